This design comes from an exercise in tuning for small area on the open sky130 flow, not from production work. RTL that was checked went through simulation tests only; none was proved equivalent to the original. Runs are listed by start time; runs that overlapped did not see each other's results, and the first one shown may already differ from the original design. Not every run is shown, and edits may drop behaviour that the tests do not exercise. Only the layout flow was run in run 1; the RTL was not checked for function there. Power is estimated from default activity; no workload was simulated.

`flow/design.v`:
```
module clk_counter_fc
  (
    input clk,
    input rstn,
    input start,
    input done,
    output reg [31:0] clk_counter
  );
  always @(posedge clk or negedge rstn) begin
    if (!rstn) begin
      clk_counter <= 32'd0;
    end
    else begin
      if (start && !done) begin
        clk_counter <= clk_counter+1;
      end
      else begin
        clk_counter <= clk_counter;
      end
    end
  end
endmodule
module fc_apb
  (
    input wire PCLK,
    input wire PRESETB,         
    input wire [31:0] PADDR,    
    input wire PSEL,            
    input wire PENABLE,         
    input wire PWRITE,          
    input wire [31:0] PWDATA,   
    output wire [31:0] PRDATA,   
    input wire [31:0] clk_counter,
    input wire [31:0] max_index,
    input wire [0:0] fc_done,
    output reg [0:0] fc_start,
    output reg [2:0] COMMAND,       
    input wire F_writedone,         
    input wire B_writedone,         
    input wire cal_done,            
    output reg [31:0] num_input_words,   
    output reg [31:0] num_output_words   
  );
  wire state_enable;
  wire state_enable_pre;
  reg [31:0] prdata_reg;
  assign state_enable = PSEL & PENABLE;
  assign state_enable_pre = PSEL & ~PENABLE;
  always @(posedge PCLK, negedge PRESETB) begin
    if (PRESETB == 1'b0) begin
      prdata_reg <= 32'h00000000;  
    end
    else begin
      if (~PWRITE & state_enable_pre) begin
        case ({PADDR[31:2], 2'h0})
          32'h00000000 : prdata_reg <= {28'd0, fc_start, COMMAND};
          32'h00000004 : prdata_reg <= {29'd0, cal_done, B_writedone, F_writedone};
          32'h00000008 : prdata_reg <= clk_counter;
          32'h0000000c : prdata_reg <= {31'd0, fc_done};
          32'h00000010 : prdata_reg <= max_index;
          32'h00000014 : prdata_reg <= num_input_words;
          32'h00000018 : prdata_reg <= num_output_words;
          default: prdata_reg <= 32'h0;
        endcase
      end
      else begin
        prdata_reg <= 32'h0;
      end
    end
  end
  assign PRDATA = (~PWRITE & state_enable) ? prdata_reg : 32'h00000000;
  always @(posedge PCLK, negedge PRESETB) begin
    if (PRESETB == 1'b0) begin
      fc_start <= 1'b0;
      COMMAND  <= 3'b000;
      num_input_words  <= 32'd64;
      num_output_words <= 32'd16;
    end
    else begin
      if (PWRITE & state_enable) begin
        case ({PADDR[31:2], 2'h0})
          32'h00000000 : begin
            COMMAND <= PWDATA[2:0];
            if(PWDATA[2:0] != 3'b000) begin
              fc_start <= 1'b1;
            end 
            else begin
              fc_start <= 1'b0;
            end
          end
          32'h00000004 : begin
          end
          32'h00000014 : begin
             num_input_words <= PWDATA;
          end
          32'h00000018 : begin
             num_output_words <= PWDATA;
          end
          default: ;
        endcase
      end
    end
  end
endmodule
module fc_module 
  #(
    parameter integer C_S00_AXIS_TDATA_WIDTH = 32
  )
  (
    input wire clk,
    input wire rstn,
    output wire S_AXIS_TREADY,
    input wire [C_S00_AXIS_TDATA_WIDTH-1 : 0] S_AXIS_TDATA,
    input wire [(C_S00_AXIS_TDATA_WIDTH/8)-1 : 0] S_AXIS_TKEEP, 
    input wire S_AXIS_TUSER, 
    input wire S_AXIS_TLAST, 
    input wire S_AXIS_TVALID, 
    input wire M_AXIS_TREADY, 
    output wire M_AXIS_TUSER, 
    output wire [C_S00_AXIS_TDATA_WIDTH-1 : 0] M_AXIS_TDATA, 
    output wire [(C_S00_AXIS_TDATA_WIDTH/8)-1 : 0] M_AXIS_TKEEP, 
    output wire M_AXIS_TLAST, 
    output wire M_AXIS_TVALID,
    input fc_start, 
    output reg fc_done,
    input wire [2:0] COMMAND,
    input wire [31:0] num_input_words,   
    input wire [31:0] num_output_words,  
    output reg F_writedone,
    output reg B_writedone,
    output reg [31:0] max_index,
    output reg cal_done
  ); 
  wire [C_S00_AXIS_TDATA_WIDTH-1 : 0] m_axis_tdata;
  reg m_axis_tlast;
  reg m_axis_tvalid;
  wire s_axis_tready;
  assign M_AXIS_TDATA = m_axis_tdata;
  assign M_AXIS_TLAST = m_axis_tlast;
  assign M_AXIS_TVALID = m_axis_tvalid;
  assign M_AXIS_TUSER = 1'b0;
  assign M_AXIS_TKEEP = {(C_S00_AXIS_TDATA_WIDTH/8) {1'b1}};
  localparam FEATURE_WORD_LEN  = 64;   
  localparam BIAS_WORD_LEN     = 16;
  localparam RESULT_WORD_LEN   = 16;
  localparam SCALE_SHIFT = 6;
  reg [31:0]        buf_feature [0:FEATURE_WORD_LEN-1]; 
  reg signed [31:0] buf_bias   [0:RESULT_WORD_LEN-1]; 
  reg [31:0]        buf_result [0:RESULT_WORD_LEN-1]; 
  reg [31:0] input_len;   
  reg [31:0] output_len; 
  reg [31:0] idx;        
  reg [31:0]  k_idx;       
  reg [31:0]  neuron_idx;  
  reg [31:0]  result_idx;  
  reg signed [31:0] current_max_val;  
  reg [31:0]        max_idx_reg;      
  always @(*) max_index = max_idx_reg;
  reg s_ready_reg;
  assign S_AXIS_TREADY = s_ready_reg;
  reg signed [63:0] acc;         
  wire signed [63:0] next_acc;       
  wire signed [31:0] scaled_val;     
  wire signed [31:0] biased_val;     
  wire signed [31:0] final_val;      
  wire signed [7:0] w0, w1, w2, w3; 
  wire signed [7:0] f0, f1, f2, f3; 
  wire [31:0] current_feat_word;    
  assign w0 = $signed(S_AXIS_TDATA[7:0]);   
  assign w1 = $signed(S_AXIS_TDATA[15:8]);
  assign w2 = $signed(S_AXIS_TDATA[23:16]);
  assign w3 = $signed(S_AXIS_TDATA[31:24]); 
  assign current_feat_word = buf_feature[k_idx];
  assign f0 = $signed(current_feat_word[7:0]); 
  assign f1 = $signed(current_feat_word[15:8]);
  assign f2 = $signed(current_feat_word[23:16]);
  assign f3 = $signed(current_feat_word[31:24]); 
  wire signed [63:0] term0 = $signed(w0) * $signed(f0);
  wire signed [63:0] term1 = $signed(w1) * $signed(f1);
  wire signed [63:0] term2 = $signed(w2) * $signed(f2);
  wire signed [63:0] term3 = $signed(w3) * $signed(f3);
  wire signed [63:0] mac_result_64 = term0 + term1 + term2 + term3;
  assign next_acc = acc + mac_result_64;
  assign scaled_val = (next_acc >>> SCALE_SHIFT);  
  wire [1:0] bias_byte_pos;
  wire [7:0] current_bias_q1_6;
  wire signed [31:0] signed_bias_32;
  assign bias_byte_pos = neuron_idx[1:0];   
  assign current_bias_q1_6 = buf_bias[result_idx] >> (8 * bias_byte_pos);
  assign signed_bias_32 = $signed({ {24{current_bias_q1_6[7]}}, current_bias_q1_6 }); 
  assign biased_val = scaled_val + signed_bias_32;
  assign final_val = (biased_val < 0)   ? 32'd0   :  
                     (biased_val > 127) ? 32'd127 :  
                     biased_val;                     
  localparam S_IDLE       = 3'd0; 
  localparam S_LOAD_FEAT  = 3'd1; 
  localparam S_LOAD_BIAS  = 3'd2; 
  localparam S_CALC_W     = 3'd3; 
  localparam S_SEND_RES   = 3'd4; 
  localparam S_WAIT_CMD   = 3'd5; 
  reg [2:0] state;
  reg [2:0] prev_command; 
  assign m_axis_tdata = (state == S_SEND_RES) ? buf_result[result_idx] : 32'h00000000;
  always @(posedge clk or negedge rstn) begin
    if (!rstn) begin
      state             <= S_IDLE;
      s_ready_reg       <= 0;
      m_axis_tvalid     <= 0; 
      m_axis_tlast      <= 0; 
      F_writedone       <= 0;
      B_writedone       <= 0;
      cal_done          <= 0;
      fc_done           <= 0;
      idx               <= 0;
      k_idx             <= 0;
      neuron_idx        <= 0;
      result_idx        <= 0;
      acc               <= 0;
      input_len         <= 0;
      output_len        <= 0;
      prev_command      <= 3'b000;
      current_max_val <= 32'h80000000;  
      max_idx_reg <= 0;
    end 
    else begin
      if (m_axis_tvalid && M_AXIS_TREADY) begin
        m_axis_tvalid <= 0;
        m_axis_tlast  <= 0;
      end
      case (state)
        S_IDLE: begin
          s_ready_reg       <= 0;
          m_axis_tvalid     <= 0; 
          m_axis_tlast      <= 0; 
          F_writedone       <= 0;
          B_writedone       <= 0;
          cal_done          <= 0;
          fc_done           <= 0;
          if (fc_start) begin
            prev_command <= COMMAND;
            current_max_val <= 32'h80000000;  
            max_idx_reg <= 0;
            case (COMMAND)
              3'b001: begin  
                state             <= S_LOAD_FEAT;
                s_ready_reg       <= 1; 
                idx               <= 0;
              end
              3'b010: begin  
                state             <= S_LOAD_BIAS;
                s_ready_reg       <= 1; 
                idx               <= 0;
              end
              3'b100: begin  
                state             <= S_CALC_W;
                s_ready_reg       <= 1; 
                k_idx             <= 0; 
                neuron_idx        <= 0; 
                result_idx        <= 0; 
                acc               <= 0;
              end
              3'b101: begin  
                state             <= S_SEND_RES;
                result_idx        <= 0;  
              end
              default: state <= S_IDLE;
            endcase
          end
        end
        S_LOAD_FEAT: begin
          if (S_AXIS_TVALID && s_ready_reg) begin
            buf_feature[idx] <= S_AXIS_TDATA; 
            idx <= idx + 1;
            if (S_AXIS_TLAST || idx == num_input_words - 1) begin
              input_len     <= idx + 1;
              s_ready_reg   <= 0; 
              F_writedone   <= 1; 
              state         <= S_WAIT_CMD;
            end
          end
        end
        S_LOAD_BIAS: begin
          if (S_AXIS_TVALID && s_ready_reg) begin
            buf_bias[idx] <= $signed(S_AXIS_TDATA); 
            idx <= idx + 1;
            if (S_AXIS_TLAST || idx == num_output_words - 1) begin
              output_len    <= idx + 1;
              s_ready_reg   <= 0; 
              B_writedone   <= 1; 
              state         <= S_WAIT_CMD;
            end
          end
        end
        S_CALC_W: begin
          if (S_AXIS_TVALID && s_ready_reg) begin
            acc   <= next_acc;
            k_idx <= k_idx + 1; 
            if (k_idx == num_input_words - 1) begin
              if (neuron_idx == 0) begin
                current_max_val <= final_val;
                max_idx_reg <= 0;
              end 
              else if (final_val > current_max_val) begin
                current_max_val <= final_val;
                max_idx_reg <= neuron_idx;  
              end
              case (neuron_idx % 4)
                0: buf_result[result_idx]        <= {24'd0, final_val[7:0]};  
                1: buf_result[result_idx][15:8]  <= final_val[7:0]; 
                2: buf_result[result_idx][23:16] <= final_val[7:0]; 
                3: begin
                  buf_result[result_idx][31:24] <= final_val[7:0]; 
                  result_idx                    <= result_idx + 1; 
                end
              endcase
              acc        <= 0;
              k_idx      <= 0; 
              neuron_idx <= neuron_idx + 1; 
            end
            if (S_AXIS_TLAST) begin
              s_ready_reg   <= 0; 
              cal_done      <= 1; 
              state         <= S_WAIT_CMD;
            end
          end
        end
        S_SEND_RES: begin
          if (!m_axis_tvalid || (M_AXIS_TREADY && m_axis_tvalid)) begin
            m_axis_tvalid <= 1;
            if (M_AXIS_TREADY && m_axis_tvalid) begin
              if (result_idx == num_output_words - 1) begin
                m_axis_tvalid <= 0;
                m_axis_tlast  <= 0;
                fc_done     <= 1; 
                state       <= S_WAIT_CMD;
              end 
              else if (result_idx == num_output_words - 2) begin
                result_idx <= result_idx + 1;
                m_axis_tlast  <= 1;
              end
              else begin
                result_idx <= result_idx + 1;
              end
            end 
          end
        end
        S_WAIT_CMD: begin
          if (fc_start == 1'b0) begin
            state <= S_IDLE;
            input_len         <= 0;
            output_len        <= 0;
            prev_command      <= 3'b000;
          end
          else if (COMMAND != prev_command) begin 
             prev_command <= COMMAND; 
             case (COMMAND)
               3'b001: begin 
                  state <= S_LOAD_FEAT;
                  s_ready_reg <= 1; 
                  idx <= 0; 
                  F_writedone <= 0; 
                end
               3'b010: begin 
                  state <= S_LOAD_BIAS;
                  s_ready_reg <= 1; 
                  idx <= 0; 
                  B_writedone <= 0; 
                end
               3'b100: begin 
                  state <= S_CALC_W;
                  s_ready_reg <= 1; 
                  k_idx <= 0; 
                  neuron_idx <= 0; 
                  result_idx <= 0; 
                  acc <= 0; 
                  cal_done <= 0;
                end
               3'b101: begin 
                  state <= S_SEND_RES;
                  result_idx <= 0; 
                  fc_done <= 0; 
                end
               default: state <= S_IDLE;
             endcase
          end
        end
        default: state <= S_IDLE;
      endcase
    end
  end
endmodule
`timescale 1ns / 1ps
module fc_top 
  #(
    parameter integer C_S00_AXIS_TDATA_WIDTH = 32
  )
  (
    input wire CLK,
    input wire RESETN,
    output wire S_AXIS_TREADY,
    input wire [C_S00_AXIS_TDATA_WIDTH-1 : 0] S_AXIS_TDATA,
    input wire [(C_S00_AXIS_TDATA_WIDTH/8)-1 : 0] S_AXIS_TKEEP, 
    input wire S_AXIS_TUSER, 
    input wire S_AXIS_TLAST, 
    input wire S_AXIS_TVALID, 
    input wire M_AXIS_TREADY, 
    output wire M_AXIS_TUSER, 
    output wire [C_S00_AXIS_TDATA_WIDTH-1 : 0] M_AXIS_TDATA, 
    output wire [(C_S00_AXIS_TDATA_WIDTH/8)-1 : 0] M_AXIS_TKEEP, 
    output wire M_AXIS_TLAST, 
    output wire M_AXIS_TVALID, 
    input wire [31:0] PADDR, 
    input wire PENABLE, 
    input wire PSEL, 
    input wire PWRITE, 
    input wire [31:0] PWDATA, 
    output wire [31:0] PRDATA, 
    output wire PREADY, 
    output wire PSLVERR
  );
  wire fc_start;
  wire fc_done;
  wire [31:0] clk_counter;
  wire [31:0] max_index;
  assign PREADY = 1'b1;
  assign PSLVERR = 1'b0;
  wire [2:0] fc_cmd;            
  wire F_writedone;             
  wire B_writedone;             
  wire cal_done;                
  wire [31:0] num_input_words;  
  wire [31:0] num_output_words; 
  clk_counter_fc u_clk_counter(
    .clk   (CLK),
    .rstn  (RESETN),
    .start (fc_start),
    .done  (fc_done),
    .clk_counter (clk_counter)
  );
  fc_apb u_fc_apb(
    .PCLK    (CLK),
    .PRESETB (RESETN),
    .PADDR   ({16'd0,PADDR[15:0]}),
    .PSEL    (PSEL),
    .PENABLE (PENABLE),
    .PWRITE  (PWRITE),
    .PWDATA  (PWDATA),
    .PRDATA  (PRDATA),
    .fc_start    (fc_start),
    .fc_done     (fc_done),
    .clk_counter (clk_counter),
    .COMMAND          (fc_cmd),            
    .F_writedone      (F_writedone),       
    .B_writedone      (B_writedone),       
    .cal_done         (cal_done),          
    .max_index        (max_index),        
    .num_input_words  (num_input_words),   
    .num_output_words (num_output_words)   
  );
  fc_module u_fc_module(
    .clk  (CLK),
    .rstn (RESETN),
    .S_AXIS_TREADY (S_AXIS_TREADY),
    .S_AXIS_TDATA  (S_AXIS_TDATA),
    .S_AXIS_TKEEP  (S_AXIS_TKEEP),
    .S_AXIS_TUSER  (S_AXIS_TUSER),
    .S_AXIS_TLAST  (S_AXIS_TLAST),
    .S_AXIS_TVALID (S_AXIS_TVALID),
    .M_AXIS_TREADY (M_AXIS_TREADY),
    .M_AXIS_TUSER  (M_AXIS_TUSER),
    .M_AXIS_TDATA  (M_AXIS_TDATA),
    .M_AXIS_TKEEP  (M_AXIS_TKEEP),
    .M_AXIS_TLAST  (M_AXIS_TLAST),
    .M_AXIS_TVALID (M_AXIS_TVALID),
    .fc_start      (fc_start),
    .fc_done       (fc_done),
    .COMMAND          (fc_cmd),            
    .F_writedone      (F_writedone),       
    .B_writedone      (B_writedone),       
    .cal_done         (cal_done),          
    .max_index        (max_index),         
    .num_input_words  (num_input_words),   
    .num_output_words (num_output_words)   
  );
endmodule
```
`flow/config.mk`:
```
export PLATFORM = sky130hd
export DESIGN_NAME = fc_top
export DESIGN_NICKNAME = fc_top
export VERILOG_FILES = /design/flow/design.v
export SDC_FILE = /design/flow/constraint.sdc
export NUM_CORES = 4
export LEC_CHECK = 0
export CAP_MARGIN = 20
export CORE_MARGIN = 2
export CORE_UTILIZATION = 40
export PLACE_DENSITY = 0.6
export SLEW_MARGIN = 20
```
`flow/constraint.sdc`:
```
create_clock -name core_clock -period 22.0 [get_ports {CLK}]
set_input_delay 4.4000 -clock core_clock [delete_from_list [all_inputs] [get_ports {CLK}]]
set_output_delay 4.4000 -clock core_clock [all_outputs]
set_load 0.01 [all_outputs]
```
`flow/run.sh`:
```
#!/bin/bash
# synth_recipe.tcl (not shown) runs the flow's synth.tcl, then flattens the netlist and writes it again
# the make line also repeats each setting of config.mk as NAME=value (left out here)
make -C /OpenROAD-flow-scripts/flow DESIGN_CONFIG=/design/flow/config.mk WORK_HOME=/design/flow/orfs CLKGATE_MAP_FILE= SYNTH_SCRIPT=/design/flow/synth_recipe.tcl finish
```
==> flow_summary.yaml, run 1 <==
outcome:
  outcome: "finished clean"
clock_tree:
  cts_buffers: 349
  numClockSinks: 3447
  clk_latency_ns: 0.98
  cts_tree: "built"
  ctsLongestPathBuffers: 4
  holdBufCountCts: 0
  post_cts_buffers: 0
  root_buffer: "clkbuf_16"
  clk_pin_slew_ns: 0.06
  cts_resized: 0
  cts_max_level: 5
timing:
  post-route-period-util_pct: 92.32
  slew_headroom_pct: 13.34
  finClkSkew_ns: 0.09997
  maxSlewViolCount: 0
  hold_viol: 0
  worstMarginPinSlew_ns: 1.300
  setup_viol: 0
  min_period_ns: 20.31
  fin_setup_tns_ns: 0
  fmax_mhz: 49.24
  rsz0062_at_grt: "no"
  whs_ns: 0.4955
floorplan:
  start_util_pct: 40.20
  dieArea_um2: 375600
  coreArea_um2: 368900
  die_h_um: 612.9
  fp.dieW_um: 612.9
  ios: 183
  row_count: 223
setup_path:
  path_class: "reg2reg"
  cp_common_cell: "fa_1"
  slowest_delay_ns: 0.98
  cp-end-kind: "flip-flop"
  worst_ep_required_time_ns: 22.83
  start_kind: "flip-flop"
  crit_arrival_ns: 21.14
  slowest_stage: "nand2b_2"
  cp_max_fo: 39
finish:
  area_growth_pct: 14.25
  fin_nets: 11120
  largest_reg_flops: 2048
  num-fill-cells: 31980
  drive_above_1_share_pct: 11.30
synth:
  async_flop_share_pct: 10.88
  post-synth-top-area-fraction_pct: 62.21
  synth_cell_type_count: 91
  yosysTopAreaCell: "edfxtp_1"
  ys_warn_count: 6
  synthCells: 10090
  synth_edf_count: 3072
  synthTopCellsByArea: "edfxtp_1 (62%), dfrtp_1 (6.3%), fa_1 (3.9%)"
  syn_area_um2: 148300
  avgSynthCellArea_um2: 14.70
  yosysSeqAreaShare_pct: 68.54
  ys_ff_latch: 3447
  synth_ff_type: "edfxtp_1"
drt:
  wirelength_um: 558900
  drc: 0
  wire_per_inst_um: 35.53
  vias_per_cell: 6.431
  ant_nets: 0
  vias: 101200
  dr.pass1.iters: 9
  drtIter0Drc: 16830
placed_design:
  post-dp-hpwl_um: 322500
  portBuffers: 152
  gp_congestion: 0.9065
global_route:
  gr-total-overflow: 0
  grt_pass1_vias: 95210
  antenna_found_initial: 28
  grt_usage_pct: 28.95
  grt_pass1_wl_um: 759300
  grt_max_degree: 86
hold_path:
  hp-class: "reg2reg"
run:
  maxCapViolations: 0
[routing by layer]
layer	vias up	share of wire, %	global-route usage (%)
met4	22	6.2	14.67
met3	1762	13	7.794
met1	51390	36	37.58
met2	7945	44	44.72
met5	-	0.029	0
li1	40040	-	-
[final cells by class]
cell class / instances / area [um2] / area share [%]
repair buffers: 486 / 4095 / 2.417
diodes: 23 / 57.56 / 0.03397
well taps: 4950 / 6193 / 3.656
clock inverters: 188 / 1932 / 1.140
clock buffers: 438 / 9243 / 5.455
flip-flops and latches: 3447 / 101600 / 59.99
inverters: 564 / 2117 / 1.250
multi-input cells: 5634 / 44150 / 26.06
[worst max-delay path: cells and delay by family (launching register included)]
family          cells  cell delay [ns]
fa+ha+maj          11             4.63
buf+inv            11             2.40
simple gates       18             6.22
compound gates     20             4.34
flops               1             0.80
mux                 2             0.99
xor+xnor            3             0.59
[synth_stat cells (all sizes together) (91+ instances only)]
library cell / number
a21oi: 256
a221oi: 357
a22o: 371
a22oi: 750
and2: 91
buf: 108
clkbuf: 429
dfrtp: 372
edfxtp: 3072
fa: 290
ha: 238
inv: 563
mux2i: 92
nand2: 390
nand3: 213
nand4: 291
nor2: 609
nor3: 95
o21ai: 164
xnor2: 278
xor2: 125
[logic make-up after synthesis]
logic type | share of synthesized area [%]
DFF | 68.54
AOI/OAI and AO/OA | 11.90
and+or+nand+nor | 7.089
buffers and inverters | 2.825
adders and majority gates | 5.923
xor gates and xnor gates | 2.472
muxes | 1.244
other | 0.005064
[path summary, 6_finish.rpt]
path,start,end,slack (ns),depth (start not counted)
worst max-delay path,u_fc_module.k_idx[5]$_DFFE_PN0P_,u_fc_module.max_idx_reg[18]$_DFFE_PN0P_,1.69,65
worst min-delay path,u_clk_counter.clk_counter[18]$_DFFE_PN0P_,u_clk_counter.clk_counter[18]$_DFFE_PN0P_,0.50,1
worst max register to register,u_fc_module.k_idx[5]$_DFFE_PN0P_,u_fc_module.max_idx_reg[18]$_DFFE_PN0P_,1.69,65
worst min register to register,u_clk_counter.clk_counter[18]$_DFFE_PN0P_,u_clk_counter.clk_counter[18]$_DFFE_PN0P_,0.50,1
max in group asynchronous,RESETN,u_fc_module.acc[3]$_DFFE_PN0P_,16.51,3
min in group asynchronous,RESETN,u_fc_apb.num_output_words[8]$_DFFE_PN0P_,3.45,1
[cell usage in the layout (no fill, tap or decap), types with 30 or more instances in the layout]
cell type           n
mux2_2             72
a22o_1            371
or3_1              41
clkbuf_16         353
nor2b_1            30
mux2i_1            92
nand3_1           211
a21oi_1           247
a221oi_1          357
o221a_2            30
inv_1             563
a222oi_1           39
or4_1              52
fa_1              290
and3_1             42
o31ai_1            32
and2_1             87
clkinv_1           75
nand2_1           387
clkinv_2           49
ha_1              238
a21o_1             47
o21ai_0           157
a31oi_1            54
dfrtp_1           371
or2_2              31
xor2_1            125
nor2_1            453
conb_1             95
nand2b_1           65
nor2_4            140
clkdlybuf4s50_1   119
buf_4             322
a22oi_1           750
xnor2_1           278
edfxtp_1         3072
nand4_1           291
clkbuf_1           76
nor3_1             87
nor4_1             80
[metrics by stage]
stage	cell area, um2	std cells	worst slack, ns	util (%)
after floorplan	148600	10180	4.453	-
after CTS	169300	15700	1.728	45.89
final	169400	15730	1.691	45.93
after global routing	169400	15710	0.6946	45.92
after global placement	158000	15080	1.628	42.84
after detailed placement	158100	15080	1.580	42.86
Power of run 1 is left out: the tool's default activity adds up to more than one toggle a clock period on the data nets, which glitch-free logic cannot reach.
==> inputs of run 2 (changes only) <==
==> flow/design.v (replaced) <==
module clk_counter_fc
  (
    input clk,
    input rstn,
    input start,
    input done,
    output reg [31:0] clk_counter
  );
  always @(posedge clk or negedge rstn) begin
    if (!rstn) begin
      clk_counter <= 32'd0;
    end
    else begin
      if (start && !done) begin
        clk_counter <= clk_counter+1;
      end
      else begin
        clk_counter <= clk_counter;
      end
    end
  end
endmodule
module fc_apb
  (
    input wire PCLK,
    input wire PRESETB,
    input wire [31:0] PADDR,
    input wire PSEL,
    input wire PENABLE,
    input wire PWRITE,
    input wire [31:0] PWDATA,
    output wire [31:0] PRDATA,
    input wire [31:0] clk_counter,
    input wire [31:0] max_index,
    input wire [0:0] fc_done,
    output reg [0:0] fc_start,
    output reg [2:0] COMMAND,
    input wire F_writedone,
    input wire B_writedone,
    input wire cal_done,
    output wire [31:0] num_input_words,
    output wire [31:0] num_output_words
  );
  reg [6:0] nin;
  reg [4:0] nout;
  reg [31:0] prdata_reg;
  assign num_input_words  = {25'd0, nin};
  assign num_output_words = {27'd0, nout};
  wire setup  = PSEL & ~PENABLE;
  wire enable = PSEL & PENABLE;
  wire [13:0] a = PADDR[15:2];
  always @(posedge PCLK, negedge PRESETB) begin
    if (PRESETB == 1'b0) begin
      prdata_reg <= 32'h0;
    end
    else begin
      if (~PWRITE & setup) begin
        case (a)
          14'd0: prdata_reg <= {28'd0, fc_start, COMMAND};
          14'd1: prdata_reg <= {29'd0, cal_done, B_writedone, F_writedone};
          14'd2: prdata_reg <= clk_counter;
          14'd3: prdata_reg <= {31'd0, fc_done};
          14'd4: prdata_reg <= max_index;
          14'd5: prdata_reg <= num_input_words;
          14'd6: prdata_reg <= num_output_words;
          default: prdata_reg <= 32'h0;
        endcase
      end
      else begin
        prdata_reg <= 32'h0;
      end
    end
  end
  assign PRDATA = (~PWRITE & enable) ? prdata_reg : 32'h0;
  always @(posedge PCLK, negedge PRESETB) begin
    if (PRESETB == 1'b0) begin
      fc_start <= 1'b0;
      COMMAND  <= 3'b000;
      nin      <= 7'd64;
      nout     <= 5'd16;
    end
    else if (PWRITE & enable) begin
      case (a)
        14'd0: begin
          COMMAND  <= PWDATA[2:0];
          fc_start <= (PWDATA[2:0] != 3'b000);
        end
        14'd5: nin  <= PWDATA[6:0];
        14'd6: nout <= PWDATA[4:0];
        default: ;
      endcase
    end
  end
endmodule
module fc_module
  #(
    parameter integer C_S00_AXIS_TDATA_WIDTH = 32
  )
  (
    input wire clk,
    input wire rstn,
    output wire S_AXIS_TREADY,
    input wire [C_S00_AXIS_TDATA_WIDTH-1 : 0] S_AXIS_TDATA,
    input wire [(C_S00_AXIS_TDATA_WIDTH/8)-1 : 0] S_AXIS_TKEEP,
    input wire S_AXIS_TUSER,
    input wire S_AXIS_TLAST,
    input wire S_AXIS_TVALID,
    input wire M_AXIS_TREADY,
    output wire M_AXIS_TUSER,
    output wire [C_S00_AXIS_TDATA_WIDTH-1 : 0] M_AXIS_TDATA,
    output wire [(C_S00_AXIS_TDATA_WIDTH/8)-1 : 0] M_AXIS_TKEEP,
    output wire M_AXIS_TLAST,
    output wire M_AXIS_TVALID,
    input fc_start,
    output reg fc_done,
    input wire [2:0] COMMAND,
    input wire [31:0] num_input_words,
    input wire [31:0] num_output_words,
    output reg F_writedone,
    output reg B_writedone,
    output wire [31:0] max_index,
    output reg cal_done
  );
  localparam S_IDLE      = 3'd0;
  localparam S_LOAD_FEAT = 3'd1;
  localparam S_LOAD_BIAS = 3'd2;
  localparam S_CALC_W    = 3'd3;
  localparam S_SEND_RES  = 3'd4;
  localparam S_WAIT_CMD  = 3'd5;
  reg [2:0] state;
  reg [2:0] prev_command;
  reg s_ready_reg;
  reg m_axis_tvalid;
  reg m_axis_tlast;
  reg [6:0] cnt;         
  reg [6:0] neuron_idx;  
  reg signed [23:0] acc;
  reg [6:0] cur_max;
  reg [6:0] max_idx;
  reg [31:0] buf_feature [0:63];
  reg [31:0] buf_bias    [0:15];
  reg [6:0]  buf_res     [0:63];    
  wire [6:0] nin  = num_input_words[6:0];
  wire [4:0] nout = num_output_words[4:0];
  assign S_AXIS_TREADY = s_ready_reg;
  assign M_AXIS_TVALID = m_axis_tvalid;
  assign M_AXIS_TLAST  = m_axis_tlast;
  assign M_AXIS_TUSER  = 1'b0;
  assign M_AXIS_TKEEP  = 4'hF;
  assign max_index     = {25'd0, max_idx};
  wire s_fire = S_AXIS_TVALID & s_ready_reg;
  wire last_in_word = (cnt == nin - 7'd1);
  wire sending = (state == S_SEND_RES);
  wire send_fire = sending & m_axis_tvalid & M_AXIS_TREADY;
  wire [63:0] f_sel = 64'd1 << cnt[5:0];
  reg [31:0] fw;
  integer q;
  always @(*) begin
    fw = 32'd0;
    for (q = 0; q < 64; q = q + 1)
      fw = fw | (buf_feature[q] & {32{f_sel[q]}});
  end
  wire signed [15:0] p0 = $signed(S_AXIS_TDATA[7:0])   * $signed(fw[7:0]);
  wire signed [15:0] p1 = $signed(S_AXIS_TDATA[15:8])  * $signed(fw[15:8]);
  wire signed [15:0] p2 = $signed(S_AXIS_TDATA[23:16]) * $signed(fw[23:16]);
  wire signed [15:0] p3 = $signed(S_AXIS_TDATA[31:24]) * $signed(fw[31:24]);
  wire signed [23:0] next_acc = acc + p0 + p1 + p2 + p3;
  wire [63:0] b_sel = 64'd1 << neuron_idx[5:0];
  reg [7:0] bias_byte;
  always @(*) begin
    bias_byte = 8'd0;
    for (q = 0; q < 64; q = q + 1)
      bias_byte = bias_byte | (buf_bias[q/4][8*(q%4) +: 8] & {8{b_sel[q]}});
  end
  wire signed [18:0] biased = (next_acc >>> 6) + $signed(bias_byte);
  wire [6:0] final_val = biased[18] ? 7'd0 : (|biased[17:7]) ? 7'd127 : biased[6:0];
  wire feat_we = (state == S_LOAD_FEAT) & s_fire;
  wire bias_we = (state == S_LOAD_BIAS) & s_fire;
  wire res_we  = (state == S_CALC_W) & s_fire & last_in_word;
  integer j, b;
  always @(posedge clk) begin
    if (feat_we) buf_feature[cnt[5:0]] <= S_AXIS_TDATA;
    if (bias_we) buf_bias[cnt[3:0]] <= S_AXIS_TDATA;
    for (j = 0; j < 16; j = j + 1)
      for (b = 0; b < 4; b = b + 1)
        if (res_we && neuron_idx[5:2] == j &&
            (neuron_idx[1:0] == b || neuron_idx[1:0] == 2'd0))
          buf_res[4*j+b] <= (neuron_idx[1:0] == b) ? final_val : 7'd0;
  end
  wire [15:0] r_sel = {15'd0, sending} << cnt[3:0];
  reg [27:0] rw;
  always @(*) begin
    rw = 28'd0;
    for (q = 0; q < 16; q = q + 1)
      rw = rw | ({buf_res[4*q+3], buf_res[4*q+2], buf_res[4*q+1], buf_res[4*q]} & {28{r_sel[q]}});
  end
  assign M_AXIS_TDATA = {1'b0, rw[27:21], 1'b0, rw[20:14], 1'b0, rw[13:7], 1'b0, rw[6:0]};
  wire phase_start = fc_start && ((state == S_IDLE) ||
                     (state == S_WAIT_CMD && COMMAND != prev_command));
  always @(posedge clk) begin
    if (phase_start && COMMAND == 3'b100) begin
      acc <= 24'd0;
      neuron_idx <= 7'd0;
    end
    else if (state == S_CALC_W && s_fire) begin
      if (last_in_word) begin
        acc <= 24'd0;
        neuron_idx <= neuron_idx + 7'd1;
        if (neuron_idx == 7'd0 || final_val > cur_max)
          cur_max <= final_val;
      end
      else begin
        acc <= next_acc;
      end
    end
  end
  wire [6:0] cnt_inc = {cnt[6] | (&cnt[5:0]), cnt[5:0] + 6'd1};
  always @(posedge clk) begin
    if (phase_start)
      cnt <= 7'd0;
    else if (s_fire && (state == S_LOAD_FEAT || state == S_LOAD_BIAS))
      cnt <= cnt_inc;
    else if (s_fire && state == S_CALC_W)
      cnt <= last_in_word ? 7'd0 : cnt_inc;
    else if (send_fire)
      cnt <= cnt_inc;
  end
  always @(posedge clk or negedge rstn) begin
    if (!rstn) begin
      state         <= S_IDLE;
      s_ready_reg   <= 1'b0;
      m_axis_tvalid <= 1'b0;
      m_axis_tlast  <= 1'b0;
      F_writedone   <= 1'b0;
      B_writedone   <= 1'b0;
      cal_done      <= 1'b0;
      fc_done       <= 1'b0;
      prev_command  <= 3'b000;
      max_idx       <= 7'd0;
    end
    else begin
      if (m_axis_tvalid && M_AXIS_TREADY) begin
        m_axis_tvalid <= 1'b0;
        m_axis_tlast  <= 1'b0;
      end
      case (state)
        S_IDLE: begin
          s_ready_reg   <= 1'b0;
          m_axis_tvalid <= 1'b0;
          m_axis_tlast  <= 1'b0;
          F_writedone   <= 1'b0;
          B_writedone   <= 1'b0;
          cal_done      <= 1'b0;
          fc_done       <= 1'b0;
          if (fc_start) begin
            prev_command <= COMMAND;
            max_idx      <= 7'd0;
            case (COMMAND)
              3'b001: begin state <= S_LOAD_FEAT; s_ready_reg <= 1'b1; end
              3'b010: begin state <= S_LOAD_BIAS; s_ready_reg <= 1'b1; end
              3'b100: begin state <= S_CALC_W;    s_ready_reg <= 1'b1; end
              3'b101: begin state <= S_SEND_RES; end
              default: state <= S_IDLE;
            endcase
          end
        end
        S_LOAD_FEAT: begin
          if (s_fire && (S_AXIS_TLAST || last_in_word)) begin
            s_ready_reg <= 1'b0;
            F_writedone <= 1'b1;
            state       <= S_WAIT_CMD;
          end
        end
        S_LOAD_BIAS: begin
          if (s_fire && (S_AXIS_TLAST || cnt == {2'b0, nout} - 7'd1)) begin
            s_ready_reg <= 1'b0;
            B_writedone <= 1'b1;
            state       <= S_WAIT_CMD;
          end
        end
        S_CALC_W: begin
          if (s_fire) begin
            if (last_in_word) begin
              if (neuron_idx == 7'd0)
                max_idx <= 7'd0;
              else if (final_val > cur_max)
                max_idx <= neuron_idx;
            end
            if (S_AXIS_TLAST) begin
              s_ready_reg <= 1'b0;
              cal_done    <= 1'b1;
              state       <= S_WAIT_CMD;
            end
          end
        end
        S_SEND_RES: begin
          if (!m_axis_tvalid || M_AXIS_TREADY) begin
            m_axis_tvalid <= 1'b1;
            if (M_AXIS_TREADY && m_axis_tvalid) begin
              if (cnt == {2'b0, nout} - 7'd1) begin
                m_axis_tvalid <= 1'b0;
                m_axis_tlast  <= 1'b0;
                fc_done       <= 1'b1;
                state         <= S_WAIT_CMD;
              end
              else if (cnt == {2'b0, nout} - 7'd2) begin
                m_axis_tlast <= 1'b1;
              end
            end
          end
        end
        S_WAIT_CMD: begin
          if (fc_start == 1'b0) begin
            state        <= S_IDLE;
            prev_command <= 3'b000;
          end
          else if (COMMAND != prev_command) begin
            prev_command <= COMMAND;
            case (COMMAND)
              3'b001: begin state <= S_LOAD_FEAT; s_ready_reg <= 1'b1; F_writedone <= 1'b0; end
              3'b010: begin state <= S_LOAD_BIAS; s_ready_reg <= 1'b1; B_writedone <= 1'b0; end
              3'b100: begin state <= S_CALC_W;    s_ready_reg <= 1'b1; cal_done <= 1'b0; end
              3'b101: begin state <= S_SEND_RES;  fc_done <= 1'b0; end
              default: state <= S_IDLE;
            endcase
          end
        end
        default: state <= S_IDLE;
      endcase
    end
  end
endmodule
`timescale 1ns / 1ps
module fc_top 
  #(
    parameter integer C_S00_AXIS_TDATA_WIDTH = 32
  )
  (
    input wire CLK,
    input wire RESETN,
    output wire S_AXIS_TREADY,
    input wire [C_S00_AXIS_TDATA_WIDTH-1 : 0] S_AXIS_TDATA,
    input wire [(C_S00_AXIS_TDATA_WIDTH/8)-1 : 0] S_AXIS_TKEEP, 
    input wire S_AXIS_TUSER, 
    input wire S_AXIS_TLAST, 
    input wire S_AXIS_TVALID, 
    input wire M_AXIS_TREADY, 
    output wire M_AXIS_TUSER, 
    output wire [C_S00_AXIS_TDATA_WIDTH-1 : 0] M_AXIS_TDATA, 
    output wire [(C_S00_AXIS_TDATA_WIDTH/8)-1 : 0] M_AXIS_TKEEP, 
    output wire M_AXIS_TLAST, 
    output wire M_AXIS_TVALID, 
    input wire [31:0] PADDR, 
    input wire PENABLE, 
    input wire PSEL, 
    input wire PWRITE, 
    input wire [31:0] PWDATA, 
    output wire [31:0] PRDATA, 
    output wire PREADY, 
    output wire PSLVERR
  );
  wire fc_start;
  wire fc_done;
  wire [31:0] clk_counter;
  wire [31:0] max_index;
  assign PREADY = 1'b1;
  assign PSLVERR = 1'b0;
  wire [2:0] fc_cmd;            
  wire F_writedone;             
  wire B_writedone;             
  wire cal_done;                
  wire [31:0] num_input_words;  
  wire [31:0] num_output_words; 
  clk_counter_fc u_clk_counter(
    .clk   (CLK),
    .rstn  (RESETN),
    .start (fc_start),
    .done  (fc_done),
    .clk_counter (clk_counter)
  );
  fc_apb u_fc_apb(
    .PCLK    (CLK),
    .PRESETB (RESETN),
    .PADDR   ({16'd0,PADDR[15:0]}),
    .PSEL    (PSEL),
    .PENABLE (PENABLE),
    .PWRITE  (PWRITE),
    .PWDATA  (PWDATA),
    .PRDATA  (PRDATA),
    .fc_start    (fc_start),
    .fc_done     (fc_done),
    .clk_counter (clk_counter),
    .COMMAND          (fc_cmd),            
    .F_writedone      (F_writedone),       
    .B_writedone      (B_writedone),       
    .cal_done         (cal_done),          
    .max_index        (max_index),        
    .num_input_words  (num_input_words),   
    .num_output_words (num_output_words)   
  );
  fc_module u_fc_module(
    .clk  (CLK),
    .rstn (RESETN),
    .S_AXIS_TREADY (S_AXIS_TREADY),
    .S_AXIS_TDATA  (S_AXIS_TDATA),
    .S_AXIS_TKEEP  (S_AXIS_TKEEP),
    .S_AXIS_TUSER  (S_AXIS_TUSER),
    .S_AXIS_TLAST  (S_AXIS_TLAST),
    .S_AXIS_TVALID (S_AXIS_TVALID),
    .M_AXIS_TREADY (M_AXIS_TREADY),
    .M_AXIS_TUSER  (M_AXIS_TUSER),
    .M_AXIS_TDATA  (M_AXIS_TDATA),
    .M_AXIS_TKEEP  (M_AXIS_TKEEP),
    .M_AXIS_TLAST  (M_AXIS_TLAST),
    .M_AXIS_TVALID (M_AXIS_TVALID),
    .fc_start      (fc_start),
    .fc_done       (fc_done),
    .COMMAND          (fc_cmd),            
    .F_writedone      (F_writedone),       
    .B_writedone      (B_writedone),       
    .cal_done         (cal_done),          
    .max_index        (max_index),         
    .num_input_words  (num_input_words),   
    .num_output_words (num_output_words)   
  );
endmodule
--- a/flow/config.mk
+++ b/flow/config.mk
@@ -10,2 +10,3 @@
 export CORE_UTILIZATION = 40
+export CTS_BUF_LIST = sky130_fd_sc_hd__clkbuf_4
 export PLACE_DENSITY = 0.6
==> run 2 against run 1 <==
  * Area after synthesis down 12%
  * Cell count fell by 11%
  * Flip-flop and latch count fell by 294
  * Routed wire length decreased by 14%
  * Clock skew grew 0.17 ns
  * Count of clock-buffer cells in the layout increased by 663
  * Fmax grew 22%
  * Critical path depth down 21
  * Critical path type unchanged
  * Largest cell class unchanged
==> flow_summary.yaml, run 2 <==
clock_tree:
  clk_latency_ns: 1.69
  ctsLongestPathBuffers: 4
  cts_tree: "built"
  post_cts_buffers: 0
  root_buffer: "clkbuf_4"
  numClockSinks: 3153
  cts_max_level: 6
  cts_buffers: 782
  cts_resized: 0
  clk_pin_slew_ns: 0.07
  holdBufCountCts: 0
placed_design:
  portBuffers: 123
  gp_congestion: 0.8803
  dpl_cell_area_um2: 139300
  post-dp-hpwl_um: 279200
synth:
  ys_warn_count: 4
  yosysMostFrequentCell: "edfxtp_1"
  synth_edf_count: 3015
  avgSynthCellArea_um2: 16.02
  synthTopCellsByCount: "edfxtp_1 (3015), a22oi_1 (948), inv_1 (477)"
  ys_ff_latch: 3153
  syn_area_um2: 130700
  synthCells: 8156
  yosysSeqAreaShare_pct: 71.78
  synth_ff_type: "edfxtp_1"
  yosysTopAreaCell: "edfxtp_1"
  synth_cell_type_count: 87
  post-synth-top-area-fraction_pct: 69.28
  async_flop_share_pct: 3.172
  synthTopCellsByArea: "edfxtp_1 (69%), fa_1 (6.1%), a22oi_1 (5.4%)"
global_route:
  grt_usage_pct: 28.40
  grt_max_degree: 89
  gr-total-overflow: 0
  grt_pass1_vias: 84350
  grt_pass1_wl_um: 656900
  antenna_found_initial: 29
timing:
  setup_viol: 0
  post-route-period-util_pct: 75.74
  fin_setup_tns_ns: 0
  slew_headroom_pct: 14.91
  whs_ns: 0.4612
  min_period_ns: 16.66
  finClkSkew_ns: 0.2712
  hold_viol: 0
  fmax_mhz: 60.01
  rsz0062_at_grt: "no"
  maxSlewViolCount: 0
  worstMarginPinSlew_ns: 1.276
setup_path:
  rr_endpoint: "u_fc_module.max_idx[1]$_DFFE_PN0P_"
  cp-endpoint: "u_fc_module.max_idx[1]$_DFFE_PN0P_"
  r2r_slack_ns: 5.34
  cp_common_cell: "fa_1"
  slowest_stage: "nor2_1"
  crit_arrival_ns: 18.02
  rr_worst_depth: 44
  start_kind: "flip-flop"
  cp_max_fo: 25
  path_class: "reg2reg"
  cp-startpoint: "u_fc_module.cnt[0]$_SDFFE_PP0P_"
  cp-end-kind: "flip-flop"
  slowest_delay_ns: 0.78
  r2r_start: "u_fc_module.cnt[0]$_SDFFE_PP0P_"
  worst_ep_required_time_ns: 23.36
floorplan:
  dieArea_um2: 331300
  row_count: 209
  start_util_pct: 40.27
  ios: 183
  coreArea_um2: 324500
  fp.dieW_um: 575.6
  die_h_um: 575.6
run:
  maxCapViolations: 0
drt:
  drc: 0
  dr.pass1.iters: 9
  ant_nets: 0
  drtIter0Drc: 15090
  wire_per_inst_um: 34.65
  wirelength_um: 482700
  vias_per_cell: 6.221
  vias: 86660
finish:
  final_cell_mix: "edfxtp_1 (3015), clkbuf_4 (1101), a22oi_1 (948)"
  drive_above_1_share_pct: 18.67
  fin_nets: 9699
  largest_reg_flops: 2048
  finish.utilization_pct: 45.97
  area_growth_pct: 14.16
  num-fill-cells: 28200
  layout_commonest_cell: "edfxtp_1"
  postLayoutCellArea_um2: 149200
hold_path:
  hp-class: "reg2reg"
  worstHoldStart: "u_fc_module.acc[1]$_SDFFE_PP0P_"
outcome:
  outcome: "finished clean"
==> run 2: cell count changes after synthesis, sizes merged, moves of 94 or more <==
cell | previous run | this run
nor2 | 609 | 359
xor2 | 125 | 31
a21oi | 256 | 107
dfrtp | 372 | 98
fa | 290 | 395
clkbuf | 429 | 192
a22o | 371 | 198
nand3 | 213 | 117
xnor2 | 278 | 69
a221oi | 357 | 195
a22oi | 750 | 948
nand4 | 291 | 186
==> run 2: worst min-delay path by stage <==
| stage | end | slack [ns] | cells after the start |
|---|---|---|---|
| 2_1_floorplan | u_fc_module.acc[1]$_SDFFE_PP0P_ | 0.43 | 2 |
| 3_3_place_gp | u_fc_module.acc[3]$_SDFFE_PP0P_ | 0.44 | 2 |
| 3_5_place_dp | u_fc_module.acc[1]$_SDFFE_PP0P_ | 0.45 | 2 |
| 4_1_cts | u_fc_module.acc[1]$_SDFFE_PP0P_ | 0.46 | 2 |
| 5_1_grt | u_fc_module.acc[2]$_SDFFE_PP0P_ | 0.48 | 2 |
| 6_report | u_fc_module.acc[1]$_SDFFE_PP0P_ | 0.46 | 2 |
==> run 2: area by class of cell <==
cell class | count | area (um2) | share of cell area (%)
clock inverter | 211 | 1290 | 0.8646
tap | 4325 | 5411 | 3.627
sequential | 3153 | 93810 | 62.88
antenna | 32 | 80.08 | 0.05367
multi-input combinational | 4177 | 34780 | 23.31
inverter | 478 | 1794 | 1.203
timing repair buffer | 452 | 3762 | 2.522
clock buffer | 1101 | 8265 | 5.540
==> run 2: logic make-up after synthesis <==
logic type      after synthesis  share of synthesized area (%)
other cells                   2                       0.005746
buf+inv                     835                          2.563
compound gates             1749                          10.22
flops                      3153                          71.78
simple gates               1696                          6.652
fa+ha+maj                   546                          7.496
xor+xnor                    101                         0.6874
mux                          74                         0.6051
==> run 2: critical path: cells and delay by family (launching register included) <==
family / cells / cell delay (ns)
adder cells (fa/ha/maj): 13 / 5.84
AND/OR/NAND/NOR: 15 / 5.56
AO/OA/AOI/OAI: 11 / 2.31
buffers and inverters: 3 / 1.39
multiplexers: 1 / 0.59
flip-flops: 1 / 0.44
XOR/XNOR: 1 / 0.21
==> run 2: stage by stage <==
| stage | cells | setup WS (ns) |
|---|---|---|
| floorplan | 8165 | 7.661 |
| global placement | 12580 | 5.050 |
| detailed placement | 12580 | 5.253 |
| CTS | 13890 | 5.580 |
| global route | 13900 | 4.768 |
| finish | 13930 | 5.337 |
==> run 2: layer usage <==
layer / routed length (um) / GRT usage [%] / vias to the layer above / part of all wire, %
met1: 169400 / 36.22 / 43680 / 35
met4: 31050 / 15.58 / 12 / 6.4
li1: - / - / 34270 / -
met3: 64870 / 7.522 / 1493 / 13
met2: 217200 / 44.23 / 7208 / 45
met5: 116 / 0 / - / 0.024
Power of run 2 is not shown: the default activity estimate is doubtful for this run.
==> inputs of run 3 (changes only) <==
--- a/flow/design.v
+++ b/flow/design.v
@@ -136,3 +136,3 @@
   reg [6:0] neuron_idx;  
-  reg signed [23:0] acc;
+  reg [23:0] acc_n;      
   reg [6:0] cur_max;
@@ -162,7 +162,14 @@
   end
-  wire signed [15:0] p0 = $signed(S_AXIS_TDATA[7:0])   * $signed(fw[7:0]);
-  wire signed [15:0] p1 = $signed(S_AXIS_TDATA[15:8])  * $signed(fw[15:8]);
-  wire signed [15:0] p2 = $signed(S_AXIS_TDATA[23:16]) * $signed(fw[23:16]);
-  wire signed [15:0] p3 = $signed(S_AXIS_TDATA[31:24]) * $signed(fw[31:24]);
-  wire signed [23:0] next_acc = acc + p0 + p1 + p2 + p3;
+  wire use_acc = (cnt != 7'd0);    
+  wire [23:0] sum_n;               
+  fc_dot u_dot (
+    .w       (S_AXIS_TDATA),
+    .f       (fw),
+    .acc_n   (acc_n),
+    .use_acc (use_acc),
+    .last    (last_in_word),
+    .bias    (bias_byte),
+    .sum_n   (sum_n)
+  );
+  wire [23:0] biased = ~sum_n;
   wire [63:0] b_sel = 64'd1 << neuron_idx[5:0];
@@ -174,4 +181,3 @@
   end
-  wire signed [18:0] biased = (next_acc >>> 6) + $signed(bias_byte);
-  wire [6:0] final_val = biased[18] ? 7'd0 : (|biased[17:7]) ? 7'd127 : biased[6:0];
+  wire [6:0] final_val = biased[23] ? 7'd0 : (|biased[22:13]) ? 7'd127 : biased[12:6];
   wire feat_we = (state == S_LOAD_FEAT) & s_fire;
@@ -200,16 +206,12 @@
   always @(posedge clk) begin
-    if (phase_start && COMMAND == 3'b100) begin
-      acc <= 24'd0;
+    if (state == S_CALC_W && s_fire)
+      acc_n <= sum_n;
+  end
+  always @(posedge clk) begin
+    if (phase_start && COMMAND == 3'b100)
       neuron_idx <= 7'd0;
-    end
-    else if (state == S_CALC_W && s_fire) begin
-      if (last_in_word) begin
-        acc <= 24'd0;
-        neuron_idx <= neuron_idx + 7'd1;
-        if (neuron_idx == 7'd0 || final_val > cur_max)
-          cur_max <= final_val;
-      end
-      else begin
-        acc <= next_acc;
-      end
+    else if (state == S_CALC_W && s_fire && last_in_word) begin
+      neuron_idx <= neuron_idx + 7'd1;
+      if (neuron_idx == 7'd0 || final_val > cur_max)
+        cur_max <= final_val;
     end
@@ -332,2 +334,1801 @@
 endmodule
+module fc_dot (
+  input wire [31:0] w,
+  input wire [31:0] f,
+  input wire [23:0] acc_n,
+  input wire use_acc,
+  input wire last,
+  input wire [7:0] bias,
+  output wire [23:0] sum_n
+);
+  wire t0;
+  wire t1;
+  wire t2;
+  wire t3;
+  wire t4;
+  wire t5;
+  wire t6;
+  wire t7;
+  wire t8;
+  wire t9;
+  wire t10;
+  wire t11;
+  wire t12;
+  wire t13;
+  wire t14;
+  wire t15;
+  wire t16;
+  wire t17;
+  wire t18;
+  wire t19;
+  wire t20;
+  wire t21;
+  wire t22;
+  wire t23;
+  wire t24;
+  wire t25;
+  wire t26;
+  wire t27;
+  wire t28;
+  wire t29;
+  wire t30;
+  wire t31;
+  wire t32;
+  wire t33;
+  wire t34;
+  wire t35;
+  wire t36;
+  wire t37;
+  wire t38;
+  wire t39;
+  wire t40;
+  wire t41;
+  wire t42;
+  wire t43;
+  wire t44;
+  wire t45;
+  wire t46;
+  wire t47;
+  wire t48;
+  wire t49;
+  wire t50;
+  wire t51;
+  wire t52;
+  wire t53;
+  wire t54;
+  wire t55;
+  wire t56;
+  wire t57;
+  wire t58;
+  wire t59;
+  wire t60;
+  wire t61;
+  wire t62;
+  wire t63;
+  wire t64;
+  wire t65;
+  wire t66;
+  wire t67;
+  wire t68;
+  wire t69;
+  wire t70;
+  wire t71;
+  wire t72;
+  wire t73;
+  wire t74;
+  wire t75;
+  wire t76;
+  wire t77;
+  wire t78;
+  wire t79;
+  wire t80;
+  wire t81;
+  wire t82;
+  wire t83;
+  wire t84;
+  wire t85;
+  wire t86;
+  wire t87;
+  wire t88;
+  wire t89;
+  wire t90;
+  wire t91;
+  wire t92;
+  wire t93;
+  wire t94;
+  wire t95;
+  wire t96;
+  wire t97;
+  wire t98;
+  wire t99;
+  wire t100;
+  wire t101;
+  wire t102;
+  wire t103;
+  wire t104;
+  wire t105;
+  wire t106;
+  wire t107;
+  wire t108;
+  wire t109;
+  wire t110;
+  wire t111;
+  wire t112;
+  wire t113;
+  wire t114;
+  wire t115;
+  wire t116;
+  wire t117;
+  wire t118;
+  wire t119;
+  wire t120;
+  wire t121;
+  wire t122;
+  wire t123;
+  wire t124;
+  wire t125;
+  wire t126;
+  wire t127;
+  wire t128;
+  wire t129;
+  wire t130;
+  wire t131;
+  wire t132;
+  wire t133;
+  wire t134;
+  wire t135;
+  wire t136;
+  wire t137;
+  wire t138;
+  wire t139;
+  wire t140;
+  wire t141;
+  wire t142;
+  wire t143;
+  wire t144;
+  wire t145;
+  wire t146;
+  wire t147;
+  wire t148;
+  wire t149;
+  wire t150;
+  wire t151;
+  wire t152;
+  wire t153;
+  wire t154;
+  wire t155;
+  wire t156;
+  wire t157;
+  wire t158;
+  wire t159;
+  wire t160;
+  wire t161;
+  wire t162;
+  wire t163;
+  wire t164;
+  wire t165;
+  wire t166;
+  wire t167;
+  wire t168;
+  wire t169;
+  wire t170;
+  wire t171;
+  wire t172;
+  wire t173;
+  wire t174;
+  wire t175;
+  wire t176;
+  wire t177;
+  wire t178;
+  wire t179;
+  wire t180;
+  wire t181;
+  wire t182;
+  wire t183;
+  wire t184;
+  wire t185;
+  wire t186;
+  wire t187;
+  wire t188;
+  wire t189;
+  wire t190;
+  wire t191;
+  wire t192;
+  wire t193;
+  wire t194;
+  wire t195;
+  wire t196;
+  wire t197;
+  wire t198;
+  wire t199;
+  wire t200;
+  wire t201;
+  wire t202;
+  wire t203;
+  wire t204;
+  wire t205;
+  wire t206;
+  wire t207;
+  wire t208;
+  wire t209;
+  wire t210;
+  wire t211;
+  wire t212;
+  wire t213;
+  wire t214;
+  wire t215;
+  wire t216;
+  wire t217;
+  wire t218;
+  wire t219;
+  wire t220;
+  wire t221;
+  wire t222;
+  wire t223;
+  wire t224;
+  wire t225;
+  wire t226;
+  wire t227;
+  wire t228;
+  wire t229;
+  wire t230;
+  wire t231;
+  wire t232;
+  wire t233;
+  wire t234;
+  wire t235;
+  wire t236;
+  wire t237;
+  wire t238;
+  wire t239;
+  wire t240;
+  wire t241;
+  wire t242;
+  wire t243;
+  wire t244;
+  wire t245;
+  wire t246;
+  wire t247;
+  wire t248;
+  wire t249;
+  wire t250;
+  wire t251;
+  wire t252;
+  wire t253;
+  wire t254;
+  wire t255;
+  wire t256;
+  wire t257;
+  wire t258;
+  wire t259;
+  wire t260;
+  wire t261;
+  wire t262;
+  wire t263;
+  wire t264;
+  wire t265;
+  wire t266;
+  wire t267;
+  wire t268;
+  wire t269;
+  wire t270;
+  wire t271;
+  wire t272;
+  wire t273;
+  wire t274;
+  wire t275;
+  wire t276;
+  wire t277;
+  wire t278;
+  wire t279;
+  wire t280;
+  wire t281;
+  wire t282;
+  wire t283;
+  wire t284;
+  wire t285;
+  wire t286;
+  wire t287;
+  wire t288;
+  wire t289;
+  wire t290;
+  wire t291;
+  wire t292;
+  wire t293;
+  wire t294;
+  wire t295;
+  wire t296;
+  wire t297;
+  wire t298;
+  wire t299;
+  wire t300;
+  wire t301;
+  wire t302;
+  wire t303;
+  wire t304;
+  wire t305;
+  wire t306;
+  wire t307;
+  wire t308;
+  wire t309;
+  wire t310;
+  wire t311;
+  wire t312;
+  wire t313;
+  wire t314;
+  wire t315;
+  wire t316;
+  wire t317;
+  wire t318;
+  wire t319;
+  wire t320;
+  wire t321;
+  wire t322;
+  wire t323;
+  wire t324;
+  wire t325;
+  wire t326;
+  wire t327;
+  wire t328;
+  wire t329;
+  wire t330;
+  wire t331;
+  wire t332;
+  wire t333;
+  wire t334;
+  wire t335;
+  wire t336;
+  wire t337;
+  wire t338;
+  wire t339;
+  wire t340;
+  wire t341;
+  wire t342;
+  wire t343;
+  wire t344;
+  wire t345;
+  wire t346;
+  wire t347;
+  wire t348;
+  wire t349;
+  wire t350;
+  wire t351;
+  wire t352;
+  wire t353;
+  wire t354;
+  wire t355;
+  wire t356;
+  wire t357;
+  wire t358;
+  wire t359;
+  wire t360;
+  wire t361;
+  wire t362;
+  wire t363;
+  wire t364;
+  wire t365;
+  wire t366;
+  wire t367;
+  wire t368;
+  wire t369;
+  wire t370;
+  wire t371;
+  wire t372;
+  wire t373;
+  wire t374;
+  wire t375;
+  wire t376;
+  wire t377;
+  wire t378;
+  wire t379;
+  wire t380;
+  wire t381;
+  wire t382;
+  wire t383;
+  wire t384;
+  wire t385;
+  wire t386;
+  wire t387;
+  wire t388;
+  wire t389;
+  wire t390;
+  wire t391;
+  wire t392;
+  wire t393;
+  wire t394;
+  wire t395;
+  wire t396;
+  wire t397;
+  wire t398;
+  wire t399;
+  wire t400;
+  wire t401;
+  wire t402;
+  wire t403;
+  wire t404;
+  wire t405;
+  wire t406;
+  wire t407;
+  wire t408;
+  wire t409;
+  wire t410;
+  wire t411;
+  wire t412;
+  wire t413;
+  wire t414;
+  wire t415;
+  wire t416;
+  wire t417;
+  wire t418;
+  wire t419;
+  wire t420;
+  wire t421;
+  wire t422;
+  wire t423;
+  wire t424;
+  wire t425;
+  wire t426;
+  wire t427;
+  wire t428;
+  wire t429;
+  wire t430;
+  wire t431;
+  wire t432;
+  wire t433;
+  wire t434;
+  wire t435;
+  wire t436;
+  wire t437;
+  wire t438;
+  wire t439;
+  wire t440;
+  wire t441;
+  wire t442;
+  wire t443;
+  wire t444;
+  wire t445;
+  wire t446;
+  wire t447;
+  wire t448;
+  wire t449;
+  wire t450;
+  wire t451;
+  wire t452;
+  wire t453;
+  wire t454;
+  wire t455;
+  wire t456;
+  wire t457;
+  wire t458;
+  wire t459;
+  wire t460;
+  wire t461;
+  wire t462;
+  wire t463;
+  wire t464;
+  wire t465;
+  wire t466;
+  wire t467;
+  wire t468;
+  wire t469;
+  wire t470;
+  wire t471;
+  wire t472;
+  wire t473;
+  wire t474;
+  wire t475;
+  wire t476;
+  wire t477;
+  wire t478;
+  wire t479;
+  wire t480;
+  wire t481;
+  wire t482;
+  wire t483;
+  wire t484;
+  wire t485;
+  wire t486;
+  wire t487;
+  wire t488;
+  wire t489;
+  wire t490;
+  wire t491;
+  wire t492;
+  wire t493;
+  wire t494;
+  wire t495;
+  wire t496;
+  wire t497;
+  wire t498;
+  wire t499;
+  wire t500;
+  wire t501;
+  wire t502;
+  wire t503;
+  wire t504;
+  wire t505;
+  wire t506;
+  wire t507;
+  wire t508;
+  wire t509;
+  wire t510;
+  wire t511;
+  wire t512;
+  wire t513;
+  wire t514;
+  wire t515;
+  wire t516;
+  wire t517;
+  wire t518;
+  wire t519;
+  wire t520;
+  wire t521;
+  wire t522;
+  wire t523;
+  wire t524;
+  wire t525;
+  wire t526;
+  wire t527;
+  wire t528;
+  wire t529;
+  wire t530;
+  wire t531;
+  wire t532;
+  wire t533;
+  wire t534;
+  wire t535;
+  wire t536;
+  wire t537;
+  wire t538;
+  wire t539;
+  wire t540;
+  wire t541;
+  wire t542;
+  wire t543;
+  wire t544;
+  wire t545;
+  wire t546;
+  wire t547;
+  wire t548;
+  wire t549;
+  wire t550;
+  wire t551;
+  wire t552;
+  wire t553;
+  wire t554;
+  wire t555;
+  wire t556;
+  wire t557;
+  wire t558;
+  wire t559;
+  wire t560;
+  wire t561;
+  wire t562;
+  wire t563;
+  wire t564;
+  wire t565;
+  wire t566;
+  wire t567;
+  wire t568;
+  wire t569;
+  wire t570;
+  wire t571;
+  wire t572;
+  wire t573;
+  wire t574;
+  wire t575;
+  wire t576;
+  wire t577;
+  wire t578;
+  wire t579;
+  wire t580;
+  wire t581;
+  wire t582;
+  wire t583;
+  wire t584;
+  wire t585;
+  wire t586;
+  wire t587;
+  wire t588;
+  wire t589;
+  wire t590;
+  wire t591;
+  wire t592;
+  wire t593;
+  wire t594;
+  wire t595;
+  wire t596;
+  wire t597;
+  wire t598;
+  wire t599;
+  wire t600;
+  wire t601;
+  wire t602;
+  wire t603;
+  wire t604;
+  wire t605;
+  wire t606;
+  wire t607;
+  wire t608;
+  wire t609;
+  wire t610;
+  wire t611;
+  wire t612;
+  wire t613;
+  wire t614;
+  wire t615;
+  wire t616;
+  wire t617;
+  wire t618;
+  wire t619;
+  wire t620;
+  wire t621;
+  wire t622;
+  wire t623;
+  wire t624;
+  wire t625;
+  wire t626;
+  wire t627;
+  wire t628;
+  wire t629;
+  wire t630;
+  wire t631;
+  wire t632;
+  wire t633;
+  wire t634;
+  wire t635;
+  wire t636;
+  wire t637;
+  wire t638;
+  wire t639;
+  wire t640;
+  wire t641;
+  wire t642;
+  wire t643;
+  wire t644;
+  wire t645;
+  wire t646;
+  wire t647;
+  wire t648;
+  wire t649;
+  wire t650;
+  wire t651;
+  wire t652;
+  wire t653;
+  wire t654;
+  wire t655;
+  wire t656;
+  wire t657;
+  wire t658;
+  wire t659;
+  wire t660;
+  wire t661;
+  wire t662;
+  wire t663;
+  wire t664;
+  wire t665;
+  wire t666;
+  wire t667;
+  wire t668;
+  wire t669;
+  wire t670;
+  wire t671;
+  wire t672;
+  wire t673;
+  wire t674;
+  wire t675;
+  wire t676;
+  wire t677;
+  wire t678;
+  wire t679;
+  wire t680;
+  wire t681;
+  wire t682;
+  wire t683;
+  wire t684;
+  wire t685;
+  wire t686;
+  wire t687;
+  wire t688;
+  wire t689;
+  wire t690;
+  wire t691;
+  wire t692;
+  wire t693;
+  wire t694;
+  wire t695;
+  wire t696;
+  wire t697;
+  wire t698;
+  wire t699;
+  wire t700;
+  wire t701;
+  wire t702;
+  wire t703;
+  wire t704;
+  wire t705;
+  wire t706;
+  wire t707;
+  wire t708;
+  wire t709;
+  wire t710;
+  wire t711;
+  wire t712;
+  wire t713;
+  wire t714;
+  wire t715;
+  wire t716;
+  wire t717;
+  wire t718;
+  wire t719;
+  wire t720;
+  wire t721;
+  wire t722;
+  wire t723;
+  wire t724;
+  wire t725;
+  wire t726;
+  wire t727;
+  wire t728;
+  wire t729;
+  wire t730;
+  wire t731;
+  wire t732;
+  wire t733;
+  wire t734;
+  wire t735;
+  wire t736;
+  wire t737;
+  wire t738;
+  wire t739;
+  wire t740;
+  wire t741;
+  wire t742;
+  wire t743;
+  wire t744;
+  wire t745;
+  wire t746;
+  wire t747;
+  wire t748;
+  wire t749;
+  wire t750;
+  wire t751;
+  wire t752;
+  wire t753;
+  wire t754;
+  wire t755;
+  wire t756;
+  wire t757;
+  wire t758;
+  wire t759;
+  wire t760;
+  wire t761;
+  wire t762;
+  wire t763;
+  wire t764;
+  wire t765;
+  wire t766;
+  wire t767;
+  wire t768;
+  wire t769;
+  wire t770;
+  wire t771;
+  wire t772;
+  wire t773;
+  wire t774;
+  wire t775;
+  wire t776;
+  wire t777;
+  wire t778;
+  wire t779;
+  wire t780;
+  wire t781;
+  wire t782;
+  wire t783;
+  wire t784;
+  wire t785;
+  wire t786;
+  wire t787;
+  wire t788;
+  wire t789;
+  wire t790;
+  wire t791;
+  wire t792;
+  wire t793;
+  wire t794;
+  wire t795;
+  wire t796;
+  wire t797;
+  wire t798;
+  wire t799;
+  wire t800;
+  wire t801;
+  wire t802;
+  wire t803;
+  wire t804;
+  wire t805;
+  wire t806;
+  wire t807;
+  wire t808;
+  wire t809;
+  wire t810;
+  wire t811;
+  wire t812;
+  wire t813;
+  wire t814;
+  wire t815;
+  wire t816;
+  wire t817;
+  wire t818;
+  wire t819;
+  wire t820;
+  wire t821;
+  wire t822;
+  wire t823;
+  wire t824;
+  wire t825;
+  wire t826;
+  wire t827;
+  wire t828;
+  wire t829;
+  wire t830;
+  wire t831;
+  wire t832;
+  wire t833;
+  wire t834;
+  wire t835;
+  wire t836;
+  wire t837;
+  wire t838;
+  wire t839;
+  wire t840;
+  wire t841;
+  wire t842;
+  wire t843;
+  wire t844;
+  wire t845;
+  wire t846;
+  wire t847;
+  wire t848;
+  wire t849;
+  wire t850;
+  wire t851;
+  wire t852;
+  wire t853;
+  wire t854;
+  wire t855;
+  wire t856;
+  wire t857;
+  wire t858;
+  wire t859;
+  wire t860;
+  wire t861;
+  wire t862;
+  wire t863;
+  wire t864;
+  wire t865;
+  wire t866;
+  wire t867;
+  wire t868;
+  wire t869;
+  wire t870;
+  wire t871;
+  wire t872;
+  wire t873;
+  wire t874;
+  wire t875;
+  wire t876;
+  wire t877;
+  wire t878;
+  wire t879;
+  wire t880;
+  wire t881;
+  wire t882;
+  wire t883;
+  wire t884;
+  wire t885;
+  wire t886;
+  wire t887;
+  wire t888;
+  wire t889;
+  wire t890;
+  wire t891;
+  wire t892;
+  wire t893;
+  assign t0 = ~(w[0] & f[0]);
+  assign t1 = ~(w[0] & f[1]);
+  assign t2 = ~(w[0] & f[2]);
+  assign t3 = ~(w[0] & f[3]);
+  assign t4 = ~(w[0] & f[4]);
+  assign t5 = ~(w[0] & f[5]);
+  assign t6 = ~(w[0] & f[6]);
+  assign t7 = (w[0] & f[7]);
+  assign t8 = ~(w[1] & f[0]);
+  assign t9 = ~(w[1] & f[1]);
+  assign t10 = ~(w[1] & f[2]);
+  assign t11 = ~(w[1] & f[3]);
+  assign t12 = ~(w[1] & f[4]);
+  assign t13 = ~(w[1] & f[5]);
+  assign t14 = ~(w[1] & f[6]);
+  assign t15 = (w[1] & f[7]);
+  assign t16 = ~(w[2] & f[0]);
+  assign t17 = ~(w[2] & f[1]);
+  assign t18 = ~(w[2] & f[2]);
+  assign t19 = ~(w[2] & f[3]);
+  assign t20 = ~(w[2] & f[4]);
+  assign t21 = ~(w[2] & f[5]);
+  assign t22 = ~(w[2] & f[6]);
+  assign t23 = (w[2] & f[7]);
+  assign t24 = ~(w[3] & f[0]);
+  assign t25 = ~(w[3] & f[1]);
+  assign t26 = ~(w[3] & f[2]);
+  assign t27 = ~(w[3] & f[3]);
+  assign t28 = ~(w[3] & f[4]);
+  assign t29 = ~(w[3] & f[5]);
+  assign t30 = ~(w[3] & f[6]);
+  assign t31 = (w[3] & f[7]);
+  assign t32 = ~(w[4] & f[0]);
+  assign t33 = ~(w[4] & f[1]);
+  assign t34 = ~(w[4] & f[2]);
+  assign t35 = ~(w[4] & f[3]);
+  assign t36 = ~(w[4] & f[4]);
+  assign t37 = ~(w[4] & f[5]);
+  assign t38 = ~(w[4] & f[6]);
+  assign t39 = (w[4] & f[7]);
+  assign t40 = ~(w[5] & f[0]);
+  assign t41 = ~(w[5] & f[1]);
+  assign t42 = ~(w[5] & f[2]);
+  assign t43 = ~(w[5] & f[3]);
+  assign t44 = ~(w[5] & f[4]);
+  assign t45 = ~(w[5] & f[5]);
+  assign t46 = ~(w[5] & f[6]);
+  assign t47 = (w[5] & f[7]);
+  assign t48 = ~(w[6] & f[0]);
+  assign t49 = ~(w[6] & f[1]);
+  assign t50 = ~(w[6] & f[2]);
+  assign t51 = ~(w[6] & f[3]);
+  assign t52 = ~(w[6] & f[4]);
+  assign t53 = ~(w[6] & f[5]);
+  assign t54 = ~(w[6] & f[6]);
+  assign t55 = (w[6] & f[7]);
+  assign t56 = (w[7] & f[0]);
+  assign t57 = (w[7] & f[1]);
+  assign t58 = (w[7] & f[2]);
+  assign t59 = (w[7] & f[3]);
+  assign t60 = (w[7] & f[4]);
+  assign t61 = (w[7] & f[5]);
+  assign t62 = (w[7] & f[6]);
+  assign t63 = ~(w[7] & f[7]);
+  assign t64 = ~(w[8] & f[8]);
+  assign t65 = ~(w[8] & f[9]);
+  assign t66 = ~(w[8] & f[10]);
+  assign t67 = ~(w[8] & f[11]);
+  assign t68 = ~(w[8] & f[12]);
+  assign t69 = ~(w[8] & f[13]);
+  assign t70 = ~(w[8] & f[14]);
+  assign t71 = (w[8] & f[15]);
+  assign t72 = ~(w[9] & f[8]);
+  assign t73 = ~(w[9] & f[9]);
+  assign t74 = ~(w[9] & f[10]);
+  assign t75 = ~(w[9] & f[11]);
+  assign t76 = ~(w[9] & f[12]);
+  assign t77 = ~(w[9] & f[13]);
+  assign t78 = ~(w[9] & f[14]);
+  assign t79 = (w[9] & f[15]);
+  assign t80 = ~(w[10] & f[8]);
+  assign t81 = ~(w[10] & f[9]);
+  assign t82 = ~(w[10] & f[10]);
+  assign t83 = ~(w[10] & f[11]);
+  assign t84 = ~(w[10] & f[12]);
+  assign t85 = ~(w[10] & f[13]);
+  assign t86 = ~(w[10] & f[14]);
+  assign t87 = (w[10] & f[15]);
+  assign t88 = ~(w[11] & f[8]);
+  assign t89 = ~(w[11] & f[9]);
+  assign t90 = ~(w[11] & f[10]);
+  assign t91 = ~(w[11] & f[11]);
+  assign t92 = ~(w[11] & f[12]);
+  assign t93 = ~(w[11] & f[13]);
+  assign t94 = ~(w[11] & f[14]);
+  assign t95 = (w[11] & f[15]);
+  assign t96 = ~(w[12] & f[8]);
+  assign t97 = ~(w[12] & f[9]);
+  assign t98 = ~(w[12] & f[10]);
+  assign t99 = ~(w[12] & f[11]);
+  assign t100 = ~(w[12] & f[12]);
+  assign t101 = ~(w[12] & f[13]);
+  assign t102 = ~(w[12] & f[14]);
+  assign t103 = (w[12] & f[15]);
+  assign t104 = ~(w[13] & f[8]);
+  assign t105 = ~(w[13] & f[9]);
+  assign t106 = ~(w[13] & f[10]);
+  assign t107 = ~(w[13] & f[11]);
+  assign t108 = ~(w[13] & f[12]);
+  assign t109 = ~(w[13] & f[13]);
+  assign t110 = ~(w[13] & f[14]);
+  assign t111 = (w[13] & f[15]);
+  assign t112 = ~(w[14] & f[8]);
+  assign t113 = ~(w[14] & f[9]);
+  assign t114 = ~(w[14] & f[10]);
+  assign t115 = ~(w[14] & f[11]);
+  assign t116 = ~(w[14] & f[12]);
+  assign t117 = ~(w[14] & f[13]);
+  assign t118 = ~(w[14] & f[14]);
+  assign t119 = (w[14] & f[15]);
+  assign t120 = (w[15] & f[8]);
+  assign t121 = (w[15] & f[9]);
+  assign t122 = (w[15] & f[10]);
+  assign t123 = (w[15] & f[11]);
+  assign t124 = (w[15] & f[12]);
+  assign t125 = (w[15] & f[13]);
+  assign t126 = (w[15] & f[14]);
+  assign t127 = ~(w[15] & f[15]);
+  assign t128 = ~(w[16] & f[16]);
+  assign t129 = ~(w[16] & f[17]);
+  assign t130 = ~(w[16] & f[18]);
+  assign t131 = ~(w[16] & f[19]);
+  assign t132 = ~(w[16] & f[20]);
+  assign t133 = ~(w[16] & f[21]);
+  assign t134 = ~(w[16] & f[22]);
+  assign t135 = (w[16] & f[23]);
+  assign t136 = ~(w[17] & f[16]);
+  assign t137 = ~(w[17] & f[17]);
+  assign t138 = ~(w[17] & f[18]);
+  assign t139 = ~(w[17] & f[19]);
+  assign t140 = ~(w[17] & f[20]);
+  assign t141 = ~(w[17] & f[21]);
+  assign t142 = ~(w[17] & f[22]);
+  assign t143 = (w[17] & f[23]);
+  assign t144 = ~(w[18] & f[16]);
+  assign t145 = ~(w[18] & f[17]);
+  assign t146 = ~(w[18] & f[18]);
+  assign t147 = ~(w[18] & f[19]);
+  assign t148 = ~(w[18] & f[20]);
+  assign t149 = ~(w[18] & f[21]);
+  assign t150 = ~(w[18] & f[22]);
+  assign t151 = (w[18] & f[23]);
+  assign t152 = ~(w[19] & f[16]);
+  assign t153 = ~(w[19] & f[17]);
+  assign t154 = ~(w[19] & f[18]);
+  assign t155 = ~(w[19] & f[19]);
+  assign t156 = ~(w[19] & f[20]);
+  assign t157 = ~(w[19] & f[21]);
+  assign t158 = ~(w[19] & f[22]);
+  assign t159 = (w[19] & f[23]);
+  assign t160 = ~(w[20] & f[16]);
+  assign t161 = ~(w[20] & f[17]);
+  assign t162 = ~(w[20] & f[18]);
+  assign t163 = ~(w[20] & f[19]);
+  assign t164 = ~(w[20] & f[20]);
+  assign t165 = ~(w[20] & f[21]);
+  assign t166 = ~(w[20] & f[22]);
+  assign t167 = (w[20] & f[23]);
+  assign t168 = ~(w[21] & f[16]);
+  assign t169 = ~(w[21] & f[17]);
+  assign t170 = ~(w[21] & f[18]);
+  assign t171 = ~(w[21] & f[19]);
+  assign t172 = ~(w[21] & f[20]);
+  assign t173 = ~(w[21] & f[21]);
+  assign t174 = ~(w[21] & f[22]);
+  assign t175 = (w[21] & f[23]);
+  assign t176 = ~(w[22] & f[16]);
+  assign t177 = ~(w[22] & f[17]);
+  assign t178 = ~(w[22] & f[18]);
+  assign t179 = ~(w[22] & f[19]);
+  assign t180 = ~(w[22] & f[20]);
+  assign t181 = ~(w[22] & f[21]);
+  assign t182 = ~(w[22] & f[22]);
+  assign t183 = (w[22] & f[23]);
+  assign t184 = (w[23] & f[16]);
+  assign t185 = (w[23] & f[17]);
+  assign t186 = (w[23] & f[18]);
+  assign t187 = (w[23] & f[19]);
+  assign t188 = (w[23] & f[20]);
+  assign t189 = (w[23] & f[21]);
+  assign t190 = (w[23] & f[22]);
+  assign t191 = ~(w[23] & f[23]);
+  assign t192 = ~(w[24] & f[24]);
+  assign t193 = ~(w[24] & f[25]);
+  assign t194 = ~(w[24] & f[26]);
+  assign t195 = ~(w[24] & f[27]);
+  assign t196 = ~(w[24] & f[28]);
+  assign t197 = ~(w[24] & f[29]);
+  assign t198 = ~(w[24] & f[30]);
+  assign t199 = (w[24] & f[31]);
+  assign t200 = ~(w[25] & f[24]);
+  assign t201 = ~(w[25] & f[25]);
+  assign t202 = ~(w[25] & f[26]);
+  assign t203 = ~(w[25] & f[27]);
+  assign t204 = ~(w[25] & f[28]);
+  assign t205 = ~(w[25] & f[29]);
+  assign t206 = ~(w[25] & f[30]);
+  assign t207 = (w[25] & f[31]);
+  assign t208 = ~(w[26] & f[24]);
+  assign t209 = ~(w[26] & f[25]);
+  assign t210 = ~(w[26] & f[26]);
+  assign t211 = ~(w[26] & f[27]);
+  assign t212 = ~(w[26] & f[28]);
+  assign t213 = ~(w[26] & f[29]);
+  assign t214 = ~(w[26] & f[30]);
+  assign t215 = (w[26] & f[31]);
+  assign t216 = ~(w[27] & f[24]);
+  assign t217 = ~(w[27] & f[25]);
+  assign t218 = ~(w[27] & f[26]);
+  assign t219 = ~(w[27] & f[27]);
+  assign t220 = ~(w[27] & f[28]);
+  assign t221 = ~(w[27] & f[29]);
+  assign t222 = ~(w[27] & f[30]);
+  assign t223 = (w[27] & f[31]);
+  assign t224 = ~(w[28] & f[24]);
+  assign t225 = ~(w[28] & f[25]);
+  assign t226 = ~(w[28] & f[26]);
+  assign t227 = ~(w[28] & f[27]);
+  assign t228 = ~(w[28] & f[28]);
+  assign t229 = ~(w[28] & f[29]);
+  assign t230 = ~(w[28] & f[30]);
+  assign t231 = (w[28] & f[31]);
+  assign t232 = ~(w[29] & f[24]);
+  assign t233 = ~(w[29] & f[25]);
+  assign t234 = ~(w[29] & f[26]);
+  assign t235 = ~(w[29] & f[27]);
+  assign t236 = ~(w[29] & f[28]);
+  assign t237 = ~(w[29] & f[29]);
+  assign t238 = ~(w[29] & f[30]);
+  assign t239 = (w[29] & f[31]);
+  assign t240 = ~(w[30] & f[24]);
+  assign t241 = ~(w[30] & f[25]);
+  assign t242 = ~(w[30] & f[26]);
+  assign t243 = ~(w[30] & f[27]);
+  assign t244 = ~(w[30] & f[28]);
+  assign t245 = ~(w[30] & f[29]);
+  assign t246 = ~(w[30] & f[30]);
+  assign t247 = (w[30] & f[31]);
+  assign t248 = (w[31] & f[24]);
+  assign t249 = (w[31] & f[25]);
+  assign t250 = (w[31] & f[26]);
+  assign t251 = (w[31] & f[27]);
+  assign t252 = (w[31] & f[28]);
+  assign t253 = (w[31] & f[29]);
+  assign t254 = (w[31] & f[30]);
+  assign t255 = ~(w[31] & f[31]);
+  assign t256 = (~use_acc | acc_n[0]);
+  assign t257 = (~use_acc | acc_n[1]);
+  assign t258 = (~use_acc | acc_n[2]);
+  assign t259 = (~use_acc | acc_n[3]);
+  assign t260 = (~use_acc | acc_n[4]);
+  assign t261 = (~use_acc | acc_n[5]);
+  assign t262 = (~use_acc | acc_n[6]);
+  assign t263 = (~use_acc | acc_n[7]);
+  assign t264 = (~use_acc | acc_n[8]);
+  assign t265 = (~use_acc | acc_n[9]);
+  assign t266 = (~use_acc | acc_n[10]);
+  assign t267 = (~use_acc | acc_n[11]);
+  assign t268 = (~use_acc | acc_n[12]);
+  assign t269 = (~use_acc | acc_n[13]);
+  assign t270 = (~use_acc | acc_n[14]);
+  assign t271 = (~use_acc | acc_n[15]);
+  assign t272 = (~use_acc | acc_n[16]);
+  assign t273 = (~use_acc | acc_n[17]);
+  assign t274 = (~use_acc | acc_n[18]);
+  assign t275 = (~use_acc | acc_n[19]);
+  assign t276 = (~use_acc | acc_n[20]);
+  assign t277 = (~use_acc | acc_n[21]);
+  assign t278 = (~use_acc | acc_n[22]);
+  assign t279 = (~use_acc | acc_n[23]);
+  assign t280 = ~(last & bias[0]);
+  assign t281 = ~(last & bias[1]);
+  assign t282 = ~(last & bias[2]);
+  assign t283 = ~(last & bias[3]);
+  assign t284 = ~(last & bias[4]);
+  assign t285 = ~(last & bias[5]);
+  assign t286 = ~(last & bias[6]);
+  assign t287 = (last & bias[7]);
+  assign t288 = t6 ^ t13 ^ t20;
+  assign t289 = (t6 & t13) | (t6 & t20) | (t13 & t20);
+  assign t290 = t7 ^ t14 ^ t21;
+  assign t291 = (t7 & t14) | (t7 & t21) | (t14 & t21);
+  assign t292 = t28 ^ t35 ^ t42;
+  assign t293 = (t28 & t35) | (t28 & t42) | (t35 & t42);
+  assign t294 = t49 ^ t56 ^ t71;
+  assign t295 = (t49 & t56) | (t49 & t71) | (t56 & t71);
+  assign t296 = t78 ^ t85;
+  assign t297 = t78 & t85;
+  assign t298 = t15 ^ t22 ^ t29;
+  assign t299 = (t15 & t22) | (t15 & t29) | (t22 & t29);
+  assign t300 = t36 ^ t43 ^ t50;
+  assign t301 = (t36 & t43) | (t36 & t50) | (t43 & t50);
+  assign t302 = t57 ^ t79 ^ t86;
+  assign t303 = (t57 & t79) | (t57 & t86) | (t79 & t86);
+  assign t304 = t23 ^ t30;
+  assign t305 = t23 & t30;
+  assign t306 = t4 ^ t11 ^ t18;
+  assign t307 = (t4 & t11) | (t4 & t18) | (t11 & t18);
+  assign t308 = t25 ^ t32;
+  assign t309 = t25 & t32;
+  assign t310 = t5 ^ t12 ^ t19;
+  assign t311 = (t5 & t12) | (t5 & t19) | (t12 & t19);
+  assign t312 = t26 ^ t33 ^ t40;
+  assign t313 = (t26 & t33) | (t26 & t40) | (t33 & t40);
+  assign t314 = t69 ^ t76 ^ t83;
+  assign t315 = (t69 & t76) | (t69 & t83) | (t76 & t83);
+  assign t316 = t90 ^ t97 ^ t104;
+  assign t317 = (t90 & t97) | (t90 & t104) | (t97 & t104);
+  assign t318 = t133 ^ t140;
+  assign t319 = t133 & t140;
+  assign t320 = t27 ^ t34 ^ t41;
+  assign t321 = (t27 & t34) | (t27 & t41) | (t34 & t41);
+  assign t322 = t48 ^ t70 ^ t77;
+  assign t323 = (t48 & t70) | (t48 & t77) | (t70 & t77);
+  assign t324 = t84 ^ t91 ^ t98;
+  assign t325 = (t84 & t91) | (t84 & t98) | (t91 & t98);
+  assign t326 = t105 ^ t112 ^ t134;
+  assign t327 = (t105 & t112) | (t105 & t134) | (t112 & t134);
+  assign t328 = t141 ^ t148 ^ t155;
+  assign t329 = (t141 & t148) | (t141 & t155) | (t148 & t155);
+  assign t330 = t162 ^ t169 ^ t176;
+  assign t331 = (t162 & t169) | (t162 & t176) | (t169 & t176);
+  assign t332 = t198 ^ t205 ^ t212;
+  assign t333 = (t198 & t205) | (t198 & t212) | (t205 & t212);
+  assign t334 = t92 ^ t99 ^ t106;
+  assign t335 = (t92 & t99) | (t92 & t106) | (t99 & t106);
+  assign t336 = t113 ^ t120 ^ t135;
+  assign t337 = (t113 & t120) | (t113 & t135) | (t120 & t135);
+  assign t338 = t142 ^ t149 ^ t156;
+  assign t339 = (t142 & t149) | (t142 & t156) | (t149 & t156);
+  assign t340 = t163 ^ t170 ^ t177;
+  assign t341 = (t163 & t170) | (t163 & t177) | (t170 & t177);
+  assign t342 = t184 ^ t199 ^ t206;
+  assign t343 = (t184 & t199) | (t184 & t206) | (t199 & t206);
+  assign t344 = t213 ^ t220 ^ t227;
+  assign t345 = (t213 & t220) | (t213 & t227) | (t220 & t227);
+  assign t346 = t234 ^ t241 ^ t248;
+  assign t347 = (t234 & t241) | (t234 & t248) | (t241 & t248);
+  assign t348 = t263 ^ t281 ^ t290;
+  assign t349 = (t263 & t281) | (t263 & t290) | (t281 & t290);
+  assign t350 = t93 ^ t100 ^ t107;
+  assign t351 = (t93 & t100) | (t93 & t107) | (t100 & t107);
+  assign t352 = t114 ^ t121 ^ t143;
+  assign t353 = (t114 & t121) | (t114 & t143) | (t121 & t143);
+  assign t354 = t150 ^ t157 ^ t164;
+  assign t355 = (t150 & t157) | (t150 & t164) | (t157 & t164);
+  assign t356 = t171 ^ t178 ^ t185;
+  assign t357 = (t171 & t178) | (t171 & t185) | (t178 & t185);
+  assign t358 = t207 ^ t214 ^ t221;
+  assign t359 = (t207 & t214) | (t207 & t221) | (t214 & t221);
+  assign t360 = t228 ^ t235 ^ t242;
+  assign t361 = (t228 & t235) | (t228 & t242) | (t235 & t242);
+  assign t362 = t249 ^ t264 ^ t282;
+  assign t363 = (t249 & t264) | (t249 & t282) | (t264 & t282);
+  assign t364 = t298 ^ t300 ^ t302;
+  assign t365 = (t298 & t300) | (t298 & t302) | (t300 & t302);
+  assign t366 = t291 ^ t293;
+  assign t367 = t291 & t293;
+  assign t368 = t37 ^ t44 ^ t51;
+  assign t369 = (t37 & t44) | (t37 & t51) | (t44 & t51);
+  assign t370 = t58 ^ t87 ^ t94;
+  assign t371 = (t58 & t87) | (t58 & t94) | (t87 & t94);
+  assign t372 = t101 ^ t108 ^ t115;
+  assign t373 = (t101 & t108) | (t101 & t115) | (t108 & t115);
+  assign t374 = t122 ^ t151 ^ t158;
+  assign t375 = (t122 & t151) | (t122 & t158) | (t151 & t158);
+  assign t376 = t165 ^ t172 ^ t179;
+  assign t377 = (t165 & t172) | (t165 & t179) | (t172 & t179);
+  assign t378 = t186 ^ t215 ^ t222;
+  assign t379 = (t186 & t215) | (t186 & t222) | (t215 & t222);
+  assign t380 = t229 ^ t236 ^ t243;
+  assign t381 = (t229 & t236) | (t229 & t243) | (t236 & t243);
+  assign t382 = t250 ^ t265 ^ t283;
+  assign t383 = (t250 & t265) | (t250 & t283) | (t265 & t283);
+  assign t384 = t304 ^ t299 ^ t301;
+  assign t385 = (t304 & t299) | (t304 & t301) | (t299 & t301);
+  assign t386 = t31 ^ t38 ^ t45;
+  assign t387 = (t31 & t38) | (t31 & t45) | (t38 & t45);
+  assign t388 = t52 ^ t59 ^ t95;
+  assign t389 = (t52 & t59) | (t52 & t95) | (t59 & t95);
+  assign t390 = t102 ^ t109 ^ t116;
+  assign t391 = (t102 & t109) | (t102 & t116) | (t109 & t116);
+  assign t392 = t123 ^ t159 ^ t166;
+  assign t393 = (t123 & t159) | (t123 & t166) | (t159 & t166);
+  assign t394 = t173 ^ t180 ^ t187;
+  assign t395 = (t173 & t180) | (t173 & t187) | (t180 & t187);
+  assign t396 = t223 ^ t230 ^ t237;
+  assign t397 = (t223 & t230) | (t223 & t237) | (t230 & t237);
+  assign t398 = t244 ^ t251 ^ t266;
+  assign t399 = (t244 & t251) | (t244 & t266) | (t251 & t266);
+  assign t400 = t39 ^ t46 ^ t53;
+  assign t401 = (t39 & t46) | (t39 & t53) | (t46 & t53);
+  assign t402 = t60 ^ t103 ^ t110;
+  assign t403 = (t60 & t103) | (t60 & t110) | (t103 & t110);
+  assign t404 = t117 ^ t124 ^ t167;
+  assign t405 = (t117 & t124) | (t117 & t167) | (t124 & t167);
+  assign t406 = t2 ^ t9;
+  assign t407 = t2 & t9;
+  assign t408 = t3 ^ t10 ^ t17;
+  assign t409 = (t3 & t10) | (t3 & t17) | (t10 & t17);
+  assign t410 = t24 ^ t67 ^ t74;
+  assign t411 = (t24 & t67) | (t24 & t74) | (t67 & t74);
+  assign t412 = t81 ^ t88 ^ t131;
+  assign t413 = (t81 & t88) | (t81 & t131) | (t88 & t131);
+  assign t414 = t68 ^ t75 ^ t82;
+  assign t415 = (t68 & t75) | (t68 & t82) | (t75 & t82);
+  assign t416 = t89 ^ t96 ^ t132;
+  assign t417 = (t89 & t96) | (t89 & t132) | (t96 & t132);
+  assign t418 = t139 ^ t146 ^ t153;
+  assign t419 = (t139 & t146) | (t139 & t153) | (t146 & t153);
+  assign t420 = t160 ^ t196 ^ t203;
+  assign t421 = (t160 & t196) | (t160 & t203) | (t196 & t203);
+  assign t422 = t210 ^ t217;
+  assign t423 = t210 & t217;
+  assign t424 = t147 ^ t154 ^ t161;
+  assign t425 = (t147 & t154) | (t147 & t161) | (t154 & t161);
+  assign t426 = t168 ^ t197 ^ t204;
+  assign t427 = (t168 & t197) | (t168 & t204) | (t197 & t204);
+  assign t428 = t211 ^ t218 ^ t225;
+  assign t429 = (t211 & t218) | (t211 & t225) | (t218 & t225);
+  assign t430 = t232 ^ t261 ^ 1'b1;
+  assign t431 = (t232 & t261) | (t232 & 1'b1) | (t261 & 1'b1);
+  assign t432 = t310 ^ t312 ^ t314;
+  assign t433 = (t310 & t312) | (t310 & t314) | (t312 & t314);
+  assign t434 = t316 ^ t318;
+  assign t435 = t316 & t318;
+  assign t436 = t219 ^ t226 ^ t233;
+  assign t437 = (t219 & t226) | (t219 & t233) | (t226 & t233);
+  assign t438 = t240 ^ t262 ^ t280;
+  assign t439 = (t240 & t262) | (t240 & t280) | (t262 & t280);
+  assign t440 = t288 ^ t320 ^ t322;
+  assign t441 = (t288 & t320) | (t288 & t322) | (t320 & t322);
+  assign t442 = t324 ^ t326 ^ t328;
+  assign t443 = (t324 & t326) | (t324 & t328) | (t326 & t328);
+  assign t444 = t330 ^ t332 ^ t311;
+  assign t445 = (t330 & t332) | (t330 & t311) | (t332 & t311);
+  assign t446 = t313 ^ t315 ^ t317;
+  assign t447 = (t313 & t315) | (t313 & t317) | (t315 & t317);
+  assign t448 = t292 ^ t294 ^ t296;
+  assign t449 = (t292 & t294) | (t292 & t296) | (t294 & t296);
+  assign t450 = t289 ^ t334 ^ t336;
+  assign t451 = (t289 & t334) | (t289 & t336) | (t334 & t336);
+  assign t452 = t338 ^ t340 ^ t342;
+  assign t453 = (t338 & t340) | (t338 & t342) | (t340 & t342);
+  assign t454 = t344 ^ t346 ^ t348;
+  assign t455 = (t344 & t346) | (t344 & t348) | (t346 & t348);
+  assign t456 = t321 ^ t323 ^ t325;
+  assign t457 = (t321 & t323) | (t321 & t325) | (t323 & t325);
+  assign t458 = t327 ^ t329 ^ t331;
+  assign t459 = (t327 & t329) | (t327 & t331) | (t329 & t331);
+  assign t460 = t295 ^ t297 ^ t350;
+  assign t461 = (t295 & t297) | (t295 & t350) | (t297 & t350);
+  assign t462 = t352 ^ t354 ^ t356;
+  assign t463 = (t352 & t354) | (t352 & t356) | (t354 & t356);
+  assign t464 = t358 ^ t360 ^ t362;
+  assign t465 = (t358 & t360) | (t358 & t362) | (t360 & t362);
+  assign t466 = t364 ^ t366 ^ t335;
+  assign t467 = (t364 & t366) | (t364 & t335) | (t366 & t335);
+  assign t468 = t337 ^ t339 ^ t341;
+  assign t469 = (t337 & t339) | (t337 & t341) | (t339 & t341);
+  assign t470 = t343 ^ t345 ^ t347;
+  assign t471 = (t343 & t345) | (t343 & t347) | (t345 & t347);
+  assign t472 = t303 ^ t368 ^ t370;
+  assign t473 = (t303 & t368) | (t303 & t370) | (t368 & t370);
+  assign t474 = t372 ^ t374 ^ t376;
+  assign t475 = (t372 & t374) | (t372 & t376) | (t374 & t376);
+  assign t476 = t378 ^ t380 ^ t382;
+  assign t477 = (t378 & t380) | (t378 & t382) | (t380 & t382);
+  assign t478 = t384 ^ t351 ^ t353;
+  assign t479 = (t384 & t351) | (t384 & t353) | (t351 & t353);
+  assign t480 = t355 ^ t357 ^ t359;
+  assign t481 = (t355 & t357) | (t355 & t359) | (t357 & t359);
+  assign t482 = t361 ^ t363 ^ t365;
+  assign t483 = (t361 & t363) | (t361 & t365) | (t363 & t365);
+  assign t484 = t284 ^ 1'b1 ^ t305;
+  assign t485 = (t284 & 1'b1) | (t284 & t305) | (1'b1 & t305);
+  assign t486 = t386 ^ t388 ^ t390;
+  assign t487 = (t386 & t388) | (t386 & t390) | (t388 & t390);
+  assign t488 = t392 ^ t394 ^ t396;
+  assign t489 = (t392 & t394) | (t392 & t396) | (t394 & t396);
+  assign t490 = t398 ^ t369 ^ t371;
+  assign t491 = (t398 & t369) | (t398 & t371) | (t369 & t371);
+  assign t492 = t373 ^ t375 ^ t377;
+  assign t493 = (t373 & t375) | (t373 & t377) | (t375 & t377);
+  assign t494 = t379 ^ t381 ^ t383;
+  assign t495 = (t379 & t381) | (t379 & t383) | (t381 & t383);
+  assign t496 = t174 ^ t181 ^ t188;
+  assign t497 = (t174 & t181) | (t174 & t188) | (t181 & t188);
+  assign t498 = t231 ^ t238 ^ t245;
+  assign t499 = (t231 & t238) | (t231 & t245) | (t238 & t245);
+  assign t500 = t252 ^ t267 ^ t285;
+  assign t501 = (t252 & t267) | (t252 & t285) | (t267 & t285);
+  assign t502 = t400 ^ t402 ^ t404;
+  assign t503 = (t400 & t402) | (t400 & t404) | (t402 & t404);
+  assign t504 = t387 ^ t389 ^ t391;
+  assign t505 = (t387 & t389) | (t387 & t391) | (t389 & t391);
+  assign t506 = t393 ^ t395 ^ t397;
+  assign t507 = (t393 & t395) | (t393 & t397) | (t395 & t397);
+  assign t508 = t47 ^ t54 ^ t61;
+  assign t509 = (t47 & t54) | (t47 & t61) | (t54 & t61);
+  assign t510 = t111 ^ t118 ^ t125;
+  assign t511 = (t111 & t118) | (t111 & t125) | (t118 & t125);
+  assign t512 = t175 ^ t182 ^ t189;
+  assign t513 = (t175 & t182) | (t175 & t189) | (t182 & t189);
+  assign t514 = t239 ^ t246 ^ t253;
+  assign t515 = (t239 & t246) | (t239 & t253) | (t246 & t253);
+  assign t516 = t268 ^ t286 ^ t401;
+  assign t517 = (t268 & t286) | (t268 & t401) | (t286 & t401);
+  assign t518 = t55 ^ t62 ^ t119;
+  assign t519 = (t55 & t62) | (t55 & t119) | (t62 & t119);
+  assign t520 = t126 ^ t183;
+  assign t521 = t126 & t183;
+  assign t522 = t16 ^ t66 ^ t73;
+  assign t523 = (t16 & t66) | (t16 & t73) | (t66 & t73);
+  assign t524 = t80 ^ t130 ^ t137;
+  assign t525 = (t80 & t130) | (t80 & t137) | (t130 & t137);
+  assign t526 = t138 ^ t145 ^ t152;
+  assign t527 = (t138 & t145) | (t138 & t152) | (t145 & t152);
+  assign t528 = t195 ^ t202 ^ t209;
+  assign t529 = (t195 & t202) | (t195 & t209) | (t202 & t209);
+  assign t530 = t216 ^ t259 ^ 1'b1;
+  assign t531 = (t216 & t259) | (t216 & 1'b1) | (t259 & 1'b1);
+  assign t532 = t224 ^ t260 ^ 1'b1;
+  assign t533 = (t224 & t260) | (t224 & 1'b1) | (t260 & 1'b1);
+  assign t534 = t306 ^ t308 ^ t414;
+  assign t535 = (t306 & t308) | (t306 & t414) | (t308 & t414);
+  assign t536 = t416 ^ t418 ^ t420;
+  assign t537 = (t416 & t418) | (t416 & t420) | (t418 & t420);
+  assign t538 = t422 ^ t409;
+  assign t539 = t422 & t409;
+  assign t540 = t307 ^ t309 ^ t424;
+  assign t541 = (t307 & t309) | (t307 & t424) | (t309 & t424);
+  assign t542 = t426 ^ t428 ^ t430;
+  assign t543 = (t426 & t428) | (t426 & t430) | (t428 & t430);
+  assign t544 = t432 ^ t434 ^ t415;
+  assign t545 = (t432 & t434) | (t432 & t415) | (t434 & t415);
+  assign t546 = t417 ^ t419 ^ t421;
+  assign t547 = (t417 & t419) | (t417 & t421) | (t419 & t421);
+  assign t548 = t319 ^ t436 ^ t438;
+  assign t549 = (t319 & t436) | (t319 & t438) | (t436 & t438);
+  assign t550 = t440 ^ t442 ^ t444;
+  assign t551 = (t440 & t442) | (t440 & t444) | (t442 & t444);
+  assign t552 = t446 ^ t425 ^ t427;
+  assign t553 = (t446 & t425) | (t446 & t427) | (t425 & t427);
+  assign t554 = t429 ^ t431 ^ t433;
+  assign t555 = (t429 & t431) | (t429 & t433) | (t431 & t433);
+  assign t556 = t333 ^ t448 ^ t450;
+  assign t557 = (t333 & t448) | (t333 & t450) | (t448 & t450);
+  assign t558 = t452 ^ t454 ^ t456;
+  assign t559 = (t452 & t454) | (t452 & t456) | (t454 & t456);
+  assign t560 = t458 ^ t437 ^ t439;
+  assign t561 = (t458 & t437) | (t458 & t439) | (t437 & t439);
+  assign t562 = t441 ^ t443 ^ t445;
+  assign t563 = (t441 & t443) | (t441 & t445) | (t443 & t445);
+  assign t564 = t349 ^ t460 ^ t462;
+  assign t565 = (t349 & t460) | (t349 & t462) | (t460 & t462);
+  assign t566 = t464 ^ t466 ^ t468;
+  assign t567 = (t464 & t466) | (t464 & t468) | (t466 & t468);
+  assign t568 = t470 ^ t449 ^ t451;
+  assign t569 = (t470 & t449) | (t470 & t451) | (t449 & t451);
+  assign t570 = t453 ^ t455 ^ t457;
+  assign t571 = (t453 & t455) | (t453 & t457) | (t455 & t457);
+  assign t572 = t367 ^ t472 ^ t474;
+  assign t573 = (t367 & t472) | (t367 & t474) | (t472 & t474);
+  assign t574 = t476 ^ t478 ^ t480;
+  assign t575 = (t476 & t478) | (t476 & t480) | (t478 & t480);
+  assign t576 = t482 ^ t461 ^ t463;
+  assign t577 = (t482 & t461) | (t482 & t463) | (t461 & t463);
+  assign t578 = t465 ^ t467 ^ t469;
+  assign t579 = (t465 & t467) | (t465 & t469) | (t467 & t469);
+  assign t580 = t385 ^ t484 ^ t486;
+  assign t581 = (t385 & t484) | (t385 & t486) | (t484 & t486);
+  assign t582 = t488 ^ t490 ^ t492;
+  assign t583 = (t488 & t490) | (t488 & t492) | (t490 & t492);
+  assign t584 = t494 ^ t473 ^ t475;
+  assign t585 = (t494 & t473) | (t494 & t475) | (t473 & t475);
+  assign t586 = t477 ^ t479 ^ t481;
+  assign t587 = (t477 & t479) | (t477 & t481) | (t479 & t481);
+  assign t588 = t399 ^ t496 ^ t498;
+  assign t589 = (t399 & t496) | (t399 & t498) | (t496 & t498);
+  assign t590 = t500 ^ t502 ^ t504;
+  assign t591 = (t500 & t502) | (t500 & t504) | (t502 & t504);
+  assign t592 = t506 ^ t485 ^ t487;
+  assign t593 = (t506 & t485) | (t506 & t487) | (t485 & t487);
+  assign t594 = t489 ^ t491 ^ t493;
+  assign t595 = (t489 & t491) | (t489 & t493) | (t491 & t493);
+  assign t596 = t403 ^ t405 ^ t508;
+  assign t597 = (t403 & t405) | (t403 & t508) | (t405 & t508);
+  assign t598 = t510 ^ t512 ^ t514;
+  assign t599 = (t510 & t512) | (t510 & t514) | (t512 & t514);
+  assign t600 = t516 ^ t497 ^ t499;
+  assign t601 = (t516 & t497) | (t516 & t499) | (t497 & t499);
+  assign t602 = t501 ^ t503 ^ t505;
+  assign t603 = (t501 & t503) | (t501 & t505) | (t503 & t505);
+  assign t604 = t190 ^ t247 ^ t254;
+  assign t605 = (t190 & t247) | (t190 & t254) | (t247 & t254);
+  assign t606 = t269 ^ t287 ^ 1'b1;
+  assign t607 = (t269 & t287) | (t269 & 1'b1) | (t287 & 1'b1);
+  assign t608 = t518 ^ t520 ^ t509;
+  assign t609 = (t518 & t520) | (t518 & t509) | (t520 & t509);
+  assign t610 = t511 ^ t513 ^ t515;
+  assign t611 = (t511 & t513) | (t511 & t515) | (t513 & t515);
+  assign t612 = t63 ^ t127 ^ t191;
+  assign t613 = (t63 & t127) | (t63 & t191) | (t127 & t191);
+  assign t614 = t255 ^ t270;
+  assign t615 = t255 & t270;
+  assign t616 = t1 ^ t8 ^ t65;
+  assign t617 = (t1 & t8) | (t1 & t65) | (t8 & t65);
+  assign t618 = t72 ^ t129;
+  assign t619 = t72 & t129;
+  assign t620 = t144 ^ t194 ^ t201;
+  assign t621 = (t144 & t194) | (t144 & t201) | (t194 & t201);
+  assign t622 = t208 ^ t258 ^ 1'b1;
+  assign t623 = (t208 & t258) | (t208 & 1'b1) | (t258 & 1'b1);
+  assign t624 = t406 ^ t522;
+  assign t625 = t406 & t522;
+  assign t626 = t408 ^ t410 ^ t412;
+  assign t627 = (t408 & t410) | (t408 & t412) | (t410 & t412);
+  assign t628 = t407 ^ t526 ^ t528;
+  assign t629 = (t407 & t526) | (t407 & t528) | (t526 & t528);
+  assign t630 = t530 ^ t523 ^ t525;
+  assign t631 = (t530 & t523) | (t530 & t525) | (t523 & t525);
+  assign t632 = t411 ^ t413 ^ t532;
+  assign t633 = (t411 & t413) | (t411 & t532) | (t413 & t532);
+  assign t634 = t534 ^ t536 ^ t538;
+  assign t635 = (t534 & t536) | (t534 & t538) | (t536 & t538);
+  assign t636 = t527 ^ t529 ^ t531;
+  assign t637 = (t527 & t529) | (t527 & t531) | (t529 & t531);
+  assign t638 = t423 ^ t540 ^ t542;
+  assign t639 = (t423 & t540) | (t423 & t542) | (t540 & t542);
+  assign t640 = t544 ^ t546 ^ t533;
+  assign t641 = (t544 & t546) | (t544 & t533) | (t546 & t533);
+  assign t642 = t535 ^ t537 ^ t539;
+  assign t643 = (t535 & t537) | (t535 & t539) | (t537 & t539);
+  assign t644 = t435 ^ t548 ^ t550;
+  assign t645 = (t435 & t548) | (t435 & t550) | (t548 & t550);
+  assign t646 = t552 ^ t554 ^ t541;
+  assign t647 = (t552 & t554) | (t552 & t541) | (t554 & t541);
+  assign t648 = t543 ^ t545 ^ t547;
+  assign t649 = (t543 & t545) | (t543 & t547) | (t545 & t547);
+  assign t650 = t447 ^ t556 ^ t558;
+  assign t651 = (t447 & t556) | (t447 & t558) | (t556 & t558);
+  assign t652 = t560 ^ t562 ^ t549;
+  assign t653 = (t560 & t562) | (t560 & t549) | (t562 & t549);
+  assign t654 = t551 ^ t553 ^ t555;
+  assign t655 = (t551 & t553) | (t551 & t555) | (t553 & t555);
+  assign t656 = t459 ^ t564 ^ t566;
+  assign t657 = (t459 & t564) | (t459 & t566) | (t564 & t566);
+  assign t658 = t568 ^ t570 ^ t557;
+  assign t659 = (t568 & t570) | (t568 & t557) | (t570 & t557);
+  assign t660 = t559 ^ t561 ^ t563;
+  assign t661 = (t559 & t561) | (t559 & t563) | (t561 & t563);
+  assign t662 = t471 ^ t572 ^ t574;
+  assign t663 = (t471 & t572) | (t471 & t574) | (t572 & t574);
+  assign t664 = t576 ^ t578 ^ t565;
+  assign t665 = (t576 & t578) | (t576 & t565) | (t578 & t565);
+  assign t666 = t567 ^ t569 ^ t571;
+  assign t667 = (t567 & t569) | (t567 & t571) | (t569 & t571);
+  assign t668 = t483 ^ t580 ^ t582;
+  assign t669 = (t483 & t580) | (t483 & t582) | (t580 & t582);
+  assign t670 = t584 ^ t586 ^ t573;
+  assign t671 = (t584 & t586) | (t584 & t573) | (t586 & t573);
+  assign t672 = t575 ^ t577 ^ t579;
+  assign t673 = (t575 & t577) | (t575 & t579) | (t577 & t579);
+  assign t674 = t495 ^ t588 ^ t590;
+  assign t675 = (t495 & t588) | (t495 & t590) | (t588 & t590);
+  assign t676 = t592 ^ t594 ^ t581;
+  assign t677 = (t592 & t594) | (t592 & t581) | (t594 & t581);
+  assign t678 = t583 ^ t585 ^ t587;
+  assign t679 = (t583 & t585) | (t583 & t587) | (t585 & t587);
+  assign t680 = t507 ^ t596 ^ t598;
+  assign t681 = (t507 & t596) | (t507 & t598) | (t596 & t598);
+  assign t682 = t600 ^ t602 ^ t589;
+  assign t683 = (t600 & t602) | (t600 & t589) | (t602 & t589);
+  assign t684 = t591 ^ t593 ^ t595;
+  assign t685 = (t591 & t593) | (t591 & t595) | (t593 & t595);
+  assign t686 = t517 ^ t604 ^ t606;
+  assign t687 = (t517 & t604) | (t517 & t606) | (t604 & t606);
+  assign t688 = t608 ^ t610 ^ t597;
+  assign t689 = (t608 & t610) | (t608 & t597) | (t610 & t597);
+  assign t690 = t599 ^ t601 ^ t603;
+  assign t691 = (t599 & t601) | (t599 & t603) | (t601 & t603);
+  assign t692 = 1'b1 ^ t519 ^ t521;
+  assign t693 = (1'b1 & t519) | (1'b1 & t521) | (t519 & t521);
+  assign t694 = t612 ^ t614 ^ t605;
+  assign t695 = (t612 & t614) | (t612 & t605) | (t614 & t605);
+  assign t696 = t607 ^ t609 ^ t611;
+  assign t697 = (t607 & t609) | (t607 & t611) | (t609 & t611);
+  assign t698 = t271 ^ 1'b1;
+  assign t699 = t271 & 1'b1;
+  assign t700 = t0 ^ t64;
+  assign t701 = t0 & t64;
+  assign t702 = t136 ^ t193 ^ t200;
+  assign t703 = (t136 & t193) | (t136 & t200) | (t193 & t200);
+  assign t704 = t257 ^ t616;
+  assign t705 = t257 & t616;
+  assign t706 = t524 ^ t620 ^ t622;
+  assign t707 = (t524 & t620) | (t524 & t622) | (t620 & t622);
+  assign t708 = t624 ^ t617 ^ t619;
+  assign t709 = (t624 & t617) | (t624 & t619) | (t617 & t619);
+  assign t710 = t626 ^ t628 ^ t630;
+  assign t711 = (t626 & t628) | (t626 & t630) | (t628 & t630);
+  assign t712 = t621 ^ t623 ^ t625;
+  assign t713 = (t621 & t623) | (t621 & t625) | (t623 & t625);
+  assign t714 = t632 ^ t634 ^ t636;
+  assign t715 = (t632 & t634) | (t632 & t636) | (t634 & t636);
+  assign t716 = t627 ^ t629 ^ t631;
+  assign t717 = (t627 & t629) | (t627 & t631) | (t629 & t631);
+  assign t718 = t638 ^ t640 ^ t642;
+  assign t719 = (t638 & t640) | (t638 & t642) | (t640 & t642);
+  assign t720 = t633 ^ t635 ^ t637;
+  assign t721 = (t633 & t635) | (t633 & t637) | (t635 & t637);
+  assign t722 = t644 ^ t646 ^ t648;
+  assign t723 = (t644 & t646) | (t644 & t648) | (t646 & t648);
+  assign t724 = t639 ^ t641 ^ t643;
+  assign t725 = (t639 & t641) | (t639 & t643) | (t641 & t643);
+  assign t726 = t650 ^ t652 ^ t654;
+  assign t727 = (t650 & t652) | (t650 & t654) | (t652 & t654);
+  assign t728 = t645 ^ t647 ^ t649;
+  assign t729 = (t645 & t647) | (t645 & t649) | (t647 & t649);
+  assign t730 = t656 ^ t658 ^ t660;
+  assign t731 = (t656 & t658) | (t656 & t660) | (t658 & t660);
+  assign t732 = t651 ^ t653 ^ t655;
+  assign t733 = (t651 & t653) | (t651 & t655) | (t653 & t655);
+  assign t734 = t662 ^ t664 ^ t666;
+  assign t735 = (t662 & t664) | (t662 & t666) | (t664 & t666);
+  assign t736 = t657 ^ t659 ^ t661;
+  assign t737 = (t657 & t659) | (t657 & t661) | (t659 & t661);
+  assign t738 = t668 ^ t670 ^ t672;
+  assign t739 = (t668 & t670) | (t668 & t672) | (t670 & t672);
+  assign t740 = t663 ^ t665 ^ t667;
+  assign t741 = (t663 & t665) | (t663 & t667) | (t665 & t667);
+  assign t742 = t674 ^ t676 ^ t678;
+  assign t743 = (t674 & t676) | (t674 & t678) | (t676 & t678);
+  assign t744 = t669 ^ t671 ^ t673;
+  assign t745 = (t669 & t671) | (t669 & t673) | (t671 & t673);
+  assign t746 = t680 ^ t682 ^ t684;
+  assign t747 = (t680 & t682) | (t680 & t684) | (t682 & t684);
+  assign t748 = t675 ^ t677 ^ t679;
+  assign t749 = (t675 & t677) | (t675 & t679) | (t677 & t679);
+  assign t750 = t686 ^ t688 ^ t690;
+  assign t751 = (t686 & t688) | (t686 & t690) | (t688 & t690);
+  assign t752 = t681 ^ t683 ^ t685;
+  assign t753 = (t681 & t683) | (t681 & t685) | (t683 & t685);
+  assign t754 = t692 ^ t694 ^ t696;
+  assign t755 = (t692 & t694) | (t692 & t696) | (t694 & t696);
+  assign t756 = t687 ^ t689 ^ t691;
+  assign t757 = (t687 & t689) | (t687 & t691) | (t689 & t691);
+  assign t758 = t613 ^ t615 ^ t698;
+  assign t759 = (t613 & t615) | (t613 & t698) | (t615 & t698);
+  assign t760 = t693 ^ t695 ^ t697;
+  assign t761 = (t693 & t695) | (t693 & t697) | (t695 & t697);
+  assign t762 = t272 ^ 1'b1;
+  assign t763 = t272 & 1'b1;
+  assign t764 = t128 ^ t192;
+  assign t765 = t128 & t192;
+  assign t766 = t618 ^ t702 ^ t704;
+  assign t767 = (t618 & t702) | (t618 & t704) | (t702 & t704);
+  assign t768 = t706 ^ t708 ^ t703;
+  assign t769 = (t706 & t708) | (t706 & t703) | (t708 & t703);
+  assign t770 = t710 ^ t712 ^ t707;
+  assign t771 = (t710 & t712) | (t710 & t707) | (t712 & t707);
+  assign t772 = t714 ^ t716 ^ t711;
+  assign t773 = (t714 & t716) | (t714 & t711) | (t716 & t711);
+  assign t774 = t718 ^ t720 ^ t715;
+  assign t775 = (t718 & t720) | (t718 & t715) | (t720 & t715);
+  assign t776 = t722 ^ t724 ^ t719;
+  assign t777 = (t722 & t724) | (t722 & t719) | (t724 & t719);
+  assign t778 = t726 ^ t728 ^ t723;
+  assign t779 = (t726 & t728) | (t726 & t723) | (t728 & t723);
+  assign t780 = t730 ^ t732 ^ t727;
+  assign t781 = (t730 & t732) | (t730 & t727) | (t732 & t727);
+  assign t782 = t734 ^ t736 ^ t731;
+  assign t783 = (t734 & t736) | (t734 & t731) | (t736 & t731);
+  assign t784 = t738 ^ t740 ^ t735;
+  assign t785 = (t738 & t740) | (t738 & t735) | (t740 & t735);
+  assign t786 = t742 ^ t744 ^ t739;
+  assign t787 = (t742 & t744) | (t742 & t739) | (t744 & t739);
+  assign t788 = t746 ^ t748 ^ t743;
+  assign t789 = (t746 & t748) | (t746 & t743) | (t748 & t743);
+  assign t790 = t750 ^ t752 ^ t747;
+  assign t791 = (t750 & t752) | (t750 & t747) | (t752 & t747);
+  assign t792 = t754 ^ t756 ^ t751;
+  assign t793 = (t754 & t756) | (t754 & t751) | (t756 & t751);
+  assign t794 = t758 ^ t760 ^ t755;
+  assign t795 = (t758 & t760) | (t758 & t755) | (t760 & t755);
+  assign t796 = t699 ^ t762 ^ t759;
+  assign t797 = (t699 & t762) | (t699 & t759) | (t762 & t759);
+  assign t798 = t256 ^ t700;
+  assign t799 = t256 & t700;
+  assign t800 = t701 ^ t766 ^ t765;
+  assign t801 = (t701 & t766) | (t701 & t765) | (t766 & t765);
+  assign t802 = t705 ^ t768 ^ t767;
+  assign t803 = (t705 & t768) | (t705 & t767) | (t768 & t767);
+  assign t804 = t709 ^ t770 ^ t769;
+  assign t805 = (t709 & t770) | (t709 & t769) | (t770 & t769);
+  assign t806 = t713 ^ t772 ^ t771;
+  assign t807 = (t713 & t772) | (t713 & t771) | (t772 & t771);
+  assign t808 = t717 ^ t774 ^ t773;
+  assign t809 = (t717 & t774) | (t717 & t773) | (t774 & t773);
+  assign t810 = t721 ^ t776 ^ t775;
+  assign t811 = (t721 & t776) | (t721 & t775) | (t776 & t775);
+  assign t812 = t725 ^ t778 ^ t777;
+  assign t813 = (t725 & t778) | (t725 & t777) | (t778 & t777);
+  assign t814 = t729 ^ t780 ^ t779;
+  assign t815 = (t729 & t780) | (t729 & t779) | (t780 & t779);
+  assign t816 = t733 ^ t782 ^ t781;
+  assign t817 = (t733 & t782) | (t733 & t781) | (t782 & t781);
+  assign t818 = t737 ^ t784 ^ t783;
+  assign t819 = (t737 & t784) | (t737 & t783) | (t784 & t783);
+  assign t820 = t741 ^ t786 ^ t785;
+  assign t821 = (t741 & t786) | (t741 & t785) | (t786 & t785);
+  assign t822 = t745 ^ t788 ^ t787;
+  assign t823 = (t745 & t788) | (t745 & t787) | (t788 & t787);
+  assign t824 = t749 ^ t790 ^ t789;
+  assign t825 = (t749 & t790) | (t749 & t789) | (t790 & t789);
+  assign t826 = t753 ^ t792 ^ t791;
+  assign t827 = (t753 & t792) | (t753 & t791) | (t792 & t791);
+  assign t828 = t757 ^ t794 ^ t793;
+  assign t829 = (t757 & t794) | (t757 & t793) | (t794 & t793);
+  assign t830 = t761 ^ t796 ^ t795;
+  assign t831 = (t761 & t796) | (t761 & t795) | (t796 & t795);
+  assign t832 = t273 ^ t763 ^ t797;
+  assign t833 = (t273 & t763) | (t273 & t797) | (t763 & t797);
+  assign t834 = t274 ^ 1'b1;
+  assign t835 = t274 & 1'b1;
+  assign t836 = t275 ^ 1'b1;
+  assign t837 = t275 & 1'b1;
+  assign t838 = t276 ^ 1'b1;
+  assign t839 = t276 & 1'b1;
+  assign t840 = t277 ^ 1'b1;
+  assign t841 = t277 & 1'b1;
+  assign t842 = t278 ^ 1'b1;
+  assign t843 = t278 & 1'b1;
+  assign t844 = t279 ^ 1'b1;
+  assign t845 = t279 & 1'b1;
+  assign t846 = t764 ^ t798;
+  assign t847 = t764 & t798;
+  assign t848 = t800 ^ t799 ^ t847;
+  assign t849 = (t800 & t799) | (t800 & t847) | (t799 & t847);
+  assign t850 = t802 ^ t801 ^ t849;
+  assign t851 = (t802 & t801) | (t802 & t849) | (t801 & t849);
+  assign t852 = t804 ^ t803 ^ t851;
+  assign t853 = (t804 & t803) | (t804 & t851) | (t803 & t851);
+  assign t854 = t806 ^ t805 ^ t853;
+  assign t855 = (t806 & t805) | (t806 & t853) | (t805 & t853);
+  assign t856 = t808 ^ t807 ^ t855;
+  assign t857 = (t808 & t807) | (t808 & t855) | (t807 & t855);
+  assign t858 = t810 ^ t809 ^ t857;
+  assign t859 = (t810 & t809) | (t810 & t857) | (t809 & t857);
+  assign t860 = t812 ^ t811 ^ t859;
+  assign t861 = (t812 & t811) | (t812 & t859) | (t811 & t859);
+  assign t862 = t814 ^ t813 ^ t861;
+  assign t863 = (t814 & t813) | (t814 & t861) | (t813 & t861);
+  assign t864 = t816 ^ t815 ^ t863;
+  assign t865 = (t816 & t815) | (t816 & t863) | (t815 & t863);
+  assign t866 = t818 ^ t817 ^ t865;
+  assign t867 = (t818 & t817) | (t818 & t865) | (t817 & t865);
+  assign t868 = t820 ^ t819 ^ t867;
+  assign t869 = (t820 & t819) | (t820 & t867) | (t819 & t867);
+  assign t870 = t822 ^ t821 ^ t869;
+  assign t871 = (t822 & t821) | (t822 & t869) | (t821 & t869);
+  assign t872 = t824 ^ t823 ^ t871;
+  assign t873 = (t824 & t823) | (t824 & t871) | (t823 & t871);
+  assign t874 = t826 ^ t825 ^ t873;
+  assign t875 = (t826 & t825) | (t826 & t873) | (t825 & t873);
+  assign t876 = t828 ^ t827 ^ t875;
+  assign t877 = (t828 & t827) | (t828 & t875) | (t827 & t875);
+  assign t878 = t830 ^ t829 ^ t877;
+  assign t879 = (t830 & t829) | (t830 & t877) | (t829 & t877);
+  assign t880 = t832 ^ t831 ^ t879;
+  assign t881 = (t832 & t831) | (t832 & t879) | (t831 & t879);
+  assign t882 = t834 ^ t833 ^ t881;
+  assign t883 = (t834 & t833) | (t834 & t881) | (t833 & t881);
+  assign t884 = t836 ^ t835 ^ t883;
+  assign t885 = (t836 & t835) | (t836 & t883) | (t835 & t883);
+  assign t886 = t838 ^ t837 ^ t885;
+  assign t887 = (t838 & t837) | (t838 & t885) | (t837 & t885);
+  assign t888 = t840 ^ t839 ^ t887;
+  assign t889 = (t840 & t839) | (t840 & t887) | (t839 & t887);
+  assign t890 = t842 ^ t841 ^ t889;
+  assign t891 = (t842 & t841) | (t842 & t889) | (t841 & t889);
+  assign t892 = t844 ^ t843 ^ t891;
+  assign t893 = (t844 & t843) | (t844 & t891) | (t843 & t891);
+  assign sum_n = {t892, t890, t888, t886, t884, t882, t880, t878, t876, t874, t872, t870, t868, t866, t864, t862, t860, t858, t856, t854, t852, t850, t848, t846};
+endmodule
 `timescale 1ns / 1ps
==> flow/flow/run.sh (new file) <==
#!/bin/bash
# Layout flow: the standard flow (standard.sh, standard synthesis, floorplan,
# placement, routing), with a leaner clock tree: no dummy loads, clkbuf_8 only,
# and sink clusters of up to 14 flip-flops within 60 um. Port buffers use buf_1.
# make's output goes to make_finish.log; ORFS writes each step's log under orfs/logs.
set -euo pipefail
CTS="-sink_clustering_enable -repair_clock_nets -dont_use_dummy_load"
CTS="$CTS -buf_list sky130_fd_sc_hd__clkbuf_8 -sink_clustering_size 14 -sink_clustering_max_diameter 60"
bash standard.sh "CTS_ARGS=$CTS" "BUFFER_PORTS_ARGS=-buffer_cell sky130_fd_sc_hd__buf_1" finish > make_finish.log 2>&1
==> flow/standard.sh (new file) <==
#!/bin/bash
# synth_recipe.tcl (not shown) runs the flow's synth.tcl, then flattens the netlist and writes it again
# the make line also repeats each setting of config.mk as NAME=value (left out here)
make -C /OpenROAD-flow-scripts/flow DESIGN_CONFIG=/design/flow/config.mk WORK_HOME=/design/flow/orfs CLKGATE_MAP_FILE= SYNTH_SCRIPT=/design/flow/synth_recipe.tcl "${@:-finish}"
--- a/flow/config.mk
+++ b/flow/config.mk
@@ -9,5 +9,4 @@
 export CORE_MARGIN = 2
-export CORE_UTILIZATION = 40
-export CTS_BUF_LIST = sky130_fd_sc_hd__clkbuf_4
-export PLACE_DENSITY = 0.6
+export CORE_UTILIZATION = 55
+export PLACE_DENSITY = 0.7
 export SLEW_MARGIN = 20
removed: flow/run.sh
==> run 3 against run 2 <==
  * Still clean on timing, DRC and antenna
  * Via count shrank 2.9%
  * Worst hold slack gained 0.030 ns
  * Sequential share of layout area grew 5.4 points
  * Register-to-register slack lost 2.2 ns
  * Cell count shrank 19%
  * Count of clock-buffer cells in the layout shrank 820
  * Routed wire length shrank 4.1%
  * Setup slack lost 2.2 ns
  * Fmax shrank 11%
  * Non-clock buffer count grew 13
  * First-iteration DRC count grew 22%
  * Critical endpoint is now u_fc_module.max_idx[5]$_DFFE_PN0P_
  * Largest cell class unchanged
==> flow_summary.yaml, run 3 <==
synth:
  synthTopCellsByCount: "edfxtp_1 (3039), a22oi_1 (913), nand2_1 (452)"
  yosysTopAreaCell: "edfxtp_1"
  synth_ff_type: "edfxtp_1"
  synth_cell_type_count: 90
  synthCells: 7943
  post-synth-top-area-fraction_pct: 71.51
  ys_warn_count: 4
  syn_area_um2: 127600
  synthTopCellsByArea: "edfxtp_1 (72%), a22oi_1 (5.4%), fa_1 (4.2%)"
  ys_ff_latch: 3153
  avgSynthCellArea_um2: 16.07
  yosysMostFrequentCell: "edfxtp_1"
  async_flop_share_pct: 3.172
  synth_edf_count: 3039
  yosysSeqAreaShare_pct: 73.69
finish:
  postLayoutCellArea_um2: 137800
  layout_commonest_cell: "edfxtp_1"
  final_cell_mix: "edfxtp_1 (3039), a22oi_1 (913), nand2_1 (452)"
  finish.utilization_pct: 59.83
  fin_nets: 8710
  num-fill-cells: 16900
  drive_above_1_share_pct: 11.42
  largest_reg_flops: 2048
  area_growth_pct: 7.983
drt:
  wirelength_um: 462900
  drtIter0Drc: 18390
  dr.pass1.iters: 12
  ant_nets: 0
  vias_per_cell: 7.423
  drc: 0
  wire_per_inst_um: 40.85
  vias: 84110
setup_path:
  cp_common_cell: "fa_1"
  start_kind: "flip-flop"
  path_class: "reg2reg"
  crit_arrival_ns: 19.81
  slowest_delay_ns: 1.09
  rr_worst_depth: 54
  cp_max_fo: 18
  slowest_stage: "nand3_1"
  worst_ep_required_time_ns: 22.99
  r2r_start: "u_fc_module.cnt[0]$_SDFFE_PP0P_"
  r2r_slack_ns: 3.18
  critPathTopFamily: "adder cells"
  cp-end-kind: "flip-flop"
  rr_endpoint: "u_fc_module.max_idx[5]$_DFFE_PN0P_"
  cp_num_buf_inv: 11
  cp-startpoint: "u_fc_module.cnt[0]$_SDFFE_PP0P_"
timing:
  hold_viol: 0
  slew_headroom_pct: 16.27
  whs_ns: 0.4916
  rsz0062_at_grt: "no"
  min_period_ns: 18.82
  worstMarginPinSlew_ns: 1.256
  fin_setup_tns_ns: 0
  fmax_mhz: 53.14
  maxSlewViolCount: 0
  finClkSkew_ns: 0.1174
  setup_viol: 0
  post-route-period-util_pct: 85.54
clock_tree:
  holdBufCountCts: 0
  cts_resized: 0
  post_cts_buffers: 0
  root_buffer: "clkbuf_8"
  cts_tree: "built"
  ctsLongestPathBuffers: 4
  cts_max_level: 5
  numClockSinks: 3153
  clk_latency_ns: 1.17
  clk_pin_slew_ns: 0.09
  cts_buffers: 281
floorplan:
  fp.dieW_um: 485.7
  row_count: 176
  dieArea_um2: 235900
  ios: 183
  start_util_pct: 55.40
  die_h_um: 485.7
  coreArea_um2: 230300
global_route:
  gr-total-overflow: 0
  grt_pass1_vias: 79000
  grt_max_degree: 89
  grt_usage_pct: 38.58
  grt_pass1_wl_um: 625400
  antenna_found_initial: 24
placed_design:
  gp_congestion: 0.9697
  portBuffers: 123
  post-dp-hpwl_um: 272600
  dpl_cell_area_um2: 133800
hold_path:
  hp-class: "reg2reg"
  min_to: "u_clk_counter.clk_counter[31]$_DFFE_PN0P_"
  min_path_cells: 1
  worstHoldStart: "u_clk_counter.clk_counter[31]$_DFFE_PN0P_"
outcome:
  outcome: "finished clean"
run:
  maxCapViolations: 0
[run 3: worst max-delay path by stage]
| stage | end | cells past startpoint |
|---|---|---|
| 2_1_floorplan | u_fc_module.cur_max[0]$_DFFE_PP_ | 42 |
| 3_3_place_gp | u_fc_module.cur_max[1]$_DFFE_PP_ | 45 |
| 3_5_place_dp | u_fc_module.max_idx[5]$_DFFE_PN0P_ | 46 |
| 4_1_cts | u_fc_module.cur_max[0]$_DFFE_PP_ | 53 |
| 5_1_grt | u_fc_module.max_idx[5]$_DFFE_PN0P_ | 55 |
| 6_report | u_fc_module.max_idx[5]$_DFFE_PN0P_ | 54 |
[run 3: cell type report]
type | instances | area [um2] | area share, %
diodes | 24 | 60.06 | 0.04358
clock buffers | 281 | 3867 | 2.807
inverters | 362 | 1359 | 0.9861
multi-input cells | 4020 | 31480 | 22.84
flip-flops and latches | 3153 | 94070 | 68.26
well taps | 3026 | 3786 | 2.748
repair buffers | 465 | 3189 | 2.314
[run 3: routing by layer]
layer  track usage, %  wire (um)  up-vias
met3            16.33      84720     1851
li1                 -          -    31510
met2            54.77     193100     9001
met4            20.97      32300       30
met5           0.1837        494        -
met1            50.41     152300    41720
[run 3: cells by family (layout without fill, tap and decap cells)]
group | count (synthesis) | after routing | synth area share [%]
DFF | 3153 | 3153 | 73.69
and+or+nand+nor | 1737 | 1737 | 6.822
AOI/OAI and AO/OA | 1633 | 1633 | 9.616
buffers and inverters | 779 | 1108 | 2.479
adders and majority gates | 318 | 318 | 4.700
muxes | 257 | 257 | 2.229
xor gates and xnor gates | 64 | 64 | 0.4559
other | 2 | 35 | 0.005885
[run 3: stage by stage]
stage	instances	worst slack [ns]
detailed placement	11030	3.188
floorplan	7952	5.235
global placement	11020	3.338
CTS	11310	3.455
global route	11310	2.745
finish	11330	3.180
Power of run 3 is not shown: the default activity estimate is doubtful for this run.
==> inputs of run 4 (changes only) <==
--- a/flow/config.mk
+++ b/flow/config.mk
@@ -9,4 +9,4 @@
 export CORE_MARGIN = 2
-export CORE_UTILIZATION = 55
-export PLACE_DENSITY = 0.7
+export CORE_UTILIZATION = 40
+export PLACE_DENSITY = 0.6
 export SLEW_MARGIN = 20
==> run 4 against run 3 <==
  * Setup slack lost 0.031 ns
  * Worst hold slack got worse by 0.0049 ns
  * Global-route usage fell by 8.9 points
  * Fmax shrank 0.16%
  * Area after synthesis did not move
  * Highest routed layer unchanged
  * Still clean
==> flow_summary.yaml, run 4 <==
setup_path:
  slowest_stage: "a2111oi_1"
  path_class: "reg2reg"
  slowest_delay_ns: 1.16
  rr_worst_depth: 55
  cp-startpoint: "u_fc_module.cnt[0]$_SDFFE_PP0P_"
  crit_arrival_ns: 19.71
  r2r_start: "u_fc_module.cnt[0]$_SDFFE_PP0P_"
  cp-endpoint: "u_fc_module.max_idx[2]$_DFFE_PN0P_"
  r2r_slack_ns: 3.15
  rr_endpoint: "u_fc_module.max_idx[2]$_DFFE_PN0P_"
  cp_max_fo: 14
  start_kind: "flip-flop"
  cp-end-kind: "flip-flop"
  worst_ep_required_time_ns: 22.86
  cp_common_cell: "fa_1"
global_route:
  gr-total-overflow: 0
  antenna_found_initial: 36
  grt_usage_pct: 29.70
  grt_pass1_wl_um: 660000
  grt_pass1_vias: 77590
  grt_max_degree: 89
timing:
  setup_viol: 0
  maxSlewViolCount: 0
  post-route-period-util_pct: 85.68
  worstMarginPinSlew_ns: 1.360
  min_period_ns: 18.85
  fin_setup_tns_ns: 0
  rsz0062_at_grt: "no"
  hold_viol: 0
  finClkSkew_ns: 0.2169
  slew_headroom_pct: 9.074
  fmax_mhz: 53.05
synth:
  avgSynthCellArea_um2: 16.07
  post-synth-top-area-fraction_pct: 71.51
  synthCells: 7943
  synth_cell_type_count: 90
  yosysTopAreaCell: "edfxtp_1"
  yosysMostFrequentCell: "edfxtp_1"
  ys_ff_latch: 3153
  ys_warn_count: 4
  synth_ff_type: "edfxtp_1"
  synthTopCellsByArea: "edfxtp_1 (72%), a22oi_1 (5.4%), fa_1 (4.2%)"
  async_flop_share_pct: 3.172
  synthTopCellsByCount: "edfxtp_1 (3039), a22oi_1 (913), nand2_1 (452)"
  synth_edf_count: 3039
  yosysSeqAreaShare_pct: 73.69
  syn_area_um2: 127600
clock_tree:
  cts_max_level: 5
  post_cts_buffers: 0
  root_buffer: "clkbuf_8"
  clk_latency_ns: 1.16
  clk_pin_slew_ns: 0.08
  numClockSinks: 3153
  cts_resized: 0
  cts_tree: "built"
  holdBufCountCts: 0
  ctsLongestPathBuffers: 4
  cts_buffers: 282
finish:
  largest_reg_flops: 2048
  fin_nets: 8722
  area_growth_pct: 9.293
  final_cell_mix: "edfxtp_1 (3039), a22oi_1 (913), nand2_1 (452)"
  layout_commonest_cell: "edfxtp_1"
  drive_above_1_share_pct: 11.62
drt:
  wirelength_um: 492600
  wire_per_inst_um: 39.44
  ant_nets: 0
  drc: 0
  vias: 82700
  dr.pass1.iters: 9
  vias_per_cell: 6.622
  drtIter0Drc: 16240
floorplan:
  die_h_um: 568.8
  dieArea_um2: 323600
  ios: 183
  start_util_pct: 40.16
  fp.dieW_um: 568.8
  coreArea_um2: 317800
  row_count: 207
placed_design:
  post-dp-hpwl_um: 290000
  gp_congestion: 0.9327
  portBuffers: 123
run:
  maxCapViolations: 0
outcome:
  outcome: "finished clean"
hold_path:
  hp-class: "reg2reg"
[run 4: cell counts after synthesis]
Identical to the previous run, type by type.
[run 4: how the worst min path moves through the flow]
| stage | start | end | depth (start not counted) |
|---|---|---|---|
| 6_report | u_clk_counter.clk_counter[31]$_DFFE_PN0P_ | u_clk_counter.clk_counter[31]$_DFFE_PN0P_ | 1 |
| 3_3_place_gp | u_clk_counter.clk_counter[31]$_DFFE_PN0P_ | u_clk_counter.clk_counter[31]$_DFFE_PN0P_ | 1 |
| 3_5_place_dp | u_clk_counter.clk_counter[18]$_DFFE_PN0P_ | u_clk_counter.clk_counter[18]$_DFFE_PN0P_ | 1 |
| 2_1_floorplan | u_clk_counter.clk_counter[31]$_DFFE_PN0P_ | u_clk_counter.clk_counter[31]$_DFFE_PN0P_ | 1 |
| 5_1_grt | u_clk_counter.clk_counter[31]$_DFFE_PN0P_ | u_clk_counter.clk_counter[31]$_DFFE_PN0P_ | 1 |
| 4_1_cts | u_clk_counter.clk_counter[18]$_DFFE_PN0P_ | u_clk_counter.clk_counter[18]$_DFFE_PN0P_ | 1 |
[run 4: per-layer routing]
metal / global-route usage [%] / routed length, um
met1: 39.49 / 176000
met2: 43.11 / 208400
met3: 10.19 / 77170
met4: 15.25 / 30800
met5: 0 / 201
[run 4: cell type report]
type,count,area (um2)
Sequential cell,3153,94070
Antenna cell,15,37.54
Multi-Input combinational cell,4020,31570
Fill cell,27650,178300
Timing Repair Buffer,476,3336
Clock buffer,282,3881
Tap cell,4180,5230
Inverter,362,1359
[run 4: critical path: cells and delay by family, from the launching register on]
| family | cells | cell delay [ns] |
|---|---|---|
| compound gates | 6 | 2.81 |
| fa+ha+maj | 27 | 10.69 |
| buf+inv | 11 | 1.69 |
| flops | 1 | 0.56 |
| mux | 1 | 0.24 |
| simple gates | 10 | 2.68 |
[run 4: cells by family (layout without fill, tap and decap cells)]
kind of cell	count (synthesis)	count (layout)	share of synthesized area, %
DFF	3153	3153	73.69
and+or+nand+nor	1737	1737	6.822
AOI/OAI and AO/OA	1633	1633	9.616
buffers and inverters	779	1120	2.479
adders and majority gates	318	318	4.700
muxes	257	257	2.229
xor gates and xnor gates	64	64	0.4559
other	2	26	0.005885
[run 4: metrics by stage]
stage / cells / cell area [um2] / hold slack [ns] / setup WS (ns) / utilization, %
after floorplan: 7952 / 127600 / 0.4376 / 5.235 / -
after global placement: 12190 / 135300 / 0.4563 / 3.194 / 42.58
after detailed placement: 12190 / 135400 / 0.4772 / 3.258 / 42.59
after CTS: 12470 / 139200 / 0.4907 / 3.515 / 43.81
after global routing: 12480 / 139400 / 0.5087 / 2.603 / 43.88
final: 12490 / 139500 / 0.4867 / 3.150 / 43.89
Power of run 4 is not shown: the default activity estimate is doubtful for this run.
==> inputs of run 5 (changes only) <==
--- a/flow/design.v
+++ b/flow/design.v
@@ -8,4 +8,14 @@
   );
+  reg inc_d;
+  wire [32:0] carry;
+  assign carry[0] = inc_d;
+  genvar i;
+  generate
+    for (i = 0; i < 32; i = i + 1) begin : g_inc
+      assign carry[i+1] = carry[i] & clk_counter[i];
+    end
+  endgenerate
   always @(posedge clk or negedge rstn) begin
     if (!rstn) begin
+      inc_d       <= 1'b0;
       clk_counter <= 32'd0;
@@ -13,8 +23,4 @@
     else begin
-      if (start && !done) begin
-        clk_counter <= clk_counter+1;
-      end
-      else begin
-        clk_counter <= clk_counter;
-      end
+      inc_d       <= start && !done;
+      clk_counter <= clk_counter ^ carry[31:0];
     end
@@ -35,3 +41,3 @@
     input wire [0:0] fc_done,
-    output reg [0:0] fc_start,
+    output wire [0:0] fc_start,
     output reg [2:0] COMMAND,
@@ -45,5 +51,7 @@
   reg [4:0] nout;
-  reg [31:0] prdata_reg;
+  reg [2:0] rsel;       
+  reg [6:0] cap;        
   assign num_input_words  = {25'd0, nin};
   assign num_output_words = {27'd0, nout};
+  assign fc_start = (COMMAND != 3'b000);
   wire setup  = PSEL & ~PENABLE;
@@ -51,28 +59,32 @@
   wire [13:0] a = PADDR[15:2];
+  wire rd_setup = ~PWRITE & setup;
   always @(posedge PCLK, negedge PRESETB) begin
-    if (PRESETB == 1'b0) begin
-      prdata_reg <= 32'h0;
-    end
-    else begin
-      if (~PWRITE & setup) begin
-        case (a)
-          14'd0: prdata_reg <= {28'd0, fc_start, COMMAND};
-          14'd1: prdata_reg <= {29'd0, cal_done, B_writedone, F_writedone};
-          14'd2: prdata_reg <= clk_counter;
-          14'd3: prdata_reg <= {31'd0, fc_done};
-          14'd4: prdata_reg <= max_index;
-          14'd5: prdata_reg <= num_input_words;
-          14'd6: prdata_reg <= num_output_words;
-          default: prdata_reg <= 32'h0;
-        endcase
-      end
-      else begin
-        prdata_reg <= 32'h0;
-      end
-    end
+    if (PRESETB == 1'b0)
+      rsel <= 3'd7;
+    else if (rd_setup && a < 14'd7)
+      rsel <= a[2:0];
+    else
+      rsel <= 3'd7;
+  end
+  always @(posedge PCLK) begin
+    case (a[2:0])
+      3'd1: cap <= {4'd0, cal_done, B_writedone, F_writedone};
+      3'd3: cap <= {6'd0, fc_done};
+      default: cap <= max_index[6:0];
+    endcase
+  end
+  reg [31:0] rdata;
+  always @(*) begin
+    case (rsel)
+      3'd0: rdata = {28'd0, fc_start, COMMAND};
+      3'd1, 3'd3, 3'd4: rdata = {25'd0, cap};
+      3'd2: rdata = clk_counter;
+      3'd5: rdata = num_input_words;
+      3'd6: rdata = num_output_words;
+      default: rdata = 32'd0;
+    endcase
   end
-  assign PRDATA = (~PWRITE & enable) ? prdata_reg : 32'h0;
+  assign PRDATA = (~PWRITE & enable) ? rdata : 32'h0;
   always @(posedge PCLK, negedge PRESETB) begin
     if (PRESETB == 1'b0) begin
-      fc_start <= 1'b0;
       COMMAND  <= 3'b000;
@@ -83,6 +95,3 @@
       case (a)
-        14'd0: begin
-          COMMAND  <= PWDATA[2:0];
-          fc_start <= (PWDATA[2:0] != 3'b000);
-        end
+        14'd0: COMMAND <= PWDATA[2:0];
         14'd5: nin  <= PWDATA[6:0];
==> flow/flow/run.sh (replaced) <==
#!/bin/bash
# Layout flow: the standard flow (standard.sh) with three changes.
#  - Synthesis: the standard synthesis script, except that ABC maps the logic
#    with flow/area.abc (area-oriented mapping with don't-care optimisation)
#    instead of ORFS's abc_speed script. Registers are mapped before ABC runs,
#    so they are the standard synthesis's.
#  - Clock tree: no dummy loads, clkbuf_8 only, sink clusters of up to 14
#    flip-flops within 60 um.
#  - Port buffers: buf_1.
# make's output goes to make_finish.log; ORFS writes each step's log under orfs/logs.
set -euo pipefail
W=$(pwd)
F=$W/flow
# ORFS's synth.tcl with only the ABC script changed
sed 's|^  log_cmd abc {\*}\$abc_args$|  log_cmd abc {*}[lreplace $abc_args 1 1 $::env(FLOW_ABC_SCRIPT)]|' \
  "$FLOW_HOME/scripts/synth.tcl" > "$W/orfs_synth_area.tcl"
grep -q 'FLOW_ABC_SCRIPT' "$W/orfs_synth_area.tcl"
sed "s|source \$::env(SCRIPTS_DIR)/synth.tcl|source $W/orfs_synth_area.tcl|" \
  "$W/synth_recipe.tcl" > "$W/flow_synth.tcl"
grep -q 'orfs_synth_area.tcl' "$W/flow_synth.tcl"
export FLOW_ABC_SCRIPT=$F/area.abc
CTS="-sink_clustering_enable -repair_clock_nets -dont_use_dummy_load"
CTS="$CTS -buf_list sky130_fd_sc_hd__clkbuf_8 -sink_clustering_size 14 -sink_clustering_max_diameter 60"
bash standard.sh "SYNTH_SCRIPT=$W/flow_synth.tcl" "CTS_ARGS=$CTS" \
  "BUFFER_PORTS_ARGS=-buffer_cell sky130_fd_sc_hd__buf_1" ${FLOW_TARGETS:-finish} > make_finish.log 2>&1
==> flow/flow/area.abc (new file) <==
strash
dc2
&get -n
&st
&dch -f
&nf -a
&put
mfs2
&get -n
&st
&dch -f
&nf -a
&put
==> run 5 against run 4 <==
  * Cell area shrank 4.2%
  * Clock skew shrank 0.012 ns
  * Critical path depth shrank 3
  * Worst hold slack lost 0.023 ns
  * Global-route usage shrank 1.1 points
  * Via count shrank 8.7%
  * Area after synthesis shrank 5.7%
  * Non-clock buffer count shrank 9
  * First-iteration DRC count grew 7.9%
  * Setup slack lost 0.41 ns
  * Die area shrank 5.7%
  * Still clean on timing, DRC and antenna
  * Fmax shrank 2.1%
==> flow_summary.yaml, run 5 <==
setup_path:
  r2r_start: "u_fc_module.cnt[0]$_SDFFE_PP0P_"
  slowest_delay_ns: 0.97
  rr_worst_depth: 52
  start_kind: "flip-flop"
  worst_ep_required_time_ns: 22.65
  cp-end-kind: "flip-flop"
  rr_endpoint: "u_fc_module.cur_max[0]$_DFFE_PP_"
  crit_arrival_ns: 19.91
  path_class: "reg2reg"
  r2r_slack_ns: 2.74
  slowest_stage: "nor4_4"
  cp-endpoint: "u_fc_module.cur_max[0]$_DFFE_PP_"
  cp_max_fo: 21
  cp-startpoint: "u_fc_module.cnt[0]$_SDFFE_PP0P_"
  cp_common_cell: "fa_1"
drt:
  wire_per_inst_um: 39.68
  drc: 0
  drtIter0Drc: 17530
  vias: 75510
  vias_per_cell: 6.660
  wirelength_um: 449800
  dr.pass1.iters: 13
  ant_nets: 0
synth:
  post-synth-top-area-fraction_pct: 75.84
  synth_ff_type: "edfxtp_1"
  synthTopCellsByCount: "edfxtp_1 (3039), a222oi_1 (615), a22oi_1 (401)"
  yosysTopAreaCell: "edfxtp_1"
  syn_area_um2: 120300
  ys_ff_latch: 3131
  yosysMostFrequentCell: "edfxtp_1"
  synth_cell_type_count: 58
  yosysSeqAreaShare_pct: 77.67
  avgSynthCellArea_um2: 18.19
  synthTopCellsByArea: "edfxtp_1 (76%), a222oi_1 (5.1%), fa_1 (4.5%)"
  synth_edf_count: 3039
  async_flop_share_pct: 2.268
  ys_warn_count: 4
  synthCells: 6614
pwr:
  p_seq_share_pct: 58.0
  power_density_nw_per_um2: 86.74
  p_int_uw: 8491
  p_sw_uw: 3097
  combPwrFrac_pct: 16.1
  clockPowerShare_pct: 25.9
  p_sw_share_pct: 26.73
  p_leak_uw: 0.04121
  ir_drop_mv: 0.1567
  finalPower_uw: 11590
floorplan:
  coreArea_um2: 299500
  start_util_pct: 40.17
  die_h_um: 552.5
  dieArea_um2: 305200
  fp.dieW_um: 552.5
  row_count: 201
  ios: 183
clock_tree:
  numClockSinks: 3131
  ctsLongestPathBuffers: 4
  cts_buffers: 278
  cts_max_level: 5
  holdBufCountCts: 0
  clk_pin_slew_ns: 0.09
  root_buffer: "clkbuf_8"
  cts_resized: 0
  cts_tree: "built"
  post_cts_buffers: 0
  clk_latency_ns: 1.12
placed_design:
  dp_slack_ns: 2.642
  portBuffers: 123
  dpl_cell_area_um2: 129700
  post-dp-hpwl_um: 262400
  gp_congestion: 0.9158
timing:
  hold_viol: 0
  fmax_mhz: 51.92
  finClkSkew_ns: 0.2047
  slew_headroom_pct: 20.45
  min_period_ns: 19.26
  post-route-period-util_pct: 87.54
  fin_setup_tns_ns: 0
  rsz0062_at_grt: "no"
  maxSlewViolCount: 0
  worstMarginPinSlew_ns: 1.189
  setup_viol: 0
  fin_ws_ns: 2.741
  whs_ns: 0.4634
hold_path:
  hp-class: "reg2reg"
  worstHoldStart: "u_clk_counter.clk_counter[31]$_DFF_PN0_"
finish:
  largest_reg_flops: 2048
  drive_above_1_share_pct: 11.54
  final_cell_mix: "edfxtp_1 (3039), a222oi_1 (615), a22oi_1 (401)"
  fin_nets: 7816
  layout_commonest_cell: "edfxtp_1"
  area_growth_pct: 11.03
  postLayoutCellArea_um2: 133600
global_route:
  gr-total-overflow: 0
  grt_pass1_wl_um: 603400
  grt_usage_pct: 28.62
  grt_max_degree: 89
  antenna_found_initial: 33
  grt_pass1_vias: 72340
outcome:
  outcome: "finished clean"
run:
  maxCapViolations: 0
[run 5: changes by cell type after synthesis, sizes merged, moves of 142 or more]
| cell | change |
|---|---|
| inv | -358 |
| clkinv | +343 |
| a22oi | -512 |
| clkbuf | -264 |
| a222oi | +590 |
| mux2i | -192 |
| nand2 | -198 |
| buf | -142 |
[run 5: area by class of cell]
cell class	count	area, um2
fill	25680	165900
sequential	3131	93460
multi-input combinational	3134	26700
tap	3958	4952
clock buffer	278	3826
timing repair buffer	467	3298
inverter	347	1303
antenna	22	55.05
[run 5: routing by layer]
| layer | global-route usage, % | routed length (um) | vias up |
|---|---|---|---|
| li1 | - | - | 28770 |
| met1 | 37.48 | 158400 | 38640 |
| met2 | 43.16 | 196300 | 6769 |
| met3 | 9.197 | 69480 | 1322 |
| met4 | 13.68 | 25570 | 14 |
| met5 | 0 | 103 | - |
[run 5: power groups by stage]
stage	logic (uW)	clock network, uW	registers [uW]
4_1_cts	1910	3000	6730
5_1_grt	2060	3200	6730
3_5_place_dp	1900	0	6860
6_report	1860	3000	6730
2_1_floorplan	1040	0	6860
3_3_place_gp	1880	0	6860
[run 5: how the worst min path moves through the flow]
stage,to,slack [ns],cells past startpoint
2_1_floorplan,u_clk_counter.inc_d$_DFF_PN0_,0.43,1
3_3_place_gp,u_clk_counter.clk_counter[31]$_DFF_PN0_,0.45,1
3_5_place_dp,u_clk_counter.clk_counter[31]$_DFF_PN0_,0.45,1
4_1_cts,u_clk_counter.inc_d$_DFF_PN0_,0.46,1
5_1_grt,u_clk_counter.inc_d$_DFF_PN0_,0.46,1
6_report,u_clk_counter.clk_counter[31]$_DFF_PN0_,0.46,1
[run 5: per-stage QoR]
step | cells | utilization [%]
after floorplan | 6623 | -
after global placement | 11040 | 43.29
after detailed placement | 11040 | 43.29
after CTS | 11310 | 44.57
after global routing | 11320 | 44.59
final | 11340 | 44.60
[run 5: kinds of logic after synthesis]
family	after synthesis	share of synthesized area, %
compound gates	1265	9.157
flops	3131	77.67
fa+ha+maj	348	5.297
mux	22	0.2049
xor+xnor	28	0.2152
other cells	2	0.006241
simple gates	1460	6.294
buf+inv	358	1.151
[run 5: worst max-delay path: cells and delay by family (launching register included)]
kind | cells | cell delay, ns
fa+ha+maj | 26 | 10.76
buf+inv | 9 | 1.32
simple gates | 9 | 3.48
compound gates | 8 | 2.49
flops | 1 | 0.80
==> inputs of run 6 (changes only) <==
--- a/flow/config.mk
+++ b/flow/config.mk
@@ -7,6 +7,6 @@
 export LEC_CHECK = 0
-export CAP_MARGIN = 20
+export CAP_MARGIN = 5
 export CORE_MARGIN = 2
-export CORE_UTILIZATION = 40
-export PLACE_DENSITY = 0.6
-export SLEW_MARGIN = 20
+export CORE_UTILIZATION = 55
+export PLACE_DENSITY = 0.7
+export SLEW_MARGIN = 5
==> run 6 against run 5 <==
  * Now fails the layout checks on max-capacitance violations
  * Cell count down 9.8%
  * Worst hold slack worse by 0.0012 ns
  * Flip-flop and latch count unchanged
  * Via count up 1.5%
  * Total power down 2.8%
  * Core utilization up 16 points
  * Global-route usage up 9.0 points
  * Register-to-register slack worse by 0.32 ns
  * Fmax down 1.7%
  * Non-clock buffer count down 7
  * Largest cell class unchanged
  * Largest power group unchanged
  * Highest routed layer unchanged
==> flow_summary.yaml, run 6 <==
outcome:
  outcome: "complete, but fails checks"
  violations: "max-capacitance violations"
pwr:
  finalPower_uw: 11260
  ir_drop_mv: 0.2346
  power_density_nw_per_um2: 85.28
  p_leak_uw: 0.04116
global_route:
  grt_max_degree: 89
  grt_pass1_vias: 72530
  grt_usage_pct: 37.64
  antenna_found_initial: 31
  gr-total-overflow: 0
  grt_pass1_wl_um: 574200
clock_tree:
  post_cts_buffers: 0
  cts_resized: 0
  numClockSinks: 3131
  root_buffer: "clkbuf_8"
  cts_tree: "built"
  ctsLongestPathBuffers: 4
  clk_pin_slew_ns: 0.09
  clk_latency_ns: 1.13
  cts_max_level: 5
  holdBufCountCts: 0
  cts_buffers: 279
timing:
  rsz0062_at_grt: "no"
  worstMarginPinSlew_ns: 1.537
  slew_headroom_pct: -3.242
  finClkSkew_ns: 0.1122
  hold_viol: 0
  min_period_ns: 19.58
  fmax_mhz: 51.06
  fin_setup_tns_ns: 0
  setup_viol: 0
  maxSlewViolCount: 2
  post-route-period-util_pct: 89.02
setup_path:
  slowest_delay_ns: 1.12
  critPathTopFamily: "adder cells"
  crit_arrival_ns: 20.30
  start_kind: "flip-flop"
  cp_max_fo: 18
  worst_ep_required_time_ns: 22.71
  path_class: "reg2reg"
  cp-startpoint: "u_fc_module.cnt[0]$_SDFFE_PP0P_"
  cp_num_buf_inv: 10
  rr_worst_depth: 52
  r2r_start: "u_fc_module.cnt[0]$_SDFFE_PP0P_"
  slowest_stage: "nor3_1"
  crit_cells: 52
  cp-end-kind: "flip-flop"
  cp_common_cell: "fa_1"
floorplan:
  start_util_pct: 55.35
  fp.dieW_um: 471.7
  dieArea_um2: 222500
  ios: 183
  die_h_um: 471.7
  coreArea_um2: 217400
  row_count: 171
drt:
  wirelength_um: 424600
  dr_wl_met3_um: 79420
  vias_per_cell: 7.496
  wl_met2_um: 180500
  drtIter0Drc: 19800
  ant_nets: 0
  drc: 0
  dr.pass1.iters: 13
  wire_per_inst_um: 41.53
  top_layer_used: "met5"
  vias: 76650
  wl_met1_um: 136300
finish:
  drive_above_1_share_pct: 11.41
  area_growth_pct: 9.757
  final_cell_mix: "edfxtp_1 (3039), a222oi_1 (615), a22oi_1 (401)"
  fin_nets: 7810
  largest_reg_flops: 2048
  layout_commonest_cell: "edfxtp_1"
  finish.utilization_pct: 60.75
synth:
  async_flop_share_pct: 2.268
  yosysTopAreaCell: "edfxtp_1"
  yosysMostFrequentCell: "edfxtp_1"
  synth_cell_type_count: 58
  post-synth-top-area-fraction_pct: 75.84
  synthCells: 6614
  ys_ff_latch: 3131
  synthTopCellsByCount: "edfxtp_1 (3039), a222oi_1 (615), a22oi_1 (401)"
  synthTopCellsByArea: "edfxtp_1 (76%), a222oi_1 (5.1%), fa_1 (4.5%)"
  ys_warn_count: 4
  synth_ff_type: "edfxtp_1"
  avgSynthCellArea_um2: 18.19
  synth_edf_count: 3039
  syn_area_um2: 120300
  yosysSeqAreaShare_pct: 77.67
placed_design:
  post-dp-hpwl_um: 248800
  portBuffers: 123
  gp_congestion: 0.9770
run:
  maxCapViolations: 1
hold_path:
  worstHoldStart: "u_clk_counter.clk_counter[31]$_DFF_PN0_"
  min_path_cells: 1
  hp-class: "reg2reg"
[run 6: cells by family (layout without fill, tap and decap cells)]
group | count (synthesis) | count (layout) | share of synthesized area, %
fa+ha+maj | 348 | 348 | 5.297
flops | 3131 | 3131 | 77.67
simple gates | 1460 | 1460 | 6.294
xor+xnor | 28 | 28 | 0.2152
compound gates | 1265 | 1265 | 9.157
buf+inv | 358 | 1086 | 1.151
mux | 22 | 22 | 0.2049
other cells | 2 | 31 | 0.006241
[run 6: routing by layer]
metal	vias to the layer above	GRT usage (%)
met2	8139	54.97
li1	28770	-
met1	38120	48.84
met5	-	0.9085
met4	36	18.84
met3	1580	15.43
[run 6: path summary, 6_finish.rpt]
check / endpoint / slack (ns)
setup reg to reg: u_fc_module.cur_max[3]$_DFFE_PP_ / 2.42
setup / recovery: u_fc_module.cur_max[3]$_DFFE_PP_ / 2.42
hold reg to reg: u_clk_counter.clk_counter[31]$_DFF_PN0_ / 0.46
min in group asynchronous: u_clk_counter.clk_counter[19]$_DFF_PN0_ / 3.50
max in group asynchronous: u_fc_module.max_idx[3]$_DFFE_PN0P_ / 17.83
hold / removal: u_clk_counter.clk_counter[31]$_DFF_PN0_ / 0.46
[run 6: where the power goes]
| part | internal (uW) | leakage, uW | switching (uW) |
|---|---|---|---|
| Clock | 1140 | 0.00201 | 1800 |
| Sequential | 6730 | 0.0282 | 0.928 |
| Combinational | 588 | 0.0109 | 1000 |
[run 6: area by class of cell]
class / instances / area [um2]
flip-flops and latches: 3131 / 93460
well taps: 2854 / 3571
fillers: 15430 / 85310
repair buffers: 460 / 3138
clock buffers: 279 / 3840
multi-input cells: 3134 / 26700
inverters: 347 / 1303
diodes: 20 / 50.05
[run 6: metrics by stage]
step           instance area [um2]  hold slack, ns  instances  setup slack (ns)
6_report                    132100          0.4622      10230             2.416
5_1_grt                     132000          0.4835      10210             1.784
4_1_cts                     132000          0.4667      10200             2.909
3_5_place_dp                128200          0.4558       9925             2.581
3_3_place_gp                128200          0.4477       9925             2.603
2_1_floorplan               120400          0.4267       6623             4.717
==> inputs of run 7 (changes only) <==
--- a/flow/flow/run.sh
+++ b/flow/flow/run.sh
@@ -6,4 +6,4 @@
 #    so they are the standard synthesis's.
-#  - Clock tree: no dummy loads, clkbuf_8 only, sink clusters of up to 14
-#    flip-flops within 60 um.
+#  - Clock tree: no dummy loads, clkbuf_4 only, sink clusters of up to 8
+#    flip-flops within 40 um.
 #  - Port buffers: buf_1.
@@ -22,3 +22,3 @@
 CTS="-sink_clustering_enable -repair_clock_nets -dont_use_dummy_load"
-CTS="$CTS -buf_list sky130_fd_sc_hd__clkbuf_8 -sink_clustering_size 14 -sink_clustering_max_diameter 60"
+CTS="$CTS -buf_list sky130_fd_sc_hd__clkbuf_4 -sink_clustering_size 8 -sink_clustering_max_diameter 40"
 bash standard.sh "SYNTH_SCRIPT=$W/flow_synth.tcl" "CTS_ARGS=$CTS" \
--- a/flow/config.mk
+++ b/flow/config.mk
@@ -7,3 +7,3 @@
 export LEC_CHECK = 0
-export CAP_MARGIN = 5
+export CAP_MARGIN = 20
 export CORE_MARGIN = 2
@@ -11,2 +11,2 @@
 export PLACE_DENSITY = 0.7
-export SLEW_MARGIN = 5
+export SLEW_MARGIN = 20
==> run 7 against run 6 <==
  * Global-route usage is 0.30 points higher
  * The run now finishes clean
  * Critical path type unchanged
  * Largest cell class unchanged
  * Cell count is 1.9% higher
  * Flip-flop and latch count unchanged
  * Clock power is 5% lower
  * Sequential power about the same
  * Core utilization decreased by 0.15 points
  * Total power is 1.3% lower
==> flow_summary.yaml, run 7 <==
outcome:
  outcome: "finished clean"
drt:
  drc: 0
  vias: 77980
  wirelength_um: 427200
  ant_nets: 0
  drtIter0Drc: 19970
  vias_per_cell: 7.486
  dr.pass1.iters: 22
  wire_per_inst_um: 41.02
clock_tree:
  ctsLongestPathBuffers: 4
  cts_tree: "built"
  numClockSinks: 3131
  clk_latency_ns: 1.65
  cts_resized: 0
  cts_max_level: 5
  cts_buffers: 461
  root_buffer: "clkbuf_4"
  post_cts_buffers: 0
  clk_pin_slew_ns: 0.08
  holdBufCountCts: 0
floorplan:
  dieArea_um2: 222500
  fp.dieW_um: 471.7
  row_count: 171
  ios: 183
  start_util_pct: 55.35
  coreArea_um2: 217400
  die_h_um: 471.7
pwr:
  p_sw_uw: 2848
  ir_drop_mv: 0.2224
  combPwrFrac_pct: 14.3
  p_leak_uw: 0.04128
  p_int_uw: 8271
  p_seq_share_pct: 60.5
  p_sw_share_pct: 25.61
  clockPowerShare_pct: 25.2
  power_density_nw_per_um2: 84.40
setup_path:
  cp_max_fo: 19
  crit_cells: 52
  slowest_delay_ns: 0.77
  cp_num_buf_inv: 10
  rr_worst_depth: 52
  slowest_stage: "and4_1"
  start_kind: "flip-flop"
  r2r_slack_ns: 2.68
  cp-end-kind: "flip-flop"
  crit_arrival_ns: 20.41
  worst_ep_required_time_ns: 23.09
  critPathTopFamily: "adder cells"
  path_class: "reg2reg"
  cp_common_cell: "fa_1"
global_route:
  grt_usage_pct: 37.94
  antenna_found_initial: 36
  met2_usage_pct: 54.96
  grt_pass1_vias: 74100
  met1_usage_pct: 49.17
  busiest_layer: "met2"
  grt_max_degree: 89
  use_met3_pct: 15.77
  gr-total-overflow: 0
  grt_pass1_wl_um: 579100
timing:
  min_period_ns: 19.32
  maxSlewViolCount: 0
  hold_viol: 0
  finClkSkew_ns: 0.2420
  post-route-period-util_pct: 87.82
  setup_viol: 0
  fin_setup_tns_ns: 0
  worstMarginPinSlew_ns: 1.342
  slew_headroom_pct: 9.851
  fmax_mhz: 51.76
  rsz0062_at_grt: "no"
synth:
  synthTopCellsByCount: "edfxtp_1 (3039), a222oi_1 (615), a22oi_1 (401)"
  synth_edf_count: 3039
  ys_ff_latch: 3131
  yosysMostFrequentCell: "edfxtp_1"
  synthCells: 6614
  avgSynthCellArea_um2: 18.19
  ys_warn_count: 4
  synth_cell_type_count: 58
  yosysTopAreaCell: "edfxtp_1"
  syn_area_um2: 120300
  synthTopCellsByArea: "edfxtp_1 (76%), a222oi_1 (5.1%), fa_1 (4.5%)"
  yosysSeqAreaShare_pct: 77.67
  post-synth-top-area-fraction_pct: 75.84
  synth_ff_type: "edfxtp_1"
  async_flop_share_pct: 2.268
finish:
  area_growth_pct: 9.491
  final_cells: 10420
  postLayoutCellArea_um2: 131700
  largest_reg_flops: 2048
  fin_nets: 7992
  final_cell_mix: "edfxtp_1 (3039), a222oi_1 (615), clkbuf_4 (492)"
  drive_above_1_share_pct: 13.62
  layout_commonest_cell: "edfxtp_1"
hold_path:
  hp-class: "reg2reg"
  min_path_cells: 1
run:
  maxCapViolations: 0
placed_design:
  dpl_cell_area_um2: 128200
  post-dp-hpwl_um: 248900
  dpl.cell_count: 9925
  portBuffers: 123
  gp_congestion: 0.9770
==> run 7: cell counts after synthesis <==
No cell type changed its count.
==> run 7: routing by layer <==
metal	routed length, um	vias up	part of all wire, %
met5	299	-	0.070
met4	28110	26	6.6
met1	136300	38340	32
met3	80650	1659	19
met2	181900	8618	43
li1	-	29340	-
==> run 7: kinds of logic (layout without fill, tap and decap cells) <==
group,after synthesis,count (layout),share of synthesized area [%]
buffers and inverters,358,1268,1.151
adder cells (fa/ha/maj),348,348,5.297
AO/OA/AOI/OAI,1265,1265,9.157
AND/OR/NAND/NOR,1460,1460,6.294
flip-flops,3131,3131,77.67
multiplexers,22,22,0.2049
other,2,40,0.006241
XOR/XNOR,28,28,0.2152
==> run 7: layout make-up <==
class / instances / area, um2
antenna: 29 / 72.57
clock buffer: 461 / 3461
fill: 15660 / 85630
inverter: 347 / 1303
multi-input combinational: 3134 / 26730
sequential: 3131 / 93460
tap: 2854 / 3571
timing repair buffer: 460 / 3142
==> run 7: worst paths after layout <==
| check | from | endpoint |
|---|---|---|
| worst min-delay path | u_fc_module.fc_done$_DFFE_PN0P_ | u_clk_counter.inc_d$_DFF_PN0_ |
| min in group asynchronous | RESETN | u_clk_counter.clk_counter[26]$_DFF_PN0_ |
| worst max-delay path | u_fc_module.cnt[0]$_SDFFE_PP0P_ | u_fc_module.cur_max[3]$_DFFE_PP_ |
| max in group asynchronous | RESETN | u_fc_module.state[2]$_DFFE_PN0P_ |
| worst min register to register | u_fc_module.fc_done$_DFFE_PN0P_ | u_clk_counter.inc_d$_DFF_PN0_ |
| worst max register to register | u_fc_module.cnt[0]$_SDFFE_PP0P_ | u_fc_module.cur_max[3]$_DFFE_PP_ |
==> run 7: through the flow <==
| stage | util [%] | power (uW) | setup slack (ns) | hold slack, ns |
|---|---|---|---|---|
| after floorplan | - | 7905 | 4.717 | 0.4267 |
| after global placement | 58.96 | 8420 | 2.603 | 0.4477 |
| after detailed placement | 58.97 | 8436 | 2.580 | 0.4558 |
| after CTS | 60.56 | 11090 | 2.888 | 0.4208 |
| after global routing | 60.58 | 11530 | 2.128 | 0.4269 |
| final | 60.61 | 11120 | 2.679 | 0.4337 |
==> run 7: power groups by stage <==
stage	clock [uW]	sequential, uW	combinational, uW
final	2800	6730	1590
after global routing	3010	6730	1790
after CTS	2780	6730	1580
after detailed placement	0	6860	1570
after global placement	0	6860	1560
after floorplan	0	6860	1040
==> inputs of run 8 (changes only) <==
--- a/flow/design.v
+++ b/flow/design.v
@@ -148,3 +148,5 @@
   reg [6:0] max_idx;
-  reg [31:0] buf_feature [0:63];
+  reg [31:0] feat0 [0:15];         
+  reg [31:0] ring [1:3][0:15];     
+  reg [3:0] ring_rot [1:3];
   reg [31:0] buf_bias    [0:15];
@@ -163,10 +165,14 @@
   wire send_fire = sending & m_axis_tvalid & M_AXIS_TREADY;
-  wire [63:0] f_sel = 64'd1 << cnt[5:0];
-  reg [31:0] fw;
+  wire [15:0] f_sel = 16'd1 << cnt[3:0];
+  reg [31:0] fw0;
   integer q;
   always @(*) begin
-    fw = 32'd0;
-    for (q = 0; q < 64; q = q + 1)
-      fw = fw | (buf_feature[q] & {32{f_sel[q]}});
+    fw0 = 32'd0;
+    for (q = 0; q < 16; q = q + 1)
+      fw0 = fw0 | (feat0[q] & {32{f_sel[q]}});
   end
+  wire [1:0] grp = cnt[5:4];
+  wire [31:0] fw = (grp == 2'd0) ? fw0 :
+                   (grp == 2'd1) ? ring[1][0] :
+                   (grp == 2'd2) ? ring[2][0] : ring[3][0];
   wire use_acc = (cnt != 7'd0);    
@@ -196,3 +202,3 @@
   always @(posedge clk) begin
-    if (feat_we) buf_feature[cnt[5:0]] <= S_AXIS_TDATA;
+    if (feat_we && grp == 2'd0) feat0[cnt[3:0]] <= S_AXIS_TDATA;
     if (bias_we) buf_bias[cnt[3:0]] <= S_AXIS_TDATA;
@@ -212,2 +218,22 @@
   assign M_AXIS_TDATA = {1'b0, rw[27:21], 1'b0, rw[20:14], 1'b0, rw[13:7], 1'b0, rw[6:0]};
+  wire feat_busy = (state == S_LOAD_FEAT) || (state == S_CALC_W);
+  wire calc_fire = (state == S_CALC_W) & s_fire;
+  reg [3:1] ring_step, ring_load;
+  integer g, p;
+  always @(*) begin
+    for (g = 1; g <= 3; g = g + 1) begin
+      ring_load[g] = feat_we && grp == g;
+      ring_step[g] = ring_load[g] || (calc_fire && grp == g) ||
+                     (ring_rot[g] != 4'd0 && !(feat_busy && grp == g));
+    end
+  end
+  always @(posedge clk) begin
+    for (g = 1; g <= 3; g = g + 1)
+      if (ring_step[g]) begin
+        ring_rot[g] <= ring_rot[g] + 4'd1;
+        for (p = 0; p < 15; p = p + 1)
+          ring[g][p] <= ring[g][p+1];
+        ring[g][15] <= ring_load[g] ? S_AXIS_TDATA : ring[g][0];
+      end
+  end
   wire phase_start = fc_start && ((state == S_IDLE) ||
==> run 8 against run 7 <==
  * Worst hold slack lost 0.15 ns
  * Sequential share of layout area up 4.6 points
  * First-iteration DRC count decreased by 55%
  * Sequential power is 2% lower
  * Fmax is 7.5% higher
  * Cell count down 8.9%
  * Clock power is 3% lower
  * Still clean on timing, DRC and antenna
  * Clock skew is 0.036 ns lower
  * Global-route usage down 13 points
==> flow_summary.yaml, run 8 <==
outcome:
  outcome: "finished clean"
finish:
  finish.utilization_pct: 59.94
  area_growth_pct: 8.129
  final_cell_mix: "edfxtp_1 (3051), clkbuf_4 (463), nand2_1 (365)"
  fin_nets: 7152
  layout_commonest_cell: "edfxtp_1"
  largest_reg_flops: 1536
  drive_above_1_share_pct: 11.46
timing:
  maxSlewViolCount: 0
  post-route-period-util_pct: 81.67
  worstMarginPinSlew_ns: 1.302
  rsz0062_at_grt: "no"
  finClkSkew_ns: 0.2057
  min_period_ns: 17.97
  fin_setup_tns_ns: 0
  fmax_mhz: 55.65
  hold_viol: 0
  setup_viol: 0
  slew_headroom_pct: 13.21
clock_tree:
  root_buffer: "clkbuf_4"
  holdBufCountCts: 0
  ctsLongestPathBuffers: 4
  numClockSinks: 3143
  post_cts_buffers: 0
  cts_tree: "built"
  cts_resized: 0
  cts_max_level: 5
  clk_pin_slew_ns: 0.08
  cts_buffers: 463
  clk_latency_ns: 1.53
synth:
  post-synth-top-area-fraction_pct: 79.74
  synth_cell_type_count: 51
  ys_ff_latch: 3143
  syn_area_um2: 114900
  avgSynthCellArea_um2: 19.44
  ys_warn_count: 6
  yosysTopAreaCell: "edfxtp_1"
  synthTopCellsByArea: "edfxtp_1 (80%), fa_1 (4.7%), a222oi_1 (2.0%)"
  yosysSeqAreaShare_pct: 81.66
  synthCells: 5909
  yosysMostFrequentCell: "edfxtp_1"
  synth_edf_count: 3051
  synth_ff_type: "edfxtp_1"
  synthTopCellsByCount: "edfxtp_1 (3051), nand2_1 (367), clkinv_1 (359)"
  async_flop_share_pct: 2.259
pwr:
  power_density_nw_per_um2: 86.69
  p_leak_uw: 0.03702
  ir_drop_mv: 0.3506
setup_path:
  slowest_delay_ns: 0.85
  cp_common_cell: "fa_1"
  crit_arrival_ns: 18.99
  cp_max_fo: 22
  path_class: "reg2reg"
  start_kind: "flip-flop"
  worst_ep_required_time_ns: 23.02
  cp-end-kind: "flip-flop"
  slowest_stage: "xor2_1"
global_route:
  gr-total-overflow: 0
  grt_max_degree: 202
  grt_pass1_wl_um: 388700
  grt_pass1_vias: 58730
  antenna_found_initial: 16
  grt_usage_pct: 25.42
drt:
  vias_per_cell: 6.242
  vias: 59220
  ant_nets: 0
  drtIter0Drc: 9065
  drc: 0
  wire_per_inst_um: 28.55
  dr.pass1.iters: 9
  wirelength_um: 270800
placed_design:
  gp_congestion: 0.9081
  portBuffers: 123
  post-dp-hpwl_um: 159500
floorplan:
  dieArea_um2: 212600
  die_h_um: 461.1
  coreArea_um2: 207300
  ios: 183
  start_util_pct: 55.43
  fp.dieW_um: 461.1
  row_count: 167
run:
  maxCapViolations: 0
hold_path:
  hp-class: "reg2reg"
[run 8: final cells by class]
cell class                      instances  area (um2)
Sequential cell                      3143       93820
Fill cell                           14960       83040
Multi-Input combinational cell       2405       20050
Tap cell                             2788        3488
Clock buffer                          463        3476
Timing Repair Buffer                  317        2017
Inverter                              359        1348
Antenna cell                           12       30.03
[run 8: power breakdown]
| part | internal, uW | leakage [uW] | total, uW | switching (uW) |
|---|---|---|---|---|
| clock network | 961 | 0.00213 | 2730 | 1770 |
| logic | 542 | 0.00863 | 1450 | 906 |
| registers | 6590 | 0.0263 | 6590 | 0.223 |
| total | 8090 | 0.0370 | 10800 | 2670 |
[run 8: critical path, delay by kind of cell, from the launching register on]
kind	cells	cell delay (ns)
AO/OA/AOI/OAI	7	2.20
adder cells (fa/ha/maj)	26	10.61
flip-flops	1	0.73
AND/OR/NAND/NOR	5	1.35
XOR/XNOR	1	0.85
buffers and inverters	12	1.74
[run 8: path summary, 6_finish.rpt]
kind                       slack [ns]  cells past startpoint                                       to                                from
max                              4.03                     51         u_fc_module.cur_max[0]$_DFFE_PP_     u_fc_module.cnt[1]$_SDFFE_PP0P_
min                              0.29                      0       u_fc_module.ring[14][28]$_DFFE_PP_  u_fc_module.ring[15][28]$_DFFE_PP_
max reg2reg                      4.03                     51         u_fc_module.cur_max[0]$_DFFE_PP_     u_fc_module.cnt[1]$_SDFFE_PP0P_
min reg2reg                      0.29                      0       u_fc_module.ring[14][28]$_DFFE_PP_  u_fc_module.ring[15][28]$_DFFE_PP_
max in group asynchronous       18.24                      2         u_fc_module.cal_done$_DFFE_PN0P_                              RESETN
min in group asynchronous        3.16                      2  u_clk_counter.clk_counter[14]$_DFF_PN0_                              RESETN
[run 8: metal layers]
metal | wire (um) | part of all wire [%] | global-route usage, %
met1 | 104300 | 39 | 35.47
met2 | 120400 | 44 | 38.07
met3 | 31490 | 12 | 6.033
met4 | 14500 | 5.4 | 12.38
met5 | 31 | 0.011 | 0
[run 8: logic make-up (layout without fill, tap and decap cells)]
group	count (synthesis)	in the layout	synth area share (%)
AND/OR/NAND/NOR	1114	1114	4.580
adder cells (fa/ha/maj)	354	354	5.613
buffers and inverters	370	1139	1.245
other	2	23	0.006536
flip-flops	3143	3143	81.66
XOR/XNOR	35	35	0.2668
AO/OA/AOI/OAI	772	772	5.467
multiplexers	119	119	1.163
[run 8: through the flow]
stage / cells / hold slack [ns] / worst slack (ns) / cell area [um2] / power, uW
2_1_floorplan: 5918 / 0.4003 / 1.837 / 114900 / 7598
3_3_place_gp: 9011 / 0.4004 / 2.885 / 120700 / 8144
3_5_place_dp: 9012 / 0.4045 / 2.732 / 120700 / 8117
4_1_cts: 9475 / 0.2680 / 4.057 / 124200 / 10820
5_1_grt: 9477 / 0.2988 / 3.482 / 124200 / 11250
6_report: 9487 / 0.2877 / 4.032 / 124200 / 10770
==> inputs of run 9 (changes only) <==
--- a/flow/design.v
+++ b/flow/design.v
@@ -148,5 +148,9 @@
   reg [6:0] max_idx;
-  reg [31:0] feat0 [0:15];         
-  reg [31:0] ring [1:3][0:15];     
-  reg [3:0] ring_rot [1:3];
+  reg [31:0] feat0 [0:7];          
+  reg [31:0] ring1 [0:7];           
+  reg [31:0] ring2 [0:15];          
+  reg [31:0] ring3 [0:31];          
+  reg [2:0] rot1;
+  reg [3:0] rot2;
+  reg [4:0] rot3;
   reg [31:0] buf_bias    [0:15];
@@ -165,3 +169,3 @@
   wire send_fire = sending & m_axis_tvalid & M_AXIS_TREADY;
-  wire [15:0] f_sel = 16'd1 << cnt[3:0];
+  wire [7:0] f_sel = 8'd1 << cnt[2:0];
   reg [31:0] fw0;
@@ -170,9 +174,10 @@
     fw0 = 32'd0;
-    for (q = 0; q < 16; q = q + 1)
+    for (q = 0; q < 8; q = q + 1)
       fw0 = fw0 | (feat0[q] & {32{f_sel[q]}});
   end
-  wire [1:0] grp = cnt[5:4];
-  wire [31:0] fw = (grp == 2'd0) ? fw0 :
-                   (grp == 2'd1) ? ring[1][0] :
-                   (grp == 2'd2) ? ring[2][0] : ring[3][0];
+  wire in_g0 = (cnt[5:3] == 3'd0);
+  wire in_r1 = (cnt[5:3] == 3'd1);
+  wire in_r2 = (cnt[5:4] == 2'd1);
+  wire in_r3 = cnt[5];
+  wire [31:0] fw = in_r3 ? ring3[0] : in_r2 ? ring2[0] : in_r1 ? ring1[0] : fw0;
   wire use_acc = (cnt != 7'd0);    
@@ -202,3 +207,3 @@
   always @(posedge clk) begin
-    if (feat_we && grp == 2'd0) feat0[cnt[3:0]] <= S_AXIS_TDATA;
+    if (feat_we && in_g0) feat0[cnt[2:0]] <= S_AXIS_TDATA;
     if (bias_we) buf_bias[cnt[3:0]] <= S_AXIS_TDATA;
@@ -220,19 +225,25 @@
   wire calc_fire = (state == S_CALC_W) & s_fire;
-  reg [3:1] ring_step, ring_load;
-  integer g, p;
-  always @(*) begin
-    for (g = 1; g <= 3; g = g + 1) begin
-      ring_load[g] = feat_we && grp == g;
-      ring_step[g] = ring_load[g] || (calc_fire && grp == g) ||
-                     (ring_rot[g] != 4'd0 && !(feat_busy && grp == g));
-    end
-  end
+  wire load1 = feat_we & in_r1;
+  wire load2 = feat_we & in_r2;
+  wire load3 = feat_we & in_r3;
+  wire step1 = load1 | (calc_fire & in_r1) | (rot1 != 3'd0 & ~(feat_busy & in_r1));
+  wire step2 = load2 | (calc_fire & in_r2) | (rot2 != 4'd0 & ~(feat_busy & in_r2));
+  wire step3 = load3 | (calc_fire & in_r3) | (rot3 != 5'd0 & ~(feat_busy & in_r3));
+  integer p;
   always @(posedge clk) begin
-    for (g = 1; g <= 3; g = g + 1)
-      if (ring_step[g]) begin
-        ring_rot[g] <= ring_rot[g] + 4'd1;
-        for (p = 0; p < 15; p = p + 1)
-          ring[g][p] <= ring[g][p+1];
-        ring[g][15] <= ring_load[g] ? S_AXIS_TDATA : ring[g][0];
-      end
+    if (step1) begin
+      rot1 <= rot1 + 3'd1;
+      for (p = 0; p < 7; p = p + 1) ring1[p] <= ring1[p+1];
+      ring1[7] <= load1 ? S_AXIS_TDATA : ring1[0];
+    end
+    if (step2) begin
+      rot2 <= rot2 + 4'd1;
+      for (p = 0; p < 15; p = p + 1) ring2[p] <= ring2[p+1];
+      ring2[15] <= load2 ? S_AXIS_TDATA : ring2[0];
+    end
+    if (step3) begin
+      rot3 <= rot3 + 5'd1;
+      for (p = 0; p < 31; p = p + 1) ring3[p] <= ring3[p+1];
+      ring3[31] <= load3 ? S_AXIS_TDATA : ring3[0];
+    end
   end
==> run 9 against run 8 <==
  * Area after synthesis fell by 1.3%
  * Synthesized cell count fell by 3.9%
  * Clock power fell by 1%
  * Clock skew fell by 0.063 ns
  * Total power rose by 6.3%
  * Sequential power rose by 0.6%
  * Critical path type unchanged
  * Core utilization fell by 0.21 points
  * Flip-flop and latch count did not move
  * Routed wire length fell by 9.3%
  * Global-route usage fell by 2.1 points
  * Via count fell by 5.6%
==> flow_summary.yaml, run 9 <==
setup_path:
  slowest_delay_ns: 0.85
  crit_arrival_ns: 18.81
  cp_max_fo: 32
  rr_endpoint: "u_fc_module.cur_max[2]$_DFFE_PP_"
  cp-end-kind: "flip-flop"
  r2r_start: "u_fc_module.cnt[0]$_SDFFE_PP0P_"
  cp_common_cell: "fa_1"
  slowest_stage: "dfxtp_1"
  start_kind: "flip-flop"
  rr_worst_depth: 50
  worst_ep_required_time_ns: 23.03
  path_class: "reg2reg"
  r2r_slack_ns: 4.22
clock_tree:
  root_buffer: "clkbuf_4"
  cts_max_level: 5
  clk_latency_ns: 1.49
  ctsLongestPathBuffers: 4
  holdBufCountCts: 0
  numClockSinks: 3143
  post_cts_buffers: 0
  cts_buffers: 454
  cts_tree: "built"
  clk_pin_slew_ns: 0.11
  cts_resized: 0
pwr:
  ir_drop_mv: 0.4225
  power_density_nw_per_um2: 93.62
  p_leak_uw: 0.03479
synth:
  post-synth-top-area-fraction_pct: 80.81
  async_flop_share_pct: 2.259
  synth_edf_count: 3051
  yosysSeqAreaShare_pct: 82.75
  avgSynthCellArea_um2: 19.98
  synth_cell_type_count: 53
  ys_ff_latch: 3143
  yosysMostFrequentCell: "edfxtp_1"
  syn_area_um2: 113400
  ys_warn_count: 7
  synthCells: 5676
  yosysTopAreaCell: "edfxtp_1"
  synthTopCellsByCount: "edfxtp_1 (3051), clkinv_1 (353), nand2_1 (320)"
  synth_ff_type: "edfxtp_1"
  synthTopCellsByArea: "edfxtp_1 (81%), fa_1 (4.7%), a222oi_1 (2.1%)"
global_route:
  grt_pass1_vias: 55220
  grt_pass1_wl_um: 356600
  grt_usage_pct: 23.29
  gr-total-overflow: 0
  grt_max_degree: 203
  antenna_found_initial: 21
finish:
  final_cell_mix: "edfxtp_1 (3051), clkbuf_4 (454), clkinv_1 (353)"
  fin_nets: 6885
  layout_commonest_cell: "edfxtp_1"
  area_growth_pct: 7.876
  largest_reg_flops: 1024
  postLayoutCellArea_um2: 122300
  finish.utilization_pct: 59.72
  drive_above_1_share_pct: 10.92
floorplan:
  die_h_um: 458.0
  row_count: 166
  fp.dieW_um: 458.0
  coreArea_um2: 204800
  start_util_pct: 55.36
  ios: 183
  dieArea_um2: 209800
timing:
  post-route-period-util_pct: 80.81
  rsz0062_at_grt: "no"
  setup_viol: 0
  finClkSkew_ns: 0.1432
  slew_headroom_pct: 17.37
  worstMarginPinSlew_ns: 1.235
  min_period_ns: 17.78
  hold_viol: 0
  fin_setup_tns_ns: 0
  fmax_mhz: 56.25
  maxSlewViolCount: 0
  fin_ws_ns: 4.221
drt:
  dr.pass1.iters: 10
  ant_nets: 0
  vias_per_cell: 6.129
  wirelength_um: 245600
  drtIter0Drc: 8682
  wire_per_inst_um: 26.92
  vias: 55920
  drc: 0
placed_design:
  dpl_cell_area_um2: 118800
  post-dp-hpwl_um: 145900
  gp_congestion: 0.8926
  portBuffers: 123
  dp_slack_ns: 2.978
hold_path:
  worstHoldStart: "u_fc_module.ring2[15][17]$_DFFE_PP_"
  min_path_cells: 0
  hp-class: "reg2reg"
  min_to: "u_fc_module.ring2[14][17]$_DFFE_PP_"
outcome:
  outcome: "finished clean"
run:
  maxCapViolations: 0
-- run 9: stage by stage --
step	cells	total power, uW	hold slack (ns)
2_1_floorplan	5685	8068	0.4003
3_3_place_gp	8650	8855	0.4000
3_5_place_dp	8652	8844	0.4045
4_1_cts	9106	11530	0.3272
5_1_grt	9114	12010	0.3223
6_report	9123	11450	0.3381
-- run 9: worst max-delay path by stage --
stage,cells after the start,endpoint,start,slack [ns]
finish,50,u_fc_module.cur_max[2]$_DFFE_PP_,u_fc_module.cnt[0]$_SDFFE_PP0P_,4.22
floorplan,3,u_fc_module.ring3[0][0]$_DFFE_PP_,S_AXIS_TVALID,-0.63
detailed placement,46,u_fc_module.max_idx[1]$_DFFE_PN0P_,S_AXIS_TDATA[2],2.98
CTS,52,u_fc_module.max_idx[1]$_DFFE_PN0P_,u_fc_module.cnt[0]$_SDFFE_PP0P_,4.37
global route,52,u_fc_module.max_idx[3]$_DFFE_PN0P_,u_fc_module.cnt[0]$_SDFFE_PP0P_,3.68
global placement,42,u_fc_module.cur_max[0]$_DFFE_PP_,S_AXIS_TDATA[15],2.84
-- run 9: layout make-up --
cell class	instances	area [um2]
timing repair buffer	292	1886
fill	14660	82480
clock buffer	454	3408
inverter	353	1325
antenna	15	37.54
tap	2688	3363
sequential	3143	93820
multi-input combinational	2178	18470
-- run 9: logic make-up after synthesis --
| logic type | after synthesis | synth area share, % |
|---|---|---|
| XOR/XNOR | 39 | 0.3013 |
| flip-flops | 3143 | 82.75 |
| AO/OA/AOI/OAI | 641 | 4.631 |
| adder cells (fa/ha/maj) | 354 | 5.688 |
| AND/OR/NAND/NOR | 1020 | 4.260 |
| buffers and inverters | 364 | 1.242 |
| multiplexers | 113 | 1.122 |
| other | 2 | 0.006624 |
-- run 9: per-layer routing --
layer / track usage (%) / vias up / share of wire [%] / wire length (um)
li1: - / 23770 / - / -
met1: 33.78 / 28220 / 40 / 98450
met2: 33.96 / 3341 / 44 / 108400
met3: 5.845 / 582 / 12 / 28300
met4: 9.997 / 4 / 4.2 / 10400
met5: 0 / - / 0.0094 / 23
-- run 9: critical path, delay by kind of cell, from the launching register on --
family | cells | cell delay, ns
fa+ha+maj | 26 | 10.30
compound gates | 9 | 3.06
simple gates | 7 | 1.79
buf+inv | 8 | 1.26
flops | 1 | 0.85
-- run 9: power breakdown --
part	switching, uW	internal (uW)	total, uW	leakage, uW
combinational	1320	807	2130	0.00808
clock	1750	944	2690	0.00209
sequential	0.958	6630	6630	0.0246
total	3070	8380	11500	0.0348
==> inputs of run 10 (changes only) <==
==> flow/design.v (replaced) <==
module clk_counter_fc
  (
    input clk,
    input rstn,
    input start,
    input done,
    output reg [31:0] clk_counter
  );
  reg inc_d;
  wire [32:0] carry;
  assign carry[0] = inc_d;
  genvar i;
  generate
    for (i = 0; i < 32; i = i + 1) begin : g_inc
      assign carry[i+1] = carry[i] & clk_counter[i];
    end
  endgenerate
  always @(posedge clk or negedge rstn) begin
    if (!rstn) begin
      inc_d       <= 1'b0;
      clk_counter <= 32'd0;
    end
    else begin
      inc_d       <= start && !done;
      clk_counter <= clk_counter ^ carry[31:0];
    end
  end
endmodule
module fc_apb
  (
    input wire PCLK,
    input wire PRESETB,
    input wire [31:0] PADDR,
    input wire PSEL,
    input wire PENABLE,
    input wire PWRITE,
    input wire [31:0] PWDATA,
    output wire [31:0] PRDATA,
    input wire [31:0] clk_counter,
    input wire [31:0] max_index,
    input wire [0:0] fc_done,
    output wire [0:0] fc_start,
    output reg [2:0] COMMAND,
    input wire F_writedone,
    input wire B_writedone,
    input wire cal_done,
    output wire [31:0] num_input_words,
    output wire [31:0] num_output_words
  );
  reg [6:0] nin;
  reg [4:0] nout;
  reg [2:0] rsel;       
  reg [6:0] cap;        
  assign num_input_words  = {25'd0, nin};
  assign num_output_words = {27'd0, nout};
  assign fc_start = (COMMAND != 3'b000);
  wire setup  = PSEL & ~PENABLE;
  wire enable = PSEL & PENABLE;
  wire [13:0] a = PADDR[15:2];
  wire rd_setup = ~PWRITE & setup;
  always @(posedge PCLK, negedge PRESETB) begin
    if (PRESETB == 1'b0)
      rsel <= 3'd7;
    else if (rd_setup && a < 14'd7)
      rsel <= a[2:0];
    else
      rsel <= 3'd7;
  end
  always @(posedge PCLK) begin
    case (a[2:0])
      3'd1: cap[2:0] <= {cal_done, B_writedone, F_writedone};
      3'd3: cap[2:0] <= {2'd0, fc_done};
      default: cap[2:0] <= max_index[2:0];
    endcase
    cap[6:3] <= max_index[6:3];
  end
  reg [31:0] rdata;
  always @(*) begin
    case (rsel)
      3'd0: rdata = {28'd0, fc_start, COMMAND};
      3'd1, 3'd3: rdata = {29'd0, cap[2:0]};
      3'd4: rdata = {25'd0, cap};
      3'd2: rdata = clk_counter;
      3'd5: rdata = num_input_words;
      3'd6: rdata = num_output_words;
      default: rdata = 32'd0;
    endcase
  end
  assign PRDATA = (~PWRITE & enable) ? rdata : 32'h0;
  always @(posedge PCLK, negedge PRESETB) begin
    if (PRESETB == 1'b0) begin
      COMMAND  <= 3'b000;
      nin      <= 7'd64;
      nout     <= 5'd16;
    end
    else if (PWRITE & enable) begin
      case (a)
        14'd0: COMMAND <= PWDATA[2:0];
        14'd5: nin  <= PWDATA[6:0];
        14'd6: nout <= PWDATA[4:0];
        default: ;
      endcase
    end
  end
endmodule
module fc_module
  #(
    parameter integer C_S00_AXIS_TDATA_WIDTH = 32
  )
  (
    input wire clk,
    input wire rstn,
    output wire S_AXIS_TREADY,
    input wire [C_S00_AXIS_TDATA_WIDTH-1 : 0] S_AXIS_TDATA,
    input wire [(C_S00_AXIS_TDATA_WIDTH/8)-1 : 0] S_AXIS_TKEEP,
    input wire S_AXIS_TUSER,
    input wire S_AXIS_TLAST,
    input wire S_AXIS_TVALID,
    input wire M_AXIS_TREADY,
    output wire M_AXIS_TUSER,
    output wire [C_S00_AXIS_TDATA_WIDTH-1 : 0] M_AXIS_TDATA,
    output wire [(C_S00_AXIS_TDATA_WIDTH/8)-1 : 0] M_AXIS_TKEEP,
    output wire M_AXIS_TLAST,
    output wire M_AXIS_TVALID,
    input fc_start,
    output reg fc_done,
    input wire [2:0] COMMAND,
    input wire [31:0] num_input_words,
    input wire [31:0] num_output_words,
    output reg F_writedone,
    output reg B_writedone,
    output wire [31:0] max_index,
    output reg cal_done
  );
  localparam S_IDLE      = 3'd0;
  localparam S_LOAD_FEAT = 3'd1;
  localparam S_LOAD_BIAS = 3'd2;
  localparam S_CALC_W    = 3'd3;
  localparam S_SEND_RES  = 3'd4;
  localparam S_WAIT_CMD  = 3'd5;
  reg [2:0] state;
  reg [2:0] prev_command;
  reg s_ready_reg;
  reg m_axis_tvalid;
  reg m_axis_tlast;
  reg [6:0] cnt;         
  reg [6:0] neuron_idx;  
  reg [23:0] acc;
  reg [6:0] cur_max;
  reg [6:0] max_idx;
  reg [31:0] feat0 [0:7];          
  reg [31:0] ring1 [0:7];           
  reg [31:0] ring2 [0:15];          
  reg [31:0] ring3 [0:31];          
  reg [2:0] rot1;
  reg [3:0] rot2;
  reg [4:0] rot3;
  reg [31:0] buf_bias    [0:15];
  reg [6:0]  buf_res     [0:63];    
  wire [6:0] nin  = num_input_words[6:0];
  wire [4:0] nout = num_output_words[4:0];
  assign S_AXIS_TREADY = s_ready_reg;
  assign M_AXIS_TVALID = m_axis_tvalid;
  assign M_AXIS_TLAST  = m_axis_tlast;
  assign M_AXIS_TUSER  = 1'b0;
  assign M_AXIS_TKEEP  = 4'hF;
  assign max_index     = {25'd0, max_idx};
  wire s_fire = S_AXIS_TVALID & s_ready_reg;
  wire last_in_word = (cnt == nin - 7'd1);
  wire sending = (state == S_SEND_RES);
  wire send_fire = sending & m_axis_tvalid & M_AXIS_TREADY;
  wire [7:0] f_sel = 8'd1 << cnt[2:0];
  reg [31:0] fw0;
  integer q;
  always @(*) begin
    fw0 = 32'd0;
    for (q = 0; q < 8; q = q + 1)
      fw0 = fw0 | (feat0[q] & {32{f_sel[q]}});
  end
  wire in_g0 = (cnt[5:3] == 3'd0);
  wire in_r1 = (cnt[5:3] == 3'd1);
  wire in_r2 = (cnt[5:4] == 2'd1);
  wire in_r3 = cnt[5];
  wire [31:0] fw = in_r3 ? ring3[0] : in_r2 ? ring2[0] : in_r1 ? ring1[0] : fw0;
  wire use_acc = (cnt != 7'd0);    
  wire [23:0] sum;                 
  fc_dot u_dot (
    .w       (S_AXIS_TDATA),
    .f       (fw),
    .acc     (acc),
    .use_acc (use_acc),
    .last    (last_in_word),
    .bias    (bias_byte),
    .sum     (sum)
  );
  wire [23:0] biased = sum;
  wire [63:0] b_sel = 64'd1 << neuron_idx[5:0];
  reg [7:0] bias_byte;
  always @(*) begin
    bias_byte = 8'd0;
    for (q = 0; q < 64; q = q + 1)
      bias_byte = bias_byte | (buf_bias[q/4][8*(q%4) +: 8] & {8{b_sel[q]}});
  end
  wire [6:0] final_val = biased[23] ? 7'd0 : (|biased[22:13]) ? 7'd127 : biased[12:6];
  wire feat_we = (state == S_LOAD_FEAT) & s_fire;
  wire bias_we = (state == S_LOAD_BIAS) & s_fire;
  wire res_we  = (state == S_CALC_W) & s_fire & last_in_word;
  integer j, b;
  always @(posedge clk) begin
    if (feat_we && in_g0) feat0[cnt[2:0]] <= S_AXIS_TDATA;
    if (bias_we) buf_bias[cnt[3:0]] <= S_AXIS_TDATA;
    for (j = 0; j < 16; j = j + 1)
      for (b = 0; b < 4; b = b + 1)
        if (res_we && neuron_idx[5:2] == j &&
            (neuron_idx[1:0] == b || neuron_idx[1:0] == 2'd0))
          buf_res[4*j+b] <= (neuron_idx[1:0] == b) ? final_val : 7'd0;
  end
  wire [15:0] r_sel = {15'd0, sending} << cnt[3:0];
  reg [27:0] rw;
  always @(*) begin
    rw = 28'd0;
    for (q = 0; q < 16; q = q + 1)
      rw = rw | ({buf_res[4*q+3], buf_res[4*q+2], buf_res[4*q+1], buf_res[4*q]} & {28{r_sel[q]}});
  end
  assign M_AXIS_TDATA = {1'b0, rw[27:21], 1'b0, rw[20:14], 1'b0, rw[13:7], 1'b0, rw[6:0]};
  wire feat_busy = (state == S_LOAD_FEAT) || (state == S_CALC_W);
  wire calc_fire = (state == S_CALC_W) & s_fire;
  wire load1 = feat_we & in_r1;
  wire load2 = feat_we & in_r2;
  wire load3 = feat_we & in_r3;
  wire step1 = load1 | (calc_fire & in_r1) | (rot1 != 3'd0 & ~(feat_busy & in_r1));
  wire step2 = load2 | (calc_fire & in_r2) | (rot2 != 4'd0 & ~(feat_busy & in_r2));
  wire step3 = load3 | (calc_fire & in_r3) | (rot3 != 5'd0 & ~(feat_busy & in_r3));
  integer p;
  always @(posedge clk) begin
    if (step1) begin
      rot1 <= rot1 + 3'd1;
      for (p = 0; p < 7; p = p + 1) ring1[p] <= ring1[p+1];
      ring1[7] <= load1 ? S_AXIS_TDATA : ring1[0];
    end
    if (step2) begin
      rot2 <= rot2 + 4'd1;
      for (p = 0; p < 15; p = p + 1) ring2[p] <= ring2[p+1];
      ring2[15] <= load2 ? S_AXIS_TDATA : ring2[0];
    end
    if (step3) begin
      rot3 <= rot3 + 5'd1;
      for (p = 0; p < 31; p = p + 1) ring3[p] <= ring3[p+1];
      ring3[31] <= load3 ? S_AXIS_TDATA : ring3[0];
    end
  end
  wire phase_start = fc_start && ((state == S_IDLE) ||
                     (state == S_WAIT_CMD && COMMAND != prev_command));
  always @(posedge clk) begin
    if (state == S_CALC_W && s_fire)
      acc <= sum;
  end
  always @(posedge clk) begin
    if (phase_start && COMMAND == 3'b100)
      neuron_idx <= 7'd0;
    else if (state == S_CALC_W && s_fire && last_in_word) begin
      neuron_idx <= neuron_idx + 7'd1;
      if (neuron_idx == 7'd0 || final_val > cur_max)
        cur_max <= final_val;
    end
  end
  wire [6:0] cnt_inc = {cnt[6] | (&cnt[5:0]), cnt[5:0] + 6'd1};
  always @(posedge clk) begin
    if (phase_start)
      cnt <= 7'd0;
    else if (s_fire && (state == S_LOAD_FEAT || state == S_LOAD_BIAS))
      cnt <= cnt_inc;
    else if (s_fire && state == S_CALC_W)
      cnt <= last_in_word ? 7'd0 : cnt_inc;
    else if (send_fire)
      cnt <= cnt_inc;
  end
  always @(posedge clk or negedge rstn) begin
    if (!rstn) begin
      state         <= S_IDLE;
      s_ready_reg   <= 1'b0;
      m_axis_tvalid <= 1'b0;
      m_axis_tlast  <= 1'b0;
      F_writedone   <= 1'b0;
      B_writedone   <= 1'b0;
      cal_done      <= 1'b0;
      fc_done       <= 1'b0;
      prev_command  <= 3'b000;
      max_idx       <= 7'd0;
    end
    else begin
      if (m_axis_tvalid && M_AXIS_TREADY) begin
        m_axis_tvalid <= 1'b0;
        m_axis_tlast  <= 1'b0;
      end
      case (state)
        S_IDLE: begin
          s_ready_reg   <= 1'b0;
          m_axis_tvalid <= 1'b0;
          m_axis_tlast  <= 1'b0;
          F_writedone   <= 1'b0;
          B_writedone   <= 1'b0;
          cal_done      <= 1'b0;
          fc_done       <= 1'b0;
          if (fc_start) begin
            prev_command <= COMMAND;
            max_idx      <= 7'd0;
            case (COMMAND)
              3'b001: begin state <= S_LOAD_FEAT; s_ready_reg <= 1'b1; end
              3'b010: begin state <= S_LOAD_BIAS; s_ready_reg <= 1'b1; end
              3'b100: begin state <= S_CALC_W;    s_ready_reg <= 1'b1; end
              3'b101: begin state <= S_SEND_RES; end
              default: state <= S_IDLE;
            endcase
          end
        end
        S_LOAD_FEAT: begin
          if (s_fire && (S_AXIS_TLAST || last_in_word)) begin
            s_ready_reg <= 1'b0;
            F_writedone <= 1'b1;
            state       <= S_WAIT_CMD;
          end
        end
        S_LOAD_BIAS: begin
          if (s_fire && (S_AXIS_TLAST || cnt == {2'b0, nout} - 7'd1)) begin
            s_ready_reg <= 1'b0;
            B_writedone <= 1'b1;
            state       <= S_WAIT_CMD;
          end
        end
        S_CALC_W: begin
          if (s_fire) begin
            if (last_in_word) begin
              if (neuron_idx == 7'd0)
                max_idx <= 7'd0;
              else if (final_val > cur_max)
                max_idx <= neuron_idx;
            end
            if (S_AXIS_TLAST) begin
              s_ready_reg <= 1'b0;
              cal_done    <= 1'b1;
              state       <= S_WAIT_CMD;
            end
          end
        end
        S_SEND_RES: begin
          if (!m_axis_tvalid || M_AXIS_TREADY) begin
            m_axis_tvalid <= 1'b1;
            if (M_AXIS_TREADY && m_axis_tvalid) begin
              if (cnt == {2'b0, nout} - 7'd1) begin
                m_axis_tvalid <= 1'b0;
                m_axis_tlast  <= 1'b0;
                fc_done       <= 1'b1;
                state         <= S_WAIT_CMD;
              end
              else if (cnt == {2'b0, nout} - 7'd2) begin
                m_axis_tlast <= 1'b1;
              end
            end
          end
        end
        S_WAIT_CMD: begin
          if (fc_start == 1'b0) begin
            state        <= S_IDLE;
            prev_command <= 3'b000;
          end
          else if (COMMAND != prev_command) begin
            prev_command <= COMMAND;
            case (COMMAND)
              3'b001: begin state <= S_LOAD_FEAT; s_ready_reg <= 1'b1; F_writedone <= 1'b0; end
              3'b010: begin state <= S_LOAD_BIAS; s_ready_reg <= 1'b1; B_writedone <= 1'b0; end
              3'b100: begin state <= S_CALC_W;    s_ready_reg <= 1'b1; cal_done <= 1'b0; end
              3'b101: begin state <= S_SEND_RES;  fc_done <= 1'b0; end
              default: state <= S_IDLE;
            endcase
          end
        end
        default: state <= S_IDLE;
      endcase
    end
  end
endmodule
module fc_dot (
  input wire [31:0] w,
  input wire [31:0] f,
  input wire [23:0] acc,
  input wire use_acc,
  input wire last,
  input wire [7:0] bias,
  output wire [23:0] sum
);
  wire t0;
  wire t1;
  wire t2;
  wire t3;
  wire t4;
  wire t5;
  wire t6;
  wire t7;
  wire t8;
  wire t9;
  wire t10;
  wire t11;
  wire t12;
  wire t13;
  wire t14;
  wire t15;
  wire t16;
  wire t17;
  wire t18;
  wire t19;
  wire t20;
  wire t21;
  wire t22;
  wire t23;
  wire t24;
  wire t25;
  wire t26;
  wire t27;
  wire t28;
  wire t29;
  wire t30;
  wire t31;
  wire t32;
  wire t33;
  wire t34;
  wire t35;
  wire t36;
  wire t37;
  wire t38;
  wire t39;
  wire t40;
  wire t41;
  wire t42;
  wire t43;
  wire t44;
  wire t45;
  wire t46;
  wire t47;
  wire t48;
  wire t49;
  wire t50;
  wire t51;
  wire t52;
  wire t53;
  wire t54;
  wire t55;
  wire t56;
  wire t57;
  wire t58;
  wire t59;
  wire t60;
  wire t61;
  wire t62;
  wire t63;
  wire t64;
  wire t65;
  wire t66;
  wire t67;
  wire t68;
  wire t69;
  wire t70;
  wire t71;
  wire t72;
  wire t73;
  wire t74;
  wire t75;
  wire t76;
  wire t77;
  wire t78;
  wire t79;
  wire t80;
  wire t81;
  wire t82;
  wire t83;
  wire t84;
  wire t85;
  wire t86;
  wire t87;
  wire t88;
  wire t89;
  wire t90;
  wire t91;
  wire t92;
  wire t93;
  wire t94;
  wire t95;
  wire t96;
  wire t97;
  wire t98;
  wire t99;
  wire t100;
  wire t101;
  wire t102;
  wire t103;
  wire t104;
  wire t105;
  wire t106;
  wire t107;
  wire t108;
  wire t109;
  wire t110;
  wire t111;
  wire t112;
  wire t113;
  wire t114;
  wire t115;
  wire t116;
  wire t117;
  wire t118;
  wire t119;
  wire t120;
  wire t121;
  wire t122;
  wire t123;
  wire t124;
  wire t125;
  wire t126;
  wire t127;
  wire t128;
  wire t129;
  wire t130;
  wire t131;
  wire t132;
  wire t133;
  wire t134;
  wire t135;
  wire t136;
  wire t137;
  wire t138;
  wire t139;
  wire t140;
  wire t141;
  wire t142;
  wire t143;
  wire t144;
  wire t145;
  wire t146;
  wire t147;
  wire t148;
  wire t149;
  wire t150;
  wire t151;
  wire t152;
  wire t153;
  wire t154;
  wire t155;
  wire t156;
  wire t157;
  wire t158;
  wire t159;
  wire t160;
  wire t161;
  wire t162;
  wire t163;
  wire t164;
  wire t165;
  wire t166;
  wire t167;
  wire t168;
  wire t169;
  wire t170;
  wire t171;
  wire t172;
  wire t173;
  wire t174;
  wire t175;
  wire t176;
  wire t177;
  wire t178;
  wire t179;
  wire t180;
  wire t181;
  wire t182;
  wire t183;
  wire t184;
  wire t185;
  wire t186;
  wire t187;
  wire t188;
  wire t189;
  wire t190;
  wire t191;
  wire t192;
  wire t193;
  wire t194;
  wire t195;
  wire t196;
  wire t197;
  wire t198;
  wire t199;
  wire t200;
  wire t201;
  wire t202;
  wire t203;
  wire t204;
  wire t205;
  wire t206;
  wire t207;
  wire t208;
  wire t209;
  wire t210;
  wire t211;
  wire t212;
  wire t213;
  wire t214;
  wire t215;
  wire t216;
  wire t217;
  wire t218;
  wire t219;
  wire t220;
  wire t221;
  wire t222;
  wire t223;
  wire t224;
  wire t225;
  wire t226;
  wire t227;
  wire t228;
  wire t229;
  wire t230;
  wire t231;
  wire t232;
  wire t233;
  wire t234;
  wire t235;
  wire t236;
  wire t237;
  wire t238;
  wire t239;
  wire t240;
  wire t241;
  wire t242;
  wire t243;
  wire t244;
  wire t245;
  wire t246;
  wire t247;
  wire t248;
  wire t249;
  wire t250;
  wire t251;
  wire t252;
  wire t253;
  wire t254;
  wire t255;
  wire t256;
  wire t257;
  wire t258;
  wire t259;
  wire t260;
  wire t261;
  wire t262;
  wire t263;
  wire t264;
  wire t265;
  wire t266;
  wire t267;
  wire t268;
  wire t269;
  wire t270;
  wire t271;
  wire t272;
  wire t273;
  wire t274;
  wire t275;
  wire t276;
  wire t277;
  wire t278;
  wire t279;
  wire t280;
  wire t281;
  wire t282;
  wire t283;
  wire t284;
  wire t285;
  wire t286;
  wire t287;
  wire t288;
  wire t289;
  wire t290;
  wire t291;
  wire t292;
  wire t293;
  wire t294;
  wire t295;
  wire t296;
  wire t297;
  wire t298;
  wire t299;
  wire t300;
  wire t301;
  wire t302;
  wire t303;
  wire t304;
  wire t305;
  wire t306;
  wire t307;
  wire t308;
  wire t309;
  wire t310;
  wire t311;
  wire t312;
  wire t313;
  wire t314;
  wire t315;
  wire t316;
  wire t317;
  wire t318;
  wire t319;
  wire t320;
  wire t321;
  wire t322;
  wire t323;
  wire t324;
  wire t325;
  wire t326;
  wire t327;
  wire t328;
  wire t329;
  wire t330;
  wire t331;
  wire t332;
  wire t333;
  wire t334;
  wire t335;
  wire t336;
  wire t337;
  wire t338;
  wire t339;
  wire t340;
  wire t341;
  wire t342;
  wire t343;
  wire t344;
  wire t345;
  wire t346;
  wire t347;
  wire t348;
  wire t349;
  wire t350;
  wire t351;
  wire t352;
  wire t353;
  wire t354;
  wire t355;
  wire t356;
  wire t357;
  wire t358;
  wire t359;
  wire t360;
  wire t361;
  wire t362;
  wire t363;
  wire t364;
  wire t365;
  wire t366;
  wire t367;
  wire t368;
  wire t369;
  wire t370;
  wire t371;
  wire t372;
  wire t373;
  wire t374;
  wire t375;
  wire t376;
  wire t377;
  wire t378;
  wire t379;
  wire t380;
  wire t381;
  wire t382;
  wire t383;
  wire t384;
  wire t385;
  wire t386;
  wire t387;
  wire t388;
  wire t389;
  wire t390;
  wire t391;
  wire t392;
  wire t393;
  wire t394;
  wire t395;
  wire t396;
  wire t397;
  wire t398;
  wire t399;
  wire t400;
  wire t401;
  wire t402;
  wire t403;
  wire t404;
  wire t405;
  wire t406;
  wire t407;
  wire t408;
  wire t409;
  wire t410;
  wire t411;
  wire t412;
  wire t413;
  wire t414;
  wire t415;
  wire t416;
  wire t417;
  wire t418;
  wire t419;
  wire t420;
  wire t421;
  wire t422;
  wire t423;
  wire t424;
  wire t425;
  wire t426;
  wire t427;
  wire t428;
  wire t429;
  wire t430;
  wire t431;
  wire t432;
  wire t433;
  wire t434;
  wire t435;
  wire t436;
  wire t437;
  wire t438;
  wire t439;
  wire t440;
  wire t441;
  wire t442;
  wire t443;
  wire t444;
  wire t445;
  wire t446;
  wire t447;
  wire t448;
  wire t449;
  wire t450;
  wire t451;
  wire t452;
  wire t453;
  wire t454;
  wire t455;
  wire t456;
  wire t457;
  wire t458;
  wire t459;
  wire t460;
  wire t461;
  wire t462;
  wire t463;
  wire t464;
  wire t465;
  wire t466;
  wire t467;
  wire t468;
  wire t469;
  wire t470;
  wire t471;
  wire t472;
  wire t473;
  wire t474;
  wire t475;
  wire t476;
  wire t477;
  wire t478;
  wire t479;
  wire t480;
  wire t481;
  wire t482;
  wire t483;
  wire t484;
  wire t485;
  wire t486;
  wire t487;
  wire t488;
  wire t489;
  wire t490;
  wire t491;
  wire t492;
  wire t493;
  wire t494;
  wire t495;
  wire t496;
  wire t497;
  wire t498;
  wire t499;
  wire t500;
  wire t501;
  wire t502;
  wire t503;
  wire t504;
  wire t505;
  wire t506;
  wire t507;
  wire t508;
  wire t509;
  wire t510;
  wire t511;
  wire t512;
  wire t513;
  wire t514;
  wire t515;
  wire t516;
  wire t517;
  wire t518;
  wire t519;
  wire t520;
  wire t521;
  wire t522;
  wire t523;
  wire t524;
  wire t525;
  wire t526;
  wire t527;
  wire t528;
  wire t529;
  wire t530;
  wire t531;
  wire t532;
  wire t533;
  wire t534;
  wire t535;
  wire t536;
  wire t537;
  wire t538;
  wire t539;
  wire t540;
  wire t541;
  wire t542;
  wire t543;
  wire t544;
  wire t545;
  wire t546;
  wire t547;
  wire t548;
  wire t549;
  wire t550;
  wire t551;
  wire t552;
  wire t553;
  wire t554;
  wire t555;
  wire t556;
  wire t557;
  wire t558;
  wire t559;
  wire t560;
  wire t561;
  wire t562;
  wire t563;
  wire t564;
  wire t565;
  wire t566;
  wire t567;
  wire t568;
  wire t569;
  wire t570;
  wire t571;
  wire t572;
  wire t573;
  wire t574;
  wire t575;
  wire t576;
  wire t577;
  wire t578;
  wire t579;
  wire t580;
  wire t581;
  wire t582;
  wire t583;
  wire t584;
  wire t585;
  wire t586;
  wire t587;
  wire t588;
  wire t589;
  wire t590;
  wire t591;
  wire t592;
  wire t593;
  wire t594;
  wire t595;
  wire t596;
  wire t597;
  wire t598;
  wire t599;
  wire t600;
  wire t601;
  wire t602;
  wire t603;
  wire t604;
  wire t605;
  wire t606;
  wire t607;
  wire t608;
  wire t609;
  wire t610;
  wire t611;
  wire t612;
  wire t613;
  wire t614;
  wire t615;
  wire t616;
  wire t617;
  wire t618;
  wire t619;
  wire t620;
  wire t621;
  wire t622;
  wire t623;
  wire t624;
  wire t625;
  wire t626;
  wire t627;
  wire t628;
  wire t629;
  wire t630;
  wire t631;
  wire t632;
  wire t633;
  wire t634;
  wire t635;
  wire t636;
  wire t637;
  wire t638;
  wire t639;
  wire t640;
  wire t641;
  wire t642;
  wire t643;
  wire t644;
  wire t645;
  wire t646;
  wire t647;
  wire t648;
  wire t649;
  wire t650;
  wire t651;
  wire t652;
  wire t653;
  wire t654;
  wire t655;
  wire t656;
  wire t657;
  wire t658;
  wire t659;
  wire t660;
  wire t661;
  wire t662;
  wire t663;
  wire t664;
  wire t665;
  wire t666;
  wire t667;
  wire t668;
  wire t669;
  wire t670;
  wire t671;
  wire t672;
  wire t673;
  wire t674;
  wire t675;
  wire t676;
  wire t677;
  wire t678;
  wire t679;
  wire t680;
  wire t681;
  wire t682;
  wire t683;
  wire t684;
  wire t685;
  wire t686;
  wire t687;
  wire t688;
  wire t689;
  wire t690;
  wire t691;
  wire t692;
  wire t693;
  wire t694;
  wire t695;
  wire t696;
  wire t697;
  wire t698;
  wire t699;
  wire t700;
  wire t701;
  wire t702;
  wire t703;
  wire t704;
  wire t705;
  wire t706;
  wire t707;
  wire t708;
  wire t709;
  wire t710;
  wire t711;
  wire t712;
  wire t713;
  wire t714;
  wire t715;
  wire t716;
  wire t717;
  wire t718;
  wire t719;
  wire t720;
  wire t721;
  wire t722;
  wire t723;
  wire t724;
  wire t725;
  wire t726;
  wire t727;
  wire t728;
  wire t729;
  wire t730;
  wire t731;
  wire t732;
  wire t733;
  wire t734;
  wire t735;
  wire t736;
  wire t737;
  wire t738;
  wire t739;
  wire t740;
  wire t741;
  wire t742;
  wire t743;
  wire t744;
  wire t745;
  wire t746;
  wire t747;
  wire t748;
  wire t749;
  wire t750;
  wire t751;
  wire t752;
  wire t753;
  wire t754;
  wire t755;
  wire t756;
  wire t757;
  wire t758;
  wire t759;
  wire t760;
  wire t761;
  wire t762;
  wire t763;
  wire t764;
  wire t765;
  wire t766;
  wire t767;
  wire t768;
  wire t769;
  wire t770;
  wire t771;
  wire t772;
  wire t773;
  wire t774;
  wire t775;
  wire t776;
  wire t777;
  wire t778;
  wire t779;
  wire t780;
  wire t781;
  wire t782;
  wire t783;
  wire t784;
  wire t785;
  wire t786;
  wire t787;
  wire t788;
  wire t789;
  wire t790;
  wire t791;
  wire t792;
  wire t793;
  wire t794;
  wire t795;
  wire t796;
  wire t797;
  wire t798;
  wire t799;
  wire t800;
  wire t801;
  wire t802;
  wire t803;
  wire t804;
  wire t805;
  wire t806;
  wire t807;
  wire t808;
  wire t809;
  wire t810;
  wire t811;
  wire t812;
  wire t813;
  wire t814;
  wire t815;
  wire t816;
  wire t817;
  wire t818;
  wire t819;
  wire t820;
  wire t821;
  wire t822;
  wire t823;
  wire t824;
  wire t825;
  wire t826;
  wire t827;
  wire t828;
  wire t829;
  wire t830;
  wire t831;
  wire t832;
  wire t833;
  wire t834;
  wire t835;
  wire t836;
  wire t837;
  wire t838;
  wire t839;
  wire t840;
  wire t841;
  wire t842;
  wire t843;
  wire t844;
  wire t845;
  wire t846;
  wire t847;
  wire t848;
  wire t849;
  wire t850;
  wire t851;
  wire t852;
  wire t853;
  wire t854;
  wire t855;
  wire t856;
  wire t857;
  wire t858;
  wire t859;
  wire t860;
  wire t861;
  wire t862;
  wire t863;
  wire t864;
  wire t865;
  wire t866;
  wire t867;
  wire t868;
  wire t869;
  wire t870;
  wire t871;
  wire t872;
  wire t873;
  wire t874;
  wire t875;
  wire t876;
  wire t877;
  wire t878;
  wire t879;
  wire t880;
  wire t881;
  assign t0 = (w[0] & f[0]);
  assign t1 = (w[0] & f[1]);
  assign t2 = (w[0] & f[2]);
  assign t3 = (w[0] & f[3]);
  assign t4 = (w[0] & f[4]);
  assign t5 = (w[0] & f[5]);
  assign t6 = (w[0] & f[6]);
  assign t7 = ~(w[0] & f[7]);
  assign t8 = (w[1] & f[0]);
  assign t9 = (w[1] & f[1]);
  assign t10 = (w[1] & f[2]);
  assign t11 = (w[1] & f[3]);
  assign t12 = (w[1] & f[4]);
  assign t13 = (w[1] & f[5]);
  assign t14 = (w[1] & f[6]);
  assign t15 = ~(w[1] & f[7]);
  assign t16 = (w[2] & f[0]);
  assign t17 = (w[2] & f[1]);
  assign t18 = (w[2] & f[2]);
  assign t19 = (w[2] & f[3]);
  assign t20 = (w[2] & f[4]);
  assign t21 = (w[2] & f[5]);
  assign t22 = (w[2] & f[6]);
  assign t23 = ~(w[2] & f[7]);
  assign t24 = (w[3] & f[0]);
  assign t25 = (w[3] & f[1]);
  assign t26 = (w[3] & f[2]);
  assign t27 = (w[3] & f[3]);
  assign t28 = (w[3] & f[4]);
  assign t29 = (w[3] & f[5]);
  assign t30 = (w[3] & f[6]);
  assign t31 = ~(w[3] & f[7]);
  assign t32 = (w[4] & f[0]);
  assign t33 = (w[4] & f[1]);
  assign t34 = (w[4] & f[2]);
  assign t35 = (w[4] & f[3]);
  assign t36 = (w[4] & f[4]);
  assign t37 = (w[4] & f[5]);
  assign t38 = (w[4] & f[6]);
  assign t39 = ~(w[4] & f[7]);
  assign t40 = (w[5] & f[0]);
  assign t41 = (w[5] & f[1]);
  assign t42 = (w[5] & f[2]);
  assign t43 = (w[5] & f[3]);
  assign t44 = (w[5] & f[4]);
  assign t45 = (w[5] & f[5]);
  assign t46 = (w[5] & f[6]);
  assign t47 = ~(w[5] & f[7]);
  assign t48 = (w[6] & f[0]);
  assign t49 = (w[6] & f[1]);
  assign t50 = (w[6] & f[2]);
  assign t51 = (w[6] & f[3]);
  assign t52 = (w[6] & f[4]);
  assign t53 = (w[6] & f[5]);
  assign t54 = (w[6] & f[6]);
  assign t55 = ~(w[6] & f[7]);
  assign t56 = ~(w[7] & f[0]);
  assign t57 = ~(w[7] & f[1]);
  assign t58 = ~(w[7] & f[2]);
  assign t59 = ~(w[7] & f[3]);
  assign t60 = ~(w[7] & f[4]);
  assign t61 = ~(w[7] & f[5]);
  assign t62 = ~(w[7] & f[6]);
  assign t63 = (w[7] & f[7]);
  assign t64 = (w[8] & f[8]);
  assign t65 = (w[8] & f[9]);
  assign t66 = (w[8] & f[10]);
  assign t67 = (w[8] & f[11]);
  assign t68 = (w[8] & f[12]);
  assign t69 = (w[8] & f[13]);
  assign t70 = (w[8] & f[14]);
  assign t71 = ~(w[8] & f[15]);
  assign t72 = (w[9] & f[8]);
  assign t73 = (w[9] & f[9]);
  assign t74 = (w[9] & f[10]);
  assign t75 = (w[9] & f[11]);
  assign t76 = (w[9] & f[12]);
  assign t77 = (w[9] & f[13]);
  assign t78 = (w[9] & f[14]);
  assign t79 = ~(w[9] & f[15]);
  assign t80 = (w[10] & f[8]);
  assign t81 = (w[10] & f[9]);
  assign t82 = (w[10] & f[10]);
  assign t83 = (w[10] & f[11]);
  assign t84 = (w[10] & f[12]);
  assign t85 = (w[10] & f[13]);
  assign t86 = (w[10] & f[14]);
  assign t87 = ~(w[10] & f[15]);
  assign t88 = (w[11] & f[8]);
  assign t89 = (w[11] & f[9]);
  assign t90 = (w[11] & f[10]);
  assign t91 = (w[11] & f[11]);
  assign t92 = (w[11] & f[12]);
  assign t93 = (w[11] & f[13]);
  assign t94 = (w[11] & f[14]);
  assign t95 = ~(w[11] & f[15]);
  assign t96 = (w[12] & f[8]);
  assign t97 = (w[12] & f[9]);
  assign t98 = (w[12] & f[10]);
  assign t99 = (w[12] & f[11]);
  assign t100 = (w[12] & f[12]);
  assign t101 = (w[12] & f[13]);
  assign t102 = (w[12] & f[14]);
  assign t103 = ~(w[12] & f[15]);
  assign t104 = (w[13] & f[8]);
  assign t105 = (w[13] & f[9]);
  assign t106 = (w[13] & f[10]);
  assign t107 = (w[13] & f[11]);
  assign t108 = (w[13] & f[12]);
  assign t109 = (w[13] & f[13]);
  assign t110 = (w[13] & f[14]);
  assign t111 = ~(w[13] & f[15]);
  assign t112 = (w[14] & f[8]);
  assign t113 = (w[14] & f[9]);
  assign t114 = (w[14] & f[10]);
  assign t115 = (w[14] & f[11]);
  assign t116 = (w[14] & f[12]);
  assign t117 = (w[14] & f[13]);
  assign t118 = (w[14] & f[14]);
  assign t119 = ~(w[14] & f[15]);
  assign t120 = ~(w[15] & f[8]);
  assign t121 = ~(w[15] & f[9]);
  assign t122 = ~(w[15] & f[10]);
  assign t123 = ~(w[15] & f[11]);
  assign t124 = ~(w[15] & f[12]);
  assign t125 = ~(w[15] & f[13]);
  assign t126 = ~(w[15] & f[14]);
  assign t127 = (w[15] & f[15]);
  assign t128 = (w[16] & f[16]);
  assign t129 = (w[16] & f[17]);
  assign t130 = (w[16] & f[18]);
  assign t131 = (w[16] & f[19]);
  assign t132 = (w[16] & f[20]);
  assign t133 = (w[16] & f[21]);
  assign t134 = (w[16] & f[22]);
  assign t135 = ~(w[16] & f[23]);
  assign t136 = (w[17] & f[16]);
  assign t137 = (w[17] & f[17]);
  assign t138 = (w[17] & f[18]);
  assign t139 = (w[17] & f[19]);
  assign t140 = (w[17] & f[20]);
  assign t141 = (w[17] & f[21]);
  assign t142 = (w[17] & f[22]);
  assign t143 = ~(w[17] & f[23]);
  assign t144 = (w[18] & f[16]);
  assign t145 = (w[18] & f[17]);
  assign t146 = (w[18] & f[18]);
  assign t147 = (w[18] & f[19]);
  assign t148 = (w[18] & f[20]);
  assign t149 = (w[18] & f[21]);
  assign t150 = (w[18] & f[22]);
  assign t151 = ~(w[18] & f[23]);
  assign t152 = (w[19] & f[16]);
  assign t153 = (w[19] & f[17]);
  assign t154 = (w[19] & f[18]);
  assign t155 = (w[19] & f[19]);
  assign t156 = (w[19] & f[20]);
  assign t157 = (w[19] & f[21]);
  assign t158 = (w[19] & f[22]);
  assign t159 = ~(w[19] & f[23]);
  assign t160 = (w[20] & f[16]);
  assign t161 = (w[20] & f[17]);
  assign t162 = (w[20] & f[18]);
  assign t163 = (w[20] & f[19]);
  assign t164 = (w[20] & f[20]);
  assign t165 = (w[20] & f[21]);
  assign t166 = (w[20] & f[22]);
  assign t167 = ~(w[20] & f[23]);
  assign t168 = (w[21] & f[16]);
  assign t169 = (w[21] & f[17]);
  assign t170 = (w[21] & f[18]);
  assign t171 = (w[21] & f[19]);
  assign t172 = (w[21] & f[20]);
  assign t173 = (w[21] & f[21]);
  assign t174 = (w[21] & f[22]);
  assign t175 = ~(w[21] & f[23]);
  assign t176 = (w[22] & f[16]);
  assign t177 = (w[22] & f[17]);
  assign t178 = (w[22] & f[18]);
  assign t179 = (w[22] & f[19]);
  assign t180 = (w[22] & f[20]);
  assign t181 = (w[22] & f[21]);
  assign t182 = (w[22] & f[22]);
  assign t183 = ~(w[22] & f[23]);
  assign t184 = ~(w[23] & f[16]);
  assign t185 = ~(w[23] & f[17]);
  assign t186 = ~(w[23] & f[18]);
  assign t187 = ~(w[23] & f[19]);
  assign t188 = ~(w[23] & f[20]);
  assign t189 = ~(w[23] & f[21]);
  assign t190 = ~(w[23] & f[22]);
  assign t191 = (w[23] & f[23]);
  assign t192 = (w[24] & f[24]);
  assign t193 = (w[24] & f[25]);
  assign t194 = (w[24] & f[26]);
  assign t195 = (w[24] & f[27]);
  assign t196 = (w[24] & f[28]);
  assign t197 = (w[24] & f[29]);
  assign t198 = (w[24] & f[30]);
  assign t199 = ~(w[24] & f[31]);
  assign t200 = (w[25] & f[24]);
  assign t201 = (w[25] & f[25]);
  assign t202 = (w[25] & f[26]);
  assign t203 = (w[25] & f[27]);
  assign t204 = (w[25] & f[28]);
  assign t205 = (w[25] & f[29]);
  assign t206 = (w[25] & f[30]);
  assign t207 = ~(w[25] & f[31]);
  assign t208 = (w[26] & f[24]);
  assign t209 = (w[26] & f[25]);
  assign t210 = (w[26] & f[26]);
  assign t211 = (w[26] & f[27]);
  assign t212 = (w[26] & f[28]);
  assign t213 = (w[26] & f[29]);
  assign t214 = (w[26] & f[30]);
  assign t215 = ~(w[26] & f[31]);
  assign t216 = (w[27] & f[24]);
  assign t217 = (w[27] & f[25]);
  assign t218 = (w[27] & f[26]);
  assign t219 = (w[27] & f[27]);
  assign t220 = (w[27] & f[28]);
  assign t221 = (w[27] & f[29]);
  assign t222 = (w[27] & f[30]);
  assign t223 = ~(w[27] & f[31]);
  assign t224 = (w[28] & f[24]);
  assign t225 = (w[28] & f[25]);
  assign t226 = (w[28] & f[26]);
  assign t227 = (w[28] & f[27]);
  assign t228 = (w[28] & f[28]);
  assign t229 = (w[28] & f[29]);
  assign t230 = (w[28] & f[30]);
  assign t231 = ~(w[28] & f[31]);
  assign t232 = (w[29] & f[24]);
  assign t233 = (w[29] & f[25]);
  assign t234 = (w[29] & f[26]);
  assign t235 = (w[29] & f[27]);
  assign t236 = (w[29] & f[28]);
  assign t237 = (w[29] & f[29]);
  assign t238 = (w[29] & f[30]);
  assign t239 = ~(w[29] & f[31]);
  assign t240 = (w[30] & f[24]);
  assign t241 = (w[30] & f[25]);
  assign t242 = (w[30] & f[26]);
  assign t243 = (w[30] & f[27]);
  assign t244 = (w[30] & f[28]);
  assign t245 = (w[30] & f[29]);
  assign t246 = (w[30] & f[30]);
  assign t247 = ~(w[30] & f[31]);
  assign t248 = ~(w[31] & f[24]);
  assign t249 = ~(w[31] & f[25]);
  assign t250 = ~(w[31] & f[26]);
  assign t251 = ~(w[31] & f[27]);
  assign t252 = ~(w[31] & f[28]);
  assign t253 = ~(w[31] & f[29]);
  assign t254 = ~(w[31] & f[30]);
  assign t255 = (w[31] & f[31]);
  assign t256 = (use_acc & acc[0]);
  assign t257 = (use_acc & acc[1]);
  assign t258 = (use_acc & acc[2]);
  assign t259 = (use_acc & acc[3]);
  assign t260 = (use_acc & acc[4]);
  assign t261 = (use_acc & acc[5]);
  assign t262 = (use_acc & acc[6]);
  assign t263 = (use_acc & acc[7]);
  assign t264 = (use_acc & acc[8]);
  assign t265 = (use_acc & acc[9]);
  assign t266 = (use_acc & acc[10]);
  assign t267 = (use_acc & acc[11]);
  assign t268 = (use_acc & acc[12]);
  assign t269 = (use_acc & acc[13]);
  assign t270 = (use_acc & acc[14]);
  assign t271 = (use_acc & acc[15]);
  assign t272 = (use_acc & acc[16]);
  assign t273 = (use_acc & acc[17]);
  assign t274 = (use_acc & acc[18]);
  assign t275 = (use_acc & acc[19]);
  assign t276 = (use_acc & acc[20]);
  assign t277 = (use_acc & acc[21]);
  assign t278 = (use_acc & acc[22]);
  assign t279 = (use_acc & acc[23]);
  assign t280 = (last & bias[0]);
  assign t281 = (last & bias[1]);
  assign t282 = (last & bias[2]);
  assign t283 = (last & bias[3]);
  assign t284 = (last & bias[4]);
  assign t285 = (last & bias[5]);
  assign t286 = (last & bias[6]);
  assign t287 = ~(last & bias[7]);
  assign t288 = t6 ^ t13 ^ t20;
  assign t289 = (t6 & t13) | (t6 & t20) | (t13 & t20);
  assign t290 = t7 ^ t14 ^ t21;
  assign t291 = (t7 & t14) | (t7 & t21) | (t14 & t21);
  assign t292 = t28 ^ t35 ^ t42;
  assign t293 = (t28 & t35) | (t28 & t42) | (t35 & t42);
  assign t294 = t49 ^ t56 ^ t71;
  assign t295 = (t49 & t56) | (t49 & t71) | (t56 & t71);
  assign t296 = t78 ^ t85;
  assign t297 = t78 & t85;
  assign t298 = t15 ^ t22 ^ t29;
  assign t299 = (t15 & t22) | (t15 & t29) | (t22 & t29);
  assign t300 = t36 ^ t43 ^ t50;
  assign t301 = (t36 & t43) | (t36 & t50) | (t43 & t50);
  assign t302 = t57 ^ t79 ^ t86;
  assign t303 = (t57 & t79) | (t57 & t86) | (t79 & t86);
  assign t304 = t23 ^ t30;
  assign t305 = t23 & t30;
  assign t306 = t4 ^ t11 ^ t18;
  assign t307 = (t4 & t11) | (t4 & t18) | (t11 & t18);
  assign t308 = t5 ^ t12 ^ t19;
  assign t309 = (t5 & t12) | (t5 & t19) | (t12 & t19);
  assign t310 = t26 ^ t33 ^ t40;
  assign t311 = (t26 & t33) | (t26 & t40) | (t33 & t40);
  assign t312 = t69 ^ t76 ^ t83;
  assign t313 = (t69 & t76) | (t69 & t83) | (t76 & t83);
  assign t314 = t90 ^ t97;
  assign t315 = t90 & t97;
  assign t316 = t27 ^ t34 ^ t41;
  assign t317 = (t27 & t34) | (t27 & t41) | (t34 & t41);
  assign t318 = t48 ^ t70 ^ t77;
  assign t319 = (t48 & t70) | (t48 & t77) | (t70 & t77);
  assign t320 = t84 ^ t91 ^ t98;
  assign t321 = (t84 & t91) | (t84 & t98) | (t91 & t98);
  assign t322 = t105 ^ t112 ^ t134;
  assign t323 = (t105 & t112) | (t105 & t134) | (t112 & t134);
  assign t324 = t141 ^ t148 ^ t155;
  assign t325 = (t141 & t148) | (t141 & t155) | (t148 & t155);
  assign t326 = t162 ^ t169 ^ t176;
  assign t327 = (t162 & t169) | (t162 & t176) | (t169 & t176);
  assign t328 = t198 ^ t205;
  assign t329 = t198 & t205;
  assign t330 = t92 ^ t99 ^ t106;
  assign t331 = (t92 & t99) | (t92 & t106) | (t99 & t106);
  assign t332 = t113 ^ t120 ^ t135;
  assign t333 = (t113 & t120) | (t113 & t135) | (t120 & t135);
  assign t334 = t142 ^ t149 ^ t156;
  assign t335 = (t142 & t149) | (t142 & t156) | (t149 & t156);
  assign t336 = t163 ^ t170 ^ t177;
  assign t337 = (t163 & t170) | (t163 & t177) | (t170 & t177);
  assign t338 = t184 ^ t199 ^ t206;
  assign t339 = (t184 & t199) | (t184 & t206) | (t199 & t206);
  assign t340 = t213 ^ t220 ^ t227;
  assign t341 = (t213 & t220) | (t213 & t227) | (t220 & t227);
  assign t342 = t234 ^ t241 ^ t248;
  assign t343 = (t234 & t241) | (t234 & t248) | (t241 & t248);
  assign t344 = t263 ^ t281 ^ t290;
  assign t345 = (t263 & t281) | (t263 & t290) | (t281 & t290);
  assign t346 = t93 ^ t100 ^ t107;
  assign t347 = (t93 & t100) | (t93 & t107) | (t100 & t107);
  assign t348 = t114 ^ t121 ^ t143;
  assign t349 = (t114 & t121) | (t114 & t143) | (t121 & t143);
  assign t350 = t150 ^ t157 ^ t164;
  assign t351 = (t150 & t157) | (t150 & t164) | (t157 & t164);
  assign t352 = t171 ^ t178 ^ t185;
  assign t353 = (t171 & t178) | (t171 & t185) | (t178 & t185);
  assign t354 = t207 ^ t214 ^ t221;
  assign t355 = (t207 & t214) | (t207 & t221) | (t214 & t221);
  assign t356 = t228 ^ t235 ^ t242;
  assign t357 = (t228 & t235) | (t228 & t242) | (t235 & t242);
  assign t358 = t249 ^ t264 ^ t282;
  assign t359 = (t249 & t264) | (t249 & t282) | (t264 & t282);
  assign t360 = t298 ^ t300 ^ t302;
  assign t361 = (t298 & t300) | (t298 & t302) | (t300 & t302);
  assign t362 = t291 ^ t293;
  assign t363 = t291 & t293;
  assign t364 = t37 ^ t44 ^ t51;
  assign t365 = (t37 & t44) | (t37 & t51) | (t44 & t51);
  assign t366 = t58 ^ t87 ^ t94;
  assign t367 = (t58 & t87) | (t58 & t94) | (t87 & t94);
  assign t368 = t101 ^ t108 ^ t115;
  assign t369 = (t101 & t108) | (t101 & t115) | (t108 & t115);
  assign t370 = t122 ^ t151 ^ t158;
  assign t371 = (t122 & t151) | (t122 & t158) | (t151 & t158);
  assign t372 = t165 ^ t172 ^ t179;
  assign t373 = (t165 & t172) | (t165 & t179) | (t172 & t179);
  assign t374 = t186 ^ t215 ^ t222;
  assign t375 = (t186 & t215) | (t186 & t222) | (t215 & t222);
  assign t376 = t229 ^ t236 ^ t243;
  assign t377 = (t229 & t236) | (t229 & t243) | (t236 & t243);
  assign t378 = t250 ^ t265 ^ t283;
  assign t379 = (t250 & t265) | (t250 & t283) | (t265 & t283);
  assign t380 = t304 ^ t299 ^ t301;
  assign t381 = (t304 & t299) | (t304 & t301) | (t299 & t301);
  assign t382 = t31 ^ t38 ^ t45;
  assign t383 = (t31 & t38) | (t31 & t45) | (t38 & t45);
  assign t384 = t52 ^ t59 ^ t95;
  assign t385 = (t52 & t59) | (t52 & t95) | (t59 & t95);
  assign t386 = t102 ^ t109 ^ t116;
  assign t387 = (t102 & t109) | (t102 & t116) | (t109 & t116);
  assign t388 = t123 ^ t159 ^ t166;
  assign t389 = (t123 & t159) | (t123 & t166) | (t159 & t166);
  assign t390 = t173 ^ t180 ^ t187;
  assign t391 = (t173 & t180) | (t173 & t187) | (t180 & t187);
  assign t392 = t223 ^ t230 ^ t237;
  assign t393 = (t223 & t230) | (t223 & t237) | (t230 & t237);
  assign t394 = t244 ^ t251 ^ t266;
  assign t395 = (t244 & t251) | (t244 & t266) | (t251 & t266);
  assign t396 = t39 ^ t46 ^ t53;
  assign t397 = (t39 & t46) | (t39 & t53) | (t46 & t53);
  assign t398 = t60 ^ t103 ^ t110;
  assign t399 = (t60 & t103) | (t60 & t110) | (t103 & t110);
  assign t400 = t117 ^ t124 ^ t167;
  assign t401 = (t117 & t124) | (t117 & t167) | (t124 & t167);
  assign t402 = t3 ^ t10 ^ t17;
  assign t403 = (t3 & t10) | (t3 & t17) | (t10 & t17);
  assign t404 = t24 ^ t67 ^ t74;
  assign t405 = (t24 & t67) | (t24 & t74) | (t67 & t74);
  assign t406 = t25 ^ t32 ^ t68;
  assign t407 = (t25 & t32) | (t25 & t68) | (t32 & t68);
  assign t408 = t75 ^ t82 ^ t89;
  assign t409 = (t75 & t82) | (t75 & t89) | (t82 & t89);
  assign t410 = t96 ^ t132 ^ t139;
  assign t411 = (t96 & t132) | (t96 & t139) | (t132 & t139);
  assign t412 = t146 ^ t153 ^ t160;
  assign t413 = (t146 & t153) | (t146 & t160) | (t153 & t160);
  assign t414 = t104 ^ t133 ^ t140;
  assign t415 = (t104 & t133) | (t104 & t140) | (t133 & t140);
  assign t416 = t147 ^ t154 ^ t161;
  assign t417 = (t147 & t154) | (t147 & t161) | (t154 & t161);
  assign t418 = t168 ^ t197 ^ t204;
  assign t419 = (t168 & t197) | (t168 & t204) | (t197 & t204);
  assign t420 = t211 ^ t218 ^ t225;
  assign t421 = (t211 & t218) | (t211 & t225) | (t218 & t225);
  assign t422 = t232 ^ t261 ^ t308;
  assign t423 = (t232 & t261) | (t232 & t308) | (t261 & t308);
  assign t424 = t212 ^ t219 ^ t226;
  assign t425 = (t212 & t219) | (t212 & t226) | (t219 & t226);
  assign t426 = t233 ^ t240 ^ t262;
  assign t427 = (t233 & t240) | (t233 & t262) | (t240 & t262);
  assign t428 = t280 ^ t288 ^ t316;
  assign t429 = (t280 & t288) | (t280 & t316) | (t288 & t316);
  assign t430 = t318 ^ t320 ^ t322;
  assign t431 = (t318 & t320) | (t318 & t322) | (t320 & t322);
  assign t432 = t324 ^ t326 ^ t328;
  assign t433 = (t324 & t326) | (t324 & t328) | (t326 & t328);
  assign t434 = t309 ^ t311;
  assign t435 = t309 & t311;
  assign t436 = t292 ^ t294 ^ t296;
  assign t437 = (t292 & t294) | (t292 & t296) | (t294 & t296);
  assign t438 = t289 ^ t330 ^ t332;
  assign t439 = (t289 & t330) | (t289 & t332) | (t330 & t332);
  assign t440 = t334 ^ t336 ^ t338;
  assign t441 = (t334 & t336) | (t334 & t338) | (t336 & t338);
  assign t442 = t340 ^ t342 ^ t344;
  assign t443 = (t340 & t342) | (t340 & t344) | (t342 & t344);
  assign t444 = t317 ^ t319 ^ t321;
  assign t445 = (t317 & t319) | (t317 & t321) | (t319 & t321);
  assign t446 = t323 ^ t325 ^ t327;
  assign t447 = (t323 & t325) | (t323 & t327) | (t325 & t327);
  assign t448 = t295 ^ t297 ^ t346;
  assign t449 = (t295 & t297) | (t295 & t346) | (t297 & t346);
  assign t450 = t348 ^ t350 ^ t352;
  assign t451 = (t348 & t350) | (t348 & t352) | (t350 & t352);
  assign t452 = t354 ^ t356 ^ t358;
  assign t453 = (t354 & t356) | (t354 & t358) | (t356 & t358);
  assign t454 = t360 ^ t362 ^ t331;
  assign t455 = (t360 & t362) | (t360 & t331) | (t362 & t331);
  assign t456 = t333 ^ t335 ^ t337;
  assign t457 = (t333 & t335) | (t333 & t337) | (t335 & t337);
  assign t458 = t339 ^ t341 ^ t343;
  assign t459 = (t339 & t341) | (t339 & t343) | (t341 & t343);
  assign t460 = t303 ^ t364 ^ t366;
  assign t461 = (t303 & t364) | (t303 & t366) | (t364 & t366);
  assign t462 = t368 ^ t370 ^ t372;
  assign t463 = (t368 & t370) | (t368 & t372) | (t370 & t372);
  assign t464 = t374 ^ t376 ^ t378;
  assign t465 = (t374 & t376) | (t374 & t378) | (t376 & t378);
  assign t466 = t380 ^ t347 ^ t349;
  assign t467 = (t380 & t347) | (t380 & t349) | (t347 & t349);
  assign t468 = t351 ^ t353 ^ t355;
  assign t469 = (t351 & t353) | (t351 & t355) | (t353 & t355);
  assign t470 = t357 ^ t359 ^ t361;
  assign t471 = (t357 & t359) | (t357 & t361) | (t359 & t361);
  assign t472 = t284 ^ 1'b1 ^ t305;
  assign t473 = (t284 & 1'b1) | (t284 & t305) | (1'b1 & t305);
  assign t474 = t382 ^ t384 ^ t386;
  assign t475 = (t382 & t384) | (t382 & t386) | (t384 & t386);
  assign t476 = t388 ^ t390 ^ t392;
  assign t477 = (t388 & t390) | (t388 & t392) | (t390 & t392);
  assign t478 = t394 ^ t365 ^ t367;
  assign t479 = (t394 & t365) | (t394 & t367) | (t365 & t367);
  assign t480 = t369 ^ t371 ^ t373;
  assign t481 = (t369 & t371) | (t369 & t373) | (t371 & t373);
  assign t482 = t375 ^ t377 ^ t379;
  assign t483 = (t375 & t377) | (t375 & t379) | (t377 & t379);
  assign t484 = t174 ^ t181 ^ t188;
  assign t485 = (t174 & t181) | (t174 & t188) | (t181 & t188);
  assign t486 = t231 ^ t238 ^ t245;
  assign t487 = (t231 & t238) | (t231 & t245) | (t238 & t245);
  assign t488 = t252 ^ t267 ^ t285;
  assign t489 = (t252 & t267) | (t252 & t285) | (t267 & t285);
  assign t490 = t396 ^ t398 ^ t400;
  assign t491 = (t396 & t398) | (t396 & t400) | (t398 & t400);
  assign t492 = t383 ^ t385 ^ t387;
  assign t493 = (t383 & t385) | (t383 & t387) | (t385 & t387);
  assign t494 = t389 ^ t391 ^ t393;
  assign t495 = (t389 & t391) | (t389 & t393) | (t391 & t393);
  assign t496 = t47 ^ t54 ^ t61;
  assign t497 = (t47 & t54) | (t47 & t61) | (t54 & t61);
  assign t498 = t111 ^ t118 ^ t125;
  assign t499 = (t111 & t118) | (t111 & t125) | (t118 & t125);
  assign t500 = t175 ^ t182 ^ t189;
  assign t501 = (t175 & t182) | (t175 & t189) | (t182 & t189);
  assign t502 = t239 ^ t246 ^ t253;
  assign t503 = (t239 & t246) | (t239 & t253) | (t246 & t253);
  assign t504 = t268 ^ t286 ^ t397;
  assign t505 = (t268 & t286) | (t268 & t397) | (t286 & t397);
  assign t506 = t55 ^ t62 ^ t119;
  assign t507 = (t55 & t62) | (t55 & t119) | (t62 & t119);
  assign t508 = t126 ^ t183;
  assign t509 = t126 & t183;
  assign t510 = t2 ^ t9 ^ t16;
  assign t511 = (t2 & t9) | (t2 & t16) | (t9 & t16);
  assign t512 = t66 ^ t73 ^ t80;
  assign t513 = (t66 & t73) | (t66 & t80) | (t73 & t80);
  assign t514 = t81 ^ t88 ^ t131;
  assign t515 = (t81 & t88) | (t81 & t131) | (t88 & t131);
  assign t516 = t138 ^ t145 ^ t152;
  assign t517 = (t138 & t145) | (t138 & t152) | (t145 & t152);
  assign t518 = t195 ^ t202 ^ t209;
  assign t519 = (t195 & t202) | (t195 & t209) | (t202 & t209);
  assign t520 = t196 ^ t203 ^ t210;
  assign t521 = (t196 & t203) | (t196 & t210) | (t203 & t210);
  assign t522 = t217 ^ t224 ^ t260;
  assign t523 = (t217 & t224) | (t217 & t260) | (t224 & t260);
  assign t524 = t306 ^ t406 ^ t408;
  assign t525 = (t306 & t406) | (t306 & t408) | (t406 & t408);
  assign t526 = t410 ^ t412;
  assign t527 = t410 & t412;
  assign t528 = t310 ^ t312 ^ t314;
  assign t529 = (t310 & t312) | (t310 & t314) | (t312 & t314);
  assign t530 = t307 ^ t414 ^ t416;
  assign t531 = (t307 & t414) | (t307 & t416) | (t414 & t416);
  assign t532 = t418 ^ t420 ^ t422;
  assign t533 = (t418 & t420) | (t418 & t422) | (t420 & t422);
  assign t534 = t407 ^ t409 ^ t411;
  assign t535 = (t407 & t409) | (t407 & t411) | (t409 & t411);
  assign t536 = t313 ^ t315 ^ t424;
  assign t537 = (t313 & t315) | (t313 & t424) | (t315 & t424);
  assign t538 = t426 ^ t428 ^ t430;
  assign t539 = (t426 & t428) | (t426 & t430) | (t428 & t430);
  assign t540 = t432 ^ t434 ^ t415;
  assign t541 = (t432 & t434) | (t432 & t415) | (t434 & t415);
  assign t542 = t417 ^ t419 ^ t421;
  assign t543 = (t417 & t419) | (t417 & t421) | (t419 & t421);
  assign t544 = t329 ^ t436 ^ t438;
  assign t545 = (t329 & t436) | (t329 & t438) | (t436 & t438);
  assign t546 = t440 ^ t442 ^ t444;
  assign t547 = (t440 & t442) | (t440 & t444) | (t442 & t444);
  assign t548 = t446 ^ t425 ^ t427;
  assign t549 = (t446 & t425) | (t446 & t427) | (t425 & t427);
  assign t550 = t429 ^ t431 ^ t433;
  assign t551 = (t429 & t431) | (t429 & t433) | (t431 & t433);
  assign t552 = t345 ^ t448 ^ t450;
  assign t553 = (t345 & t448) | (t345 & t450) | (t448 & t450);
  assign t554 = t452 ^ t454 ^ t456;
  assign t555 = (t452 & t454) | (t452 & t456) | (t454 & t456);
  assign t556 = t458 ^ t437 ^ t439;
  assign t557 = (t458 & t437) | (t458 & t439) | (t437 & t439);
  assign t558 = t441 ^ t443 ^ t445;
  assign t559 = (t441 & t443) | (t441 & t445) | (t443 & t445);
  assign t560 = t363 ^ t460 ^ t462;
  assign t561 = (t363 & t460) | (t363 & t462) | (t460 & t462);
  assign t562 = t464 ^ t466 ^ t468;
  assign t563 = (t464 & t466) | (t464 & t468) | (t466 & t468);
  assign t564 = t470 ^ t449 ^ t451;
  assign t565 = (t470 & t449) | (t470 & t451) | (t449 & t451);
  assign t566 = t453 ^ t455 ^ t457;
  assign t567 = (t453 & t455) | (t453 & t457) | (t455 & t457);
  assign t568 = t381 ^ t472 ^ t474;
  assign t569 = (t381 & t472) | (t381 & t474) | (t472 & t474);
  assign t570 = t476 ^ t478 ^ t480;
  assign t571 = (t476 & t478) | (t476 & t480) | (t478 & t480);
  assign t572 = t482 ^ t461 ^ t463;
  assign t573 = (t482 & t461) | (t482 & t463) | (t461 & t463);
  assign t574 = t465 ^ t467 ^ t469;
  assign t575 = (t465 & t467) | (t465 & t469) | (t467 & t469);
  assign t576 = t395 ^ t484 ^ t486;
  assign t577 = (t395 & t484) | (t395 & t486) | (t484 & t486);
  assign t578 = t488 ^ t490 ^ t492;
  assign t579 = (t488 & t490) | (t488 & t492) | (t490 & t492);
  assign t580 = t494 ^ t473 ^ t475;
  assign t581 = (t494 & t473) | (t494 & t475) | (t473 & t475);
  assign t582 = t477 ^ t479 ^ t481;
  assign t583 = (t477 & t479) | (t477 & t481) | (t479 & t481);
  assign t584 = t399 ^ t401 ^ t496;
  assign t585 = (t399 & t401) | (t399 & t496) | (t401 & t496);
  assign t586 = t498 ^ t500 ^ t502;
  assign t587 = (t498 & t500) | (t498 & t502) | (t500 & t502);
  assign t588 = t504 ^ t485 ^ t487;
  assign t589 = (t504 & t485) | (t504 & t487) | (t485 & t487);
  assign t590 = t489 ^ t491 ^ t493;
  assign t591 = (t489 & t491) | (t489 & t493) | (t491 & t493);
  assign t592 = t190 ^ t247 ^ t254;
  assign t593 = (t190 & t247) | (t190 & t254) | (t247 & t254);
  assign t594 = t269 ^ t287 ^ 1'b1;
  assign t595 = (t269 & t287) | (t269 & 1'b1) | (t287 & 1'b1);
  assign t596 = t506 ^ t508 ^ t497;
  assign t597 = (t506 & t508) | (t506 & t497) | (t508 & t497);
  assign t598 = t499 ^ t501 ^ t503;
  assign t599 = (t499 & t501) | (t499 & t503) | (t501 & t503);
  assign t600 = t63 ^ t127 ^ t191;
  assign t601 = (t63 & t127) | (t63 & t191) | (t127 & t191);
  assign t602 = t255 ^ t270;
  assign t603 = t255 & t270;
  assign t604 = t1 ^ t8 ^ t65;
  assign t605 = (t1 & t8) | (t1 & t65) | (t8 & t65);
  assign t606 = t72 ^ t129;
  assign t607 = t72 & t129;
  assign t608 = t130 ^ t137 ^ t144;
  assign t609 = (t130 & t137) | (t130 & t144) | (t137 & t144);
  assign t610 = t194 ^ t201 ^ t208;
  assign t611 = (t194 & t201) | (t194 & t208) | (t201 & t208);
  assign t612 = t258 ^ t510;
  assign t613 = t258 & t510;
  assign t614 = t216 ^ t259 ^ t402;
  assign t615 = (t216 & t259) | (t216 & t402) | (t259 & t402);
  assign t616 = t404 ^ t514 ^ t516;
  assign t617 = (t404 & t514) | (t404 & t516) | (t514 & t516);
  assign t618 = t518 ^ t511 ^ t513;
  assign t619 = (t518 & t511) | (t518 & t513) | (t511 & t513);
  assign t620 = t403 ^ t405 ^ t520;
  assign t621 = (t403 & t405) | (t403 & t520) | (t405 & t520);
  assign t622 = t522 ^ t524 ^ t526;
  assign t623 = (t522 & t524) | (t522 & t526) | (t524 & t526);
  assign t624 = t515 ^ t517 ^ t519;
  assign t625 = (t515 & t517) | (t515 & t519) | (t517 & t519);
  assign t626 = t413 ^ t528 ^ t530;
  assign t627 = (t413 & t528) | (t413 & t530) | (t528 & t530);
  assign t628 = t532 ^ t534 ^ t521;
  assign t629 = (t532 & t534) | (t532 & t521) | (t534 & t521);
  assign t630 = t523 ^ t525 ^ t527;
  assign t631 = (t523 & t525) | (t523 & t527) | (t525 & t527);
  assign t632 = t423 ^ t536 ^ t538;
  assign t633 = (t423 & t536) | (t423 & t538) | (t536 & t538);
  assign t634 = t540 ^ t542 ^ t529;
  assign t635 = (t540 & t542) | (t540 & t529) | (t542 & t529);
  assign t636 = t531 ^ t533 ^ t535;
  assign t637 = (t531 & t533) | (t531 & t535) | (t533 & t535);
  assign t638 = t435 ^ t544 ^ t546;
  assign t639 = (t435 & t544) | (t435 & t546) | (t544 & t546);
  assign t640 = t548 ^ t550 ^ t537;
  assign t641 = (t548 & t550) | (t548 & t537) | (t550 & t537);
  assign t642 = t539 ^ t541 ^ t543;
  assign t643 = (t539 & t541) | (t539 & t543) | (t541 & t543);
  assign t644 = t447 ^ t552 ^ t554;
  assign t645 = (t447 & t552) | (t447 & t554) | (t552 & t554);
  assign t646 = t556 ^ t558 ^ t545;
  assign t647 = (t556 & t558) | (t556 & t545) | (t558 & t545);
  assign t648 = t547 ^ t549 ^ t551;
  assign t649 = (t547 & t549) | (t547 & t551) | (t549 & t551);
  assign t650 = t459 ^ t560 ^ t562;
  assign t651 = (t459 & t560) | (t459 & t562) | (t560 & t562);
  assign t652 = t564 ^ t566 ^ t553;
  assign t653 = (t564 & t566) | (t564 & t553) | (t566 & t553);
  assign t654 = t555 ^ t557 ^ t559;
  assign t655 = (t555 & t557) | (t555 & t559) | (t557 & t559);
  assign t656 = t471 ^ t568 ^ t570;
  assign t657 = (t471 & t568) | (t471 & t570) | (t568 & t570);
  assign t658 = t572 ^ t574 ^ t561;
  assign t659 = (t572 & t574) | (t572 & t561) | (t574 & t561);
  assign t660 = t563 ^ t565 ^ t567;
  assign t661 = (t563 & t565) | (t563 & t567) | (t565 & t567);
  assign t662 = t483 ^ t576 ^ t578;
  assign t663 = (t483 & t576) | (t483 & t578) | (t576 & t578);
  assign t664 = t580 ^ t582 ^ t569;
  assign t665 = (t580 & t582) | (t580 & t569) | (t582 & t569);
  assign t666 = t571 ^ t573 ^ t575;
  assign t667 = (t571 & t573) | (t571 & t575) | (t573 & t575);
  assign t668 = t495 ^ t584 ^ t586;
  assign t669 = (t495 & t584) | (t495 & t586) | (t584 & t586);
  assign t670 = t588 ^ t590 ^ t577;
  assign t671 = (t588 & t590) | (t588 & t577) | (t590 & t577);
  assign t672 = t579 ^ t581 ^ t583;
  assign t673 = (t579 & t581) | (t579 & t583) | (t581 & t583);
  assign t674 = t505 ^ t592 ^ t594;
  assign t675 = (t505 & t592) | (t505 & t594) | (t592 & t594);
  assign t676 = t596 ^ t598 ^ t585;
  assign t677 = (t596 & t598) | (t596 & t585) | (t598 & t585);
  assign t678 = t587 ^ t589 ^ t591;
  assign t679 = (t587 & t589) | (t587 & t591) | (t589 & t591);
  assign t680 = 1'b1 ^ t507 ^ t509;
  assign t681 = (1'b1 & t507) | (1'b1 & t509) | (t507 & t509);
  assign t682 = t600 ^ t602 ^ t593;
  assign t683 = (t600 & t602) | (t600 & t593) | (t602 & t593);
  assign t684 = t595 ^ t597 ^ t599;
  assign t685 = (t595 & t597) | (t595 & t599) | (t597 & t599);
  assign t686 = t271 ^ 1'b1;
  assign t687 = t271 & 1'b1;
  assign t688 = t0 ^ t64;
  assign t689 = t0 & t64;
  assign t690 = t136 ^ t193 ^ t200;
  assign t691 = (t136 & t193) | (t136 & t200) | (t193 & t200);
  assign t692 = t257 ^ t604;
  assign t693 = t257 & t604;
  assign t694 = t512 ^ t608 ^ t610;
  assign t695 = (t512 & t608) | (t512 & t610) | (t608 & t610);
  assign t696 = t612 ^ t605 ^ t607;
  assign t697 = (t612 & t605) | (t612 & t607) | (t605 & t607);
  assign t698 = t614 ^ t616 ^ t618;
  assign t699 = (t614 & t616) | (t614 & t618) | (t616 & t618);
  assign t700 = t609 ^ t611 ^ t613;
  assign t701 = (t609 & t611) | (t609 & t613) | (t611 & t613);
  assign t702 = t620 ^ t622 ^ t624;
  assign t703 = (t620 & t622) | (t620 & t624) | (t622 & t624);
  assign t704 = t615 ^ t617 ^ t619;
  assign t705 = (t615 & t617) | (t615 & t619) | (t617 & t619);
  assign t706 = t626 ^ t628 ^ t630;
  assign t707 = (t626 & t628) | (t626 & t630) | (t628 & t630);
  assign t708 = t621 ^ t623 ^ t625;
  assign t709 = (t621 & t623) | (t621 & t625) | (t623 & t625);
  assign t710 = t632 ^ t634 ^ t636;
  assign t711 = (t632 & t634) | (t632 & t636) | (t634 & t636);
  assign t712 = t627 ^ t629 ^ t631;
  assign t713 = (t627 & t629) | (t627 & t631) | (t629 & t631);
  assign t714 = t638 ^ t640 ^ t642;
  assign t715 = (t638 & t640) | (t638 & t642) | (t640 & t642);
  assign t716 = t633 ^ t635 ^ t637;
  assign t717 = (t633 & t635) | (t633 & t637) | (t635 & t637);
  assign t718 = t644 ^ t646 ^ t648;
  assign t719 = (t644 & t646) | (t644 & t648) | (t646 & t648);
  assign t720 = t639 ^ t641 ^ t643;
  assign t721 = (t639 & t641) | (t639 & t643) | (t641 & t643);
  assign t722 = t650 ^ t652 ^ t654;
  assign t723 = (t650 & t652) | (t650 & t654) | (t652 & t654);
  assign t724 = t645 ^ t647 ^ t649;
  assign t725 = (t645 & t647) | (t645 & t649) | (t647 & t649);
  assign t726 = t656 ^ t658 ^ t660;
  assign t727 = (t656 & t658) | (t656 & t660) | (t658 & t660);
  assign t728 = t651 ^ t653 ^ t655;
  assign t729 = (t651 & t653) | (t651 & t655) | (t653 & t655);
  assign t730 = t662 ^ t664 ^ t666;
  assign t731 = (t662 & t664) | (t662 & t666) | (t664 & t666);
  assign t732 = t657 ^ t659 ^ t661;
  assign t733 = (t657 & t659) | (t657 & t661) | (t659 & t661);
  assign t734 = t668 ^ t670 ^ t672;
  assign t735 = (t668 & t670) | (t668 & t672) | (t670 & t672);
  assign t736 = t663 ^ t665 ^ t667;
  assign t737 = (t663 & t665) | (t663 & t667) | (t665 & t667);
  assign t738 = t674 ^ t676 ^ t678;
  assign t739 = (t674 & t676) | (t674 & t678) | (t676 & t678);
  assign t740 = t669 ^ t671 ^ t673;
  assign t741 = (t669 & t671) | (t669 & t673) | (t671 & t673);
  assign t742 = t680 ^ t682 ^ t684;
  assign t743 = (t680 & t682) | (t680 & t684) | (t682 & t684);
  assign t744 = t675 ^ t677 ^ t679;
  assign t745 = (t675 & t677) | (t675 & t679) | (t677 & t679);
  assign t746 = t601 ^ t603 ^ t686;
  assign t747 = (t601 & t603) | (t601 & t686) | (t603 & t686);
  assign t748 = t681 ^ t683 ^ t685;
  assign t749 = (t681 & t683) | (t681 & t685) | (t683 & t685);
  assign t750 = t272 ^ 1'b1;
  assign t751 = t272 & 1'b1;
  assign t752 = t128 ^ t192;
  assign t753 = t128 & t192;
  assign t754 = t606 ^ t690 ^ t692;
  assign t755 = (t606 & t690) | (t606 & t692) | (t690 & t692);
  assign t756 = t694 ^ t696 ^ t691;
  assign t757 = (t694 & t696) | (t694 & t691) | (t696 & t691);
  assign t758 = t698 ^ t700 ^ t695;
  assign t759 = (t698 & t700) | (t698 & t695) | (t700 & t695);
  assign t760 = t702 ^ t704 ^ t699;
  assign t761 = (t702 & t704) | (t702 & t699) | (t704 & t699);
  assign t762 = t706 ^ t708 ^ t703;
  assign t763 = (t706 & t708) | (t706 & t703) | (t708 & t703);
  assign t764 = t710 ^ t712 ^ t707;
  assign t765 = (t710 & t712) | (t710 & t707) | (t712 & t707);
  assign t766 = t714 ^ t716 ^ t711;
  assign t767 = (t714 & t716) | (t714 & t711) | (t716 & t711);
  assign t768 = t718 ^ t720 ^ t715;
  assign t769 = (t718 & t720) | (t718 & t715) | (t720 & t715);
  assign t770 = t722 ^ t724 ^ t719;
  assign t771 = (t722 & t724) | (t722 & t719) | (t724 & t719);
  assign t772 = t726 ^ t728 ^ t723;
  assign t773 = (t726 & t728) | (t726 & t723) | (t728 & t723);
  assign t774 = t730 ^ t732 ^ t727;
  assign t775 = (t730 & t732) | (t730 & t727) | (t732 & t727);
  assign t776 = t734 ^ t736 ^ t731;
  assign t777 = (t734 & t736) | (t734 & t731) | (t736 & t731);
  assign t778 = t738 ^ t740 ^ t735;
  assign t779 = (t738 & t740) | (t738 & t735) | (t740 & t735);
  assign t780 = t742 ^ t744 ^ t739;
  assign t781 = (t742 & t744) | (t742 & t739) | (t744 & t739);
  assign t782 = t746 ^ t748 ^ t743;
  assign t783 = (t746 & t748) | (t746 & t743) | (t748 & t743);
  assign t784 = t687 ^ t750 ^ t747;
  assign t785 = (t687 & t750) | (t687 & t747) | (t750 & t747);
  assign t786 = t256 ^ t688;
  assign t787 = t256 & t688;
  assign t788 = t689 ^ t754 ^ t753;
  assign t789 = (t689 & t754) | (t689 & t753) | (t754 & t753);
  assign t790 = t693 ^ t756 ^ t755;
  assign t791 = (t693 & t756) | (t693 & t755) | (t756 & t755);
  assign t792 = t697 ^ t758 ^ t757;
  assign t793 = (t697 & t758) | (t697 & t757) | (t758 & t757);
  assign t794 = t701 ^ t760 ^ t759;
  assign t795 = (t701 & t760) | (t701 & t759) | (t760 & t759);
  assign t796 = t705 ^ t762 ^ t761;
  assign t797 = (t705 & t762) | (t705 & t761) | (t762 & t761);
  assign t798 = t709 ^ t764 ^ t763;
  assign t799 = (t709 & t764) | (t709 & t763) | (t764 & t763);
  assign t800 = t713 ^ t766 ^ t765;
  assign t801 = (t713 & t766) | (t713 & t765) | (t766 & t765);
  assign t802 = t717 ^ t768 ^ t767;
  assign t803 = (t717 & t768) | (t717 & t767) | (t768 & t767);
  assign t804 = t721 ^ t770 ^ t769;
  assign t805 = (t721 & t770) | (t721 & t769) | (t770 & t769);
  assign t806 = t725 ^ t772 ^ t771;
  assign t807 = (t725 & t772) | (t725 & t771) | (t772 & t771);
  assign t808 = t729 ^ t774 ^ t773;
  assign t809 = (t729 & t774) | (t729 & t773) | (t774 & t773);
  assign t810 = t733 ^ t776 ^ t775;
  assign t811 = (t733 & t776) | (t733 & t775) | (t776 & t775);
  assign t812 = t737 ^ t778 ^ t777;
  assign t813 = (t737 & t778) | (t737 & t777) | (t778 & t777);
  assign t814 = t741 ^ t780 ^ t779;
  assign t815 = (t741 & t780) | (t741 & t779) | (t780 & t779);
  assign t816 = t745 ^ t782 ^ t781;
  assign t817 = (t745 & t782) | (t745 & t781) | (t782 & t781);
  assign t818 = t749 ^ t784 ^ t783;
  assign t819 = (t749 & t784) | (t749 & t783) | (t784 & t783);
  assign t820 = t273 ^ t751 ^ t785;
  assign t821 = (t273 & t751) | (t273 & t785) | (t751 & t785);
  assign t822 = t274 ^ 1'b1;
  assign t823 = t274 & 1'b1;
  assign t824 = t275 ^ 1'b1;
  assign t825 = t275 & 1'b1;
  assign t826 = t276 ^ 1'b1;
  assign t827 = t276 & 1'b1;
  assign t828 = t277 ^ 1'b1;
  assign t829 = t277 & 1'b1;
  assign t830 = t278 ^ 1'b1;
  assign t831 = t278 & 1'b1;
  assign t832 = t279 ^ 1'b1;
  assign t833 = t279 & 1'b1;
  assign t834 = t752 ^ t786;
  assign t835 = t752 & t786;
  assign t836 = t788 ^ t787 ^ t835;
  assign t837 = (t788 & t787) | (t788 & t835) | (t787 & t835);
  assign t838 = t790 ^ t789 ^ t837;
  assign t839 = (t790 & t789) | (t790 & t837) | (t789 & t837);
  assign t840 = t792 ^ t791 ^ t839;
  assign t841 = (t792 & t791) | (t792 & t839) | (t791 & t839);
  assign t842 = t794 ^ t793 ^ t841;
  assign t843 = (t794 & t793) | (t794 & t841) | (t793 & t841);
  assign t844 = t796 ^ t795 ^ t843;
  assign t845 = (t796 & t795) | (t796 & t843) | (t795 & t843);
  assign t846 = t798 ^ t797 ^ t845;
  assign t847 = (t798 & t797) | (t798 & t845) | (t797 & t845);
  assign t848 = t800 ^ t799 ^ t847;
  assign t849 = (t800 & t799) | (t800 & t847) | (t799 & t847);
  assign t850 = t802 ^ t801 ^ t849;
  assign t851 = (t802 & t801) | (t802 & t849) | (t801 & t849);
  assign t852 = t804 ^ t803 ^ t851;
  assign t853 = (t804 & t803) | (t804 & t851) | (t803 & t851);
  assign t854 = t806 ^ t805 ^ t853;
  assign t855 = (t806 & t805) | (t806 & t853) | (t805 & t853);
  assign t856 = t808 ^ t807 ^ t855;
  assign t857 = (t808 & t807) | (t808 & t855) | (t807 & t855);
  assign t858 = t810 ^ t809 ^ t857;
  assign t859 = (t810 & t809) | (t810 & t857) | (t809 & t857);
  assign t860 = t812 ^ t811 ^ t859;
  assign t861 = (t812 & t811) | (t812 & t859) | (t811 & t859);
  assign t862 = t814 ^ t813 ^ t861;
  assign t863 = (t814 & t813) | (t814 & t861) | (t813 & t861);
  assign t864 = t816 ^ t815 ^ t863;
  assign t865 = (t816 & t815) | (t816 & t863) | (t815 & t863);
  assign t866 = t818 ^ t817 ^ t865;
  assign t867 = (t818 & t817) | (t818 & t865) | (t817 & t865);
  assign t868 = t820 ^ t819 ^ t867;
  assign t869 = (t820 & t819) | (t820 & t867) | (t819 & t867);
  assign t870 = t822 ^ t821 ^ t869;
  assign t871 = (t822 & t821) | (t822 & t869) | (t821 & t869);
  assign t872 = t824 ^ t823 ^ t871;
  assign t873 = (t824 & t823) | (t824 & t871) | (t823 & t871);
  assign t874 = t826 ^ t825 ^ t873;
  assign t875 = (t826 & t825) | (t826 & t873) | (t825 & t873);
  assign t876 = t828 ^ t827 ^ t875;
  assign t877 = (t828 & t827) | (t828 & t875) | (t827 & t875);
  assign t878 = t830 ^ t829 ^ t877;
  assign t879 = (t830 & t829) | (t830 & t877) | (t829 & t877);
  assign t880 = t832 ^ t831 ^ t879;
  assign t881 = (t832 & t831) | (t832 & t879) | (t831 & t879);
  assign sum = {t880, t878, t876, t874, t872, t870, t868, t866, t864, t862, t860, t858, t856, t854, t852, t850, t848, t846, t844, t842, t840, t838, t836, t834};
endmodule
`timescale 1ns / 1ps
module fc_top 
  #(
    parameter integer C_S00_AXIS_TDATA_WIDTH = 32
  )
  (
    input wire CLK,
    input wire RESETN,
    output wire S_AXIS_TREADY,
    input wire [C_S00_AXIS_TDATA_WIDTH-1 : 0] S_AXIS_TDATA,
    input wire [(C_S00_AXIS_TDATA_WIDTH/8)-1 : 0] S_AXIS_TKEEP, 
    input wire S_AXIS_TUSER, 
    input wire S_AXIS_TLAST, 
    input wire S_AXIS_TVALID, 
    input wire M_AXIS_TREADY, 
    output wire M_AXIS_TUSER, 
    output wire [C_S00_AXIS_TDATA_WIDTH-1 : 0] M_AXIS_TDATA, 
    output wire [(C_S00_AXIS_TDATA_WIDTH/8)-1 : 0] M_AXIS_TKEEP, 
    output wire M_AXIS_TLAST, 
    output wire M_AXIS_TVALID, 
    input wire [31:0] PADDR, 
    input wire PENABLE, 
    input wire PSEL, 
    input wire PWRITE, 
    input wire [31:0] PWDATA, 
    output wire [31:0] PRDATA, 
    output wire PREADY, 
    output wire PSLVERR
  );
  wire fc_start;
  wire fc_done;
  wire [31:0] clk_counter;
  wire [31:0] max_index;
  assign PREADY = 1'b1;
  assign PSLVERR = 1'b0;
  wire [2:0] fc_cmd;            
  wire F_writedone;             
  wire B_writedone;             
  wire cal_done;                
  wire [31:0] num_input_words;  
  wire [31:0] num_output_words; 
  clk_counter_fc u_clk_counter(
    .clk   (CLK),
    .rstn  (RESETN),
    .start (fc_start),
    .done  (fc_done),
    .clk_counter (clk_counter)
  );
  fc_apb u_fc_apb(
    .PCLK    (CLK),
    .PRESETB (RESETN),
    .PADDR   ({16'd0,PADDR[15:0]}),
    .PSEL    (PSEL),
    .PENABLE (PENABLE),
    .PWRITE  (PWRITE),
    .PWDATA  (PWDATA),
    .PRDATA  (PRDATA),
    .fc_start    (fc_start),
    .fc_done     (fc_done),
    .clk_counter (clk_counter),
    .COMMAND          (fc_cmd),            
    .F_writedone      (F_writedone),       
    .B_writedone      (B_writedone),       
    .cal_done         (cal_done),          
    .max_index        (max_index),        
    .num_input_words  (num_input_words),   
    .num_output_words (num_output_words)   
  );
  fc_module u_fc_module(
    .clk  (CLK),
    .rstn (RESETN),
    .S_AXIS_TREADY (S_AXIS_TREADY),
    .S_AXIS_TDATA  (S_AXIS_TDATA),
    .S_AXIS_TKEEP  (S_AXIS_TKEEP),
    .S_AXIS_TUSER  (S_AXIS_TUSER),
    .S_AXIS_TLAST  (S_AXIS_TLAST),
    .S_AXIS_TVALID (S_AXIS_TVALID),
    .M_AXIS_TREADY (M_AXIS_TREADY),
    .M_AXIS_TUSER  (M_AXIS_TUSER),
    .M_AXIS_TDATA  (M_AXIS_TDATA),
    .M_AXIS_TKEEP  (M_AXIS_TKEEP),
    .M_AXIS_TLAST  (M_AXIS_TLAST),
    .M_AXIS_TVALID (M_AXIS_TVALID),
    .fc_start      (fc_start),
    .fc_done       (fc_done),
    .COMMAND          (fc_cmd),            
    .F_writedone      (F_writedone),       
    .B_writedone      (B_writedone),       
    .cal_done         (cal_done),          
    .max_index        (max_index),         
    .num_input_words  (num_input_words),   
    .num_output_words (num_output_words)   
  );
endmodule
--- a/flow/flow/run.sh
+++ b/flow/flow/run.sh
@@ -4,4 +4,7 @@
 #    with flow/area.abc (area-oriented mapping with don't-care optimisation)
-#    instead of ORFS's abc_speed script. Registers are mapped before ABC runs,
-#    so they are the standard synthesis's.
+#    instead of ORFS's abc_speed script, and Yosys's generic synth skips its
+#    quick ABC pass before full adders are extracted (that pass rewrites the
+#    adders' XORs so that the extracted adders need inverters between them).
+#    Registers are mapped before the final ABC run, so they are the standard
+#    synthesis's.
 #  - Clock tree: no dummy loads, clkbuf_4 only, sink clusters of up to 8
@@ -14,5 +17,7 @@
 # ORFS's synth.tcl with only the ABC script changed
-sed 's|^  log_cmd abc {\*}\$abc_args$|  log_cmd abc {*}[lreplace $abc_args 1 1 $::env(FLOW_ABC_SCRIPT)]|' \
+sed -e 's|^  log_cmd abc {\*}\$abc_args$|  log_cmd abc {*}[lreplace $abc_args 1 1 $::env(FLOW_ABC_SCRIPT)]|' \
+  -e 's|^  synth -top \$::env(DESIGN_NAME) -run fine: {\*}\$synth_full_args$|  synth -top $::env(DESIGN_NAME) -run fine: -noabc {*}$synth_full_args|' \
   "$FLOW_HOME/scripts/synth.tcl" > "$W/orfs_synth_area.tcl"
 grep -q 'FLOW_ABC_SCRIPT' "$W/orfs_synth_area.tcl"
+grep -q 'run fine: -noabc' "$W/orfs_synth_area.tcl"
 sed "s|source \$::env(SCRIPTS_DIR)/synth.tcl|source $W/orfs_synth_area.tcl|" \
==> run 10 against run 9 <==
  * Cell count decreased by 1.5%
  * Critical endpoint is now u_fc_module.max_idx[4]$_DFFE_PN0P_
  * Setup slack improved by 0.60 ns
  * Via count hardly changed
  * Clock power about the same
  * Combinational power is 34% lower
  * Still clean on timing, DRC and antenna
  * Sequential power fell by 0.8%
  * Global-route usage up 0.81 points
  * Die area fell by 0.25%
  * First-iteration DRC count shrank 2.8%
  * Register-to-register slack better by 1.4 ns
==> flow_summary.yaml, run 10 <==
hold_path:
  min_to: "u_fc_module.ring3[14][15]$_DFFE_PP_"
  hp-class: "reg2reg"
  worstHoldStart: "u_fc_module.ring3[15][15]$_DFFE_PP_"
  min_path_cells: 0
global_route:
  grt_usage_pct: 24.10
  grt_pass1_wl_um: 367100
  antenna_found_initial: 22
  grt_pass1_vias: 55620
  grt_max_degree: 224
  gr-total-overflow: 0
pwr:
  p_sw_share_pct: 24.50
  p_sw_uw: 2616
  clockPowerShare_pct: 25.3
  combPwrFrac_pct: 13.1
  ir_drop_mv: 0.2038
  p_int_uw: 8059
  p_seq_share_pct: 61.6
  p_leak_uw: 0.03659
  power_density_nw_per_um2: 87.05
  finalPower_uw: 10680
synth:
  synth_cell_type_count: 56
  synthCells: 5464
  yosysMostFrequentCell: "edfxtp_1"
  synthTopCellsByCount: "edfxtp_1 (3051), fa_1 (269), nand2_1 (222)"
  avgSynthCellArea_um2: 20.70
  ys_ff_latch: 3143
  async_flop_share_pct: 2.259
  post-synth-top-area-fraction_pct: 81.01
  synth_edf_count: 3051
  synth_ff_type: "edfxtp_1"
  syn_area_um2: 113100
  yosysTopAreaCell: "edfxtp_1"
  synthTopCellsByArea: "edfxtp_1 (81%), fa_1 (4.8%), a222oi_1 (1.7%)"
  ys_warn_count: 7
  yosysSeqAreaShare_pct: 82.96
clock_tree:
  cts_buffers: 463
  cts_max_level: 5
  holdBufCountCts: 0
  cts_resized: 0
  clk_latency_ns: 1.45
  root_buffer: "clkbuf_4"
  clk_pin_slew_ns: 0.08
  cts_tree: "built"
  post_cts_buffers: 0
  ctsLongestPathBuffers: 4
  numClockSinks: 3143
floorplan:
  dieArea_um2: 209300
  start_util_pct: 55.28
  coreArea_um2: 204600
  ios: 183
  die_h_um: 457.5
  fp.dieW_um: 457.5
  row_count: 166
setup_path:
  cp_max_fo: 35
  rr_worst_depth: 49
  slowest_stage: "clkbuf_2"
  cp-end-kind: "flip-flop"
  rr_endpoint: "u_fc_module.max_idx[4]$_DFFE_PN0P_"
  r2r_start: "u_fc_module.cnt[0]$_SDFFE_PP0P_"
  cp_common_cell: "fa_1"
  slowest_delay_ns: 0.82
  crit_arrival_ns: 18.47
  worst_ep_required_time_ns: 23.28
  path_class: "in2reg"
  start_kind: "input pin"
  r2r_slack_ns: 5.60
drt:
  wirelength_um: 254000
  ant_nets: 0
  vias_per_cell: 6.230
  wire_per_inst_um: 28.28
  drc: 0
  vias: 55970
  drtIter0Drc: 8436
  dr.pass1.iters: 10
timing:
  min_period_ns: 17.18
  fmax_mhz: 58.19
  slew_headroom_pct: 17.41
  setup_viol: 0
  fin_setup_tns_ns: 0
  finClkSkew_ns: 0.1010
  rsz0062_at_grt: "no"
  post-route-period-util_pct: 78.11
  worstMarginPinSlew_ns: 1.239
  hold_viol: 0
  fin_ws_ns: 4.816
  maxSlewViolCount: 0
finish:
  largest_reg_flops: 1024
  finish.utilization_pct: 59.94
  postLayoutCellArea_um2: 122600
  final_cell_mix: "edfxtp_1 (3051), clkbuf_4 (463), fa_1 (269)"
  drive_above_1_share_pct: 12.50
  num-fill-cells: 14280
  fin_nets: 6735
  layout_commonest_cell: "edfxtp_1"
  area_growth_pct: 8.439
placed_design:
  dpl_cell_area_um2: 119000
  portBuffers: 123
  dp_slack_ns: 3.541
  gp_congestion: 0.8863
  post-dp-hpwl_um: 149100
outcome:
  outcome: "finished clean"
run:
  maxCapViolations: 0
run 10: cells by family after synthesis:
logic type	share of synthesized area [%]
fa+ha+maj	5.614
xor+xnor	0.2666
compound gates	4.914
buf+inv	0.4547
flops	82.96
mux	1.205
simple gates	4.579
other cells	0.006641
run 10: layout make-up:
type                    count  area (um2)  share of cell area [%]
inverters                 115       431.7                  0.3520
well taps                2688        3363                   2.742
multi-input cells        2204       19110                   15.59
flip-flops and latches   3143       93820                   76.50
clock buffers             463        3476                   2.834
repair buffers            353        2387                   1.947
diodes                     17       42.54                 0.03469
run 10: power groups by stage:
stage / Combinational, uW / Clock [uW] / Sequential [uW]
2_1_floorplan: 699 / 0 / 6710
3_3_place_gp: 1400 / 0 / 6710
4_1_cts: 1410 / 2790 / 6580
6_report: 1400 / 2700 / 6580
3_5_place_dp: 1400 / 0 / 6710
5_1_grt: 1470 / 3020 / 6580
run 10: worst max-delay path: cells and delay by family:
kind / cells / cell delay [ns]
adder cells (fa/ha/maj): 26 / 10.17
multiplexers: 1 / 0.38
AO/OA/AOI/OAI: 6 / 1.65
AND/OR/NAND/NOR: 5 / 0.84
buffers and inverters: 3 / 1.02
run 10: through the flow:
stage          hold WS, ns  std cells
6_report            0.3415       8983
5_1_grt             0.3527       8975
4_1_cts             0.3449       8961
3_5_place_dp        0.3803       8498
3_3_place_gp        0.3752       8496
2_1_floorplan       0.3402       5473
run 10: routing by layer:
| metal | vias to the layer above | GRT usage [%] | routed length [um] | part of all wire, % |
|---|---|---|---|---|
| li1 | 23540 | - | - | - |
| met1 | 28390 | 33.67 | 99130 | 39 |
| met2 | 3313 | 36.46 | 115700 | 46 |
| met3 | 721 | 5.316 | 26050 | 10 |
| met4 | 10 | 11.69 | 13100 | 5.2 |
| met5 | - | 0 | 50 | 0.020 |
run 10: how the worst max path moves through the flow:
stage,slack (ns),from,cells after the start,to
after floorplan,-9.23,S_AXIS_TVALID,2,u_fc_module.ring2[0][0]$_DFFE_PP_
after global placement,3.60,S_AXIS_TDATA[1],41,u_fc_module.max_idx[4]$_DFFE_PN0P_
after detailed placement,3.54,S_AXIS_TDATA[1],41,u_fc_module.max_idx[4]$_DFFE_PN0P_
after CTS,5.05,S_AXIS_TDATA[1],41,u_fc_module.max_idx[4]$_DFFE_PN0P_
after global routing,4.38,S_AXIS_TDATA[1],41,u_fc_module.max_idx[4]$_DFFE_PN0P_
final,4.82,S_AXIS_TDATA[1],41,u_fc_module.max_idx[4]$_DFFE_PN0P_
==> inputs of run 11 (changes only) <==
--- a/flow/config.mk
+++ b/flow/config.mk
@@ -9,4 +9,4 @@
 export CORE_MARGIN = 2
-export CORE_UTILIZATION = 55
-export PLACE_DENSITY = 0.7
+export CORE_UTILIZATION = 62
+export PLACE_DENSITY = 0.78
 export SLEW_MARGIN = 20
==> run 11 against run 10 <==
  * Still clean
  * Cell area is 0.45% lower
  * Count of clock-buffer cells in the layout is 4 lower
  * Routed wire length is 0.93% higher
  * Fmax is 0.26% lower
==> flow_summary.yaml, run 11 <==
clock_tree:
  clk_latency_ns: 1.46
  cts_buffers: 459
  holdBufCountCts: 0
  root_buffer: "clkbuf_4"
  cts_tree: "built"
  ctsLongestPathBuffers: 4
  numClockSinks: 3143
  clk_pin_slew_ns: 0.11
  cts_max_level: 5
  cts_resized: 0
  post_cts_buffers: 0
drt:
  vias_per_cell: 6.522
  vias: 56400
  dr.pass1.iters: 9
  ant_nets: 0
  drtIter0Drc: 9069
  drc: 0
  wirelength_um: 256400
  wire_per_inst_um: 29.64
synth:
  async_flop_share_pct: 2.259
  synthCells: 5464
  syn_area_um2: 113100
  synth_cell_type_count: 56
  yosysSeqAreaShare_pct: 82.96
  yosysMostFrequentCell: "edfxtp_1"
  synth_ff_type: "edfxtp_1"
  yosysTopAreaCell: "edfxtp_1"
  ys_warn_count: 7
  synthTopCellsByArea: "edfxtp_1 (81%), fa_1 (4.8%), a222oi_1 (1.7%)"
  synth_edf_count: 3051
  synthTopCellsByCount: "edfxtp_1 (3051), fa_1 (269), nand2_1 (222)"
  ys_ff_latch: 3143
  avgSynthCellArea_um2: 20.70
  post-synth-top-area-fraction_pct: 81.01
floorplan:
  start_util_pct: 62.50
  row_count: 156
  ios: 183
  dieArea_um2: 185800
  fp.dieW_um: 431.1
  coreArea_um2: 180900
  die_h_um: 431.1
global_route:
  grt_usage_pct: 27.35
  grt_pass1_vias: 56560
  gr-total-overflow: 0
  grt_max_degree: 213
  grt_pass1_wl_um: 366700
  antenna_found_initial: 20
setup_path:
  cp_common_cell: "fa_1"
  r2r_start: "u_fc_module.cnt[0]$_SDFFE_PP0P_"
  path_class: "in2reg"
  worst_ep_required_time_ns: 23.23
  cp-startpoint: "S_AXIS_TDATA[3]"
  slowest_delay_ns: 0.73
  start_kind: "input pin"
  cp-end-kind: "flip-flop"
  crit_arrival_ns: 18.46
  cp_max_fo: 35
  slowest_stage: "a21oi_1"
placed_design:
  gp_congestion: 0.8729
  dpl_cell_area_um2: 118500
  portBuffers: 123
  post-dp-hpwl_um: 149400
hold_path:
  worstHoldStart: "u_fc_module.ring3[14][14]$_DFFE_PP_"
  hp-class: "reg2reg"
pwr:
  finalPower_uw: 10620
  p_leak_uw: 0.03647
  ir_drop_mv: 0.1480
  power_density_nw_per_um2: 87.00
timing:
  fmax_mhz: 58.04
  finClkSkew_ns: 0.1517
  hold_viol: 0
  maxSlewViolCount: 0
  setup_viol: 0
  rsz0062_at_grt: "no"
  worstMarginPinSlew_ns: 1.228
  min_period_ns: 17.23
  post-route-period-util_pct: 78.31
  slew_headroom_pct: 17.80
finish:
  layout_commonest_cell: "edfxtp_1"
  num-fill-cells: 11040
  area_growth_pct: 7.953
  largest_reg_flops: 1024
  multiInputGateArea_um2: 19130
  final_cell_mix: "edfxtp_1 (3051), clkbuf_4 (459), fa_1 (269)"
  fin_nets: 6721
  drive_above_1_share_pct: 12.31
  seqCellArea_um2: 93820
  postLayoutCellArea_um2: 122100
outcome:
  outcome: "finished clean"
run:
  maxCapViolations: 0
run 11: cell counts after synthesis:
No cell type changed its count.
run 11: cell families (layout without fill, tap and decap cells):
kind of cell | Yosys count | count (layout) | synth area share, %
flops | 3143 | 3143 | 82.96
simple gates | 995 | 995 | 4.579
compound gates | 699 | 699 | 4.914
fa+ha+maj | 346 | 346 | 5.614
buf+inv | 126 | 917 | 0.4547
mux | 122 | 122 | 1.205
xor+xnor | 31 | 31 | 0.2666
other cells | 2 | 25 | 0.006641
run 11: power breakdown:
group	total [uW]	leakage [uW]	switching [uW]	internal (uW)
Clock	2710	0.00211	1760	954
Sequential	6580	0.0260	0.175	6580
Combinational	1330	0.00840	820	515
run 11: metrics by stage:
stage	util (%)	hold WS [ns]	setup TNS, ns	cells	setup slack [ns]
2_1_floorplan	-	0.3402	-5742.63	5473	-9.234
3_3_place_gp	65.45	0.3740	0	8171	3.722
3_5_place_dp	65.48	0.3660	0	8171	3.631
4_1_cts	67.38	0.3634	0	8630	5.092
5_1_grt	67.46	0.3770	0	8641	4.405
6_report	67.47	0.3764	0	8648	4.771
run 11: path summary, 6_finish.rpt:
path | endpoint | slack [ns] | cells past startpoint
worst max register to register | u_fc_module.max_idx[4]$_DFFE_PN0P_ | 5.07 | 47
worst max-delay path | u_fc_module.max_idx[4]$_DFFE_PN0P_ | 4.77 | 41
min in group asynchronous | u_clk_counter.clk_counter[12]$_DFF_PN0_ | 3.25 | 2
max in group asynchronous | u_fc_module.s_ready_reg$_DFFE_PN0P_ | 18.15 | 2
worst min register to register | u_fc_module.ring3[13][14]$_DFFE_PP_ | 0.38 | 0
worst min-delay path | u_fc_module.ring3[13][14]$_DFFE_PP_ | 0.38 | 0
run 11: cell type report:
class,instances,share of cell area (%)
inverters,115,0.3536
multi-input cells,2204,15.67
flip-flops and latches,3143,76.85
diodes,14,0.02870
clock buffers,459,2.822
well taps,2370,2.429
repair buffers,343,1.851
run 11: routing by layer:
layer / vias up / part of all wire [%] / global-route usage (%)
li1: 23490 / - / -
met1: 28190 / 37 / 37.57
met2: 3935 / 46 / 41.61
met3: 771 / 12 / 6.652
met4: 12 / 5.3 / 13.81
met5: - / 0.034 / 0
run 11: critical path, delay by kind of cell:
kind / cells / cell delay [ns]
fa+ha+maj: 26 / 10.17
buf+inv: 3 / 0.83
compound gates: 6 / 1.70
mux: 1 / 0.39
simple gates: 5 / 0.93
==> inputs of run 12 (changes only) <==
--- a/flow/config.mk
+++ b/flow/config.mk
@@ -9,4 +9,5 @@
 export CORE_MARGIN = 2
-export CORE_UTILIZATION = 62
-export PLACE_DENSITY = 0.78
+export CORE_UTILIZATION = 55
+export GPL_TIMING_DRIVEN = 0
+export PLACE_DENSITY = 0.7
 export SLEW_MARGIN = 20
==> run 12 against run 11 <==
  * Still clean on timing, DRC and antenna
  * Cell count increased by 3.8%
  * First-iteration DRC count decreased by 6.0%
  * Count of clock-buffer cells in the layout increased by 2
  * Setup slack got worse by 0.73 ns
  * Worst hold slack got worse by 0.044 ns
  * Core utilization decreased by 5.9 points
  * Highest routed layer unchanged
  * Clock power about the same
  * Clock skew increased by 0.027 ns
  * Routed wire length decreased by 0.67%
  * Die area increased by 13%
  * Critical path type is now reg2reg
  * Synthesized cell count unchanged
  * Critical endpoint unchanged
==> flow_summary.yaml, run 12 <==
hold_path:
  hp-class: "reg2reg"
synth:
  yosysTopAreaCell: "edfxtp_1"
  synth_edf_count: 3051
  synthTopCellsByArea: "edfxtp_1 (81%), fa_1 (4.8%), a222oi_1 (1.7%)"
  syn_area_um2: 113100
  synthTopCellsByCount: "edfxtp_1 (3051), fa_1 (269), nand2_1 (222)"
  synth_ff_type: "edfxtp_1"
  ys_ff_latch: 3143
  yosysSeqAreaShare_pct: 82.96
  synth_cell_type_count: 56
  synthCells: 5464
  async_flop_share_pct: 2.259
  post-synth-top-area-fraction_pct: 81.01
  yosysMostFrequentCell: "edfxtp_1"
  ys_warn_count: 7
  avgSynthCellArea_um2: 20.70
finish:
  area_growth_pct: 11.38
  layout_commonest_cell: "edfxtp_1"
  drive_above_1_share_pct: 14.22
  num-fill-cells: 13740
  fin_nets: 6729
  largest_reg_flops: 1024
  final_cell_mix: "edfxtp_1 (3051), clkbuf_4 (461), fa_1 (269)"
timing:
  min_period_ns: 17.96
  slew_headroom_pct: 13.83
  fmax_mhz: 55.69
  whs_ns: 0.3321
  rsz0062_at_grt: "no"
  worstMarginPinSlew_ns: 1.288
  setup_viol: 0
  hold_viol: 0
  maxSlewViolCount: 0
  finClkSkew_ns: 0.1783
  post-route-period-util_pct: 81.61
floorplan:
  start_util_pct: 55.28
  fp.dieW_um: 457.5
  row_count: 166
  dieArea_um2: 209300
  ios: 183
  die_h_um: 457.5
  coreArea_um2: 204600
clock_tree:
  clk_latency_ns: 1.48
  post_cts_buffers: 0
  holdBufCountCts: 0
  ctsLongestPathBuffers: 4
  root_buffer: "clkbuf_4"
  cts_max_level: 5
  clk_pin_slew_ns: 0.09
  cts_resized: 0
  cts_buffers: 461
  cts_tree: "built"
  numClockSinks: 3143
placed_design:
  portBuffers: 123
  gp_congestion: 0.8820
  post-dp-hpwl_um: 162500
global_route:
  gr-total-overflow: 0
  grt_pass1_wl_um: 369200
  grt_max_degree: 50
  antenna_found_initial: 22
  grt_usage_pct: 24.19
  grt_pass1_vias: 56110
run:
  maxCapViolations: 0
drt:
  wl_met1_um: 99810
  drtIter0Drc: 8527
  vias_per_cell: 6.250
  dr.pass1.iters: 11
  dr_wl_met3_um: 24740
  wirelength_um: 254600
  ant_nets: 0
  top_layer_used: "met5"
  wl_met2_um: 117600
  wire_per_inst_um: 28.36
  vias: 56110
  drc: 0
setup_path:
  slowest_delay_ns: 1.13
  r2r_start: "u_fc_module.cnt[3]$_SDFFE_PP0P_"
  worst_ep_required_time_ns: 23.35
  cp-end-kind: "flip-flop"
  cp-startpoint: "u_fc_module.cnt[3]$_SDFFE_PP0P_"
  start_kind: "flip-flop"
  path_class: "reg2reg"
  cp_common_cell: "fa_1"
  r2r_slack_ns: 4.04
  rr_worst_depth: 46
  crit_arrival_ns: 19.30
  cp_max_fo: 26
  rr_endpoint: "u_fc_module.max_idx[4]$_DFFE_PN0P_"
  cp-endpoint: "u_fc_module.max_idx[4]$_DFFE_PN0P_"
  slowest_stage: "nand2_1"
outcome:
  outcome: "finished clean"
pwr:
  p_leak_uw: 0.03772
  ir_drop_mv: 0.1536
  finalPower_uw: 10460
  power_density_nw_per_um2: 83.04
==> run 12: metrics by stage <==
stage	instance area, um2	worst slack, ns	std cells	util [%]	TNS, ns
finish	126000	4.045	8978	61.57	0
global route	125900	3.548	8969	61.56	0
CTS	125900	4.203	8959	61.54	0
detailed placement	122400	3.390	8498	59.85	0
global placement	117000	-21.19	8284	57.18	-
floorplan	113200	-9.234	5473	-	-5742.63
==> run 12: worst min-delay path by stage <==
stage / start / to / slack [ns] / cells after the start
after floorplan: u_fc_module.max_idx[4]$_DFFE_PN0P_ / u_fc_apb.cap[4]$_DFF_P_ / 0.34 / 0
after global placement: u_fc_module.max_idx[4]$_DFFE_PN0P_ / u_fc_apb.cap[4]$_DFF_P_ / 0.36 / 0
after detailed placement: u_fc_module.max_idx[4]$_DFFE_PN0P_ / u_fc_apb.cap[4]$_DFF_P_ / 0.37 / 0
after CTS: u_fc_module.ring3[4][25]$_DFFE_PP_ / u_fc_module.ring3[3][25]$_DFFE_PP_ / 0.29 / 0
after global routing: u_fc_module.ring3[4][25]$_DFFE_PP_ / u_fc_module.ring3[3][25]$_DFFE_PP_ / 0.28 / 0
final: u_fc_module.ring3[4][25]$_DFFE_PP_ / u_fc_module.ring3[3][25]$_DFFE_PP_ / 0.33 / 0
==> run 12: kinds of logic after synthesis <==
kind of cell | after synthesis | share of synthesized area [%]
compound gates | 699 | 4.914
flops | 3143 | 82.96
mux | 122 | 1.205
simple gates | 995 | 4.579
buf+inv | 126 | 0.4547
fa+ha+maj | 346 | 5.614
xor+xnor | 31 | 0.2666
other cells | 2 | 0.006641
==> run 12: cell type report <==
class | instances | area (um2) | area share (%)
Sequential cell | 3143 | 93830 | 74.49
Multi-Input combinational cell | 2204 | 19590 | 15.55
Timing Repair Buffer | 338 | 5162 | 4.098
Clock buffer | 461 | 3461 | 2.747
Tap cell | 2688 | 3363 | 2.670
Inverter | 115 | 432.9 | 0.3437
Buffer | 11 | 82.58 | 0.06556
Antenna cell | 18 | 45.04 | 0.03576
==> run 12: report_power, final <==
group | switching, uW | internal (uW)
registers | 0.157 | 6570
clock network | 1750 | 957
logic | 672 | 504
total | 2430 | 8030
==> run 12: per-layer routing <==
metal / vias up / GRT usage, %
met1: 28520 / 33.53
met3: 717 / 5.282
li1: 23570 / -
met5: - / 0
met2: 3288 / 37.22
met4: 14 / 11.13
==> run 12: critical path: cells and delay by family, from the launching register on <==
| kind | cells | cell delay, ns |
|---|---|---|
| AND/OR/NAND/NOR | 6 | 1.86 |
| multiplexers | 1 | 0.38 |
| buffers and inverters | 3 | 1.19 |
| adder cells (fa/ha/maj) | 27 | 10.34 |
| AO/OA/AOI/OAI | 9 | 3.19 |
| flip-flops | 1 | 0.83 |
==> inputs of run 13 (changes only) <==
==> flow/design.v (replaced) <==
module clk_counter_fc
  (
    input clk,
    input rstn,
    input start,
    input done,
    output reg [31:0] clk_counter
  );
  reg inc_d;
  wire [32:0] carry;
  assign carry[0] = inc_d;
  genvar i;
  generate
    for (i = 0; i < 32; i = i + 1) begin : g_inc
      assign carry[i+1] = carry[i] & clk_counter[i];
    end
  endgenerate
  always @(posedge clk or negedge rstn) begin
    if (!rstn) begin
      inc_d       <= 1'b0;
      clk_counter <= 32'd0;
    end
    else begin
      inc_d       <= start && !done;
      clk_counter <= clk_counter ^ carry[31:0];
    end
  end
endmodule
module fc_apb
  (
    input wire PCLK,
    input wire PRESETB,
    input wire [31:0] PADDR,
    input wire PSEL,
    input wire PENABLE,
    input wire PWRITE,
    input wire [31:0] PWDATA,
    output wire [31:0] PRDATA,
    input wire [31:0] clk_counter,
    input wire [31:0] max_index,
    input wire [0:0] fc_done,
    output wire [0:0] fc_start,
    output reg [2:0] COMMAND,
    input wire F_writedone,
    input wire B_writedone,
    input wire cal_done,
    output wire [31:0] num_input_words,
    output wire [31:0] num_output_words
  );
  reg [6:0] nin;
  reg [4:0] nout;
  reg [2:0] rsel;       
  reg [6:0] cap;        
  assign num_input_words  = {25'd0, nin};
  assign num_output_words = {27'd0, nout};
  assign fc_start = (COMMAND != 3'b000);
  wire setup  = PSEL & ~PENABLE;
  wire enable = PSEL & PENABLE;
  wire [13:0] a = PADDR[15:2];
  wire rd_setup = ~PWRITE & setup;
  always @(posedge PCLK, negedge PRESETB) begin
    if (PRESETB == 1'b0)
      rsel <= 3'd7;
    else if (rd_setup && a < 14'd7)
      rsel <= a[2:0];
    else
      rsel <= 3'd7;
  end
  always @(posedge PCLK) begin
    case (a[2:0])
      3'd1: cap <= {4'd0, cal_done, B_writedone, F_writedone};
      3'd3: cap <= {6'd0, fc_done};
      default: cap <= max_index[6:0];
    endcase
  end
  reg [31:0] rdata;
  always @(*) begin
    case (rsel)
      3'd0: rdata = {28'd0, fc_start, COMMAND};
      3'd1, 3'd3, 3'd4: rdata = {25'd0, cap};
      3'd2: rdata = clk_counter;
      3'd5: rdata = num_input_words;
      3'd6: rdata = num_output_words;
      default: rdata = 32'd0;
    endcase
  end
  assign PRDATA = (~PWRITE & enable) ? rdata : 32'h0;
  always @(posedge PCLK, negedge PRESETB) begin
    if (PRESETB == 1'b0) begin
      COMMAND  <= 3'b000;
      nin      <= 7'd64;
      nout     <= 5'd16;
    end
    else if (PWRITE & enable) begin
      case (a)
        14'd0: COMMAND <= PWDATA[2:0];
        14'd5: nin  <= PWDATA[6:0];
        14'd6: nout <= PWDATA[4:0];
        default: ;
      endcase
    end
  end
endmodule
module fc_module
  #(
    parameter integer C_S00_AXIS_TDATA_WIDTH = 32
  )
  (
    input wire clk,
    input wire rstn,
    output wire S_AXIS_TREADY,
    input wire [C_S00_AXIS_TDATA_WIDTH-1 : 0] S_AXIS_TDATA,
    input wire [(C_S00_AXIS_TDATA_WIDTH/8)-1 : 0] S_AXIS_TKEEP,
    input wire S_AXIS_TUSER,
    input wire S_AXIS_TLAST,
    input wire S_AXIS_TVALID,
    input wire M_AXIS_TREADY,
    output wire M_AXIS_TUSER,
    output wire [C_S00_AXIS_TDATA_WIDTH-1 : 0] M_AXIS_TDATA,
    output wire [(C_S00_AXIS_TDATA_WIDTH/8)-1 : 0] M_AXIS_TKEEP,
    output wire M_AXIS_TLAST,
    output wire M_AXIS_TVALID,
    input fc_start,
    output reg fc_done,
    input wire [2:0] COMMAND,
    input wire [31:0] num_input_words,
    input wire [31:0] num_output_words,
    output reg F_writedone,
    output reg B_writedone,
    output wire [31:0] max_index,
    output reg cal_done
  );
  localparam S_IDLE      = 3'd0;
  localparam S_LOAD_FEAT = 3'd1;
  localparam S_LOAD_BIAS = 3'd2;
  localparam S_CALC_W    = 3'd3;
  localparam S_SEND_RES  = 3'd4;
  localparam S_WAIT_CMD  = 3'd5;
  reg [2:0] state;
  reg [2:0] prev_command;
  reg s_ready_reg;
  reg m_axis_tvalid;
  reg m_axis_tlast;
  reg [6:0] cnt;         
  reg [6:0] neuron_idx;  
  reg [23:0] acc_n;      
  reg [6:0] cur_max;
  reg [6:0] max_idx;
  reg [31:0] feat0 [0:7];          
  reg [31:0] ring1 [0:7];           
  reg [31:0] ring2 [0:15];          
  reg [31:0] ring3 [0:31];          
  reg [2:0] rot1;
  reg [3:0] rot2;
  reg [4:0] rot3;
  reg [31:0] buf_bias    [0:15];
  reg [6:0]  buf_res     [0:63];    
  wire [6:0] nin  = num_input_words[6:0];
  wire [4:0] nout = num_output_words[4:0];
  assign S_AXIS_TREADY = s_ready_reg;
  assign M_AXIS_TVALID = m_axis_tvalid;
  assign M_AXIS_TLAST  = m_axis_tlast;
  assign M_AXIS_TUSER  = 1'b0;
  assign M_AXIS_TKEEP  = 4'hF;
  assign max_index     = {25'd0, max_idx};
  wire s_fire = S_AXIS_TVALID & s_ready_reg;
  wire last_in_word = (cnt == nin - 7'd1);
  wire sending = (state == S_SEND_RES);
  wire send_fire = sending & m_axis_tvalid & M_AXIS_TREADY;
  wire [7:0] f_sel = 8'd1 << cnt[2:0];
  reg [31:0] fw0;
  integer q;
  always @(*) begin
    fw0 = 32'd0;
    for (q = 0; q < 8; q = q + 1)
      fw0 = fw0 | (feat0[q] & {32{f_sel[q]}});
  end
  wire in_g0 = (cnt[5:3] == 3'd0);
  wire in_r1 = (cnt[5:3] == 3'd1);
  wire in_r2 = (cnt[5:4] == 2'd1);
  wire in_r3 = cnt[5];
  wire [31:0] fw = in_r3 ? ring3[0] : in_r2 ? ring2[0] : in_r1 ? ring1[0] : fw0;
  wire use_acc = (cnt != 7'd0);    
  wire [23:0] sum_n;               
  fc_dot u_dot (
    .w       (S_AXIS_TDATA),
    .f       (fw),
    .acc_n   (acc_n),
    .use_acc (use_acc),
    .last    (last_in_word),
    .bias    (bias_byte),
    .sum_n   (sum_n)
  );
  wire [23:0] biased = ~sum_n;
  wire [63:0] b_sel = 64'd1 << neuron_idx[5:0];
  reg [7:0] bias_byte;
  always @(*) begin
    bias_byte = 8'd0;
    for (q = 0; q < 64; q = q + 1)
      bias_byte = bias_byte | (buf_bias[q/4][8*(q%4) +: 8] & {8{b_sel[q]}});
  end
  wire [6:0] final_val = biased[23] ? 7'd0 : (|biased[22:13]) ? 7'd127 : biased[12:6];
  wire feat_we = (state == S_LOAD_FEAT) & s_fire;
  wire bias_we = (state == S_LOAD_BIAS) & s_fire;
  wire res_we  = (state == S_CALC_W) & s_fire & last_in_word;
  integer j, b;
  always @(posedge clk) begin
    if (feat_we && in_g0) feat0[cnt[2:0]] <= S_AXIS_TDATA;
    if (bias_we) buf_bias[cnt[3:0]] <= S_AXIS_TDATA;
    for (j = 0; j < 16; j = j + 1)
      for (b = 0; b < 4; b = b + 1)
        if (res_we && neuron_idx[5:2] == j &&
            (neuron_idx[1:0] == b || neuron_idx[1:0] == 2'd0))
          buf_res[4*j+b] <= (neuron_idx[1:0] == b) ? final_val : 7'd0;
  end
  wire [15:0] r_sel = {15'd0, sending} << cnt[3:0];
  reg [27:0] rw;
  always @(*) begin
    rw = 28'd0;
    for (q = 0; q < 16; q = q + 1)
      rw = rw | ({buf_res[4*q+3], buf_res[4*q+2], buf_res[4*q+1], buf_res[4*q]} & {28{r_sel[q]}});
  end
  assign M_AXIS_TDATA = {1'b0, rw[27:21], 1'b0, rw[20:14], 1'b0, rw[13:7], 1'b0, rw[6:0]};
  wire feat_busy = (state == S_LOAD_FEAT) || (state == S_CALC_W);
  wire calc_fire = (state == S_CALC_W) & s_fire;
  wire load1 = feat_we & in_r1;
  wire load2 = feat_we & in_r2;
  wire load3 = feat_we & in_r3;
  wire step1 = load1 | (calc_fire & in_r1) | (rot1 != 3'd0 & ~(feat_busy & in_r1));
  wire step2 = load2 | (calc_fire & in_r2) | (rot2 != 4'd0 & ~(feat_busy & in_r2));
  wire step3 = load3 | (calc_fire & in_r3) | (rot3 != 5'd0 & ~(feat_busy & in_r3));
  integer p;
  always @(posedge clk) begin
    if (step1) begin
      rot1 <= rot1 + 3'd1;
      for (p = 0; p < 7; p = p + 1) ring1[p] <= ring1[p+1];
      ring1[7] <= load1 ? S_AXIS_TDATA : ring1[0];
    end
    if (step2) begin
      rot2 <= rot2 + 4'd1;
      for (p = 0; p < 15; p = p + 1) ring2[p] <= ring2[p+1];
      ring2[15] <= load2 ? S_AXIS_TDATA : ring2[0];
    end
    if (step3) begin
      rot3 <= rot3 + 5'd1;
      for (p = 0; p < 31; p = p + 1) ring3[p] <= ring3[p+1];
      ring3[31] <= load3 ? S_AXIS_TDATA : ring3[0];
    end
  end
  wire phase_start = fc_start && ((state == S_IDLE) ||
                     (state == S_WAIT_CMD && COMMAND != prev_command));
  always @(posedge clk) begin
    if (state == S_CALC_W && s_fire)
      acc_n <= sum_n;
  end
  always @(posedge clk) begin
    if (phase_start && COMMAND == 3'b100)
      neuron_idx <= 7'd0;
    else if (state == S_CALC_W && s_fire && last_in_word) begin
      neuron_idx <= neuron_idx + 7'd1;
      if (neuron_idx == 7'd0 || final_val > cur_max)
        cur_max <= final_val;
    end
  end
  wire [6:0] cnt_inc = {cnt[6] | (&cnt[5:0]), cnt[5:0] + 6'd1};
  always @(posedge clk) begin
    if (phase_start)
      cnt <= 7'd0;
    else if (s_fire && (state == S_LOAD_FEAT || state == S_LOAD_BIAS))
      cnt <= cnt_inc;
    else if (s_fire && state == S_CALC_W)
      cnt <= last_in_word ? 7'd0 : cnt_inc;
    else if (send_fire)
      cnt <= cnt_inc;
  end
  always @(posedge clk or negedge rstn) begin
    if (!rstn) begin
      state         <= S_IDLE;
      s_ready_reg   <= 1'b0;
      m_axis_tvalid <= 1'b0;
      m_axis_tlast  <= 1'b0;
      F_writedone   <= 1'b0;
      B_writedone   <= 1'b0;
      cal_done      <= 1'b0;
      fc_done       <= 1'b0;
      prev_command  <= 3'b000;
      max_idx       <= 7'd0;
    end
    else begin
      if (m_axis_tvalid && M_AXIS_TREADY) begin
        m_axis_tvalid <= 1'b0;
        m_axis_tlast  <= 1'b0;
      end
      case (state)
        S_IDLE: begin
          s_ready_reg   <= 1'b0;
          m_axis_tvalid <= 1'b0;
          m_axis_tlast  <= 1'b0;
          F_writedone   <= 1'b0;
          B_writedone   <= 1'b0;
          cal_done      <= 1'b0;
          fc_done       <= 1'b0;
          if (fc_start) begin
            prev_command <= COMMAND;
            max_idx      <= 7'd0;
            case (COMMAND)
              3'b001: begin state <= S_LOAD_FEAT; s_ready_reg <= 1'b1; end
              3'b010: begin state <= S_LOAD_BIAS; s_ready_reg <= 1'b1; end
              3'b100: begin state <= S_CALC_W;    s_ready_reg <= 1'b1; end
              3'b101: begin state <= S_SEND_RES; end
              default: state <= S_IDLE;
            endcase
          end
        end
        S_LOAD_FEAT: begin
          if (s_fire && (S_AXIS_TLAST || last_in_word)) begin
            s_ready_reg <= 1'b0;
            F_writedone <= 1'b1;
            state       <= S_WAIT_CMD;
          end
        end
        S_LOAD_BIAS: begin
          if (s_fire && (S_AXIS_TLAST || cnt == {2'b0, nout} - 7'd1)) begin
            s_ready_reg <= 1'b0;
            B_writedone <= 1'b1;
            state       <= S_WAIT_CMD;
          end
        end
        S_CALC_W: begin
          if (s_fire) begin
            if (last_in_word) begin
              if (neuron_idx == 7'd0)
                max_idx <= 7'd0;
              else if (final_val > cur_max)
                max_idx <= neuron_idx;
            end
            if (S_AXIS_TLAST) begin
              s_ready_reg <= 1'b0;
              cal_done    <= 1'b1;
              state       <= S_WAIT_CMD;
            end
          end
        end
        S_SEND_RES: begin
          if (!m_axis_tvalid || M_AXIS_TREADY) begin
            m_axis_tvalid <= 1'b1;
            if (M_AXIS_TREADY && m_axis_tvalid) begin
              if (cnt == {2'b0, nout} - 7'd1) begin
                m_axis_tvalid <= 1'b0;
                m_axis_tlast  <= 1'b0;
                fc_done       <= 1'b1;
                state         <= S_WAIT_CMD;
              end
              else if (cnt == {2'b0, nout} - 7'd2) begin
                m_axis_tlast <= 1'b1;
              end
            end
          end
        end
        S_WAIT_CMD: begin
          if (fc_start == 1'b0) begin
            state        <= S_IDLE;
            prev_command <= 3'b000;
          end
          else if (COMMAND != prev_command) begin
            prev_command <= COMMAND;
            case (COMMAND)
              3'b001: begin state <= S_LOAD_FEAT; s_ready_reg <= 1'b1; F_writedone <= 1'b0; end
              3'b010: begin state <= S_LOAD_BIAS; s_ready_reg <= 1'b1; B_writedone <= 1'b0; end
              3'b100: begin state <= S_CALC_W;    s_ready_reg <= 1'b1; cal_done <= 1'b0; end
              3'b101: begin state <= S_SEND_RES;  fc_done <= 1'b0; end
              default: state <= S_IDLE;
            endcase
          end
        end
        default: state <= S_IDLE;
      endcase
    end
  end
endmodule
module fc_dot (
  input wire [31:0] w,
  input wire [31:0] f,
  input wire [23:0] acc_n,
  input wire use_acc,
  input wire last,
  input wire [7:0] bias,
  output wire [23:0] sum_n
);
  wire t0;
  wire t1;
  wire t2;
  wire t3;
  wire t4;
  wire t5;
  wire t6;
  wire t7;
  wire t8;
  wire t9;
  wire t10;
  wire t11;
  wire t12;
  wire t13;
  wire t14;
  wire t15;
  wire t16;
  wire t17;
  wire t18;
  wire t19;
  wire t20;
  wire t21;
  wire t22;
  wire t23;
  wire t24;
  wire t25;
  wire t26;
  wire t27;
  wire t28;
  wire t29;
  wire t30;
  wire t31;
  wire t32;
  wire t33;
  wire t34;
  wire t35;
  wire t36;
  wire t37;
  wire t38;
  wire t39;
  wire t40;
  wire t41;
  wire t42;
  wire t43;
  wire t44;
  wire t45;
  wire t46;
  wire t47;
  wire t48;
  wire t49;
  wire t50;
  wire t51;
  wire t52;
  wire t53;
  wire t54;
  wire t55;
  wire t56;
  wire t57;
  wire t58;
  wire t59;
  wire t60;
  wire t61;
  wire t62;
  wire t63;
  wire t64;
  wire t65;
  wire t66;
  wire t67;
  wire t68;
  wire t69;
  wire t70;
  wire t71;
  wire t72;
  wire t73;
  wire t74;
  wire t75;
  wire t76;
  wire t77;
  wire t78;
  wire t79;
  wire t80;
  wire t81;
  wire t82;
  wire t83;
  wire t84;
  wire t85;
  wire t86;
  wire t87;
  wire t88;
  wire t89;
  wire t90;
  wire t91;
  wire t92;
  wire t93;
  wire t94;
  wire t95;
  wire t96;
  wire t97;
  wire t98;
  wire t99;
  wire t100;
  wire t101;
  wire t102;
  wire t103;
  wire t104;
  wire t105;
  wire t106;
  wire t107;
  wire t108;
  wire t109;
  wire t110;
  wire t111;
  wire t112;
  wire t113;
  wire t114;
  wire t115;
  wire t116;
  wire t117;
  wire t118;
  wire t119;
  wire t120;
  wire t121;
  wire t122;
  wire t123;
  wire t124;
  wire t125;
  wire t126;
  wire t127;
  wire t128;
  wire t129;
  wire t130;
  wire t131;
  wire t132;
  wire t133;
  wire t134;
  wire t135;
  wire t136;
  wire t137;
  wire t138;
  wire t139;
  wire t140;
  wire t141;
  wire t142;
  wire t143;
  wire t144;
  wire t145;
  wire t146;
  wire t147;
  wire t148;
  wire t149;
  wire t150;
  wire t151;
  wire t152;
  wire t153;
  wire t154;
  wire t155;
  wire t156;
  wire t157;
  wire t158;
  wire t159;
  wire t160;
  wire t161;
  wire t162;
  wire t163;
  wire t164;
  wire t165;
  wire t166;
  wire t167;
  wire t168;
  wire t169;
  wire t170;
  wire t171;
  wire t172;
  wire t173;
  wire t174;
  wire t175;
  wire t176;
  wire t177;
  wire t178;
  wire t179;
  wire t180;
  wire t181;
  wire t182;
  wire t183;
  wire t184;
  wire t185;
  wire t186;
  wire t187;
  wire t188;
  wire t189;
  wire t190;
  wire t191;
  wire t192;
  wire t193;
  wire t194;
  wire t195;
  wire t196;
  wire t197;
  wire t198;
  wire t199;
  wire t200;
  wire t201;
  wire t202;
  wire t203;
  wire t204;
  wire t205;
  wire t206;
  wire t207;
  wire t208;
  wire t209;
  wire t210;
  wire t211;
  wire t212;
  wire t213;
  wire t214;
  wire t215;
  wire t216;
  wire t217;
  wire t218;
  wire t219;
  wire t220;
  wire t221;
  wire t222;
  wire t223;
  wire t224;
  wire t225;
  wire t226;
  wire t227;
  wire t228;
  wire t229;
  wire t230;
  wire t231;
  wire t232;
  wire t233;
  wire t234;
  wire t235;
  wire t236;
  wire t237;
  wire t238;
  wire t239;
  wire t240;
  wire t241;
  wire t242;
  wire t243;
  wire t244;
  wire t245;
  wire t246;
  wire t247;
  wire t248;
  wire t249;
  wire t250;
  wire t251;
  wire t252;
  wire t253;
  wire t254;
  wire t255;
  wire t256;
  wire t257;
  wire t258;
  wire t259;
  wire t260;
  wire t261;
  wire t262;
  wire t263;
  wire t264;
  wire t265;
  wire t266;
  wire t267;
  wire t268;
  wire t269;
  wire t270;
  wire t271;
  wire t272;
  wire t273;
  wire t274;
  wire t275;
  wire t276;
  wire t277;
  wire t278;
  wire t279;
  wire t280;
  wire t281;
  wire t282;
  wire t283;
  wire t284;
  wire t285;
  wire t286;
  wire t287;
  wire t288;
  wire t289;
  wire t290;
  wire t291;
  wire t292;
  wire t293;
  wire t294;
  wire t295;
  wire t296;
  wire t297;
  wire t298;
  wire t299;
  wire t300;
  wire t301;
  wire t302;
  wire t303;
  wire t304;
  wire t305;
  wire t306;
  wire t307;
  wire t308;
  wire t309;
  wire t310;
  wire t311;
  wire t312;
  wire t313;
  wire t314;
  wire t315;
  wire t316;
  wire t317;
  wire t318;
  wire t319;
  wire t320;
  wire t321;
  wire t322;
  wire t323;
  wire t324;
  wire t325;
  wire t326;
  wire t327;
  wire t328;
  wire t329;
  wire t330;
  wire t331;
  wire t332;
  wire t333;
  wire t334;
  wire t335;
  wire t336;
  wire t337;
  wire t338;
  wire t339;
  wire t340;
  wire t341;
  wire t342;
  wire t343;
  wire t344;
  wire t345;
  wire t346;
  wire t347;
  wire t348;
  wire t349;
  wire t350;
  wire t351;
  wire t352;
  wire t353;
  wire t354;
  wire t355;
  wire t356;
  wire t357;
  wire t358;
  wire t359;
  wire t360;
  wire t361;
  wire t362;
  wire t363;
  wire t364;
  wire t365;
  wire t366;
  wire t367;
  wire t368;
  wire t369;
  wire t370;
  wire t371;
  wire t372;
  wire t373;
  wire t374;
  wire t375;
  wire t376;
  wire t377;
  wire t378;
  wire t379;
  wire t380;
  wire t381;
  wire t382;
  wire t383;
  wire t384;
  wire t385;
  wire t386;
  wire t387;
  wire t388;
  wire t389;
  wire t390;
  wire t391;
  wire t392;
  wire t393;
  wire t394;
  wire t395;
  wire t396;
  wire t397;
  wire t398;
  wire t399;
  wire t400;
  wire t401;
  wire t402;
  wire t403;
  wire t404;
  wire t405;
  wire t406;
  wire t407;
  wire t408;
  wire t409;
  wire t410;
  wire t411;
  wire t412;
  wire t413;
  wire t414;
  wire t415;
  wire t416;
  wire t417;
  wire t418;
  wire t419;
  wire t420;
  wire t421;
  wire t422;
  wire t423;
  wire t424;
  wire t425;
  wire t426;
  wire t427;
  wire t428;
  wire t429;
  wire t430;
  wire t431;
  wire t432;
  wire t433;
  wire t434;
  wire t435;
  wire t436;
  wire t437;
  wire t438;
  wire t439;
  wire t440;
  wire t441;
  wire t442;
  wire t443;
  wire t444;
  wire t445;
  wire t446;
  wire t447;
  wire t448;
  wire t449;
  wire t450;
  wire t451;
  wire t452;
  wire t453;
  wire t454;
  wire t455;
  wire t456;
  wire t457;
  wire t458;
  wire t459;
  wire t460;
  wire t461;
  wire t462;
  wire t463;
  wire t464;
  wire t465;
  wire t466;
  wire t467;
  wire t468;
  wire t469;
  wire t470;
  wire t471;
  wire t472;
  wire t473;
  wire t474;
  wire t475;
  wire t476;
  wire t477;
  wire t478;
  wire t479;
  wire t480;
  wire t481;
  wire t482;
  wire t483;
  wire t484;
  wire t485;
  wire t486;
  wire t487;
  wire t488;
  wire t489;
  wire t490;
  wire t491;
  wire t492;
  wire t493;
  wire t494;
  wire t495;
  wire t496;
  wire t497;
  wire t498;
  wire t499;
  wire t500;
  wire t501;
  wire t502;
  wire t503;
  wire t504;
  wire t505;
  wire t506;
  wire t507;
  wire t508;
  wire t509;
  wire t510;
  wire t511;
  wire t512;
  wire t513;
  wire t514;
  wire t515;
  wire t516;
  wire t517;
  wire t518;
  wire t519;
  wire t520;
  wire t521;
  wire t522;
  wire t523;
  wire t524;
  wire t525;
  wire t526;
  wire t527;
  wire t528;
  wire t529;
  wire t530;
  wire t531;
  wire t532;
  wire t533;
  wire t534;
  wire t535;
  wire t536;
  wire t537;
  wire t538;
  wire t539;
  wire t540;
  wire t541;
  wire t542;
  wire t543;
  wire t544;
  wire t545;
  wire t546;
  wire t547;
  wire t548;
  wire t549;
  wire t550;
  wire t551;
  wire t552;
  wire t553;
  wire t554;
  wire t555;
  wire t556;
  wire t557;
  wire t558;
  wire t559;
  wire t560;
  wire t561;
  wire t562;
  wire t563;
  wire t564;
  wire t565;
  wire t566;
  wire t567;
  wire t568;
  wire t569;
  wire t570;
  wire t571;
  wire t572;
  wire t573;
  wire t574;
  wire t575;
  wire t576;
  wire t577;
  wire t578;
  wire t579;
  wire t580;
  wire t581;
  wire t582;
  wire t583;
  wire t584;
  wire t585;
  wire t586;
  wire t587;
  wire t588;
  wire t589;
  wire t590;
  wire t591;
  wire t592;
  wire t593;
  wire t594;
  wire t595;
  wire t596;
  wire t597;
  wire t598;
  wire t599;
  wire t600;
  wire t601;
  wire t602;
  wire t603;
  wire t604;
  wire t605;
  wire t606;
  wire t607;
  wire t608;
  wire t609;
  wire t610;
  wire t611;
  wire t612;
  wire t613;
  wire t614;
  wire t615;
  wire t616;
  wire t617;
  wire t618;
  wire t619;
  wire t620;
  wire t621;
  wire t622;
  wire t623;
  wire t624;
  wire t625;
  wire t626;
  wire t627;
  wire t628;
  wire t629;
  wire t630;
  wire t631;
  wire t632;
  wire t633;
  wire t634;
  wire t635;
  wire t636;
  wire t637;
  wire t638;
  wire t639;
  wire t640;
  wire t641;
  wire t642;
  wire t643;
  wire t644;
  wire t645;
  wire t646;
  wire t647;
  wire t648;
  wire t649;
  wire t650;
  wire t651;
  wire t652;
  wire t653;
  wire t654;
  wire t655;
  wire t656;
  wire t657;
  wire t658;
  wire t659;
  wire t660;
  wire t661;
  wire t662;
  wire t663;
  wire t664;
  wire t665;
  wire t666;
  wire t667;
  wire t668;
  wire t669;
  wire t670;
  wire t671;
  wire t672;
  wire t673;
  wire t674;
  wire t675;
  wire t676;
  wire t677;
  wire t678;
  wire t679;
  wire t680;
  wire t681;
  wire t682;
  wire t683;
  wire t684;
  wire t685;
  wire t686;
  wire t687;
  wire t688;
  wire t689;
  wire t690;
  wire t691;
  wire t692;
  wire t693;
  wire t694;
  wire t695;
  wire t696;
  wire t697;
  wire t698;
  wire t699;
  wire t700;
  wire t701;
  wire t702;
  wire t703;
  wire t704;
  wire t705;
  wire t706;
  wire t707;
  wire t708;
  wire t709;
  wire t710;
  wire t711;
  wire t712;
  wire t713;
  wire t714;
  wire t715;
  wire t716;
  wire t717;
  wire t718;
  wire t719;
  wire t720;
  wire t721;
  wire t722;
  wire t723;
  wire t724;
  wire t725;
  wire t726;
  wire t727;
  wire t728;
  wire t729;
  wire t730;
  wire t731;
  wire t732;
  wire t733;
  wire t734;
  wire t735;
  wire t736;
  wire t737;
  wire t738;
  wire t739;
  wire t740;
  wire t741;
  wire t742;
  wire t743;
  wire t744;
  wire t745;
  wire t746;
  wire t747;
  wire t748;
  wire t749;
  wire t750;
  wire t751;
  wire t752;
  wire t753;
  wire t754;
  wire t755;
  wire t756;
  wire t757;
  wire t758;
  wire t759;
  wire t760;
  wire t761;
  wire t762;
  wire t763;
  wire t764;
  wire t765;
  wire t766;
  wire t767;
  wire t768;
  wire t769;
  wire t770;
  wire t771;
  wire t772;
  wire t773;
  wire t774;
  wire t775;
  wire t776;
  wire t777;
  wire t778;
  wire t779;
  wire t780;
  wire t781;
  wire t782;
  wire t783;
  wire t784;
  wire t785;
  wire t786;
  wire t787;
  wire t788;
  wire t789;
  wire t790;
  wire t791;
  wire t792;
  wire t793;
  wire t794;
  wire t795;
  wire t796;
  wire t797;
  wire t798;
  wire t799;
  wire t800;
  wire t801;
  wire t802;
  wire t803;
  wire t804;
  wire t805;
  wire t806;
  wire t807;
  wire t808;
  wire t809;
  wire t810;
  wire t811;
  wire t812;
  wire t813;
  wire t814;
  wire t815;
  wire t816;
  wire t817;
  wire t818;
  wire t819;
  wire t820;
  wire t821;
  wire t822;
  wire t823;
  wire t824;
  wire t825;
  wire t826;
  wire t827;
  wire t828;
  wire t829;
  wire t830;
  wire t831;
  wire t832;
  wire t833;
  wire t834;
  wire t835;
  wire t836;
  wire t837;
  wire t838;
  wire t839;
  wire t840;
  wire t841;
  wire t842;
  wire t843;
  wire t844;
  wire t845;
  wire t846;
  wire t847;
  wire t848;
  wire t849;
  wire t850;
  wire t851;
  wire t852;
  wire t853;
  wire t854;
  wire t855;
  wire t856;
  wire t857;
  wire t858;
  wire t859;
  wire t860;
  wire t861;
  wire t862;
  wire t863;
  wire t864;
  wire t865;
  wire t866;
  wire t867;
  wire t868;
  wire t869;
  wire t870;
  wire t871;
  wire t872;
  wire t873;
  wire t874;
  wire t875;
  wire t876;
  wire t877;
  wire t878;
  wire t879;
  wire t880;
  wire t881;
  wire t882;
  wire t883;
  wire t884;
  wire t885;
  wire t886;
  wire t887;
  wire t888;
  wire t889;
  wire t890;
  wire t891;
  wire t892;
  wire t893;
  assign t0 = ~(w[0] & f[0]);
  assign t1 = ~(w[0] & f[1]);
  assign t2 = ~(w[0] & f[2]);
  assign t3 = ~(w[0] & f[3]);
  assign t4 = ~(w[0] & f[4]);
  assign t5 = ~(w[0] & f[5]);
  assign t6 = ~(w[0] & f[6]);
  assign t7 = (w[0] & f[7]);
  assign t8 = ~(w[1] & f[0]);
  assign t9 = ~(w[1] & f[1]);
  assign t10 = ~(w[1] & f[2]);
  assign t11 = ~(w[1] & f[3]);
  assign t12 = ~(w[1] & f[4]);
  assign t13 = ~(w[1] & f[5]);
  assign t14 = ~(w[1] & f[6]);
  assign t15 = (w[1] & f[7]);
  assign t16 = ~(w[2] & f[0]);
  assign t17 = ~(w[2] & f[1]);
  assign t18 = ~(w[2] & f[2]);
  assign t19 = ~(w[2] & f[3]);
  assign t20 = ~(w[2] & f[4]);
  assign t21 = ~(w[2] & f[5]);
  assign t22 = ~(w[2] & f[6]);
  assign t23 = (w[2] & f[7]);
  assign t24 = ~(w[3] & f[0]);
  assign t25 = ~(w[3] & f[1]);
  assign t26 = ~(w[3] & f[2]);
  assign t27 = ~(w[3] & f[3]);
  assign t28 = ~(w[3] & f[4]);
  assign t29 = ~(w[3] & f[5]);
  assign t30 = ~(w[3] & f[6]);
  assign t31 = (w[3] & f[7]);
  assign t32 = ~(w[4] & f[0]);
  assign t33 = ~(w[4] & f[1]);
  assign t34 = ~(w[4] & f[2]);
  assign t35 = ~(w[4] & f[3]);
  assign t36 = ~(w[4] & f[4]);
  assign t37 = ~(w[4] & f[5]);
  assign t38 = ~(w[4] & f[6]);
  assign t39 = (w[4] & f[7]);
  assign t40 = ~(w[5] & f[0]);
  assign t41 = ~(w[5] & f[1]);
  assign t42 = ~(w[5] & f[2]);
  assign t43 = ~(w[5] & f[3]);
  assign t44 = ~(w[5] & f[4]);
  assign t45 = ~(w[5] & f[5]);
  assign t46 = ~(w[5] & f[6]);
  assign t47 = (w[5] & f[7]);
  assign t48 = ~(w[6] & f[0]);
  assign t49 = ~(w[6] & f[1]);
  assign t50 = ~(w[6] & f[2]);
  assign t51 = ~(w[6] & f[3]);
  assign t52 = ~(w[6] & f[4]);
  assign t53 = ~(w[6] & f[5]);
  assign t54 = ~(w[6] & f[6]);
  assign t55 = (w[6] & f[7]);
  assign t56 = (w[7] & f[0]);
  assign t57 = (w[7] & f[1]);
  assign t58 = (w[7] & f[2]);
  assign t59 = (w[7] & f[3]);
  assign t60 = (w[7] & f[4]);
  assign t61 = (w[7] & f[5]);
  assign t62 = (w[7] & f[6]);
  assign t63 = ~(w[7] & f[7]);
  assign t64 = ~(w[8] & f[8]);
  assign t65 = ~(w[8] & f[9]);
  assign t66 = ~(w[8] & f[10]);
  assign t67 = ~(w[8] & f[11]);
  assign t68 = ~(w[8] & f[12]);
  assign t69 = ~(w[8] & f[13]);
  assign t70 = ~(w[8] & f[14]);
  assign t71 = (w[8] & f[15]);
  assign t72 = ~(w[9] & f[8]);
  assign t73 = ~(w[9] & f[9]);
  assign t74 = ~(w[9] & f[10]);
  assign t75 = ~(w[9] & f[11]);
  assign t76 = ~(w[9] & f[12]);
  assign t77 = ~(w[9] & f[13]);
  assign t78 = ~(w[9] & f[14]);
  assign t79 = (w[9] & f[15]);
  assign t80 = ~(w[10] & f[8]);
  assign t81 = ~(w[10] & f[9]);
  assign t82 = ~(w[10] & f[10]);
  assign t83 = ~(w[10] & f[11]);
  assign t84 = ~(w[10] & f[12]);
  assign t85 = ~(w[10] & f[13]);
  assign t86 = ~(w[10] & f[14]);
  assign t87 = (w[10] & f[15]);
  assign t88 = ~(w[11] & f[8]);
  assign t89 = ~(w[11] & f[9]);
  assign t90 = ~(w[11] & f[10]);
  assign t91 = ~(w[11] & f[11]);
  assign t92 = ~(w[11] & f[12]);
  assign t93 = ~(w[11] & f[13]);
  assign t94 = ~(w[11] & f[14]);
  assign t95 = (w[11] & f[15]);
  assign t96 = ~(w[12] & f[8]);
  assign t97 = ~(w[12] & f[9]);
  assign t98 = ~(w[12] & f[10]);
  assign t99 = ~(w[12] & f[11]);
  assign t100 = ~(w[12] & f[12]);
  assign t101 = ~(w[12] & f[13]);
  assign t102 = ~(w[12] & f[14]);
  assign t103 = (w[12] & f[15]);
  assign t104 = ~(w[13] & f[8]);
  assign t105 = ~(w[13] & f[9]);
  assign t106 = ~(w[13] & f[10]);
  assign t107 = ~(w[13] & f[11]);
  assign t108 = ~(w[13] & f[12]);
  assign t109 = ~(w[13] & f[13]);
  assign t110 = ~(w[13] & f[14]);
  assign t111 = (w[13] & f[15]);
  assign t112 = ~(w[14] & f[8]);
  assign t113 = ~(w[14] & f[9]);
  assign t114 = ~(w[14] & f[10]);
  assign t115 = ~(w[14] & f[11]);
  assign t116 = ~(w[14] & f[12]);
  assign t117 = ~(w[14] & f[13]);
  assign t118 = ~(w[14] & f[14]);
  assign t119 = (w[14] & f[15]);
  assign t120 = (w[15] & f[8]);
  assign t121 = (w[15] & f[9]);
  assign t122 = (w[15] & f[10]);
  assign t123 = (w[15] & f[11]);
  assign t124 = (w[15] & f[12]);
  assign t125 = (w[15] & f[13]);
  assign t126 = (w[15] & f[14]);
  assign t127 = ~(w[15] & f[15]);
  assign t128 = ~(w[16] & f[16]);
  assign t129 = ~(w[16] & f[17]);
  assign t130 = ~(w[16] & f[18]);
  assign t131 = ~(w[16] & f[19]);
  assign t132 = ~(w[16] & f[20]);
  assign t133 = ~(w[16] & f[21]);
  assign t134 = ~(w[16] & f[22]);
  assign t135 = (w[16] & f[23]);
  assign t136 = ~(w[17] & f[16]);
  assign t137 = ~(w[17] & f[17]);
  assign t138 = ~(w[17] & f[18]);
  assign t139 = ~(w[17] & f[19]);
  assign t140 = ~(w[17] & f[20]);
  assign t141 = ~(w[17] & f[21]);
  assign t142 = ~(w[17] & f[22]);
  assign t143 = (w[17] & f[23]);
  assign t144 = ~(w[18] & f[16]);
  assign t145 = ~(w[18] & f[17]);
  assign t146 = ~(w[18] & f[18]);
  assign t147 = ~(w[18] & f[19]);
  assign t148 = ~(w[18] & f[20]);
  assign t149 = ~(w[18] & f[21]);
  assign t150 = ~(w[18] & f[22]);
  assign t151 = (w[18] & f[23]);
  assign t152 = ~(w[19] & f[16]);
  assign t153 = ~(w[19] & f[17]);
  assign t154 = ~(w[19] & f[18]);
  assign t155 = ~(w[19] & f[19]);
  assign t156 = ~(w[19] & f[20]);
  assign t157 = ~(w[19] & f[21]);
  assign t158 = ~(w[19] & f[22]);
  assign t159 = (w[19] & f[23]);
  assign t160 = ~(w[20] & f[16]);
  assign t161 = ~(w[20] & f[17]);
  assign t162 = ~(w[20] & f[18]);
  assign t163 = ~(w[20] & f[19]);
  assign t164 = ~(w[20] & f[20]);
  assign t165 = ~(w[20] & f[21]);
  assign t166 = ~(w[20] & f[22]);
  assign t167 = (w[20] & f[23]);
  assign t168 = ~(w[21] & f[16]);
  assign t169 = ~(w[21] & f[17]);
  assign t170 = ~(w[21] & f[18]);
  assign t171 = ~(w[21] & f[19]);
  assign t172 = ~(w[21] & f[20]);
  assign t173 = ~(w[21] & f[21]);
  assign t174 = ~(w[21] & f[22]);
  assign t175 = (w[21] & f[23]);
  assign t176 = ~(w[22] & f[16]);
  assign t177 = ~(w[22] & f[17]);
  assign t178 = ~(w[22] & f[18]);
  assign t179 = ~(w[22] & f[19]);
  assign t180 = ~(w[22] & f[20]);
  assign t181 = ~(w[22] & f[21]);
  assign t182 = ~(w[22] & f[22]);
  assign t183 = (w[22] & f[23]);
  assign t184 = (w[23] & f[16]);
  assign t185 = (w[23] & f[17]);
  assign t186 = (w[23] & f[18]);
  assign t187 = (w[23] & f[19]);
  assign t188 = (w[23] & f[20]);
  assign t189 = (w[23] & f[21]);
  assign t190 = (w[23] & f[22]);
  assign t191 = ~(w[23] & f[23]);
  assign t192 = ~(w[24] & f[24]);
  assign t193 = ~(w[24] & f[25]);
  assign t194 = ~(w[24] & f[26]);
  assign t195 = ~(w[24] & f[27]);
  assign t196 = ~(w[24] & f[28]);
  assign t197 = ~(w[24] & f[29]);
  assign t198 = ~(w[24] & f[30]);
  assign t199 = (w[24] & f[31]);
  assign t200 = ~(w[25] & f[24]);
  assign t201 = ~(w[25] & f[25]);
  assign t202 = ~(w[25] & f[26]);
  assign t203 = ~(w[25] & f[27]);
  assign t204 = ~(w[25] & f[28]);
  assign t205 = ~(w[25] & f[29]);
  assign t206 = ~(w[25] & f[30]);
  assign t207 = (w[25] & f[31]);
  assign t208 = ~(w[26] & f[24]);
  assign t209 = ~(w[26] & f[25]);
  assign t210 = ~(w[26] & f[26]);
  assign t211 = ~(w[26] & f[27]);
  assign t212 = ~(w[26] & f[28]);
  assign t213 = ~(w[26] & f[29]);
  assign t214 = ~(w[26] & f[30]);
  assign t215 = (w[26] & f[31]);
  assign t216 = ~(w[27] & f[24]);
  assign t217 = ~(w[27] & f[25]);
  assign t218 = ~(w[27] & f[26]);
  assign t219 = ~(w[27] & f[27]);
  assign t220 = ~(w[27] & f[28]);
  assign t221 = ~(w[27] & f[29]);
  assign t222 = ~(w[27] & f[30]);
  assign t223 = (w[27] & f[31]);
  assign t224 = ~(w[28] & f[24]);
  assign t225 = ~(w[28] & f[25]);
  assign t226 = ~(w[28] & f[26]);
  assign t227 = ~(w[28] & f[27]);
  assign t228 = ~(w[28] & f[28]);
  assign t229 = ~(w[28] & f[29]);
  assign t230 = ~(w[28] & f[30]);
  assign t231 = (w[28] & f[31]);
  assign t232 = ~(w[29] & f[24]);
  assign t233 = ~(w[29] & f[25]);
  assign t234 = ~(w[29] & f[26]);
  assign t235 = ~(w[29] & f[27]);
  assign t236 = ~(w[29] & f[28]);
  assign t237 = ~(w[29] & f[29]);
  assign t238 = ~(w[29] & f[30]);
  assign t239 = (w[29] & f[31]);
  assign t240 = ~(w[30] & f[24]);
  assign t241 = ~(w[30] & f[25]);
  assign t242 = ~(w[30] & f[26]);
  assign t243 = ~(w[30] & f[27]);
  assign t244 = ~(w[30] & f[28]);
  assign t245 = ~(w[30] & f[29]);
  assign t246 = ~(w[30] & f[30]);
  assign t247 = (w[30] & f[31]);
  assign t248 = (w[31] & f[24]);
  assign t249 = (w[31] & f[25]);
  assign t250 = (w[31] & f[26]);
  assign t251 = (w[31] & f[27]);
  assign t252 = (w[31] & f[28]);
  assign t253 = (w[31] & f[29]);
  assign t254 = (w[31] & f[30]);
  assign t255 = ~(w[31] & f[31]);
  assign t256 = (~use_acc | acc_n[0]);
  assign t257 = (~use_acc | acc_n[1]);
  assign t258 = (~use_acc | acc_n[2]);
  assign t259 = (~use_acc | acc_n[3]);
  assign t260 = (~use_acc | acc_n[4]);
  assign t261 = (~use_acc | acc_n[5]);
  assign t262 = (~use_acc | acc_n[6]);
  assign t263 = (~use_acc | acc_n[7]);
  assign t264 = (~use_acc | acc_n[8]);
  assign t265 = (~use_acc | acc_n[9]);
  assign t266 = (~use_acc | acc_n[10]);
  assign t267 = (~use_acc | acc_n[11]);
  assign t268 = (~use_acc | acc_n[12]);
  assign t269 = (~use_acc | acc_n[13]);
  assign t270 = (~use_acc | acc_n[14]);
  assign t271 = (~use_acc | acc_n[15]);
  assign t272 = (~use_acc | acc_n[16]);
  assign t273 = (~use_acc | acc_n[17]);
  assign t274 = (~use_acc | acc_n[18]);
  assign t275 = (~use_acc | acc_n[19]);
  assign t276 = (~use_acc | acc_n[20]);
  assign t277 = (~use_acc | acc_n[21]);
  assign t278 = (~use_acc | acc_n[22]);
  assign t279 = (~use_acc | acc_n[23]);
  assign t280 = ~(last & bias[0]);
  assign t281 = ~(last & bias[1]);
  assign t282 = ~(last & bias[2]);
  assign t283 = ~(last & bias[3]);
  assign t284 = ~(last & bias[4]);
  assign t285 = ~(last & bias[5]);
  assign t286 = ~(last & bias[6]);
  assign t287 = (last & bias[7]);
  assign {t289, t288} = {1'b0, t6} + {1'b0, t13} + {1'b0, t20};
  assign {t291, t290} = {1'b0, t7} + {1'b0, t14} + {1'b0, t21};
  assign {t293, t292} = {1'b0, t28} + {1'b0, t35} + {1'b0, t42};
  assign {t295, t294} = {1'b0, t49} + {1'b0, t56} + {1'b0, t71};
  assign {t297, t296} = {1'b0, t78} + {1'b0, t85};
  assign {t299, t298} = {1'b0, t15} + {1'b0, t22} + {1'b0, t29};
  assign {t301, t300} = {1'b0, t36} + {1'b0, t43} + {1'b0, t50};
  assign {t303, t302} = {1'b0, t57} + {1'b0, t79} + {1'b0, t86};
  assign {t305, t304} = {1'b0, t23} + {1'b0, t30};
  assign {t307, t306} = {1'b0, t4} + {1'b0, t11} + {1'b0, t18};
  assign {t309, t308} = {1'b0, t25} + {1'b0, t32};
  assign {t311, t310} = {1'b0, t5} + {1'b0, t12} + {1'b0, t19};
  assign {t313, t312} = {1'b0, t26} + {1'b0, t33} + {1'b0, t40};
  assign {t315, t314} = {1'b0, t69} + {1'b0, t76} + {1'b0, t83};
  assign {t317, t316} = {1'b0, t90} + {1'b0, t97} + {1'b0, t104};
  assign {t319, t318} = {1'b0, t133} + {1'b0, t140};
  assign {t321, t320} = {1'b0, t27} + {1'b0, t34} + {1'b0, t41};
  assign {t323, t322} = {1'b0, t48} + {1'b0, t70} + {1'b0, t77};
  assign {t325, t324} = {1'b0, t84} + {1'b0, t91} + {1'b0, t98};
  assign {t327, t326} = {1'b0, t105} + {1'b0, t112} + {1'b0, t134};
  assign {t329, t328} = {1'b0, t141} + {1'b0, t148} + {1'b0, t155};
  assign {t331, t330} = {1'b0, t162} + {1'b0, t169} + {1'b0, t176};
  assign {t333, t332} = {1'b0, t198} + {1'b0, t205} + {1'b0, t212};
  assign {t335, t334} = {1'b0, t92} + {1'b0, t99} + {1'b0, t106};
  assign {t337, t336} = {1'b0, t113} + {1'b0, t120} + {1'b0, t135};
  assign {t339, t338} = {1'b0, t142} + {1'b0, t149} + {1'b0, t156};
  assign {t341, t340} = {1'b0, t163} + {1'b0, t170} + {1'b0, t177};
  assign {t343, t342} = {1'b0, t184} + {1'b0, t199} + {1'b0, t206};
  assign {t345, t344} = {1'b0, t213} + {1'b0, t220} + {1'b0, t227};
  assign {t347, t346} = {1'b0, t234} + {1'b0, t241} + {1'b0, t248};
  assign {t349, t348} = {1'b0, t263} + {1'b0, t281} + {1'b0, t290};
  assign {t351, t350} = {1'b0, t93} + {1'b0, t100} + {1'b0, t107};
  assign {t353, t352} = {1'b0, t114} + {1'b0, t121} + {1'b0, t143};
  assign {t355, t354} = {1'b0, t150} + {1'b0, t157} + {1'b0, t164};
  assign {t357, t356} = {1'b0, t171} + {1'b0, t178} + {1'b0, t185};
  assign {t359, t358} = {1'b0, t207} + {1'b0, t214} + {1'b0, t221};
  assign {t361, t360} = {1'b0, t228} + {1'b0, t235} + {1'b0, t242};
  assign {t363, t362} = {1'b0, t249} + {1'b0, t264} + {1'b0, t282};
  assign {t365, t364} = {1'b0, t298} + {1'b0, t300} + {1'b0, t302};
  assign {t367, t366} = {1'b0, t291} + {1'b0, t293};
  assign {t369, t368} = {1'b0, t37} + {1'b0, t44} + {1'b0, t51};
  assign {t371, t370} = {1'b0, t58} + {1'b0, t87} + {1'b0, t94};
  assign {t373, t372} = {1'b0, t101} + {1'b0, t108} + {1'b0, t115};
  assign {t375, t374} = {1'b0, t122} + {1'b0, t151} + {1'b0, t158};
  assign {t377, t376} = {1'b0, t165} + {1'b0, t172} + {1'b0, t179};
  assign {t379, t378} = {1'b0, t186} + {1'b0, t215} + {1'b0, t222};
  assign {t381, t380} = {1'b0, t229} + {1'b0, t236} + {1'b0, t243};
  assign {t383, t382} = {1'b0, t250} + {1'b0, t265} + {1'b0, t283};
  assign {t385, t384} = {1'b0, t304} + {1'b0, t299} + {1'b0, t301};
  assign {t387, t386} = {1'b0, t31} + {1'b0, t38} + {1'b0, t45};
  assign {t389, t388} = {1'b0, t52} + {1'b0, t59} + {1'b0, t95};
  assign {t391, t390} = {1'b0, t102} + {1'b0, t109} + {1'b0, t116};
  assign {t393, t392} = {1'b0, t123} + {1'b0, t159} + {1'b0, t166};
  assign {t395, t394} = {1'b0, t173} + {1'b0, t180} + {1'b0, t187};
  assign {t397, t396} = {1'b0, t223} + {1'b0, t230} + {1'b0, t237};
  assign {t399, t398} = {1'b0, t244} + {1'b0, t251} + {1'b0, t266};
  assign {t401, t400} = {1'b0, t39} + {1'b0, t46} + {1'b0, t53};
  assign {t403, t402} = {1'b0, t60} + {1'b0, t103} + {1'b0, t110};
  assign {t405, t404} = {1'b0, t117} + {1'b0, t124} + {1'b0, t167};
  assign {t407, t406} = {1'b0, t2} + {1'b0, t9};
  assign {t409, t408} = {1'b0, t3} + {1'b0, t10} + {1'b0, t17};
  assign {t411, t410} = {1'b0, t24} + {1'b0, t67} + {1'b0, t74};
  assign {t413, t412} = {1'b0, t81} + {1'b0, t88} + {1'b0, t131};
  assign {t415, t414} = {1'b0, t68} + {1'b0, t75} + {1'b0, t82};
  assign {t417, t416} = {1'b0, t89} + {1'b0, t96} + {1'b0, t132};
  assign {t419, t418} = {1'b0, t139} + {1'b0, t146} + {1'b0, t153};
  assign {t421, t420} = {1'b0, t160} + {1'b0, t196} + {1'b0, t203};
  assign {t423, t422} = {1'b0, t210} + {1'b0, t217};
  assign {t425, t424} = {1'b0, t147} + {1'b0, t154} + {1'b0, t161};
  assign {t427, t426} = {1'b0, t168} + {1'b0, t197} + {1'b0, t204};
  assign {t429, t428} = {1'b0, t211} + {1'b0, t218} + {1'b0, t225};
  assign {t431, t430} = {1'b0, t232} + {1'b0, t261} + {1'b0, 1'b1};
  assign {t433, t432} = {1'b0, t310} + {1'b0, t312} + {1'b0, t314};
  assign {t435, t434} = {1'b0, t316} + {1'b0, t318};
  assign {t437, t436} = {1'b0, t219} + {1'b0, t226} + {1'b0, t233};
  assign {t439, t438} = {1'b0, t240} + {1'b0, t262} + {1'b0, t280};
  assign {t441, t440} = {1'b0, t288} + {1'b0, t320} + {1'b0, t322};
  assign {t443, t442} = {1'b0, t324} + {1'b0, t326} + {1'b0, t328};
  assign {t445, t444} = {1'b0, t330} + {1'b0, t332} + {1'b0, t311};
  assign {t447, t446} = {1'b0, t313} + {1'b0, t315} + {1'b0, t317};
  assign {t449, t448} = {1'b0, t292} + {1'b0, t294} + {1'b0, t296};
  assign {t451, t450} = {1'b0, t289} + {1'b0, t334} + {1'b0, t336};
  assign {t453, t452} = {1'b0, t338} + {1'b0, t340} + {1'b0, t342};
  assign {t455, t454} = {1'b0, t344} + {1'b0, t346} + {1'b0, t348};
  assign {t457, t456} = {1'b0, t321} + {1'b0, t323} + {1'b0, t325};
  assign {t459, t458} = {1'b0, t327} + {1'b0, t329} + {1'b0, t331};
  assign {t461, t460} = {1'b0, t295} + {1'b0, t297} + {1'b0, t350};
  assign {t463, t462} = {1'b0, t352} + {1'b0, t354} + {1'b0, t356};
  assign {t465, t464} = {1'b0, t358} + {1'b0, t360} + {1'b0, t362};
  assign {t467, t466} = {1'b0, t364} + {1'b0, t366} + {1'b0, t335};
  assign {t469, t468} = {1'b0, t337} + {1'b0, t339} + {1'b0, t341};
  assign {t471, t470} = {1'b0, t343} + {1'b0, t345} + {1'b0, t347};
  assign {t473, t472} = {1'b0, t303} + {1'b0, t368} + {1'b0, t370};
  assign {t475, t474} = {1'b0, t372} + {1'b0, t374} + {1'b0, t376};
  assign {t477, t476} = {1'b0, t378} + {1'b0, t380} + {1'b0, t382};
  assign {t479, t478} = {1'b0, t384} + {1'b0, t351} + {1'b0, t353};
  assign {t481, t480} = {1'b0, t355} + {1'b0, t357} + {1'b0, t359};
  assign {t483, t482} = {1'b0, t361} + {1'b0, t363} + {1'b0, t365};
  assign {t485, t484} = {1'b0, t284} + {1'b0, 1'b1} + {1'b0, t305};
  assign {t487, t486} = {1'b0, t386} + {1'b0, t388} + {1'b0, t390};
  assign {t489, t488} = {1'b0, t392} + {1'b0, t394} + {1'b0, t396};
  assign {t491, t490} = {1'b0, t398} + {1'b0, t369} + {1'b0, t371};
  assign {t493, t492} = {1'b0, t373} + {1'b0, t375} + {1'b0, t377};
  assign {t495, t494} = {1'b0, t379} + {1'b0, t381} + {1'b0, t383};
  assign {t497, t496} = {1'b0, t174} + {1'b0, t181} + {1'b0, t188};
  assign {t499, t498} = {1'b0, t231} + {1'b0, t238} + {1'b0, t245};
  assign {t501, t500} = {1'b0, t252} + {1'b0, t267} + {1'b0, t285};
  assign {t503, t502} = {1'b0, t400} + {1'b0, t402} + {1'b0, t404};
  assign {t505, t504} = {1'b0, t387} + {1'b0, t389} + {1'b0, t391};
  assign {t507, t506} = {1'b0, t393} + {1'b0, t395} + {1'b0, t397};
  assign {t509, t508} = {1'b0, t47} + {1'b0, t54} + {1'b0, t61};
  assign {t511, t510} = {1'b0, t111} + {1'b0, t118} + {1'b0, t125};
  assign {t513, t512} = {1'b0, t175} + {1'b0, t182} + {1'b0, t189};
  assign {t515, t514} = {1'b0, t239} + {1'b0, t246} + {1'b0, t253};
  assign {t517, t516} = {1'b0, t268} + {1'b0, t286} + {1'b0, t401};
  assign {t519, t518} = {1'b0, t55} + {1'b0, t62} + {1'b0, t119};
  assign {t521, t520} = {1'b0, t126} + {1'b0, t183};
  assign {t523, t522} = {1'b0, t16} + {1'b0, t66} + {1'b0, t73};
  assign {t525, t524} = {1'b0, t80} + {1'b0, t130} + {1'b0, t137};
  assign {t527, t526} = {1'b0, t138} + {1'b0, t145} + {1'b0, t152};
  assign {t529, t528} = {1'b0, t195} + {1'b0, t202} + {1'b0, t209};
  assign {t531, t530} = {1'b0, t216} + {1'b0, t259} + {1'b0, 1'b1};
  assign {t533, t532} = {1'b0, t224} + {1'b0, t260} + {1'b0, 1'b1};
  assign {t535, t534} = {1'b0, t306} + {1'b0, t308} + {1'b0, t414};
  assign {t537, t536} = {1'b0, t416} + {1'b0, t418} + {1'b0, t420};
  assign {t539, t538} = {1'b0, t422} + {1'b0, t409};
  assign {t541, t540} = {1'b0, t307} + {1'b0, t309} + {1'b0, t424};
  assign {t543, t542} = {1'b0, t426} + {1'b0, t428} + {1'b0, t430};
  assign {t545, t544} = {1'b0, t432} + {1'b0, t434} + {1'b0, t415};
  assign {t547, t546} = {1'b0, t417} + {1'b0, t419} + {1'b0, t421};
  assign {t549, t548} = {1'b0, t319} + {1'b0, t436} + {1'b0, t438};
  assign {t551, t550} = {1'b0, t440} + {1'b0, t442} + {1'b0, t444};
  assign {t553, t552} = {1'b0, t446} + {1'b0, t425} + {1'b0, t427};
  assign {t555, t554} = {1'b0, t429} + {1'b0, t431} + {1'b0, t433};
  assign {t557, t556} = {1'b0, t333} + {1'b0, t448} + {1'b0, t450};
  assign {t559, t558} = {1'b0, t452} + {1'b0, t454} + {1'b0, t456};
  assign {t561, t560} = {1'b0, t458} + {1'b0, t437} + {1'b0, t439};
  assign {t563, t562} = {1'b0, t441} + {1'b0, t443} + {1'b0, t445};
  assign {t565, t564} = {1'b0, t349} + {1'b0, t460} + {1'b0, t462};
  assign {t567, t566} = {1'b0, t464} + {1'b0, t466} + {1'b0, t468};
  assign {t569, t568} = {1'b0, t470} + {1'b0, t449} + {1'b0, t451};
  assign {t571, t570} = {1'b0, t453} + {1'b0, t455} + {1'b0, t457};
  assign {t573, t572} = {1'b0, t367} + {1'b0, t472} + {1'b0, t474};
  assign {t575, t574} = {1'b0, t476} + {1'b0, t478} + {1'b0, t480};
  assign {t577, t576} = {1'b0, t482} + {1'b0, t461} + {1'b0, t463};
  assign {t579, t578} = {1'b0, t465} + {1'b0, t467} + {1'b0, t469};
  assign {t581, t580} = {1'b0, t385} + {1'b0, t484} + {1'b0, t486};
  assign {t583, t582} = {1'b0, t488} + {1'b0, t490} + {1'b0, t492};
  assign {t585, t584} = {1'b0, t494} + {1'b0, t473} + {1'b0, t475};
  assign {t587, t586} = {1'b0, t477} + {1'b0, t479} + {1'b0, t481};
  assign {t589, t588} = {1'b0, t399} + {1'b0, t496} + {1'b0, t498};
  assign {t591, t590} = {1'b0, t500} + {1'b0, t502} + {1'b0, t504};
  assign {t593, t592} = {1'b0, t506} + {1'b0, t485} + {1'b0, t487};
  assign {t595, t594} = {1'b0, t489} + {1'b0, t491} + {1'b0, t493};
  assign {t597, t596} = {1'b0, t403} + {1'b0, t405} + {1'b0, t508};
  assign {t599, t598} = {1'b0, t510} + {1'b0, t512} + {1'b0, t514};
  assign {t601, t600} = {1'b0, t516} + {1'b0, t497} + {1'b0, t499};
  assign {t603, t602} = {1'b0, t501} + {1'b0, t503} + {1'b0, t505};
  assign {t605, t604} = {1'b0, t190} + {1'b0, t247} + {1'b0, t254};
  assign {t607, t606} = {1'b0, t269} + {1'b0, t287} + {1'b0, 1'b1};
  assign {t609, t608} = {1'b0, t518} + {1'b0, t520} + {1'b0, t509};
  assign {t611, t610} = {1'b0, t511} + {1'b0, t513} + {1'b0, t515};
  assign {t613, t612} = {1'b0, t63} + {1'b0, t127} + {1'b0, t191};
  assign {t615, t614} = {1'b0, t255} + {1'b0, t270};
  assign {t617, t616} = {1'b0, t1} + {1'b0, t8} + {1'b0, t65};
  assign {t619, t618} = {1'b0, t72} + {1'b0, t129};
  assign {t621, t620} = {1'b0, t144} + {1'b0, t194} + {1'b0, t201};
  assign {t623, t622} = {1'b0, t208} + {1'b0, t258} + {1'b0, 1'b1};
  assign {t625, t624} = {1'b0, t406} + {1'b0, t522};
  assign {t627, t626} = {1'b0, t408} + {1'b0, t410} + {1'b0, t412};
  assign {t629, t628} = {1'b0, t407} + {1'b0, t526} + {1'b0, t528};
  assign {t631, t630} = {1'b0, t530} + {1'b0, t523} + {1'b0, t525};
  assign {t633, t632} = {1'b0, t411} + {1'b0, t413} + {1'b0, t532};
  assign {t635, t634} = {1'b0, t534} + {1'b0, t536} + {1'b0, t538};
  assign {t637, t636} = {1'b0, t527} + {1'b0, t529} + {1'b0, t531};
  assign {t639, t638} = {1'b0, t423} + {1'b0, t540} + {1'b0, t542};
  assign {t641, t640} = {1'b0, t544} + {1'b0, t546} + {1'b0, t533};
  assign {t643, t642} = {1'b0, t535} + {1'b0, t537} + {1'b0, t539};
  assign {t645, t644} = {1'b0, t435} + {1'b0, t548} + {1'b0, t550};
  assign {t647, t646} = {1'b0, t552} + {1'b0, t554} + {1'b0, t541};
  assign {t649, t648} = {1'b0, t543} + {1'b0, t545} + {1'b0, t547};
  assign {t651, t650} = {1'b0, t447} + {1'b0, t556} + {1'b0, t558};
  assign {t653, t652} = {1'b0, t560} + {1'b0, t562} + {1'b0, t549};
  assign {t655, t654} = {1'b0, t551} + {1'b0, t553} + {1'b0, t555};
  assign {t657, t656} = {1'b0, t459} + {1'b0, t564} + {1'b0, t566};
  assign {t659, t658} = {1'b0, t568} + {1'b0, t570} + {1'b0, t557};
  assign {t661, t660} = {1'b0, t559} + {1'b0, t561} + {1'b0, t563};
  assign {t663, t662} = {1'b0, t471} + {1'b0, t572} + {1'b0, t574};
  assign {t665, t664} = {1'b0, t576} + {1'b0, t578} + {1'b0, t565};
  assign {t667, t666} = {1'b0, t567} + {1'b0, t569} + {1'b0, t571};
  assign {t669, t668} = {1'b0, t483} + {1'b0, t580} + {1'b0, t582};
  assign {t671, t670} = {1'b0, t584} + {1'b0, t586} + {1'b0, t573};
  assign {t673, t672} = {1'b0, t575} + {1'b0, t577} + {1'b0, t579};
  assign {t675, t674} = {1'b0, t495} + {1'b0, t588} + {1'b0, t590};
  assign {t677, t676} = {1'b0, t592} + {1'b0, t594} + {1'b0, t581};
  assign {t679, t678} = {1'b0, t583} + {1'b0, t585} + {1'b0, t587};
  assign {t681, t680} = {1'b0, t507} + {1'b0, t596} + {1'b0, t598};
  assign {t683, t682} = {1'b0, t600} + {1'b0, t602} + {1'b0, t589};
  assign {t685, t684} = {1'b0, t591} + {1'b0, t593} + {1'b0, t595};
  assign {t687, t686} = {1'b0, t517} + {1'b0, t604} + {1'b0, t606};
  assign {t689, t688} = {1'b0, t608} + {1'b0, t610} + {1'b0, t597};
  assign {t691, t690} = {1'b0, t599} + {1'b0, t601} + {1'b0, t603};
  assign {t693, t692} = {1'b0, 1'b1} + {1'b0, t519} + {1'b0, t521};
  assign {t695, t694} = {1'b0, t612} + {1'b0, t614} + {1'b0, t605};
  assign {t697, t696} = {1'b0, t607} + {1'b0, t609} + {1'b0, t611};
  assign {t699, t698} = {1'b0, t271} + {1'b0, 1'b1};
  assign {t701, t700} = {1'b0, t0} + {1'b0, t64};
  assign {t703, t702} = {1'b0, t136} + {1'b0, t193} + {1'b0, t200};
  assign {t705, t704} = {1'b0, t257} + {1'b0, t616};
  assign {t707, t706} = {1'b0, t524} + {1'b0, t620} + {1'b0, t622};
  assign {t709, t708} = {1'b0, t624} + {1'b0, t617} + {1'b0, t619};
  assign {t711, t710} = {1'b0, t626} + {1'b0, t628} + {1'b0, t630};
  assign {t713, t712} = {1'b0, t621} + {1'b0, t623} + {1'b0, t625};
  assign {t715, t714} = {1'b0, t632} + {1'b0, t634} + {1'b0, t636};
  assign {t717, t716} = {1'b0, t627} + {1'b0, t629} + {1'b0, t631};
  assign {t719, t718} = {1'b0, t638} + {1'b0, t640} + {1'b0, t642};
  assign {t721, t720} = {1'b0, t633} + {1'b0, t635} + {1'b0, t637};
  assign {t723, t722} = {1'b0, t644} + {1'b0, t646} + {1'b0, t648};
  assign {t725, t724} = {1'b0, t639} + {1'b0, t641} + {1'b0, t643};
  assign {t727, t726} = {1'b0, t650} + {1'b0, t652} + {1'b0, t654};
  assign {t729, t728} = {1'b0, t645} + {1'b0, t647} + {1'b0, t649};
  assign {t731, t730} = {1'b0, t656} + {1'b0, t658} + {1'b0, t660};
  assign {t733, t732} = {1'b0, t651} + {1'b0, t653} + {1'b0, t655};
  assign {t735, t734} = {1'b0, t662} + {1'b0, t664} + {1'b0, t666};
  assign {t737, t736} = {1'b0, t657} + {1'b0, t659} + {1'b0, t661};
  assign {t739, t738} = {1'b0, t668} + {1'b0, t670} + {1'b0, t672};
  assign {t741, t740} = {1'b0, t663} + {1'b0, t665} + {1'b0, t667};
  assign {t743, t742} = {1'b0, t674} + {1'b0, t676} + {1'b0, t678};
  assign {t745, t744} = {1'b0, t669} + {1'b0, t671} + {1'b0, t673};
  assign {t747, t746} = {1'b0, t680} + {1'b0, t682} + {1'b0, t684};
  assign {t749, t748} = {1'b0, t675} + {1'b0, t677} + {1'b0, t679};
  assign {t751, t750} = {1'b0, t686} + {1'b0, t688} + {1'b0, t690};
  assign {t753, t752} = {1'b0, t681} + {1'b0, t683} + {1'b0, t685};
  assign {t755, t754} = {1'b0, t692} + {1'b0, t694} + {1'b0, t696};
  assign {t757, t756} = {1'b0, t687} + {1'b0, t689} + {1'b0, t691};
  assign {t759, t758} = {1'b0, t613} + {1'b0, t615} + {1'b0, t698};
  assign {t761, t760} = {1'b0, t693} + {1'b0, t695} + {1'b0, t697};
  assign {t763, t762} = {1'b0, t272} + {1'b0, 1'b1};
  assign {t765, t764} = {1'b0, t128} + {1'b0, t192};
  assign {t767, t766} = {1'b0, t618} + {1'b0, t702} + {1'b0, t704};
  assign {t769, t768} = {1'b0, t706} + {1'b0, t708} + {1'b0, t703};
  assign {t771, t770} = {1'b0, t710} + {1'b0, t712} + {1'b0, t707};
  assign {t773, t772} = {1'b0, t714} + {1'b0, t716} + {1'b0, t711};
  assign {t775, t774} = {1'b0, t718} + {1'b0, t720} + {1'b0, t715};
  assign {t777, t776} = {1'b0, t722} + {1'b0, t724} + {1'b0, t719};
  assign {t779, t778} = {1'b0, t726} + {1'b0, t728} + {1'b0, t723};
  assign {t781, t780} = {1'b0, t730} + {1'b0, t732} + {1'b0, t727};
  assign {t783, t782} = {1'b0, t734} + {1'b0, t736} + {1'b0, t731};
  assign {t785, t784} = {1'b0, t738} + {1'b0, t740} + {1'b0, t735};
  assign {t787, t786} = {1'b0, t742} + {1'b0, t744} + {1'b0, t739};
  assign {t789, t788} = {1'b0, t746} + {1'b0, t748} + {1'b0, t743};
  assign {t791, t790} = {1'b0, t750} + {1'b0, t752} + {1'b0, t747};
  assign {t793, t792} = {1'b0, t754} + {1'b0, t756} + {1'b0, t751};
  assign {t795, t794} = {1'b0, t758} + {1'b0, t760} + {1'b0, t755};
  assign {t797, t796} = {1'b0, t699} + {1'b0, t762} + {1'b0, t759};
  assign {t799, t798} = {1'b0, t256} + {1'b0, t700};
  assign {t801, t800} = {1'b0, t701} + {1'b0, t766} + {1'b0, t765};
  assign {t803, t802} = {1'b0, t705} + {1'b0, t768} + {1'b0, t767};
  assign {t805, t804} = {1'b0, t709} + {1'b0, t770} + {1'b0, t769};
  assign {t807, t806} = {1'b0, t713} + {1'b0, t772} + {1'b0, t771};
  assign {t809, t808} = {1'b0, t717} + {1'b0, t774} + {1'b0, t773};
  assign {t811, t810} = {1'b0, t721} + {1'b0, t776} + {1'b0, t775};
  assign {t813, t812} = {1'b0, t725} + {1'b0, t778} + {1'b0, t777};
  assign {t815, t814} = {1'b0, t729} + {1'b0, t780} + {1'b0, t779};
  assign {t817, t816} = {1'b0, t733} + {1'b0, t782} + {1'b0, t781};
  assign {t819, t818} = {1'b0, t737} + {1'b0, t784} + {1'b0, t783};
  assign {t821, t820} = {1'b0, t741} + {1'b0, t786} + {1'b0, t785};
  assign {t823, t822} = {1'b0, t745} + {1'b0, t788} + {1'b0, t787};
  assign {t825, t824} = {1'b0, t749} + {1'b0, t790} + {1'b0, t789};
  assign {t827, t826} = {1'b0, t753} + {1'b0, t792} + {1'b0, t791};
  assign {t829, t828} = {1'b0, t757} + {1'b0, t794} + {1'b0, t793};
  assign {t831, t830} = {1'b0, t761} + {1'b0, t796} + {1'b0, t795};
  assign {t833, t832} = {1'b0, t273} + {1'b0, t763} + {1'b0, t797};
  assign {t835, t834} = {1'b0, t274} + {1'b0, 1'b1};
  assign {t837, t836} = {1'b0, t275} + {1'b0, 1'b1};
  assign {t839, t838} = {1'b0, t276} + {1'b0, 1'b1};
  assign {t841, t840} = {1'b0, t277} + {1'b0, 1'b1};
  assign {t843, t842} = {1'b0, t278} + {1'b0, 1'b1};
  assign {t845, t844} = {1'b0, t279} + {1'b0, 1'b1};
  assign {t847, t846} = {1'b0, t764} + {1'b0, t798};
  assign {t849, t848} = {1'b0, t800} + {1'b0, t799} + {1'b0, t847};
  assign {t851, t850} = {1'b0, t802} + {1'b0, t801} + {1'b0, t849};
  assign {t853, t852} = {1'b0, t804} + {1'b0, t803} + {1'b0, t851};
  assign {t855, t854} = {1'b0, t806} + {1'b0, t805} + {1'b0, t853};
  assign {t857, t856} = {1'b0, t808} + {1'b0, t807} + {1'b0, t855};
  assign {t859, t858} = {1'b0, t810} + {1'b0, t809} + {1'b0, t857};
  assign {t861, t860} = {1'b0, t812} + {1'b0, t811} + {1'b0, t859};
  assign {t863, t862} = {1'b0, t814} + {1'b0, t813} + {1'b0, t861};
  assign {t865, t864} = {1'b0, t816} + {1'b0, t815} + {1'b0, t863};
  assign {t867, t866} = {1'b0, t818} + {1'b0, t817} + {1'b0, t865};
  assign {t869, t868} = {1'b0, t820} + {1'b0, t819} + {1'b0, t867};
  assign {t871, t870} = {1'b0, t822} + {1'b0, t821} + {1'b0, t869};
  assign {t873, t872} = {1'b0, t824} + {1'b0, t823} + {1'b0, t871};
  assign {t875, t874} = {1'b0, t826} + {1'b0, t825} + {1'b0, t873};
  assign {t877, t876} = {1'b0, t828} + {1'b0, t827} + {1'b0, t875};
  assign {t879, t878} = {1'b0, t830} + {1'b0, t829} + {1'b0, t877};
  assign {t881, t880} = {1'b0, t832} + {1'b0, t831} + {1'b0, t879};
  assign {t883, t882} = {1'b0, t834} + {1'b0, t833} + {1'b0, t881};
  assign {t885, t884} = {1'b0, t836} + {1'b0, t835} + {1'b0, t883};
  assign {t887, t886} = {1'b0, t838} + {1'b0, t837} + {1'b0, t885};
  assign {t889, t888} = {1'b0, t840} + {1'b0, t839} + {1'b0, t887};
  assign {t891, t890} = {1'b0, t842} + {1'b0, t841} + {1'b0, t889};
  assign {t893, t892} = {1'b0, t844} + {1'b0, t843} + {1'b0, t891};
  assign sum_n = {t892, t890, t888, t886, t884, t882, t880, t878, t876, t874, t872, t870, t868, t866, t864, t862, t860, t858, t856, t854, t852, t850, t848, t846};
endmodule
`timescale 1ns / 1ps
module fc_top 
  #(
    parameter integer C_S00_AXIS_TDATA_WIDTH = 32
  )
  (
    input wire CLK,
    input wire RESETN,
    output wire S_AXIS_TREADY,
    input wire [C_S00_AXIS_TDATA_WIDTH-1 : 0] S_AXIS_TDATA,
    input wire [(C_S00_AXIS_TDATA_WIDTH/8)-1 : 0] S_AXIS_TKEEP, 
    input wire S_AXIS_TUSER, 
    input wire S_AXIS_TLAST, 
    input wire S_AXIS_TVALID, 
    input wire M_AXIS_TREADY, 
    output wire M_AXIS_TUSER, 
    output wire [C_S00_AXIS_TDATA_WIDTH-1 : 0] M_AXIS_TDATA, 
    output wire [(C_S00_AXIS_TDATA_WIDTH/8)-1 : 0] M_AXIS_TKEEP, 
    output wire M_AXIS_TLAST, 
    output wire M_AXIS_TVALID, 
    input wire [31:0] PADDR, 
    input wire PENABLE, 
    input wire PSEL, 
    input wire PWRITE, 
    input wire [31:0] PWDATA, 
    output wire [31:0] PRDATA, 
    output wire PREADY, 
    output wire PSLVERR
  );
  wire fc_start;
  wire fc_done;
  wire [31:0] clk_counter;
  wire [31:0] max_index;
  assign PREADY = 1'b1;
  assign PSLVERR = 1'b0;
  wire [2:0] fc_cmd;            
  wire F_writedone;             
  wire B_writedone;             
  wire cal_done;                
  wire [31:0] num_input_words;  
  wire [31:0] num_output_words; 
  clk_counter_fc u_clk_counter(
    .clk   (CLK),
    .rstn  (RESETN),
    .start (fc_start),
    .done  (fc_done),
    .clk_counter (clk_counter)
  );
  fc_apb u_fc_apb(
    .PCLK    (CLK),
    .PRESETB (RESETN),
    .PADDR   ({16'd0,PADDR[15:0]}),
    .PSEL    (PSEL),
    .PENABLE (PENABLE),
    .PWRITE  (PWRITE),
    .PWDATA  (PWDATA),
    .PRDATA  (PRDATA),
    .fc_start    (fc_start),
    .fc_done     (fc_done),
    .clk_counter (clk_counter),
    .COMMAND          (fc_cmd),            
    .F_writedone      (F_writedone),       
    .B_writedone      (B_writedone),       
    .cal_done         (cal_done),          
    .max_index        (max_index),        
    .num_input_words  (num_input_words),   
    .num_output_words (num_output_words)   
  );
  fc_module u_fc_module(
    .clk  (CLK),
    .rstn (RESETN),
    .S_AXIS_TREADY (S_AXIS_TREADY),
    .S_AXIS_TDATA  (S_AXIS_TDATA),
    .S_AXIS_TKEEP  (S_AXIS_TKEEP),
    .S_AXIS_TUSER  (S_AXIS_TUSER),
    .S_AXIS_TLAST  (S_AXIS_TLAST),
    .S_AXIS_TVALID (S_AXIS_TVALID),
    .M_AXIS_TREADY (M_AXIS_TREADY),
    .M_AXIS_TUSER  (M_AXIS_TUSER),
    .M_AXIS_TDATA  (M_AXIS_TDATA),
    .M_AXIS_TKEEP  (M_AXIS_TKEEP),
    .M_AXIS_TLAST  (M_AXIS_TLAST),
    .M_AXIS_TVALID (M_AXIS_TVALID),
    .fc_start      (fc_start),
    .fc_done       (fc_done),
    .COMMAND          (fc_cmd),            
    .F_writedone      (F_writedone),       
    .B_writedone      (B_writedone),       
    .cal_done         (cal_done),          
    .max_index        (max_index),         
    .num_input_words  (num_input_words),   
    .num_output_words (num_output_words)   
  );
endmodule
--- a/flow/flow/run.sh
+++ b/flow/flow/run.sh
@@ -4,7 +4,4 @@
 #    with flow/area.abc (area-oriented mapping with don't-care optimisation)
-#    instead of ORFS's abc_speed script, and Yosys's generic synth skips its
-#    quick ABC pass before full adders are extracted (that pass rewrites the
-#    adders' XORs so that the extracted adders need inverters between them).
-#    Registers are mapped before the final ABC run, so they are the standard
-#    synthesis's.
+#    instead of ORFS's abc_speed script. Registers are mapped before ABC runs,
+#    so they are the standard synthesis's.
 #  - Clock tree: no dummy loads, clkbuf_4 only, sink clusters of up to 8
@@ -17,7 +14,5 @@
 # ORFS's synth.tcl with only the ABC script changed
-sed -e 's|^  log_cmd abc {\*}\$abc_args$|  log_cmd abc {*}[lreplace $abc_args 1 1 $::env(FLOW_ABC_SCRIPT)]|' \
-  -e 's|^  synth -top \$::env(DESIGN_NAME) -run fine: {\*}\$synth_full_args$|  synth -top $::env(DESIGN_NAME) -run fine: -noabc {*}$synth_full_args|' \
+sed 's|^  log_cmd abc {\*}\$abc_args$|  log_cmd abc {*}[lreplace $abc_args 1 1 $::env(FLOW_ABC_SCRIPT)]|' \
   "$FLOW_HOME/scripts/synth.tcl" > "$W/orfs_synth_area.tcl"
 grep -q 'FLOW_ABC_SCRIPT' "$W/orfs_synth_area.tcl"
-grep -q 'run fine: -noabc' "$W/orfs_synth_area.tcl"
 sed "s|source \$::env(SCRIPTS_DIR)/synth.tcl|source $W/orfs_synth_area.tcl|" \
--- a/flow/config.mk
+++ b/flow/config.mk
@@ -10,3 +10,2 @@
 export CORE_UTILIZATION = 55
-export GPL_TIMING_DRIVEN = 0
 export PLACE_DENSITY = 0.7
==> run 13 against run 12 <==
  * Still clean on timing, DRC and antenna
  * Die area down 0.17%
  * Combinational power up 130%
  * Core utilization fell by 1.9 points
  * Critical endpoint is now u_fc_module.max_idx[5]$_DFFE_PN0P_
==> flow_summary.yaml, run 13 <==
placed_design:
  gp_congestion: 0.8904
  post-dp-hpwl_um: 146500
  portBuffers: 123
  dpl_cell_area_um2: 118300
  dp_slack_ns: 2.138
finish:
  largest_reg_flops: 1024
  drive_above_1_share_pct: 11.42
  final_cell_mix: "edfxtp_1 (3051), clkbuf_4 (466), fa_1 (269)"
  finish.utilization_pct: 59.64
  layout_commonest_cell: "edfxtp_1"
  fin_nets: 6707
  area_growth_pct: 7.955
  num-fill-cells: 14550
  postLayoutCellArea_um2: 121900
synth:
  synthTopCellsByCount: "edfxtp_1 (3051), fa_1 (269), nor2_1 (250)"
  synth_edf_count: 3051
  synth_cell_type_count: 54
  async_flop_share_pct: 2.259
  avgSynthCellArea_um2: 20.60
  synthCells: 5481
  syn_area_um2: 112900
  post-synth-top-area-fraction_pct: 81.15
  yosysMostFrequentCell: "edfxtp_1"
  synth_ff_type: "edfxtp_1"
  ys_warn_count: 7
  ys_ff_latch: 3143
  synthTopCellsByArea: "edfxtp_1 (81%), fa_1 (4.8%), a222oi_1 (1.9%)"
  yosysSeqAreaShare_pct: 83.10
  yosysTopAreaCell: "edfxtp_1"
run:
  maxCapViolations: 0
pwr:
  power_density_nw_per_um2: 98.86
  ir_drop_mv: 0.4002
  p_leak_uw: 0.03597
timing:
  setup_viol: 0
  fmax_mhz: 53.99
  whs_ns: 0.3160
  worstMarginPinSlew_ns: 1.178
  hold_viol: 0
  finClkSkew_ns: 0.1607
  fin_ws_ns: 3.479
  rsz0062_at_grt: "no"
  maxSlewViolCount: 0
  post-route-period-util_pct: 84.19
  fin_setup_tns_ns: 0
  slew_headroom_pct: 21.26
  min_period_ns: 18.52
floorplan:
  row_count: 166
  coreArea_um2: 204400
  ios: 183
  dieArea_um2: 208900
  start_util_pct: 55.24
  fp.dieW_um: 457.1
  die_h_um: 457.1
clock_tree:
  root_buffer: "clkbuf_4"
  ctsLongestPathBuffers: 4
  clk_pin_slew_ns: 0.08
  holdBufCountCts: 0
  numClockSinks: 3143
  cts_resized: 0
  cts_max_level: 5
  clk_latency_ns: 1.43
  cts_buffers: 466
  cts_tree: "built"
  post_cts_buffers: 0
setup_path:
  cp_max_fo: 28
  rr_worst_depth: 48
  rr_endpoint: "u_fc_module.max_idx[5]$_DFFE_PN0P_"
  slowest_delay_ns: 0.67
  worst_ep_required_time_ns: 23.25
  cp_common_cell: "fa_1"
  slowest_stage: "a211oi_1"
  path_class: "in2reg"
  critPathTopFamily: "adder cells"
  r2r_start: "u_fc_module.neuron_idx[5]$_SDFFE_PP0P_"
  cp-end-kind: "flip-flop"
  r2r_slack_ns: 4.08
  start_kind: "input pin"
  cp_num_buf_inv: 7
  crit_arrival_ns: 19.78
hold_path:
  hp-class: "reg2reg"
  min_to: "u_fc_module.ring3[8][31]$_DFFE_PP_"
  worstHoldStart: "u_fc_module.ring3[9][31]$_DFFE_PP_"
  min_path_cells: 0
global_route:
  grt_max_degree: 188
  grt_usage_pct: 23.37
  grt_pass1_wl_um: 358000
  antenna_found_initial: 18
  gr-total-overflow: 0
  grt_pass1_vias: 55340
drt:
  wirelength_um: 245700
  vias: 55000
  wire_per_inst_um: 27.49
  ant_nets: 0
  dr.pass1.iters: 9
  vias_per_cell: 6.153
  drc: 0
  drtIter0Drc: 8527
outcome:
  outcome: "finished clean"
## run 13: worst register-to-register path: cells and delay by family (launching register included)
kind / cells / cell delay, ns
adders and majority gates: 23 / 10.03
and+or+nand+nor: 9 / 3.30
AOI/OAI and AO/OA: 11 / 3.05
DFF: 1 / 0.76
buffers and inverters: 5 / 0.62
## run 13: cell families after synthesis
logic type | after synthesis | synth area share [%]
adders and majority gates | 354 | 5.712
other | 2 | 0.006652
xor gates and xnor gates | 36 | 0.2915
muxes | 118 | 1.177
DFF | 3143 | 83.10
and+or+nand+nor | 1028 | 4.535
AOI/OAI and AO/OA | 646 | 4.628
buffers and inverters | 154 | 0.5486
## run 13: through the flow
stage	power (uW)	std cells
after floorplan	8341	5490
after global placement	9457	8463
after CTS	12150	8929
final	12050	8938
after global routing	12620	8938
after detailed placement	9471	8463
## run 13: per-layer routing
layer  wire (um)  track usage, %  up-vias  part of all wire (%)
met1       97670           32.83    27800                    40
met2      111500           35.38     3187                    45
li1            -               -    23380                     -
met5          20               0        -                0.0081
met3       26170           5.722      625                    11
met4       10360           9.949        2                   4.2
## run 13: how the worst max path moves through the flow
stage | slack (ns) | start | depth (start not counted) | end
after floorplan | -0.51 | S_AXIS_TVALID | 2 | u_fc_module.ring3[0][0]$_DFFE_PP_
after global placement | 2.27 | S_AXIS_TDATA[1] | 45 | u_fc_module.max_idx[1]$_DFFE_PN0P_
after detailed placement | 2.14 | S_AXIS_TDATA[1] | 45 | u_fc_module.max_idx[5]$_DFFE_PN0P_
after CTS | 3.65 | S_AXIS_TDATA[1] | 45 | u_fc_module.max_idx[5]$_DFFE_PN0P_
after global routing | 2.81 | S_AXIS_TDATA[11] | 48 | u_fc_module.max_idx[5]$_DFFE_PN0P_
final | 3.48 | S_AXIS_TDATA[1] | 45 | u_fc_module.max_idx[5]$_DFFE_PN0P_
## run 13: area by class of cell
cell class              count  area (um2)  area share [%]
well taps                2688        3363           2.759
clock buffers             466        3498           2.870
diodes                      8       20.02         0.01643
repair buffers            297        1869           1.534
multi-input cells        2193       18770           15.40
inverters                 143       536.8          0.4404
flip-flops and latches   3143       93820           76.98
## run 13: where the power goes
group          total [uW]  internal, uW  switching [uW]
logic                2680          1020            1660
clock network        2710           966            1750
registers            6660          6660            1.28
total               12000          8650            3400

## separate check: timing with driven ports
The results above use ideal ports. As a check the final layouts listed here were re-extracted and re-timed, cells and wires unchanged.
Step 1 sets driving cells, clkbuf_16 on the clock port and buf_2 on the other inputs (assumed; they add their load-dependent delay and slew).
Step 2 moves the port delays by t, midway between the first and last clock arrival at a register: inputs arrive t later, outputs are due t later. That takes back most of the time a late clock gives input paths.
Three values: ideal, step 1, step 2; two values: the first two.
run | shift t [ns] | setup slack, ns | worst setup path after step 2
run 1 | 1.039 | 1.691 / 1.691 / 1.351 | input to register
run 2 | 1.659 | 5.337 / 5.337 / 5.153 | input to register
run 3 | 1.205 | 3.180 / 3.180 / 3.003 | input to register
run 4 | 1.151 | 3.150 / 3.150 / 3.040 | input to register
run 5 | 1.119 | 2.741 / 2.741 / 2.559 | input to register
run 6 | 1.176 | 2.416 / 2.416 / 2.416 | register to register
run 7 | 1.615 | 2.679 / 2.679 / 2.431 | input to register
run 8 | 1.488 | 4.032 / 4.032 / 2.754 | input to register
run 9 | 1.490 | 4.221 / 4.221 / 2.905 | input to register
run 10 | 1.463 | 4.816 / 4.805 / 3.342 | input to register
run 11 | 1.469 | 4.771 / 4.808 / 3.339 | input to register
run 12 | 1.491 | 4.045 / 4.045 / 3.236 | input to register
run 13 | 1.444 | 3.479 / 3.482 / 2.038 | input to register
For run 10, which loses most, drivers alone change the setup slack by -0.011 ns; drivers and shift together by -1.474 ns.
